This design comes from an exercise in tuning for small area, a short achievable clock period and few clock cycles per item on the open sky130 flow, not from production work. In this exercise RTL edits were held to simulation tests only and were not proved equivalent to the original. Runs are listed by start time; runs that overlapped did not see each other's results, and the first one shown may already differ from the original design. Not every run is shown, and edits may drop behaviour that the tests do not exercise. Power and IR drop assume default switching activity.

===== config.mk =====
export PLATFORM = sky130hd
export DESIGN_NAME = geofence
export DESIGN_NICKNAME = geofence
export VERILOG_FILES = /design/flow/design.v
export SDC_FILE = /design/flow/constraint.sdc
export NUM_CORES = 4
export LEC_CHECK = 0
export CAP_MARGIN = 20
export CORE_MARGIN = 2
export CORE_UTILIZATION = 40
export SLEW_MARGIN = 20

===== constraint.sdc =====
create_clock -name core_clock -period 22.0 [get_ports {clk}]
set_input_delay 4.4000 -clock core_clock [delete_from_list [all_inputs] [get_ports {clk}]]
set_output_delay 4.4000 -clock core_clock [all_outputs]
set_load 0.01 [all_outputs]

===== design.v =====
module geofence_sqrt #(parameter WIDTH = 24) (a, root);
input  [WIDTH-1:0]       a;
output [(WIDTH+1)/2-1:0] root;
localparam RW = (WIDTH+1)/2;
reg [RW-1:0]  q;
reg [RW+3:0]  rem;
reg [RW+3:0]  trial;
reg [2*RW-1:0] x;
integer k;
always @(*) begin
    q = {RW{1'b0}};
    rem = {(RW+4){1'b0}};
    x = {{(2*RW-WIDTH){1'b0}}, a};
    for (k = RW-1; k >= 0; k = k - 1) begin
        rem = {rem[RW+1:0], x[2*RW-1:2*RW-2]};
        x = {x[2*RW-3:0], 2'b00};
        trial = {2'b00, q, 2'b01};
        if (rem >= trial) begin
            rem = rem - trial;
            q = {q[RW-2:0], 1'b1};
        end
        else begin
            q = {q[RW-2:0], 1'b0};
        end
    end
end
assign root = q;
endmodule
module geofence ( clk,reset,X,Y,R,valid,is_inside);
input clk;
input reset;
input [9:0] X;
input [9:0] Y;
input [10:0] R;
output valid;
output is_inside;
parameter read = 4'd0;
parameter get_vec = 4'd1;
parameter cal_out = 4'd2;
parameter reorder = 4'd3; 
parameter cal_diff = 4'd4;
parameter tri_sixarea = 4'd5;
parameter geofence_area = 4'd6;
parameter finish = 4'd7;
parameter cal_square = 4'd8;
parameter cal_radi = 4'd9;
parameter cal_s = 4'd10;
parameter compare = 4'd11;
parameter geo_mul = 4'd12;
parameter waiting = 4'd13;
parameter geo_point = 4'd14;
reg [3:0] state, next_state;
reg [9:0] xtmp[5:0];
reg [9:0] ytmp[5:0];
reg [10:0] rtmp[5:0];
reg [2:0] i,read_cnt5;
reg signed [10:0] vecx[4:0];
reg signed [10:0] vecy[4:0];
reg [2:0] outcnt [4:0];
reg s_done;
wire read_done, cal_done;
wire tri_done,geomul_done;
reg pass_wait, geo_done;
always @(posedge clk, posedge reset) begin
    if (reset) state <= read;
    else state <= next_state;
end
always @(*) begin
    case (state)
        read: begin
            if (read_done) next_state = get_vec;
            else next_state = read;
        end
        get_vec: next_state = cal_out;
        cal_out: begin
            if (cal_done) next_state = reorder;
            else next_state = cal_out;
        end
        reorder : next_state = cal_diff;
        cal_diff: next_state = cal_square;   
        cal_square: next_state = cal_radi;   
        cal_radi:begin                       
            if (s_done) next_state = tri_sixarea;
            else next_state = cal_s;
        end 
        cal_s: next_state = cal_square;      
        tri_sixarea:begin                    
            if (tri_done) next_state = waiting;
            else next_state = cal_diff;
        end
        waiting: next_state = geo_point;     
        geo_point: next_state = geo_mul;     
        geo_mul:begin                        
            next_state = geofence_area;
        end
        geofence_area :begin                 
            if (geo_done) next_state = compare;
            else next_state = geo_point;
        end
        compare: next_state = finish;        
        finish: next_state = read;           
        default: next_state = read;
    endcase
end
reg [11:0] p1,p2,p3,p4;
wire [23:0] x_squar, y_squar;
reg [23:0] sqrsum,sqrsum1;
wire [9:0] next_vecx,next_vecy,pos_x,pos_y;
wire [10:0] next_r,pos_r;
reg signed [23:0] tri_area, total;  
reg [2:0] tri_cnt;
wire [11:0] root1,root0;
wire [11:0] s;
reg [11:0] edge_reg;
always @(posedge clk, posedge reset) begin
    if (reset) tri_cnt <= 3'd0;
    else if (state == tri_sixarea | state == geofence_area) begin
        if (tri_cnt == 3'd5) tri_cnt <= 3'd0;
        else tri_cnt <= tri_cnt + 3'd1;
    end
    else if (state == waiting | state == finish) tri_cnt <= 3'd0;
end
assign next_vecx = (tri_cnt==3'd5)? xtmp[0] : xtmp[tri_cnt+1];
assign next_vecy = (tri_cnt==3'd5)? ytmp[0] : ytmp[tri_cnt+1];
assign next_r = (tri_cnt==3'd5)? rtmp[0] : rtmp[tri_cnt+1];
assign pos_x = xtmp[tri_cnt];
assign pos_y = ytmp[tri_cnt];
assign pos_r = rtmp[tri_cnt];
always @(posedge clk, posedge reset) begin
    if(reset) begin
        p1 <= 12'd0;
        p2 <= 12'd0;
        p3 <= 12'd0;
        p4 <= 12'd0;
    end
    else begin
        case (state)
        cal_diff:begin
            p1 <= (pos_x > next_vecx)? pos_x - next_vecx: next_vecx - pos_x;
            p2 <= (pos_x > next_vecx)? pos_x - next_vecx: next_vecx - pos_x;
            p3 <= (pos_y > next_vecy)? pos_y - next_vecy: next_vecy - pos_y;
            p4 <= (pos_y > next_vecy)? pos_y - next_vecy: next_vecy - pos_y;
        end
        cal_s:begin
            p1 <= s;
            p2 <= (s > pos_r)?s - pos_r : pos_r -s ;
            p3 <= (s > next_r)?s - next_r : next_r -s;
            p4 <= (s > edge_reg)?s - edge_reg : edge_reg - s;
        end
        geo_point:begin
            p1 <= pos_x;         
            p2 <= next_vecy;     
            p3 <= pos_y;         
            p4 <= next_vecx;     
        end
        endcase
    end
end
assign x_squar = p1 * p2;
assign y_squar = p3 * p4;
always @(posedge clk, posedge reset) begin
    if(reset) begin
        sqrsum <= 24'd0;
        sqrsum1 <= 24'd0;
    end
    else if (state== cal_square)begin
       if (s_done)begin
           sqrsum <= x_squar;
           sqrsum1 <= y_squar;
       end
       else begin
           sqrsum <= x_squar + y_squar; 
           sqrsum1 <= 24'd0;
       end
    end
    else if (state == geo_mul) begin
         sqrsum <= x_squar;
        sqrsum1 <= y_squar;
    end
end
wire signed [23:0]part_total;
assign part_total = sqrsum - sqrsum1;
geofence_sqrt #(24) U1(.a(sqrsum), .root(root0));
geofence_sqrt #(24) U2(.a(sqrsum1), .root(root1));
reg [11:0] edge_reg2;
always @(posedge clk, posedge reset) begin
    if (reset) begin
        edge_reg <= 12'd0;
        edge_reg2 <= 12'd0;
    end
    else if (state == cal_radi) begin
        edge_reg <= root0;
        edge_reg2 <= root1;
    end
end
always @(posedge clk, posedge reset) begin
    if (reset) s_done <= 0;
    else if (state == cal_s) s_done <= 1;
    else if (state == tri_sixarea) s_done <= 0; 
end
wire [12:0] s_mul2;
assign s_mul2 = (edge_reg + pos_r + next_r);
assign s = s_mul2 >> 1;
wire [23:0] product_tri;
assign product_tri = edge_reg * edge_reg2;
always @(posedge clk, posedge reset) begin
    if (reset) tri_area <= 24'd0;
    else if (state == tri_sixarea) tri_area <= tri_area + product_tri;
    else if (state == finish) tri_area <= 24'd0;
end
assign tri_done = (tri_cnt == 3'd5);
always @(posedge clk, posedge reset) begin
    if (reset) total <= 24'd0;
    else if (state == geofence_area) total <= total + part_total;
    else if (state == finish) total <= 24'd0;
end
always @(posedge clk, posedge reset) begin
    if (reset) geo_done <= 0;
    else if (state == geo_mul && tri_cnt == 3'd5)geo_done <= 1;
    else if (state == finish) geo_done <= 0;
end
wire compare_flag;
reg c_reg;
wire signed [23:0] total_geo;
assign total_geo = total >> 1;
assign compare_flag = (tri_area > total_geo);
always @(posedge clk, posedge reset) begin
    if (reset) c_reg <= 0;
    else if (state == compare) c_reg <= compare_flag;
    else if (state == read) c_reg <= 0;
end
assign is_inside = ~c_reg;
assign valid = (state == finish);
always @(posedge clk, posedge reset) begin
    if (reset)begin
        for (i=0;i<3'd6;i=i+1)begin
        xtmp[i] <= 10'd0;
        ytmp[i] <= 10'd0;
        rtmp[i] <= 11'd0;
        end
    end
    else if (state == read)begin
        xtmp[read_cnt5] <= X;
        ytmp[read_cnt5] <= Y;
        rtmp[read_cnt5] <= R;
    end
    else if (state == reorder) begin
        xtmp[outcnt[0]+3'd1] <= xtmp[1];
        xtmp[outcnt[1]+3'd1] <= xtmp[2];
        xtmp[outcnt[2]+3'd1] <= xtmp[3];
        xtmp[outcnt[3]+3'd1] <= xtmp[4];
        xtmp[outcnt[4]+3'd1] <= xtmp[5];
        ytmp[outcnt[0]+3'd1] <= ytmp[1];
        ytmp[outcnt[1]+3'd1] <= ytmp[2];
        ytmp[outcnt[2]+3'd1] <= ytmp[3];
        ytmp[outcnt[3]+3'd1] <= ytmp[4];
        ytmp[outcnt[4]+3'd1] <= ytmp[5];
        rtmp[outcnt[0]+3'd1] <= rtmp[1];
        rtmp[outcnt[1]+3'd1] <= rtmp[2];
        rtmp[outcnt[2]+3'd1] <= rtmp[3];
        rtmp[outcnt[3]+3'd1] <= rtmp[4];
        rtmp[outcnt[4]+3'd1] <= rtmp[5];
    end
end
assign read_done = (read_cnt5==3'd5);
always @(posedge clk, posedge reset) begin
    if (reset) read_cnt5 <= 3'd0;
    else if (state == read) read_cnt5 <= read_cnt5 + 3'd1;
    else read_cnt5 <= 3'd0; 
end
wire [9:0]ori_x,ori_y;
wire signed [21:0] outres1,outres2,fin_res;
assign ori_x = xtmp[0];
assign ori_y = ytmp[0];
reg [2:0] vid1,vid2;
always @(posedge clk, posedge reset) begin
    if (reset)begin
        for(i=0;i<5;i=i+1)begin
            vecx[i] <= 10'd0;
            vecy[i] <= 10'd0;
        end      
    end
    else if (state == get_vec)begin
        for(i=0;i<5;i=i+1)begin
           vecx[i] <= xtmp[i+1] - ori_x;
           vecy[i] <= ytmp[i+1] - ori_y;
        end
    end
end
always @(posedge clk, posedge reset) begin
    if (reset)begin
        vid1 <= 3'd0;
        vid2 <= 3'd0;
    end
    else if (state == cal_out) begin
        if (vid2==3'd4)begin
            vid2 <= 3'd0;
            if (vid1==3'd4)vid1 <= 3'd0;
            else vid1 <= vid1 + 3'd1;
        end
        else vid2 <= vid2 + 3'd1;
    end
    else if (state == reorder)begin
        vid1 <= 3'd0;
        vid2 <= 3'd0;
    end
end
assign cal_done = (vid1==3'd4 && vid2==3'd4);
wire signed [10:0] p1_x,p1_y,p2_x,p2_y;
assign p1_x = vecx[vid1];  
assign p1_y = vecy[vid1];  
assign p2_x = vecx[vid2];  
assign p2_y = vecy[vid2];  
assign outres1 = p1_x*p2_y; 
assign outres2 = p1_y*p2_x;
assign fin_res = outres1 - outres2;
always @(posedge clk, posedge reset)begin
    if(reset) begin
        for (i=0;i<5;i=i+1)
            outcnt[i] <= 3'd0; 
    end
    else if (state == cal_out)begin
        if (fin_res < 0) outcnt[vid1] <= outcnt[vid1] + 3'd1;
    end
    else if (state == finish) begin
        for (i=0;i<5;i=i+1)
            outcnt[i] <= 3'd0; 
    end
end
endmodule

===== run.sh =====
#!/bin/bash
# synth_recipe.tcl (not shown) runs the flow's synth.tcl, then flattens the netlist and writes it again
# the make line also repeats each setting of config.mk as NAME=value (left out here)
make -C /OpenROAD-flow-scripts/flow DESIGN_CONFIG=/design/flow/config.mk WORK_HOME=/design/flow/orfs CLKGATE_MAP_FILE= SYNTH_SCRIPT=/design/flow/synth_recipe.tcl finish

==> results by group, run 1 <==
Place
  • Port bufs: 34
  • DP Cell Count: 11728
  • Routability cong.: 0.941
  • Final HPWL DP: 195 mm

Job
  • Max-cap violations: 0

Global routing
  • First-pass GRT wire length: 410 mm
  • Residual overflow from global routing: 0
  • GR Util All Layers: 0.263
  • Largest net degree at the start of global routing: 218
  • Initial antenna violation count: 3
  • Vias in the first global route: 68686

Setup path
  • Most used cell, CP: nor2_1
  • Critical Path AT: 21.31 ns
  • Path type of the worst setup path: reg2reg
  • Highest-delay cell along the critical path: or4b_4
  • CP endpoint kind: register
  • Worst EP required: 22.55 ns
  • Slowest Stage Delay on Critical Path: 0.59 ns
  • Nature of the critical path startpoint: register
  • Crit-path max FO: 13

Logic synthesis
  • Top cells by area, synth: fa_1 17%, dfrtp_1 16%, ha_1 12%, nand2_1 5.1%, inv_1 5.0%
  • Syn Inst Count: 9577
  • Synth cell count leaders: 1049 x nand2_1, 1030 x inv_1, 819 x nor2_1, 749 x ha_1, 649 x a21oi_1
  • Sequential area share after synthesis: 0.161
  • Syn. warnings: 8
  • Most used flip-flop cell after synthesis: dfrtp_1
  • Post-Syn Area: 77600 um2
  • Syn avg cell area: 8.10 um2
  • EDFF count, synth: 0
  • #FFs+latches synth: 498
  • Async set-reset flop share out of synthesis: 1.00
  • Synth cell types: 120
  • Area leader, netlist: fa_1
  • Synth top area share: 0.166
  • Most frequent cell after synthesis: nand2_1

Finish
  • Biggest register: rtmp
  • Area delta synth->final: 7.70%
  • Max reg flops: 66
  • Fillers: 19095
  • # nets final: 10728
  • Largest regs: rtmp: 66 flops, xtmp: 60 flops, ytmp: 60 flops
  • Share of cells above drive strength 1: 0.0687
  • Final non-filler cell total: 11887

Routing
  • Number of routed nets with antenna violations: 0
  • DRC: 0
  • Vias after detailed routing: 69864
  • Initial DRC count: 6482
  • Metal1 wirelength: 121 mm
  • Met3 WL: 20.1 mm
  • Met2 wire len: 111 mm
  • Top Metal Used: met5
  • Vias per cell: 5.88
  • Drt pass-1 iters: 6
  • Routed WL: 264 mm
  • Post-DR wirelength/cell: 22.2 um

Floorplanning
  • Die height: 444 um
  • Die X: 444 um
  • Full die area: 197000 um2
  • # rows: 161
  • Ports: 35
  • Initial core utilization: 0.403
  • Core area: 193000 um2

Timing
  • Actual slew at the worst max-slew pin: 1.26 ns
  • Max Fclk: 0.0482 GHz
  • Relative slew slack: 0.158
  • Post-Route Skew: 0.0600 ns
  • Final hold viol count: 0
  • Final setup fails: 0
  • Final slew viol count: 0
  • Period Utilization, post-route: 0.943
  • Crit path time final: 20.76 ns

Outcome
  • Status: complete, no violations

Clock network
  • CTS HTree Levels: 3
  • Sink Count: 498
  • Num CTS Buffers: 70
  • Clock transition at the registers of the reported paths: 0.06 ns
  • Longest Clk Path Bufs: 3
  • CTS tree: built
  • Root buffer cell: clkbuf_16
  • Worst-Skew Late Latency: 0.72 ns

Min path
  • Worst min path class: reg2reg
## logic make-up after synthesis
kind of cell               share of synthesized area
buffers and inverters                         0.0829
xor gates and xnor gates                      0.0453
AOI/OAI and AO/OA                              0.220
other                                      0.0000483
adders and majority gates                      0.286
muxes                                         0.0447
and+or+nand+nor                                0.160
DFF                                            0.161
## area by class of cell
| cell class | count | area, um2 | area share |
|---|---|---|---|
| Antenna cell | 1 | 2.50 | 0.0000300 |
| Clock buffer | 91 | 1960 | 0.0235 |
| Clock inverter | 37 | 569 | 0.00681 |
| Inverter | 1042 | 3940 | 0.0471 |
| Multi-Input combinational cell | 7410 | 59200 | 0.709 |
| Sequential cell | 498 | 12500 | 0.149 |
| Tap cell | 2526 | 3160 | 0.0378 |
| Timing Repair Buffer | 282 | 2240 | 0.0268 |
## worst paths after layout
check | from | to | slack (ns) | cells after the start
worst max-delay path | sqrsum1[20]$_DFFE_PP0P_ | edge_reg2[0]$_DFFE_PP0N_ | 1.24 | 113
worst min-delay path | vecy[0][5]$_DFFE_PP0P_ | vecy[0][5]$_DFFE_PP0P_ | 0.50 | 2
worst max register to register | sqrsum1[20]$_DFFE_PP0P_ | edge_reg2[0]$_DFFE_PP0N_ | 1.24 | 113
worst min register to register | vecy[0][5]$_DFFE_PP0P_ | vecy[0][5]$_DFFE_PP0P_ | 0.50 | 2
max in group asynchronous | reset | vecy[4][10]$_DFFE_PP0P_ | 15.42 | 4
min in group asynchronous | reset | rtmp[4][9]$_DFFE_PP0P_ | 4.21 | 2
## metal layers
layer | up-vias | GRT usage
met3 | 524 | 0.0381
met2 | 2772 | 0.394
li1 | 32237 | -
met5 | - | 0
met4 | 2 | 0.106
met1 | 34329 | 0.379
## metrics by stage
step | setup WS, ns | setup TNS, ns | hold slack [ns] | util | area, um2
6_report | 1.24 | 0 | 0.496 | 0.434 | 83500
4_1_cts | 0.0909 | 0 | 0.496 | 0.431 | 83000
3_3_place_gp | 0.375 | 0 | 0.480 | 0.418 | 80500
3_5_place_dp | -0.117 | -0.117 | 0.488 | 0.418 | 80500
5_1_grt | -0.136 | -0.263 | 0.517 | 0.434 | 83500
2_1_floorplan | 0.0224 | 0 | 0.460 | - | 77600
## timing repair
| item | CTS | global route |
|---|---|---|
| setup buffers | 1 | 25 |
| endpoints found under the setup margin | 1 | 4 |
| pin swaps | 1 | 23 |
| cloned | 0 | 2 |
| hold buffers | 0 | 0 |
| resized for setup | 2 | 76 |
## worst max-delay path, delay by kind of cell, from the launching register on
| family | cells | cell delay [ns] |
|---|---|---|
| muxes | 2 | 0.64 |
| DFF | 1 | 0.47 |
| xor gates and xnor gates | 3 | 0.79 |
| adders and majority gates | 11 | 3.59 |
| and+or+nand+nor | 45 | 6.23 |
| buffers and inverters | 17 | 2.39 |
| AOI/OAI and AO/OA | 35 | 6.46 |
## placed cells by master, fill, tap and decap left out, types with 196 or more instances in the layout
master / n
fa_1: 642
a21o_1: 203
ha_1: 729
o21ai_0: 410
nand2_1: 1039
mux2i_1: 257
dfrtp_1: 493
a21oi_1: 639
o31ai_1: 196
inv_1: 1026
nor2_1: 812
a211oi_1: 295
buf_4: 243
xnor2_1: 309
Testbench counts, summed over its fixed seeds: cycles 230,392, objects 2,400.
Power of run 1 is not shown: default switching activity piles up to over one toggle a cycle in this logic, so the estimate is an artifact.
==> run 2, diff against run 1 <==
==> design.v (replaced) <==
module geofence_sqrt #(parameter [11:0] CUT = 12'b0000_0100_0100) (
    input         clk,
    input  [23:0] a,
    output [11:0] root
);
genvar k;
generate
for (k = 1; k <= 12; k = k + 1) begin : st
    wire [k-1:0]        r_in;
    wire [2*(13-k)-1:0] a_in;
    wire [k:0]          r_out;
    wire [k-1:0]        q_out;
    wire [k+1:0]        rem2;
    wire [k+2:0]        diff;
    wire                ge;
    if (k == 1) begin : f
        assign r_in = 1'b0;
        assign a_in = a;
        assign rem2 = {r_in, a_in[23:22]};
        assign diff = {1'b0, rem2} - 4'd1;
        assign ge = ~diff[k+2];
        assign q_out = ge;
    end else begin : n
        wire [k-2:0] q_in;
        if (CUT[k-2]) begin : c
            reg [k-2:0]         q_r;
            reg [k-1:0]         r_r;
            reg [2*(13-k)-1:0]  a_r;
            always @(posedge clk) begin
                q_r <= st[k-1].q_out;
                r_r <= st[k-1].r_out;
                a_r <= st[k-1].a_in[2*(13-k)-1:0];
            end
            assign q_in = q_r;
            assign r_in = r_r;
            assign a_in = a_r;
        end else begin : w
            assign q_in = st[k-1].q_out;
            assign r_in = st[k-1].r_out;
            assign a_in = st[k-1].a_in[2*(13-k)-1:0];
        end
        assign rem2 = {r_in, a_in[2*(13-k)-1:2*(12-k)]};
        assign diff = {1'b0, rem2} - {2'b00, q_in, 2'b01};
        assign ge = ~diff[k+2];
        assign q_out = {q_in, ge};
    end
    assign r_out = ge ? diff[k:0] : rem2[k:0];
end
endgenerate
reg [11:0] root_r;
always @(posedge clk) root_r <= st[12].q_out;
assign root = root_r;
endmodule
module geofence ( clk,reset,X,Y,R,valid,is_inside);
input clk;
input reset;
input [9:0] X;
input [9:0] Y;
input [10:0] R;
output valid;
output is_inside;
reg [5:0] cyc;
reg valid_r, isin_r;
reg [1:0] opm;    
reg       pm;     
reg [2:0] pa, pb;
reg [1:0] sq;     
reg       rh;     
reg       ce;     
reg [2:0] ci, cj;
reg       acc;    
always @(*) begin
    opm = 2'd0; pm = 1'b0; pa = 3'd0; pb = 3'd0; sq = 2'd0; rh = 1'b0; ce = 1'b0; ci = 3'd0; cj = 3'd0; acc = 1'b0;
    case (cyc)
    6'd0: begin opm = 2'd0; pm = 1'b0; pa = 3'd0; pb = 3'd0; sq = 2'd0; rh = 1'b0; ce = 1'b0; ci = 3'd0; cj = 3'd0; acc = 1'b0; end
    6'd1: begin opm = 2'd0; pm = 1'b0; pa = 3'd0; pb = 3'd0; sq = 2'd0; rh = 1'b0; ce = 1'b0; ci = 3'd0; cj = 3'd0; acc = 1'b0; end
    6'd2: begin opm = 2'd0; pm = 1'b0; pa = 3'd0; pb = 3'd0; sq = 2'd0; rh = 1'b0; ce = 1'b0; ci = 3'd0; cj = 3'd0; acc = 1'b0; end
    6'd3: begin opm = 2'd0; pm = 1'b0; pa = 3'd1; pb = 3'd2; sq = 2'd0; rh = 1'b0; ce = 1'b0; ci = 3'd0; cj = 3'd0; acc = 1'b0; end
    6'd4: begin opm = 2'd0; pm = 1'b0; pa = 3'd1; pb = 3'd3; sq = 2'd0; rh = 1'b0; ce = 1'b0; ci = 3'd0; cj = 3'd0; acc = 1'b0; end
    6'd5: begin opm = 2'd0; pm = 1'b0; pa = 3'd2; pb = 3'd3; sq = 2'd0; rh = 1'b0; ce = 1'b1; ci = 3'd1; cj = 3'd2; acc = 1'b0; end
    6'd6: begin opm = 2'd0; pm = 1'b0; pa = 3'd1; pb = 3'd4; sq = 2'd0; rh = 1'b0; ce = 1'b1; ci = 3'd1; cj = 3'd3; acc = 1'b0; end
    6'd7: begin opm = 2'd0; pm = 1'b0; pa = 3'd2; pb = 3'd4; sq = 2'd0; rh = 1'b0; ce = 1'b1; ci = 3'd2; cj = 3'd3; acc = 1'b0; end
    6'd8: begin opm = 2'd0; pm = 1'b0; pa = 3'd3; pb = 3'd4; sq = 2'd0; rh = 1'b0; ce = 1'b1; ci = 3'd1; cj = 3'd4; acc = 1'b0; end
    6'd9: begin opm = 2'd0; pm = 1'b0; pa = 3'd1; pb = 3'd5; sq = 2'd0; rh = 1'b0; ce = 1'b1; ci = 3'd2; cj = 3'd4; acc = 1'b0; end
    6'd10: begin opm = 2'd0; pm = 1'b0; pa = 3'd2; pb = 3'd5; sq = 2'd0; rh = 1'b0; ce = 1'b1; ci = 3'd3; cj = 3'd4; acc = 1'b0; end
    6'd11: begin opm = 2'd0; pm = 1'b0; pa = 3'd3; pb = 3'd5; sq = 2'd0; rh = 1'b0; ce = 1'b1; ci = 3'd1; cj = 3'd5; acc = 1'b0; end
    6'd12: begin opm = 2'd0; pm = 1'b0; pa = 3'd4; pb = 3'd5; sq = 2'd0; rh = 1'b0; ce = 1'b1; ci = 3'd2; cj = 3'd5; acc = 1'b0; end
    6'd13: begin opm = 2'd0; pm = 1'b0; pa = 3'd0; pb = 3'd0; sq = 2'd0; rh = 1'b0; ce = 1'b1; ci = 3'd3; cj = 3'd5; acc = 1'b0; end
    6'd14: begin opm = 2'd0; pm = 1'b0; pa = 3'd0; pb = 3'd0; sq = 2'd0; rh = 1'b0; ce = 1'b1; ci = 3'd4; cj = 3'd5; acc = 1'b0; end
    6'd15: begin opm = 2'd1; pm = 1'b1; pa = 3'd0; pb = 3'd0; sq = 2'd0; rh = 1'b0; ce = 1'b0; ci = 3'd0; cj = 3'd0; acc = 1'b0; end
    6'd16: begin opm = 2'd0; pm = 1'b0; pa = 3'd0; pb = 3'd0; sq = 2'd0; rh = 1'b0; ce = 1'b0; ci = 3'd0; cj = 3'd0; acc = 1'b0; end
    6'd17: begin opm = 2'd0; pm = 1'b0; pa = 3'd0; pb = 3'd0; sq = 2'd0; rh = 1'b0; ce = 1'b0; ci = 3'd0; cj = 3'd0; acc = 1'b0; end
    6'd18: begin opm = 2'd1; pm = 1'b1; pa = 3'd1; pb = 3'd0; sq = 2'd0; rh = 1'b0; ce = 1'b0; ci = 3'd0; cj = 3'd0; acc = 1'b0; end
    6'd19: begin opm = 2'd0; pm = 1'b1; pa = 3'd0; pb = 3'd0; sq = 2'd0; rh = 1'b1; ce = 1'b0; ci = 3'd0; cj = 3'd0; acc = 1'b0; end
    6'd20: begin opm = 2'd0; pm = 1'b0; pa = 3'd0; pb = 3'd0; sq = 2'd0; rh = 1'b0; ce = 1'b0; ci = 3'd0; cj = 3'd0; acc = 1'b0; end
    6'd21: begin opm = 2'd1; pm = 1'b1; pa = 3'd2; pb = 3'd0; sq = 2'd0; rh = 1'b0; ce = 1'b0; ci = 3'd0; cj = 3'd0; acc = 1'b0; end
    6'd22: begin opm = 2'd2; pm = 1'b1; pa = 3'd1; pb = 3'd0; sq = 2'd0; rh = 1'b1; ce = 1'b0; ci = 3'd0; cj = 3'd0; acc = 1'b0; end
    6'd23: begin opm = 2'd0; pm = 1'b0; pa = 3'd0; pb = 3'd0; sq = 2'd0; rh = 1'b0; ce = 1'b0; ci = 3'd0; cj = 3'd0; acc = 1'b0; end
    6'd24: begin opm = 2'd1; pm = 1'b1; pa = 3'd3; pb = 3'd0; sq = 2'd1; rh = 1'b0; ce = 1'b0; ci = 3'd0; cj = 3'd0; acc = 1'b0; end
    6'd25: begin opm = 2'd2; pm = 1'b1; pa = 3'd2; pb = 3'd0; sq = 2'd2; rh = 1'b1; ce = 1'b0; ci = 3'd0; cj = 3'd0; acc = 1'b0; end
    6'd26: begin opm = 2'd0; pm = 1'b0; pa = 3'd0; pb = 3'd0; sq = 2'd0; rh = 1'b0; ce = 1'b0; ci = 3'd0; cj = 3'd0; acc = 1'b0; end
    6'd27: begin opm = 2'd1; pm = 1'b1; pa = 3'd4; pb = 3'd0; sq = 2'd1; rh = 1'b0; ce = 1'b0; ci = 3'd0; cj = 3'd0; acc = 1'b0; end
    6'd28: begin opm = 2'd2; pm = 1'b1; pa = 3'd3; pb = 3'd0; sq = 2'd2; rh = 1'b1; ce = 1'b0; ci = 3'd0; cj = 3'd0; acc = 1'b0; end
    6'd29: begin opm = 2'd3; pm = 1'b1; pa = 3'd0; pb = 3'd0; sq = 2'd0; rh = 1'b0; ce = 1'b0; ci = 3'd0; cj = 3'd0; acc = 1'b0; end
    6'd30: begin opm = 2'd1; pm = 1'b1; pa = 3'd5; pb = 3'd0; sq = 2'd1; rh = 1'b0; ce = 1'b0; ci = 3'd0; cj = 3'd0; acc = 1'b0; end
    6'd31: begin opm = 2'd2; pm = 1'b1; pa = 3'd4; pb = 3'd0; sq = 2'd2; rh = 1'b1; ce = 1'b0; ci = 3'd0; cj = 3'd0; acc = 1'b1; end
    6'd32: begin opm = 2'd3; pm = 1'b1; pa = 3'd1; pb = 3'd0; sq = 2'd0; rh = 1'b0; ce = 1'b0; ci = 3'd0; cj = 3'd0; acc = 1'b0; end
    6'd33: begin opm = 2'd0; pm = 1'b0; pa = 3'd0; pb = 3'd0; sq = 2'd1; rh = 1'b0; ce = 1'b0; ci = 3'd0; cj = 3'd0; acc = 1'b0; end
    6'd34: begin opm = 2'd2; pm = 1'b1; pa = 3'd5; pb = 3'd0; sq = 2'd2; rh = 1'b1; ce = 1'b0; ci = 3'd0; cj = 3'd0; acc = 1'b1; end
    6'd35: begin opm = 2'd3; pm = 1'b1; pa = 3'd2; pb = 3'd0; sq = 2'd0; rh = 1'b0; ce = 1'b0; ci = 3'd0; cj = 3'd0; acc = 1'b0; end
    6'd36: begin opm = 2'd0; pm = 1'b0; pa = 3'd0; pb = 3'd0; sq = 2'd1; rh = 1'b0; ce = 1'b0; ci = 3'd0; cj = 3'd0; acc = 1'b0; end
    6'd37: begin opm = 2'd2; pm = 1'b0; pa = 3'd0; pb = 3'd0; sq = 2'd2; rh = 1'b0; ce = 1'b0; ci = 3'd0; cj = 3'd0; acc = 1'b1; end
    6'd38: begin opm = 2'd3; pm = 1'b1; pa = 3'd3; pb = 3'd0; sq = 2'd0; rh = 1'b0; ce = 1'b0; ci = 3'd0; cj = 3'd0; acc = 1'b0; end
    6'd39: begin opm = 2'd0; pm = 1'b0; pa = 3'd0; pb = 3'd0; sq = 2'd1; rh = 1'b0; ce = 1'b0; ci = 3'd0; cj = 3'd0; acc = 1'b0; end
    6'd40: begin opm = 2'd0; pm = 1'b0; pa = 3'd0; pb = 3'd0; sq = 2'd2; rh = 1'b0; ce = 1'b0; ci = 3'd0; cj = 3'd0; acc = 1'b1; end
    6'd41: begin opm = 2'd3; pm = 1'b1; pa = 3'd4; pb = 3'd0; sq = 2'd0; rh = 1'b0; ce = 1'b0; ci = 3'd0; cj = 3'd0; acc = 1'b0; end
    6'd42: begin opm = 2'd0; pm = 1'b0; pa = 3'd0; pb = 3'd0; sq = 2'd0; rh = 1'b0; ce = 1'b0; ci = 3'd0; cj = 3'd0; acc = 1'b0; end
    6'd43: begin opm = 2'd0; pm = 1'b0; pa = 3'd0; pb = 3'd0; sq = 2'd0; rh = 1'b0; ce = 1'b0; ci = 3'd0; cj = 3'd0; acc = 1'b1; end
    6'd44: begin opm = 2'd3; pm = 1'b1; pa = 3'd5; pb = 3'd0; sq = 2'd0; rh = 1'b0; ce = 1'b0; ci = 3'd0; cj = 3'd0; acc = 1'b0; end
    6'd45: begin opm = 2'd0; pm = 1'b0; pa = 3'd0; pb = 3'd0; sq = 2'd0; rh = 1'b0; ce = 1'b0; ci = 3'd0; cj = 3'd0; acc = 1'b0; end
    6'd46: begin opm = 2'd0; pm = 1'b0; pa = 3'd0; pb = 3'd0; sq = 2'd0; rh = 1'b0; ce = 1'b0; ci = 3'd0; cj = 3'd0; acc = 1'b1; end
    6'd47: begin opm = 2'd0; pm = 1'b0; pa = 3'd0; pb = 3'd0; sq = 2'd0; rh = 1'b0; ce = 1'b0; ci = 3'd0; cj = 3'd0; acc = 1'b0; end
    default: ;
    endcase
end
always @(posedge clk, posedge reset) begin
    if (reset) begin
        cyc <= 6'd0;
        valid_r <= 1'b0;
    end else begin
        cyc <= (cyc == 6'd47) ? 6'd0 : cyc + 6'd1;
        valid_r <= (cyc == 6'd46);
    end
end
assign valid = valid_r;
assign is_inside = isin_r;
reg [9:0]  px [0:5];
reg [9:0]  py [0:5];
reg [10:0] pr [0:5];
integer n;
always @(posedge clk) begin
    for (n = 0; n < 6; n = n + 1)
        if (cyc == n) begin
            px[n] <= X;
            py[n] <= Y;
            pr[n] <= R;
        end
end
reg [2:0] rank [1:5];
reg [5:0] sa, sb;    
integer m;
always @(*) begin
    sa = 6'd0; sb = 6'd0;
    if (!pm) begin
        sa[pa] = 1'b1;
        sb[pb] = 1'b1;
    end else begin
        sa[0] = (pa == 3'd0);
        sb[0] = (pa == 3'd5);
        for (m = 1; m < 6; m = m + 1) begin
            sa[m] = (rank[m] == pa - 3'd1);
            sb[m] = (rank[m] == pa);
        end
    end
end
reg [9:0]  xa, ya, xb, yb;
reg [10:0] ra, rb;
always @(*) begin
    xa = 10'd0; ya = 10'd0; ra = 11'd0; xb = 10'd0; yb = 10'd0; rb = 11'd0;
    for (m = 0; m < 6; m = m + 1) begin
        xa = xa | (px[m] & {10{sa[m]}});
        ya = ya | (py[m] & {10{sa[m]}});
        ra = ra | (pr[m] & {11{sa[m]}});
        xb = xb | (px[m] & {10{sb[m]}});
        yb = yb | (py[m] & {10{sb[m]}});
        rb = rb | (pr[m] & {11{sb[m]}});
    end
end
wire [11:0] sqo;             
reg  [10:0] rah, rbh;        
reg  [11:0] s_h, a_h;        
reg  [23:0] vh;              
reg  [11:0] t1h;             
reg  [23:0] p1, p2;          
reg         g1, g2;          
reg         gp1, gp2;        
wire [12:0] s2 = sqo + rah + rbh;
always @(posedge clk) begin
    if (rh) begin
        rah <= ra;
        rbh <= rb;
    end
    s_h <= s2[12:1];
    a_h <= sqo;
    vh  <= p2;
    t1h <= sqo;
end
reg [11:0] u1p, u1q, u2p, u2q, u3p, u3q, u4p, u4q;
reg        u3add;
always @(*) begin
    u3add = 1'b0;
    case (opm)
    2'd0: begin  
        u1p = xa;  u1q = px[0];
        u2p = yb;  u2q = py[0];
        u3p = ya;  u3q = py[0];
        u4p = xb;  u4q = px[0];
    end
    2'd1: begin  
        u1p = xa;  u1q = xb;
        u2p = xa;  u2q = xb;
        u3p = ya;  u3q = yb;
        u4p = ya;  u4q = yb;
    end
    2'd2: begin  
        u1p = s_h; u1q = 12'd0;
        u2p = s_h; u2q = rah;
        u3p = s_h; u3q = rbh;
        u4p = s_h; u4q = a_h;
    end
    default: begin  
        u1p = t1h; u1q = 12'd0;
        u2p = sqo; u2q = 12'd0;
        u3p = xa;  u3q = xb; u3add = 1'b1;
        u4p = yb;  u4q = ya;
    end
    endcase
end
wire [12:0] d1 = {1'b0, u1p} - {1'b0, u1q};
wire [12:0] d2 = {1'b0, u2p} - {1'b0, u2q};
wire [12:0] d3 = u3add ? ({1'b0, u3p} + {1'b0, u3q}) : ({1'b0, u3p} - {1'b0, u3q});
wire [12:0] d4 = {1'b0, u4p} - {1'b0, u4q};
wire [11:0] m1 = d1[12] ? -d1[11:0] : d1[11:0];
wire [11:0] m2 = d2[12] ? -d2[11:0] : d2[11:0];
wire [11:0] m3 = d3[12] ? -d3[11:0] : d3[11:0];
wire [11:0] m4 = d4[12] ? -d4[11:0] : d4[11:0];
reg [11:0] o1, o2, o3, o4;
always @(posedge clk) begin
    o1 <= m1; o2 <= m2; o3 <= m3; o4 <= m4;
    g1 <= d1[12] ^ d2[12];
    g2 <= d3[12] ^ d4[12];
    p1 <= o1 * o2;
    p2 <= o3 * o4;
    gp1 <= g1;
    gp2 <= g2;
end
wire p2gt = p2 > p1;
wire p2lt = p2 < p1;
wire ccw = gp2 ? (gp1 ? p2gt : 1'b1) : (gp1 ? 1'b0 : p2lt);
always @(posedge clk) begin
    for (m = 1; m < 6; m = m + 1) begin
        if (cyc == 6'd0)
            rank[m] <= 3'd0;
        else if (ce && ((ccw && cj == m) || (!ccw && ci == m)))
            rank[m] <= rank[m] + 3'd1;
    end
end
reg [23:0] sqi;
always @(*) begin
    case (sq)
    2'd0: sqi = p1 + p2;
    2'd1: sqi = p1;
    default: sqi = vh;
    endcase
end
geofence_sqrt #(.CUT(12'b0001_0010_0100)) U_SQ (.clk(clk), .a(sqi), .root(sqo));
reg [25:0] tacc;
reg [25:0] sacc;
wire [25:0] tnew = tacc + p1;
wire [25:0] snew = gp2 ? sacc - p2 : sacc + p2;
always @(posedge clk) begin
    if (cyc == 6'd0) begin
        tacc <= 26'd0;
        sacc <= 26'd0;
    end else if (acc) begin
        tacc <= tnew;
        sacc <= snew;
    end
    if (cyc == 6'd46)
        isin_r <= !snew[25] && ({tnew, 1'b0} <= {1'b0, snew});
end
endmodule
--- a/config.mk
+++ b/config.mk
@@ -7,2 +7,3 @@
 export LEC_CHECK = 0
+export ABC_CLOCK_PERIOD_IN_PS = 6000
 export CAP_MARGIN = 20
==> results by group, run 2 <==
Outcome
  • Status: complete, no violations

Logic synthesis
  • Syn Inst Count: 4526 (-53%)
  • Synth top area share: 0.154 (-0.0119)
  • Most frequent cell after synthesis: nand2_1
  • Top cells by area, synth: edfxtp_1 15%, dfxtp_1 15%, ha_1 12%, fa_1 11%, nand2_1 4.9%
  • #FFs+latches synth: 518 (+4.0%)
  • Area leader, netlist: edfxtp_1
  • Most used flip-flop cell after synthesis: dfxtp_1
  • Syn avg cell area: 9.01 um2 (+11%)
  • Post-Syn Area: 40800 um2 (-47%)
  • EDFF count, synth: 209 (+209)
  • Syn. warnings: 6 (-2)
  • Synth cell count leaders: 534 x nand2_1, 409 x inv_1, 403 x ha_1, 318 x nor2_1, 302 x dfxtp_1
  • Sequential area share after synthesis: 0.306 (+0.146)
  • Synth cell types: 101 (-16%)
  • Async set-reset flop share out of synthesis: 0.0135 (-0.986)

Clock network
  • Sink Count: 518 (+4.0%)
  • CTS tree: built
  • Longest Clk Path Bufs: 3 (unchanged)
  • Num CTS Buffers: 59 (-16%)
  • Clock transition at the registers of the reported paths: 0.07 ns (about the same)
  • Post-CTS Resized: 0 (-2)
  • Post-CTS setup buffer count: 0 (-1)
  • Worst-Skew Late Latency: 0.69 ns (-0.03 ns)
  • Hold_buf cts: 0 (unchanged)
  • Root buffer cell: clkbuf_16
  • CTS HTree Levels: 2 (-1)

Floorplanning
  • Ports: 35 (unchanged)
  • # rows: 117 (-27%)
  • Die height: 323 um (-27%)
  • Core area: 101000 um2 (-47%)
  • Initial core utilization: 0.402 (-0.000633)
  • Die X: 323 um (-27%)
  • Full die area: 105000 um2 (-47%)

Routing
  • Metal1 wirelength: 50.9 mm (-58%)
  • Met2 wire len: 52.9 mm (-53%)
  • Number of routed nets with antenna violations: 0 (unchanged)
  • Vias per cell: 5.59 (-4.9%)
  • Post-DR wirelength/cell: 19.6 um (-12%)
  • Initial DRC count: 3118 (-52%)
  • Drt pass-1 iters: 10 (+4)
  • Met3 WL: 7.09 mm (-65%)
  • Routed WL: 115 mm (-56%)
  • DRC: 0 (unchanged)
  • Top Metal Used: met4
  • Vias after detailed routing: 32924 (-53%)

Setup path
  • Worst r2r src: cyc[2]$_DFF_PP0_
  • Slowest Stage Delay on Critical Path: 0.99 ns (+0.40 ns)
  • WP buf/inv: 1 (-16)
  • CP endpoint kind: register
  • CP top delay family: compound AO/OA/AOI/OAI gates
  • Most used cell, CP: a21oi_1
  • CP startpoint: cyc[2]$_DFF_PP0_
  • Path type of the worst setup path: reg2reg
  • Highest-delay cell along the critical path: dfrtp_1
  • Critical Path AT: 9.39 ns (-11.92 ns)
  • Crit-path max FO: 35 (+22)
  • Worst EP required: 22.56 ns (about the same)
  • Nature of the critical path startpoint: register

Timing
  • Actual slew at the worst max-slew pin: 1.03 ns (-0.236 ns)
  • Relative slew slack: 0.315 (+0.157)
  • Post-Route Skew: 0.0416 ns (-0.0184 ns)
  • Final slew viol count: 0 (unchanged)
  • Final setup TNS: 0 ns (unchanged)
  • Setup ws final: 13.17 ns (+11.92 ns)
  • Crit path time final: 8.83 ns (-11.92 ns)
  • Final setup fails: 0 (unchanged)
  • RSZ-0062 raised after global routing: false
  • Period Utilization, post-route: 0.402 (-0.542)
  • Max Fclk: 0.113 GHz (+130%)
  • Final hold viol count: 0 (unchanged)

Place
  • Final HPWL DP: 88.0 mm (-55%)
  • Port bufs: 34 (unchanged)
  • Routability cong.: 0.944 (+0.32%)
  • Pre-CTS setup slack: 13.23 ns (+13.35 ns)
  • Placed instance area: 42600 um2 (-47%)

Finish
  • # nets final: 5124 (-52%)
  • Area delta synth->final: 9.47%
  • Design Area, Final: 44700 um2 (-47%)
  • Biggest register: pr
  • Commonest non-fill, non-tap cell in the layout: nand2_1
  • Share of cells above drive strength 1: 0.0500 (-0.0187)
  • ANT cells: 0 (-1)
  • Fillers: 9819 (-49%)
  • Largest regs: pr: 66 flops, px: 60 flops, py: 60 flops
  • Most frequent cells in the layout: 534 x nand2_1, 412 x inv_1, 403 x ha_1
  • Max reg flops: 66 (unchanged)

Job
  • Max-cap violations: 0 (unchanged)

Global routing
  • GR Util All Layers: 0.220 (-0.0435)
  • First-pass GRT wire length: 180 mm (-56%)
  • Largest net degree at the start of global routing: 70 (-68%)
  • Residual overflow from global routing: 0 (unchanged)
  • Vias in the first global route: 31951 (-53%)
  • Initial antenna violation count: 1 (-2)

Pwr
  • Pwr dens: 65.8 nW/um2
  • Peak VDD IR: 0.143 mV
  • Total power: 2940 uW
  • LEAKAGE: 0.0194 uW

Min path
  • Worst min path class: reg2reg
  • Hold Path Origin: U_SQ.st[4].n.c.a_r[2]$_DFF_P_
run 2: area by class of cell:
cell class	count	area [um2]	share of cell area
multi-input cells	3404	26200	0.586
clock buffers	73	1650	0.0370
repair buffers	74	641	0.0143
inverters	413	1550	0.0347
well taps	1368	1710	0.0383
clock inverters	39	439	0.00983
flip-flops and latches	518	12500	0.280
run 2: final timing paths:
path | end | slack (ns) | cells past startpoint
worst min-delay path | U_SQ.st[7].n.c.a_r[2]$_DFF_P_ | 0.32 | 0
max in group asynchronous | cyc[4]$_DFF_PP0_ | 17.79 | 2
min in group asynchronous | cyc[0]$_DFF_PP0_ | 3.97 | 2
worst min register to register | U_SQ.st[7].n.c.a_r[2]$_DFF_P_ | 0.32 | 0
worst max-delay path | o3[1]$_DFF_P_ | 13.17 | 30
worst max register to register | o3[1]$_DFF_P_ | 13.17 | 30
run 2: cells by family (layout without fill, tap and decap cells):
kind of cell    after synthesis  count (layout)  share of synthesized area
simple gates               1406            1406                      0.161
xor+xnor                    253             253                     0.0543
fa+ha+maj                   621             621                      0.231
buf+inv                     604             599                     0.0564
flops                       518             518                      0.306
compound gates             1078            1078                      0.178
mux                          46              46                     0.0132
run 2: power by group:
| part | switching [uW] | internal [uW] |
|---|---|---|
| clock network | 444 | 591 |
| registers | 28.2 | 1030 |
| logic | 468 | 383 |
| total | 940 | 2000 |
run 2: stage by stage:
| stage | cells | utilization | hold WS (ns) |
|---|---|---|---|
| 3_5_place_dp | 5777 | 0.420 | 0.312 |
| 5_1_grt | 5889 | 0.440 | 0.336 |
| 4_1_cts | 5889 | 0.440 | 0.324 |
| 2_1_floorplan | 4526 | - | 0.310 |
| 6_report | 5889 | 0.440 | 0.325 |
| 3_3_place_gp | 5777 | 0.419 | 0.312 |
run 2: per-layer routing:
layer	global-route usage	up-vias
met3	0.0281	226
met5	0	-
met1	0.296	15838
met2	0.358	1088
met4	0.0861	0
li1	-	15772
Testbench counts for the RTL of run 2, summed over its fixed seeds: cycles 115,192, objects 2,400.
==> run 3, diff against run 2 <==
==> design.v (replaced) <==
module geofence_sqrt #(parameter [11:0] CUT = 12'b0000_0100_0100) (
    input         clk,
    input  [23:0] a,
    output [11:0] root
);
genvar k;
generate
for (k = 1; k <= 12; k = k + 1) begin : st
    wire [k-1:0]        r_in;
    wire [2*(13-k)-1:0] a_in;
    wire [k:0]          r_out;
    wire [k-1:0]        q_out;
    wire [k+1:0]        rem2;
    wire [k+2:0]        diff;
    wire                ge;
    if (k == 1) begin : f
        assign r_in = 1'b0;
        assign a_in = a;
        assign rem2 = {r_in, a_in[23:22]};
        assign diff = {1'b0, rem2} - 4'd1;
        assign ge = ~diff[k+2];
        assign q_out = ge;
    end else begin : n
        wire [k-2:0] q_in;
        if (CUT[k-2]) begin : c
            reg [k-2:0]         q_r;
            reg [k-1:0]         r_r;
            reg [2*(13-k)-1:0]  a_r;
            always @(posedge clk) begin
                q_r <= st[k-1].q_out;
                r_r <= st[k-1].r_out;
                a_r <= st[k-1].a_in[2*(13-k)-1:0];
            end
            assign q_in = q_r;
            assign r_in = r_r;
            assign a_in = a_r;
        end else begin : w
            assign q_in = st[k-1].q_out;
            assign r_in = st[k-1].r_out;
            assign a_in = st[k-1].a_in[2*(13-k)-1:0];
        end
        assign rem2 = {r_in, a_in[2*(13-k)-1:2*(12-k)]};
        assign diff = {1'b0, rem2} - {2'b00, q_in, 2'b01};
        assign ge = ~diff[k+2];
        assign q_out = {q_in, ge};
    end
    assign r_out = ge ? diff[k:0] : rem2[k:0];
end
endgenerate
reg [11:0] root_r;
always @(posedge clk) root_r <= st[12].q_out;
assign root = root_r;
endmodule
module geofence ( clk,reset,X,Y,R,valid,is_inside);
input clk;
input reset;
input [9:0] X;
input [9:0] Y;
input [10:0] R;
output valid;
output is_inside;
reg [5:0] cyc;
reg valid_r, isin_r;
reg [1:0] opm;    
reg       npm;    
reg [2:0] npa, npb;
reg [2:0] nrot;   
reg [1:0] sq;     
reg       rh;     
reg       ce;     
reg [2:0] ci, cj;
reg       acc;    
localparam LAST = 6'd48;
always @(*) begin
    opm = 2'd0; sq = 2'd0; rh = 1'b0; ce = 1'b0; ci = 3'd0; cj = 3'd0; acc = 1'b0;
    npm = 1'b0; npa = 3'd0; npb = 3'd0; nrot = 3'd0;
    case (cyc)
    6'd0: begin opm = 2'd0; sq = 2'd0; rh = 1'b0; ce = 1'b0; ci = 3'd0; cj = 3'd0; acc = 1'b0; npm = 1'b0; npa = 3'd0; npb = 3'd0; nrot = 3'd1; end
    6'd1: begin opm = 2'd0; sq = 2'd0; rh = 1'b0; ce = 1'b0; ci = 3'd0; cj = 3'd0; acc = 1'b0; npm = 1'b0; npa = 3'd0; npb = 3'd0; nrot = 3'd2; end
    6'd2: begin opm = 2'd0; sq = 2'd0; rh = 1'b0; ce = 1'b0; ci = 3'd0; cj = 3'd0; acc = 1'b0; npm = 1'b0; npa = 3'd1; npb = 3'd2; nrot = 3'd3; end
    6'd3: begin opm = 2'd0; sq = 2'd0; rh = 1'b0; ce = 1'b0; ci = 3'd0; cj = 3'd0; acc = 1'b0; npm = 1'b0; npa = 3'd1; npb = 3'd3; nrot = 3'd4; end
    6'd4: begin opm = 2'd0; sq = 2'd0; rh = 1'b0; ce = 1'b0; ci = 3'd0; cj = 3'd0; acc = 1'b0; npm = 1'b0; npa = 3'd2; npb = 3'd3; nrot = 3'd5; end
    6'd5: begin opm = 2'd0; sq = 2'd0; rh = 1'b0; ce = 1'b1; ci = 3'd1; cj = 3'd2; acc = 1'b0; npm = 1'b0; npa = 3'd1; npb = 3'd4; nrot = 3'd0; end
    6'd6: begin opm = 2'd0; sq = 2'd0; rh = 1'b0; ce = 1'b1; ci = 3'd1; cj = 3'd3; acc = 1'b0; npm = 1'b0; npa = 3'd2; npb = 3'd4; nrot = 3'd1; end
    6'd7: begin opm = 2'd0; sq = 2'd0; rh = 1'b0; ce = 1'b1; ci = 3'd2; cj = 3'd3; acc = 1'b0; npm = 1'b0; npa = 3'd3; npb = 3'd4; nrot = 3'd2; end
    6'd8: begin opm = 2'd0; sq = 2'd0; rh = 1'b0; ce = 1'b1; ci = 3'd1; cj = 3'd4; acc = 1'b0; npm = 1'b0; npa = 3'd1; npb = 3'd5; nrot = 3'd3; end
    6'd9: begin opm = 2'd0; sq = 2'd0; rh = 1'b0; ce = 1'b1; ci = 3'd2; cj = 3'd4; acc = 1'b0; npm = 1'b0; npa = 3'd2; npb = 3'd5; nrot = 3'd4; end
    6'd10: begin opm = 2'd0; sq = 2'd0; rh = 1'b0; ce = 1'b1; ci = 3'd3; cj = 3'd4; acc = 1'b0; npm = 1'b0; npa = 3'd3; npb = 3'd5; nrot = 3'd5; end
    6'd11: begin opm = 2'd0; sq = 2'd0; rh = 1'b0; ce = 1'b1; ci = 3'd1; cj = 3'd5; acc = 1'b0; npm = 1'b0; npa = 3'd4; npb = 3'd5; nrot = 3'd0; end
    6'd12: begin opm = 2'd0; sq = 2'd0; rh = 1'b0; ce = 1'b1; ci = 3'd2; cj = 3'd5; acc = 1'b0; npm = 1'b0; npa = 3'd0; npb = 3'd0; nrot = 3'd1; end
    6'd13: begin opm = 2'd0; sq = 2'd0; rh = 1'b0; ce = 1'b1; ci = 3'd3; cj = 3'd5; acc = 1'b0; npm = 1'b0; npa = 3'd0; npb = 3'd0; nrot = 3'd2; end
    6'd14: begin opm = 2'd0; sq = 2'd0; rh = 1'b0; ce = 1'b1; ci = 3'd4; cj = 3'd5; acc = 1'b0; npm = 1'b0; npa = 3'd0; npb = 3'd0; nrot = 3'd3; end
    6'd15: begin opm = 2'd0; sq = 2'd0; rh = 1'b0; ce = 1'b0; ci = 3'd0; cj = 3'd0; acc = 1'b0; npm = 1'b1; npa = 3'd0; npb = 3'd0; nrot = 3'd4; end
    6'd16: begin opm = 2'd1; sq = 2'd0; rh = 1'b0; ce = 1'b0; ci = 3'd0; cj = 3'd0; acc = 1'b0; npm = 1'b0; npa = 3'd0; npb = 3'd0; nrot = 3'd5; end
    6'd17: begin opm = 2'd0; sq = 2'd0; rh = 1'b0; ce = 1'b0; ci = 3'd0; cj = 3'd0; acc = 1'b0; npm = 1'b0; npa = 3'd0; npb = 3'd0; nrot = 3'd0; end
    6'd18: begin opm = 2'd0; sq = 2'd0; rh = 1'b0; ce = 1'b0; ci = 3'd0; cj = 3'd0; acc = 1'b0; npm = 1'b1; npa = 3'd1; npb = 3'd0; nrot = 3'd1; end
    6'd19: begin opm = 2'd1; sq = 2'd0; rh = 1'b0; ce = 1'b0; ci = 3'd0; cj = 3'd0; acc = 1'b0; npm = 1'b1; npa = 3'd0; npb = 3'd0; nrot = 3'd2; end
    6'd20: begin opm = 2'd0; sq = 2'd0; rh = 1'b1; ce = 1'b0; ci = 3'd0; cj = 3'd0; acc = 1'b0; npm = 1'b0; npa = 3'd0; npb = 3'd0; nrot = 3'd3; end
    6'd21: begin opm = 2'd0; sq = 2'd0; rh = 1'b0; ce = 1'b0; ci = 3'd0; cj = 3'd0; acc = 1'b0; npm = 1'b1; npa = 3'd2; npb = 3'd0; nrot = 3'd4; end
    6'd22: begin opm = 2'd1; sq = 2'd0; rh = 1'b0; ce = 1'b0; ci = 3'd0; cj = 3'd0; acc = 1'b0; npm = 1'b1; npa = 3'd1; npb = 3'd0; nrot = 3'd5; end
    6'd23: begin opm = 2'd2; sq = 2'd0; rh = 1'b1; ce = 1'b0; ci = 3'd0; cj = 3'd0; acc = 1'b0; npm = 1'b0; npa = 3'd0; npb = 3'd0; nrot = 3'd0; end
    6'd24: begin opm = 2'd0; sq = 2'd0; rh = 1'b0; ce = 1'b0; ci = 3'd0; cj = 3'd0; acc = 1'b0; npm = 1'b1; npa = 3'd3; npb = 3'd0; nrot = 3'd1; end
    6'd25: begin opm = 2'd1; sq = 2'd1; rh = 1'b0; ce = 1'b0; ci = 3'd0; cj = 3'd0; acc = 1'b0; npm = 1'b1; npa = 3'd2; npb = 3'd0; nrot = 3'd2; end
    6'd26: begin opm = 2'd2; sq = 2'd2; rh = 1'b1; ce = 1'b0; ci = 3'd0; cj = 3'd0; acc = 1'b0; npm = 1'b0; npa = 3'd0; npb = 3'd0; nrot = 3'd3; end
    6'd27: begin opm = 2'd0; sq = 2'd0; rh = 1'b0; ce = 1'b0; ci = 3'd0; cj = 3'd0; acc = 1'b0; npm = 1'b1; npa = 3'd4; npb = 3'd0; nrot = 3'd4; end
    6'd28: begin opm = 2'd1; sq = 2'd1; rh = 1'b0; ce = 1'b0; ci = 3'd0; cj = 3'd0; acc = 1'b0; npm = 1'b1; npa = 3'd3; npb = 3'd0; nrot = 3'd5; end
    6'd29: begin opm = 2'd2; sq = 2'd2; rh = 1'b1; ce = 1'b0; ci = 3'd0; cj = 3'd0; acc = 1'b0; npm = 1'b1; npa = 3'd0; npb = 3'd0; nrot = 3'd0; end
    6'd30: begin opm = 2'd3; sq = 2'd0; rh = 1'b0; ce = 1'b0; ci = 3'd0; cj = 3'd0; acc = 1'b0; npm = 1'b1; npa = 3'd5; npb = 3'd0; nrot = 3'd1; end
    6'd31: begin opm = 2'd1; sq = 2'd1; rh = 1'b0; ce = 1'b0; ci = 3'd0; cj = 3'd0; acc = 1'b0; npm = 1'b1; npa = 3'd4; npb = 3'd0; nrot = 3'd2; end
    6'd32: begin opm = 2'd2; sq = 2'd2; rh = 1'b1; ce = 1'b0; ci = 3'd0; cj = 3'd0; acc = 1'b1; npm = 1'b1; npa = 3'd1; npb = 3'd0; nrot = 3'd3; end
    6'd33: begin opm = 2'd3; sq = 2'd0; rh = 1'b0; ce = 1'b0; ci = 3'd0; cj = 3'd0; acc = 1'b0; npm = 1'b0; npa = 3'd0; npb = 3'd0; nrot = 3'd4; end
    6'd34: begin opm = 2'd0; sq = 2'd1; rh = 1'b0; ce = 1'b0; ci = 3'd0; cj = 3'd0; acc = 1'b0; npm = 1'b1; npa = 3'd5; npb = 3'd0; nrot = 3'd5; end
    6'd35: begin opm = 2'd2; sq = 2'd2; rh = 1'b1; ce = 1'b0; ci = 3'd0; cj = 3'd0; acc = 1'b1; npm = 1'b1; npa = 3'd2; npb = 3'd0; nrot = 3'd0; end
    6'd36: begin opm = 2'd3; sq = 2'd0; rh = 1'b0; ce = 1'b0; ci = 3'd0; cj = 3'd0; acc = 1'b0; npm = 1'b0; npa = 3'd0; npb = 3'd0; nrot = 3'd1; end
    6'd37: begin opm = 2'd0; sq = 2'd1; rh = 1'b0; ce = 1'b0; ci = 3'd0; cj = 3'd0; acc = 1'b0; npm = 1'b0; npa = 3'd0; npb = 3'd0; nrot = 3'd2; end
    6'd38: begin opm = 2'd2; sq = 2'd2; rh = 1'b0; ce = 1'b0; ci = 3'd0; cj = 3'd0; acc = 1'b1; npm = 1'b1; npa = 3'd3; npb = 3'd0; nrot = 3'd3; end
    6'd39: begin opm = 2'd3; sq = 2'd0; rh = 1'b0; ce = 1'b0; ci = 3'd0; cj = 3'd0; acc = 1'b0; npm = 1'b0; npa = 3'd0; npb = 3'd0; nrot = 3'd4; end
    6'd40: begin opm = 2'd0; sq = 2'd1; rh = 1'b0; ce = 1'b0; ci = 3'd0; cj = 3'd0; acc = 1'b0; npm = 1'b0; npa = 3'd0; npb = 3'd0; nrot = 3'd5; end
    6'd41: begin opm = 2'd0; sq = 2'd2; rh = 1'b0; ce = 1'b0; ci = 3'd0; cj = 3'd0; acc = 1'b1; npm = 1'b1; npa = 3'd4; npb = 3'd0; nrot = 3'd0; end
    6'd42: begin opm = 2'd3; sq = 2'd0; rh = 1'b0; ce = 1'b0; ci = 3'd0; cj = 3'd0; acc = 1'b0; npm = 1'b0; npa = 3'd0; npb = 3'd0; nrot = 3'd1; end
    6'd43: begin opm = 2'd0; sq = 2'd0; rh = 1'b0; ce = 1'b0; ci = 3'd0; cj = 3'd0; acc = 1'b0; npm = 1'b0; npa = 3'd0; npb = 3'd0; nrot = 3'd2; end
    6'd44: begin opm = 2'd0; sq = 2'd0; rh = 1'b0; ce = 1'b0; ci = 3'd0; cj = 3'd0; acc = 1'b1; npm = 1'b1; npa = 3'd5; npb = 3'd0; nrot = 3'd3; end
    6'd45: begin opm = 2'd3; sq = 2'd0; rh = 1'b0; ce = 1'b0; ci = 3'd0; cj = 3'd0; acc = 1'b0; npm = 1'b0; npa = 3'd0; npb = 3'd0; nrot = 3'd4; end
    6'd46: begin opm = 2'd0; sq = 2'd0; rh = 1'b0; ce = 1'b0; ci = 3'd0; cj = 3'd0; acc = 1'b0; npm = 1'b0; npa = 3'd0; npb = 3'd0; nrot = 3'd5; end
    6'd47: begin opm = 2'd0; sq = 2'd0; rh = 1'b0; ce = 1'b0; ci = 3'd0; cj = 3'd0; acc = 1'b1; npm = 1'b0; npa = 3'd0; npb = 3'd0; nrot = 3'd0; end
    6'd48: begin opm = 2'd0; sq = 2'd0; rh = 1'b0; ce = 1'b0; ci = 3'd0; cj = 3'd0; acc = 1'b0; npm = 1'b0; npa = 3'd0; npb = 3'd0; nrot = 3'd0; end
    default: ;
    endcase
end
always @(posedge clk, posedge reset) begin
    if (reset) begin
        cyc <= 6'd0;
        valid_r <= 1'b0;
    end else begin
        cyc <= (cyc == LAST) ? 6'd0 : cyc + 6'd1;
        valid_r <= (cyc == LAST - 6'd1);
    end
end
assign valid = valid_r;
assign is_inside = isin_r;
reg [30:0] ring [0:5];
reg [9:0]  x0, y0;    
integer n;
always @(posedge clk) begin
    for (n = 0; n < 5; n = n + 1)
        ring[n] <= ring[n+1];
    ring[5] <= (cyc < 6'd6) ? {X, Y, R} : ring[0];
    if (cyc == 6'd0) begin
        x0 <= X;
        y0 <= Y;
    end
end
reg [2:0] rank [1:5];
reg [5:0] la, lb;    
reg [5:0] na, nb;    
reg [5:0] sa, sb;
integer m;
always @(*) begin
    la = 6'd0; lb = 6'd0;
    if (!npm) begin
        la[npa] = 1'b1;
        lb[npb] = 1'b1;
    end else begin
        la[0] = (npa == 3'd0);
        lb[0] = (npa == 3'd5);
        for (m = 1; m < 6; m = m + 1) begin
            la[m] = (rank[m] == npa - 3'd1);
            lb[m] = (rank[m] == npa);
        end
    end
    for (m = 0; m < 6; m = m + 1) begin
        na[m] = la[(m + nrot) % 6];
        nb[m] = lb[(m + nrot) % 6];
    end
end
always @(posedge clk) begin
    sa <= na;
    sb <= nb;
end
reg [9:0]  xa, ya, xb, yb;
reg [10:0] ra, rb;
always @(*) begin
    xa = 10'd0; ya = 10'd0; ra = 11'd0; xb = 10'd0; yb = 10'd0; rb = 11'd0;
    for (m = 0; m < 6; m = m + 1) begin
        xa = xa | (ring[m][30:21] & {10{sa[m]}});
        ya = ya | (ring[m][20:11] & {10{sa[m]}});
        ra = ra | (ring[m][10:0]  & {11{sa[m]}});
        xb = xb | (ring[m][30:21] & {10{sb[m]}});
        yb = yb | (ring[m][20:11] & {10{sb[m]}});
        rb = rb | (ring[m][10:0]  & {11{sb[m]}});
    end
end
wire [11:0] sqo;             
reg  [10:0] rah, rbh;        
reg  [11:0] s_h, a_h;        
reg  [23:0] vh;              
reg  [11:0] t1h;             
reg  [23:0] p1, p2;          
reg         g1, g2;          
reg         gp1, gp2;        
wire [12:0] s2 = sqo + rah + rbh;
always @(posedge clk) begin
    if (rh) begin
        rah <= ra;
        rbh <= rb;
    end
    s_h <= s2[12:1];
    a_h <= sqo;
    vh  <= p2;
    t1h <= sqo;
end
reg [11:0] u1p, u1q, u2p, u2q, u3p, u3q, u4p, u4q;
reg        u3add;
always @(*) begin
    u3add = 1'b0;
    case (opm)
    2'd0: begin  
        u1p = xa;  u1q = x0;
        u2p = yb;  u2q = y0;
        u3p = ya;  u3q = y0;
        u4p = xb;  u4q = x0;
    end
    2'd1: begin  
        u1p = xa;  u1q = xb;
        u2p = xa;  u2q = xb;
        u3p = ya;  u3q = yb;
        u4p = ya;  u4q = yb;
    end
    2'd2: begin  
        u1p = s_h; u1q = 12'd0;
        u2p = s_h; u2q = rah;
        u3p = s_h; u3q = rbh;
        u4p = s_h; u4q = a_h;
    end
    default: begin  
        u1p = t1h; u1q = 12'd0;
        u2p = sqo; u2q = 12'd0;
        u3p = xa;  u3q = xb; u3add = 1'b1;
        u4p = yb;  u4q = ya;
    end
    endcase
end
wire [12:0] d1 = {1'b0, u1p} - {1'b0, u1q};
wire [12:0] d2 = {1'b0, u2p} - {1'b0, u2q};
wire [12:0] d3 = u3add ? ({1'b0, u3p} + {1'b0, u3q}) : ({1'b0, u3p} - {1'b0, u3q});
wire [12:0] d4 = {1'b0, u4p} - {1'b0, u4q};
wire [11:0] m1 = d1[12] ? -d1[11:0] : d1[11:0];
wire [11:0] m2 = d2[12] ? -d2[11:0] : d2[11:0];
wire [11:0] m3 = d3[12] ? -d3[11:0] : d3[11:0];
wire [11:0] m4 = d4[12] ? -d4[11:0] : d4[11:0];
reg [11:0] o1, o2, o3, o4;
always @(posedge clk) begin
    o1 <= m1; o2 <= m2; o3 <= m3; o4 <= m4;
    g1 <= d1[12] ^ d2[12];
    g2 <= d3[12] ^ d4[12];
    p1 <= o1 * o2;
    p2 <= o3 * o4;
    gp1 <= g1;
    gp2 <= g2;
end
wire p2gt = p2 > p1;
wire p2lt = p2 < p1;
wire ccw = gp2 ? (gp1 ? p2gt : 1'b1) : (gp1 ? 1'b0 : p2lt);
always @(posedge clk) begin
    for (m = 1; m < 6; m = m + 1) begin
        if (cyc == 6'd0)
            rank[m] <= 3'd0;
        else if (ce && ((ccw && cj == m) || (!ccw && ci == m)))
            rank[m] <= rank[m] + 3'd1;
    end
end
reg [23:0] sqi;
always @(*) begin
    case (sq)
    2'd0: sqi = p1 + p2;
    2'd1: sqi = p1;
    default: sqi = vh;
    endcase
end
geofence_sqrt #(.CUT(12'b0001_0010_0100)) U_SQ (.clk(clk), .a(sqi), .root(sqo));
reg [25:0] tacc;
reg [25:0] sacc;
wire [25:0] tnew = tacc + p1;
wire [25:0] snew = gp2 ? sacc - p2 : sacc + p2;
always @(posedge clk) begin
    if (cyc == 6'd0) begin
        tacc <= 26'd0;
        sacc <= 26'd0;
    end else if (acc) begin
        tacc <= tnew;
        sacc <= snew;
    end
    if (cyc == LAST - 6'd1)
        isin_r <= !snew[25] && ({tnew, 1'b0} <= {1'b0, snew});
end
endmodule
==> results by group, run 3 <==
Global routing
  • First-pass GRT wire length: 174 mm (-3.3%)
  • Vias in the first global route: 31698 (-0.79%)
  • GR Util All Layers: 0.208 (-0.0120)
  • Residual overflow from global routing: 0 (unchanged)
  • Initial antenna violation count: 3 (+2)
  • Largest net degree at the start of global routing: 83 (+19%)

Finish
  • # nets final: 5294 (+3.3%)
  • Area delta synth->final: 9.31%
  • ANT cells: 0 (unchanged)
  • Largest regs: ring: 186 flops, U_SQ.st.n.c.a_r: 36 flops
  • Commonest non-fill, non-tap cell in the layout: nand2_1
  • Share of cells above drive strength 1: 0.0556 (+0.00561)
  • Max reg flops: 186 (+180%)
  • Biggest register: ring
  • Most frequent cells in the layout: 531 x nand2_1, 500 x dfxtp_1, 420 x ha_1
  • Post-layout util: 0.440 (about the same)
  • Final non-filler cell total: 6044 (+2.6%)

Routing
  • Vias after detailed routing: 32834 (-0.27%)
  • Post-DR wirelength/cell: 18.1 um (-7.6%)
  • Vias per cell: 5.43 (-2.8%)
  • Routed WL: 109 mm (-5.2%)
  • Drt pass-1 iters: 6 (-4)
  • DRC: 0 (unchanged)
  • Number of routed nets with antenna violations: 0 (unchanged)
  • Initial DRC count: 2598 (-17%)

Clock network
  • CTS HTree Levels: 2 (unchanged)
  • Worst-Skew Late Latency: 0.68 ns (about the same)
  • Post-CTS setup buffer count: 0 (unchanged)
  • Clock transition at the registers of the reported paths: 0.06 ns (about the same)
  • Longest Clk Path Bufs: 3 (unchanged)
  • Post-CTS Resized: 0 (unchanged)
  • Root buffer cell: clkbuf_16
  • Hold_buf cts: 0 (unchanged)
  • Sink Count: 550 (+6.2%)
  • Num CTS Buffers: 61 (+3.4%)
  • CTS tree: built

Timing
  • Final setup TNS: 0 ns (unchanged)
  • Post-Route Skew: 0.0610 ns (+0.0194 ns)
  • Relative slew slack: 0.318 (+0.00249)
  • Actual slew at the worst max-slew pin: 1.01 ns (-0.0131 ns)
  • Max Fclk: 0.141 GHz (+25%)
  • Final hold slack: 0.324 ns (-0.000191 ns)
  • Period Utilization, post-route: 0.322 (-0.0792)
  • Final slew viol count: 0 (unchanged)
  • RSZ-0062 raised after global routing: false
  • Crit path time final: 7.09 ns (-1.74 ns)
  • Final hold viol count: 0 (unchanged)
  • Final setup fails: 0 (unchanged)

Floorplanning
  • Die X: 324 um (+0.15%)
  • Ports: 35 (unchanged)
  • Initial core utilization: 0.403 (+0.000652)
  • Die height: 324 um (+0.15%)
  • # rows: 117 (unchanged)
  • Full die area: 105000 um2 (+0.30%)
  • Core area: 102000 um2 (+0.14%)

Logic synthesis
  • #FFs+latches synth: 550 (+6.2%)
  • EDFF count, synth: 43 (-79%)
  • Synth cell types: 90 (-11%)
  • Most used flip-flop cell after synthesis: dfxtp_1
  • Synth cell count leaders: 531 x nand2_1, 500 x dfxtp_1, 420 x ha_1, 420 x inv_1, 333 x a21oi_1
  • Area leader, netlist: dfxtp_1
  • Top cells by area, synth: dfxtp_1 24%, ha_1 13%, fa_1 11%, nand2_1 4.9%, xnor2_1 4.4%
  • Syn avg cell area: 8.72 um2 (-3.3%)
  • Syn Inst Count: 4695 (+3.7%)
  • Most frequent cell after synthesis: nand2_1
  • Syn. warnings: 4 (-2)
  • Sequential area share after synthesis: 0.280 (-0.0259)
  • Post-Syn Area: 40900 um2 (+0.31%)
  • Async set-reset flop share out of synthesis: 0.0127 (-0.000786)
  • Synth top area share: 0.245 (+0.0908)

Setup path
  • Highest-delay cell along the critical path: o21ai_1
  • CP endpoint kind: register
  • Path type of the worst setup path: reg2reg
  • RR Endpoint: U_SQ.root_r[0]$_DFF_P_
  • Worst r2r src: U_SQ.st[10].n.c.q_r[0]$_DFF_P_
  • Slowest Stage Delay on Critical Path: 0.70 ns (-0.29 ns)
  • R2R Setup Slk: 14.91 ns (+1.74 ns)
  • Crit-path max FO: 17 (-51%)
  • Nature of the critical path startpoint: register
  • Critical Path AT: 7.58 ns (-1.81 ns)
  • Register-to-Register Path Depth: 29 (-3.3%)
  • Worst EP required: 22.49 ns (-0.07 ns)
  • Most used cell, CP: a21o_1

Place
  • Port bufs: 34 (unchanged)
  • DP Cell Count: 5928 (+2.6%)
  • Routability cong.: 0.901 (-4.5%)
  • Final HPWL DP: 82.8 mm (-5.9%)

Min path
  • WHS Path Cells: 0 (unchanged)
  • Worst Hold Path EP: U_SQ.st[7].n.c.a_r[10]$_DFF_P_
  • Hold Path Origin: U_SQ.st[4].n.c.a_r[10]$_DFF_P_
  • Worst min path class: reg2reg

Job
  • Max-cap violations: 0 (unchanged)

Outcome
  • Status: complete, no violations
run 3: kinds of logic (layout without fill, tap and decap cells):
kind of cell | after synthesis | after routing | share of synthesized area
AO/OA/AOI/OAI | 1136 | 1136 | 0.180
XOR/XNOR | 300 | 300 | 0.0642
adder cells (fa/ha/maj) | 638 | 638 | 0.235
buffers and inverters | 621 | 602 | 0.0584
flip-flops | 550 | 550 | 0.280
multiplexers | 96 | 96 | 0.0260
AND/OR/NAND/NOR | 1354 | 1354 | 0.156
run 3: metal layers:
layer | track usage | routed length [um] | up-vias
met3 | 0.0226 | 5240 | 172
met4 | 0.0600 | 2890 | 0
li1 | - | - | 16077
met5 | 0 | 0 | -
met1 | 0.290 | 51300 | 15778
met2 | 0.339 | 49900 | 807
run 3: worst max-delay path by stage:
stage / to / slack [ns] / cells past startpoint / start
finish: U_SQ.root_r[0]$_DFF_P_ / 14.91 / 29 / U_SQ.st[10].n.c.q_r[0]$_DFF_P_
global route: U_SQ.root_r[0]$_DFF_P_ / 14.24 / 29 / U_SQ.st[10].n.c.q_r[0]$_DFF_P_
CTS: U_SQ.root_r[0]$_DFF_P_ / 14.96 / 29 / U_SQ.st[10].n.c.q_r[0]$_DFF_P_
detailed placement: U_SQ.root_r[0]$_DFF_P_ / 15.03 / 29 / U_SQ.st[10].n.c.q_r[0]$_DFF_P_
global placement: U_SQ.root_r[0]$_DFF_P_ / 15.07 / 29 / U_SQ.st[10].n.c.q_r[0]$_DFF_P_
floorplan: o4[10]$_DFF_P_ / 16.27 / 28 / cyc[1]$_DFF_PP0_
run 3: layout make-up:
cell class / instances / area (um2)
repair buffers: 64 / 566
inverters: 422 / 1590
multi-input cells: 3524 / 27100
clock buffers: 76 / 1690
well taps: 1368 / 1710
flip-flops and latches: 550 / 11500
clock inverters: 40 / 569
fillers: 10022 / 56900
run 3: worst max-delay path: cells and delay by family (launching register included):
kind                     cells  cell delay, ns
AO/OA/AOI/OAI               17            3.94
adder cells (fa/ha/maj)      3            0.95
buffers and inverters        3            0.90
AND/OR/NAND/NOR              6            0.84
flip-flops                   1            0.33
run 3: per-stage QoR:
| step | instance area [um2] | worst slack (ns) |
|---|---|---|
| finish | 44700 | 14.91 |
| global route | 44700 | 14.24 |
| CTS | 44700 | 14.96 |
| detailed placement | 42500 | 15.03 |
| global placement | 42500 | 15.07 |
| floorplan | 40900 | 16.27 |
Testbench counts for the RTL of run 3, summed over its fixed seeds: cycles 117,592, objects 2,400.
Power of run 3 is not shown: default switching activity piles up to over one toggle a cycle in this logic, so the estimate is an artifact.
==> run 4, diff against run 3 <==
==> flow/run.sh (new file) <==
#!/bin/bash
# The standard layout (standard.sh, unchanged synthesis and steps),
# with repair_timing asked for 15 ns of extra setup slack so that it works
# on the paths that set the achieved period. Same clock and constraints.
set -euo pipefail
bash standard.sh SETUP_SLACK_MARGIN=15 finish > flow_make.log 2>&1
==> standard.sh (new file) <==
#!/bin/bash
# synth_recipe.tcl (not shown) runs the flow's synth.tcl, then flattens the netlist and writes it again
# the make line also repeats each setting of config.mk as NAME=value (left out here)
make -C /OpenROAD-flow-scripts/flow DESIGN_CONFIG=/design/flow/config.mk WORK_HOME=/design/flow/orfs CLKGATE_MAP_FILE= SYNTH_SCRIPT=/design/flow/synth_recipe.tcl "${@:-finish}"
removed: run.sh
==> results by group, run 4 <==
Clock network
  • CTS HTree Levels: 2 (unchanged)
  • Worst-Skew Late Latency: 0.68 ns (about the same)
  • Root buffer cell: clkbuf_16
  • Clock transition at the registers of the reported paths: 0.06 ns (about the same)
  • Sink Count: 550 (unchanged)
  • CTS tree: built
  • Num CTS Buffers: 61 (unchanged)
  • Longest Clk Path Bufs: 3 (unchanged)

Routing
  • DRC: 0 (unchanged)
  • Routed WL: 109 mm (+0.11%)
  • Drt pass-1 iters: 7 (+1)
  • Post-DR wirelength/cell: 18.1 um (about the same)
  • Vias per cell: 5.43 (about the same)
  • Vias after detailed routing: 32862 (+0.085%)
  • Number of routed nets with antenna violations: 0 (unchanged)
  • Initial DRC count: 2317 (-11%)

Timing
  • RSZ-0062 raised after global routing: false
  • Final setup fails: 0 (unchanged)
  • Actual slew at the worst max-slew pin: 1.04 ns (+0.0243 ns)
  • Final slew viol count: 0 (unchanged)
  • Final setup TNS: 0 ns (unchanged)
  • Crit path time final: 6.48 ns (-0.606 ns)
  • Final hold viol count: 0 (unchanged)
  • Relative slew slack: 0.301 (-0.0164)
  • Post-Route Skew: 0.0625 ns (+0.00154 ns)
  • Max Fclk: 0.154 GHz (+9.3%)
  • Period Utilization, post-route: 0.295 (-0.0276)

Setup path
  • Slowest Stage Delay on Critical Path: 0.62 ns (-0.08 ns)
  • CP endpoint kind: register
  • Critical-path cell list: inv_1 -> ha_1 -> nand2_1 -> a31oi_2 -> a32o_2 -> nor2_4 -> buf_6 -> mux4_2 -> o311ai_1 -> mux2_2 -> ha_1 -> a21boi_0 -> o21a_1 -> nor3_1 -> a211oi_1 -> nand2_1 -> a21oi_1 -> o21bai_1 -> nand2_2 -> o31ai_1 -> xnor2_1
  • Nature of the critical path startpoint: register
  • CP startpoint: cyc[1]$_DFF_PP0_
  • Path type of the worst setup path: reg2reg
  • Worst r2r src: cyc[1]$_DFF_PP0_
  • Crit-path max FO: 78 (+61)
  • Worst EP required: 22.56 ns (+0.07 ns)
  • Highest-delay cell along the critical path: mux4_2
  • Critical Path AT: 7.04 ns (-0.54 ns)

Finish
  • # nets final: 5297 (+0.057%)
  • ANT cells: 0 (unchanged)
  • Max reg flops: 186 (unchanged)
  • Most frequent cells in the layout: 531 x nand2_1, 500 x dfxtp_1, 420 x ha_1
  • Share of cells above drive strength 1: 0.0568 (+0.00125)
  • Largest regs: ring: 186 flops, U_SQ.st.n.c.a_r: 36 flops
  • Storage cell area: 11500 um2 (unchanged)
  • Biggest register: ring
  • Multi-input gate area: 27100 um2 (about the same)
  • Area delta synth->final: 9.44%
  • Fillers: 10017 (-0.050%)
  • Commonest non-fill, non-tap cell in the layout: nand2_1

Logic synthesis
  • #FFs+latches synth: 550 (unchanged)
  • Synth cell count leaders: 531 x nand2_1, 500 x dfxtp_1, 420 x ha_1, 420 x inv_1, 333 x a21oi_1
  • Syn Inst Count: 4695 (unchanged)
  • Syn avg cell area: 8.72 um2 (unchanged)
  • Synth cell types: 90 (unchanged)
  • Most frequent cell after synthesis: nand2_1
  • Syn. warnings: 4 (unchanged)
  • Post-Syn Area: 40900 um2 (unchanged)
  • Top cells by area, synth: dfxtp_1 24%, ha_1 13%, fa_1 11%, nand2_1 4.9%, xnor2_1 4.4%
  • Area leader, netlist: dfxtp_1
  • Most used flip-flop cell after synthesis: dfxtp_1
  • Synth top area share: 0.245 (unchanged)
  • Async set-reset flop share out of synthesis: 0.0127 (unchanged)
  • EDFF count, synth: 43 (unchanged)
  • Sequential area share after synthesis: 0.280 (unchanged)

Place
  • Port bufs: 34 (unchanged)
  • Final HPWL DP: 82.8 mm (unchanged)
  • Routability cong.: 0.901 (unchanged)

Global routing
  • First-pass GRT wire length: 174 mm (about the same)
  • Residual overflow from global routing: 0 (unchanged)
  • GR Util All Layers: 0.208 (about the same)
  • Largest net degree at the start of global routing: 83 (unchanged)
  • Vias in the first global route: 31695 (-0.0095%)
  • Initial antenna violation count: 3 (unchanged)

Floorplanning
  • Initial core utilization: 0.403 (unchanged)
  • Core area: 102000 um2 (unchanged)
  • # rows: 117 (unchanged)
  • Full die area: 105000 um2 (unchanged)
  • Die height: 324 um (unchanged)
  • Die X: 324 um (unchanged)
  • Ports: 35 (unchanged)

Min path
  • Hold Path Origin: U_SQ.st[4].n.c.a_r[10]$_DFF_P_
  • Worst min path class: reg2reg

Job
  • Max-cap violations: 0 (unchanged)

Outcome
  • Status: complete, no violations
==> run 4: cell type report <==
cell class	count	share of cell area
inverters	422	0.0355
clock inverters	40	0.0127
repair buffers	67	0.0135
clock buffers	76	0.0378
well taps	1368	0.0382
multi-input cells	3524	0.606
flip-flops and latches	550	0.256
==> run 4: routing by layer <==
layer  wire (um)  GRT usage
met5           0          0
met4        2860     0.0600
met3        5250     0.0226
met2       49800      0.339
met1       51600      0.290
==> run 4: cells by family (layout without fill, tap and decap cells) <==
kind of cell / Yosys count / count (layout) / synth area share
AND/OR/NAND/NOR: 1354 / 1354 / 0.156
AO/OA/AOI/OAI: 1136 / 1136 / 0.180
adder cells (fa/ha/maj): 638 / 638 / 0.235
buffers and inverters: 621 / 605 / 0.0584
flip-flops: 550 / 550 / 0.280
XOR/XNOR: 300 / 300 / 0.0642
multiplexers: 96 / 96 / 0.0260
==> run 4: repair_timing <==
item	CTS	global route
gates resized for setup	1	8
buffers inserted	0	3
hold buffers	0	0
setup endpoints to repair	1	26
cloned	0	0
==> run 4: worst paths after layout <==
check	endpoint	slack [ns]	depth (start not counted)
worst min register to register	U_SQ.st[7].n.c.a_r[10]$_DFF_P_	0.32	0
worst max-delay path	o3[11]$_DFF_P_	15.52	21
min in group asynchronous	valid_r$_DFF_PP0_	3.96	2
worst min-delay path	U_SQ.st[7].n.c.a_r[10]$_DFF_P_	0.32	0
max in group asynchronous	cyc[1]$_DFF_PP0_	17.82	2
worst max register to register	o3[11]$_DFF_P_	15.52	21
==> run 4: critical path: cells and delay by family (launching register included) <==
family	cells	cell delay (ns)
compound gates	9	2.05
simple gates	5	1.08
mux	2	1.02
fa+ha+maj	2	0.85
buf+inv	2	0.64
flops	1	0.56
xor+xnor	1	0.12
==> run 4: through the flow <==
stage	instance area [um2]	util	cells	worst slack (ns)	hold slack, ns
floorplan	40900	-	4695	16.27	0.310
global placement	42500	0.418	5928	15.07	0.313
detailed placement	42500	0.418	5928	15.03	0.315
CTS	44700	0.440	6044	15.32	0.333
global route	44800	0.441	6047	15.01	0.333
finish	44800	0.441	6047	15.52	0.324
Power of run 4 is left out for the same reason.
==> run 5, diff against run 4 <==
--- a/design.v
+++ b/design.v
@@ -72,3 +72,3 @@
 reg       acc;    
-localparam LAST = 6'd48;
+localparam LAST = 6'd47;
 always @(*) begin
@@ -91,37 +91,36 @@
     6'd13: begin opm = 2'd0; sq = 2'd0; rh = 1'b0; ce = 1'b1; ci = 3'd3; cj = 3'd5; acc = 1'b0; npm = 1'b0; npa = 3'd0; npb = 3'd0; nrot = 3'd2; end
-    6'd14: begin opm = 2'd0; sq = 2'd0; rh = 1'b0; ce = 1'b1; ci = 3'd4; cj = 3'd5; acc = 1'b0; npm = 1'b0; npa = 3'd0; npb = 3'd0; nrot = 3'd3; end
-    6'd15: begin opm = 2'd0; sq = 2'd0; rh = 1'b0; ce = 1'b0; ci = 3'd0; cj = 3'd0; acc = 1'b0; npm = 1'b1; npa = 3'd0; npb = 3'd0; nrot = 3'd4; end
-    6'd16: begin opm = 2'd1; sq = 2'd0; rh = 1'b0; ce = 1'b0; ci = 3'd0; cj = 3'd0; acc = 1'b0; npm = 1'b0; npa = 3'd0; npb = 3'd0; nrot = 3'd5; end
-    6'd17: begin opm = 2'd0; sq = 2'd0; rh = 1'b0; ce = 1'b0; ci = 3'd0; cj = 3'd0; acc = 1'b0; npm = 1'b0; npa = 3'd0; npb = 3'd0; nrot = 3'd0; end
-    6'd18: begin opm = 2'd0; sq = 2'd0; rh = 1'b0; ce = 1'b0; ci = 3'd0; cj = 3'd0; acc = 1'b0; npm = 1'b1; npa = 3'd1; npb = 3'd0; nrot = 3'd1; end
-    6'd19: begin opm = 2'd1; sq = 2'd0; rh = 1'b0; ce = 1'b0; ci = 3'd0; cj = 3'd0; acc = 1'b0; npm = 1'b1; npa = 3'd0; npb = 3'd0; nrot = 3'd2; end
-    6'd20: begin opm = 2'd0; sq = 2'd0; rh = 1'b1; ce = 1'b0; ci = 3'd0; cj = 3'd0; acc = 1'b0; npm = 1'b0; npa = 3'd0; npb = 3'd0; nrot = 3'd3; end
-    6'd21: begin opm = 2'd0; sq = 2'd0; rh = 1'b0; ce = 1'b0; ci = 3'd0; cj = 3'd0; acc = 1'b0; npm = 1'b1; npa = 3'd2; npb = 3'd0; nrot = 3'd4; end
-    6'd22: begin opm = 2'd1; sq = 2'd0; rh = 1'b0; ce = 1'b0; ci = 3'd0; cj = 3'd0; acc = 1'b0; npm = 1'b1; npa = 3'd1; npb = 3'd0; nrot = 3'd5; end
-    6'd23: begin opm = 2'd2; sq = 2'd0; rh = 1'b1; ce = 1'b0; ci = 3'd0; cj = 3'd0; acc = 1'b0; npm = 1'b0; npa = 3'd0; npb = 3'd0; nrot = 3'd0; end
-    6'd24: begin opm = 2'd0; sq = 2'd0; rh = 1'b0; ce = 1'b0; ci = 3'd0; cj = 3'd0; acc = 1'b0; npm = 1'b1; npa = 3'd3; npb = 3'd0; nrot = 3'd1; end
-    6'd25: begin opm = 2'd1; sq = 2'd1; rh = 1'b0; ce = 1'b0; ci = 3'd0; cj = 3'd0; acc = 1'b0; npm = 1'b1; npa = 3'd2; npb = 3'd0; nrot = 3'd2; end
-    6'd26: begin opm = 2'd2; sq = 2'd2; rh = 1'b1; ce = 1'b0; ci = 3'd0; cj = 3'd0; acc = 1'b0; npm = 1'b0; npa = 3'd0; npb = 3'd0; nrot = 3'd3; end
-    6'd27: begin opm = 2'd0; sq = 2'd0; rh = 1'b0; ce = 1'b0; ci = 3'd0; cj = 3'd0; acc = 1'b0; npm = 1'b1; npa = 3'd4; npb = 3'd0; nrot = 3'd4; end
-    6'd28: begin opm = 2'd1; sq = 2'd1; rh = 1'b0; ce = 1'b0; ci = 3'd0; cj = 3'd0; acc = 1'b0; npm = 1'b1; npa = 3'd3; npb = 3'd0; nrot = 3'd5; end
-    6'd29: begin opm = 2'd2; sq = 2'd2; rh = 1'b1; ce = 1'b0; ci = 3'd0; cj = 3'd0; acc = 1'b0; npm = 1'b1; npa = 3'd0; npb = 3'd0; nrot = 3'd0; end
-    6'd30: begin opm = 2'd3; sq = 2'd0; rh = 1'b0; ce = 1'b0; ci = 3'd0; cj = 3'd0; acc = 1'b0; npm = 1'b1; npa = 3'd5; npb = 3'd0; nrot = 3'd1; end
-    6'd31: begin opm = 2'd1; sq = 2'd1; rh = 1'b0; ce = 1'b0; ci = 3'd0; cj = 3'd0; acc = 1'b0; npm = 1'b1; npa = 3'd4; npb = 3'd0; nrot = 3'd2; end
-    6'd32: begin opm = 2'd2; sq = 2'd2; rh = 1'b1; ce = 1'b0; ci = 3'd0; cj = 3'd0; acc = 1'b1; npm = 1'b1; npa = 3'd1; npb = 3'd0; nrot = 3'd3; end
-    6'd33: begin opm = 2'd3; sq = 2'd0; rh = 1'b0; ce = 1'b0; ci = 3'd0; cj = 3'd0; acc = 1'b0; npm = 1'b0; npa = 3'd0; npb = 3'd0; nrot = 3'd4; end
-    6'd34: begin opm = 2'd0; sq = 2'd1; rh = 1'b0; ce = 1'b0; ci = 3'd0; cj = 3'd0; acc = 1'b0; npm = 1'b1; npa = 3'd5; npb = 3'd0; nrot = 3'd5; end
-    6'd35: begin opm = 2'd2; sq = 2'd2; rh = 1'b1; ce = 1'b0; ci = 3'd0; cj = 3'd0; acc = 1'b1; npm = 1'b1; npa = 3'd2; npb = 3'd0; nrot = 3'd0; end
-    6'd36: begin opm = 2'd3; sq = 2'd0; rh = 1'b0; ce = 1'b0; ci = 3'd0; cj = 3'd0; acc = 1'b0; npm = 1'b0; npa = 3'd0; npb = 3'd0; nrot = 3'd1; end
-    6'd37: begin opm = 2'd0; sq = 2'd1; rh = 1'b0; ce = 1'b0; ci = 3'd0; cj = 3'd0; acc = 1'b0; npm = 1'b0; npa = 3'd0; npb = 3'd0; nrot = 3'd2; end
-    6'd38: begin opm = 2'd2; sq = 2'd2; rh = 1'b0; ce = 1'b0; ci = 3'd0; cj = 3'd0; acc = 1'b1; npm = 1'b1; npa = 3'd3; npb = 3'd0; nrot = 3'd3; end
-    6'd39: begin opm = 2'd3; sq = 2'd0; rh = 1'b0; ce = 1'b0; ci = 3'd0; cj = 3'd0; acc = 1'b0; npm = 1'b0; npa = 3'd0; npb = 3'd0; nrot = 3'd4; end
-    6'd40: begin opm = 2'd0; sq = 2'd1; rh = 1'b0; ce = 1'b0; ci = 3'd0; cj = 3'd0; acc = 1'b0; npm = 1'b0; npa = 3'd0; npb = 3'd0; nrot = 3'd5; end
-    6'd41: begin opm = 2'd0; sq = 2'd2; rh = 1'b0; ce = 1'b0; ci = 3'd0; cj = 3'd0; acc = 1'b1; npm = 1'b1; npa = 3'd4; npb = 3'd0; nrot = 3'd0; end
-    6'd42: begin opm = 2'd3; sq = 2'd0; rh = 1'b0; ce = 1'b0; ci = 3'd0; cj = 3'd0; acc = 1'b0; npm = 1'b0; npa = 3'd0; npb = 3'd0; nrot = 3'd1; end
-    6'd43: begin opm = 2'd0; sq = 2'd0; rh = 1'b0; ce = 1'b0; ci = 3'd0; cj = 3'd0; acc = 1'b0; npm = 1'b0; npa = 3'd0; npb = 3'd0; nrot = 3'd2; end
-    6'd44: begin opm = 2'd0; sq = 2'd0; rh = 1'b0; ce = 1'b0; ci = 3'd0; cj = 3'd0; acc = 1'b1; npm = 1'b1; npa = 3'd5; npb = 3'd0; nrot = 3'd3; end
-    6'd45: begin opm = 2'd3; sq = 2'd0; rh = 1'b0; ce = 1'b0; ci = 3'd0; cj = 3'd0; acc = 1'b0; npm = 1'b0; npa = 3'd0; npb = 3'd0; nrot = 3'd4; end
-    6'd46: begin opm = 2'd0; sq = 2'd0; rh = 1'b0; ce = 1'b0; ci = 3'd0; cj = 3'd0; acc = 1'b0; npm = 1'b0; npa = 3'd0; npb = 3'd0; nrot = 3'd5; end
-    6'd47: begin opm = 2'd0; sq = 2'd0; rh = 1'b0; ce = 1'b0; ci = 3'd0; cj = 3'd0; acc = 1'b1; npm = 1'b0; npa = 3'd0; npb = 3'd0; nrot = 3'd0; end
-    6'd48: begin opm = 2'd0; sq = 2'd0; rh = 1'b0; ce = 1'b0; ci = 3'd0; cj = 3'd0; acc = 1'b0; npm = 1'b0; npa = 3'd0; npb = 3'd0; nrot = 3'd0; end
+    6'd14: begin opm = 2'd0; sq = 2'd0; rh = 1'b0; ce = 1'b1; ci = 3'd4; cj = 3'd5; acc = 1'b0; npm = 1'b1; npa = 3'd0; npb = 3'd0; nrot = 3'd3; end
+    6'd15: begin opm = 2'd1; sq = 2'd0; rh = 1'b0; ce = 1'b0; ci = 3'd0; cj = 3'd0; acc = 1'b0; npm = 1'b0; npa = 3'd0; npb = 3'd0; nrot = 3'd4; end
+    6'd16: begin opm = 2'd0; sq = 2'd0; rh = 1'b0; ce = 1'b0; ci = 3'd0; cj = 3'd0; acc = 1'b0; npm = 1'b0; npa = 3'd0; npb = 3'd0; nrot = 3'd5; end
+    6'd17: begin opm = 2'd0; sq = 2'd0; rh = 1'b0; ce = 1'b0; ci = 3'd0; cj = 3'd0; acc = 1'b0; npm = 1'b1; npa = 3'd1; npb = 3'd0; nrot = 3'd0; end
+    6'd18: begin opm = 2'd1; sq = 2'd0; rh = 1'b0; ce = 1'b0; ci = 3'd0; cj = 3'd0; acc = 1'b0; npm = 1'b1; npa = 3'd0; npb = 3'd0; nrot = 3'd1; end
+    6'd19: begin opm = 2'd0; sq = 2'd0; rh = 1'b1; ce = 1'b0; ci = 3'd0; cj = 3'd0; acc = 1'b0; npm = 1'b0; npa = 3'd0; npb = 3'd0; nrot = 3'd2; end
+    6'd20: begin opm = 2'd0; sq = 2'd0; rh = 1'b0; ce = 1'b0; ci = 3'd0; cj = 3'd0; acc = 1'b0; npm = 1'b1; npa = 3'd2; npb = 3'd0; nrot = 3'd3; end
+    6'd21: begin opm = 2'd1; sq = 2'd0; rh = 1'b0; ce = 1'b0; ci = 3'd0; cj = 3'd0; acc = 1'b0; npm = 1'b1; npa = 3'd1; npb = 3'd0; nrot = 3'd4; end
+    6'd22: begin opm = 2'd2; sq = 2'd0; rh = 1'b1; ce = 1'b0; ci = 3'd0; cj = 3'd0; acc = 1'b0; npm = 1'b0; npa = 3'd0; npb = 3'd0; nrot = 3'd5; end
+    6'd23: begin opm = 2'd0; sq = 2'd0; rh = 1'b0; ce = 1'b0; ci = 3'd0; cj = 3'd0; acc = 1'b0; npm = 1'b1; npa = 3'd3; npb = 3'd0; nrot = 3'd0; end
+    6'd24: begin opm = 2'd1; sq = 2'd1; rh = 1'b0; ce = 1'b0; ci = 3'd0; cj = 3'd0; acc = 1'b0; npm = 1'b1; npa = 3'd2; npb = 3'd0; nrot = 3'd1; end
+    6'd25: begin opm = 2'd2; sq = 2'd2; rh = 1'b1; ce = 1'b0; ci = 3'd0; cj = 3'd0; acc = 1'b0; npm = 1'b0; npa = 3'd0; npb = 3'd0; nrot = 3'd2; end
+    6'd26: begin opm = 2'd0; sq = 2'd0; rh = 1'b0; ce = 1'b0; ci = 3'd0; cj = 3'd0; acc = 1'b0; npm = 1'b1; npa = 3'd4; npb = 3'd0; nrot = 3'd3; end
+    6'd27: begin opm = 2'd1; sq = 2'd1; rh = 1'b0; ce = 1'b0; ci = 3'd0; cj = 3'd0; acc = 1'b0; npm = 1'b1; npa = 3'd3; npb = 3'd0; nrot = 3'd4; end
+    6'd28: begin opm = 2'd2; sq = 2'd2; rh = 1'b1; ce = 1'b0; ci = 3'd0; cj = 3'd0; acc = 1'b0; npm = 1'b1; npa = 3'd0; npb = 3'd0; nrot = 3'd5; end
+    6'd29: begin opm = 2'd3; sq = 2'd0; rh = 1'b0; ce = 1'b0; ci = 3'd0; cj = 3'd0; acc = 1'b0; npm = 1'b1; npa = 3'd5; npb = 3'd0; nrot = 3'd0; end
+    6'd30: begin opm = 2'd1; sq = 2'd1; rh = 1'b0; ce = 1'b0; ci = 3'd0; cj = 3'd0; acc = 1'b0; npm = 1'b1; npa = 3'd4; npb = 3'd0; nrot = 3'd1; end
+    6'd31: begin opm = 2'd2; sq = 2'd2; rh = 1'b1; ce = 1'b0; ci = 3'd0; cj = 3'd0; acc = 1'b1; npm = 1'b1; npa = 3'd1; npb = 3'd0; nrot = 3'd2; end
+    6'd32: begin opm = 2'd3; sq = 2'd0; rh = 1'b0; ce = 1'b0; ci = 3'd0; cj = 3'd0; acc = 1'b0; npm = 1'b0; npa = 3'd0; npb = 3'd0; nrot = 3'd3; end
+    6'd33: begin opm = 2'd0; sq = 2'd1; rh = 1'b0; ce = 1'b0; ci = 3'd0; cj = 3'd0; acc = 1'b0; npm = 1'b1; npa = 3'd5; npb = 3'd0; nrot = 3'd4; end
+    6'd34: begin opm = 2'd2; sq = 2'd2; rh = 1'b1; ce = 1'b0; ci = 3'd0; cj = 3'd0; acc = 1'b1; npm = 1'b1; npa = 3'd2; npb = 3'd0; nrot = 3'd5; end
+    6'd35: begin opm = 2'd3; sq = 2'd0; rh = 1'b0; ce = 1'b0; ci = 3'd0; cj = 3'd0; acc = 1'b0; npm = 1'b0; npa = 3'd0; npb = 3'd0; nrot = 3'd0; end
+    6'd36: begin opm = 2'd0; sq = 2'd1; rh = 1'b0; ce = 1'b0; ci = 3'd0; cj = 3'd0; acc = 1'b0; npm = 1'b0; npa = 3'd0; npb = 3'd0; nrot = 3'd1; end
+    6'd37: begin opm = 2'd2; sq = 2'd2; rh = 1'b0; ce = 1'b0; ci = 3'd0; cj = 3'd0; acc = 1'b1; npm = 1'b1; npa = 3'd3; npb = 3'd0; nrot = 3'd2; end
+    6'd38: begin opm = 2'd3; sq = 2'd0; rh = 1'b0; ce = 1'b0; ci = 3'd0; cj = 3'd0; acc = 1'b0; npm = 1'b0; npa = 3'd0; npb = 3'd0; nrot = 3'd3; end
+    6'd39: begin opm = 2'd0; sq = 2'd1; rh = 1'b0; ce = 1'b0; ci = 3'd0; cj = 3'd0; acc = 1'b0; npm = 1'b0; npa = 3'd0; npb = 3'd0; nrot = 3'd4; end
+    6'd40: begin opm = 2'd0; sq = 2'd2; rh = 1'b0; ce = 1'b0; ci = 3'd0; cj = 3'd0; acc = 1'b1; npm = 1'b1; npa = 3'd4; npb = 3'd0; nrot = 3'd5; end
+    6'd41: begin opm = 2'd3; sq = 2'd0; rh = 1'b0; ce = 1'b0; ci = 3'd0; cj = 3'd0; acc = 1'b0; npm = 1'b0; npa = 3'd0; npb = 3'd0; nrot = 3'd0; end
+    6'd42: begin opm = 2'd0; sq = 2'd0; rh = 1'b0; ce = 1'b0; ci = 3'd0; cj = 3'd0; acc = 1'b0; npm = 1'b0; npa = 3'd0; npb = 3'd0; nrot = 3'd1; end
+    6'd43: begin opm = 2'd0; sq = 2'd0; rh = 1'b0; ce = 1'b0; ci = 3'd0; cj = 3'd0; acc = 1'b1; npm = 1'b1; npa = 3'd5; npb = 3'd0; nrot = 3'd2; end
+    6'd44: begin opm = 2'd3; sq = 2'd0; rh = 1'b0; ce = 1'b0; ci = 3'd0; cj = 3'd0; acc = 1'b0; npm = 1'b0; npa = 3'd0; npb = 3'd0; nrot = 3'd3; end
+    6'd45: begin opm = 2'd0; sq = 2'd0; rh = 1'b0; ce = 1'b0; ci = 3'd0; cj = 3'd0; acc = 1'b0; npm = 1'b0; npa = 3'd0; npb = 3'd0; nrot = 3'd4; end
+    6'd46: begin opm = 2'd0; sq = 2'd0; rh = 1'b0; ce = 1'b0; ci = 3'd0; cj = 3'd0; acc = 1'b1; npm = 1'b0; npa = 3'd0; npb = 3'd0; nrot = 3'd5; end
+    6'd47: begin opm = 2'd0; sq = 2'd0; rh = 1'b0; ce = 1'b0; ci = 3'd0; cj = 3'd0; acc = 1'b0; npm = 1'b0; npa = 3'd0; npb = 3'd0; nrot = 3'd0; end
     default: ;
@@ -153,2 +152,3 @@
 reg [2:0] rank [1:5];
+reg [2:0] rankn [1:5];    
 reg [5:0] la, lb;    
@@ -166,4 +166,4 @@
         for (m = 1; m < 6; m = m + 1) begin
-            la[m] = (rank[m] == npa - 3'd1);
-            lb[m] = (rank[m] == npa);
+            la[m] = (rankn[m] == npa - 3'd1);
+            lb[m] = (rankn[m] == npa);
         end
@@ -263,9 +263,15 @@
 wire ccw = gp2 ? (gp1 ? p2gt : 1'b1) : (gp1 ? 1'b0 : p2lt);
-always @(posedge clk) begin
+always @(*) begin
     for (m = 1; m < 6; m = m + 1) begin
         if (cyc == 6'd0)
-            rank[m] <= 3'd0;
+            rankn[m] = 3'd0;
         else if (ce && ((ccw && cj == m) || (!ccw && ci == m)))
-            rank[m] <= rank[m] + 3'd1;
-    end
+            rankn[m] = rank[m] + 3'd1;
+        else
+            rankn[m] = rank[m];
+    end
+end
+always @(posedge clk) begin
+    for (m = 1; m < 6; m = m + 1)
+        rank[m] <= rankn[m];
 end
==> flow/run.sh (replaced) <==
#!/bin/bash
# The standard layout (standard.sh, unchanged synthesis and steps),
# with repair_timing asked for 16.5 ns of extra setup slack so that it works
# on the paths that set the achieved period. Same clock and constraints.
set -euo pipefail
bash standard.sh SETUP_SLACK_MARGIN=16.5 finish > flow_make.log 2>&1
==> results by group, run 5 <==
Outcome
  • Status: complete, no violations

Global routing
  • Largest net degree at the start of global routing: 68 (-18%)
  • Vias in the first global route: 32687 (+3.1%)
  • Residual overflow from global routing: 0 (unchanged)
  • First-pass GRT wire length: 179 mm (+3.1%)
  • GR Util All Layers: 0.211 (+0.00281)
  • Initial antenna violation count: 3 (unchanged)

Setup path
  • Slowest Stage Delay on Critical Path: 0.37 ns (-0.25 ns)
  • CP top delay family: flip-flops
  • Critical-path cell list: buf_2
  • Critical Path AT: 1.20 ns (-5.84 ns)
  • WP buf/inv: 1 (-1)
  • CP endpoint kind: primary output
  • Path type of the worst setup path: reg2out
  • Nature of the critical path startpoint: register
  • Crit-path max FO: 1 (-99%)
  • Worst EP required: 17.60 ns (-4.96 ns)
  • Highest-delay cell along the critical path: edfxtp_1

Logic synthesis
  • Synth top area share: 0.244 (-0.000708)
  • Synth cell types: 99 (+10%)
  • Area leader, netlist: dfxtp_1
  • Most used flip-flop cell after synthesis: dfxtp_1
  • Syn. warnings: 5 (+1)
  • Synth cell count leaders: 517 x nand2_1, 500 x dfxtp_1, 456 x inv_1, 420 x ha_1, 359 x nor2_1
  • Syn avg cell area: 8.61 um2 (-1.2%)
  • Syn Inst Count: 4765 (+1.5%)
  • EDFF count, synth: 43 (unchanged)
  • Sequential area share after synthesis: 0.280 (-0.000812)
  • Most frequent cell after synthesis: nand2_1
  • Async set-reset flop share out of synthesis: 0.0127 (unchanged)
  • #FFs+latches synth: 550 (unchanged)
  • Top cells by area, synth: dfxtp_1 24%, ha_1 13%, fa_1 11%, nand2_1 4.7%, xnor2_1 4.5%
  • Post-Syn Area: 41000 um2 (+0.29%)

Timing
  • Crit path time final: 5.60 ns (-0.888 ns)
  • Max Fclk: 0.179 GHz (+16%)
  • Relative slew slack: 0.165 (-0.136)
  • Final slew viol count: 0 (unchanged)
  • Final hold viol count: 0 (unchanged)
  • RSZ-0062 raised after global routing: true
  • Final setup fails: 0 (unchanged)
  • Final setup TNS: 0 ns (unchanged)
  • Period Utilization, post-route: 0.254 (-0.0403)
  • Post-Route Skew: 0.0493 ns (-0.0133 ns)
  • Actual slew at the worst max-slew pin: 1.25 ns (+0.213 ns)

Routing
  • Vias after detailed routing: 33973 (+3.4%)
  • Number of routed nets with antenna violations: 0 (unchanged)
  • Routed WL: 116 mm (+5.7%)
  • Initial DRC count: 2131 (-8.0%)
  • DRC: 0 (unchanged)
  • Drt pass-1 iters: 6 (-1)
  • Post-DR wirelength/cell: 18.6 um (+2.5%)
  • Vias per cell: 5.45 (+0.30%)

Floorplanning
  • Initial core utilization: 0.403 (+0.000589)
  • Die height: 324 um (+0.14%)
  • # rows: 117 (unchanged)
  • Die X: 324 um (+0.14%)
  • Ports: 35 (unchanged)
  • Full die area: 105000 um2 (+0.29%)
  • Core area: 102000 um2 (+0.14%)

Place
  • Final HPWL DP: 85.2 mm (+2.9%)
  • Port bufs: 34 (unchanged)
  • Routability cong.: 0.931 (+3.4%)

Finish
  • Most frequent cells in the layout: 511 x nand2_1, 450 x inv_1, 445 x dfxtp_1
  • Max reg flops: 186 (unchanged)
  • Largest regs: ring: 186 flops, U_SQ.st.n.c.a_r: 36 flops
  • Area delta synth->final: 14.6%
  • Share of cells above drive strength 1: 0.117 (+0.0599)
  • Biggest register: ring
  • Commonest non-fill, non-tap cell in the layout: nand2_1
  • # nets final: 5482 (+3.5%)

Clock network
  • CTS HTree Levels: 2 (unchanged)
  • Worst-Skew Late Latency: 0.69 ns (about the same)
  • Hold_buf cts: 0 (unchanged)
  • Sink Count: 550 (unchanged)
  • Num CTS Buffers: 61 (unchanged)
  • Root buffer cell: clkbuf_16
  • Longest Clk Path Bufs: 3 (unchanged)
  • Clock transition at the registers of the reported paths: 0.06 ns (about the same)
  • CTS tree: built

Min path
  • Worst min path class: reg2reg

Job
  • Max-cap violations: 0 (unchanged)
## run 5: cell families (layout without fill, tap and decap cells)
family	Yosys count	in the layout	share of synthesized area
muxes	87	87	0.0232
buffers and inverters	653	748	0.0604
xor gates and xnor gates	273	273	0.0583
DFF	550	550	0.280
adders and majority gates	638	638	0.234
other	0	1	0
AOI/OAI and AO/OA	1122	1125	0.180
and+or+nand+nor	1442	1443	0.165
## run 5: metal layers
| layer | vias to the layer above | wire, um | track usage |
|---|---|---|---|
| met3 | 212 | 5330 | 0.0214 |
| met2 | 870 | 54500 | 0.355 |
| met1 | 16385 | 52000 | 0.280 |
| met4 | 0 | 3850 | 0.0738 |
| met5 | - | 0 | 0 |
| li1 | 16506 | - | - |
## run 5: final cells by class
class	count	area, um2
diodes	1	2.50
clock buffers	78	1660
clock inverters	38	563
fillers	9705	54700
inverters	460	1740
multi-input cells	3566	28200
flip-flops and latches	550	11600
well taps	1368	1710
repair buffers	172	1570
## run 5: final timing paths
| check | from | endpoint | slack (ns) | cells past startpoint |
|---|---|---|---|---|
| max | isin_r$_DFFE_PP_ | is_inside | 16.40 | 1 |
| min | U_SQ.st[4].n.c.a_r[6]$_DFF_P_ | U_SQ.st[7].n.c.a_r[6]$_DFF_P_ | 0.32 | 0 |
| max reg2reg | o3[5]$_DFF_P_ | p2[22]$_DFF_P_ | 16.49 | 19 |
| min reg2reg | U_SQ.st[4].n.c.a_r[6]$_DFF_P_ | U_SQ.st[7].n.c.a_r[6]$_DFF_P_ | 0.32 | 0 |
| max in group asynchronous | reset | cyc[4]$_DFF_PP0_ | 17.64 | 2 |
| min in group asynchronous | reset | cyc[5]$_DFF_PP0_ | 4.03 | 2 |
## run 5: metrics by stage
stage	hold slack, ns	std cells	setup slack, ns	utilization	area [um2]
after floorplan	0.310	4765	16.50	-	41100
after global placement	0.310	6006	14.71	0.419	42700
after CTS	0.323	6180	16.33	0.452	46000
final	0.324	6233	16.40	0.462	47100
after detailed placement	0.312	6006	14.64	0.419	42700
after global routing	0.322	6232	16.36	0.462	47000
## run 5: timing repair
item | 4_1_cts | 5_1_grt
gates cloned | 6 | 2
setup buffers | 52 | 50
pin swaps | 34 | 83
resized for setup | 184 | 151
endpoints found under the setup margin | 70 | 74
hold endpoints to repair | 0 | 0
Testbench counts for the RTL of run 5, summed over its fixed seeds: cycles 115,192, objects 2,400.
Power of run 5 is not shown: the default activity estimate is doubtful for this run.
==> run 6, diff against run 5 <==
--- a/design.v
+++ b/design.v
@@ -226,3 +226,3 @@
         u3p = ya;  u3q = yb;
-        u4p = ya;  u4q = yb;
+        u4p = yb;  u4q = ya;
     end
@@ -261,4 +261,3 @@
 wire p2gt = p2 > p1;
-wire p2lt = p2 < p1;
-wire ccw = gp2 ? (gp1 ? p2gt : 1'b1) : (gp1 ? 1'b0 : p2lt);
+wire ccw = gp2 ? (gp1 ? p2gt : 1'b1) : (gp1 ? 1'b0 : !p2gt);
 always @(*) begin
@@ -286,16 +285,12 @@
 geofence_sqrt #(.CUT(12'b0001_0010_0100)) U_SQ (.clk(clk), .a(sqi), .root(sqo));
-reg [25:0] tacc;
-reg [25:0] sacc;
-wire [25:0] tnew = tacc + p1;
-wire [25:0] snew = gp2 ? sacc - p2 : sacc + p2;
-always @(posedge clk) begin
-    if (cyc == 6'd0) begin
-        tacc <= 26'd0;
-        sacc <= 26'd0;
-    end else if (acc) begin
-        tacc <= tnew;
-        sacc <= snew;
-    end
+reg  [26:0] dacc;
+wire [26:0] dadd = {2'b00, p1, 1'b0} + (gp2 ? {3'b000, p2} : ~{3'b000, p2}) + {26'd0, ~gp2};
+wire [26:0] dnew = dacc + dadd;
+always @(posedge clk) begin
+    if (cyc == 6'd0)
+        dacc <= 27'd0;
+    else if (acc)
+        dacc <= dnew;
     if (cyc == LAST - 6'd1)
-        isin_r <= !snew[25] && ({tnew, 1'b0} <= {1'b0, snew});
+        isin_r <= dnew[26] || (dnew == 27'd0);
 end
==> flow/run.sh (replaced) <==
#!/bin/bash
# The standard layout (standard.sh, unchanged synthesis and steps),
# with repair_timing asked for 17 ns of extra setup slack so that it works
# on the paths that set the achieved period. Same clock and constraints.
set -euo pipefail
bash standard.sh SETUP_SLACK_MARGIN=17 finish > flow_make.log 2>&1
==> results by group, run 6 <==
Floorplanning
  • # rows: 114 (-2.6%)
  • Ports: 35 (unchanged)
  • Full die area: 99700 um2 (-5.2%)
  • Die height: 316 um (-2.6%)
  • Die X: 316 um (-2.6%)
  • Initial core utilization: 0.403 (-0.000700)
  • Core area: 96600 um2 (-5.1%)

Routing
  • Routed WL: 113 mm (-2.5%)
  • Vias after detailed routing: 32384 (-4.7%)
  • Drt pass-1 iters: 6 (unchanged)
  • DRC: 0 (unchanged)
  • Post-DR wirelength/cell: 18.8 um (+1.3%)
  • Number of routed nets with antenna violations: 0 (unchanged)
  • Initial DRC count: 2235 (+4.9%)
  • Vias per cell: 5.40 (-1.0%)

Global routing
  • First-pass GRT wire length: 172 mm (-4.3%)
  • Residual overflow from global routing: 0 (unchanged)
  • Met1 usage: 0.291 (+0.0108)
  • Gr busiest metal: met2
  • Vias in the first global route: 31226 (-4.5%)
  • GR Util All Layers: 0.217 (+0.00616)
  • M2 GR Usage: 0.354 (-0.000421)
  • Largest net degree at the start of global routing: 54 (-21%)
  • Met3 GRT Util: 0.0310 (+0.00959)
  • Initial antenna violation count: 2 (-1)

Logic synthesis
  • Syn. warnings: 5 (unchanged)
  • Async set-reset flop share out of synthesis: 0.0133 (+0.000606)
  • Synth cell types: 84 (-15%)
  • Synth top area share: 0.245 (+0.000649)
  • Most frequent cell after synthesis: nand2_1
  • #FFs+latches synth: 525 (-4.5%)
  • Synth cell count leaders: 521 x nand2_1, 485 x inv_1, 475 x dfxtp_1, 371 x ha_1, 270 x a21oi_1
  • Syn Inst Count: 4475 (-6.1%)
  • Syn avg cell area: 8.69 um2 (+0.89%)
  • Sequential area share after synthesis: 0.282 (+0.00263)
  • Most used flip-flop cell after synthesis: dfxtp_1
  • EDFF count, synth: 43 (unchanged)
  • Post-Syn Area: 38900 um2 (-5.3%)
  • Area leader, netlist: dfxtp_1
  • Top cells by area, synth: dfxtp_1 24%, fa_1 12%, ha_1 12%, nand2_1 5.0%, inv_1 4.7%

Timing
  • Actual slew at the worst max-slew pin: 0.920 ns (-0.332 ns)
  • Final setup TNS: 0 ns (unchanged)
  • Post-Route Skew: 0.0600 ns (+0.0107 ns)
  • Max Fclk: 0.180 GHz (+0.75%)
  • Final setup fails: 0 (unchanged)
  • Final hold viol count: 0 (unchanged)
  • Final slew viol count: 0 (unchanged)
  • Crit path time final: 5.56 ns (-0.0418 ns)
  • Period Utilization, post-route: 0.253 (-0.00190)
  • Relative slew slack: 0.381 (+0.216)
  • RSZ-0062 raised after global routing: true

Place
  • Routability cong.: 0.891 (-4.3%)
  • Port bufs: 34 (unchanged)
  • Final HPWL DP: 79.0 mm (-7.3%)

Clock network
  • Sink Count: 525 (-4.5%)
  • Clock transition at the registers of the reported paths: 0.06 ns (about the same)
  • Root buffer cell: clkbuf_16
  • Hold_buf cts: 0 (unchanged)
  • Num CTS Buffers: 59 (-3.3%)
  • CTS HTree Levels: 2 (unchanged)
  • Longest Clk Path Bufs: 3 (unchanged)
  • Worst-Skew Late Latency: 0.69 ns (about the same)
  • CTS tree: built

Min path
  • Hold Path Origin: U_SQ.st[4].n.c.a_r[7]$_DFF_P_
  • Worst Hold Path EP: U_SQ.st[7].n.c.a_r[7]$_DFF_P_
  • WHS Path Cells: 0 (unchanged)
  • Worst min path class: reg2reg

Finish
  • Share of cells above drive strength 1: 0.183 (+0.0663)
  • ANT cells: 0 (-1)
  • # nets final: 5324 (-2.9%)
  • Biggest register: ring
  • Commonest non-fill, non-tap cell in the layout: nand2_1
  • Max reg flops: 186 (unchanged)
  • Most frequent cells in the layout: 498 x nand2_1, 460 x inv_1, 420 x dfxtp_1
  • Largest regs: ring: 186 flops, U_SQ.st.n.c.a_r: 36 flops, dacc: 27 flops
  • Post-layout util: 0.490 (+0.0277)
  • Area delta synth->final: 21.7%

Setup path
  • CP top delay family: flip-flops
  • Critical Path AT: 1.16 ns (-0.04 ns)
  • CP endpoint kind: primary output
  • Worst r2r src: o2[4]$_DFF_P_
  • Critical-path cell list: buf_6
  • Nature of the critical path startpoint: register
  • Path type of the worst setup path: reg2out
  • Crit path depth: 1 (unchanged)
  • WP buf/inv: 1 (unchanged)
  • Slowest Stage Delay on Critical Path: 0.37 ns (about the same)
  • R2R Setup Slk: 16.53 ns (+0.04 ns)
  • RR Endpoint: p1[22]$_DFF_P_
  • Worst EP required: 17.60 ns (about the same)
  • Crit-path max FO: 1 (unchanged)
  • Highest-delay cell along the critical path: dfrtp_1
  • Register-to-Register Path Depth: 22 (+3)

Job
  • Max-cap violations: 0 (unchanged)

Outcome
  • Status: complete, no violations
[run 6: cell count changes after synthesis, sizes merged, moves of 27 or more]
cell / change
and3: -27
a21oi: -44
xnor2: -32
xor2: +27
nor2: -99
ha: -49
inv: +31
[run 6: final cells by class]
class | instances | area [um2]
Inverter | 489 | 1860
Clock inverter | 28 | 325
Sequential cell | 525 | 11200
Fill cell | 8987 | 49200
Multi-Input combinational cell | 3275 | 27600
Timing Repair Buffer | 329 | 3170
Tap cell | 1276 | 1600
Clock buffer | 80 | 1640
[run 6: logic make-up (layout without fill, tap and decap cells)]
logic type,count (synthesis),count (layout),synth area share
and+or+nand+nor,1291,1291,0.153
AOI/OAI and AO/OA,1002,1003,0.167
buffers and inverters,676,926,0.0655
adders and majority gates,612,612,0.243
DFF,525,525,0.282
xor gates and xnor gates,268,268,0.0604
muxes,101,101,0.0283
[run 6: layer usage]
layer | wire length, um | part of all wire
met1 | 50300 | 0.45
met2 | 52200 | 0.46
met3 | 5730 | 0.051
met4 | 4590 | 0.041
met5 | 0 | 0
[run 6: how the worst max path moves through the flow]
stage	slack, ns	to	start
floorplan	16.81	p1[22]$_DFF_P_	o1[2]$_DFF_P_
global placement	15.49	o2[4]$_DFF_P_	cyc[5]$_DFF_PP0_
detailed placement	15.33	o2[4]$_DFF_P_	cyc[5]$_DFF_PP0_
CTS	16.40	valid	valid_r$_DFF_PP0_
global route	16.37	p1[22]$_DFF_P_	o2[4]$_DFF_P_
finish	16.44	valid	valid_r$_DFF_PP0_
[run 6: timing repair]
item | CTS | global route
pin swaps | 157 | 184
endpoints found under the hold margin | 0 | 0
cloned | 12 | 4
gates resized for setup | 338 | 281
setup buffers | 154 | 86
setup endpoints to repair | 89 | 96
[run 6: stage by stage]
| step | std cells | area (um2) | setup WS [ns] | hold WS (ns) |
|---|---|---|---|---|
| after global placement | 5638 | 40700 | 15.49 | 0.310 |
| after detailed placement | 5638 | 40700 | 15.33 | 0.313 |
| after CTS | 5912 | 45400 | 16.40 | 0.320 |
| after global routing | 6002 | 47300 | 16.37 | 0.319 |
| final | 6002 | 47300 | 16.44 | 0.319 |
| after floorplan | 4475 | 39500 | 16.81 | 0.310 |
Testbench counts for the RTL of run 6, summed over its fixed seeds: cycles 115,192, objects 2,400.
Power of run 6 is left out: the tool's default activity adds up to more than one toggle a clock period on the data nets, which glitch-free logic cannot reach.
==> run 7, diff against run 6 <==
==> design.v (replaced) <==
module geofence_sqrt #(parameter [11:0] CUT = 12'b0000_0100_0100) (
    input         clk,
    input  [23:0] a,
    output [11:0] root
);
genvar k;
generate
for (k = 1; k <= 12; k = k + 1) begin : st
    wire [k-1:0]        r_in;
    wire [2*(13-k)-1:0] a_in;
    wire [k:0]          r_out;
    wire [k-1:0]        q_out;
    wire [k+1:0]        rem2;
    wire [k+2:0]        diff;
    wire                ge;
    if (k == 1) begin : f
        assign r_in = 1'b0;
        assign a_in = a;
        assign rem2 = {r_in, a_in[23:22]};
        assign diff = {1'b0, rem2} - 4'd1;
        assign ge = ~diff[k+2];
        assign q_out = ge;
    end else begin : n
        wire [k-2:0] q_in;
        if (CUT[k-2]) begin : c
            reg [k-2:0]         q_r;
            reg [k-1:0]         r_r;
            reg [2*(13-k)-1:0]  a_r;
            always @(posedge clk) begin
                q_r <= st[k-1].q_out;
                r_r <= st[k-1].r_out;
                a_r <= st[k-1].a_in[2*(13-k)-1:0];
            end
            assign q_in = q_r;
            assign r_in = r_r;
            assign a_in = a_r;
        end else begin : w
            assign q_in = st[k-1].q_out;
            assign r_in = st[k-1].r_out;
            assign a_in = st[k-1].a_in[2*(13-k)-1:0];
        end
        assign rem2 = {r_in, a_in[2*(13-k)-1:2*(12-k)]};
        assign diff = {1'b0, rem2} - {2'b00, q_in, 2'b01};
        assign ge = ~diff[k+2];
        assign q_out = {q_in, ge};
    end
    assign r_out = ge ? diff[k:0] : rem2[k:0];
end
endgenerate
reg [11:0] root_r;
always @(posedge clk) root_r <= st[12].q_out;
assign root = root_r;
endmodule
module geofence ( clk,reset,X,Y,R,valid,is_inside);
input clk;
input reset;
input [9:0] X;
input [9:0] Y;
input [10:0] R;
output valid;
output is_inside;
reg [5:0] cyc;
reg valid_r, isin_r;
reg [1:0] opm;    
reg       npm;    
reg [2:0] npa, npb;
reg [2:0] nrot;   
reg [1:0] sq;     
reg [2:0] we;     
reg [1:0] asel;   
reg [2:0] nre;    
reg       ce;     
reg [2:0] ci, cj;
reg       acc;    
localparam LAST = 6'd41;
always @(*) begin
    opm = 2'd0; sq = 2'd0; we = 3'd0; asel = 2'd0; acc = 1'b0; ce = 1'b0; ci = 3'd0; cj = 3'd0;
    npm = 1'b0; npa = 3'd0; npb = 3'd0; nre = 3'd0; nrot = 3'd0;
    case (cyc)
    6'd0: begin opm = 2'd0; sq = 2'd0; we = 3'd0; asel = 2'd0; acc = 1'b0; ce = 1'b0; ci = 3'd0; cj = 3'd0; npm = 1'b0; npa = 3'd0; npb = 3'd0; nre = 3'd0; nrot = 3'd1; end
    6'd1: begin opm = 2'd0; sq = 2'd0; we = 3'd0; asel = 2'd0; acc = 1'b0; ce = 1'b0; ci = 3'd0; cj = 3'd0; npm = 1'b0; npa = 3'd0; npb = 3'd0; nre = 3'd0; nrot = 3'd2; end
    6'd2: begin opm = 2'd0; sq = 2'd0; we = 3'd0; asel = 2'd0; acc = 1'b0; ce = 1'b0; ci = 3'd0; cj = 3'd0; npm = 1'b0; npa = 3'd1; npb = 3'd2; nre = 3'd0; nrot = 3'd3; end
    6'd3: begin opm = 2'd0; sq = 2'd0; we = 3'd0; asel = 2'd0; acc = 1'b0; ce = 1'b0; ci = 3'd0; cj = 3'd0; npm = 1'b0; npa = 3'd1; npb = 3'd3; nre = 3'd0; nrot = 3'd4; end
    6'd4: begin opm = 2'd0; sq = 2'd0; we = 3'd0; asel = 2'd0; acc = 1'b0; ce = 1'b0; ci = 3'd0; cj = 3'd0; npm = 1'b0; npa = 3'd2; npb = 3'd3; nre = 3'd0; nrot = 3'd5; end
    6'd5: begin opm = 2'd0; sq = 2'd0; we = 3'd0; asel = 2'd0; acc = 1'b0; ce = 1'b1; ci = 3'd1; cj = 3'd2; npm = 1'b0; npa = 3'd1; npb = 3'd4; nre = 3'd0; nrot = 3'd0; end
    6'd6: begin opm = 2'd0; sq = 2'd0; we = 3'd0; asel = 2'd0; acc = 1'b0; ce = 1'b1; ci = 3'd1; cj = 3'd3; npm = 1'b0; npa = 3'd2; npb = 3'd4; nre = 3'd0; nrot = 3'd1; end
    6'd7: begin opm = 2'd0; sq = 2'd0; we = 3'd0; asel = 2'd0; acc = 1'b0; ce = 1'b1; ci = 3'd2; cj = 3'd3; npm = 1'b0; npa = 3'd3; npb = 3'd4; nre = 3'd0; nrot = 3'd2; end
    6'd8: begin opm = 2'd0; sq = 2'd0; we = 3'd0; asel = 2'd0; acc = 1'b0; ce = 1'b1; ci = 3'd1; cj = 3'd4; npm = 1'b0; npa = 3'd1; npb = 3'd5; nre = 3'd0; nrot = 3'd3; end
    6'd9: begin opm = 2'd0; sq = 2'd0; we = 3'd0; asel = 2'd0; acc = 1'b0; ce = 1'b1; ci = 3'd2; cj = 3'd4; npm = 1'b0; npa = 3'd2; npb = 3'd5; nre = 3'd0; nrot = 3'd4; end
    6'd10: begin opm = 2'd0; sq = 2'd0; we = 3'd0; asel = 2'd0; acc = 1'b0; ce = 1'b1; ci = 3'd3; cj = 3'd4; npm = 1'b0; npa = 3'd3; npb = 3'd5; nre = 3'd0; nrot = 3'd5; end
    6'd11: begin opm = 2'd0; sq = 2'd0; we = 3'd0; asel = 2'd0; acc = 1'b0; ce = 1'b1; ci = 3'd1; cj = 3'd5; npm = 1'b0; npa = 3'd4; npb = 3'd5; nre = 3'd0; nrot = 3'd0; end
    6'd12: begin opm = 2'd0; sq = 2'd0; we = 3'd0; asel = 2'd0; acc = 1'b0; ce = 1'b1; ci = 3'd2; cj = 3'd5; npm = 1'b0; npa = 3'd0; npb = 3'd0; nre = 3'd0; nrot = 3'd1; end
    6'd13: begin opm = 2'd0; sq = 2'd0; we = 3'd0; asel = 2'd0; acc = 1'b0; ce = 1'b1; ci = 3'd3; cj = 3'd5; npm = 1'b0; npa = 3'd0; npb = 3'd0; nre = 3'd0; nrot = 3'd2; end
    6'd14: begin opm = 2'd0; sq = 2'd0; we = 3'd0; asel = 2'd0; acc = 1'b0; ce = 1'b1; ci = 3'd4; cj = 3'd5; npm = 1'b1; npa = 3'd0; npb = 3'd0; nre = 3'd0; nrot = 3'd3; end
    6'd15: begin opm = 2'd1; sq = 2'd0; we = 3'd0; asel = 2'd0; acc = 1'b0; ce = 1'b0; ci = 3'd0; cj = 3'd0; npm = 1'b1; npa = 3'd1; npb = 3'd0; nre = 3'd0; nrot = 3'd4; end
    6'd16: begin opm = 2'd1; sq = 2'd0; we = 3'd0; asel = 2'd0; acc = 1'b0; ce = 1'b0; ci = 3'd0; cj = 3'd0; npm = 1'b1; npa = 3'd2; npb = 3'd0; nre = 3'd0; nrot = 3'd5; end
    6'd17: begin opm = 2'd1; sq = 2'd0; we = 3'd0; asel = 2'd0; acc = 1'b0; ce = 1'b0; ci = 3'd0; cj = 3'd0; npm = 1'b1; npa = 3'd3; npb = 3'd0; nre = 3'd0; nrot = 3'd0; end
    6'd18: begin opm = 2'd1; sq = 2'd0; we = 3'd0; asel = 2'd0; acc = 1'b0; ce = 1'b0; ci = 3'd0; cj = 3'd0; npm = 1'b1; npa = 3'd4; npb = 3'd0; nre = 3'd0; nrot = 3'd1; end
    6'd19: begin opm = 2'd1; sq = 2'd0; we = 3'd0; asel = 2'd0; acc = 1'b0; ce = 1'b0; ci = 3'd0; cj = 3'd0; npm = 1'b1; npa = 3'd5; npb = 3'd0; nre = 3'd0; nrot = 3'd2; end
    6'd20: begin opm = 2'd1; sq = 2'd0; we = 3'd0; asel = 2'd0; acc = 1'b0; ce = 1'b0; ci = 3'd0; cj = 3'd0; npm = 1'b0; npa = 3'd0; npb = 3'd0; nre = 3'd0; nrot = 3'd3; end
    6'd21: begin opm = 2'd2; sq = 2'd0; we = 3'd0; asel = 2'd0; acc = 1'b0; ce = 1'b0; ci = 3'd0; cj = 3'd0; npm = 1'b0; npa = 3'd0; npb = 3'd0; nre = 3'd1; nrot = 3'd4; end
    6'd22: begin opm = 2'd0; sq = 2'd0; we = 3'd1; asel = 2'd0; acc = 1'b0; ce = 1'b0; ci = 3'd0; cj = 3'd0; npm = 1'b0; npa = 3'd0; npb = 3'd0; nre = 3'd0; nrot = 3'd5; end
    6'd23: begin opm = 2'd2; sq = 2'd1; we = 3'd2; asel = 2'd1; acc = 1'b0; ce = 1'b0; ci = 3'd0; cj = 3'd0; npm = 1'b0; npa = 3'd0; npb = 3'd0; nre = 3'd2; nrot = 3'd0; end
    6'd24: begin opm = 2'd0; sq = 2'd2; we = 3'd4; asel = 2'd0; acc = 1'b0; ce = 1'b0; ci = 3'd0; cj = 3'd0; npm = 1'b0; npa = 3'd0; npb = 3'd0; nre = 3'd0; nrot = 3'd1; end
    6'd25: begin opm = 2'd2; sq = 2'd1; we = 3'd1; asel = 2'd2; acc = 1'b0; ce = 1'b0; ci = 3'd0; cj = 3'd0; npm = 1'b0; npa = 3'd0; npb = 3'd0; nre = 3'd3; nrot = 3'd2; end
    6'd26: begin opm = 2'd0; sq = 2'd2; we = 3'd2; asel = 2'd0; acc = 1'b0; ce = 1'b0; ci = 3'd0; cj = 3'd0; npm = 1'b0; npa = 3'd0; npb = 3'd0; nre = 3'd0; nrot = 3'd3; end
    6'd27: begin opm = 2'd2; sq = 2'd1; we = 3'd0; asel = 2'd3; acc = 1'b0; ce = 1'b0; ci = 3'd0; cj = 3'd0; npm = 1'b1; npa = 3'd0; npb = 3'd0; nre = 3'd4; nrot = 3'd4; end
    6'd28: begin opm = 2'd3; sq = 2'd2; we = 3'd0; asel = 2'd0; acc = 1'b0; ce = 1'b0; ci = 3'd0; cj = 3'd0; npm = 1'b0; npa = 3'd0; npb = 3'd0; nre = 3'd0; nrot = 3'd5; end
    6'd29: begin opm = 2'd2; sq = 2'd1; we = 3'd0; asel = 2'd1; acc = 1'b0; ce = 1'b0; ci = 3'd0; cj = 3'd0; npm = 1'b1; npa = 3'd1; npb = 3'd0; nre = 3'd5; nrot = 3'd0; end
    6'd30: begin opm = 2'd3; sq = 2'd2; we = 3'd0; asel = 2'd0; acc = 1'b1; ce = 1'b0; ci = 3'd0; cj = 3'd0; npm = 1'b0; npa = 3'd0; npb = 3'd0; nre = 3'd0; nrot = 3'd1; end
    6'd31: begin opm = 2'd2; sq = 2'd1; we = 3'd0; asel = 2'd2; acc = 1'b0; ce = 1'b0; ci = 3'd0; cj = 3'd0; npm = 1'b1; npa = 3'd2; npb = 3'd0; nre = 3'd0; nrot = 3'd2; end
    6'd32: begin opm = 2'd3; sq = 2'd2; we = 3'd0; asel = 2'd0; acc = 1'b1; ce = 1'b0; ci = 3'd0; cj = 3'd0; npm = 1'b0; npa = 3'd0; npb = 3'd0; nre = 3'd0; nrot = 3'd3; end
    6'd33: begin opm = 2'd0; sq = 2'd1; we = 3'd0; asel = 2'd0; acc = 1'b0; ce = 1'b0; ci = 3'd0; cj = 3'd0; npm = 1'b1; npa = 3'd3; npb = 3'd0; nre = 3'd0; nrot = 3'd4; end
    6'd34: begin opm = 2'd3; sq = 2'd2; we = 3'd0; asel = 2'd0; acc = 1'b1; ce = 1'b0; ci = 3'd0; cj = 3'd0; npm = 1'b0; npa = 3'd0; npb = 3'd0; nre = 3'd0; nrot = 3'd5; end
    6'd35: begin opm = 2'd0; sq = 2'd0; we = 3'd0; asel = 2'd0; acc = 1'b0; ce = 1'b0; ci = 3'd0; cj = 3'd0; npm = 1'b1; npa = 3'd4; npb = 3'd0; nre = 3'd0; nrot = 3'd0; end
    6'd36: begin opm = 2'd3; sq = 2'd0; we = 3'd0; asel = 2'd0; acc = 1'b1; ce = 1'b0; ci = 3'd0; cj = 3'd0; npm = 1'b0; npa = 3'd0; npb = 3'd0; nre = 3'd0; nrot = 3'd1; end
    6'd37: begin opm = 2'd0; sq = 2'd0; we = 3'd0; asel = 2'd0; acc = 1'b0; ce = 1'b0; ci = 3'd0; cj = 3'd0; npm = 1'b1; npa = 3'd5; npb = 3'd0; nre = 3'd0; nrot = 3'd2; end
    6'd38: begin opm = 2'd3; sq = 2'd0; we = 3'd0; asel = 2'd0; acc = 1'b1; ce = 1'b0; ci = 3'd0; cj = 3'd0; npm = 1'b0; npa = 3'd0; npb = 3'd0; nre = 3'd0; nrot = 3'd3; end
    6'd39: begin opm = 2'd0; sq = 2'd0; we = 3'd0; asel = 2'd0; acc = 1'b0; ce = 1'b0; ci = 3'd0; cj = 3'd0; npm = 1'b0; npa = 3'd0; npb = 3'd0; nre = 3'd0; nrot = 3'd4; end
    6'd40: begin opm = 2'd0; sq = 2'd0; we = 3'd0; asel = 2'd0; acc = 1'b1; ce = 1'b0; ci = 3'd0; cj = 3'd0; npm = 1'b0; npa = 3'd0; npb = 3'd0; nre = 3'd0; nrot = 3'd5; end
    6'd41: begin opm = 2'd0; sq = 2'd0; we = 3'd0; asel = 2'd0; acc = 1'b0; ce = 1'b0; ci = 3'd0; cj = 3'd0; npm = 1'b0; npa = 3'd0; npb = 3'd0; nre = 3'd0; nrot = 3'd0; end
    default: ;
    endcase
end
always @(posedge clk, posedge reset) begin
    if (reset) begin
        cyc <= 6'd0;
        valid_r <= 1'b0;
    end else begin
        cyc <= (cyc == LAST) ? 6'd0 : cyc + 6'd1;
        valid_r <= (cyc == LAST - 6'd1);
    end
end
assign valid = valid_r;
assign is_inside = isin_r;
reg [30:0] ring [0:5];
reg [9:0]  x0, y0;    
integer n;
always @(posedge clk) begin
    for (n = 0; n < 5; n = n + 1)
        ring[n] <= ring[n+1];
    ring[5] <= (cyc < 6'd6) ? {X, Y, R} : ring[0];
    if (cyc == 6'd0) begin
        x0 <= X;
        y0 <= Y;
    end
end
reg [2:0] rank [1:5];
reg [2:0] rankn [1:5];    
reg [5:0] la, lb, lra, lrb;    
reg [5:0] na, nb, nra, nrb;    
reg [5:0] sa, sb, sra, srb;
integer m;
always @(*) begin
    la = 6'd0; lb = 6'd0;
    if (!npm) begin
        la[npa] = 1'b1;
        lb[npb] = 1'b1;
    end else begin
        la[0] = (npa == 3'd0);
        lb[0] = (npa == 3'd5);
        for (m = 1; m < 6; m = m + 1) begin
            la[m] = (rankn[m] == npa - 3'd1);
            lb[m] = (rankn[m] == npa);
        end
    end
    lra[0] = (nre == 3'd0);
    lrb[0] = (nre == 3'd5);
    for (m = 1; m < 6; m = m + 1) begin
        lra[m] = (rankn[m] == nre - 3'd1);
        lrb[m] = (rankn[m] == nre);
    end
    for (m = 0; m < 6; m = m + 1) begin
        na[m] = la[(m + nrot) % 6];
        nb[m] = lb[(m + nrot) % 6];
        nra[m] = lra[(m + nrot) % 6];
        nrb[m] = lrb[(m + nrot) % 6];
    end
end
always @(posedge clk) begin
    sa <= na;
    sb <= nb;
    sra <= nra;
    srb <= nrb;
end
reg [9:0]  xa, ya, xb, yb;
reg [10:0] ra, rb;
always @(*) begin
    xa = 10'd0; ya = 10'd0; ra = 11'd0; xb = 10'd0; yb = 10'd0; rb = 11'd0;
    for (m = 0; m < 6; m = m + 1) begin
        xa = xa | (ring[m][30:21] & {10{sa[m]}});
        ya = ya | (ring[m][20:11] & {10{sa[m]}});
        ra = ra | (ring[m][10:0]  & {11{sra[m]}});
        xb = xb | (ring[m][30:21] & {10{sb[m]}});
        yb = yb | (ring[m][20:11] & {10{sb[m]}});
        rb = rb | (ring[m][10:0]  & {11{srb[m]}});
    end
end
wire [11:0] sqo;             
reg  [11:0] rsum;            
reg  [11:0] rdif;            
reg  [11:0] af [0:2];        
reg  [11:0] as;              
reg  [23:0] vh;              
reg  [11:0] t1h;             
reg  [23:0] p1, p2;          
reg         g1, g2;          
reg         gp1, gp2;        
always @(*) begin
    case (asel)
    2'd0: as = sqo;
    2'd1: as = af[0];
    2'd2: as = af[1];
    default: as = af[2];
    endcase
end
always @(posedge clk) begin
    rsum <= ra + rb;
    rdif <= ra - rb;
    for (m = 0; m < 3; m = m + 1)
        if (we[m]) af[m] <= sqo;
    vh  <= p2;
    t1h <= sqo;
end
reg [13:0] u1p, u1q, u2p, u2q, u3p, u3q, u4p, u4q;
reg        sb1, sb2, sb3, sb4, hv;
always @(*) begin
    sb1 = 1'b1; sb2 = 1'b1; sb3 = 1'b1; sb4 = 1'b1; hv = 1'b0;
    case (opm)
    2'd0: begin  
        u1p = xa;  u1q = x0;
        u2p = yb;  u2q = y0;
        u3p = ya;  u3q = y0;
        u4p = xb;  u4q = x0;
    end
    2'd1: begin  
        u1p = xa;  u1q = xb;
        u2p = xa;  u2q = xb;
        u3p = ya;  u3q = yb;
        u4p = yb;  u4q = ya;
    end
    2'd2: begin  
        hv = 1'b1;
        u1p = as;   u1q = rsum; sb1 = 1'b0;
        u2p = as;   u2q = {{2{rdif[11]}}, rdif};
        u3p = as;   u3q = {{2{rdif[11]}}, rdif}; sb3 = 1'b0;
        u4p = rsum; u4q = as;
    end
    default: begin  
        u1p = t1h; u1q = 14'd0;
        u2p = sqo; u2q = 14'd0;
        u3p = xa;  u3q = xb; sb3 = 1'b0;
        u4p = yb;  u4q = ya;
    end
    endcase
end
function [12:0] opu;    
    input [13:0] p, q;
    input        sub, h;
    reg [13:0] x, y;
    begin
        x = sub ? p - q : p + q;
        y = h ? {x[13], x[13:1]} : x;
        opu = {y[13], (y[13] ? -y[11:0] : y[11:0])};
    end
endfunction
wire [12:0] d1 = opu(u1p, u1q, sb1, hv);
wire [12:0] d2 = opu(u2p, u2q, sb2, hv);
wire [12:0] d3 = opu(u3p, u3q, sb3, hv);
wire [12:0] d4 = opu(u4p, u4q, sb4, hv);
reg [11:0] o1, o2, o3, o4;
always @(posedge clk) begin
    o1 <= d1[11:0]; o2 <= d2[11:0]; o3 <= d3[11:0]; o4 <= d4[11:0];
    g1 <= d1[12] ^ d2[12];
    g2 <= d3[12] ^ d4[12];
    p1 <= o1 * o2;
    p2 <= o3 * o4;
    gp1 <= g1;
    gp2 <= g2;
end
wire p2gt = p2 > p1;
wire ccw = gp2 ? (gp1 ? p2gt : 1'b1) : (gp1 ? 1'b0 : !p2gt);
always @(*) begin
    for (m = 1; m < 6; m = m + 1) begin
        if (cyc == 6'd0)
            rankn[m] = 3'd0;
        else if (ce && ((ccw && cj == m) || (!ccw && ci == m)))
            rankn[m] = rank[m] + 3'd1;
        else
            rankn[m] = rank[m];
    end
end
always @(posedge clk) begin
    for (m = 1; m < 6; m = m + 1)
        rank[m] <= rankn[m];
end
reg [23:0] sqi;
always @(*) begin
    case (sq)
    2'd0: sqi = p1 + p2;
    2'd1: sqi = p1;
    default: sqi = vh;
    endcase
end
geofence_sqrt #(.CUT(12'b0001_0010_0100)) U_SQ (.clk(clk), .a(sqi), .root(sqo));
reg  [26:0] dacc;
wire [26:0] dadd = {2'b00, p1, 1'b0} + (gp2 ? {3'b000, p2} : ~{3'b000, p2}) + {26'd0, ~gp2};
wire [26:0] dnew = dacc + dadd;
always @(posedge clk) begin
    if (cyc == 6'd0)
        dacc <= 27'd0;
    else if (acc)
        dacc <= dnew;
    if (cyc == LAST - 6'd1)
        isin_r <= dnew[26] || (dnew == 27'd0);
end
endmodule
==> flow/run.sh (replaced) <==
#!/bin/bash
# The standard layout (standard.sh, unchanged synthesis and steps),
# with repair_timing asked for 16.5 ns of extra setup slack so that it works
# on the paths that set the achieved period. Same clock and constraints.
set -euo pipefail
bash standard.sh SETUP_SLACK_MARGIN=16.5 finish > flow_make.log 2>&1
==> results by group, run 7 <==
Setup path
  • CP top delay family: flip-flops
  • CP endpoint kind: primary output
  • Nature of the critical path startpoint: register
  • RR Endpoint: p1[19]$_DFF_P_
  • Critical Path AT: 1.20 ns (+0.04 ns)
  • Slowest Stage Delay on Critical Path: 0.42 ns (+0.05 ns)
  • Crit-path max FO: 1 (unchanged)
  • Worst r2r src: o2[4]$_DFF_P_
  • Critical-path cell list: buf_6
  • R2R Setup Slk: 16.65 ns (+0.12 ns)
  • Path type of the worst setup path: reg2out
  • Highest-delay cell along the critical path: edfxtp_1
  • WP buf/inv: 1 (unchanged)
  • Worst EP required: 17.60 ns (about the same)
  • Register-to-Register Path Depth: 18 (-18%)
  • CP startpoint: isin_r$_DFFE_PP_
  • End point of the critical path: is_inside
  • Crit path depth: 1 (unchanged)

Clock network
  • Longest Clk Path Bufs: 3 (unchanged)
  • Hold_buf cts: 0 (unchanged)
  • CTS HTree Levels: 2 (unchanged)
  • Sink Count: 562 (+7.0%)
  • CTS tree: built
  • Root buffer cell: clkbuf_16
  • Clock transition at the registers of the reported paths: 0.07 ns (about the same)
  • Num CTS Buffers: 61 (+3.4%)
  • Worst-Skew Late Latency: 0.69 ns (about the same)

Timing
  • Post-Route Skew: 0.0799 ns (+0.0200 ns)
  • Final hold viol count: 0 (unchanged)
  • RSZ-0062 raised after global routing: true
  • Crit path time final: 5.60 ns (+0.0413 ns)
  • Period Utilization, post-route: 0.254 (+0.00188)
  • Relative slew slack: 0.341 (-0.0397)
  • Final hold slack: 0.322 ns (+0.00231 ns)
  • Final setup fails: 0 (unchanged)
  • Actual slew at the worst max-slew pin: 0.988 ns (+0.0681 ns)
  • Final slew viol count: 0 (unchanged)
  • Max Fclk: 0.179 GHz (-0.74%)
  • Setup ws final: 16.40 ns (-0.0413 ns)
  • Final setup TNS: 0 ns (unchanged)

Global routing
  • First-pass GRT wire length: 184 mm (+7.2%)
  • Met3 GRT Util: 0.0241 (-0.00681)
  • GR Util All Layers: 0.211 (-0.00545)
  • Largest net degree at the start of global routing: 90 (+67%)
  • Residual overflow from global routing: 0 (unchanged)
  • Met1 usage: 0.284 (-0.00728)
  • Gr busiest metal: met2
  • Initial antenna violation count: 2 (unchanged)
  • M2 GR Usage: 0.350 (-0.00404)
  • Vias in the first global route: 33377 (+6.9%)

Place
  • Pre-CTS setup slack: 15.43 ns (+0.101 ns)
  • Port bufs: 34 (unchanged)
  • Routability cong.: 0.910 (+2.1%)
  • Final HPWL DP: 88.2 mm (+12%)

Floorplanning
  • Initial core utilization: 0.403 (about the same)
  • Ports: 35 (unchanged)
  • Die X: 329 um (+4.3%)
  • # rows: 119 (+4.4%)
  • Core area: 105000 um2 (+8.9%)
  • Full die area: 108000 um2 (+8.8%)
  • Die height: 329 um (+4.3%)

Finish
  • Multi-input gate area: 28300 um2 (+2.6%)
  • Fillers: 10375 (+15%)
  • Biggest register: ring
  • ANT cells: 0 (unchanged)
  • Share of cells above drive strength 1: 0.104 (-0.0788)
  • Storage cell area: 12000 um2 (+7.8%)
  • Commonest non-fill, non-tap cell in the layout: nand2_1
  • Area delta synth->final: 12.8%
  • # nets final: 5620 (+5.6%)
  • Post-layout util: 0.454 (-0.0357)
  • Max reg flops: 186 (unchanged)
  • Most frequent cells in the layout: 536 x nand2_1, 527 x inv_1, 453 x dfxtp_1
  • Largest regs: ring: 186 flops, U_SQ.st.n.c.a_r: 36 flops, af: 36 flops

Logic synthesis
  • Syn avg cell area: 8.59 um2 (-1.1%)
  • Most frequent cell after synthesis: nand2_1
  • EDFF count, synth: 57 (+33%)
  • Syn. warnings: 6 (+1)
  • Synth cell count leaders: 543 x nand2_1, 533 x inv_1, 498 x dfxtp_1, 400 x ha_1, 355 x a21oi_1
  • Area leader, netlist: dfxtp_1
  • Synth top area share: 0.235 (-0.00910)
  • Post-Syn Area: 42300 um2 (+8.9%)
  • Top cells by area, synth: dfxtp_1 24%, ha_1 12%, fa_1 11%, nand2_1 4.8%, inv_1 4.7%
  • Syn Inst Count: 4928 (+10%)
  • Async set-reset flop share out of synthesis: 0.0125 (-0.000878)
  • Most used flip-flop cell after synthesis: dfxtp_1
  • #FFs+latches synth: 562 (+7.0%)
  • Synth cell types: 108 (+29%)
  • Sequential area share after synthesis: 0.280 (-0.00226)

Routing
  • Initial DRC count: 2446 (+9.4%)
  • Vias per cell: 5.42 (+0.48%)
  • DRC: 0 (unchanged)
  • Number of routed nets with antenna violations: 0 (unchanged)
  • Vias after detailed routing: 34682 (+7.1%)
  • Post-DR wirelength/cell: 18.4 um (-1.9%)
  • Routed WL: 118 mm (+4.6%)
  • Drt pass-1 iters: 8 (+2)

Min path
  • Worst min path class: reg2reg

Job
  • Max-cap violations: 0 (unchanged)

Outcome
  • Status: complete, no violations
-- run 7: cell count changes after synthesis, moves of 14 or more --
| cell | delta |
|---|---|
| a211oi_1 | +30 |
| nor2_1 | +43 |
| xnor2_1 | +25 |
| o211ai_1 | +18 |
| a21oi_1 | +85 |
| clkbuf_1 | +14 |
| and3_1 | +19 |
| o22ai_1 | +27 |
| inv_1 | +48 |
| ha_1 | +29 |
| edfxtp_1 | +14 |
| nand2_1 | +22 |
| dfxtp_1 | +23 |
| buf_2 | +15 |
-- run 7: how the worst min path moves through the flow --
stage,startpoint,endpoint,slack [ns],cells after the start
final,U_SQ.st[4].n.c.a_r[2]$_DFF_P_,U_SQ.st[7].n.c.a_r[2]$_DFF_P_,0.32,0
after global routing,U_SQ.st[4].n.c.a_r[9]$_DFF_P_,U_SQ.st[7].n.c.a_r[9]$_DFF_P_,0.33,0
after CTS,U_SQ.st[7].n.c.a_r[4]$_DFF_P_,U_SQ.st[10].n.c.a_r[4]$_DFF_P_,0.33,0
after detailed placement,U_SQ.st[7].n.c.a_r[2]$_DFF_P_,U_SQ.st[10].n.c.a_r[2]$_DFF_P_,0.31,0
after global placement,U_SQ.st[4].n.c.a_r[10]$_DFF_P_,U_SQ.st[7].n.c.a_r[10]$_DFF_P_,0.31,0
after floorplan,U_SQ.st[7].n.c.a_r[0]$_DFF_P_,U_SQ.st[10].n.c.a_r[0]$_DFF_P_,0.31,0
-- run 7: area by class of cell --
cell class	count	share of cell area
inverters	538	0.0424
repair buffers	173	0.0323
clock inverters	34	0.00859
flip-flops and latches	562	0.252
multi-input cells	3618	0.593
well taps	1391	0.0364
clock buffers	81	0.0357
-- run 7: timing repair --
| item | in CTS | in global routing |
|---|---|---|
| gates cloned | 0 | 4 |
| resized for setup | 144 | 156 |
| pin swaps | 12 | 83 |
| setup endpoints to repair | 72 | 86 |
| buffers inserted | 20 | 70 |
-- run 7: per-layer routing --
metal	vias to the layer above	share of wire
li1	16931	-
met1	16567	0.45
met2	972	0.47
met3	212	0.050
met4	0	0.035
met5	-	0
-- run 7: stage by stage --
step,cells,instance area [um2]
after floorplan,4928,42400
after detailed placement,6188,44000
after global routing,6397,47800
after CTS,6323,46600
after global placement,6188,44000
final,6397,47800
-- run 7: logic make-up after synthesis --
| kind of cell | share of synthesized area |
|---|---|
| mux | 0.0269 |
| flops | 0.280 |
| fa+ha+maj | 0.229 |
| xor+xnor | 0.0629 |
| buf+inv | 0.0673 |
| compound gates | 0.181 |
| simple gates | 0.153 |
Testbench counts for the RTL of run 7, summed over its fixed seeds: cycles 100,792, objects 2,400.
Power of run 7 is not shown: the default activity estimate is doubtful for this run.
==> run 8, diff against run 7 <==
==> design.v (replaced) <==
module geofence_sqrt #(parameter [11:0] CUT = 12'b0000_0100_0100) (
    input         clk,
    input  [23:0] a,
    output [11:0] root
);
genvar k;
generate
for (k = 1; k <= 12; k = k + 1) begin : st
    wire [k-1:0]        r_in;
    wire [2*(13-k)-1:0] a_in;
    wire [k:0]          r_out;
    wire [k-1:0]        q_out;
    wire [k+1:0]        rem2;
    wire [k+2:0]        diff;
    wire                ge;
    if (k == 1) begin : f
        assign r_in = 1'b0;
        assign a_in = a;
        assign rem2 = {r_in, a_in[23:22]};
        assign diff = {1'b0, rem2} - 4'd1;
        assign ge = ~diff[k+2];
        assign q_out = ge;
    end else begin : n
        wire [k-2:0] q_in;
        if (CUT[k-2]) begin : c
            reg [k-2:0]         q_r;
            reg [k-1:0]         r_r;
            reg [2*(13-k)-1:0]  a_r;
            always @(posedge clk) begin
                q_r <= st[k-1].q_out;
                r_r <= st[k-1].r_out;
                a_r <= st[k-1].a_in[2*(13-k)-1:0];
            end
            assign q_in = q_r;
            assign r_in = r_r;
            assign a_in = a_r;
        end else begin : w
            assign q_in = st[k-1].q_out;
            assign r_in = st[k-1].r_out;
            assign a_in = st[k-1].a_in[2*(13-k)-1:0];
        end
        assign rem2 = {r_in, a_in[2*(13-k)-1:2*(12-k)]};
        assign diff = {1'b0, rem2} - {2'b00, q_in, 2'b01};
        assign ge = ~diff[k+2];
        assign q_out = {q_in, ge};
    end
    assign r_out = ge ? diff[k:0] : rem2[k:0];
end
endgenerate
reg [11:0] root_r;
always @(posedge clk) root_r <= st[12].q_out;
assign root = root_r;
endmodule
module geofence ( clk,reset,X,Y,R,valid,is_inside);
input clk;
input reset;
input [9:0] X;
input [9:0] Y;
input [10:0] R;
output valid;
output is_inside;
reg [5:0] cyc;
reg valid_r, isin_r;
reg [1:0] opm;    
reg       npm;    
reg [2:0] npa, npb;
reg [2:0] nrot;   
reg       sq;     
reg [2:0] nre;    
reg       ce;     
reg [2:0] ci, cj;
reg       acc;    
localparam LAST = 6'd35;
always @(*) begin
    opm = 2'd0; sq = 1'b0; acc = 1'b0; ce = 1'b0; ci = 3'd0; cj = 3'd0;
    npm = 1'b0; npa = 3'd0; npb = 3'd0; nre = 3'd0; nrot = 3'd0;
    case (cyc)
    6'd0: begin opm = 2'd0; sq = 1'b0; acc = 1'b0; ce = 1'b0; ci = 3'd0; cj = 3'd0; npm = 1'b0; npa = 3'd0; npb = 3'd0; nre = 3'd0; nrot = 3'd1; end
    6'd1: begin opm = 2'd0; sq = 1'b0; acc = 1'b0; ce = 1'b0; ci = 3'd0; cj = 3'd0; npm = 1'b0; npa = 3'd0; npb = 3'd0; nre = 3'd0; nrot = 3'd2; end
    6'd2: begin opm = 2'd0; sq = 1'b0; acc = 1'b0; ce = 1'b0; ci = 3'd0; cj = 3'd0; npm = 1'b0; npa = 3'd1; npb = 3'd2; nre = 3'd0; nrot = 3'd3; end
    6'd3: begin opm = 2'd0; sq = 1'b0; acc = 1'b0; ce = 1'b0; ci = 3'd0; cj = 3'd0; npm = 1'b0; npa = 3'd1; npb = 3'd3; nre = 3'd0; nrot = 3'd4; end
    6'd4: begin opm = 2'd0; sq = 1'b0; acc = 1'b0; ce = 1'b0; ci = 3'd0; cj = 3'd0; npm = 1'b0; npa = 3'd2; npb = 3'd3; nre = 3'd0; nrot = 3'd5; end
    6'd5: begin opm = 2'd0; sq = 1'b0; acc = 1'b0; ce = 1'b1; ci = 3'd1; cj = 3'd2; npm = 1'b0; npa = 3'd1; npb = 3'd4; nre = 3'd0; nrot = 3'd0; end
    6'd6: begin opm = 2'd0; sq = 1'b0; acc = 1'b0; ce = 1'b1; ci = 3'd1; cj = 3'd3; npm = 1'b0; npa = 3'd2; npb = 3'd4; nre = 3'd0; nrot = 3'd1; end
    6'd7: begin opm = 2'd0; sq = 1'b0; acc = 1'b0; ce = 1'b1; ci = 3'd2; cj = 3'd3; npm = 1'b0; npa = 3'd3; npb = 3'd4; nre = 3'd0; nrot = 3'd2; end
    6'd8: begin opm = 2'd0; sq = 1'b0; acc = 1'b0; ce = 1'b1; ci = 3'd1; cj = 3'd4; npm = 1'b0; npa = 3'd1; npb = 3'd5; nre = 3'd0; nrot = 3'd3; end
    6'd9: begin opm = 2'd0; sq = 1'b0; acc = 1'b0; ce = 1'b1; ci = 3'd2; cj = 3'd4; npm = 1'b0; npa = 3'd2; npb = 3'd5; nre = 3'd0; nrot = 3'd4; end
    6'd10: begin opm = 2'd0; sq = 1'b0; acc = 1'b0; ce = 1'b1; ci = 3'd3; cj = 3'd4; npm = 1'b0; npa = 3'd3; npb = 3'd5; nre = 3'd0; nrot = 3'd5; end
    6'd11: begin opm = 2'd0; sq = 1'b0; acc = 1'b0; ce = 1'b1; ci = 3'd1; cj = 3'd5; npm = 1'b0; npa = 3'd4; npb = 3'd5; nre = 3'd0; nrot = 3'd0; end
    6'd12: begin opm = 2'd0; sq = 1'b0; acc = 1'b0; ce = 1'b1; ci = 3'd2; cj = 3'd5; npm = 1'b0; npa = 3'd0; npb = 3'd0; nre = 3'd0; nrot = 3'd1; end
    6'd13: begin opm = 2'd0; sq = 1'b0; acc = 1'b0; ce = 1'b1; ci = 3'd3; cj = 3'd5; npm = 1'b0; npa = 3'd0; npb = 3'd0; nre = 3'd0; nrot = 3'd2; end
    6'd14: begin opm = 2'd0; sq = 1'b0; acc = 1'b0; ce = 1'b1; ci = 3'd4; cj = 3'd5; npm = 1'b1; npa = 3'd0; npb = 3'd0; nre = 3'd0; nrot = 3'd3; end
    6'd15: begin opm = 2'd1; sq = 1'b0; acc = 1'b0; ce = 1'b0; ci = 3'd0; cj = 3'd0; npm = 1'b1; npa = 3'd1; npb = 3'd0; nre = 3'd0; nrot = 3'd4; end
    6'd16: begin opm = 2'd1; sq = 1'b0; acc = 1'b0; ce = 1'b0; ci = 3'd0; cj = 3'd0; npm = 1'b1; npa = 3'd2; npb = 3'd0; nre = 3'd0; nrot = 3'd5; end
    6'd17: begin opm = 2'd1; sq = 1'b0; acc = 1'b0; ce = 1'b0; ci = 3'd0; cj = 3'd0; npm = 1'b1; npa = 3'd3; npb = 3'd0; nre = 3'd0; nrot = 3'd0; end
    6'd18: begin opm = 2'd1; sq = 1'b0; acc = 1'b0; ce = 1'b0; ci = 3'd0; cj = 3'd0; npm = 1'b1; npa = 3'd4; npb = 3'd0; nre = 3'd0; nrot = 3'd1; end
    6'd19: begin opm = 2'd1; sq = 1'b0; acc = 1'b0; ce = 1'b0; ci = 3'd0; cj = 3'd0; npm = 1'b1; npa = 3'd5; npb = 3'd0; nre = 3'd0; nrot = 3'd2; end
    6'd20: begin opm = 2'd1; sq = 1'b0; acc = 1'b0; ce = 1'b0; ci = 3'd0; cj = 3'd0; npm = 1'b0; npa = 3'd0; npb = 3'd0; nre = 3'd1; nrot = 3'd3; end
    6'd21: begin opm = 2'd2; sq = 1'b0; acc = 1'b0; ce = 1'b0; ci = 3'd0; cj = 3'd0; npm = 1'b0; npa = 3'd0; npb = 3'd0; nre = 3'd2; nrot = 3'd4; end
    6'd22: begin opm = 2'd2; sq = 1'b0; acc = 1'b0; ce = 1'b0; ci = 3'd0; cj = 3'd0; npm = 1'b0; npa = 3'd0; npb = 3'd0; nre = 3'd3; nrot = 3'd5; end
    6'd23: begin opm = 2'd2; sq = 1'b1; acc = 1'b0; ce = 1'b0; ci = 3'd0; cj = 3'd0; npm = 1'b0; npa = 3'd0; npb = 3'd0; nre = 3'd4; nrot = 3'd0; end
    6'd24: begin opm = 2'd2; sq = 1'b1; acc = 1'b0; ce = 1'b0; ci = 3'd0; cj = 3'd0; npm = 1'b0; npa = 3'd0; npb = 3'd0; nre = 3'd5; nrot = 3'd1; end
    6'd25: begin opm = 2'd2; sq = 1'b1; acc = 1'b0; ce = 1'b0; ci = 3'd0; cj = 3'd0; npm = 1'b0; npa = 3'd0; npb = 3'd0; nre = 3'd0; nrot = 3'd2; end
    6'd26: begin opm = 2'd2; sq = 1'b1; acc = 1'b0; ce = 1'b0; ci = 3'd0; cj = 3'd0; npm = 1'b1; npa = 3'd0; npb = 3'd0; nre = 3'd0; nrot = 3'd3; end
    6'd27: begin opm = 2'd3; sq = 1'b1; acc = 1'b0; ce = 1'b0; ci = 3'd0; cj = 3'd0; npm = 1'b1; npa = 3'd1; npb = 3'd0; nre = 3'd0; nrot = 3'd4; end
    6'd28: begin opm = 2'd3; sq = 1'b1; acc = 1'b0; ce = 1'b0; ci = 3'd0; cj = 3'd0; npm = 1'b1; npa = 3'd2; npb = 3'd0; nre = 3'd0; nrot = 3'd5; end
    6'd29: begin opm = 2'd3; sq = 1'b0; acc = 1'b1; ce = 1'b0; ci = 3'd0; cj = 3'd0; npm = 1'b1; npa = 3'd3; npb = 3'd0; nre = 3'd0; nrot = 3'd0; end
    6'd30: begin opm = 2'd3; sq = 1'b0; acc = 1'b1; ce = 1'b0; ci = 3'd0; cj = 3'd0; npm = 1'b1; npa = 3'd4; npb = 3'd0; nre = 3'd0; nrot = 3'd1; end
    6'd31: begin opm = 2'd3; sq = 1'b0; acc = 1'b1; ce = 1'b0; ci = 3'd0; cj = 3'd0; npm = 1'b1; npa = 3'd5; npb = 3'd0; nre = 3'd0; nrot = 3'd2; end
    6'd32: begin opm = 2'd3; sq = 1'b0; acc = 1'b1; ce = 1'b0; ci = 3'd0; cj = 3'd0; npm = 1'b0; npa = 3'd0; npb = 3'd0; nre = 3'd0; nrot = 3'd3; end
    6'd33: begin opm = 2'd0; sq = 1'b0; acc = 1'b1; ce = 1'b0; ci = 3'd0; cj = 3'd0; npm = 1'b0; npa = 3'd0; npb = 3'd0; nre = 3'd0; nrot = 3'd4; end
    6'd34: begin opm = 2'd0; sq = 1'b0; acc = 1'b1; ce = 1'b0; ci = 3'd0; cj = 3'd0; npm = 1'b0; npa = 3'd0; npb = 3'd0; nre = 3'd0; nrot = 3'd5; end
    6'd35: begin opm = 2'd0; sq = 1'b0; acc = 1'b0; ce = 1'b0; ci = 3'd0; cj = 3'd0; npm = 1'b0; npa = 3'd0; npb = 3'd0; nre = 3'd0; nrot = 3'd0; end
    default: ;
    endcase
end
always @(posedge clk, posedge reset) begin
    if (reset) begin
        cyc <= 6'd0;
        valid_r <= 1'b0;
    end else begin
        cyc <= (cyc == LAST) ? 6'd0 : cyc + 6'd1;
        valid_r <= (cyc == LAST - 6'd1);
    end
end
assign valid = valid_r;
assign is_inside = isin_r;
reg [30:0] ring [0:5];
reg [9:0]  x0, y0;    
integer n;
always @(posedge clk) begin
    for (n = 0; n < 5; n = n + 1)
        ring[n] <= ring[n+1];
    ring[5] <= (cyc < 6'd6) ? {X, Y, R} : ring[0];
    if (cyc == 6'd0) begin
        x0 <= X;
        y0 <= Y;
    end
end
reg [2:0] rank [1:5];
reg [2:0] rankn [1:5];    
reg [5:0] la, lb, lra, lrb;    
reg [5:0] na, nb, nra, nrb;    
reg [5:0] sa, sb, sra, srb;
integer m;
always @(*) begin
    la = 6'd0; lb = 6'd0;
    if (!npm) begin
        la[npa] = 1'b1;
        lb[npb] = 1'b1;
    end else begin
        la[0] = (npa == 3'd0);
        lb[0] = (npa == 3'd5);
        for (m = 1; m < 6; m = m + 1) begin
            la[m] = (rankn[m] == npa - 3'd1);
            lb[m] = (rankn[m] == npa);
        end
    end
    lra[0] = (nre == 3'd0);
    lrb[0] = (nre == 3'd5);
    for (m = 1; m < 6; m = m + 1) begin
        lra[m] = (rankn[m] == nre - 3'd1);
        lrb[m] = (rankn[m] == nre);
    end
    for (m = 0; m < 6; m = m + 1) begin
        na[m] = la[(m + nrot) % 6];
        nb[m] = lb[(m + nrot) % 6];
        nra[m] = lra[(m + nrot) % 6];
        nrb[m] = lrb[(m + nrot) % 6];
    end
end
always @(posedge clk) begin
    sa <= na;
    sb <= nb;
    sra <= nra;
    srb <= nrb;
end
reg [9:0]  xa, ya, xb, yb;
reg [10:0] ra, rb;
always @(*) begin
    xa = 10'd0; ya = 10'd0; ra = 11'd0; xb = 10'd0; yb = 10'd0; rb = 11'd0;
    for (m = 0; m < 6; m = m + 1) begin
        xa = xa | (ring[m][30:21] & {10{sa[m]}});
        ya = ya | (ring[m][20:11] & {10{sa[m]}});
        ra = ra | (ring[m][10:0]  & {11{sra[m]}});
        xb = xb | (ring[m][30:21] & {10{sb[m]}});
        yb = yb | (ring[m][20:11] & {10{sb[m]}});
        rb = rb | (ring[m][10:0]  & {11{srb[m]}});
    end
end
wire [11:0] sqo;             
wire [11:0] sqo1;            
reg  [11:0] rsum;            
reg  [11:0] rdif;            
wire [11:0] as = sqo;        
reg  [23:0] p1, p2;          
reg         g1, g2;          
reg         gp1, gp2;        
always @(posedge clk) begin
    rsum <= ra + rb;
    rdif <= ra - rb;
end
reg [13:0] u1p, u1q, u2p, u2q, u3p, u3q, u4p, u4q;
reg        sb1, sb2, sb3, sb4, hv;
always @(*) begin
    sb1 = 1'b1; sb2 = 1'b1; sb3 = 1'b1; sb4 = 1'b1; hv = 1'b0;
    case (opm)
    2'd0: begin  
        u1p = xa;  u1q = x0;
        u2p = yb;  u2q = y0;
        u3p = ya;  u3q = y0;
        u4p = xb;  u4q = x0;
    end
    2'd1: begin  
        u1p = xa;  u1q = xb;
        u2p = xa;  u2q = xb;
        u3p = ya;  u3q = yb;
        u4p = yb;  u4q = ya;
    end
    2'd2: begin  
        hv = 1'b1;
        u1p = as;   u1q = rsum; sb1 = 1'b0;
        u2p = as;   u2q = {{2{rdif[11]}}, rdif};
        u3p = as;   u3q = {{2{rdif[11]}}, rdif}; sb3 = 1'b0;
        u4p = rsum; u4q = as;
    end
    default: begin  
        u1p = sqo; u1q = 14'd0;
        u2p = sqo1; u2q = 14'd0;
        u3p = xa;  u3q = xb; sb3 = 1'b0;
        u4p = yb;  u4q = ya;
    end
    endcase
end
function [12:0] opu;    
    input [13:0] p, q;
    input        sub, h;
    reg [13:0] x, y;
    begin
        x = sub ? p - q : p + q;
        y = h ? {x[13], x[13:1]} : x;
        opu = {y[13], (y[13] ? -y[11:0] : y[11:0])};
    end
endfunction
wire [12:0] d1 = opu(u1p, u1q, sb1, hv);
wire [12:0] d2 = opu(u2p, u2q, sb2, hv);
wire [12:0] d3 = opu(u3p, u3q, sb3, hv);
wire [12:0] d4 = opu(u4p, u4q, sb4, hv);
reg [11:0] o1, o2, o3, o4;
always @(posedge clk) begin
    o1 <= d1[11:0]; o2 <= d2[11:0]; o3 <= d3[11:0]; o4 <= d4[11:0];
    g1 <= d1[12] ^ d2[12];
    g2 <= d3[12] ^ d4[12];
    p1 <= o1 * o2;
    p2 <= o3 * o4;
    gp1 <= g1;
    gp2 <= g2;
end
wire p2gt = p2 > p1;
wire ccw = gp2 ? (gp1 ? p2gt : 1'b1) : (gp1 ? 1'b0 : !p2gt);
always @(*) begin
    for (m = 1; m < 6; m = m + 1) begin
        if (cyc == 6'd0)
            rankn[m] = 3'd0;
        else if (ce && ((ccw && cj == m) || (!ccw && ci == m)))
            rankn[m] = rank[m] + 3'd1;
        else
            rankn[m] = rank[m];
    end
end
always @(posedge clk) begin
    for (m = 1; m < 6; m = m + 1)
        rank[m] <= rankn[m];
end
wire [23:0] sqi = sq ? p1 : p1 + p2;
geofence_sqrt #(.CUT(12'b0001_0010_0100)) U_SQ (.clk(clk), .a(sqi), .root(sqo));
geofence_sqrt #(.CUT(12'b0001_0010_0100)) U_SQ1 (.clk(clk), .a(p2), .root(sqo1));
reg  [26:0] dacc;
wire [26:0] dadd = {2'b00, p1, 1'b0} + (gp2 ? {3'b000, p2} : ~{3'b000, p2}) + {26'd0, ~gp2};
wire [26:0] dnew = dacc + dadd;
always @(posedge clk) begin
    if (cyc == 6'd0)
        dacc <= 27'd0;
    else if (acc)
        dacc <= dnew;
    if (cyc == LAST - 6'd1)
        isin_r <= dnew[26] || (dnew == 27'd0);
end
endmodule
==> results by group, run 8 <==
Timing
  • Final setup TNS: 0 ns (unchanged)
  • Final hold viol count: 0 (unchanged)
  • Actual slew at the worst max-slew pin: 0.988 ns (-0.000621 ns)
  • Final hold slack: 0.320 ns (-0.00123 ns)
  • Period Utilization, post-route: 0.253 (-0.00189)
  • Max Fclk: 0.180 GHz (+0.75%)
  • Crit path time final: 5.56 ns (-0.0416 ns)
  • Post-Route Skew: 0.0245 ns (-0.0554 ns)
  • Relative slew slack: 0.333 (-0.00820)
  • Final setup fails: 0 (unchanged)
  • Final slew viol count: 0 (unchanged)
  • RSZ-0062 raised after global routing: true

Global routing
  • Largest net degree at the start of global routing: 64 (-29%)
  • Initial antenna violation count: 1 (-1)
  • Residual overflow from global routing: 0 (unchanged)
  • First-pass GRT wire length: 204 mm (+11%)
  • GR Util All Layers: 0.219 (+0.00772)
  • Vias in the first global route: 36754 (+10%)

Routing
  • DRC: 0 (unchanged)
  • Drt pass-1 iters: 7 (-1)
  • Post-DR wirelength/cell: 18.8 um (+2.0%)
  • Number of routed nets with antenna violations: 0 (unchanged)
  • Initial DRC count: 2725 (+11%)
  • Vias per cell: 5.43 (+0.24%)
  • Routed WL: 131 mm (+11%)
  • Vias after detailed routing: 37938 (+9.4%)

Floorplanning
  • Core area: 113000 um2 (+7.2%)
  • Die X: 341 um (+3.6%)
  • Die height: 341 um (+3.6%)
  • Ports: 35 (unchanged)
  • Initial core utilization: 0.404 (+0.00127)
  • # rows: 123 (+3.4%)
  • Full die area: 117000 um2 (+7.4%)

Logic synthesis
  • Async set-reset flop share out of synthesis: 0.0121 (-0.000324)
  • Most frequent cell after synthesis: inv_1
  • Post-Syn Area: 45500 um2 (+7.5%)
  • Synth cell count leaders: 622 x inv_1, 554 x nand2_1, 549 x dfxtp_1, 476 x ha_1, 358 x nor2_1
  • Most used flip-flop cell after synthesis: dfxtp_1
  • Sequential area share after synthesis: 0.259 (-0.0209)
  • Top cells by area, synth: dfxtp_1 24%, ha_1 13%, fa_1 10%, inv_1 5.1%, xnor2_1 4.9%
  • Syn Inst Count: 5343 (+8.4%)
  • #FFs+latches synth: 577 (+2.7%)
  • Area leader, netlist: dfxtp_1
  • Synth cell types: 116 (+7.4%)
  • EDFF count, synth: 21 (-63%)
  • Synth top area share: 0.241 (+0.00599)
  • Syn. warnings: 5 (-1)
  • Syn avg cell area: 8.52 um2 (-0.85%)

Place
  • Final HPWL DP: 98.8 mm (+12%)
  • Port bufs: 34 (unchanged)
  • Routability cong.: 0.943 (+3.6%)

Job
  • Max-cap violations: 0 (unchanged)

Setup path
  • Worst EP required: 22.50 ns (+4.90 ns)
  • Highest-delay cell along the critical path: dfxtp_1
  • Crit-path max FO: 8 (+7)
  • Slowest Stage Delay on Critical Path: 0.44 ns (+0.02 ns)
  • Path type of the worst setup path: reg2reg
  • Critical Path AT: 6.06 ns (+4.86 ns)
  • CP endpoint kind: register
  • Nature of the critical path startpoint: register
  • Register-to-Register Path Depth: 28 (+10)

Clock network
  • Num CTS Buffers: 67 (+9.8%)
  • CTS HTree Levels: 3 (+1)
  • Root buffer cell: clkbuf_16
  • Longest Clk Path Bufs: 3 (unchanged)
  • CTS tree: built
  • Sink Count: 577 (+2.7%)
  • Worst-Skew Late Latency: 0.63 ns (-0.06 ns)
  • Clock transition at the registers of the reported paths: 0.06 ns (about the same)
  • Hold_buf cts: 0 (unchanged)

Finish
  • # nets final: 6175 (+9.9%)
  • Largest regs: ring: 186 flops, U_SQ.st.n.c.a_r: 36 flops, U_SQ1.st.n.c.a_r: 36 flops
  • Area delta synth->final: 15.3%
  • Most frequent cells in the layout: 611 x inv_1, 542 x nand2_1, 502 x dfxtp_1
  • Commonest non-fill, non-tap cell in the layout: inv_1
  • Max reg flops: 186 (unchanged)
  • Share of cells above drive strength 1: 0.131 (+0.0265)
  • Biggest register: ring
  • Fillers: 10851 (+4.6%)
  • ANT cells: 0 (unchanged)

Outcome
  • Status: complete, no violations

Min path
  • WHS Path Cells: 0 (unchanged)
  • Worst min path class: reg2reg
-- run 8: changes by cell type in the layout (fill, tap and decap cells not counted), sizes merged, moves of 45 or more --
cell,before,now
buf,137,182
dfxtp,498,549
ha,400,476
inv,536,630
nor2,304,360
xnor2,202,256
-- run 8: critical path, delay by kind of cell, from the launching register on --
kind / cells / cell delay [ns]
AO/OA/AOI/OAI: 15 / 2.73
multiplexers: 1 / 0.18
AND/OR/NAND/NOR: 5 / 0.51
buffers and inverters: 4 / 0.66
adder cells (fa/ha/maj): 3 / 0.88
flip-flops: 1 / 0.44
-- run 8: cell families after synthesis --
group,synth area share
adders and majority gates,0.233
muxes,0.0282
buffers and inverters,0.0700
DFF,0.259
xor gates and xnor gates,0.0679
and+or+nand+nor,0.158
AOI/OAI and AO/OA,0.183
-- run 8: stage by stage --
step                      worst slack, ns  area (um2)  cells  utilization
final                               16.45       52500   6981        0.466
after global routing                16.29       52500   6981        0.466
after CTS                           16.42       50800   6899        0.451
after detailed placement            14.76       47300   6710        0.420
after global placement              14.91       47300   6710        0.420
after floorplan                     16.46       45700   5343            -
-- run 8: worst paths after layout --
| check | start | end | slack, ns |
|---|---|---|---|
| worst max-delay path | U_SQ1.st[10].n.c.q_r[2]$_DFF_P_ | U_SQ1.root_r[0]$_DFF_P_ | 16.45 |
| worst min-delay path | U_SQ.st[7].n.c.a_r[3]$_DFF_P_ | U_SQ.st[10].n.c.a_r[3]$_DFF_P_ | 0.32 |
| worst max register to register | U_SQ1.st[10].n.c.q_r[2]$_DFF_P_ | U_SQ1.root_r[0]$_DFF_P_ | 16.45 |
| worst min register to register | U_SQ.st[7].n.c.a_r[3]$_DFF_P_ | U_SQ.st[10].n.c.a_r[3]$_DFF_P_ | 0.32 |
| max in group asynchronous | reset | cyc[2]$_DFF_PP0_ | 17.68 |
| min in group asynchronous | reset | cyc[3]$_DFF_PP0_ | 4.04 |
-- run 8: what timing repair did --
action	4_1_cts	5_1_grt
endpoints found under the setup margin	89	94
pin swaps	44	94
gates cloned	6	2
resized for setup	190	231
setup buffers	66	80
-- run 8: final cells by class --
type | instances | area, um2 | area share
Multi-Input combinational cell | 3943 | 32200 | 0.613
Sequential cell | 577 | 11900 | 0.227
Inverter | 627 | 2380 | 0.0453
Clock buffer | 91 | 1930 | 0.0368
Timing Repair Buffer | 217 | 1900 | 0.0362
Tap cell | 1500 | 1880 | 0.0357
Clock inverter | 26 | 319 | 0.00608
-- run 8: layer usage --
metal,routed length (um),track usage,part of all wire
met1,58600,0.288,0.45
met2,60900,0.364,0.46
met3,6360,0.0286,0.048
met5,13,0,0.000099
met4,5350,0.0867,0.041
Testbench counts for the RTL of run 8, summed over its fixed seeds: cycles 86,392, objects 2,400.
Power of run 8 is left out: the tool's default activity adds up to more than one toggle a clock period on the data nets, which glitch-free logic cannot reach.
==> run 9, diff against run 8 <==
--- a/design.v
+++ b/design.v
@@ -53,2 +53,227 @@
 endmodule
+module geofence_mul (input [11:0] a, input [11:0] b, output [23:0] y);
+wire w0 = (a[0] & b[9]) ^ (a[1] & b[8]);
+wire w1 = (a[0] & b[9]) & (a[1] & b[8]);
+wire w2 = (a[0] & b[10]) ^ (a[1] & b[9]) ^ (a[2] & b[8]);
+wire w3 = ((a[0] & b[10]) & (a[1] & b[9])) | ((a[0] & b[10]) & (a[2] & b[8])) | ((a[1] & b[9]) & (a[2] & b[8]));
+wire w4 = (a[3] & b[7]) ^ (a[4] & b[6]);
+wire w5 = (a[3] & b[7]) & (a[4] & b[6]);
+wire w6 = (a[0] & b[11]) ^ (a[1] & b[10]) ^ (a[2] & b[9]);
+wire w7 = ((a[0] & b[11]) & (a[1] & b[10])) | ((a[0] & b[11]) & (a[2] & b[9])) | ((a[1] & b[10]) & (a[2] & b[9]));
+wire w8 = (a[3] & b[8]) ^ (a[4] & b[7]) ^ (a[5] & b[6]);
+wire w9 = ((a[3] & b[8]) & (a[4] & b[7])) | ((a[3] & b[8]) & (a[5] & b[6])) | ((a[4] & b[7]) & (a[5] & b[6]));
+wire w10 = (a[6] & b[5]) ^ (a[7] & b[4]);
+wire w11 = (a[6] & b[5]) & (a[7] & b[4]);
+wire w12 = (a[1] & b[11]) ^ (a[2] & b[10]) ^ (a[3] & b[9]);
+wire w13 = ((a[1] & b[11]) & (a[2] & b[10])) | ((a[1] & b[11]) & (a[3] & b[9])) | ((a[2] & b[10]) & (a[3] & b[9]));
+wire w14 = (a[4] & b[8]) ^ (a[5] & b[7]) ^ (a[6] & b[6]);
+wire w15 = ((a[4] & b[8]) & (a[5] & b[7])) | ((a[4] & b[8]) & (a[6] & b[6])) | ((a[5] & b[7]) & (a[6] & b[6]));
+wire w16 = (a[7] & b[5]) ^ (a[8] & b[4]);
+wire w17 = (a[7] & b[5]) & (a[8] & b[4]);
+wire w18 = (a[2] & b[11]) ^ (a[3] & b[10]) ^ (a[4] & b[9]);
+wire w19 = ((a[2] & b[11]) & (a[3] & b[10])) | ((a[2] & b[11]) & (a[4] & b[9])) | ((a[3] & b[10]) & (a[4] & b[9]));
+wire w20 = (a[5] & b[8]) ^ (a[6] & b[7]) ^ (a[7] & b[6]);
+wire w21 = ((a[5] & b[8]) & (a[6] & b[7])) | ((a[5] & b[8]) & (a[7] & b[6])) | ((a[6] & b[7]) & (a[7] & b[6]));
+wire w22 = (a[3] & b[11]) ^ (a[4] & b[10]) ^ (a[5] & b[9]);
+wire w23 = ((a[3] & b[11]) & (a[4] & b[10])) | ((a[3] & b[11]) & (a[5] & b[9])) | ((a[4] & b[10]) & (a[5] & b[9]));
+wire w24 = (a[0] & b[6]) ^ (a[1] & b[5]);
+wire w25 = (a[0] & b[6]) & (a[1] & b[5]);
+wire w26 = (a[0] & b[7]) ^ (a[1] & b[6]) ^ (a[2] & b[5]);
+wire w27 = ((a[0] & b[7]) & (a[1] & b[6])) | ((a[0] & b[7]) & (a[2] & b[5])) | ((a[1] & b[6]) & (a[2] & b[5]));
+wire w28 = (a[3] & b[4]) ^ (a[4] & b[3]);
+wire w29 = (a[3] & b[4]) & (a[4] & b[3]);
+wire w30 = (a[0] & b[8]) ^ (a[1] & b[7]) ^ (a[2] & b[6]);
+wire w31 = ((a[0] & b[8]) & (a[1] & b[7])) | ((a[0] & b[8]) & (a[2] & b[6])) | ((a[1] & b[7]) & (a[2] & b[6]));
+wire w32 = (a[3] & b[5]) ^ (a[4] & b[4]) ^ (a[5] & b[3]);
+wire w33 = ((a[3] & b[5]) & (a[4] & b[4])) | ((a[3] & b[5]) & (a[5] & b[3])) | ((a[4] & b[4]) & (a[5] & b[3]));
+wire w34 = (a[6] & b[2]) ^ (a[7] & b[1]);
+wire w35 = (a[6] & b[2]) & (a[7] & b[1]);
+wire w36 = (w0) ^ (a[2] & b[7]) ^ (a[3] & b[6]);
+wire w37 = ((w0) & (a[2] & b[7])) | ((w0) & (a[3] & b[6])) | ((a[2] & b[7]) & (a[3] & b[6]));
+wire w38 = (a[4] & b[5]) ^ (a[5] & b[4]) ^ (a[6] & b[3]);
+wire w39 = ((a[4] & b[5]) & (a[5] & b[4])) | ((a[4] & b[5]) & (a[6] & b[3])) | ((a[5] & b[4]) & (a[6] & b[3]));
+wire w40 = (a[7] & b[2]) ^ (a[8] & b[1]) ^ (a[9] & b[0]);
+wire w41 = ((a[7] & b[2]) & (a[8] & b[1])) | ((a[7] & b[2]) & (a[9] & b[0])) | ((a[8] & b[1]) & (a[9] & b[0]));
+wire w42 = (w2) ^ (w4) ^ (a[5] & b[5]);
+wire w43 = ((w2) & (w4)) | ((w2) & (a[5] & b[5])) | ((w4) & (a[5] & b[5]));
+wire w44 = (a[6] & b[4]) ^ (a[7] & b[3]) ^ (a[8] & b[2]);
+wire w45 = ((a[6] & b[4]) & (a[7] & b[3])) | ((a[6] & b[4]) & (a[8] & b[2])) | ((a[7] & b[3]) & (a[8] & b[2]));
+wire w46 = (a[9] & b[1]) ^ (a[10] & b[0]) ^ (w1);
+wire w47 = ((a[9] & b[1]) & (a[10] & b[0])) | ((a[9] & b[1]) & (w1)) | ((a[10] & b[0]) & (w1));
+wire w48 = (w6) ^ (w8) ^ (w10);
+wire w49 = ((w6) & (w8)) | ((w6) & (w10)) | ((w8) & (w10));
+wire w50 = (a[8] & b[3]) ^ (a[9] & b[2]) ^ (a[10] & b[1]);
+wire w51 = ((a[8] & b[3]) & (a[9] & b[2])) | ((a[8] & b[3]) & (a[10] & b[1])) | ((a[9] & b[2]) & (a[10] & b[1]));
+wire w52 = (a[11] & b[0]) ^ (w3) ^ (w5);
+wire w53 = ((a[11] & b[0]) & (w3)) | ((a[11] & b[0]) & (w5)) | ((w3) & (w5));
+wire w54 = (w12) ^ (w14) ^ (w16);
+wire w55 = ((w12) & (w14)) | ((w12) & (w16)) | ((w14) & (w16));
+wire w56 = (a[9] & b[3]) ^ (a[10] & b[2]) ^ (a[11] & b[1]);
+wire w57 = ((a[9] & b[3]) & (a[10] & b[2])) | ((a[9] & b[3]) & (a[11] & b[1])) | ((a[10] & b[2]) & (a[11] & b[1]));
+wire w58 = (w7) ^ (w9) ^ (w11);
+wire w59 = ((w7) & (w9)) | ((w7) & (w11)) | ((w9) & (w11));
+wire w60 = (w18) ^ (w20) ^ (a[8] & b[5]);
+wire w61 = ((w18) & (w20)) | ((w18) & (a[8] & b[5])) | ((w20) & (a[8] & b[5]));
+wire w62 = (a[9] & b[4]) ^ (a[10] & b[3]) ^ (a[11] & b[2]);
+wire w63 = ((a[9] & b[4]) & (a[10] & b[3])) | ((a[9] & b[4]) & (a[11] & b[2])) | ((a[10] & b[3]) & (a[11] & b[2]));
+wire w64 = (w13) ^ (w15) ^ (w17);
+wire w65 = ((w13) & (w15)) | ((w13) & (w17)) | ((w15) & (w17));
+wire w66 = (w22) ^ (a[6] & b[8]) ^ (a[7] & b[7]);
+wire w67 = ((w22) & (a[6] & b[8])) | ((w22) & (a[7] & b[7])) | ((a[6] & b[8]) & (a[7] & b[7]));
+wire w68 = (a[8] & b[6]) ^ (a[9] & b[5]) ^ (a[10] & b[4]);
+wire w69 = ((a[8] & b[6]) & (a[9] & b[5])) | ((a[8] & b[6]) & (a[10] & b[4])) | ((a[9] & b[5]) & (a[10] & b[4]));
+wire w70 = (a[11] & b[3]) ^ (w19) ^ (w21);
+wire w71 = ((a[11] & b[3]) & (w19)) | ((a[11] & b[3]) & (w21)) | ((w19) & (w21));
+wire w72 = (a[4] & b[11]) ^ (a[5] & b[10]) ^ (a[6] & b[9]);
+wire w73 = ((a[4] & b[11]) & (a[5] & b[10])) | ((a[4] & b[11]) & (a[6] & b[9])) | ((a[5] & b[10]) & (a[6] & b[9]));
+wire w74 = (a[7] & b[8]) ^ (a[8] & b[7]) ^ (a[9] & b[6]);
+wire w75 = ((a[7] & b[8]) & (a[8] & b[7])) | ((a[7] & b[8]) & (a[9] & b[6])) | ((a[8] & b[7]) & (a[9] & b[6]));
+wire w76 = (a[10] & b[5]) ^ (a[11] & b[4]) ^ (w23);
+wire w77 = ((a[10] & b[5]) & (a[11] & b[4])) | ((a[10] & b[5]) & (w23)) | ((a[11] & b[4]) & (w23));
+wire w78 = (a[5] & b[11]) ^ (a[6] & b[10]) ^ (a[7] & b[9]);
+wire w79 = ((a[5] & b[11]) & (a[6] & b[10])) | ((a[5] & b[11]) & (a[7] & b[9])) | ((a[6] & b[10]) & (a[7] & b[9]));
+wire w80 = (a[8] & b[8]) ^ (a[9] & b[7]) ^ (a[10] & b[6]);
+wire w81 = ((a[8] & b[8]) & (a[9] & b[7])) | ((a[8] & b[8]) & (a[10] & b[6])) | ((a[9] & b[7]) & (a[10] & b[6]));
+wire w82 = (a[6] & b[11]) ^ (a[7] & b[10]) ^ (a[8] & b[9]);
+wire w83 = ((a[6] & b[11]) & (a[7] & b[10])) | ((a[6] & b[11]) & (a[8] & b[9])) | ((a[7] & b[10]) & (a[8] & b[9]));
+wire w84 = (a[0] & b[4]) ^ (a[1] & b[3]);
+wire w85 = (a[0] & b[4]) & (a[1] & b[3]);
+wire w86 = (a[0] & b[5]) ^ (a[1] & b[4]) ^ (a[2] & b[3]);
+wire w87 = ((a[0] & b[5]) & (a[1] & b[4])) | ((a[0] & b[5]) & (a[2] & b[3])) | ((a[1] & b[4]) & (a[2] & b[3]));
+wire w88 = (a[3] & b[2]) ^ (a[4] & b[1]);
+wire w89 = (a[3] & b[2]) & (a[4] & b[1]);
+wire w90 = (w24) ^ (a[2] & b[4]) ^ (a[3] & b[3]);
+wire w91 = ((w24) & (a[2] & b[4])) | ((w24) & (a[3] & b[3])) | ((a[2] & b[4]) & (a[3] & b[3]));
+wire w92 = (a[4] & b[2]) ^ (a[5] & b[1]) ^ (a[6] & b[0]);
+wire w93 = ((a[4] & b[2]) & (a[5] & b[1])) | ((a[4] & b[2]) & (a[6] & b[0])) | ((a[5] & b[1]) & (a[6] & b[0]));
+wire w94 = (w26) ^ (w28) ^ (a[5] & b[2]);
+wire w95 = ((w26) & (w28)) | ((w26) & (a[5] & b[2])) | ((w28) & (a[5] & b[2]));
+wire w96 = (a[6] & b[1]) ^ (a[7] & b[0]) ^ (w25);
+wire w97 = ((a[6] & b[1]) & (a[7] & b[0])) | ((a[6] & b[1]) & (w25)) | ((a[7] & b[0]) & (w25));
+wire w98 = (w30) ^ (w32) ^ (w34);
+wire w99 = ((w30) & (w32)) | ((w30) & (w34)) | ((w32) & (w34));
+wire w100 = (a[8] & b[0]) ^ (w27) ^ (w29);
+wire w101 = ((a[8] & b[0]) & (w27)) | ((a[8] & b[0]) & (w29)) | ((w27) & (w29));
+wire w102 = (w36) ^ (w38) ^ (w40);
+wire w103 = ((w36) & (w38)) | ((w36) & (w40)) | ((w38) & (w40));
+wire w104 = (w31) ^ (w33) ^ (w35);
+wire w105 = ((w31) & (w33)) | ((w31) & (w35)) | ((w33) & (w35));
+wire w106 = (w42) ^ (w44) ^ (w46);
+wire w107 = ((w42) & (w44)) | ((w42) & (w46)) | ((w44) & (w46));
+wire w108 = (w37) ^ (w39) ^ (w41);
+wire w109 = ((w37) & (w39)) | ((w37) & (w41)) | ((w39) & (w41));
+wire w110 = (w48) ^ (w50) ^ (w52);
+wire w111 = ((w48) & (w50)) | ((w48) & (w52)) | ((w50) & (w52));
+wire w112 = (w43) ^ (w45) ^ (w47);
+wire w113 = ((w43) & (w45)) | ((w43) & (w47)) | ((w45) & (w47));
+wire w114 = (w54) ^ (w56) ^ (w58);
+wire w115 = ((w54) & (w56)) | ((w54) & (w58)) | ((w56) & (w58));
+wire w116 = (w49) ^ (w51) ^ (w53);
+wire w117 = ((w49) & (w51)) | ((w49) & (w53)) | ((w51) & (w53));
+wire w118 = (w60) ^ (w62) ^ (w64);
+wire w119 = ((w60) & (w62)) | ((w60) & (w64)) | ((w62) & (w64));
+wire w120 = (w55) ^ (w57) ^ (w59);
+wire w121 = ((w55) & (w57)) | ((w55) & (w59)) | ((w57) & (w59));
+wire w122 = (w66) ^ (w68) ^ (w70);
+wire w123 = ((w66) & (w68)) | ((w66) & (w70)) | ((w68) & (w70));
+wire w124 = (w61) ^ (w63) ^ (w65);
+wire w125 = ((w61) & (w63)) | ((w61) & (w65)) | ((w63) & (w65));
+wire w126 = (w72) ^ (w74) ^ (w76);
+wire w127 = ((w72) & (w74)) | ((w72) & (w76)) | ((w74) & (w76));
+wire w128 = (w67) ^ (w69) ^ (w71);
+wire w129 = ((w67) & (w69)) | ((w67) & (w71)) | ((w69) & (w71));
+wire w130 = (w78) ^ (w80) ^ (a[11] & b[5]);
+wire w131 = ((w78) & (w80)) | ((w78) & (a[11] & b[5])) | ((w80) & (a[11] & b[5]));
+wire w132 = (w73) ^ (w75) ^ (w77);
+wire w133 = ((w73) & (w75)) | ((w73) & (w77)) | ((w75) & (w77));
+wire w134 = (w82) ^ (a[9] & b[8]) ^ (a[10] & b[7]);
+wire w135 = ((w82) & (a[9] & b[8])) | ((w82) & (a[10] & b[7])) | ((a[9] & b[8]) & (a[10] & b[7]));
+wire w136 = (a[11] & b[6]) ^ (w79) ^ (w81);
+wire w137 = ((a[11] & b[6]) & (w79)) | ((a[11] & b[6]) & (w81)) | ((w79) & (w81));
+wire w138 = (a[7] & b[11]) ^ (a[8] & b[10]) ^ (a[9] & b[9]);
+wire w139 = ((a[7] & b[11]) & (a[8] & b[10])) | ((a[7] & b[11]) & (a[9] & b[9])) | ((a[8] & b[10]) & (a[9] & b[9]));
+wire w140 = (a[10] & b[8]) ^ (a[11] & b[7]) ^ (w83);
+wire w141 = ((a[10] & b[8]) & (a[11] & b[7])) | ((a[10] & b[8]) & (w83)) | ((a[11] & b[7]) & (w83));
+wire w142 = (a[8] & b[11]) ^ (a[9] & b[10]) ^ (a[10] & b[9]);
+wire w143 = ((a[8] & b[11]) & (a[9] & b[10])) | ((a[8] & b[11]) & (a[10] & b[9])) | ((a[9] & b[10]) & (a[10] & b[9]));
+wire w144 = (a[0] & b[3]) ^ (a[1] & b[2]);
+wire w145 = (a[0] & b[3]) & (a[1] & b[2]);
+wire w146 = (w84) ^ (a[2] & b[2]) ^ (a[3] & b[1]);
+wire w147 = ((w84) & (a[2] & b[2])) | ((w84) & (a[3] & b[1])) | ((a[2] & b[2]) & (a[3] & b[1]));
+wire w148 = (w86) ^ (w88) ^ (a[5] & b[0]);
+wire w149 = ((w86) & (w88)) | ((w86) & (a[5] & b[0])) | ((w88) & (a[5] & b[0]));
+wire w150 = (w90) ^ (w92) ^ (w87);
+wire w151 = ((w90) & (w92)) | ((w90) & (w87)) | ((w92) & (w87));
+wire w152 = (w94) ^ (w96) ^ (w91);
+wire w153 = ((w94) & (w96)) | ((w94) & (w91)) | ((w96) & (w91));
+wire w154 = (w98) ^ (w100) ^ (w95);
+wire w155 = ((w98) & (w100)) | ((w98) & (w95)) | ((w100) & (w95));
+wire w156 = (w102) ^ (w104) ^ (w99);
+wire w157 = ((w102) & (w104)) | ((w102) & (w99)) | ((w104) & (w99));
+wire w158 = (w106) ^ (w108) ^ (w103);
+wire w159 = ((w106) & (w108)) | ((w106) & (w103)) | ((w108) & (w103));
+wire w160 = (w110) ^ (w112) ^ (w107);
+wire w161 = ((w110) & (w112)) | ((w110) & (w107)) | ((w112) & (w107));
+wire w162 = (w114) ^ (w116) ^ (w111);
+wire w163 = ((w114) & (w116)) | ((w114) & (w111)) | ((w116) & (w111));
+wire w164 = (w118) ^ (w120) ^ (w115);
+wire w165 = ((w118) & (w120)) | ((w118) & (w115)) | ((w120) & (w115));
+wire w166 = (w122) ^ (w124) ^ (w119);
+wire w167 = ((w122) & (w124)) | ((w122) & (w119)) | ((w124) & (w119));
+wire w168 = (w126) ^ (w128) ^ (w123);
+wire w169 = ((w126) & (w128)) | ((w126) & (w123)) | ((w128) & (w123));
+wire w170 = (w130) ^ (w132) ^ (w127);
+wire w171 = ((w130) & (w132)) | ((w130) & (w127)) | ((w132) & (w127));
+wire w172 = (w134) ^ (w136) ^ (w131);
+wire w173 = ((w134) & (w136)) | ((w134) & (w131)) | ((w136) & (w131));
+wire w174 = (w138) ^ (w140) ^ (w135);
+wire w175 = ((w138) & (w140)) | ((w138) & (w135)) | ((w140) & (w135));
+wire w176 = (w142) ^ (a[11] & b[8]) ^ (w139);
+wire w177 = ((w142) & (a[11] & b[8])) | ((w142) & (w139)) | ((a[11] & b[8]) & (w139));
+wire w178 = (a[9] & b[11]) ^ (a[10] & b[10]) ^ (a[11] & b[9]);
+wire w179 = ((a[9] & b[11]) & (a[10] & b[10])) | ((a[9] & b[11]) & (a[11] & b[9])) | ((a[10] & b[10]) & (a[11] & b[9]));
+wire w180 = (a[0] & b[2]) ^ (a[1] & b[1]);
+wire w181 = (a[0] & b[2]) & (a[1] & b[1]);
+wire w182 = (w144) ^ (a[2] & b[1]) ^ (a[3] & b[0]);
+wire w183 = ((w144) & (a[2] & b[1])) | ((w144) & (a[3] & b[0])) | ((a[2] & b[1]) & (a[3] & b[0]));
+wire w184 = (w146) ^ (a[4] & b[0]) ^ (w145);
+wire w185 = ((w146) & (a[4] & b[0])) | ((w146) & (w145)) | ((a[4] & b[0]) & (w145));
+wire w186 = (w148) ^ (w85) ^ (w147);
+wire w187 = ((w148) & (w85)) | ((w148) & (w147)) | ((w85) & (w147));
+wire w188 = (w150) ^ (w89) ^ (w149);
+wire w189 = ((w150) & (w89)) | ((w150) & (w149)) | ((w89) & (w149));
+wire w190 = (w152) ^ (w93) ^ (w151);
+wire w191 = ((w152) & (w93)) | ((w152) & (w151)) | ((w93) & (w151));
+wire w192 = (w154) ^ (w97) ^ (w153);
+wire w193 = ((w154) & (w97)) | ((w154) & (w153)) | ((w97) & (w153));
+wire w194 = (w156) ^ (w101) ^ (w155);
+wire w195 = ((w156) & (w101)) | ((w156) & (w155)) | ((w101) & (w155));
+wire w196 = (w158) ^ (w105) ^ (w157);
+wire w197 = ((w158) & (w105)) | ((w158) & (w157)) | ((w105) & (w157));
+wire w198 = (w160) ^ (w109) ^ (w159);
+wire w199 = ((w160) & (w109)) | ((w160) & (w159)) | ((w109) & (w159));
+wire w200 = (w162) ^ (w113) ^ (w161);
+wire w201 = ((w162) & (w113)) | ((w162) & (w161)) | ((w113) & (w161));
+wire w202 = (w164) ^ (w117) ^ (w163);
+wire w203 = ((w164) & (w117)) | ((w164) & (w163)) | ((w117) & (w163));
+wire w204 = (w166) ^ (w121) ^ (w165);
+wire w205 = ((w166) & (w121)) | ((w166) & (w165)) | ((w121) & (w165));
+wire w206 = (w168) ^ (w125) ^ (w167);
+wire w207 = ((w168) & (w125)) | ((w168) & (w167)) | ((w125) & (w167));
+wire w208 = (w170) ^ (w129) ^ (w169);
+wire w209 = ((w170) & (w129)) | ((w170) & (w169)) | ((w129) & (w169));
+wire w210 = (w172) ^ (w133) ^ (w171);
+wire w211 = ((w172) & (w133)) | ((w172) & (w171)) | ((w133) & (w171));
+wire w212 = (w174) ^ (w137) ^ (w173);
+wire w213 = ((w174) & (w137)) | ((w174) & (w173)) | ((w137) & (w173));
+wire w214 = (w176) ^ (w141) ^ (w175);
+wire w215 = ((w176) & (w141)) | ((w176) & (w175)) | ((w141) & (w175));
+wire w216 = (w178) ^ (w143) ^ (w177);
+wire w217 = ((w178) & (w143)) | ((w178) & (w177)) | ((w143) & (w177));
+wire w218 = (a[10] & b[11]) ^ (a[11] & b[10]) ^ (w179);
+wire w219 = ((a[10] & b[11]) & (a[11] & b[10])) | ((a[10] & b[11]) & (w179)) | ((a[11] & b[10]) & (w179));
+wire [23:0] r0 = {1'b0, a[11] & b[11], w218, w216, w214, w212, w210, w208, w206, w204, w202, w200, w198, w196, w194, w192, w190, w188, w186, w184, w182, w180, a[0] & b[1], a[0] & b[0]};
+wire [23:0] r1 = {1'b0, w219, w217, w215, w213, w211, w209, w207, w205, w203, w201, w199, w197, w195, w193, w191, w189, w187, w185, w183, w181, a[2] & b[0], a[1] & b[0], 1'b0};
+assign y = r0 + r1;
+endmodule
 module geofence ( clk,reset,X,Y,R,valid,is_inside);
@@ -249,2 +474,5 @@
 reg [11:0] o1, o2, o3, o4;
+wire [23:0] m12, m34;
+geofence_mul U_M1 (.a(o1), .b(o2), .y(m12));
+geofence_mul U_M2 (.a(o3), .b(o4), .y(m34));
 always @(posedge clk) begin
@@ -253,4 +481,4 @@
     g2 <= d3[12] ^ d4[12];
-    p1 <= o1 * o2;
-    p2 <= o3 * o4;
+    p1 <= m12;
+    p2 <= m34;
     gp1 <= g1;
==> results by group, run 9 <==
Outcome
  • Status: complete, no violations

Routing
  • Vias per cell: 5.56 (+2.3%)
  • Post-DR wirelength/cell: 19.4 um (+3.1%)
  • Routed WL: 133 mm (+1.5%)
  • Number of routed nets with antenna violations: 0 (unchanged)
  • Drt pass-1 iters: 11 (+4)
  • Initial DRC count: 3177 (+17%)
  • DRC: 0 (unchanged)
  • Vias after detailed routing: 38188 (+0.66%)

Logic synthesis
  • Synth top area share: 0.244 (+0.00244)
  • Synth cell count leaders: 549 x dfxtp_1, 546 x inv_1, 417 x ha_1, 397 x nand2_1, 346 x nor2_1
  • #FFs+latches synth: 577 (unchanged)
  • Sequential area share after synthesis: 0.262 (+0.00262)
  • Synth Area in Compound Gates: 0.192 (+0.00885)
  • Post-synthesis simple-gate area fraction: 0.173 (+0.0146)
  • Most frequent cell after synthesis: dfxtp_1
  • Post-Synth Adder-Cell Area: 0.219 (-0.0140)
  • Post-Syn Area: 45100 um2 (-1.0%)
  • Syn. warnings: 5 (unchanged)
  • Async set-reset flop share out of synthesis: 0.0121 (unchanged)
  • Largest family of logic cells by synthesized area: adder cells
  • EDFF count, synth: 21 (unchanged)
  • Area leader, netlist: dfxtp_1
  • Syn avg cell area: 8.57 um2 (+0.54%)
  • Most used flip-flop cell after synthesis: dfxtp_1
  • Xor/xnor share of the synthesized area: 0.0684 (+0.000492)
  • Syn Inst Count: 5261 (-1.5%)
  • Synth cell types: 114 (-1.7%)
  • Mux share of post-synthesis cell area: 0.0205 (-0.00771)
  • Top cells by area, synth: dfxtp_1 24%, ha_1 12%, fa_1 10%, inv_1 4.5%, xnor2_1 4.5%

Setup path
  • CP endpoint kind: primary output
  • Worst EP required: 17.60 ns (-4.90 ns)
  • Slowest Stage Delay on Critical Path: 0.37 ns (-0.07 ns)
  • Critical-path cell list: buf_2
  • Crit path depth: 1 (-96%)
  • RR Endpoint: p1[22]$_DFF_P_
  • CP top delay family: flip-flops
  • Register-to-Register Path Depth: 17 (-39%)
  • WP buf/inv: 1 (-3)
  • Nature of the critical path startpoint: register
  • Critical Path AT: 1.15 ns (-4.91 ns)
  • R2R Setup Slk: 16.62 ns (+0.18 ns)
  • Worst r2r src: o2[8]$_DFF_P_
  • Path type of the worst setup path: reg2out
  • Crit-path max FO: 1 (-7)
  • Highest-delay cell along the critical path: dfrtp_1

Timing
  • Final setup fails: 0 (unchanged)
  • Final hold viol count: 0 (unchanged)
  • Relative slew slack: 0.216 (-0.117)
  • Max Fclk: 0.180 GHz (+0.13%)
  • Actual slew at the worst max-slew pin: 1.18 ns (+0.189 ns)
  • RSZ-0062 raised after global routing: true
  • Crit path time final: 5.55 ns (-0.00740 ns)
  • Final setup TNS: 0 ns (unchanged)
  • Post-Route Skew: 0.0538 ns (+0.0293 ns)
  • Final slew viol count: 0 (unchanged)
  • Period Utilization, post-route: 0.252 (-0.000336)

Floorplanning
  • Initial core utilization: 0.402 (-0.00240)
  • Ports: 35 (unchanged)
  • Die height: 340 um (-0.50%)
  • # rows: 123 (unchanged)
  • Full die area: 115000 um2 (-0.99%)
  • Core area: 112000 um2 (-0.41%)
  • Die X: 340 um (-0.50%)

Finish
  • Commonest non-fill, non-tap cell in the layout: inv_1
  • Biggest register: ring
  • ANT cells: 0 (unchanged)
  • # nets final: 5998 (-2.9%)
  • Largest regs: ring: 186 flops, U_SQ.st.n.c.a_r: 36 flops, U_SQ1.st.n.c.a_r: 36 flops
  • Final non-filler cell total: 6869 (-1.6%)
  • Multi-input gate area: 31500 um2 (-2.1%)
  • Fillers: 10825 (-0.24%)
  • Area delta synth->final: 14.2%
  • Max reg flops: 186 (unchanged)
  • Storage cell area: 11900 um2 (-0.45%)
  • Share of cells above drive strength 1: 0.110 (-0.0213)
  • Most frequent cells in the layout: 535 x inv_1, 516 x dfxtp_1, 395 x ha_1
  • Design Area, Final: 51500 um2 (-2.0%)

Global routing
  • Residual overflow from global routing: 0 (unchanged)
  • Initial antenna violation count: 0 (-1)
  • GR Util All Layers: 0.220 (+0.00131)
  • Largest net degree at the start of global routing: 65 (+1.6%)
  • First-pass GRT wire length: 204 mm (about the same)
  • Vias in the first global route: 36717 (-0.10%)

Job
  • Max-cap violations: 0 (unchanged)

Clock network
  • Sink Count: 577 (unchanged)
  • Worst-Skew Late Latency: 0.66 ns (+0.03 ns)
  • Num CTS Buffers: 67 (unchanged)
  • Clock transition at the registers of the reported paths: 0.06 ns (about the same)
  • Longest Clk Path Bufs: 3 (unchanged)
  • CTS HTree Levels: 3 (unchanged)
  • CTS tree: built
  • Root buffer cell: clkbuf_16

Place
  • Placed instance area: 46900 um2 (-0.86%)
  • Port bufs: 34 (unchanged)
  • DP Cell Count: 6626 (-1.3%)
  • Routability cong.: 0.965 (+2.3%)
  • Final HPWL DP: 98.8 mm (about the same)

Min path
  • Worst Hold Path EP: U_SQ1.st[7].n.c.a_r[10]$_DFF_P_
  • Hold Path Origin: U_SQ1.st[4].n.c.a_r[10]$_DFF_P_
  • WHS Path Cells: 0 (unchanged)
  • Worst min path class: reg2reg
-- run 9: cell types whose count changed after synthesis, sizes merged, moves of 17 or more --
cell    delta
nand2    -156
and2     +137
inv       -73
ha        -59
nand3     +34
a221oi    -26
xnor2     -25
a222oi    +24
xor2      +24
mux2      -23
o21ai     +21
o41ai     -21
a21oi     -17
o221ai    +17
-- run 9: how the worst max path moves through the flow --
stage,start,to,slack [ns]
finish,valid_r$_DFF_PP0_,valid,16.45
detailed placement,U_SQ1.st[7].n.c.q_r[1]$_DFF_P_,U_SQ1.st[10].n.c.r_r[8]$_DFF_P_,15.42
global placement,U_SQ.st[10].n.c.q_r[0]$_DFF_P_,U_SQ.root_r[0]$_DFF_P_,15.44
global route,cyc[1]$_DFF_PP0_,o3[9]$_DFF_P_,16.39
floorplan,cyc[0]$_DFF_PP0_,o4[11]$_DFF_P_,16.42
CTS,valid_r$_DFF_PP0_,valid,16.39
-- run 9: logic make-up (layout without fill, tap and decap cells) --
group           after synthesis  in the layout
compound gates             1267           1271
xor+xnor                    352            352
fa+ha+maj                   650            650
buf+inv                     765            868
flops                       577            577
mux                          84             84
simple gates               1566           1567
-- run 9: area by class of cell --
cell class,count,area share
multi-input combinational,3924,0.612
sequential,577,0.231
inverter,554,0.0408
clock buffer,91,0.0383
tap,1500,0.0365
timing repair buffer,190,0.0317
clock inverter,32,0.0101
timing repair inverter,1,0.000146
-- run 9: what timing repair did --
action                                 in CTS  in global routing
gates resized for setup                   120                171
endpoints found under the hold margin       0                  0
setup endpoints to repair                  91                 87
hold buffers                                0                  0
setup buffers                              55                 54
pin swaps                                  22                 82
gates cloned                                1                 10
-- run 9: routing by layer --
layer	up-vias	track usage	routed length, um
met5	-	0	0
met2	1195	0.367	61700
li1	18346	-	-
met1	18365	0.289	58800
met3	282	0.0326	7490
met4	0	0.0807	5310
-- run 9: per-stage QoR --
step / worst slack, ns / utilization / hold WS, ns
after CTS: 16.39 / 0.447 / 0.324
after detailed placement: 15.42 / 0.418 / 0.312
after floorplan: 16.42 / - / 0.310
final: 16.45 / 0.459 / 0.322
after global placement: 15.44 / 0.418 / 0.310
after global routing: 16.39 / 0.459 / 0.328
Testbench counts for the RTL of run 9, summed over its fixed seeds: cycles 86,392, objects 2,400.
Power of run 9 is left out for the same reason.
==> run 10, diff against run 9 <==
==> design.v: back to that of run 8 <==
--- a/config.mk
+++ b/config.mk
@@ -10,3 +10,3 @@
 export CORE_MARGIN = 2
-export CORE_UTILIZATION = 40
+export CORE_UTILIZATION = 60
 export SLEW_MARGIN = 20
==> results by group, run 10 <==
Setup path
  • Worst r2r src: cyc[0]$_DFF_PP0_
  • Critical Path AT: 6.19 ns (+5.04 ns)
  • CP top delay family: compound AO/OA/AOI/OAI gates
  • CP endpoint kind: register
  • WP buf/inv: 3 (+2)
  • Highest-delay cell along the critical path: fa_1
  • R2R Setup Slk: 16.40 ns (-0.22 ns)
  • Worst EP required: 22.60 ns (+5.00 ns)
  • Register-to-Register Path Depth: 26 (+9)
  • Slowest Stage Delay on Critical Path: 0.45 ns (+0.08 ns)
  • Nature of the critical path startpoint: register
  • Path type of the worst setup path: reg2reg
  • RR Endpoint: o3[11]$_DFF_P_
  • Most used cell, CP: a21oi_2
  • Crit-path max FO: 5 (+4)
  • Crit path depth: 26 (+25)

Clock network
  • Longest Clk Path Bufs: 3 (unchanged)
  • CTS tree: built
  • Root buffer cell: clkbuf_16
  • Clock transition at the registers of the reported paths: 0.08 ns (+0.02 ns)
  • Num CTS Buffers: 66 (-1.5%)
  • Worst-Skew Late Latency: 0.65 ns (about the same)
  • CTS HTree Levels: 3 (unchanged)
  • Sink Count: 577 (unchanged)

Logic synthesis
  • Area leader, netlist: dfxtp_1
  • Mux share of post-synthesis cell area: 0.0282 (+0.00771)
  • Post-Syn Area: 45500 um2 (+1.0%)
  • Most frequent cell after synthesis: inv_1
  • Largest family of logic cells by synthesized area: adder cells
  • Post-Synth Adder-Cell Area: 0.233 (+0.0140)
  • Top cells by area, synth: dfxtp_1 24%, ha_1 13%, fa_1 10%, inv_1 5.1%, xnor2_1 4.9%
  • Most used flip-flop cell after synthesis: dfxtp_1
  • Syn. warnings: 5 (unchanged)
  • Synth Area in Compound Gates: 0.183 (-0.00885)
  • Synth cell count leaders: 622 x inv_1, 554 x nand2_1, 549 x dfxtp_1, 476 x ha_1, 358 x nor2_1
  • #FFs+latches synth: 577 (unchanged)
  • Async set-reset flop share out of synthesis: 0.0121 (unchanged)
  • Syn avg cell area: 8.52 um2 (-0.54%)
  • Synth cell types: 116 (+1.8%)
  • Xor/xnor share of the synthesized area: 0.0679 (-0.000492)
  • EDFF count, synth: 21 (unchanged)
  • Synth top area share: 0.241 (-0.00244)
  • Syn Inst Count: 5343 (+1.6%)
  • Sequential area share after synthesis: 0.259 (-0.00262)
  • Post-synthesis simple-gate area fraction: 0.158 (-0.0146)

Timing
  • Actual slew at the worst max-slew pin: 1.07 ns (-0.108 ns)
  • Final setup TNS: 0 ns (unchanged)
  • Relative slew slack: 0.287 (+0.0717)
  • Crit path time final: 5.60 ns (+0.0507 ns)
  • RSZ-0062 raised after global routing: true
  • Final slew viol count: 0 (unchanged)
  • Post-Route Skew: 0.0491 ns (-0.00465 ns)
  • Max Fclk: 0.179 GHz (-0.91%)
  • Final hold viol count: 0 (unchanged)
  • Period Utilization, post-route: 0.254 (+0.00230)
  • Final setup fails: 0 (unchanged)
  • Final hold slack: 0.299 ns (-0.0227 ns)
  • Setup ws final: 16.40 ns (-0.0507 ns)

Place
  • Routability cong.: 0.995 (+3.1%)
  • Final HPWL DP: 96.8 mm (-2.0%)
  • Port bufs: 34 (unchanged)
  • Pre-CTS setup slack: 14.90 ns (-0.518 ns)
  • Placed instance area: 46700 um2 (-0.47%)

Min path
  • WHS Path Cells: 0 (unchanged)
  • Worst min path class: reg2reg
  • Worst Hold Path EP: U_SQ1.st[7].n.c.a_r[6]$_DFF_P_
  • Hold Path Origin: U_SQ1.st[4].n.c.a_r[6]$_DFF_P_

Floorplanning
  • Core area: 75600 um2 (-33%)
  • Full die area: 78100 um2 (-32%)
  • Ports: 35 (unchanged)
  • Die X: 279 um (-18%)
  • Die height: 279 um (-18%)
  • # rows: 101 (-18%)
  • Initial core utilization: 0.602 (+0.201)

Finish
  • Biggest register: ring
  • Share of cells above drive strength 1: 0.132 (+0.0230)
  • # nets final: 6167 (+2.8%)
  • Max reg flops: 186 (unchanged)
  • Fillers: 6247 (-42%)
  • Most frequent cells in the layout: 598 x inv_1, 531 x nand2_1, 499 x dfxtp_1
  • Commonest non-fill, non-tap cell in the layout: inv_1
  • Largest regs: ring: 186 flops, U_SQ.st.n.c.a_r: 36 flops, U_SQ1.st.n.c.a_r: 36 flops
  • Design Area, Final: 51900 um2 (+0.92%)
  • Area delta synth->final: 14.1% (about the same)

Routing
  • Met3 WL: 8.40 mm (+12%)
  • Initial DRC count: 3119 (-1.8%)
  • Number of routed nets with antenna violations: 0 (unchanged)
  • Met2 wire len: 59.3 mm (-3.8%)
  • Top Metal Used: met5
  • Routed WL: 130 mm (-2.8%)
  • DRC: 0 (unchanged)
  • Metal1 wirelength: 56.4 mm (-4.0%)
  • Vias per cell: 5.99 (+7.7%)
  • Post-DR wirelength/cell: 20.1 um (+3.5%)
  • Vias after detailed routing: 38632 (+1.2%)
  • Drt pass-1 iters: 8 (-3)

Outcome
  • Status: complete, no violations

Global routing
  • Vias in the first global route: 36635 (-0.22%)
  • Residual overflow from global routing: 0 (unchanged)
  • Largest net degree at the start of global routing: 60 (-7.7%)
  • GR Util All Layers: 0.322 (+0.102)
  • First-pass GRT wire length: 199 mm (-2.4%)
  • Initial antenna violation count: 2 (+2)

Job
  • Max-cap violations: 0 (unchanged)
## run 10: cell count changes in the layout (fill, tap and decap cells not counted), sizes merged, moves of 19 or more
cell    before  now
o41ai        6   27
o21ai      228  205
xnor2      231  256
nand2      398  555
and2       267  130
buf        155  174
a222oi      30    6
ha         417  476
a221oi      18   44
xor2       121   97
inv        551  630
mux2        43   66
nand3      154  120
## run 10: logic make-up (layout without fill, tap and decap cells)
kind of cell,count (synthesis),in the layout
simple gates,1532,1533
compound gates,1229,1229
buf+inv,828,957
fa+ha+maj,709,709
flops,577,577
xor+xnor,353,353
mux,115,115
other cells,0,1
## run 10: metrics by stage
step	std cells	utilization
CTS	6386	0.666
finish	6452	0.687
global route	6451	0.687
floorplan	5343	-
detailed placement	6192	0.618
global placement	6192	0.618
## run 10: timing repair
action	in CTS	in global routing
setup endpoints to repair	89	93
pin swaps	34	142
resized for setup	185	258
buffers inserted	73	62
cloned	5	3
hold buffers	0	0
## run 10: how the worst max path moves through the flow
stage / startpoint / to / slack, ns
detailed placement: cyc[1]$_DFF_PP0_ / o2[11]$_DFF_P_ / 14.90
finish: cyc[0]$_DFF_PP0_ / o3[11]$_DFF_P_ / 16.40
global placement: cyc[1]$_DFF_PP0_ / o2[11]$_DFF_P_ / 15.01
CTS: cyc[0]$_DFF_PP0_ / o2[11]$_DFF_P_ / 16.42
global route: cyc[0]$_DFF_PP0_ / o3[11]$_DFF_P_ / 16.13
floorplan: cyc[1]$_DFF_PP0_ / o3[11]$_DFF_P_ / 16.46
## run 10: layer usage
metal / vias up / track usage
met3: 271 / 0.0519
met2: 1264 / 0.526
li1: 18519 / -
met4: 2 / 0.123
met1: 18576 / 0.430
met5: - / 0
## run 10: cell type report
cell class                 count  area, um2  share of cell area
clock inverter                35        589              0.0113
multi-input combinational   3939      32000               0.616
inverter                     627       2380              0.0458
clock buffer                  81       1790              0.0344
antenna                        1       2.50           0.0000482
sequential                   577      11900               0.230
tap                          978       1220              0.0236
timing repair buffer         214       2030              0.0390
Testbench counts for the RTL of run 10, summed over its fixed seeds: cycles 86,392, objects 2,400.
Power of run 10 is left out for the same reason.
==> run 11, diff against run 10 <==
==> design.v: back to that of run 9 <==
==> flow/run.sh (replaced) <==
#!/bin/bash
# The standard layout (standard.sh, unchanged synthesis and steps),
# with repair_timing asked for 16.7 ns of extra setup slack so that it works
# on the paths that set the achieved period. Same clock and constraints.
set -euo pipefail
bash standard.sh SETUP_SLACK_MARGIN=16.7 finish > flow_make.log 2>&1
--- a/config.mk
+++ b/config.mk
@@ -10,3 +10,3 @@
 export CORE_MARGIN = 2
-export CORE_UTILIZATION = 60
+export CORE_UTILIZATION = 40
 export SLEW_MARGIN = 20
==> results by group, run 11 <==
Min path
  • Worst min path class: reg2reg

Finish
  • Biggest register: ring
  • # nets final: 6069 (-1.6%)
  • Max reg flops: 186 (unchanged)
  • Area delta synth->final: 16.3%
  • Most frequent cells in the layout: 527 x inv_1, 509 x dfxtp_1, 384 x nand2_1
  • Final non-filler cell total: 6937 (+7.5%)
  • Largest regs: ring: 186 flops, U_SQ.st.n.c.a_r: 36 flops, U_SQ1.st.n.c.a_r: 36 flops
  • Share of cells above drive strength 1: 0.139 (+0.00642)
  • Commonest non-fill, non-tap cell in the layout: inv_1

Logic synthesis
  • Most used flip-flop cell after synthesis: dfxtp_1
  • Sequential area share after synthesis: 0.262 (+0.00262)
  • #FFs+latches synth: 577 (unchanged)
  • Synth cell count leaders: 549 x dfxtp_1, 546 x inv_1, 417 x ha_1, 397 x nand2_1, 346 x nor2_1
  • Syn Inst Count: 5261 (-1.5%)
  • Syn. warnings: 5 (unchanged)
  • Synth top area share: 0.244 (+0.00244)
  • Area leader, netlist: dfxtp_1
  • EDFF count, synth: 21 (unchanged)
  • Most frequent cell after synthesis: dfxtp_1
  • Synth cell types: 114 (-1.7%)
  • Post-Syn Area: 45100 um2 (-1.0%)
  • Syn avg cell area: 8.57 um2 (+0.54%)
  • Async set-reset flop share out of synthesis: 0.0121 (unchanged)
  • Top cells by area, synth: dfxtp_1 24%, ha_1 12%, fa_1 10%, inv_1 4.5%, xnor2_1 4.5%

Floorplanning
  • # rows: 123 (+22%)
  • Initial core utilization: 0.402 (-0.201)
  • Die height: 340 um (+22%)
  • Die X: 340 um (+22%)
  • Ports: 35 (unchanged)
  • Core area: 112000 um2 (+48%)
  • Full die area: 115000 um2 (+48%)

Clock network
  • Worst-Skew Late Latency: 0.67 ns (+0.02 ns)
  • Num CTS Buffers: 60 (-9.1%)
  • Sink Count: 577 (unchanged)
  • CTS tree: built
  • Root buffer cell: clkbuf_16
  • Clock transition at the registers of the reported paths: 0.06 ns (-0.02 ns)
  • CTS HTree Levels: 2 (-1)
  • Hold_buf cts: 0 (unchanged)
  • Longest Clk Path Bufs: 3 (unchanged)

Setup path
  • Worst EP required: 17.60 ns (-5.00 ns)
  • Critical Path AT: 1.17 ns (-5.02 ns)
  • CP endpoint kind: primary output
  • Nature of the critical path startpoint: register
  • Slowest Stage Delay on Critical Path: 0.36 ns (-0.09 ns)
  • WP buf/inv: 1 (-2)
  • Path type of the worst setup path: reg2out
  • Critical-path cell list: buf_2
  • CP top delay family: flip-flops
  • Crit-path max FO: 1 (-4)
  • Highest-delay cell along the critical path: edfxtp_1
  • R2R Setup Slk: 16.76 ns (+0.36 ns)

Global routing
  • Largest net degree at the start of global routing: 65 (+8.3%)
  • Met1 usage: 0.296 (-0.133)
  • Gr busiest metal: met2
  • Vias in the first global route: 37268 (+1.7%)
  • Residual overflow from global routing: 0 (unchanged)
  • M2 GR Usage: 0.374 (-0.153)
  • First-pass GRT wire length: 209 mm (+4.6%)
  • Met3 GRT Util: 0.0308 (-0.0211)
  • Initial antenna violation count: 1 (-1)
  • GR Util All Layers: 0.224 (-0.0987)

Timing
  • Actual slew at the worst max-slew pin: 1.21 ns (+0.137 ns)
  • Max Fclk: 0.180 GHz (+0.55%)
  • Relative slew slack: 0.196 (-0.0910)
  • Crit path time final: 5.57 ns (-0.0305 ns)
  • Final setup fails: 0 (unchanged)
  • RSZ-0062 raised after global routing: true
  • Post-Route Skew: 0.0357 ns (-0.0134 ns)
  • Period Utilization, post-route: 0.253 (-0.00139)
  • Final setup TNS: 0 ns (unchanged)
  • Final hold viol count: 0 (unchanged)
  • Final slew viol count: 0 (unchanged)

Place
  • Port bufs: 34 (unchanged)
  • Final HPWL DP: 98.8 mm (+2.0%)
  • DP Cell Count: 6626 (+7.0%)
  • Routability cong.: 0.982 (-1.2%)

Routing
  • Vias per cell: 5.56 (-7.1%)
  • Routed WL: 134 mm (+3.8%)
  • Post-DR wirelength/cell: 19.4 um (-3.5%)
  • Number of routed nets with antenna violations: 0 (unchanged)
  • Vias after detailed routing: 38586 (-0.12%)
  • DRC: 0 (unchanged)
  • Initial DRC count: 3317 (+6.3%)
  • Drt pass-1 iters: 9 (+1)

Outcome
  • Status: complete, no violations

Job
  • Max-cap violations: 0 (unchanged)
-- run 11: cell count changes after synthesis, sizes merged, moves of 23 or more --
cell,delta
mux2,-23
a222oi,+24
xnor2,-25
xor2,+24
nand3,+34
and2,+137
inv,-73
ha,-59
nand2,-156
a221oi,-26
-- run 11: area by class of cell --
cell class                 count  area, um2
antenna                        1       2.50
multi-input combinational   3924      32100
tap                         1500       1880
inverter                     554       2110
timing repair buffer         268       2360
fill                       10668      59800
timing repair inverter         1       7.51
sequential                   577      11900
clock inverter                27        317
clock buffer                  85       1760
-- run 11: cells by family after synthesis --
family,Yosys count,share of synthesized area
and+or+nand+nor,1566,0.173
AOI/OAI and AO/OA,1267,0.192
buffers and inverters,765,0.0652
adders and majority gates,650,0.219
DFF,577,0.262
xor gates and xnor gates,352,0.0684
muxes,84,0.0205
-- run 11: routing by layer --
| metal | vias up | share of wire | wire length (um) |
|---|---|---|---|
| li1 | 18492 | - | - |
| met1 | 18472 | 0.44 | 59000 |
| met2 | 1333 | 0.46 | 62300 |
| met3 | 287 | 0.059 | 7890 |
| met4 | 2 | 0.039 | 5230 |
| met5 | - | 0.000097 | 13 |
-- run 11: through the flow --
stage | hold slack, ns | setup slack, ns | utilization | instance area, um2
2_1_floorplan | 0.310 | 16.62 | - | 45300
5_1_grt | 0.332 | 16.37 | 0.467 | 52400
3_3_place_gp | 0.310 | 15.58 | 0.419 | 47000
6_report | 0.325 | 16.43 | 0.467 | 52400
3_5_place_dp | 0.312 | 15.57 | 0.419 | 47000
4_1_cts | 0.323 | 16.37 | 0.450 | 50500
-- run 11: path summary, 6_finish.rpt --
| path | from | endpoint | depth (start not counted) |
|---|---|---|---|
| max in group asynchronous | reset | cyc[5]$_DFF_PP0_ | 2 |
| worst min register to register | U_SQ1.st[4].n.c.a_r[6]$_DFF_P_ | U_SQ1.st[7].n.c.a_r[6]$_DFF_P_ | 0 |
| worst min-delay path | U_SQ1.st[4].n.c.a_r[6]$_DFF_P_ | U_SQ1.st[7].n.c.a_r[6]$_DFF_P_ | 0 |
| worst max-delay path | isin_r$_DFFE_PP_ | is_inside | 1 |
| worst max register to register | U_SQ.st[10].n.c.q_r[4]$_DFF_P_ | U_SQ.root_r[0]$_DFF_P_ | 29 |
| min in group asynchronous | reset | cyc[1]$_DFF_PP0_ | 2 |
-- run 11: repair_timing --
item | CTS | global route
buffers inserted | 90 | 94
cloned | 7 | 7
resized for setup | 178 | 267
pin swaps | 62 | 149
endpoints found under the setup margin | 104 | 98
Testbench counts for the RTL of run 11, summed over its fixed seeds: cycles 86,392, objects 2,400.
Power of run 11 is left out for the same reason.
==> run 12, diff against run 11 <==
==> flow/run.sh (replaced) <==
#!/bin/bash
# The standard layout (standard.sh, unchanged synthesis and steps),
# with repair_timing asked for 16.3 ns of extra setup slack so that it works
# on the paths that set the achieved period. Same clock and constraints.
set -euo pipefail
bash standard.sh SETUP_SLACK_MARGIN=16.3 finish > flow_make.log 2>&1
==> results by group, run 12 <==
Setup path
  • R2R Setup Slk: 16.46 ns (-0.30 ns)
  • Critical-path cell list: clkdlybuf4s15_1
  • CP top delay family: flip-flops
  • Path type of the worst setup path: reg2out
  • Critical Path AT: 1.24 ns (+0.07 ns)
  • Crit-path max FO: 1 (unchanged)
  • Worst EP required: 17.60 ns (about the same)
  • Slowest Stage Delay on Critical Path: 0.36 ns (about the same)
  • Nature of the critical path startpoint: register
  • CP endpoint kind: primary output
  • Highest-delay cell along the critical path: dfrtp_1
  • WP buf/inv: 1 (unchanged)

Finish
  • Design Area, Final: 50300 um2 (-4.0%)
  • Fillers: 10892 (+2.1%)
  • Storage cell area: 11800 um2 (-0.67%)
  • Max reg flops: 186 (unchanged)
  • Share of cells above drive strength 1: 0.0868 (-0.0521)
  • Multi-input gate area: 31000 um2 (-3.2%)
  • Largest regs: ring: 186 flops, U_SQ.st.n.c.a_r: 36 flops, U_SQ1.st.n.c.a_r: 36 flops
  • Area delta synth->final: 11.6%
  • Commonest non-fill, non-tap cell in the layout: inv_1
  • Biggest register: ring
  • Post-layout util: 0.448 (-0.0188)
  • Final non-filler cell total: 6815 (-1.8%)
  • Most frequent cells in the layout: 541 x inv_1, 527 x dfxtp_1, 409 x ha_1
  • # nets final: 5945 (-2.0%)

Clock network
  • Worst-Skew Late Latency: 0.64 ns (-0.03 ns)
  • Hold_buf cts: 0 (unchanged)
  • Sink Count: 577 (unchanged)
  • CTS HTree Levels: 3 (+1)
  • Num CTS Buffers: 66 (+10%)
  • CTS tree: built
  • Clock transition at the registers of the reported paths: 0.06 ns (about the same)
  • Longest Clk Path Bufs: 3 (unchanged)
  • Root buffer cell: clkbuf_16

Timing
  • RSZ-0062 raised after global routing: true
  • Period Utilization, post-route: 0.256 (+0.00310)
  • Max Fclk: 0.177 GHz (-1.2%)
  • Actual slew at the worst max-slew pin: 1.20 ns (-0.00596 ns)
  • Post-Route Skew: 0.0168 ns (-0.0189 ns)
  • Final setup TNS: 0 ns (unchanged)
  • Final hold viol count: 0 (unchanged)
  • Final setup fails: 0 (unchanged)
  • Relative slew slack: 0.198 (+0.00196)
  • Final slew viol count: 0 (unchanged)
  • Crit path time final: 5.64 ns (+0.0683 ns)

Outcome
  • Status: complete, no violations

Logic synthesis
  • Synth cell count leaders: 549 x dfxtp_1, 546 x inv_1, 417 x ha_1, 397 x nand2_1, 346 x nor2_1
  • Synth cell types: 114 (unchanged)
  • Most used flip-flop cell after synthesis: dfxtp_1
  • Syn avg cell area: 8.57 um2 (unchanged)
  • Syn Inst Count: 5261 (unchanged)
  • Most frequent cell after synthesis: dfxtp_1
  • #FFs+latches synth: 577 (unchanged)
  • EDFF count, synth: 21 (unchanged)
  • Area leader, netlist: dfxtp_1
  • Top cells by area, synth: dfxtp_1 24%, ha_1 12%, fa_1 10%, inv_1 4.5%, xnor2_1 4.5%
  • Syn. warnings: 5 (unchanged)
  • Post-Syn Area: 45100 um2 (unchanged)
  • Synth top area share: 0.244 (unchanged)
  • Sequential area share after synthesis: 0.262 (unchanged)
  • Async set-reset flop share out of synthesis: 0.0121 (unchanged)

Place
  • DP Cell Count: 6626 (unchanged)
  • Routability cong.: 0.946 (-3.7%)
  • Placed instance area: 46900 um2 (-0.26%)
  • Port bufs: 34 (unchanged)
  • Final HPWL DP: 98.9 mm (about the same)

Routing
  • Routed WL: 130 mm (-3.5%)
  • Post-DR wirelength/cell: 19.0 um (-1.7%)
  • Initial DRC count: 3075 (-7.3%)
  • Number of routed nets with antenna violations: 0 (unchanged)
  • Vias per cell: 5.49 (-1.2%)
  • DRC: 0 (unchanged)
  • Drt pass-1 iters: 9 (unchanged)
  • Vias after detailed routing: 37446 (-3.0%)

Floorplanning
  • Die X: 340 um (unchanged)
  • Initial core utilization: 0.402 (unchanged)
  • Core area: 112000 um2 (unchanged)
  • Die height: 340 um (unchanged)
  • Full die area: 115000 um2 (unchanged)
  • # rows: 123 (unchanged)
  • Ports: 35 (unchanged)

Global routing
  • Initial antenna violation count: 2 (+1)
  • Vias in the first global route: 35896 (-3.7%)
  • GR Util All Layers: 0.218 (-0.00605)
  • First-pass GRT wire length: 201 mm (-3.4%)
  • Residual overflow from global routing: 0 (unchanged)
  • Largest net degree at the start of global routing: 63 (-3.1%)

Min path
  • Worst min path class: reg2reg

Job
  • Max-cap violations: 0 (unchanged)
-- run 12: cell counts after synthesis --
No cell type changed its count.
-- run 12: final timing paths --
kind	from	to	cells after the start
max	valid_r$_DFF_PP0_	valid	1
min	U_SQ.st[7].n.c.a_r[1]$_DFF_P_	U_SQ.st[10].n.c.a_r[1]$_DFF_P_	0
max reg2reg	p1[20]$_DFF_P_	sa[1]$_DFF_P_	13
min reg2reg	U_SQ.st[7].n.c.a_r[1]$_DFF_P_	U_SQ.st[10].n.c.a_r[1]$_DFF_P_	0
max in group asynchronous	reset	cyc[5]$_DFF_PP0_	2
min in group asynchronous	reset	valid_r$_DFF_PP0_	2
-- run 12: per-stage QoR --
| stage | hold slack (ns) | worst slack, ns |
|---|---|---|
| floorplan | 0.310 | 16.31 |
| global placement | 0.311 | 15.15 |
| detailed placement | 0.313 | 15.07 |
| CTS | 0.321 | 16.31 |
| global route | 0.318 | 16.21 |
| finish | 0.320 | 16.36 |
-- run 12: cell families after synthesis --
group	share of synthesized area
AOI/OAI and AO/OA	0.192
xor gates and xnor gates	0.0684
muxes	0.0205
buffers and inverters	0.0652
and+or+nand+nor	0.173
adders and majority gates	0.219
DFF	0.262
-- run 12: final cells by class --
class	instances	share of cell area
antenna	2	0.0000995
clock buffer	91	0.0377
clock inverter	28	0.00771
inverter	554	0.0416
multi-input combinational	3924	0.617
sequential	577	0.235
tap	1500	0.0373
timing repair buffer	138	0.0234
timing repair inverter	1	0.000149
-- run 12: metal layers --
layer | GRT usage | vias to the layer above | part of all wire
met5 | 0 | - | 0
met4 | 0.0752 | 0 | 0.036
met3 | 0.0292 | 247 | 0.051
met2 | 0.364 | 1074 | 0.47
met1 | 0.287 | 17879 | 0.45
li1 | - | 18246 | -
-- run 12: timing repair --
item,in CTS,in global routing
buffers inserted,26,35
setup endpoints to repair,79,76
pin swaps,10,35
resized for setup,65,106
gates cloned,2,5
Power of run 12 is left out for the same reason.
==> run 13, diff against run 12 <==
==> design.v (replaced) <==
module geofence_sqrt #(parameter NS = 11, parameter [NS-1:0] CUT = 'b10_0100_1000) (
    input             clk,
    input  [2*NS-1:0] a,
    output [NS-1:0]   root
);
genvar k;
generate
for (k = 1; k <= NS; k = k + 1) begin : st
    wire [k-1:0]          r_in;
    wire [2*(NS+1-k)-1:0] a_in;
    wire [k:0]            r_out;
    wire [k-1:0]          q_out;
    wire [k+1:0]          rem2;
    wire [k+2:0]          diff;
    wire                  ge;
    if (k == 1) begin : f
        assign r_in = 1'b0;
        assign a_in = a;
        assign rem2 = {r_in, a_in[2*NS-1:2*NS-2]};
        assign diff = {1'b0, rem2} - 4'd1;
        assign ge = ~diff[k+2];
        assign q_out = ge;
    end else begin : n
        wire [k-2:0] q_in;
        if (CUT[k-2]) begin : c
            reg [k-2:0]           q_r;
            reg [k-1:0]           r_r;
            reg [2*(NS+1-k)-1:0]  a_r;
            always @(posedge clk) begin
                q_r <= st[k-1].q_out;
                r_r <= st[k-1].r_out;
                a_r <= st[k-1].a_in[2*(NS+1-k)-1:0];
            end
            assign q_in = q_r;
            assign r_in = r_r;
            assign a_in = a_r;
        end else begin : w
            assign q_in = st[k-1].q_out;
            assign r_in = st[k-1].r_out;
            assign a_in = st[k-1].a_in[2*(NS+1-k)-1:0];
        end
        assign rem2 = {r_in, a_in[2*(NS+1-k)-1:2*(NS-k)]};
        assign diff = {1'b0, rem2} - {2'b00, q_in, 2'b01};
        assign ge = ~diff[k+2];
        assign q_out = {q_in, ge};
    end
    assign r_out = ge ? diff[k:0] : rem2[k:0];
end
endgenerate
reg [NS-1:0] root_r;
always @(posedge clk) root_r <= st[NS].q_out;
assign root = root_r;
endmodule
module geofence_mul_a (input [11:0] a, input [10:0] b, output [22:0] y);
wire w0 = (a[0] & b[9]) ^ (a[1] & b[8]);
wire w1 = (a[0] & b[9]) & (a[1] & b[8]);
wire w2 = (a[0] & b[10]) ^ (a[1] & b[9]) ^ (a[2] & b[8]);
wire w3 = ((a[0] & b[10]) & (a[1] & b[9])) | ((a[0] & b[10]) & (a[2] & b[8])) | ((a[1] & b[9]) & (a[2] & b[8]));
wire w4 = (a[3] & b[7]) ^ (a[4] & b[6]);
wire w5 = (a[3] & b[7]) & (a[4] & b[6]);
wire w6 = (a[1] & b[10]) ^ (a[2] & b[9]) ^ (a[3] & b[8]);
wire w7 = ((a[1] & b[10]) & (a[2] & b[9])) | ((a[1] & b[10]) & (a[3] & b[8])) | ((a[2] & b[9]) & (a[3] & b[8]));
wire w8 = (a[4] & b[7]) ^ (a[5] & b[6]) ^ (a[6] & b[5]);
wire w9 = ((a[4] & b[7]) & (a[5] & b[6])) | ((a[4] & b[7]) & (a[6] & b[5])) | ((a[5] & b[6]) & (a[6] & b[5]));
wire w10 = (a[2] & b[10]) ^ (a[3] & b[9]) ^ (a[4] & b[8]);
wire w11 = ((a[2] & b[10]) & (a[3] & b[9])) | ((a[2] & b[10]) & (a[4] & b[8])) | ((a[3] & b[9]) & (a[4] & b[8]));
wire w12 = (a[5] & b[7]) ^ (a[6] & b[6]);
wire w13 = (a[5] & b[7]) & (a[6] & b[6]);
wire w14 = (a[3] & b[10]) ^ (a[4] & b[9]) ^ (a[5] & b[8]);
wire w15 = ((a[3] & b[10]) & (a[4] & b[9])) | ((a[3] & b[10]) & (a[5] & b[8])) | ((a[4] & b[9]) & (a[5] & b[8]));
wire w16 = (a[0] & b[6]) ^ (a[1] & b[5]);
wire w17 = (a[0] & b[6]) & (a[1] & b[5]);
wire w18 = (a[0] & b[7]) ^ (a[1] & b[6]) ^ (a[2] & b[5]);
wire w19 = ((a[0] & b[7]) & (a[1] & b[6])) | ((a[0] & b[7]) & (a[2] & b[5])) | ((a[1] & b[6]) & (a[2] & b[5]));
wire w20 = (a[3] & b[4]) ^ (a[4] & b[3]);
wire w21 = (a[3] & b[4]) & (a[4] & b[3]);
wire w22 = (a[0] & b[8]) ^ (a[1] & b[7]) ^ (a[2] & b[6]);
wire w23 = ((a[0] & b[8]) & (a[1] & b[7])) | ((a[0] & b[8]) & (a[2] & b[6])) | ((a[1] & b[7]) & (a[2] & b[6]));
wire w24 = (a[3] & b[5]) ^ (a[4] & b[4]) ^ (a[5] & b[3]);
wire w25 = ((a[3] & b[5]) & (a[4] & b[4])) | ((a[3] & b[5]) & (a[5] & b[3])) | ((a[4] & b[4]) & (a[5] & b[3]));
wire w26 = (a[6] & b[2]) ^ (a[7] & b[1]);
wire w27 = (a[6] & b[2]) & (a[7] & b[1]);
wire w28 = (w0) ^ (a[2] & b[7]) ^ (a[3] & b[6]);
wire w29 = ((w0) & (a[2] & b[7])) | ((w0) & (a[3] & b[6])) | ((a[2] & b[7]) & (a[3] & b[6]));
wire w30 = (a[4] & b[5]) ^ (a[5] & b[4]) ^ (a[6] & b[3]);
wire w31 = ((a[4] & b[5]) & (a[5] & b[4])) | ((a[4] & b[5]) & (a[6] & b[3])) | ((a[5] & b[4]) & (a[6] & b[3]));
wire w32 = (a[7] & b[2]) ^ (a[8] & b[1]) ^ (a[9] & b[0]);
wire w33 = ((a[7] & b[2]) & (a[8] & b[1])) | ((a[7] & b[2]) & (a[9] & b[0])) | ((a[8] & b[1]) & (a[9] & b[0]));
wire w34 = (w2) ^ (w4) ^ (a[5] & b[5]);
wire w35 = ((w2) & (w4)) | ((w2) & (a[5] & b[5])) | ((w4) & (a[5] & b[5]));
wire w36 = (a[6] & b[4]) ^ (a[7] & b[3]) ^ (a[8] & b[2]);
wire w37 = ((a[6] & b[4]) & (a[7] & b[3])) | ((a[6] & b[4]) & (a[8] & b[2])) | ((a[7] & b[3]) & (a[8] & b[2]));
wire w38 = (a[9] & b[1]) ^ (a[10] & b[0]) ^ (w1);
wire w39 = ((a[9] & b[1]) & (a[10] & b[0])) | ((a[9] & b[1]) & (w1)) | ((a[10] & b[0]) & (w1));
wire w40 = (w6) ^ (w8) ^ (a[7] & b[4]);
wire w41 = ((w6) & (w8)) | ((w6) & (a[7] & b[4])) | ((w8) & (a[7] & b[4]));
wire w42 = (a[8] & b[3]) ^ (a[9] & b[2]) ^ (a[10] & b[1]);
wire w43 = ((a[8] & b[3]) & (a[9] & b[2])) | ((a[8] & b[3]) & (a[10] & b[1])) | ((a[9] & b[2]) & (a[10] & b[1]));
wire w44 = (a[11] & b[0]) ^ (w3) ^ (w5);
wire w45 = ((a[11] & b[0]) & (w3)) | ((a[11] & b[0]) & (w5)) | ((w3) & (w5));
wire w46 = (w10) ^ (w12) ^ (a[7] & b[5]);
wire w47 = ((w10) & (w12)) | ((w10) & (a[7] & b[5])) | ((w12) & (a[7] & b[5]));
wire w48 = (a[8] & b[4]) ^ (a[9] & b[3]) ^ (a[10] & b[2]);
wire w49 = ((a[8] & b[4]) & (a[9] & b[3])) | ((a[8] & b[4]) & (a[10] & b[2])) | ((a[9] & b[3]) & (a[10] & b[2]));
wire w50 = (a[11] & b[1]) ^ (w7) ^ (w9);
wire w51 = ((a[11] & b[1]) & (w7)) | ((a[11] & b[1]) & (w9)) | ((w7) & (w9));
wire w52 = (w14) ^ (a[6] & b[7]) ^ (a[7] & b[6]);
wire w53 = ((w14) & (a[6] & b[7])) | ((w14) & (a[7] & b[6])) | ((a[6] & b[7]) & (a[7] & b[6]));
wire w54 = (a[8] & b[5]) ^ (a[9] & b[4]) ^ (a[10] & b[3]);
wire w55 = ((a[8] & b[5]) & (a[9] & b[4])) | ((a[8] & b[5]) & (a[10] & b[3])) | ((a[9] & b[4]) & (a[10] & b[3]));
wire w56 = (a[11] & b[2]) ^ (w11) ^ (w13);
wire w57 = ((a[11] & b[2]) & (w11)) | ((a[11] & b[2]) & (w13)) | ((w11) & (w13));
wire w58 = (a[4] & b[10]) ^ (a[5] & b[9]) ^ (a[6] & b[8]);
wire w59 = ((a[4] & b[10]) & (a[5] & b[9])) | ((a[4] & b[10]) & (a[6] & b[8])) | ((a[5] & b[9]) & (a[6] & b[8]));
wire w60 = (a[7] & b[7]) ^ (a[8] & b[6]) ^ (a[9] & b[5]);
wire w61 = ((a[7] & b[7]) & (a[8] & b[6])) | ((a[7] & b[7]) & (a[9] & b[5])) | ((a[8] & b[6]) & (a[9] & b[5]));
wire w62 = (a[10] & b[4]) ^ (a[11] & b[3]) ^ (w15);
wire w63 = ((a[10] & b[4]) & (a[11] & b[3])) | ((a[10] & b[4]) & (w15)) | ((a[11] & b[3]) & (w15));
wire w64 = (a[5] & b[10]) ^ (a[6] & b[9]) ^ (a[7] & b[8]);
wire w65 = ((a[5] & b[10]) & (a[6] & b[9])) | ((a[5] & b[10]) & (a[7] & b[8])) | ((a[6] & b[9]) & (a[7] & b[8]));
wire w66 = (a[8] & b[7]) ^ (a[9] & b[6]) ^ (a[10] & b[5]);
wire w67 = ((a[8] & b[7]) & (a[9] & b[6])) | ((a[8] & b[7]) & (a[10] & b[5])) | ((a[9] & b[6]) & (a[10] & b[5]));
wire w68 = (a[6] & b[10]) ^ (a[7] & b[9]) ^ (a[8] & b[8]);
wire w69 = ((a[6] & b[10]) & (a[7] & b[9])) | ((a[6] & b[10]) & (a[8] & b[8])) | ((a[7] & b[9]) & (a[8] & b[8]));
wire w70 = (a[0] & b[4]) ^ (a[1] & b[3]);
wire w71 = (a[0] & b[4]) & (a[1] & b[3]);
wire w72 = (a[0] & b[5]) ^ (a[1] & b[4]) ^ (a[2] & b[3]);
wire w73 = ((a[0] & b[5]) & (a[1] & b[4])) | ((a[0] & b[5]) & (a[2] & b[3])) | ((a[1] & b[4]) & (a[2] & b[3]));
wire w74 = (a[3] & b[2]) ^ (a[4] & b[1]);
wire w75 = (a[3] & b[2]) & (a[4] & b[1]);
wire w76 = (w16) ^ (a[2] & b[4]) ^ (a[3] & b[3]);
wire w77 = ((w16) & (a[2] & b[4])) | ((w16) & (a[3] & b[3])) | ((a[2] & b[4]) & (a[3] & b[3]));
wire w78 = (a[4] & b[2]) ^ (a[5] & b[1]) ^ (a[6] & b[0]);
wire w79 = ((a[4] & b[2]) & (a[5] & b[1])) | ((a[4] & b[2]) & (a[6] & b[0])) | ((a[5] & b[1]) & (a[6] & b[0]));
wire w80 = (w18) ^ (w20) ^ (a[5] & b[2]);
wire w81 = ((w18) & (w20)) | ((w18) & (a[5] & b[2])) | ((w20) & (a[5] & b[2]));
wire w82 = (a[6] & b[1]) ^ (a[7] & b[0]) ^ (w17);
wire w83 = ((a[6] & b[1]) & (a[7] & b[0])) | ((a[6] & b[1]) & (w17)) | ((a[7] & b[0]) & (w17));
wire w84 = (w22) ^ (w24) ^ (w26);
wire w85 = ((w22) & (w24)) | ((w22) & (w26)) | ((w24) & (w26));
wire w86 = (a[8] & b[0]) ^ (w19) ^ (w21);
wire w87 = ((a[8] & b[0]) & (w19)) | ((a[8] & b[0]) & (w21)) | ((w19) & (w21));
wire w88 = (w28) ^ (w30) ^ (w32);
wire w89 = ((w28) & (w30)) | ((w28) & (w32)) | ((w30) & (w32));
wire w90 = (w23) ^ (w25) ^ (w27);
wire w91 = ((w23) & (w25)) | ((w23) & (w27)) | ((w25) & (w27));
wire w92 = (w34) ^ (w36) ^ (w38);
wire w93 = ((w34) & (w36)) | ((w34) & (w38)) | ((w36) & (w38));
wire w94 = (w29) ^ (w31) ^ (w33);
wire w95 = ((w29) & (w31)) | ((w29) & (w33)) | ((w31) & (w33));
wire w96 = (w40) ^ (w42) ^ (w44);
wire w97 = ((w40) & (w42)) | ((w40) & (w44)) | ((w42) & (w44));
wire w98 = (w35) ^ (w37) ^ (w39);
wire w99 = ((w35) & (w37)) | ((w35) & (w39)) | ((w37) & (w39));
wire w100 = (w46) ^ (w48) ^ (w50);
wire w101 = ((w46) & (w48)) | ((w46) & (w50)) | ((w48) & (w50));
wire w102 = (w41) ^ (w43) ^ (w45);
wire w103 = ((w41) & (w43)) | ((w41) & (w45)) | ((w43) & (w45));
wire w104 = (w52) ^ (w54) ^ (w56);
wire w105 = ((w52) & (w54)) | ((w52) & (w56)) | ((w54) & (w56));
wire w106 = (w47) ^ (w49) ^ (w51);
wire w107 = ((w47) & (w49)) | ((w47) & (w51)) | ((w49) & (w51));
wire w108 = (w58) ^ (w60) ^ (w62);
wire w109 = ((w58) & (w60)) | ((w58) & (w62)) | ((w60) & (w62));
wire w110 = (w53) ^ (w55) ^ (w57);
wire w111 = ((w53) & (w55)) | ((w53) & (w57)) | ((w55) & (w57));
wire w112 = (w64) ^ (w66) ^ (a[11] & b[4]);
wire w113 = ((w64) & (w66)) | ((w64) & (a[11] & b[4])) | ((w66) & (a[11] & b[4]));
wire w114 = (w59) ^ (w61) ^ (w63);
wire w115 = ((w59) & (w61)) | ((w59) & (w63)) | ((w61) & (w63));
wire w116 = (w68) ^ (a[9] & b[7]) ^ (a[10] & b[6]);
wire w117 = ((w68) & (a[9] & b[7])) | ((w68) & (a[10] & b[6])) | ((a[9] & b[7]) & (a[10] & b[6]));
wire w118 = (a[11] & b[5]) ^ (w65) ^ (w67);
wire w119 = ((a[11] & b[5]) & (w65)) | ((a[11] & b[5]) & (w67)) | ((w65) & (w67));
wire w120 = (a[7] & b[10]) ^ (a[8] & b[9]) ^ (a[9] & b[8]);
wire w121 = ((a[7] & b[10]) & (a[8] & b[9])) | ((a[7] & b[10]) & (a[9] & b[8])) | ((a[8] & b[9]) & (a[9] & b[8]));
wire w122 = (a[10] & b[7]) ^ (a[11] & b[6]) ^ (w69);
wire w123 = ((a[10] & b[7]) & (a[11] & b[6])) | ((a[10] & b[7]) & (w69)) | ((a[11] & b[6]) & (w69));
wire w124 = (a[8] & b[10]) ^ (a[9] & b[9]) ^ (a[10] & b[8]);
wire w125 = ((a[8] & b[10]) & (a[9] & b[9])) | ((a[8] & b[10]) & (a[10] & b[8])) | ((a[9] & b[9]) & (a[10] & b[8]));
wire w126 = (a[0] & b[3]) ^ (a[1] & b[2]);
wire w127 = (a[0] & b[3]) & (a[1] & b[2]);
wire w128 = (w70) ^ (a[2] & b[2]) ^ (a[3] & b[1]);
wire w129 = ((w70) & (a[2] & b[2])) | ((w70) & (a[3] & b[1])) | ((a[2] & b[2]) & (a[3] & b[1]));
wire w130 = (w72) ^ (w74) ^ (a[5] & b[0]);
wire w131 = ((w72) & (w74)) | ((w72) & (a[5] & b[0])) | ((w74) & (a[5] & b[0]));
wire w132 = (w76) ^ (w78) ^ (w73);
wire w133 = ((w76) & (w78)) | ((w76) & (w73)) | ((w78) & (w73));
wire w134 = (w80) ^ (w82) ^ (w77);
wire w135 = ((w80) & (w82)) | ((w80) & (w77)) | ((w82) & (w77));
wire w136 = (w84) ^ (w86) ^ (w81);
wire w137 = ((w84) & (w86)) | ((w84) & (w81)) | ((w86) & (w81));
wire w138 = (w88) ^ (w90) ^ (w85);
wire w139 = ((w88) & (w90)) | ((w88) & (w85)) | ((w90) & (w85));
wire w140 = (w92) ^ (w94) ^ (w89);
wire w141 = ((w92) & (w94)) | ((w92) & (w89)) | ((w94) & (w89));
wire w142 = (w96) ^ (w98) ^ (w93);
wire w143 = ((w96) & (w98)) | ((w96) & (w93)) | ((w98) & (w93));
wire w144 = (w100) ^ (w102) ^ (w97);
wire w145 = ((w100) & (w102)) | ((w100) & (w97)) | ((w102) & (w97));
wire w146 = (w104) ^ (w106) ^ (w101);
wire w147 = ((w104) & (w106)) | ((w104) & (w101)) | ((w106) & (w101));
wire w148 = (w108) ^ (w110) ^ (w105);
wire w149 = ((w108) & (w110)) | ((w108) & (w105)) | ((w110) & (w105));
wire w150 = (w112) ^ (w114) ^ (w109);
wire w151 = ((w112) & (w114)) | ((w112) & (w109)) | ((w114) & (w109));
wire w152 = (w116) ^ (w118) ^ (w113);
wire w153 = ((w116) & (w118)) | ((w116) & (w113)) | ((w118) & (w113));
wire w154 = (w120) ^ (w122) ^ (w117);
wire w155 = ((w120) & (w122)) | ((w120) & (w117)) | ((w122) & (w117));
wire w156 = (w124) ^ (a[11] & b[7]) ^ (w121);
wire w157 = ((w124) & (a[11] & b[7])) | ((w124) & (w121)) | ((a[11] & b[7]) & (w121));
wire w158 = (a[9] & b[10]) ^ (a[10] & b[9]) ^ (a[11] & b[8]);
wire w159 = ((a[9] & b[10]) & (a[10] & b[9])) | ((a[9] & b[10]) & (a[11] & b[8])) | ((a[10] & b[9]) & (a[11] & b[8]));
wire w160 = (a[0] & b[2]) ^ (a[1] & b[1]);
wire w161 = (a[0] & b[2]) & (a[1] & b[1]);
wire w162 = (w126) ^ (a[2] & b[1]) ^ (a[3] & b[0]);
wire w163 = ((w126) & (a[2] & b[1])) | ((w126) & (a[3] & b[0])) | ((a[2] & b[1]) & (a[3] & b[0]));
wire w164 = (w128) ^ (a[4] & b[0]) ^ (w127);
wire w165 = ((w128) & (a[4] & b[0])) | ((w128) & (w127)) | ((a[4] & b[0]) & (w127));
wire w166 = (w130) ^ (w71) ^ (w129);
wire w167 = ((w130) & (w71)) | ((w130) & (w129)) | ((w71) & (w129));
wire w168 = (w132) ^ (w75) ^ (w131);
wire w169 = ((w132) & (w75)) | ((w132) & (w131)) | ((w75) & (w131));
wire w170 = (w134) ^ (w79) ^ (w133);
wire w171 = ((w134) & (w79)) | ((w134) & (w133)) | ((w79) & (w133));
wire w172 = (w136) ^ (w83) ^ (w135);
wire w173 = ((w136) & (w83)) | ((w136) & (w135)) | ((w83) & (w135));
wire w174 = (w138) ^ (w87) ^ (w137);
wire w175 = ((w138) & (w87)) | ((w138) & (w137)) | ((w87) & (w137));
wire w176 = (w140) ^ (w91) ^ (w139);
wire w177 = ((w140) & (w91)) | ((w140) & (w139)) | ((w91) & (w139));
wire w178 = (w142) ^ (w95) ^ (w141);
wire w179 = ((w142) & (w95)) | ((w142) & (w141)) | ((w95) & (w141));
wire w180 = (w144) ^ (w99) ^ (w143);
wire w181 = ((w144) & (w99)) | ((w144) & (w143)) | ((w99) & (w143));
wire w182 = (w146) ^ (w103) ^ (w145);
wire w183 = ((w146) & (w103)) | ((w146) & (w145)) | ((w103) & (w145));
wire w184 = (w148) ^ (w107) ^ (w147);
wire w185 = ((w148) & (w107)) | ((w148) & (w147)) | ((w107) & (w147));
wire w186 = (w150) ^ (w111) ^ (w149);
wire w187 = ((w150) & (w111)) | ((w150) & (w149)) | ((w111) & (w149));
wire w188 = (w152) ^ (w115) ^ (w151);
wire w189 = ((w152) & (w115)) | ((w152) & (w151)) | ((w115) & (w151));
wire w190 = (w154) ^ (w119) ^ (w153);
wire w191 = ((w154) & (w119)) | ((w154) & (w153)) | ((w119) & (w153));
wire w192 = (w156) ^ (w123) ^ (w155);
wire w193 = ((w156) & (w123)) | ((w156) & (w155)) | ((w123) & (w155));
wire w194 = (w158) ^ (w125) ^ (w157);
wire w195 = ((w158) & (w125)) | ((w158) & (w157)) | ((w125) & (w157));
wire w196 = (a[10] & b[10]) ^ (a[11] & b[9]) ^ (w159);
wire w197 = ((a[10] & b[10]) & (a[11] & b[9])) | ((a[10] & b[10]) & (w159)) | ((a[11] & b[9]) & (w159));
wire [22:0] r0 = {1'b0, a[11] & b[10], w196, w194, w192, w190, w188, w186, w184, w182, w180, w178, w176, w174, w172, w170, w168, w166, w164, w162, w160, a[0] & b[1], a[0] & b[0]};
wire [22:0] r1 = {1'b0, w197, w195, w193, w191, w189, w187, w185, w183, w181, w179, w177, w175, w173, w171, w169, w167, w165, w163, w161, a[2] & b[0], a[1] & b[0], 1'b0};
assign y = r0 + r1;
endmodule
module geofence_mul_b (input [10:0] a, input [10:0] b, output [21:0] y);
wire w0 = (a[0] & b[9]) ^ (a[1] & b[8]);
wire w1 = (a[0] & b[9]) & (a[1] & b[8]);
wire w2 = (a[0] & b[10]) ^ (a[1] & b[9]) ^ (a[2] & b[8]);
wire w3 = ((a[0] & b[10]) & (a[1] & b[9])) | ((a[0] & b[10]) & (a[2] & b[8])) | ((a[1] & b[9]) & (a[2] & b[8]));
wire w4 = (a[3] & b[7]) ^ (a[4] & b[6]);
wire w5 = (a[3] & b[7]) & (a[4] & b[6]);
wire w6 = (a[1] & b[10]) ^ (a[2] & b[9]) ^ (a[3] & b[8]);
wire w7 = ((a[1] & b[10]) & (a[2] & b[9])) | ((a[1] & b[10]) & (a[3] & b[8])) | ((a[2] & b[9]) & (a[3] & b[8]));
wire w8 = (a[4] & b[7]) ^ (a[5] & b[6]);
wire w9 = (a[4] & b[7]) & (a[5] & b[6]);
wire w10 = (a[2] & b[10]) ^ (a[3] & b[9]) ^ (a[4] & b[8]);
wire w11 = ((a[2] & b[10]) & (a[3] & b[9])) | ((a[2] & b[10]) & (a[4] & b[8])) | ((a[3] & b[9]) & (a[4] & b[8]));
wire w12 = (a[0] & b[6]) ^ (a[1] & b[5]);
wire w13 = (a[0] & b[6]) & (a[1] & b[5]);
wire w14 = (a[0] & b[7]) ^ (a[1] & b[6]) ^ (a[2] & b[5]);
wire w15 = ((a[0] & b[7]) & (a[1] & b[6])) | ((a[0] & b[7]) & (a[2] & b[5])) | ((a[1] & b[6]) & (a[2] & b[5]));
wire w16 = (a[3] & b[4]) ^ (a[4] & b[3]);
wire w17 = (a[3] & b[4]) & (a[4] & b[3]);
wire w18 = (a[0] & b[8]) ^ (a[1] & b[7]) ^ (a[2] & b[6]);
wire w19 = ((a[0] & b[8]) & (a[1] & b[7])) | ((a[0] & b[8]) & (a[2] & b[6])) | ((a[1] & b[7]) & (a[2] & b[6]));
wire w20 = (a[3] & b[5]) ^ (a[4] & b[4]) ^ (a[5] & b[3]);
wire w21 = ((a[3] & b[5]) & (a[4] & b[4])) | ((a[3] & b[5]) & (a[5] & b[3])) | ((a[4] & b[4]) & (a[5] & b[3]));
wire w22 = (a[6] & b[2]) ^ (a[7] & b[1]);
wire w23 = (a[6] & b[2]) & (a[7] & b[1]);
wire w24 = (w0) ^ (a[2] & b[7]) ^ (a[3] & b[6]);
wire w25 = ((w0) & (a[2] & b[7])) | ((w0) & (a[3] & b[6])) | ((a[2] & b[7]) & (a[3] & b[6]));
wire w26 = (a[4] & b[5]) ^ (a[5] & b[4]) ^ (a[6] & b[3]);
wire w27 = ((a[4] & b[5]) & (a[5] & b[4])) | ((a[4] & b[5]) & (a[6] & b[3])) | ((a[5] & b[4]) & (a[6] & b[3]));
wire w28 = (a[7] & b[2]) ^ (a[8] & b[1]) ^ (a[9] & b[0]);
wire w29 = ((a[7] & b[2]) & (a[8] & b[1])) | ((a[7] & b[2]) & (a[9] & b[0])) | ((a[8] & b[1]) & (a[9] & b[0]));
wire w30 = (w2) ^ (w4) ^ (a[5] & b[5]);
wire w31 = ((w2) & (w4)) | ((w2) & (a[5] & b[5])) | ((w4) & (a[5] & b[5]));
wire w32 = (a[6] & b[4]) ^ (a[7] & b[3]) ^ (a[8] & b[2]);
wire w33 = ((a[6] & b[4]) & (a[7] & b[3])) | ((a[6] & b[4]) & (a[8] & b[2])) | ((a[7] & b[3]) & (a[8] & b[2]));
wire w34 = (a[9] & b[1]) ^ (a[10] & b[0]) ^ (w1);
wire w35 = ((a[9] & b[1]) & (a[10] & b[0])) | ((a[9] & b[1]) & (w1)) | ((a[10] & b[0]) & (w1));
wire w36 = (w6) ^ (w8) ^ (a[6] & b[5]);
wire w37 = ((w6) & (w8)) | ((w6) & (a[6] & b[5])) | ((w8) & (a[6] & b[5]));
wire w38 = (a[7] & b[4]) ^ (a[8] & b[3]) ^ (a[9] & b[2]);
wire w39 = ((a[7] & b[4]) & (a[8] & b[3])) | ((a[7] & b[4]) & (a[9] & b[2])) | ((a[8] & b[3]) & (a[9] & b[2]));
wire w40 = (a[10] & b[1]) ^ (w3) ^ (w5);
wire w41 = ((a[10] & b[1]) & (w3)) | ((a[10] & b[1]) & (w5)) | ((w3) & (w5));
wire w42 = (w10) ^ (a[5] & b[7]) ^ (a[6] & b[6]);
wire w43 = ((w10) & (a[5] & b[7])) | ((w10) & (a[6] & b[6])) | ((a[5] & b[7]) & (a[6] & b[6]));
wire w44 = (a[7] & b[5]) ^ (a[8] & b[4]) ^ (a[9] & b[3]);
wire w45 = ((a[7] & b[5]) & (a[8] & b[4])) | ((a[7] & b[5]) & (a[9] & b[3])) | ((a[8] & b[4]) & (a[9] & b[3]));
wire w46 = (a[10] & b[2]) ^ (w7) ^ (w9);
wire w47 = ((a[10] & b[2]) & (w7)) | ((a[10] & b[2]) & (w9)) | ((w7) & (w9));
wire w48 = (a[3] & b[10]) ^ (a[4] & b[9]) ^ (a[5] & b[8]);
wire w49 = ((a[3] & b[10]) & (a[4] & b[9])) | ((a[3] & b[10]) & (a[5] & b[8])) | ((a[4] & b[9]) & (a[5] & b[8]));
wire w50 = (a[6] & b[7]) ^ (a[7] & b[6]) ^ (a[8] & b[5]);
wire w51 = ((a[6] & b[7]) & (a[7] & b[6])) | ((a[6] & b[7]) & (a[8] & b[5])) | ((a[7] & b[6]) & (a[8] & b[5]));
wire w52 = (a[9] & b[4]) ^ (a[10] & b[3]) ^ (w11);
wire w53 = ((a[9] & b[4]) & (a[10] & b[3])) | ((a[9] & b[4]) & (w11)) | ((a[10] & b[3]) & (w11));
wire w54 = (a[4] & b[10]) ^ (a[5] & b[9]) ^ (a[6] & b[8]);
wire w55 = ((a[4] & b[10]) & (a[5] & b[9])) | ((a[4] & b[10]) & (a[6] & b[8])) | ((a[5] & b[9]) & (a[6] & b[8]));
wire w56 = (a[7] & b[7]) ^ (a[8] & b[6]) ^ (a[9] & b[5]);
wire w57 = ((a[7] & b[7]) & (a[8] & b[6])) | ((a[7] & b[7]) & (a[9] & b[5])) | ((a[8] & b[6]) & (a[9] & b[5]));
wire w58 = (a[5] & b[10]) ^ (a[6] & b[9]) ^ (a[7] & b[8]);
wire w59 = ((a[5] & b[10]) & (a[6] & b[9])) | ((a[5] & b[10]) & (a[7] & b[8])) | ((a[6] & b[9]) & (a[7] & b[8]));
wire w60 = (a[0] & b[4]) ^ (a[1] & b[3]);
wire w61 = (a[0] & b[4]) & (a[1] & b[3]);
wire w62 = (a[0] & b[5]) ^ (a[1] & b[4]) ^ (a[2] & b[3]);
wire w63 = ((a[0] & b[5]) & (a[1] & b[4])) | ((a[0] & b[5]) & (a[2] & b[3])) | ((a[1] & b[4]) & (a[2] & b[3]));
wire w64 = (a[3] & b[2]) ^ (a[4] & b[1]);
wire w65 = (a[3] & b[2]) & (a[4] & b[1]);
wire w66 = (w12) ^ (a[2] & b[4]) ^ (a[3] & b[3]);
wire w67 = ((w12) & (a[2] & b[4])) | ((w12) & (a[3] & b[3])) | ((a[2] & b[4]) & (a[3] & b[3]));
wire w68 = (a[4] & b[2]) ^ (a[5] & b[1]) ^ (a[6] & b[0]);
wire w69 = ((a[4] & b[2]) & (a[5] & b[1])) | ((a[4] & b[2]) & (a[6] & b[0])) | ((a[5] & b[1]) & (a[6] & b[0]));
wire w70 = (w14) ^ (w16) ^ (a[5] & b[2]);
wire w71 = ((w14) & (w16)) | ((w14) & (a[5] & b[2])) | ((w16) & (a[5] & b[2]));
wire w72 = (a[6] & b[1]) ^ (a[7] & b[0]) ^ (w13);
wire w73 = ((a[6] & b[1]) & (a[7] & b[0])) | ((a[6] & b[1]) & (w13)) | ((a[7] & b[0]) & (w13));
wire w74 = (w18) ^ (w20) ^ (w22);
wire w75 = ((w18) & (w20)) | ((w18) & (w22)) | ((w20) & (w22));
wire w76 = (a[8] & b[0]) ^ (w15) ^ (w17);
wire w77 = ((a[8] & b[0]) & (w15)) | ((a[8] & b[0]) & (w17)) | ((w15) & (w17));
wire w78 = (w24) ^ (w26) ^ (w28);
wire w79 = ((w24) & (w26)) | ((w24) & (w28)) | ((w26) & (w28));
wire w80 = (w19) ^ (w21) ^ (w23);
wire w81 = ((w19) & (w21)) | ((w19) & (w23)) | ((w21) & (w23));
wire w82 = (w30) ^ (w32) ^ (w34);
wire w83 = ((w30) & (w32)) | ((w30) & (w34)) | ((w32) & (w34));
wire w84 = (w25) ^ (w27) ^ (w29);
wire w85 = ((w25) & (w27)) | ((w25) & (w29)) | ((w27) & (w29));
wire w86 = (w36) ^ (w38) ^ (w40);
wire w87 = ((w36) & (w38)) | ((w36) & (w40)) | ((w38) & (w40));
wire w88 = (w31) ^ (w33) ^ (w35);
wire w89 = ((w31) & (w33)) | ((w31) & (w35)) | ((w33) & (w35));
wire w90 = (w42) ^ (w44) ^ (w46);
wire w91 = ((w42) & (w44)) | ((w42) & (w46)) | ((w44) & (w46));
wire w92 = (w37) ^ (w39) ^ (w41);
wire w93 = ((w37) & (w39)) | ((w37) & (w41)) | ((w39) & (w41));
wire w94 = (w48) ^ (w50) ^ (w52);
wire w95 = ((w48) & (w50)) | ((w48) & (w52)) | ((w50) & (w52));
wire w96 = (w43) ^ (w45) ^ (w47);
wire w97 = ((w43) & (w45)) | ((w43) & (w47)) | ((w45) & (w47));
wire w98 = (w54) ^ (w56) ^ (a[10] & b[4]);
wire w99 = ((w54) & (w56)) | ((w54) & (a[10] & b[4])) | ((w56) & (a[10] & b[4]));
wire w100 = (w49) ^ (w51) ^ (w53);
wire w101 = ((w49) & (w51)) | ((w49) & (w53)) | ((w51) & (w53));
wire w102 = (w58) ^ (a[8] & b[7]) ^ (a[9] & b[6]);
wire w103 = ((w58) & (a[8] & b[7])) | ((w58) & (a[9] & b[6])) | ((a[8] & b[7]) & (a[9] & b[6]));
wire w104 = (a[10] & b[5]) ^ (w55) ^ (w57);
wire w105 = ((a[10] & b[5]) & (w55)) | ((a[10] & b[5]) & (w57)) | ((w55) & (w57));
wire w106 = (a[6] & b[10]) ^ (a[7] & b[9]) ^ (a[8] & b[8]);
wire w107 = ((a[6] & b[10]) & (a[7] & b[9])) | ((a[6] & b[10]) & (a[8] & b[8])) | ((a[7] & b[9]) & (a[8] & b[8]));
wire w108 = (a[9] & b[7]) ^ (a[10] & b[6]) ^ (w59);
wire w109 = ((a[9] & b[7]) & (a[10] & b[6])) | ((a[9] & b[7]) & (w59)) | ((a[10] & b[6]) & (w59));
wire w110 = (a[7] & b[10]) ^ (a[8] & b[9]) ^ (a[9] & b[8]);
wire w111 = ((a[7] & b[10]) & (a[8] & b[9])) | ((a[7] & b[10]) & (a[9] & b[8])) | ((a[8] & b[9]) & (a[9] & b[8]));
wire w112 = (a[0] & b[3]) ^ (a[1] & b[2]);
wire w113 = (a[0] & b[3]) & (a[1] & b[2]);
wire w114 = (w60) ^ (a[2] & b[2]) ^ (a[3] & b[1]);
wire w115 = ((w60) & (a[2] & b[2])) | ((w60) & (a[3] & b[1])) | ((a[2] & b[2]) & (a[3] & b[1]));
wire w116 = (w62) ^ (w64) ^ (a[5] & b[0]);
wire w117 = ((w62) & (w64)) | ((w62) & (a[5] & b[0])) | ((w64) & (a[5] & b[0]));
wire w118 = (w66) ^ (w68) ^ (w63);
wire w119 = ((w66) & (w68)) | ((w66) & (w63)) | ((w68) & (w63));
wire w120 = (w70) ^ (w72) ^ (w67);
wire w121 = ((w70) & (w72)) | ((w70) & (w67)) | ((w72) & (w67));
wire w122 = (w74) ^ (w76) ^ (w71);
wire w123 = ((w74) & (w76)) | ((w74) & (w71)) | ((w76) & (w71));
wire w124 = (w78) ^ (w80) ^ (w75);
wire w125 = ((w78) & (w80)) | ((w78) & (w75)) | ((w80) & (w75));
wire w126 = (w82) ^ (w84) ^ (w79);
wire w127 = ((w82) & (w84)) | ((w82) & (w79)) | ((w84) & (w79));
wire w128 = (w86) ^ (w88) ^ (w83);
wire w129 = ((w86) & (w88)) | ((w86) & (w83)) | ((w88) & (w83));
wire w130 = (w90) ^ (w92) ^ (w87);
wire w131 = ((w90) & (w92)) | ((w90) & (w87)) | ((w92) & (w87));
wire w132 = (w94) ^ (w96) ^ (w91);
wire w133 = ((w94) & (w96)) | ((w94) & (w91)) | ((w96) & (w91));
wire w134 = (w98) ^ (w100) ^ (w95);
wire w135 = ((w98) & (w100)) | ((w98) & (w95)) | ((w100) & (w95));
wire w136 = (w102) ^ (w104) ^ (w99);
wire w137 = ((w102) & (w104)) | ((w102) & (w99)) | ((w104) & (w99));
wire w138 = (w106) ^ (w108) ^ (w103);
wire w139 = ((w106) & (w108)) | ((w106) & (w103)) | ((w108) & (w103));
wire w140 = (w110) ^ (a[10] & b[7]) ^ (w107);
wire w141 = ((w110) & (a[10] & b[7])) | ((w110) & (w107)) | ((a[10] & b[7]) & (w107));
wire w142 = (a[8] & b[10]) ^ (a[9] & b[9]) ^ (a[10] & b[8]);
wire w143 = ((a[8] & b[10]) & (a[9] & b[9])) | ((a[8] & b[10]) & (a[10] & b[8])) | ((a[9] & b[9]) & (a[10] & b[8]));
wire w144 = (a[0] & b[2]) ^ (a[1] & b[1]);
wire w145 = (a[0] & b[2]) & (a[1] & b[1]);
wire w146 = (w112) ^ (a[2] & b[1]) ^ (a[3] & b[0]);
wire w147 = ((w112) & (a[2] & b[1])) | ((w112) & (a[3] & b[0])) | ((a[2] & b[1]) & (a[3] & b[0]));
wire w148 = (w114) ^ (a[4] & b[0]) ^ (w113);
wire w149 = ((w114) & (a[4] & b[0])) | ((w114) & (w113)) | ((a[4] & b[0]) & (w113));
wire w150 = (w116) ^ (w61) ^ (w115);
wire w151 = ((w116) & (w61)) | ((w116) & (w115)) | ((w61) & (w115));
wire w152 = (w118) ^ (w65) ^ (w117);
wire w153 = ((w118) & (w65)) | ((w118) & (w117)) | ((w65) & (w117));
wire w154 = (w120) ^ (w69) ^ (w119);
wire w155 = ((w120) & (w69)) | ((w120) & (w119)) | ((w69) & (w119));
wire w156 = (w122) ^ (w73) ^ (w121);
wire w157 = ((w122) & (w73)) | ((w122) & (w121)) | ((w73) & (w121));
wire w158 = (w124) ^ (w77) ^ (w123);
wire w159 = ((w124) & (w77)) | ((w124) & (w123)) | ((w77) & (w123));
wire w160 = (w126) ^ (w81) ^ (w125);
wire w161 = ((w126) & (w81)) | ((w126) & (w125)) | ((w81) & (w125));
wire w162 = (w128) ^ (w85) ^ (w127);
wire w163 = ((w128) & (w85)) | ((w128) & (w127)) | ((w85) & (w127));
wire w164 = (w130) ^ (w89) ^ (w129);
wire w165 = ((w130) & (w89)) | ((w130) & (w129)) | ((w89) & (w129));
wire w166 = (w132) ^ (w93) ^ (w131);
wire w167 = ((w132) & (w93)) | ((w132) & (w131)) | ((w93) & (w131));
wire w168 = (w134) ^ (w97) ^ (w133);
wire w169 = ((w134) & (w97)) | ((w134) & (w133)) | ((w97) & (w133));
wire w170 = (w136) ^ (w101) ^ (w135);
wire w171 = ((w136) & (w101)) | ((w136) & (w135)) | ((w101) & (w135));
wire w172 = (w138) ^ (w105) ^ (w137);
wire w173 = ((w138) & (w105)) | ((w138) & (w137)) | ((w105) & (w137));
wire w174 = (w140) ^ (w109) ^ (w139);
wire w175 = ((w140) & (w109)) | ((w140) & (w139)) | ((w109) & (w139));
wire w176 = (w142) ^ (w111) ^ (w141);
wire w177 = ((w142) & (w111)) | ((w142) & (w141)) | ((w111) & (w141));
wire w178 = (a[9] & b[10]) ^ (a[10] & b[9]) ^ (w143);
wire w179 = ((a[9] & b[10]) & (a[10] & b[9])) | ((a[9] & b[10]) & (w143)) | ((a[10] & b[9]) & (w143));
wire [21:0] r0 = {1'b0, a[10] & b[10], w178, w176, w174, w172, w170, w168, w166, w164, w162, w160, w158, w156, w154, w152, w150, w148, w146, w144, a[0] & b[1], a[0] & b[0]};
wire [21:0] r1 = {1'b0, w179, w177, w175, w173, w171, w169, w167, w165, w163, w161, w159, w157, w155, w153, w151, w149, w147, w145, a[2] & b[0], a[1] & b[0], 1'b0};
assign y = r0 + r1;
endmodule
module geofence ( clk,reset,X,Y,R,valid,is_inside);
input clk;
input reset;
input [9:0] X;
input [9:0] Y;
input [10:0] R;
output valid;
output is_inside;
reg [5:0] cyc;
reg valid_r, isin_r;
reg [1:0] opm;    
reg       npm;    
reg [2:0] npa, npb;
reg [2:0] nrot;   
reg       sq;     
reg [2:0] nre;    
reg       ce;     
reg [2:0] ci, cj;
reg       acc;    
localparam LAST = 6'd35;
always @(*) begin
    opm = 2'd0; sq = 1'b0; acc = 1'b0; ce = 1'b0; ci = 3'd0; cj = 3'd0;
    npm = 1'b0; npa = 3'd0; npb = 3'd0; nre = 3'd0; nrot = 3'd0;
    case (cyc)
    6'd0: begin opm = 2'd0; sq = 1'b0; acc = 1'b0; ce = 1'b0; ci = 3'd0; cj = 3'd0; npm = 1'b0; npa = 3'd0; npb = 3'd0; nre = 3'd0; nrot = 3'd1; end
    6'd1: begin opm = 2'd0; sq = 1'b0; acc = 1'b0; ce = 1'b0; ci = 3'd0; cj = 3'd0; npm = 1'b0; npa = 3'd0; npb = 3'd0; nre = 3'd0; nrot = 3'd2; end
    6'd2: begin opm = 2'd0; sq = 1'b0; acc = 1'b0; ce = 1'b0; ci = 3'd0; cj = 3'd0; npm = 1'b0; npa = 3'd1; npb = 3'd2; nre = 3'd0; nrot = 3'd3; end
    6'd3: begin opm = 2'd0; sq = 1'b0; acc = 1'b0; ce = 1'b0; ci = 3'd0; cj = 3'd0; npm = 1'b0; npa = 3'd1; npb = 3'd3; nre = 3'd0; nrot = 3'd4; end
    6'd4: begin opm = 2'd0; sq = 1'b0; acc = 1'b0; ce = 1'b0; ci = 3'd0; cj = 3'd0; npm = 1'b0; npa = 3'd2; npb = 3'd3; nre = 3'd0; nrot = 3'd5; end
    6'd5: begin opm = 2'd0; sq = 1'b0; acc = 1'b0; ce = 1'b1; ci = 3'd1; cj = 3'd2; npm = 1'b0; npa = 3'd1; npb = 3'd4; nre = 3'd0; nrot = 3'd0; end
    6'd6: begin opm = 2'd0; sq = 1'b0; acc = 1'b0; ce = 1'b1; ci = 3'd1; cj = 3'd3; npm = 1'b0; npa = 3'd2; npb = 3'd4; nre = 3'd0; nrot = 3'd1; end
    6'd7: begin opm = 2'd0; sq = 1'b0; acc = 1'b0; ce = 1'b1; ci = 3'd2; cj = 3'd3; npm = 1'b0; npa = 3'd3; npb = 3'd4; nre = 3'd0; nrot = 3'd2; end
    6'd8: begin opm = 2'd0; sq = 1'b0; acc = 1'b0; ce = 1'b1; ci = 3'd1; cj = 3'd4; npm = 1'b0; npa = 3'd1; npb = 3'd5; nre = 3'd0; nrot = 3'd3; end
    6'd9: begin opm = 2'd0; sq = 1'b0; acc = 1'b0; ce = 1'b1; ci = 3'd2; cj = 3'd4; npm = 1'b0; npa = 3'd2; npb = 3'd5; nre = 3'd0; nrot = 3'd4; end
    6'd10: begin opm = 2'd0; sq = 1'b0; acc = 1'b0; ce = 1'b1; ci = 3'd3; cj = 3'd4; npm = 1'b0; npa = 3'd3; npb = 3'd5; nre = 3'd0; nrot = 3'd5; end
    6'd11: begin opm = 2'd0; sq = 1'b0; acc = 1'b0; ce = 1'b1; ci = 3'd1; cj = 3'd5; npm = 1'b0; npa = 3'd4; npb = 3'd5; nre = 3'd0; nrot = 3'd0; end
    6'd12: begin opm = 2'd0; sq = 1'b0; acc = 1'b0; ce = 1'b1; ci = 3'd2; cj = 3'd5; npm = 1'b0; npa = 3'd0; npb = 3'd0; nre = 3'd0; nrot = 3'd1; end
    6'd13: begin opm = 2'd0; sq = 1'b0; acc = 1'b0; ce = 1'b1; ci = 3'd3; cj = 3'd5; npm = 1'b0; npa = 3'd0; npb = 3'd0; nre = 3'd0; nrot = 3'd2; end
    6'd14: begin opm = 2'd0; sq = 1'b0; acc = 1'b0; ce = 1'b1; ci = 3'd4; cj = 3'd5; npm = 1'b1; npa = 3'd0; npb = 3'd0; nre = 3'd0; nrot = 3'd3; end
    6'd15: begin opm = 2'd1; sq = 1'b0; acc = 1'b0; ce = 1'b0; ci = 3'd0; cj = 3'd0; npm = 1'b1; npa = 3'd1; npb = 3'd0; nre = 3'd0; nrot = 3'd4; end
    6'd16: begin opm = 2'd1; sq = 1'b0; acc = 1'b0; ce = 1'b0; ci = 3'd0; cj = 3'd0; npm = 1'b1; npa = 3'd2; npb = 3'd0; nre = 3'd0; nrot = 3'd5; end
    6'd17: begin opm = 2'd1; sq = 1'b0; acc = 1'b0; ce = 1'b0; ci = 3'd0; cj = 3'd0; npm = 1'b1; npa = 3'd3; npb = 3'd0; nre = 3'd0; nrot = 3'd0; end
    6'd18: begin opm = 2'd1; sq = 1'b0; acc = 1'b0; ce = 1'b0; ci = 3'd0; cj = 3'd0; npm = 1'b1; npa = 3'd4; npb = 3'd0; nre = 3'd0; nrot = 3'd1; end
    6'd19: begin opm = 2'd1; sq = 1'b0; acc = 1'b0; ce = 1'b0; ci = 3'd0; cj = 3'd0; npm = 1'b1; npa = 3'd5; npb = 3'd0; nre = 3'd0; nrot = 3'd2; end
    6'd20: begin opm = 2'd1; sq = 1'b0; acc = 1'b0; ce = 1'b0; ci = 3'd0; cj = 3'd0; npm = 1'b0; npa = 3'd0; npb = 3'd0; nre = 3'd1; nrot = 3'd3; end
    6'd21: begin opm = 2'd2; sq = 1'b0; acc = 1'b0; ce = 1'b0; ci = 3'd0; cj = 3'd0; npm = 1'b0; npa = 3'd0; npb = 3'd0; nre = 3'd2; nrot = 3'd4; end
    6'd22: begin opm = 2'd2; sq = 1'b0; acc = 1'b0; ce = 1'b0; ci = 3'd0; cj = 3'd0; npm = 1'b0; npa = 3'd0; npb = 3'd0; nre = 3'd3; nrot = 3'd5; end
    6'd23: begin opm = 2'd2; sq = 1'b1; acc = 1'b0; ce = 1'b0; ci = 3'd0; cj = 3'd0; npm = 1'b0; npa = 3'd0; npb = 3'd0; nre = 3'd4; nrot = 3'd0; end
    6'd24: begin opm = 2'd2; sq = 1'b1; acc = 1'b0; ce = 1'b0; ci = 3'd0; cj = 3'd0; npm = 1'b0; npa = 3'd0; npb = 3'd0; nre = 3'd5; nrot = 3'd1; end
    6'd25: begin opm = 2'd2; sq = 1'b1; acc = 1'b0; ce = 1'b0; ci = 3'd0; cj = 3'd0; npm = 1'b0; npa = 3'd0; npb = 3'd0; nre = 3'd0; nrot = 3'd2; end
    6'd26: begin opm = 2'd2; sq = 1'b1; acc = 1'b0; ce = 1'b0; ci = 3'd0; cj = 3'd0; npm = 1'b1; npa = 3'd0; npb = 3'd0; nre = 3'd0; nrot = 3'd3; end
    6'd27: begin opm = 2'd3; sq = 1'b1; acc = 1'b0; ce = 1'b0; ci = 3'd0; cj = 3'd0; npm = 1'b1; npa = 3'd1; npb = 3'd0; nre = 3'd0; nrot = 3'd4; end
    6'd28: begin opm = 2'd3; sq = 1'b1; acc = 1'b0; ce = 1'b0; ci = 3'd0; cj = 3'd0; npm = 1'b1; npa = 3'd2; npb = 3'd0; nre = 3'd0; nrot = 3'd5; end
    6'd29: begin opm = 2'd3; sq = 1'b0; acc = 1'b1; ce = 1'b0; ci = 3'd0; cj = 3'd0; npm = 1'b1; npa = 3'd3; npb = 3'd0; nre = 3'd0; nrot = 3'd0; end
    6'd30: begin opm = 2'd3; sq = 1'b0; acc = 1'b1; ce = 1'b0; ci = 3'd0; cj = 3'd0; npm = 1'b1; npa = 3'd4; npb = 3'd0; nre = 3'd0; nrot = 3'd1; end
    6'd31: begin opm = 2'd3; sq = 1'b0; acc = 1'b1; ce = 1'b0; ci = 3'd0; cj = 3'd0; npm = 1'b1; npa = 3'd5; npb = 3'd0; nre = 3'd0; nrot = 3'd2; end
    6'd32: begin opm = 2'd3; sq = 1'b0; acc = 1'b1; ce = 1'b0; ci = 3'd0; cj = 3'd0; npm = 1'b0; npa = 3'd0; npb = 3'd0; nre = 3'd0; nrot = 3'd3; end
    6'd33: begin opm = 2'd0; sq = 1'b0; acc = 1'b1; ce = 1'b0; ci = 3'd0; cj = 3'd0; npm = 1'b0; npa = 3'd0; npb = 3'd0; nre = 3'd0; nrot = 3'd4; end
    6'd34: begin opm = 2'd0; sq = 1'b0; acc = 1'b1; ce = 1'b0; ci = 3'd0; cj = 3'd0; npm = 1'b0; npa = 3'd0; npb = 3'd0; nre = 3'd0; nrot = 3'd5; end
    6'd35: begin opm = 2'd0; sq = 1'b0; acc = 1'b0; ce = 1'b0; ci = 3'd0; cj = 3'd0; npm = 1'b0; npa = 3'd0; npb = 3'd0; nre = 3'd0; nrot = 3'd0; end
    default: ;
    endcase
end
always @(posedge clk, posedge reset) begin
    if (reset) begin
        cyc <= 6'd0;
        valid_r <= 1'b0;
    end else begin
        cyc <= (cyc == LAST) ? 6'd0 : cyc + 6'd1;
        valid_r <= (cyc == LAST - 6'd1);
    end
end
assign valid = valid_r;
assign is_inside = isin_r;
reg [30:0] ring [0:5];
reg [9:0]  x0, y0;    
integer n;
always @(posedge clk) begin
    for (n = 0; n < 5; n = n + 1)
        ring[n] <= ring[n+1];
    ring[5] <= (cyc < 6'd6) ? {X, Y, R} : ring[0];
    if (cyc == 6'd0) begin
        x0 <= X;
        y0 <= Y;
    end
end
reg [2:0] rank [1:5];
reg [2:0] rankn [1:5];    
reg [5:0] la, lb, lra, lrb;    
reg [5:0] na, nb, nra, nrb;    
reg [5:0] sa, sb, sra, srb;
integer m;
always @(*) begin
    la = 6'd0; lb = 6'd0;
    if (!npm) begin
        la[npa] = 1'b1;
        lb[npb] = 1'b1;
    end else begin
        la[0] = (npa == 3'd0);
        lb[0] = (npa == 3'd5);
        for (m = 1; m < 6; m = m + 1) begin
            la[m] = (rankn[m] == npa - 3'd1);
            lb[m] = (rankn[m] == npa);
        end
    end
    lra[0] = (nre == 3'd0);
    lrb[0] = (nre == 3'd5);
    for (m = 1; m < 6; m = m + 1) begin
        lra[m] = (rankn[m] == nre - 3'd1);
        lrb[m] = (rankn[m] == nre);
    end
    for (m = 0; m < 6; m = m + 1) begin
        na[m] = la[(m + nrot) % 6];
        nb[m] = lb[(m + nrot) % 6];
        nra[m] = lra[(m + nrot) % 6];
        nrb[m] = lrb[(m + nrot) % 6];
    end
end
always @(posedge clk) begin
    sa <= na;
    sb <= nb;
    sra <= nra;
    srb <= nrb;
end
reg [9:0]  xa, ya, xb, yb;
reg [10:0] ra, rb;
always @(*) begin
    xa = 10'd0; ya = 10'd0; ra = 11'd0; xb = 10'd0; yb = 10'd0; rb = 11'd0;
    for (m = 0; m < 6; m = m + 1) begin
        xa = xa | (ring[m][30:21] & {10{sa[m]}});
        ya = ya | (ring[m][20:11] & {10{sa[m]}});
        ra = ra | (ring[m][10:0]  & {11{sra[m]}});
        xb = xb | (ring[m][30:21] & {10{sb[m]}});
        yb = yb | (ring[m][20:11] & {10{sb[m]}});
        rb = rb | (ring[m][10:0]  & {11{srb[m]}});
    end
end
wire [10:0] sqo;             
wire [10:0] sqo1;            
reg  [11:0] rsum;            
reg  [11:0] rdif;            
wire [10:0] as = sqo;        
reg  [21:0] p1, p2;          
reg         g1, g2;          
reg         gp1, gp2;        
always @(posedge clk) begin
    rsum <= ra + rb;
    rdif <= ra - rb;
end
reg [13:0] u1p, u1q, u2p, u2q, u3p, u3q, u4p, u4q;
reg        sb1, sb2, sb3, sb4, hv;
always @(*) begin
    sb1 = 1'b1; sb2 = 1'b1; sb3 = 1'b1; sb4 = 1'b1; hv = 1'b0;
    case (opm)
    2'd0: begin  
        u1p = xa;  u1q = x0;
        u2p = yb;  u2q = y0;
        u3p = ya;  u3q = y0;
        u4p = xb;  u4q = x0;
    end
    2'd1: begin  
        u1p = xa;  u1q = xb;
        u2p = xa;  u2q = xb;
        u3p = ya;  u3q = yb;
        u4p = yb;  u4q = ya;
    end
    2'd2: begin  
        hv = 1'b1;
        u1p = as;   u1q = rsum; sb1 = 1'b0;
        u2p = as;   u2q = {{2{rdif[11]}}, rdif};
        u3p = as;   u3q = {{2{rdif[11]}}, rdif}; sb3 = 1'b0;
        u4p = rsum; u4q = as;
    end
    default: begin  
        u1p = sqo; u1q = 14'd0;
        u2p = sqo1; u2q = 14'd0;
        u3p = xa;  u3q = xb; sb3 = 1'b0;
        u4p = yb;  u4q = ya;
    end
    endcase
end
function [12:0] opu;    
    input [13:0] p, q;
    input        sub, h;
    reg [13:0] x, y;
    begin
        x = sub ? p - q : p + q;
        y = h ? {x[13], x[13:1]} : x;
        opu = {y[13], (y[13] ? -y[11:0] : y[11:0])};
    end
endfunction
wire [12:0] d1 = opu(u1p, u1q, sb1, hv);
wire [12:0] d2 = opu(u2p, u2q, sb2, hv);
wire [12:0] d3 = opu(u3p, u3q, sb3, hv);
wire [12:0] d4 = opu(u4p, u4q, sb4, hv);
reg [11:0] o1;
reg [10:0] o2, o3, o4;
wire [22:0] m12;
wire [21:0] m34;
geofence_mul_a U_M1 (.a(o1), .b(o2), .y(m12));
geofence_mul_b U_M2 (.a(o3), .b(o4), .y(m34));
always @(posedge clk) begin
    o1 <= d1[11:0]; o2 <= d2[10:0]; o3 <= d3[10:0]; o4 <= d4[10:0];
    g1 <= d1[12] ^ d2[12];
    g2 <= d3[12] ^ d4[12];
    p1 <= m12[21:0];
    p2 <= m34;
    gp1 <= g1;
    gp2 <= g2;
end
wire p2gt = p2 > p1;
wire ccw = gp2 ? (gp1 ? p2gt : 1'b1) : (gp1 ? 1'b0 : !p2gt);
always @(*) begin
    for (m = 1; m < 6; m = m + 1) begin
        if (cyc == 6'd0)
            rankn[m] = 3'd0;
        else if (ce && ((ccw && cj == m) || (!ccw && ci == m)))
            rankn[m] = rank[m] + 3'd1;
        else
            rankn[m] = rank[m];
    end
end
always @(posedge clk) begin
    for (m = 1; m < 6; m = m + 1)
        rank[m] <= rankn[m];
end
wire [21:0] sqi = sq ? p1 : p1 + p2;
geofence_sqrt #(.NS(11), .CUT(11'b100_1001_000)) U_SQ (.clk(clk), .a(sqi), .root(sqo));
geofence_sqrt #(.NS(11), .CUT(11'b100_1001_000)) U_SQ1 (.clk(clk), .a(p2), .root(sqo1));
reg  [26:0] dacc;
wire [26:0] dadd = {4'b0000, p1, 1'b0} + (gp2 ? {5'b00000, p2} : ~{5'b00000, p2}) + {26'd0, ~gp2};
wire [26:0] dnew = dacc + dadd;
always @(posedge clk) begin
    if (cyc == 6'd0)
        dacc <= 27'd0;
    else if (acc)
        dacc <= dnew;
    if (cyc == LAST - 6'd1)
        isin_r <= dnew[26] || (dnew == 27'd0);
end
endmodule
==> flow/run.sh (replaced) <==
#!/bin/bash
# The standard layout (standard.sh, unchanged synthesis and steps),
# with repair_timing asked for 16.5 ns of extra setup slack so that it works
# on the paths that set the achieved period. Same clock and constraints.
set -euo pipefail
bash standard.sh SETUP_SLACK_MARGIN=16.5 finish > flow_make.log 2>&1
==> results by group, run 13 <==
Clock network
  • Sink Count: 556 (-3.6%)
  • Worst-Skew Late Latency: 0.67 ns (+0.03 ns)
  • Num CTS Buffers: 60 (-9.1%)
  • CTS tree: built
  • Clock transition at the registers of the reported paths: 0.06 ns (about the same)
  • Root buffer cell: clkbuf_16
  • Longest Clk Path Bufs: 3 (unchanged)
  • CTS HTree Levels: 2 (-1)
  • Hold_buf cts: 0 (unchanged)

Timing
  • Max Fclk: 0.180 GHz (+1.3%)
  • Final hold viol count: 0 (unchanged)
  • Final setup fails: 0 (unchanged)
  • Post-Route Skew: 0.0443 ns (+0.0275 ns)
  • RSZ-0062 raised after global routing: true
  • Relative slew slack: 0.342 (+0.143)
  • Period Utilization, post-route: 0.253 (-0.00333)
  • Actual slew at the worst max-slew pin: 0.988 ns (-0.212 ns)
  • Final slew viol count: 0 (unchanged)
  • Crit path time final: 5.56 ns (-0.0732 ns)
  • Final setup TNS: 0 ns (unchanged)

Routing
  • Vias per cell: 5.50 (about the same)
  • Drt pass-1 iters: 6 (-3)
  • Vias after detailed routing: 34763 (-7.2%)
  • Post-DR wirelength/cell: 19.0 um (-0.45%)
  • Number of routed nets with antenna violations: 0 (unchanged)
  • Initial DRC count: 2537 (-17%)
  • Routed WL: 120 mm (-7.6%)
  • DRC: 0 (unchanged)

Logic synthesis
  • Area leader, netlist: dfxtp_1
  • Top cells by area, synth: dfxtp_1 25%, ha_1 11%, fa_1 9.7%, xnor2_1 4.5%, inv_1 4.3%
  • EDFF count, synth: 21 (unchanged)
  • Synth top area share: 0.255 (+0.0108)
  • #FFs+latches synth: 556 (-3.6%)
  • Synth cell count leaders: 528 x dfxtp_1, 477 x inv_1, 379 x nand2_1, 378 x ha_1, 332 x nor2_1
  • Sequential area share after synthesis: 0.274 (+0.0123)
  • Syn Inst Count: 4833 (-8.1%)
  • Most frequent cell after synthesis: dfxtp_1
  • Async set-reset flop share out of synthesis: 0.0126 (+0.000458)
  • Post-Syn Area: 41500 um2 (-7.9%)
  • Syn. warnings: 5 (unchanged)
  • Syn avg cell area: 8.59 um2 (+0.27%)
  • Most used flip-flop cell after synthesis: dfxtp_1
  • Synth cell types: 105 (-7.9%)

Job
  • Max-cap violations: 0 (unchanged)

Floorplanning
  • Die X: 326 um (-4.0%)
  • Die height: 326 um (-4.0%)
  • Initial core utilization: 0.402 (+0.000552)
  • Ports: 35 (unchanged)
  • Full die area: 106000 um2 (-7.8%)
  • # rows: 118 (-4.1%)
  • Core area: 103000 um2 (-8.0%)

Setup path
  • CP top delay family: flip-flops
  • Critical-path cell list: buf_2
  • CP endpoint kind: primary output
  • Path type of the worst setup path: reg2out
  • Nature of the critical path startpoint: register
  • Worst EP required: 17.60 ns (about the same)
  • Slowest Stage Delay on Critical Path: 0.37 ns (about the same)
  • Crit-path max FO: 1 (unchanged)
  • Critical Path AT: 1.16 ns (-0.08 ns)
  • Highest-delay cell along the critical path: edfxtp_1
  • WP buf/inv: 1 (unchanged)

Place
  • Routability cong.: 0.925 (-2.2%)
  • Final HPWL DP: 88.3 mm (-11%)
  • DP Cell Count: 6084 (-8.2%)
  • Port bufs: 34 (unchanged)

Global routing
  • Largest net degree at the start of global routing: 73 (+16%)
  • GR Util All Layers: 0.215 (-0.00241)
  • Vias in the first global route: 33493 (-6.7%)
  • Initial antenna violation count: 7 (+5)
  • Residual overflow from global routing: 0 (unchanged)
  • First-pass GRT wire length: 185 mm (-8.2%)

Finish
  • Final non-filler cell total: 6324 (-7.2%)
  • Share of cells above drive strength 1: 0.132 (+0.0457)
  • Largest regs: ring: 186 flops, dacc: 27 flops
  • ANT cells: 0 (-2)
  • Most frequent cells in the layout: 481 x dfxtp_1, 461 x inv_1, 359 x nand2_1
  • Area delta synth->final: 15.5%
  • Fillers: 9814 (-9.9%)
  • Commonest non-fill, non-tap cell in the layout: dfxtp_1
  • # nets final: 5506 (-7.4%)
  • Max reg flops: 186 (unchanged)
  • Biggest register: ring

Min path
  • Worst min path class: reg2reg

Outcome
  • Status: complete, no violations
-- run 13: cell types whose count changed in the layout (fill, tap and decap cells not counted), moves of 26 or more --
cell,previous run,this run
and2_1,263,231
o211ai_1,38,12
dfxtp_1,527,481
buf_4,94,129
fa_1,232,201
inv_1,541,461
ha_1,409,336
nor2_1,342,316
nand3_1,154,124
nand2_1,395,359
-- run 13: final cells by class --
cell class                      instances  area, um2  area share
Clock buffer                           78       1680      0.0351
Clock inverter                         35        420     0.00877
Inverter                              483       1840      0.0384
Multi-Input combinational cell       3596      29000       0.604
Sequential cell                       556      11500       0.240
Tap cell                             1380       1730      0.0360
Timing Repair Buffer                  196       1800      0.0376
-- run 13: cells by family after synthesis --
group | count (synthesis) | share of synthesized area
AO/OA/AOI/OAI | 1113 | 0.177
XOR/XNOR | 328 | 0.0692
adder cells (fa/ha/maj) | 580 | 0.211
buffers and inverters | 682 | 0.0625
flip-flops | 556 | 0.274
multiplexers | 129 | 0.0333
AND/OR/NAND/NOR | 1445 | 0.172
-- run 13: layer usage --
metal  vias up  global-route usage  share of wire
li1      16768                   -              -
met3       226              0.0289          0.053
met4        10              0.0742          0.035
met2      1033               0.363           0.47
met5         -                   0        0.00061
met1     16726               0.281           0.44
-- run 13: final timing paths --
kind / start / to / slack [ns] / cells past startpoint
worst max register to register: p1[1]$_DFF_P_ / U_SQ.st[5].n.c.r_r[4]$_DFF_P_ / 16.48 / 24
min in group asynchronous: reset / valid_r$_DFF_PP0_ / 4.00 / 2
max in group asynchronous: reset / cyc[5]$_DFF_PP0_ / 17.73 / 2
worst min register to register: U_SQ1.st[5].n.c.a_r[0]$_DFF_P_ / U_SQ1.st[8].n.c.a_r[0]$_DFF_P_ / 0.32 / 0
worst max-delay path: isin_r$_DFFE_PP_ / is_inside / 16.44 / 1
worst min-delay path: U_SQ1.st[5].n.c.a_r[0]$_DFF_P_ / U_SQ1.st[8].n.c.a_r[0]$_DFF_P_ / 0.32 / 0
-- run 13: through the flow --
step	utilization	setup WS, ns	area, um2	hold slack [ns]
final	0.464	16.44	47900	0.324
after global routing	0.464	16.21	47900	0.328
after CTS	0.448	16.38	46300	0.326
after detailed placement	0.419	15.36	43200	0.312
after global placement	0.419	15.49	43200	0.311
after floorplan	-	16.49	41700	0.310
-- run 13: timing repair --
action / in CTS / in global routing
pin swaps: 44 / 89
setup endpoints to repair: 104 / 117
buffers inserted: 57 / 66
gates cloned: 1 / 3
gates resized for setup: 129 / 270
Testbench counts for the RTL of run 13, summed over its fixed seeds: cycles 86,392, objects 2,400.
Power of run 13 is left out for the same reason.
==> run 14, diff against run 13 <==
--- a/design.v
+++ b/design.v
@@ -579,3 +579,3 @@
 wire [10:0] sqo;             
-wire [10:0] sqo1;            
+wire [9:0]  sqo1;            
 reg  [11:0] rsum;            
@@ -669,3 +669,3 @@
 geofence_sqrt #(.NS(11), .CUT(11'b100_1001_000)) U_SQ (.clk(clk), .a(sqi), .root(sqo));
-geofence_sqrt #(.NS(11), .CUT(11'b100_1001_000)) U_SQ1 (.clk(clk), .a(p2), .root(sqo1));
+geofence_sqrt #(.NS(10), .CUT(10'b10_0100_100)) U_SQ1 (.clk(clk), .a(p2[19:0]), .root(sqo1));
 reg  [26:0] dacc;
==> results by group, run 14 <==
Logic synthesis
  • Syn Inst Count: 4807 (-0.54%)
  • Area leader, netlist: dfxtp_1
  • Sequential area share after synthesis: 0.273 (-0.00145)
  • Syn. warnings: 6 (+1)
  • Synth cell count leaders: 521 x dfxtp_1, 490 x inv_1, 368 x ha_1, 358 x nor2_1, 346 x nand2_1
  • Most frequent cell after synthesis: dfxtp_1
  • #FFs+latches synth: 549 (-1.3%)
  • Async set-reset flop share out of synthesis: 0.0128 (+0.000161)
  • Synth top area share: 0.253 (-0.00158)
  • Top cells by area, synth: dfxtp_1 25%, ha_1 11%, fa_1 9.8%, xnor2_1 4.5%, inv_1 4.5%
  • EDFF count, synth: 21 (unchanged)
  • Post-Syn Area: 41200 um2 (-0.71%)
  • Most used flip-flop cell after synthesis: dfxtp_1
  • Syn avg cell area: 8.58 um2 (-0.17%)
  • Synth cell types: 107 (+1.9%)

Routing
  • Number of routed nets with antenna violations: 0 (unchanged)
  • Post-DR wirelength/cell: 19.1 um (+0.58%)
  • Routed WL: 120 mm (-0.33%)
  • Vias after detailed routing: 34343 (-1.2%)
  • DRC: 0 (unchanged)
  • Drt pass-1 iters: 7 (+1)
  • Vias per cell: 5.48 (-0.31%)
  • Initial DRC count: 2432 (-4.1%)

Setup path
  • CP top delay family: flip-flops
  • End point of the critical path: is_inside
  • Critical Path AT: 1.18 ns (+0.02 ns)
  • Register-to-Register Path Depth: 25 (+4.2%)
  • CP endpoint kind: primary output
  • Critical-path cell list: buf_2
  • Slowest Stage Delay on Critical Path: 0.37 ns (about the same)
  • CP startpoint: isin_r$_DFFE_PP_
  • Worst r2r src: U_SQ.st[8].n.c.q_r[0]$_DFF_P_
  • WP buf/inv: 1 (unchanged)
  • Highest-delay cell along the critical path: edfxtp_1
  • Path type of the worst setup path: reg2out
  • Crit path depth: 1 (unchanged)
  • Crit-path max FO: 1 (unchanged)
  • R2R Setup Slk: 16.48 ns (about the same)
  • Nature of the critical path startpoint: register
  • RR Endpoint: U_SQ.st[11].n.c.r_r[4]$_DFF_P_
  • Worst EP required: 17.60 ns (about the same)

Finish
  • Max reg flops: 186 (unchanged)
  • Fillers: 9944 (+1.3%)
  • Design Area, Final: 46900 um2 (-2.2%)
  • Most frequent cells in the layout: 490 x dfxtp_1, 473 x inv_1, 352 x nor2_1
  • Largest regs: ring: 186 flops, dacc: 27 flops
  • Share of cells above drive strength 1: 0.113 (-0.0191)
  • # nets final: 5450 (-1.0%)
  • Commonest non-fill, non-tap cell in the layout: dfxtp_1
  • Area delta synth->final: 13.7%
  • Biggest register: ring
  • Final non-filler cell total: 6267 (-0.90%)

Global routing
  • Residual overflow from global routing: 0 (unchanged)
  • GR Util All Layers: 0.218 (+0.00260)
  • Largest net degree at the start of global routing: 53 (-27%)
  • Initial antenna violation count: 3 (-4)
  • Vias in the first global route: 33501 (+0.024%)
  • First-pass GRT wire length: 186 mm (+0.52%)

Timing
  • Relative slew slack: 0.256 (-0.0859)
  • Actual slew at the worst max-slew pin: 1.12 ns (+0.129 ns)
  • Crit path time final: 5.58 ns (+0.0194 ns)
  • Final hold viol count: 0 (unchanged)
  • Post-Route Skew: 0.0409 ns (-0.00347 ns)
  • Max Fclk: 0.179 GHz (-0.35%)
  • Final hold slack: 0.305 ns (-0.0195 ns)
  • Final slew viol count: 0 (unchanged)
  • Final setup fails: 0 (unchanged)
  • RSZ-0062 raised after global routing: true
  • Period Utilization, post-route: 0.254 (+0.000882)
  • Final setup TNS: 0 ns (unchanged)

Outcome
  • Status: complete, no violations

Floorplanning
  • # rows: 117 (-0.85%)
  • Full die area: 106000 um2 (-0.70%)
  • Ports: 35 (unchanged)
  • Die X: 325 um (-0.35%)
  • Initial core utilization: 0.404 (+0.00172)
  • Die height: 325 um (-0.35%)
  • Core area: 102000 um2 (-1.1%)

Clock network
  • Longest Clk Path Bufs: 3 (unchanged)
  • CTS HTree Levels: 2 (unchanged)
  • Hold_buf cts: 0 (unchanged)
  • Worst-Skew Late Latency: 0.67 ns (about the same)
  • Sink Count: 549 (-1.3%)
  • Root buffer cell: clkbuf_16
  • CTS tree: built
  • Clock transition at the registers of the reported paths: 0.07 ns (about the same)
  • Num CTS Buffers: 61 (+1.7%)

Place
  • Port bufs: 34 (unchanged)
  • Placed instance area: 42900 um2 (-0.83%)
  • DP Cell Count: 6051 (-0.54%)
  • Routability cong.: 0.945 (+2.1%)
  • Final HPWL DP: 90.0 mm (+1.9%)

Job
  • Max-cap violations: 0 (unchanged)

Min path
  • Worst min path class: reg2reg
-- run 14: logic make-up after synthesis --
| group | share of synthesized area |
|---|---|
| adder cells (fa/ha/maj) | 0.210 |
| buffers and inverters | 0.0642 |
| AO/OA/AOI/OAI | 0.189 |
| multiplexers | 0.0267 |
| XOR/XNOR | 0.0663 |
| AND/OR/NAND/NOR | 0.171 |
| flip-flops | 0.273 |
-- run 14: worst min-delay path by stage --
stage / startpoint / end / cells after the start
global route: U_SQ1.st[4].n.c.a_r[4]$_DFF_P_ / U_SQ1.st[7].n.c.a_r[4]$_DFF_P_ / 0
floorplan: U_SQ.st[8].n.c.a_r[0]$_DFF_P_ / U_SQ.st[11].n.c.a_r[0]$_DFF_P_ / 0
global placement: U_SQ1.st[4].n.c.a_r[3]$_DFF_P_ / U_SQ1.st[7].n.c.a_r[3]$_DFF_P_ / 0
finish: U_SQ1.st[4].n.c.a_r[4]$_DFF_P_ / U_SQ1.st[7].n.c.a_r[4]$_DFF_P_ / 0
detailed placement: U_SQ.st[8].n.c.a_r[0]$_DFF_P_ / U_SQ.st[11].n.c.a_r[0]$_DFF_P_ / 0
CTS: U_SQ1.st[4].n.c.a_r[4]$_DFF_P_ / U_SQ1.st[7].n.c.a_r[4]$_DFF_P_ / 0
-- run 14: layout make-up --
cell class,instances,area [um2],share of cell area
multi-input combinational,3571,28400,0.607
sequential,549,11300,0.241
inverter,493,1880,0.0401
tap,1368,1710,0.0365
clock buffer,77,1690,0.0360
timing repair buffer,171,1460,0.0311
clock inverter,36,398,0.00849
antenna,2,5.00,0.000107
-- run 14: metrics by stage --
step            util  setup slack [ns]
6_report       0.459             16.42
5_1_grt        0.459             16.31
4_1_cts        0.449             16.32
3_5_place_dp   0.420             15.15
3_3_place_gp   0.420             15.16
2_1_floorplan      -             16.50
-- run 14: routing by layer --
| layer | global-route usage | part of all wire |
|---|---|---|
| met5 | 0 | 0 |
| met4 | 0.0723 | 0.033 |
| met3 | 0.0273 | 0.052 |
| met2 | 0.374 | 0.48 |
| met1 | 0.282 | 0.44 |
-- run 14: what timing repair did --
action / CTS / global route
setup buffers: 52 / 45
gates resized for setup: 119 / 162
hold endpoints to repair: 0 / 0
pin swaps: 27 / 61
setup endpoints to repair: 85 / 91
cloned: 2 / 2
Testbench counts for the RTL of run 14, summed over its fixed seeds: cycles 86,392, objects 2,400.
Power of run 14 is left out for the same reason.
==> run 15, diff against run 14 <==
--- a/design.v
+++ b/design.v
@@ -454,3 +454,2 @@
 reg [2:0] npa, npb;
-reg [2:0] nrot;   
 reg       sq;     
@@ -463,40 +462,40 @@
     opm = 2'd0; sq = 1'b0; acc = 1'b0; ce = 1'b0; ci = 3'd0; cj = 3'd0;
-    npm = 1'b0; npa = 3'd0; npb = 3'd0; nre = 3'd0; nrot = 3'd0;
+    npm = 1'b0; npa = 3'd0; npb = 3'd0; nre = 3'd0;
     case (cyc)
-    6'd0: begin opm = 2'd0; sq = 1'b0; acc = 1'b0; ce = 1'b0; ci = 3'd0; cj = 3'd0; npm = 1'b0; npa = 3'd0; npb = 3'd0; nre = 3'd0; nrot = 3'd1; end
-    6'd1: begin opm = 2'd0; sq = 1'b0; acc = 1'b0; ce = 1'b0; ci = 3'd0; cj = 3'd0; npm = 1'b0; npa = 3'd0; npb = 3'd0; nre = 3'd0; nrot = 3'd2; end
-    6'd2: begin opm = 2'd0; sq = 1'b0; acc = 1'b0; ce = 1'b0; ci = 3'd0; cj = 3'd0; npm = 1'b0; npa = 3'd1; npb = 3'd2; nre = 3'd0; nrot = 3'd3; end
-    6'd3: begin opm = 2'd0; sq = 1'b0; acc = 1'b0; ce = 1'b0; ci = 3'd0; cj = 3'd0; npm = 1'b0; npa = 3'd1; npb = 3'd3; nre = 3'd0; nrot = 3'd4; end
-    6'd4: begin opm = 2'd0; sq = 1'b0; acc = 1'b0; ce = 1'b0; ci = 3'd0; cj = 3'd0; npm = 1'b0; npa = 3'd2; npb = 3'd3; nre = 3'd0; nrot = 3'd5; end
-    6'd5: begin opm = 2'd0; sq = 1'b0; acc = 1'b0; ce = 1'b1; ci = 3'd1; cj = 3'd2; npm = 1'b0; npa = 3'd1; npb = 3'd4; nre = 3'd0; nrot = 3'd0; end
-    6'd6: begin opm = 2'd0; sq = 1'b0; acc = 1'b0; ce = 1'b1; ci = 3'd1; cj = 3'd3; npm = 1'b0; npa = 3'd2; npb = 3'd4; nre = 3'd0; nrot = 3'd1; end
-    6'd7: begin opm = 2'd0; sq = 1'b0; acc = 1'b0; ce = 1'b1; ci = 3'd2; cj = 3'd3; npm = 1'b0; npa = 3'd3; npb = 3'd4; nre = 3'd0; nrot = 3'd2; end
-    6'd8: begin opm = 2'd0; sq = 1'b0; acc = 1'b0; ce = 1'b1; ci = 3'd1; cj = 3'd4; npm = 1'b0; npa = 3'd1; npb = 3'd5; nre = 3'd0; nrot = 3'd3; end
-    6'd9: begin opm = 2'd0; sq = 1'b0; acc = 1'b0; ce = 1'b1; ci = 3'd2; cj = 3'd4; npm = 1'b0; npa = 3'd2; npb = 3'd5; nre = 3'd0; nrot = 3'd4; end
-    6'd10: begin opm = 2'd0; sq = 1'b0; acc = 1'b0; ce = 1'b1; ci = 3'd3; cj = 3'd4; npm = 1'b0; npa = 3'd3; npb = 3'd5; nre = 3'd0; nrot = 3'd5; end
-    6'd11: begin opm = 2'd0; sq = 1'b0; acc = 1'b0; ce = 1'b1; ci = 3'd1; cj = 3'd5; npm = 1'b0; npa = 3'd4; npb = 3'd5; nre = 3'd0; nrot = 3'd0; end
-    6'd12: begin opm = 2'd0; sq = 1'b0; acc = 1'b0; ce = 1'b1; ci = 3'd2; cj = 3'd5; npm = 1'b0; npa = 3'd0; npb = 3'd0; nre = 3'd0; nrot = 3'd1; end
-    6'd13: begin opm = 2'd0; sq = 1'b0; acc = 1'b0; ce = 1'b1; ci = 3'd3; cj = 3'd5; npm = 1'b0; npa = 3'd0; npb = 3'd0; nre = 3'd0; nrot = 3'd2; end
-    6'd14: begin opm = 2'd0; sq = 1'b0; acc = 1'b0; ce = 1'b1; ci = 3'd4; cj = 3'd5; npm = 1'b1; npa = 3'd0; npb = 3'd0; nre = 3'd0; nrot = 3'd3; end
-    6'd15: begin opm = 2'd1; sq = 1'b0; acc = 1'b0; ce = 1'b0; ci = 3'd0; cj = 3'd0; npm = 1'b1; npa = 3'd1; npb = 3'd0; nre = 3'd0; nrot = 3'd4; end
-    6'd16: begin opm = 2'd1; sq = 1'b0; acc = 1'b0; ce = 1'b0; ci = 3'd0; cj = 3'd0; npm = 1'b1; npa = 3'd2; npb = 3'd0; nre = 3'd0; nrot = 3'd5; end
-    6'd17: begin opm = 2'd1; sq = 1'b0; acc = 1'b0; ce = 1'b0; ci = 3'd0; cj = 3'd0; npm = 1'b1; npa = 3'd3; npb = 3'd0; nre = 3'd0; nrot = 3'd0; end
-    6'd18: begin opm = 2'd1; sq = 1'b0; acc = 1'b0; ce = 1'b0; ci = 3'd0; cj = 3'd0; npm = 1'b1; npa = 3'd4; npb = 3'd0; nre = 3'd0; nrot = 3'd1; end
-    6'd19: begin opm = 2'd1; sq = 1'b0; acc = 1'b0; ce = 1'b0; ci = 3'd0; cj = 3'd0; npm = 1'b1; npa = 3'd5; npb = 3'd0; nre = 3'd0; nrot = 3'd2; end
-    6'd20: begin opm = 2'd1; sq = 1'b0; acc = 1'b0; ce = 1'b0; ci = 3'd0; cj = 3'd0; npm = 1'b0; npa = 3'd0; npb = 3'd0; nre = 3'd1; nrot = 3'd3; end
-    6'd21: begin opm = 2'd2; sq = 1'b0; acc = 1'b0; ce = 1'b0; ci = 3'd0; cj = 3'd0; npm = 1'b0; npa = 3'd0; npb = 3'd0; nre = 3'd2; nrot = 3'd4; end
-    6'd22: begin opm = 2'd2; sq = 1'b0; acc = 1'b0; ce = 1'b0; ci = 3'd0; cj = 3'd0; npm = 1'b0; npa = 3'd0; npb = 3'd0; nre = 3'd3; nrot = 3'd5; end
-    6'd23: begin opm = 2'd2; sq = 1'b1; acc = 1'b0; ce = 1'b0; ci = 3'd0; cj = 3'd0; npm = 1'b0; npa = 3'd0; npb = 3'd0; nre = 3'd4; nrot = 3'd0; end
-    6'd24: begin opm = 2'd2; sq = 1'b1; acc = 1'b0; ce = 1'b0; ci = 3'd0; cj = 3'd0; npm = 1'b0; npa = 3'd0; npb = 3'd0; nre = 3'd5; nrot = 3'd1; end
-    6'd25: begin opm = 2'd2; sq = 1'b1; acc = 1'b0; ce = 1'b0; ci = 3'd0; cj = 3'd0; npm = 1'b0; npa = 3'd0; npb = 3'd0; nre = 3'd0; nrot = 3'd2; end
-    6'd26: begin opm = 2'd2; sq = 1'b1; acc = 1'b0; ce = 1'b0; ci = 3'd0; cj = 3'd0; npm = 1'b1; npa = 3'd0; npb = 3'd0; nre = 3'd0; nrot = 3'd3; end
-    6'd27: begin opm = 2'd3; sq = 1'b1; acc = 1'b0; ce = 1'b0; ci = 3'd0; cj = 3'd0; npm = 1'b1; npa = 3'd1; npb = 3'd0; nre = 3'd0; nrot = 3'd4; end
-    6'd28: begin opm = 2'd3; sq = 1'b1; acc = 1'b0; ce = 1'b0; ci = 3'd0; cj = 3'd0; npm = 1'b1; npa = 3'd2; npb = 3'd0; nre = 3'd0; nrot = 3'd5; end
-    6'd29: begin opm = 2'd3; sq = 1'b0; acc = 1'b1; ce = 1'b0; ci = 3'd0; cj = 3'd0; npm = 1'b1; npa = 3'd3; npb = 3'd0; nre = 3'd0; nrot = 3'd0; end
-    6'd30: begin opm = 2'd3; sq = 1'b0; acc = 1'b1; ce = 1'b0; ci = 3'd0; cj = 3'd0; npm = 1'b1; npa = 3'd4; npb = 3'd0; nre = 3'd0; nrot = 3'd1; end
-    6'd31: begin opm = 2'd3; sq = 1'b0; acc = 1'b1; ce = 1'b0; ci = 3'd0; cj = 3'd0; npm = 1'b1; npa = 3'd5; npb = 3'd0; nre = 3'd0; nrot = 3'd2; end
-    6'd32: begin opm = 2'd3; sq = 1'b0; acc = 1'b1; ce = 1'b0; ci = 3'd0; cj = 3'd0; npm = 1'b0; npa = 3'd0; npb = 3'd0; nre = 3'd0; nrot = 3'd3; end
-    6'd33: begin opm = 2'd0; sq = 1'b0; acc = 1'b1; ce = 1'b0; ci = 3'd0; cj = 3'd0; npm = 1'b0; npa = 3'd0; npb = 3'd0; nre = 3'd0; nrot = 3'd4; end
-    6'd34: begin opm = 2'd0; sq = 1'b0; acc = 1'b1; ce = 1'b0; ci = 3'd0; cj = 3'd0; npm = 1'b0; npa = 3'd0; npb = 3'd0; nre = 3'd0; nrot = 3'd5; end
-    6'd35: begin opm = 2'd0; sq = 1'b0; acc = 1'b0; ce = 1'b0; ci = 3'd0; cj = 3'd0; npm = 1'b0; npa = 3'd0; npb = 3'd0; nre = 3'd0; nrot = 3'd0; end
+    6'd0: begin opm = 2'd0; sq = 1'b0; acc = 1'b0; ce = 1'b0; ci = 3'd0; cj = 3'd0; npm = 1'b0; npa = 3'd0; npb = 3'd0; nre = 3'd0; end
+    6'd1: begin opm = 2'd0; sq = 1'b0; acc = 1'b0; ce = 1'b0; ci = 3'd0; cj = 3'd0; npm = 1'b0; npa = 3'd0; npb = 3'd0; nre = 3'd0; end
+    6'd2: begin opm = 2'd0; sq = 1'b0; acc = 1'b0; ce = 1'b0; ci = 3'd0; cj = 3'd0; npm = 1'b0; npa = 3'd4; npb = 3'd5; nre = 3'd0; end
+    6'd3: begin opm = 2'd0; sq = 1'b0; acc = 1'b0; ce = 1'b0; ci = 3'd0; cj = 3'd0; npm = 1'b0; npa = 3'd3; npb = 3'd5; nre = 3'd0; end
+    6'd4: begin opm = 2'd0; sq = 1'b0; acc = 1'b0; ce = 1'b0; ci = 3'd0; cj = 3'd0; npm = 1'b0; npa = 3'd3; npb = 3'd4; nre = 3'd0; end
+    6'd5: begin opm = 2'd0; sq = 1'b0; acc = 1'b0; ce = 1'b1; ci = 3'd2; cj = 3'd3; npm = 1'b0; npa = 3'd1; npb = 3'd4; nre = 3'd0; end
+    6'd6: begin opm = 2'd0; sq = 1'b0; acc = 1'b0; ce = 1'b1; ci = 3'd1; cj = 3'd3; npm = 1'b0; npa = 3'd1; npb = 3'd3; nre = 3'd0; end
+    6'd7: begin opm = 2'd0; sq = 1'b0; acc = 1'b0; ce = 1'b1; ci = 3'd1; cj = 3'd2; npm = 1'b0; npa = 3'd1; npb = 3'd2; nre = 3'd0; end
+    6'd8: begin opm = 2'd0; sq = 1'b0; acc = 1'b0; ce = 1'b1; ci = 3'd5; cj = 3'd2; npm = 1'b0; npa = 3'd4; npb = 3'd2; nre = 3'd0; end
+    6'd9: begin opm = 2'd0; sq = 1'b0; acc = 1'b0; ce = 1'b1; ci = 3'd5; cj = 3'd1; npm = 1'b0; npa = 3'd4; npb = 3'd1; nre = 3'd0; end
+    6'd10: begin opm = 2'd0; sq = 1'b0; acc = 1'b0; ce = 1'b1; ci = 3'd5; cj = 3'd0; npm = 1'b0; npa = 3'd4; npb = 3'd0; nre = 3'd0; end
+    6'd11: begin opm = 2'd0; sq = 1'b0; acc = 1'b0; ce = 1'b1; ci = 3'd2; cj = 3'd0; npm = 1'b0; npa = 3'd4; npb = 3'd5; nre = 3'd0; end
+    6'd12: begin opm = 2'd0; sq = 1'b0; acc = 1'b0; ce = 1'b1; ci = 3'd2; cj = 3'd5; npm = 1'b0; npa = 3'd0; npb = 3'd0; nre = 3'd0; end
+    6'd13: begin opm = 2'd0; sq = 1'b0; acc = 1'b0; ce = 1'b1; ci = 3'd2; cj = 3'd4; npm = 1'b0; npa = 3'd0; npb = 3'd0; nre = 3'd0; end
+    6'd14: begin opm = 2'd0; sq = 1'b0; acc = 1'b0; ce = 1'b1; ci = 3'd2; cj = 3'd3; npm = 1'b1; npa = 3'd0; npb = 3'd0; nre = 3'd0; end
+    6'd15: begin opm = 2'd1; sq = 1'b0; acc = 1'b0; ce = 1'b0; ci = 3'd0; cj = 3'd0; npm = 1'b1; npa = 3'd1; npb = 3'd0; nre = 3'd0; end
+    6'd16: begin opm = 2'd1; sq = 1'b0; acc = 1'b0; ce = 1'b0; ci = 3'd0; cj = 3'd0; npm = 1'b1; npa = 3'd2; npb = 3'd0; nre = 3'd0; end
+    6'd17: begin opm = 2'd1; sq = 1'b0; acc = 1'b0; ce = 1'b0; ci = 3'd0; cj = 3'd0; npm = 1'b1; npa = 3'd3; npb = 3'd0; nre = 3'd0; end
+    6'd18: begin opm = 2'd1; sq = 1'b0; acc = 1'b0; ce = 1'b0; ci = 3'd0; cj = 3'd0; npm = 1'b1; npa = 3'd4; npb = 3'd0; nre = 3'd0; end
+    6'd19: begin opm = 2'd1; sq = 1'b0; acc = 1'b0; ce = 1'b0; ci = 3'd0; cj = 3'd0; npm = 1'b1; npa = 3'd5; npb = 3'd0; nre = 3'd0; end
+    6'd20: begin opm = 2'd1; sq = 1'b0; acc = 1'b0; ce = 1'b0; ci = 3'd0; cj = 3'd0; npm = 1'b0; npa = 3'd0; npb = 3'd0; nre = 3'd1; end
+    6'd21: begin opm = 2'd2; sq = 1'b0; acc = 1'b0; ce = 1'b0; ci = 3'd0; cj = 3'd0; npm = 1'b0; npa = 3'd0; npb = 3'd0; nre = 3'd2; end
+    6'd22: begin opm = 2'd2; sq = 1'b0; acc = 1'b0; ce = 1'b0; ci = 3'd0; cj = 3'd0; npm = 1'b0; npa = 3'd0; npb = 3'd0; nre = 3'd3; end
+    6'd23: begin opm = 2'd2; sq = 1'b1; acc = 1'b0; ce = 1'b0; ci = 3'd0; cj = 3'd0; npm = 1'b0; npa = 3'd0; npb = 3'd0; nre = 3'd4; end
+    6'd24: begin opm = 2'd2; sq = 1'b1; acc = 1'b0; ce = 1'b0; ci = 3'd0; cj = 3'd0; npm = 1'b0; npa = 3'd0; npb = 3'd0; nre = 3'd5; end
+    6'd25: begin opm = 2'd2; sq = 1'b1; acc = 1'b0; ce = 1'b0; ci = 3'd0; cj = 3'd0; npm = 1'b0; npa = 3'd0; npb = 3'd0; nre = 3'd0; end
+    6'd26: begin opm = 2'd2; sq = 1'b1; acc = 1'b0; ce = 1'b0; ci = 3'd0; cj = 3'd0; npm = 1'b1; npa = 3'd0; npb = 3'd0; nre = 3'd0; end
+    6'd27: begin opm = 2'd3; sq = 1'b1; acc = 1'b0; ce = 1'b0; ci = 3'd0; cj = 3'd0; npm = 1'b1; npa = 3'd1; npb = 3'd0; nre = 3'd0; end
+    6'd28: begin opm = 2'd3; sq = 1'b1; acc = 1'b0; ce = 1'b0; ci = 3'd0; cj = 3'd0; npm = 1'b1; npa = 3'd2; npb = 3'd0; nre = 3'd0; end
+    6'd29: begin opm = 2'd3; sq = 1'b0; acc = 1'b1; ce = 1'b0; ci = 3'd0; cj = 3'd0; npm = 1'b1; npa = 3'd3; npb = 3'd0; nre = 3'd0; end
+    6'd30: begin opm = 2'd3; sq = 1'b0; acc = 1'b1; ce = 1'b0; ci = 3'd0; cj = 3'd0; npm = 1'b1; npa = 3'd4; npb = 3'd0; nre = 3'd0; end
+    6'd31: begin opm = 2'd3; sq = 1'b0; acc = 1'b1; ce = 1'b0; ci = 3'd0; cj = 3'd0; npm = 1'b1; npa = 3'd5; npb = 3'd0; nre = 3'd0; end
+    6'd32: begin opm = 2'd3; sq = 1'b0; acc = 1'b1; ce = 1'b0; ci = 3'd0; cj = 3'd0; npm = 1'b0; npa = 3'd0; npb = 3'd0; nre = 3'd0; end
+    6'd33: begin opm = 2'd0; sq = 1'b0; acc = 1'b1; ce = 1'b0; ci = 3'd0; cj = 3'd0; npm = 1'b0; npa = 3'd0; npb = 3'd0; nre = 3'd0; end
+    6'd34: begin opm = 2'd0; sq = 1'b0; acc = 1'b1; ce = 1'b0; ci = 3'd0; cj = 3'd0; npm = 1'b0; npa = 3'd0; npb = 3'd0; nre = 3'd0; end
+    6'd35: begin opm = 2'd0; sq = 1'b0; acc = 1'b0; ce = 1'b0; ci = 3'd0; cj = 3'd0; npm = 1'b0; npa = 3'd0; npb = 3'd0; nre = 3'd0; end
     default: ;
@@ -516,8 +515,13 @@
 reg [30:0] ring [0:5];
-reg [9:0]  x0, y0;    
+reg [2:0]  pos [0:5];
+reg [2:0]  posn [0:5];    
+reg [9:0]  x0, y0;        
 integer n;
 always @(posedge clk) begin
-    for (n = 0; n < 5; n = n + 1)
+    for (n = 0; n < 5; n = n + 1) begin
         ring[n] <= ring[n+1];
+        pos[n] <= posn[n+1];
+    end
     ring[5] <= (cyc < 6'd6) ? {X, Y, R} : ring[0];
+    pos[5] <= (cyc < 6'd6) ? {2'b00, cyc != 6'd0} : posn[0];
     if (cyc == 6'd0) begin
@@ -527,32 +531,19 @@
 end
-reg [2:0] rank [1:5];
-reg [2:0] rankn [1:5];    
-reg [5:0] la, lb, lra, lrb;    
 reg [5:0] na, nb, nra, nrb;    
 reg [5:0] sa, sb, sra, srb;
+reg [2:0] npb1, nre1;
 integer m;
 always @(*) begin
-    la = 6'd0; lb = 6'd0;
-    if (!npm) begin
-        la[npa] = 1'b1;
-        lb[npb] = 1'b1;
-    end else begin
-        la[0] = (npa == 3'd0);
-        lb[0] = (npa == 3'd5);
-        for (m = 1; m < 6; m = m + 1) begin
-            la[m] = (rankn[m] == npa - 3'd1);
-            lb[m] = (rankn[m] == npa);
-        end
-    end
-    lra[0] = (nre == 3'd0);
-    lrb[0] = (nre == 3'd5);
-    for (m = 1; m < 6; m = m + 1) begin
-        lra[m] = (rankn[m] == nre - 3'd1);
-        lrb[m] = (rankn[m] == nre);
-    end
+    npb1 = (npa == 3'd5) ? 3'd0 : npa + 3'd1;
+    nre1 = (nre == 3'd5) ? 3'd0 : nre + 3'd1;
     for (m = 0; m < 6; m = m + 1) begin
-        na[m] = la[(m + nrot) % 6];
-        nb[m] = lb[(m + nrot) % 6];
-        nra[m] = lra[(m + nrot) % 6];
-        nrb[m] = lrb[(m + nrot) % 6];
+        if (!npm) begin
+            na[m] = (npa == m);
+            nb[m] = (npb == m);
+        end else begin
+            na[m] = (posn[(m + 1) % 6] == npa);
+            nb[m] = (posn[(m + 1) % 6] == npb1);
+        end
+        nra[m] = (posn[(m + 1) % 6] == nre);
+        nrb[m] = (posn[(m + 1) % 6] == nre1);
     end
@@ -654,14 +645,4 @@
 always @(*) begin
-    for (m = 1; m < 6; m = m + 1) begin
-        if (cyc == 6'd0)
-            rankn[m] = 3'd0;
-        else if (ce && ((ccw && cj == m) || (!ccw && ci == m)))
-            rankn[m] = rank[m] + 3'd1;
-        else
-            rankn[m] = rank[m];
-    end
-end
-always @(posedge clk) begin
-    for (m = 1; m < 6; m = m + 1)
-        rank[m] <= rankn[m];
+    for (m = 0; m < 6; m = m + 1)
+        posn[m] = pos[m] + {2'b00, ce && (ccw ? (cj == m) : (ci == m))};
 end
==> results by group, run 15 <==
Floorplanning
  • Die X: 318 um (-2.2%)
  • Core area: 98000 um2 (-4.0%)
  • Ports: 35 (unchanged)
  • Die height: 318 um (-2.2%)
  • Initial core utilization: 0.402 (-0.00221)
  • # rows: 115 (-1.7%)
  • Full die area: 101000 um2 (-4.4%)

Logic synthesis
  • Area leader, netlist: dfxtp_1
  • Async set-reset flop share out of synthesis: 0.0127 (-0.0000693)
  • Synth cell types: 98 (-8.4%)
  • Top cells by area, synth: dfxtp_1 27%, ha_1 11%, fa_1 10%, inv_1 4.5%, xnor2_1 4.4%
  • Sequential area share after synthesis: 0.287 (+0.0143)
  • Syn Inst Count: 4502 (-6.3%)
  • Most frequent cell after synthesis: dfxtp_1
  • Syn. warnings: 6 (unchanged)
  • Post-Syn Area: 39400 um2 (-4.5%)
  • Synth top area share: 0.266 (+0.0134)
  • #FFs+latches synth: 552 (+0.55%)
  • Most used flip-flop cell after synthesis: dfxtp_1
  • Synth cell count leaders: 524 x dfxtp_1, 473 x inv_1, 352 x ha_1, 340 x nor2_1, 277 x a21oi_1
  • EDFF count, synth: 21 (unchanged)
  • Syn avg cell area: 8.75 um2 (+2.0%)

Clock network
  • Root buffer cell: clkbuf_16
  • Hold_buf cts: 0 (unchanged)
  • Clock transition at the registers of the reported paths: 0.06 ns (about the same)
  • Sink Count: 552 (+0.55%)
  • Longest Clk Path Bufs: 3 (unchanged)
  • CTS HTree Levels: 2 (unchanged)
  • Num CTS Buffers: 58 (-4.9%)
  • Worst-Skew Late Latency: 0.66 ns (about the same)
  • CTS tree: built

Setup path
  • Worst r2r src: p2[5]$_DFF_P_
  • Worst EP required: 17.60 ns (about the same)
  • Crit-path max FO: 1 (unchanged)
  • Critical Path AT: 1.17 ns (about the same)
  • Crit path depth: 1 (unchanged)
  • CP startpoint: isin_r$_DFFE_PP_
  • RR Endpoint: U_SQ.st[5].n.c.r_r[4]$_DFF_P_
  • Path type of the worst setup path: reg2out
  • CP endpoint kind: primary output
  • R2R Setup Slk: 16.48 ns (about the same)
  • Register-to-Register Path Depth: 24 (-4.0%)
  • Critical-path cell list: buf_2
  • Nature of the critical path startpoint: register
  • Slowest Stage Delay on Critical Path: 0.37 ns (about the same)
  • WP buf/inv: 1 (unchanged)
  • End point of the critical path: is_inside
  • CP top delay family: flip-flops
  • Highest-delay cell along the critical path: edfxtp_1

Global routing
  • First-pass GRT wire length: 170 mm (-8.4%)
  • Largest net degree at the start of global routing: 68 (+28%)
  • Vias in the first global route: 30821 (-8.0%)
  • Residual overflow from global routing: 0 (unchanged)
  • GR Util All Layers: 0.210 (-0.00750)
  • Initial antenna violation count: 4 (+1)

Timing
  • Max Fclk: 0.180 GHz (+0.29%)
  • Final setup fails: 0 (unchanged)
  • RSZ-0062 raised after global routing: true
  • Actual slew at the worst max-slew pin: 1.10 ns (-0.0210 ns)
  • Final hold viol count: 0 (unchanged)
  • Crit path time final: 5.57 ns (-0.0164 ns)
  • Period Utilization, post-route: 0.253 (-0.000745)
  • Final setup TNS: 0 ns (unchanged)
  • Final slew viol count: 0 (unchanged)
  • Relative slew slack: 0.269 (+0.0130)
  • Post-Route Skew: 0.0403 ns (-0.000607 ns)

Outcome
  • Status: complete, no violations

Finish
  • Biggest register: ring
  • Area delta synth->final: 14.0%
  • Post-layout util: 0.458 (-0.00153)
  • Share of cells above drive strength 1: 0.110 (-0.00300)
  • Max reg flops: 186 (unchanged)
  • Commonest non-fill, non-tap cell in the layout: dfxtp_1
  • Fillers: 9413 (-5.3%)
  • Largest regs: ring: 186 flops, dacc: 27 flops
  • # nets final: 5124 (-6.0%)
  • Most frequent cells in the layout: 483 x dfxtp_1, 463 x inv_1, 337 x nor2_1

Routing
  • Initial DRC count: 2175 (-11%)
  • DRC: 0 (unchanged)
  • Routed WL: 110 mm (-7.7%)
  • Vias after detailed routing: 31671 (-7.8%)
  • Drt pass-1 iters: 6 (-1)
  • Number of routed nets with antenna violations: 0 (unchanged)
  • Post-DR wirelength/cell: 18.8 um (-1.5%)
  • Vias per cell: 5.39 (-1.7%)

Place
  • Final HPWL DP: 83.4 mm (-7.3%)
  • Routability cong.: 0.960 (+1.6%)
  • Port bufs: 34 (unchanged)

Job
  • Max-cap violations: 0 (unchanged)

Min path
  • Hold Path Origin: U_SQ.st[5].n.c.a_r[7]$_DFF_P_
  • Worst min path class: reg2reg
## run 15: per-stage QoR
stage | setup slack, ns | instances | hold WS [ns] | area, um2
floorplan | 16.48 | 4502 | 0.310 | 39400
global placement | 15.50 | 5680 | 0.310 | 40900
detailed placement | 15.33 | 5680 | 0.312 | 40900
CTS | 16.40 | 5818 | 0.325 | 43800
global route | 16.29 | 5873 | 0.329 | 44900
finish | 16.43 | 5877 | 0.324 | 44900
## run 15: kinds of logic after synthesis
kind of cell,synth area share
fa+ha+maj,0.215
mux,0.0269
compound gates,0.179
buf+inv,0.0631
flops,0.287
xor+xnor,0.0694
simple gates,0.160
## run 15: layout make-up
cell class,count,area (um2),area share
Sequential cell,552,11400,0.253
Antenna cell,4,10.0,0.000223
Timing Repair Buffer,148,1450,0.0322
Clock buffer,66,1530,0.0342
Inverter,481,1820,0.0406
Clock inverter,43,551,0.0123
Tap cell,1287,1610,0.0359
Multi-Input combinational cell,3296,26500,0.591
## run 15: layer usage
layer	part of all wire	GRT usage	routed length, um
met3	0.043	0.0209	4790
met2	0.47	0.353	51900
met1	0.44	0.274	48600
met4	0.045	0.0929	5000
met5	0	0	0
## run 15: worst min path at each step
stage | endpoint | slack (ns) | depth (start not counted)
final | U_SQ.st[8].n.c.a_r[7]$_DFF_P_ | 0.32 | 0
after global routing | U_SQ.st[8].n.c.a_r[5]$_DFF_P_ | 0.33 | 0
after CTS | U_SQ.st[8].n.c.a_r[5]$_DFF_P_ | 0.33 | 0
after detailed placement | U_SQ.st[11].n.c.a_r[1]$_DFF_P_ | 0.31 | 0
after global placement | U_SQ.st[8].n.c.a_r[2]$_DFF_P_ | 0.31 | 0
after floorplan | U_SQ.st[11].n.c.a_r[0]$_DFF_P_ | 0.31 | 0
## run 15: timing repair
action	CTS	global route
gates cloned	1	7
setup buffers	28	48
gates resized for setup	144	150
pin swaps	23	48
setup endpoints to repair	94	90
Testbench counts for the RTL of run 15, summed over its fixed seeds: cycles 86,392, objects 2,400.
Power of run 15 is left out for the same reason.
==> run 16, diff against run 15 <==
--- a/design.v
+++ b/design.v
@@ -484,8 +484,8 @@
     6'd19: begin opm = 2'd1; sq = 1'b0; acc = 1'b0; ce = 1'b0; ci = 3'd0; cj = 3'd0; npm = 1'b1; npa = 3'd5; npb = 3'd0; nre = 3'd0; end
-    6'd20: begin opm = 2'd1; sq = 1'b0; acc = 1'b0; ce = 1'b0; ci = 3'd0; cj = 3'd0; npm = 1'b0; npa = 3'd0; npb = 3'd0; nre = 3'd1; end
-    6'd21: begin opm = 2'd2; sq = 1'b0; acc = 1'b0; ce = 1'b0; ci = 3'd0; cj = 3'd0; npm = 1'b0; npa = 3'd0; npb = 3'd0; nre = 3'd2; end
-    6'd22: begin opm = 2'd2; sq = 1'b0; acc = 1'b0; ce = 1'b0; ci = 3'd0; cj = 3'd0; npm = 1'b0; npa = 3'd0; npb = 3'd0; nre = 3'd3; end
-    6'd23: begin opm = 2'd2; sq = 1'b1; acc = 1'b0; ce = 1'b0; ci = 3'd0; cj = 3'd0; npm = 1'b0; npa = 3'd0; npb = 3'd0; nre = 3'd4; end
-    6'd24: begin opm = 2'd2; sq = 1'b1; acc = 1'b0; ce = 1'b0; ci = 3'd0; cj = 3'd0; npm = 1'b0; npa = 3'd0; npb = 3'd0; nre = 3'd5; end
-    6'd25: begin opm = 2'd2; sq = 1'b1; acc = 1'b0; ce = 1'b0; ci = 3'd0; cj = 3'd0; npm = 1'b0; npa = 3'd0; npb = 3'd0; nre = 3'd0; end
+    6'd20: begin opm = 2'd1; sq = 1'b0; acc = 1'b0; ce = 1'b0; ci = 3'd0; cj = 3'd0; npm = 1'b0; npa = 3'd0; npb = 3'd0; nre = 3'd0; end
+    6'd21: begin opm = 2'd2; sq = 1'b0; acc = 1'b0; ce = 1'b0; ci = 3'd0; cj = 3'd0; npm = 1'b0; npa = 3'd0; npb = 3'd0; nre = 3'd1; end
+    6'd22: begin opm = 2'd2; sq = 1'b0; acc = 1'b0; ce = 1'b0; ci = 3'd0; cj = 3'd0; npm = 1'b0; npa = 3'd0; npb = 3'd0; nre = 3'd2; end
+    6'd23: begin opm = 2'd2; sq = 1'b1; acc = 1'b0; ce = 1'b0; ci = 3'd0; cj = 3'd0; npm = 1'b0; npa = 3'd0; npb = 3'd0; nre = 3'd3; end
+    6'd24: begin opm = 2'd2; sq = 1'b1; acc = 1'b0; ce = 1'b0; ci = 3'd0; cj = 3'd0; npm = 1'b0; npa = 3'd0; npb = 3'd0; nre = 3'd4; end
+    6'd25: begin opm = 2'd2; sq = 1'b1; acc = 1'b0; ce = 1'b0; ci = 3'd0; cj = 3'd0; npm = 1'b0; npa = 3'd0; npb = 3'd0; nre = 3'd5; end
     6'd26: begin opm = 2'd2; sq = 1'b1; acc = 1'b0; ce = 1'b0; ci = 3'd0; cj = 3'd0; npm = 1'b1; npa = 3'd0; npb = 3'd0; nre = 3'd0; end
@@ -571,4 +571,4 @@
 wire [9:0]  sqo1;            
-reg  [11:0] rsum;            
-reg  [11:0] rdif;            
+wire [11:0] rsum;            
+wire [11:0] rdif;            
 wire [10:0] as = sqo;        
@@ -577,6 +577,4 @@
 reg         gp1, gp2;        
-always @(posedge clk) begin
-    rsum <= ra + rb;
-    rdif <= ra - rb;
-end
+assign rsum = ra + rb;
+assign rdif = ra - rb;
 reg [13:0] u1p, u1q, u2p, u2q, u3p, u3q, u4p, u4q;
@@ -651,8 +649,8 @@
 geofence_sqrt #(.NS(10), .CUT(10'b10_0100_100)) U_SQ1 (.clk(clk), .a(p2[19:0]), .root(sqo1));
-reg  [26:0] dacc;
-wire [26:0] dadd = {4'b0000, p1, 1'b0} + (gp2 ? {5'b00000, p2} : ~{5'b00000, p2}) + {26'd0, ~gp2};
-wire [26:0] dnew = dacc + dadd;
+reg  [24:0] dacc;
+wire [24:0] dadd = {2'b00, p1, 1'b0} + (gp2 ? {3'b000, p2} : ~{3'b000, p2}) + {24'd0, ~gp2};
+wire [24:0] dnew = dacc + dadd;
 always @(posedge clk) begin
     if (cyc == 6'd0)
-        dacc <= 27'd0;
+        dacc <= 25'd0;
     else if (acc)
@@ -660,3 +658,3 @@
     if (cyc == LAST - 6'd1)
-        isin_r <= dnew[26] || (dnew == 27'd0);
+        isin_r <= dnew[24] || (dnew == 25'd0);
 end
==> results by group, run 16 <==
Outcome
  • Status: complete, no violations

Setup path
  • Worst EP required: 17.60 ns (about the same)
  • Path type of the worst setup path: reg2out
  • Critical Path AT: 1.29 ns (+0.12 ns)
  • CP startpoint: isin_r$_DFFE_PP_
  • R2R Setup Slk: 16.54 ns (+0.06 ns)
  • Crit-path max FO: 1 (unchanged)
  • Highest-delay cell along the critical path: edfxtp_1
  • Nature of the critical path startpoint: register
  • Register-to-Register Path Depth: 25 (+4.2%)
  • RR Endpoint: U_SQ.st[5].n.c.r_r[3]$_DFF_P_
  • Slowest Stage Delay on Critical Path: 0.47 ns (+0.10 ns)
  • Critical-path cell list: buf_2
  • CP top delay family: flip-flops
  • CP endpoint kind: primary output
  • Worst r2r src: p1[11]$_DFF_P_
  • WP buf/inv: 1 (unchanged)

Finish
  • # nets final: 5087 (-0.72%)
  • Final non-filler cell total: 5819 (-0.99%)
  • Largest regs: ring: 186 flops, dacc: 25 flops
  • Biggest register: ring
  • Fillers: 9079 (-3.5%)
  • Commonest non-fill, non-tap cell in the layout: dfxtp_1
  • Max reg flops: 186 (unchanged)
  • Share of cells above drive strength 1: 0.138 (+0.0280)
  • Most frequent cells in the layout: 451 x dfxtp_1, 437 x inv_1, 329 x nand2_1
  • Area delta synth->final: 17.2%

Routing
  • Initial DRC count: 2663 (+22%)
  • Top Metal Used: met4
  • DRC: 0 (unchanged)
  • Vias per cell: 5.51 (+2.2%)
  • Routed WL: 114 mm (+3.3%)
  • Number of routed nets with antenna violations: 0 (unchanged)
  • Metal1 wirelength: 51.3 mm (+5.6%)
  • Drt pass-1 iters: 6 (unchanged)
  • Met3 WL: 8.57 mm (+79%)
  • Vias after detailed routing: 32043 (+1.2%)
  • Post-DR wirelength/cell: 19.6 um (+4.3%)
  • Met2 wire len: 50.8 mm (-2.3%)

Min path
  • Hold Path Origin: U_SQ.st[5].n.c.a_r[4]$_DFF_P_
  • Worst Hold Path EP: U_SQ.st[8].n.c.a_r[4]$_DFF_P_
  • Worst min path class: reg2reg
  • WHS Path Cells: 0 (unchanged)

Global routing
  • Vias in the first global route: 30804 (-0.055%)
  • Initial antenna violation count: 3 (-1)
  • Largest net degree at the start of global routing: 62 (-8.8%)
  • First-pass GRT wire length: 174 mm (+2.1%)
  • Residual overflow from global routing: 0 (unchanged)
  • GR Util All Layers: 0.223 (+0.0125)

Clock network
  • Root buffer cell: clkbuf_16
  • CTS HTree Levels: 2 (unchanged)
  • Longest Clk Path Bufs: 3 (unchanged)
  • Num CTS Buffers: 59 (+1.7%)
  • Sink Count: 527 (-4.5%)
  • CTS tree: built
  • Worst-Skew Late Latency: 0.66 ns (about the same)
  • Hold_buf cts: 0 (unchanged)
  • Clock transition at the registers of the reported paths: 0.06 ns (about the same)

Floorplanning
  • Full die area: 98400 um2 (-2.6%)
  • Die X: 314 um (-1.3%)
  • Core area: 95000 um2 (-3.0%)
  • Initial core utilization: 0.404 (+0.00179)
  • Ports: 35 (unchanged)
  • Die height: 314 um (-1.3%)
  • # rows: 113 (-1.7%)

Logic synthesis
  • Synth top area share: 0.261 (-0.00592)
  • Sequential area share after synthesis: 0.282 (-0.00538)
  • EDFF count, synth: 21 (unchanged)
  • Post-Syn Area: 38300 um2 (-2.6%)
  • Syn Inst Count: 4436 (-1.5%)
  • Synth cell count leaders: 499 x dfxtp_1, 451 x inv_1, 350 x ha_1, 338 x nand2_1, 322 x nor2_1
  • Area leader, netlist: dfxtp_1
  • Async set-reset flop share out of synthesis: 0.0133 (+0.000602)
  • Synth cell types: 90 (-8.2%)
  • Syn avg cell area: 8.64 um2 (-1.2%)
  • Most used flip-flop cell after synthesis: dfxtp_1
  • Top cells by area, synth: dfxtp_1 26%, ha_1 11%, fa_1 10%, xnor2_1 5.0%, inv_1 4.4%
  • Most frequent cell after synthesis: dfxtp_1
  • Syn. warnings: 6 (unchanged)
  • #FFs+latches synth: 527 (-4.5%)

Timing
  • Final hold viol count: 0 (unchanged)
  • Final slew viol count: 0 (unchanged)
  • Final hold slack: 0.323 ns (-0.00105 ns)
  • Relative slew slack: 0.266 (-0.00229)
  • Final setup fails: 0 (unchanged)
  • Final setup TNS: 0 ns (unchanged)
  • Period Utilization, post-route: 0.259 (+0.00555)
  • Crit path time final: 5.69 ns (+0.122 ns)
  • RSZ-0062 raised after global routing: true
  • Post-Route Skew: 0.0511 ns (+0.0109 ns)
  • Max Fclk: 0.176 GHz (-2.1%)
  • Actual slew at the worst max-slew pin: 1.10 ns (+0.000884 ns)

Place
  • Final HPWL DP: 83.2 mm (-0.31%)
  • DP Cell Count: 5585 (-1.7%)
  • Routability cong.: 0.950 (-1.1%)
  • Port bufs: 34 (unchanged)

Job
  • Max-cap violations: 0 (unchanged)
-- run 16: worst reg2reg max path: cells and delay by family, from the launching register on --
family / cells / cell delay, ns
and+or+nand+nor: 7 / 1.58
adders and majority gates: 4 / 1.07
AOI/OAI and AO/OA: 6 / 0.91
muxes: 4 / 0.87
DFF: 1 / 0.47
buffers and inverters: 4 / 0.46
-- run 16: kinds of logic after synthesis --
kind of cell	after synthesis	synth area share
compound gates	1032	0.176
xor+xnor	323	0.0738
fa+ha+maj	550	0.219
buf+inv	638	0.0632
flops	527	0.282
mux	84	0.0236
simple gates	1282	0.163
-- run 16: layout make-up --
type | count | area [um2] | area share
diodes | 1 | 2.50 | 0.0000557
clock buffers | 76 | 1640 | 0.0365
clock inverters | 34 | 598 | 0.0133
inverters | 453 | 1720 | 0.0383
multi-input cells | 3271 | 26600 | 0.592
flip-flops and latches | 527 | 10900 | 0.243
well taps | 1265 | 1580 | 0.0352
repair buffers | 192 | 1870 | 0.0417
-- run 16: worst max-delay path by stage --
| stage | to | cells past startpoint |
|---|---|---|
| floorplan | U_SQ.st[5].n.c.r_r[3]$_DFF_P_ | 27 |
| global placement | U_SQ.st[11].n.c.r_r[8]$_DFF_P_ | 26 |
| detailed placement | U_SQ.st[11].n.c.r_r[9]$_DFF_P_ | 26 |
| CTS | is_inside | 1 |
| global route | is_inside | 1 |
| finish | is_inside | 1 |
-- run 16: what timing repair did --
| item | 4_1_cts | 5_1_grt |
|---|---|---|
| pin swaps | 29 | 96 |
| setup buffers | 53 | 60 |
| endpoints found under the setup margin | 94 | 93 |
| gates cloned | 4 | 5 |
| gates resized for setup | 151 | 256 |
| hold endpoints to repair | 0 | 0 |
-- run 16: routing by layer --
metal,vias to the layer above,GRT usage
met1,15497,0.308
met5,-,0
li1,15291,-
met2,1058,0.352
met4,0,0.0633
met3,197,0.0438
-- run 16: metrics by stage --
stage                     area, um2  setup slack, ns  utilization
after global routing          45000            16.25        0.473
after global placement        40000            15.50        0.421
final                         45000            16.31        0.473
after detailed placement      40000            15.41        0.421
after CTS                     43200            16.24        0.455
after floorplan               38400            16.50            -
Testbench counts for the RTL of run 16, summed over its fixed seeds: cycles 86,392, objects 2,400.
Power of run 16 is left out for the same reason.
==> run 17, diff against run 16 <==
==> flow/run.sh (replaced) <==
#!/bin/bash
# The standard layout (standard.sh, unchanged synthesis and steps),
# with repair_timing asked for 16.3 ns of extra setup slack so that it works
# on the paths that set the achieved period. Same clock and constraints.
set -euo pipefail
bash standard.sh SETUP_SLACK_MARGIN=16.3 finish > flow_make.log 2>&1
==> results by group, run 17 <==
Timing
  • Final slew viol count: 0 (unchanged)
  • Final setup TNS: 0 ns (unchanged)
  • Actual slew at the worst max-slew pin: 1.09 ns (-0.00649 ns)
  • Post-Route Skew: 0.0707 ns (+0.0196 ns)
  • Period Utilization, post-route: 0.254 (-0.00466)
  • Final hold viol count: 0 (unchanged)
  • Crit path time final: 5.59 ns (-0.103 ns)
  • Max Fclk: 0.179 GHz (+1.8%)
  • Relative slew slack: 0.273 (+0.00703)
  • RSZ-0062 raised after global routing: true
  • Final setup fails: 0 (unchanged)

Floorplanning
  • Die height: 314 um (unchanged)
  • Ports: 35 (unchanged)
  • Die X: 314 um (unchanged)
  • Core area: 95000 um2 (unchanged)
  • Full die area: 98400 um2 (unchanged)
  • # rows: 113 (unchanged)
  • Initial core utilization: 0.404 (unchanged)

Finish
  • Max reg flops: 186 (unchanged)
  • Most frequent cells in the layout: 454 x dfxtp_1, 441 x inv_1, 333 x nand2_1, 333 x ha_1, 309 x nor2_1
  • Biggest register: ring
  • Share of cells above drive strength 1: 0.114 (-0.0243)
  • Fillers: 9179 (+1.1%)
  • Design Area, Final: 43800 um2 (-2.6%)
  • # nets final: 5048 (-0.77%)
  • Commonest non-fill, non-tap cell in the layout: dfxtp_1
  • Area delta synth->final: 14.2%
  • Largest regs: ring: 186 flops, dacc: 25 flops
  • Post-layout util: 0.461 (-0.0124)
  • Storage cell area: 10900 um2 (-0.13%)
  • Multi-input gate area: 26000 um2 (-2.1%)
  • Final non-filler cell total: 5782 (-0.64%)

Clock network
  • Sink Count: 527 (unchanged)
  • Clock transition at the registers of the reported paths: 0.07 ns (about the same)
  • Worst-Skew Late Latency: 0.65 ns (about the same)
  • Num CTS Buffers: 59 (unchanged)
  • Longest Clk Path Bufs: 3 (unchanged)
  • CTS HTree Levels: 2 (unchanged)
  • Root buffer cell: clkbuf_16
  • CTS tree: built

Routing
  • Number of routed nets with antenna violations: 0 (unchanged)
  • Initial DRC count: 2477 (-7.0%)
  • Routed WL: 111 mm (-2.9%)
  • Drt pass-1 iters: 6 (unchanged)
  • Post-DR wirelength/cell: 19.1 um (-2.2%)
  • Vias per cell: 5.45 (-1.0%)
  • Vias after detailed routing: 31520 (-1.6%)
  • DRC: 0 (unchanged)

Logic synthesis
  • Synth cell count leaders: 499 x dfxtp_1, 451 x inv_1, 350 x ha_1, 338 x nand2_1, 322 x nor2_1
  • Syn Inst Count: 4436 (unchanged)
  • #FFs+latches synth: 527 (unchanged)
  • Post-Syn Area: 38300 um2 (unchanged)
  • Area leader, netlist: dfxtp_1
  • Top cells by area, synth: dfxtp_1 26%, ha_1 11%, fa_1 10%, xnor2_1 5.0%, inv_1 4.4%
  • Syn avg cell area: 8.64 um2 (unchanged)
  • Synth cell types: 90 (unchanged)
  • Sequential area share after synthesis: 0.282 (unchanged)
  • Synth top area share: 0.261 (unchanged)
  • Syn. warnings: 6 (unchanged)
  • Most used flip-flop cell after synthesis: dfxtp_1
  • Most frequent cell after synthesis: dfxtp_1
  • EDFF count, synth: 21 (unchanged)
  • Async set-reset flop share out of synthesis: 0.0133 (unchanged)

Place
  • Final HPWL DP: 82.2 mm (-1.1%)
  • DP Cell Count: 5585 (unchanged)
  • Routability cong.: 0.966 (+1.7%)
  • Port bufs: 34 (unchanged)
  • Placed instance area: 39900 um2 (-0.16%)

Outcome
  • Status: complete, no violations

Setup path
  • Critical Path AT: 1.19 ns (-0.10 ns)
  • WP buf/inv: 1 (unchanged)
  • Crit-path max FO: 1 (unchanged)
  • CP top delay family: flip-flops
  • Path type of the worst setup path: reg2out
  • RR Endpoint: p1[20]$_DFF_P_
  • Highest-delay cell along the critical path: edfxtp_1
  • Worst EP required: 17.60 ns (about the same)
  • Critical-path cell list: buf_2
  • Slowest Stage Delay on Critical Path: 0.43 ns (-0.04 ns)
  • CP endpoint kind: primary output
  • Register-to-Register Path Depth: 18 (-28%)
  • Nature of the critical path startpoint: register
  • R2R Setup Slk: 16.50 ns (-0.04 ns)
  • Worst r2r src: o2[9]$_DFF_P_

Min path
  • Hold Path Origin: U_SQ1.st[4].n.c.a_r[0]$_DFF_P_
  • WHS Path Cells: 0 (unchanged)
  • Worst Hold Path EP: U_SQ1.st[7].n.c.a_r[0]$_DFF_P_
  • Worst min path class: reg2reg

Global routing
  • First-pass GRT wire length: 171 mm (-1.4%)
  • Initial antenna violation count: 6 (+3)
  • Residual overflow from global routing: 0 (unchanged)
  • Largest net degree at the start of global routing: 65 (+4.8%)
  • GR Util All Layers: 0.219 (-0.00368)
  • Vias in the first global route: 30196 (-2.0%)

Job
  • Max-cap violations: 0 (unchanged)
## run 17: cell counts after synthesis
No cell type changed its count.
## run 17: what timing repair did
| item | CTS | global route |
|---|---|---|
| setup buffers | 24 | 56 |
| hold endpoints to repair | 0 | 0 |
| cloned | 2 | 2 |
| resized for setup | 120 | 171 |
| hold buffers | 0 | 0 |
| pin swaps | 23 | 62 |
| setup endpoints to repair | 88 | 88 |
## run 17: logic make-up (layout without fill, tap and decap cells)
group,count (synthesis),in the layout,share of synthesized area
buf+inv,638,718,0.0632
flops,527,527,0.282
fa+ha+maj,550,550,0.219
simple gates,1282,1282,0.163
compound gates,1032,1032,0.176
xor+xnor,323,323,0.0738
other cells,0,1,0
mux,84,84,0.0236
## run 17: worst max-delay path by stage
stage | slack [ns] | cells past startpoint | from | to
after floorplan | 16.34 | 28 | U_SQ.st[8].n.c.q_r[0]$_DFF_P_ | U_SQ.st[11].n.c.r_r[4]$_DFF_P_
after global placement | 15.01 | 26 | U_SQ.st[8].n.c.q_r[0]$_DFF_P_ | U_SQ.st[11].n.c.r_r[8]$_DFF_P_
after detailed placement | 14.93 | 28 | U_SQ.st[8].n.c.q_r[0]$_DFF_P_ | U_SQ.st[11].n.c.r_r[8]$_DFF_P_
after CTS | 16.30 | 18 | o2[10]$_DFF_P_ | p1[20]$_DFF_P_
after global routing | 16.20 | 28 | U_SQ.st[8].n.c.a_r[6]$_DFF_P_ | U_SQ.st[11].n.c.r_r[4]$_DFF_P_
final | 16.41 | 1 | isin_r$_DFFE_PP_ | is_inside
## run 17: per-layer routing
| layer | global-route usage | part of all wire | up-vias | routed length, um |
|---|---|---|---|---|
| li1 | - | - | 15211 | - |
| met1 | 0.313 | 0.46 | 15162 | 50900 |
| met2 | 0.354 | 0.46 | 994 | 50400 |
| met3 | 0.0261 | 0.065 | 153 | 7140 |
| met4 | 0.0495 | 0.020 | 0 | 2260 |
| met5 | 0 | 0 | - | 0 |
## run 17: stage by stage
stage,worst slack [ns],hold WS (ns)
after floorplan,16.34,0.310
after global placement,15.01,0.310
after detailed placement,14.93,0.312
after CTS,16.30,0.326
after global routing,16.20,0.331
final,16.41,0.324
## run 17: cell type report
class / instances / area share
Multi-Input combinational cell: 3271 / 0.595
Clock inverter: 37 / 0.0103
Antenna cell: 1 / 0.0000572
Tap cell: 1265 / 0.0362
Inverter: 453 / 0.0393
Sequential cell: 527 / 0.249
Clock buffer: 75 / 0.0374
Timing Repair Buffer: 153 / 0.0326
Power of run 17 is left out for the same reason.
==> run 18, diff against run 17 <==
==> design.v: back to that of run 15 <==
--- a/config.mk
+++ b/config.mk
@@ -11,2 +11,4 @@
 export CORE_UTILIZATION = 40
+export CTS_CLUSTER_DIAMETER = 150
+export CTS_CLUSTER_SIZE = 20
 export SLEW_MARGIN = 20
==> results by group, run 18 <==
Timing
  • Crit path time final: 5.66 ns (+0.0747 ns)
  • RSZ-0062 raised after global routing: true
  • Final setup fails: 0 (unchanged)
  • Final setup TNS: 0 ns (unchanged)
  • Final hold viol count: 0 (unchanged)
  • Post-Route Skew: 0.0588 ns (-0.0119 ns)
  • Max Fclk: 0.177 GHz (-1.3%)
  • Period Utilization, post-route: 0.257 (+0.00340)
  • Actual slew at the worst max-slew pin: 1.07 ns (-0.0247 ns)
  • Final slew viol count: 0 (unchanged)
  • Relative slew slack: 0.290 (+0.0164)

Setup path
  • Highest-delay cell along the critical path: dfrtp_1
  • Worst EP required: 17.60 ns (about the same)
  • Crit-path max FO: 1 (unchanged)
  • WP buf/inv: 1 (unchanged)
  • Critical-path cell list: clkdlybuf4s15_1
  • CP endpoint kind: primary output
  • Path type of the worst setup path: reg2out
  • Nature of the critical path startpoint: register
  • CP top delay family: flip-flops
  • Critical Path AT: 1.26 ns (+0.07 ns)
  • R2R Setup Slk: 16.48 ns (-0.02 ns)
  • Slowest Stage Delay on Critical Path: 0.37 ns (-0.06 ns)

Logic synthesis
  • Xor/xnor share of the synthesized area: 0.0694 (-0.00434)
  • Syn avg cell area: 8.75 um2 (+1.2%)
  • Area leader, netlist: dfxtp_1
  • Post-synthesis simple-gate area fraction: 0.160 (-0.00324)
  • Post-Syn Area: 39400 um2 (+2.7%)
  • Top cells by area, synth: dfxtp_1 27%, ha_1 11%, fa_1 10%, inv_1 4.5%, xnor2_1 4.4%
  • #FFs+latches synth: 552 (+4.7%)
  • Mux share of post-synthesis cell area: 0.0269 (+0.00326)
  • Synth Area in Compound Gates: 0.179 (+0.00311)
  • Most used flip-flop cell after synthesis: dfxtp_1
  • Synth top area share: 0.266 (+0.00592)
  • Syn Inst Count: 4502 (+1.5%)
  • Syn. warnings: 6 (unchanged)
  • Most frequent cell after synthesis: dfxtp_1
  • Synth cell count leaders: 524 x dfxtp_1, 473 x inv_1, 352 x ha_1, 340 x nor2_1, 277 x a21oi_1
  • Synth cell types: 98 (+8.9%)
  • EDFF count, synth: 21 (unchanged)
  • Largest family of logic cells by synthesized area: adder cells
  • Async set-reset flop share out of synthesis: 0.0127 (-0.000602)
  • Post-Synth Adder-Cell Area: 0.215 (-0.00404)
  • Sequential area share after synthesis: 0.287 (+0.00538)

Global routing
  • First-pass GRT wire length: 169 mm (-1.3%)
  • Initial antenna violation count: 8 (+2)
  • Largest net degree at the start of global routing: 69 (+6.2%)
  • GR Util All Layers: 0.208 (-0.0111)
  • Residual overflow from global routing: 0 (unchanged)
  • Vias in the first global route: 30377 (+0.60%)

Floorplanning
  • Full die area: 101000 um2 (+2.6%)
  • # rows: 115 (+1.8%)
  • Die height: 318 um (+1.3%)
  • Ports: 35 (unchanged)
  • Core area: 98000 um2 (+3.1%)
  • Initial core utilization: 0.402 (-0.00179)
  • Die X: 318 um (+1.3%)

Clock network
  • Longest Clk Path Bufs: 3 (unchanged)
  • Sink Count: 552 (+4.7%)
  • Root buffer cell: clkbuf_16
  • CTS HTree Levels: 1 (-1)
  • CTS tree: built
  • Clock transition at the registers of the reported paths: 0.10 ns (+0.03 ns)
  • Worst-Skew Late Latency: 0.67 ns (+0.02 ns)
  • Num CTS Buffers: 31 (-47%)

Finish
  • # nets final: 5067 (+0.38%)
  • Fillers: 9613 (+4.7%)
  • Largest regs: ring: 186 flops, dacc: 27 flops
  • Area delta synth->final: 9.21%
  • Max reg flops: 186 (unchanged)
  • Share of cells above drive strength 1: 0.0793 (-0.0348)
  • Commonest non-fill, non-tap cell in the layout: dfxtp_1
  • Multi-input gate area: 26300 um2 (+0.92%)
  • Storage cell area: 11300 um2 (+3.9%)
  • Biggest register: ring
  • Most frequent cells in the layout: 502 x dfxtp_1, 464 x inv_1, 337 x nor2_1

Routing
  • Number of routed nets with antenna violations: 0 (unchanged)
  • Post-DR wirelength/cell: 18.9 um (-1.2%)
  • Initial DRC count: 2031 (-18%)
  • Vias per cell: 5.43 (-0.47%)
  • Drt pass-1 iters: 7 (+1)
  • Routed WL: 109 mm (-1.2%)
  • DRC: 0 (unchanged)
  • Vias after detailed routing: 31362 (-0.50%)

Place
  • Final HPWL DP: 83.7 mm (+1.8%)
  • Routability cong.: 0.993 (+2.8%)
  • Port bufs: 34 (unchanged)

Outcome
  • Status: complete, no violations

Job
  • Max-cap violations: 0 (unchanged)

Min path
  • Worst min path class: reg2reg
## run 18: final timing paths
| path | to | from | cells after the start |
|---|---|---|---|
| setup / recovery | valid | valid_r$_DFF_PP0_ | 1 |
| hold / removal | U_SQ.st[11].n.c.a_r[1]$_DFF_P_ | U_SQ.st[8].n.c.a_r[1]$_DFF_P_ | 0 |
| setup reg to reg | U_SQ.st[5].n.c.r_r[3]$_DFF_P_ | p1[5]$_DFF_P_ | 26 |
| hold reg to reg | U_SQ.st[11].n.c.a_r[1]$_DFF_P_ | U_SQ.st[8].n.c.a_r[1]$_DFF_P_ | 0 |
| max in group asynchronous | cyc[2]$_DFF_PP0_ | reset | 2 |
| min in group asynchronous | cyc[3]$_DFF_PP0_ | reset | 2 |
## run 18: routing by layer
layer	up-vias	track usage	routed length [um]
met5	-	0	0
met4	0	0.0880	5170
met3	202	0.0162	4540
met2	793	0.349	50700
met1	15011	0.275	48900
li1	15356	-	-
## run 18: per-stage QoR
stage	util	instances	setup slack (ns)	hold WS [ns]	cell area, um2
2_1_floorplan	-	4502	16.31	0.310	39400
3_3_place_gp	0.418	5680	15.50	0.311	40900
3_5_place_dp	0.418	5680	15.30	0.312	40900
4_1_cts	0.430	5733	16.29	0.328	42100
5_1_grt	0.439	5778	16.24	0.338	43000
6_report	0.439	5780	16.34	0.331	43000
## run 18: layout make-up
class	count	area share
diodes	2	0.000116
clock buffers	41	0.0189
clock inverters	3	0.000757
inverters	481	0.0423
multi-input cells	3296	0.611
flip-flops and latches	552	0.264
well taps	1287	0.0375
repair buffers	118	0.0255
## run 18: cell families after synthesis
logic type | Yosys count
xor gates and xnor gates | 309
AOI/OAI and AO/OA | 1069
adders and majority gates | 554
DFF | 552
muxes | 99
buffers and inverters | 655
and+or+nand+nor | 1264
## run 18: what timing repair did
action / in CTS / in global routing
resized for setup: 76 / 124
cloned: 0 / 4
endpoints found under the setup margin: 77 / 88
buffers inserted: 9 / 41
pin swaps: 8 / 31
hold buffers: 0 / 0
hold endpoints to repair: 0 / 0
Testbench counts for the RTL of run 18, summed over its fixed seeds: cycles 86,392, objects 2,400.
Power of run 18 is left out for the same reason.
==> run 19, diff against run 18 <==
==> design.v: back to that of run 16 <==
==> results by group, run 19 <==
Routing
  • Vias after detailed routing: 31150 (-0.68%)
  • Vias per cell: 5.46 (+0.58%)
  • Number of routed nets with antenna violations: 0 (unchanged)
  • Post-DR wirelength/cell: 19.3 um (+2.0%)
  • Drt pass-1 iters: 5 (-2)
  • Initial DRC count: 2589 (+27%)
  • DRC: 0 (unchanged)
  • Routed WL: 110 mm (+0.78%)

Global routing
  • First-pass GRT wire length: 170 mm (+0.56%)
  • Largest net degree at the start of global routing: 65 (-5.8%)
  • Vias in the first global route: 29798 (-1.9%)
  • GR Util All Layers: 0.217 (+0.00905)
  • Initial antenna violation count: 5 (-3)
  • Residual overflow from global routing: 0 (unchanged)

Finish
  • # nets final: 5017 (-0.99%)
  • Design Area, Final: 42600 um2 (-1.0%)
  • Max reg flops: 186 (unchanged)
  • Commonest non-fill, non-tap cell in the layout: dfxtp_1
  • Biggest register: ring
  • Most frequent cells in the layout: 457 x dfxtp_1, 440 x inv_1, 332 x nand2_1
  • Largest regs: ring: 186 flops, dacc: 25 flops
  • Area delta synth->final: 11.0%
  • ANT cells: 0 (-2)
  • Share of cells above drive strength 1: 0.100 (+0.0211)
  • Final non-filler cell total: 5708 (-1.2%)

Clock network
  • CTS HTree Levels: 1 (unchanged)
  • Root buffer cell: clkbuf_16
  • Sink Count: 527 (-4.5%)
  • Clock transition at the registers of the reported paths: 0.09 ns (about the same)
  • Hold_buf cts: 0 (unchanged)
  • CTS tree: built
  • Longest Clk Path Bufs: 3 (unchanged)
  • Worst-Skew Late Latency: 0.64 ns (-0.03 ns)
  • Num CTS Buffers: 30 (-3.2%)

Logic synthesis
  • Syn Inst Count: 4436 (-1.5%)
  • Synth top area share: 0.261 (-0.00592)
  • Most frequent cell after synthesis: dfxtp_1
  • Area leader, netlist: dfxtp_1
  • Async set-reset flop share out of synthesis: 0.0133 (+0.000602)
  • Synth cell count leaders: 499 x dfxtp_1, 451 x inv_1, 350 x ha_1, 338 x nand2_1, 322 x nor2_1
  • Most used flip-flop cell after synthesis: dfxtp_1
  • Top cells by area, synth: dfxtp_1 26%, ha_1 11%, fa_1 10%, xnor2_1 5.0%, inv_1 4.4%
  • Syn. warnings: 6 (unchanged)
  • Synth cell types: 90 (-8.2%)
  • #FFs+latches synth: 527 (-4.5%)
  • EDFF count, synth: 21 (unchanged)
  • Syn avg cell area: 8.64 um2 (-1.2%)
  • Post-Syn Area: 38300 um2 (-2.6%)
  • Sequential area share after synthesis: 0.282 (-0.00538)

Place
  • Placed instance area: 39900 um2 (-2.5%)
  • Routability cong.: 0.966 (-2.7%)
  • Port bufs: 34 (unchanged)
  • DP Cell Count: 5585 (-1.7%)
  • Final HPWL DP: 82.2 mm (-1.8%)

Floorplanning
  • Die X: 314 um (-1.3%)
  • # rows: 113 (-1.7%)
  • Ports: 35 (unchanged)
  • Die height: 314 um (-1.3%)
  • Core area: 95000 um2 (-3.0%)
  • Initial core utilization: 0.404 (+0.00179)
  • Full die area: 98400 um2 (-2.6%)

Setup path
  • Critical-path cell list: buf_2
  • Worst EP required: 17.60 ns (about the same)
  • Crit-path max FO: 1 (unchanged)
  • Path type of the worst setup path: reg2out
  • CP top delay family: flip-flops
  • Highest-delay cell along the critical path: edfxtp_1
  • WP buf/inv: 1 (unchanged)
  • Critical Path AT: 1.24 ns (-0.02 ns)
  • Nature of the critical path startpoint: register
  • Slowest Stage Delay on Critical Path: 0.45 ns (+0.08 ns)
  • CP endpoint kind: primary output

Timing
  • Final setup TNS: 0 ns (unchanged)
  • Final hold viol count: 0 (unchanged)
  • Crit path time final: 5.64 ns (-0.0180 ns)
  • Relative slew slack: 0.263 (-0.0273)
  • Final setup fails: 0 (unchanged)
  • Period Utilization, post-route: 0.256 (-0.000818)
  • Final slew viol count: 0 (unchanged)
  • Max Fclk: 0.177 GHz (+0.32%)
  • Post-Route Skew: 0.0300 ns (-0.0288 ns)
  • RSZ-0062 raised after global routing: true
  • Actual slew at the worst max-slew pin: 1.11 ns (+0.0409 ns)

Min path
  • Worst min path class: reg2reg

Job
  • Max-cap violations: 0 (unchanged)

Outcome
  • Status: complete, no violations
==> run 19: cell types whose count changed in the layout (fill, tap and decap cells not counted), moves of 21 or more <==
cell	delta
inv_1	-24
nor2_1	-28
mux2i_1	-21
dfxtp_1	-45
buf_4	+32
nand2_1	+70
==> run 19: cell families after synthesis <==
| logic type | after synthesis | synth area share |
|---|---|---|
| XOR/XNOR | 323 | 0.0738 |
| multiplexers | 84 | 0.0236 |
| adder cells (fa/ha/maj) | 550 | 0.219 |
| flip-flops | 527 | 0.282 |
| AND/OR/NAND/NOR | 1282 | 0.163 |
| buffers and inverters | 638 | 0.0632 |
| AO/OA/AOI/OAI | 1032 | 0.176 |
==> run 19: repair_timing <==
action,in CTS,in global routing
pin swaps,23,57
endpoints found under the setup margin,86,88
resized for setup,127,169
buffers inserted,26,52
gates cloned,2,2
==> run 19: final timing paths <==
path / startpoint / to / slack, ns / cells past startpoint
setup reg to reg: p2[1]$_DFF_P_ / U_SQ.st[5].n.c.r_r[3]$_DFF_P_ / 16.48 / 26
hold reg to reg: U_SQ.st[5].n.c.a_r[7]$_DFF_P_ / U_SQ.st[8].n.c.a_r[7]$_DFF_P_ / 0.32 / 0
max in group asynchronous: reset / cyc[2]$_DFF_PP0_ / 17.67 / 2
hold / removal: U_SQ.st[5].n.c.a_r[7]$_DFF_P_ / U_SQ.st[8].n.c.a_r[7]$_DFF_P_ / 0.32 / 0
min in group asynchronous: reset / cyc[3]$_DFF_PP0_ / 4.04 / 2
setup / recovery: isin_r$_DFFE_PP_ / is_inside / 16.36 / 1
==> run 19: per-stage QoR <==
step	worst slack, ns	hold slack [ns]	utilization
floorplan	16.34	0.310	-
global placement	15.01	0.310	0.420
detailed placement	14.93	0.312	0.420
CTS	16.30	0.331	0.436
global route	16.23	0.331	0.448
finish	16.36	0.321	0.448
==> run 19: area by class of cell <==
class                           instances  area (um2)
Multi-Input combinational cell       3271       26100
Sequential cell                       527       10900
Clock inverter                          2        32.5
Inverter                              453        1720
Fill cell                            9313       52500
Tap cell                             1265        1580
Clock buffer                           39         785
Timing Repair Buffer                  151        1410
==> run 19: metal layers <==
| layer | GRT usage | routed length [um] |
|---|---|---|
| met5 | 0 | 0 |
| met4 | 0.0424 | 2150 |
| met3 | 0.0226 | 6780 |
| met2 | 0.352 | 50200 |
| met1 | 0.313 | 51100 |
Testbench counts for the RTL of run 19, summed over its fixed seeds: cycles 86,392, objects 2,400.
Power of run 19 is left out for the same reason.
==> run 20, diff against run 19 <==
--- a/design.v
+++ b/design.v
@@ -647,4 +647,4 @@
 wire [21:0] sqi = sq ? p1 : p1 + p2;
-geofence_sqrt #(.NS(11), .CUT(11'b100_1001_000)) U_SQ (.clk(clk), .a(sqi), .root(sqo));
-geofence_sqrt #(.NS(10), .CUT(10'b10_0100_100)) U_SQ1 (.clk(clk), .a(p2[19:0]), .root(sqo1));
+geofence_sqrt #(.NS(11), .CUT(11'b001_0100_1000)) U_SQ (.clk(clk), .a(sqi), .root(sqo));
+geofence_sqrt #(.NS(10), .CUT(10'b00_1010_1000)) U_SQ1 (.clk(clk), .a(p2[19:0]), .root(sqo1));
 reg  [24:0] dacc;
==> results by group, run 20 <==
Timing
  • Post-Route Skew: 0.0675 ns (+0.0375 ns)
  • Max Fclk: 0.179 GHz (+1.0%)
  • Final hold viol count: 0 (unchanged)
  • Crit path time final: 5.58 ns (-0.0586 ns)
  • Period Utilization, post-route: 0.254 (-0.00266)
  • Final slew viol count: 0 (unchanged)
  • Actual slew at the worst max-slew pin: 1.11 ns (+0.000214 ns)
  • Relative slew slack: 0.260 (-0.00251)
  • Final setup TNS: 0 ns (unchanged)
  • Final setup fails: 0 (unchanged)
  • RSZ-0062 raised after global routing: true

Global routing
  • First-pass GRT wire length: 168 mm (-0.95%)
  • GR Util All Layers: 0.214 (-0.00276)
  • Largest net degree at the start of global routing: 66 (+1.5%)
  • Initial antenna violation count: 1 (-4)
  • Vias in the first global route: 30031 (+0.78%)
  • Residual overflow from global routing: 0 (unchanged)

Clock network
  • Root buffer cell: clkbuf_16
  • Clock transition at the registers of the reported paths: 0.08 ns (about the same)
  • CTS HTree Levels: 1 (unchanged)
  • Worst-Skew Late Latency: 0.67 ns (+0.03 ns)
  • Longest Clk Path Bufs: 3 (unchanged)
  • Hold_buf cts: 0 (unchanged)
  • Num CTS Buffers: 30 (unchanged)
  • Sink Count: 527 (unchanged)
  • CTS tree: built

Logic synthesis
  • Area leader, netlist: dfxtp_1
  • Most frequent cell after synthesis: dfxtp_1
  • Post-Syn Area: 38200 um2 (-0.42%)
  • Syn avg cell area: 8.78 um2 (+1.5%)
  • EDFF count, synth: 21 (unchanged)
  • Sequential area share after synthesis: 0.283 (+0.00119)
  • #FFs+latches synth: 527 (unchanged)
  • Syn. warnings: 6 (unchanged)
  • Synth cell count leaders: 499 x dfxtp_1, 450 x inv_1, 349 x ha_1, 347 x nand2_1, 262 x a21oi_1
  • Async set-reset flop share out of synthesis: 0.0133 (unchanged)
  • Synth top area share: 0.262 (+0.00110)
  • Syn Inst Count: 4351 (-1.9%)
  • Synth cell types: 113 (+26%)
  • Top cells by area, synth: dfxtp_1 26%, ha_1 11%, fa_1 10%, inv_1 4.4%, xnor2_1 4.3%
  • Most used flip-flop cell after synthesis: dfxtp_1

Place
  • Routability cong.: 0.950 (-1.7%)
  • Port bufs: 34 (unchanged)
  • Final HPWL DP: 80.5 mm (-2.0%)

Setup path
  • CP startpoint: isin_r$_DFFE_PP_
  • Register-to-Register Path Depth: 27 (+3.8%)
  • Path type of the worst setup path: reg2out
  • Slowest Stage Delay on Critical Path: 0.38 ns (-0.07 ns)
  • R2R Setup Slk: 16.49 ns (about the same)
  • Crit-path max FO: 1 (unchanged)
  • RR Endpoint: o3[3]$_DFF_P_
  • Highest-delay cell along the critical path: edfxtp_1
  • CP endpoint kind: primary output
  • WP buf/inv: 1 (unchanged)
  • Critical-path cell list: buf_2
  • CP top delay family: flip-flops
  • Critical Path AT: 1.18 ns (-0.06 ns)
  • Worst r2r src: cyc[1]$_DFF_PP0_
  • Worst EP required: 17.60 ns (about the same)
  • Nature of the critical path startpoint: register

Min path
  • Hold Path Origin: U_SQ.st[5].n.c.a_r[7]$_DFF_P_
  • Worst min path class: reg2reg
  • WHS Path Cells: 0 (unchanged)
  • Worst Hold Path EP: U_SQ.st[8].n.c.a_r[7]$_DFF_P_

Floorplanning
  • # rows: 113 (unchanged)
  • Die height: 313 um (-0.21%)
  • Ports: 35 (unchanged)
  • Initial core utilization: 0.402 (-0.00110)
  • Full die area: 97900 um2 (-0.42%)
  • Die X: 313 um (-0.21%)
  • Core area: 94900 um2 (-0.15%)

Routing
  • Vias after detailed routing: 30476 (-2.2%)
  • Drt pass-1 iters: 8 (+3)
  • DRC: 0 (unchanged)
  • Vias per cell: 5.45 (about the same)
  • Number of routed nets with antenna violations: 0 (unchanged)
  • Routed WL: 107 mm (-3.3%)
  • Initial DRC count: 2444 (-5.6%)
  • Post-DR wirelength/cell: 19.1 um (-1.2%)

Finish
  • Commonest non-fill, non-tap cell in the layout: dfxtp_1
  • Max reg flops: 186 (unchanged)
  • Most frequent cells in the layout: 467 x dfxtp_1, 447 x inv_1, 343 x nand2_1
  • Area delta synth->final: 9.01%
  • ANT cells: 0 (unchanged)
  • # nets final: 4896 (-2.4%)
  • Share of cells above drive strength 1: 0.0773 (-0.0231)
  • Largest regs: ring: 186 flops, U_SQ.st.n.c.a_r: 26 flops, dacc: 25 flops
  • Biggest register: ring

Job
  • Max-cap violations: 0 (unchanged)

Outcome
  • Status: complete, no violations
-- run 20: repair_timing --
action	4_1_cts	5_1_grt
setup endpoints to repair	52	72
setup buffers	15	24
pin swaps	9	28
resized for setup	62	129
gates cloned	2	3
-- run 20: routing by layer --
metal | vias up | routed length (um) | track usage
met3 | 197 | 5840 | 0.0224
met2 | 898 | 48400 | 0.356
met1 | 14595 | 48600 | 0.294
li1 | 14786 | - | -
met4 | 0 | 3740 | 0.0613
met5 | - | 0 | 0
-- run 20: worst max-delay path by stage --
| stage | to | slack (ns) | depth (start not counted) |
|---|---|---|---|
| 3_3_place_gp | o3[6]$_DFF_P_ | 14.88 | 26 |
| 2_1_floorplan | o1[10]$_DFF_P_ | 16.34 | 28 |
| 6_report | is_inside | 16.42 | 1 |
| 4_1_cts | o3[3]$_DFF_P_ | 16.31 | 21 |
| 5_1_grt | o3[3]$_DFF_P_ | 16.26 | 28 |
| 3_5_place_dp | o3[6]$_DFF_P_ | 14.79 | 26 |
-- run 20: final cells by class --
class	count	area (um2)
Multi-Input combinational cell	3189	25600
Fill cell	9244	53200
Sequential cell	527	10900
Clock inverter	2	32.5
Inverter	455	1720
Tap cell	1265	1580
Clock buffer	39	785
Timing Repair Buffer	111	1050
-- run 20: kinds of logic after synthesis --
logic type	Yosys count	synth area share
mux	73	0.0211
buf+inv	637	0.0635
simple gates	1204	0.155
flops	527	0.283
xor+xnor	322	0.0744
compound gates	1039	0.184
fa+ha+maj	549	0.219
-- run 20: per-stage QoR --
| step | cell area, um2 | instances | hold slack (ns) | setup slack [ns] | util |
|---|---|---|---|---|---|
| detailed placement | 39700 | 5503 | 0.312 | 14.79 | 0.419 |
| floorplan | 38200 | 4351 | 0.310 | 16.34 | - |
| finish | 41600 | 5588 | 0.331 | 16.42 | 0.439 |
| global route | 41600 | 5588 | 0.340 | 16.26 | 0.439 |
| global placement | 39700 | 5503 | 0.310 | 14.88 | 0.419 |
| CTS | 40900 | 5561 | 0.316 | 16.31 | 0.431 |
Testbench counts for the RTL of run 20, summed over its fixed seeds: cycles 86,392, objects 2,400.
Power of run 20 is left out for the same reason.
==> run 21, diff against run 20 <==
--- a/design.v
+++ b/design.v
@@ -460,42 +460,42 @@
 localparam LAST = 6'd35;
-always @(*) begin
-    opm = 2'd0; sq = 1'b0; acc = 1'b0; ce = 1'b0; ci = 3'd0; cj = 3'd0;
-    npm = 1'b0; npa = 3'd0; npb = 3'd0; nre = 3'd0;
+always @(posedge clk) begin
+    opm <= 2'd0; sq <= 1'b0; acc <= 1'b0; ce <= 1'b0; ci <= 3'd0; cj <= 3'd0;
+    npm <= 1'b0; npa <= 3'd0; npb <= 3'd0; nre <= 3'd0;
     case (cyc)
-    6'd0: begin opm = 2'd0; sq = 1'b0; acc = 1'b0; ce = 1'b0; ci = 3'd0; cj = 3'd0; npm = 1'b0; npa = 3'd0; npb = 3'd0; nre = 3'd0; end
-    6'd1: begin opm = 2'd0; sq = 1'b0; acc = 1'b0; ce = 1'b0; ci = 3'd0; cj = 3'd0; npm = 1'b0; npa = 3'd0; npb = 3'd0; nre = 3'd0; end
-    6'd2: begin opm = 2'd0; sq = 1'b0; acc = 1'b0; ce = 1'b0; ci = 3'd0; cj = 3'd0; npm = 1'b0; npa = 3'd4; npb = 3'd5; nre = 3'd0; end
-    6'd3: begin opm = 2'd0; sq = 1'b0; acc = 1'b0; ce = 1'b0; ci = 3'd0; cj = 3'd0; npm = 1'b0; npa = 3'd3; npb = 3'd5; nre = 3'd0; end
-    6'd4: begin opm = 2'd0; sq = 1'b0; acc = 1'b0; ce = 1'b0; ci = 3'd0; cj = 3'd0; npm = 1'b0; npa = 3'd3; npb = 3'd4; nre = 3'd0; end
-    6'd5: begin opm = 2'd0; sq = 1'b0; acc = 1'b0; ce = 1'b1; ci = 3'd2; cj = 3'd3; npm = 1'b0; npa = 3'd1; npb = 3'd4; nre = 3'd0; end
-    6'd6: begin opm = 2'd0; sq = 1'b0; acc = 1'b0; ce = 1'b1; ci = 3'd1; cj = 3'd3; npm = 1'b0; npa = 3'd1; npb = 3'd3; nre = 3'd0; end
-    6'd7: begin opm = 2'd0; sq = 1'b0; acc = 1'b0; ce = 1'b1; ci = 3'd1; cj = 3'd2; npm = 1'b0; npa = 3'd1; npb = 3'd2; nre = 3'd0; end
-    6'd8: begin opm = 2'd0; sq = 1'b0; acc = 1'b0; ce = 1'b1; ci = 3'd5; cj = 3'd2; npm = 1'b0; npa = 3'd4; npb = 3'd2; nre = 3'd0; end
-    6'd9: begin opm = 2'd0; sq = 1'b0; acc = 1'b0; ce = 1'b1; ci = 3'd5; cj = 3'd1; npm = 1'b0; npa = 3'd4; npb = 3'd1; nre = 3'd0; end
-    6'd10: begin opm = 2'd0; sq = 1'b0; acc = 1'b0; ce = 1'b1; ci = 3'd5; cj = 3'd0; npm = 1'b0; npa = 3'd4; npb = 3'd0; nre = 3'd0; end
-    6'd11: begin opm = 2'd0; sq = 1'b0; acc = 1'b0; ce = 1'b1; ci = 3'd2; cj = 3'd0; npm = 1'b0; npa = 3'd4; npb = 3'd5; nre = 3'd0; end
-    6'd12: begin opm = 2'd0; sq = 1'b0; acc = 1'b0; ce = 1'b1; ci = 3'd2; cj = 3'd5; npm = 1'b0; npa = 3'd0; npb = 3'd0; nre = 3'd0; end
-    6'd13: begin opm = 2'd0; sq = 1'b0; acc = 1'b0; ce = 1'b1; ci = 3'd2; cj = 3'd4; npm = 1'b0; npa = 3'd0; npb = 3'd0; nre = 3'd0; end
-    6'd14: begin opm = 2'd0; sq = 1'b0; acc = 1'b0; ce = 1'b1; ci = 3'd2; cj = 3'd3; npm = 1'b1; npa = 3'd0; npb = 3'd0; nre = 3'd0; end
-    6'd15: begin opm = 2'd1; sq = 1'b0; acc = 1'b0; ce = 1'b0; ci = 3'd0; cj = 3'd0; npm = 1'b1; npa = 3'd1; npb = 3'd0; nre = 3'd0; end
-    6'd16: begin opm = 2'd1; sq = 1'b0; acc = 1'b0; ce = 1'b0; ci = 3'd0; cj = 3'd0; npm = 1'b1; npa = 3'd2; npb = 3'd0; nre = 3'd0; end
-    6'd17: begin opm = 2'd1; sq = 1'b0; acc = 1'b0; ce = 1'b0; ci = 3'd0; cj = 3'd0; npm = 1'b1; npa = 3'd3; npb = 3'd0; nre = 3'd0; end
-    6'd18: begin opm = 2'd1; sq = 1'b0; acc = 1'b0; ce = 1'b0; ci = 3'd0; cj = 3'd0; npm = 1'b1; npa = 3'd4; npb = 3'd0; nre = 3'd0; end
-    6'd19: begin opm = 2'd1; sq = 1'b0; acc = 1'b0; ce = 1'b0; ci = 3'd0; cj = 3'd0; npm = 1'b1; npa = 3'd5; npb = 3'd0; nre = 3'd0; end
-    6'd20: begin opm = 2'd1; sq = 1'b0; acc = 1'b0; ce = 1'b0; ci = 3'd0; cj = 3'd0; npm = 1'b0; npa = 3'd0; npb = 3'd0; nre = 3'd0; end
-    6'd21: begin opm = 2'd2; sq = 1'b0; acc = 1'b0; ce = 1'b0; ci = 3'd0; cj = 3'd0; npm = 1'b0; npa = 3'd0; npb = 3'd0; nre = 3'd1; end
-    6'd22: begin opm = 2'd2; sq = 1'b0; acc = 1'b0; ce = 1'b0; ci = 3'd0; cj = 3'd0; npm = 1'b0; npa = 3'd0; npb = 3'd0; nre = 3'd2; end
-    6'd23: begin opm = 2'd2; sq = 1'b1; acc = 1'b0; ce = 1'b0; ci = 3'd0; cj = 3'd0; npm = 1'b0; npa = 3'd0; npb = 3'd0; nre = 3'd3; end
-    6'd24: begin opm = 2'd2; sq = 1'b1; acc = 1'b0; ce = 1'b0; ci = 3'd0; cj = 3'd0; npm = 1'b0; npa = 3'd0; npb = 3'd0; nre = 3'd4; end
-    6'd25: begin opm = 2'd2; sq = 1'b1; acc = 1'b0; ce = 1'b0; ci = 3'd0; cj = 3'd0; npm = 1'b0; npa = 3'd0; npb = 3'd0; nre = 3'd5; end
-    6'd26: begin opm = 2'd2; sq = 1'b1; acc = 1'b0; ce = 1'b0; ci = 3'd0; cj = 3'd0; npm = 1'b1; npa = 3'd0; npb = 3'd0; nre = 3'd0; end
-    6'd27: begin opm = 2'd3; sq = 1'b1; acc = 1'b0; ce = 1'b0; ci = 3'd0; cj = 3'd0; npm = 1'b1; npa = 3'd1; npb = 3'd0; nre = 3'd0; end
-    6'd28: begin opm = 2'd3; sq = 1'b1; acc = 1'b0; ce = 1'b0; ci = 3'd0; cj = 3'd0; npm = 1'b1; npa = 3'd2; npb = 3'd0; nre = 3'd0; end
-    6'd29: begin opm = 2'd3; sq = 1'b0; acc = 1'b1; ce = 1'b0; ci = 3'd0; cj = 3'd0; npm = 1'b1; npa = 3'd3; npb = 3'd0; nre = 3'd0; end
-    6'd30: begin opm = 2'd3; sq = 1'b0; acc = 1'b1; ce = 1'b0; ci = 3'd0; cj = 3'd0; npm = 1'b1; npa = 3'd4; npb = 3'd0; nre = 3'd0; end
-    6'd31: begin opm = 2'd3; sq = 1'b0; acc = 1'b1; ce = 1'b0; ci = 3'd0; cj = 3'd0; npm = 1'b1; npa = 3'd5; npb = 3'd0; nre = 3'd0; end
-    6'd32: begin opm = 2'd3; sq = 1'b0; acc = 1'b1; ce = 1'b0; ci = 3'd0; cj = 3'd0; npm = 1'b0; npa = 3'd0; npb = 3'd0; nre = 3'd0; end
-    6'd33: begin opm = 2'd0; sq = 1'b0; acc = 1'b1; ce = 1'b0; ci = 3'd0; cj = 3'd0; npm = 1'b0; npa = 3'd0; npb = 3'd0; nre = 3'd0; end
-    6'd34: begin opm = 2'd0; sq = 1'b0; acc = 1'b1; ce = 1'b0; ci = 3'd0; cj = 3'd0; npm = 1'b0; npa = 3'd0; npb = 3'd0; nre = 3'd0; end
-    6'd35: begin opm = 2'd0; sq = 1'b0; acc = 1'b0; ce = 1'b0; ci = 3'd0; cj = 3'd0; npm = 1'b0; npa = 3'd0; npb = 3'd0; nre = 3'd0; end
+    6'd0: begin opm <= 2'd0; sq <= 1'b0; acc <= 1'b0; ce <= 1'b0; ci <= 3'd0; cj <= 3'd0; npm <= 1'b0; npa <= 3'd0; npb <= 3'd0; nre <= 3'd0; end
+    6'd1: begin opm <= 2'd0; sq <= 1'b0; acc <= 1'b0; ce <= 1'b0; ci <= 3'd0; cj <= 3'd0; npm <= 1'b0; npa <= 3'd4; npb <= 3'd5; nre <= 3'd0; end
+    6'd2: begin opm <= 2'd0; sq <= 1'b0; acc <= 1'b0; ce <= 1'b0; ci <= 3'd0; cj <= 3'd0; npm <= 1'b0; npa <= 3'd3; npb <= 3'd5; nre <= 3'd0; end
+    6'd3: begin opm <= 2'd0; sq <= 1'b0; acc <= 1'b0; ce <= 1'b0; ci <= 3'd0; cj <= 3'd0; npm <= 1'b0; npa <= 3'd3; npb <= 3'd4; nre <= 3'd0; end
+    6'd4: begin opm <= 2'd0; sq <= 1'b0; acc <= 1'b0; ce <= 1'b1; ci <= 3'd2; cj <= 3'd3; npm <= 1'b0; npa <= 3'd1; npb <= 3'd4; nre <= 3'd0; end
+    6'd5: begin opm <= 2'd0; sq <= 1'b0; acc <= 1'b0; ce <= 1'b1; ci <= 3'd1; cj <= 3'd3; npm <= 1'b0; npa <= 3'd1; npb <= 3'd3; nre <= 3'd0; end
+    6'd6: begin opm <= 2'd0; sq <= 1'b0; acc <= 1'b0; ce <= 1'b1; ci <= 3'd1; cj <= 3'd2; npm <= 1'b0; npa <= 3'd1; npb <= 3'd2; nre <= 3'd0; end
+    6'd7: begin opm <= 2'd0; sq <= 1'b0; acc <= 1'b0; ce <= 1'b1; ci <= 3'd5; cj <= 3'd2; npm <= 1'b0; npa <= 3'd4; npb <= 3'd2; nre <= 3'd0; end
+    6'd8: begin opm <= 2'd0; sq <= 1'b0; acc <= 1'b0; ce <= 1'b1; ci <= 3'd5; cj <= 3'd1; npm <= 1'b0; npa <= 3'd4; npb <= 3'd1; nre <= 3'd0; end
+    6'd9: begin opm <= 2'd0; sq <= 1'b0; acc <= 1'b0; ce <= 1'b1; ci <= 3'd5; cj <= 3'd0; npm <= 1'b0; npa <= 3'd4; npb <= 3'd0; nre <= 3'd0; end
+    6'd10: begin opm <= 2'd0; sq <= 1'b0; acc <= 1'b0; ce <= 1'b1; ci <= 3'd2; cj <= 3'd0; npm <= 1'b0; npa <= 3'd4; npb <= 3'd5; nre <= 3'd0; end
+    6'd11: begin opm <= 2'd0; sq <= 1'b0; acc <= 1'b0; ce <= 1'b1; ci <= 3'd2; cj <= 3'd5; npm <= 1'b0; npa <= 3'd0; npb <= 3'd0; nre <= 3'd0; end
+    6'd12: begin opm <= 2'd0; sq <= 1'b0; acc <= 1'b0; ce <= 1'b1; ci <= 3'd2; cj <= 3'd4; npm <= 1'b0; npa <= 3'd0; npb <= 3'd0; nre <= 3'd0; end
+    6'd13: begin opm <= 2'd0; sq <= 1'b0; acc <= 1'b0; ce <= 1'b1; ci <= 3'd2; cj <= 3'd3; npm <= 1'b1; npa <= 3'd0; npb <= 3'd0; nre <= 3'd0; end
+    6'd14: begin opm <= 2'd1; sq <= 1'b0; acc <= 1'b0; ce <= 1'b0; ci <= 3'd0; cj <= 3'd0; npm <= 1'b1; npa <= 3'd1; npb <= 3'd0; nre <= 3'd0; end
+    6'd15: begin opm <= 2'd1; sq <= 1'b0; acc <= 1'b0; ce <= 1'b0; ci <= 3'd0; cj <= 3'd0; npm <= 1'b1; npa <= 3'd2; npb <= 3'd0; nre <= 3'd0; end
+    6'd16: begin opm <= 2'd1; sq <= 1'b0; acc <= 1'b0; ce <= 1'b0; ci <= 3'd0; cj <= 3'd0; npm <= 1'b1; npa <= 3'd3; npb <= 3'd0; nre <= 3'd0; end
+    6'd17: begin opm <= 2'd1; sq <= 1'b0; acc <= 1'b0; ce <= 1'b0; ci <= 3'd0; cj <= 3'd0; npm <= 1'b1; npa <= 3'd4; npb <= 3'd0; nre <= 3'd0; end
+    6'd18: begin opm <= 2'd1; sq <= 1'b0; acc <= 1'b0; ce <= 1'b0; ci <= 3'd0; cj <= 3'd0; npm <= 1'b1; npa <= 3'd5; npb <= 3'd0; nre <= 3'd0; end
+    6'd19: begin opm <= 2'd1; sq <= 1'b0; acc <= 1'b0; ce <= 1'b0; ci <= 3'd0; cj <= 3'd0; npm <= 1'b0; npa <= 3'd0; npb <= 3'd0; nre <= 3'd0; end
+    6'd20: begin opm <= 2'd2; sq <= 1'b0; acc <= 1'b0; ce <= 1'b0; ci <= 3'd0; cj <= 3'd0; npm <= 1'b0; npa <= 3'd0; npb <= 3'd0; nre <= 3'd1; end
+    6'd21: begin opm <= 2'd2; sq <= 1'b0; acc <= 1'b0; ce <= 1'b0; ci <= 3'd0; cj <= 3'd0; npm <= 1'b0; npa <= 3'd0; npb <= 3'd0; nre <= 3'd2; end
+    6'd22: begin opm <= 2'd2; sq <= 1'b1; acc <= 1'b0; ce <= 1'b0; ci <= 3'd0; cj <= 3'd0; npm <= 1'b0; npa <= 3'd0; npb <= 3'd0; nre <= 3'd3; end
+    6'd23: begin opm <= 2'd2; sq <= 1'b1; acc <= 1'b0; ce <= 1'b0; ci <= 3'd0; cj <= 3'd0; npm <= 1'b0; npa <= 3'd0; npb <= 3'd0; nre <= 3'd4; end
+    6'd24: begin opm <= 2'd2; sq <= 1'b1; acc <= 1'b0; ce <= 1'b0; ci <= 3'd0; cj <= 3'd0; npm <= 1'b0; npa <= 3'd0; npb <= 3'd0; nre <= 3'd5; end
+    6'd25: begin opm <= 2'd2; sq <= 1'b1; acc <= 1'b0; ce <= 1'b0; ci <= 3'd0; cj <= 3'd0; npm <= 1'b1; npa <= 3'd0; npb <= 3'd0; nre <= 3'd0; end
+    6'd26: begin opm <= 2'd3; sq <= 1'b1; acc <= 1'b0; ce <= 1'b0; ci <= 3'd0; cj <= 3'd0; npm <= 1'b1; npa <= 3'd1; npb <= 3'd0; nre <= 3'd0; end
+    6'd27: begin opm <= 2'd3; sq <= 1'b1; acc <= 1'b0; ce <= 1'b0; ci <= 3'd0; cj <= 3'd0; npm <= 1'b1; npa <= 3'd2; npb <= 3'd0; nre <= 3'd0; end
+    6'd28: begin opm <= 2'd3; sq <= 1'b0; acc <= 1'b1; ce <= 1'b0; ci <= 3'd0; cj <= 3'd0; npm <= 1'b1; npa <= 3'd3; npb <= 3'd0; nre <= 3'd0; end
+    6'd29: begin opm <= 2'd3; sq <= 1'b0; acc <= 1'b1; ce <= 1'b0; ci <= 3'd0; cj <= 3'd0; npm <= 1'b1; npa <= 3'd4; npb <= 3'd0; nre <= 3'd0; end
+    6'd30: begin opm <= 2'd3; sq <= 1'b0; acc <= 1'b1; ce <= 1'b0; ci <= 3'd0; cj <= 3'd0; npm <= 1'b1; npa <= 3'd5; npb <= 3'd0; nre <= 3'd0; end
+    6'd31: begin opm <= 2'd3; sq <= 1'b0; acc <= 1'b1; ce <= 1'b0; ci <= 3'd0; cj <= 3'd0; npm <= 1'b0; npa <= 3'd0; npb <= 3'd0; nre <= 3'd0; end
+    6'd32: begin opm <= 2'd0; sq <= 1'b0; acc <= 1'b1; ce <= 1'b0; ci <= 3'd0; cj <= 3'd0; npm <= 1'b0; npa <= 3'd0; npb <= 3'd0; nre <= 3'd0; end
+    6'd33: begin opm <= 2'd0; sq <= 1'b0; acc <= 1'b1; ce <= 1'b0; ci <= 3'd0; cj <= 3'd0; npm <= 1'b0; npa <= 3'd0; npb <= 3'd0; nre <= 3'd0; end
+    6'd34: begin opm <= 2'd0; sq <= 1'b0; acc <= 1'b0; ce <= 1'b0; ci <= 3'd0; cj <= 3'd0; npm <= 1'b0; npa <= 3'd0; npb <= 3'd0; nre <= 3'd0; end
+    6'd35: begin opm <= 2'd0; sq <= 1'b0; acc <= 1'b0; ce <= 1'b0; ci <= 3'd0; cj <= 3'd0; npm <= 1'b0; npa <= 3'd0; npb <= 3'd0; nre <= 3'd0; end
     default: ;
==> results by group, run 21 <==
Outcome
  • Status: complete, no violations

Timing
  • Final setup fails: 0 (unchanged)
  • Final setup TNS: 0 ns (unchanged)
  • Crit path time final: 5.85 ns (+0.265 ns)
  • Period Utilization, post-route: 0.266 (+0.0120)
  • Relative slew slack: 0.296 (+0.0357)
  • Actual slew at the worst max-slew pin: 1.05 ns (-0.0597 ns)
  • RSZ-0062 raised after global routing: true
  • Final hold viol count: 0 (unchanged)
  • Post-Route Skew: 0.0513 ns (-0.0162 ns)
  • Max Fclk: 0.171 GHz (-4.5%)
  • Final slew viol count: 0 (unchanged)

Place
  • Final HPWL DP: 80.6 mm (about the same)
  • Port bufs: 34 (unchanged)
  • Placed instance area: 40400 um2 (+1.8%)
  • Routability cong.: 0.928 (-2.3%)

Logic synthesis
  • Syn avg cell area: 8.81 um2 (+0.37%)
  • Top cells by area, synth: dfxtp_1 27%, ha_1 11%, fa_1 10%, inv_1 4.5%, xnor2_1 4.0%
  • Syn Inst Count: 4415 (+1.5%)
  • Synth top area share: 0.268 (+0.00608)
  • Synth cell types: 82 (-27%)
  • Sequential area share after synthesis: 0.288 (+0.00570)
  • Most frequent cell after synthesis: dfxtp_1
  • Syn. warnings: 6 (unchanged)
  • Most used flip-flop cell after synthesis: dfxtp_1
  • Async set-reset flop share out of synthesis: 0.0128 (-0.000509)
  • Synth cell count leaders: 520 x dfxtp_1, 465 x inv_1, 339 x ha_1, 312 x nor2_1, 271 x nand2_1
  • Post-Syn Area: 38900 um2 (+1.8%)
  • Area leader, netlist: dfxtp_1
  • #FFs+latches synth: 548 (+4.0%)
  • EDFF count, synth: 21 (unchanged)

Setup path
  • CP startpoint: p2[0]$_DFF_P_
  • R2R Setup Slk: 16.15 ns (-0.34 ns)
  • RR Endpoint: U_SQ.st[5].n.c.r_r[3]$_DFF_P_
  • Worst r2r src: p2[0]$_DFF_P_
  • Critical Path AT: 6.34 ns (+5.16 ns)
  • Nature of the critical path startpoint: register
  • Register-to-Register Path Depth: 27 (unchanged)
  • CP endpoint kind: register
  • Path type of the worst setup path: reg2reg
  • Worst EP required: 22.49 ns (+4.89 ns)
  • Crit-path max FO: 4 (+3)
  • End point of the critical path: U_SQ.st[5].n.c.r_r[3]$_DFF_P_

Routing
  • Number of routed nets with antenna violations: 0 (unchanged)
  • Drt pass-1 iters: 6 (-2)
  • Vias after detailed routing: 30896 (+1.4%)
  • Vias per cell: 5.46 (+0.11%)
  • Initial DRC count: 2293 (-6.2%)
  • Post-DR wirelength/cell: 18.8 um (-1.4%)
  • Routed WL: 106 mm (-0.17%)
  • DRC: 0 (unchanged)

Finish
  • # nets final: 4942 (+0.94%)
  • Area delta synth->final: 9.32%
  • Post-layout util: 0.440 (+0.00147)
  • Commonest non-fill, non-tap cell in the layout: dfxtp_1
  • ANT cells: 0 (unchanged)
  • Share of cells above drive strength 1: 0.0824 (+0.00510)
  • Max reg flops: 186 (unchanged)
  • Design Area, Final: 42500 um2 (+2.1%)
  • Most frequent cells in the layout: 489 x dfxtp_1, 458 x inv_1, 320 x ha_1
  • Largest regs: ring: 186 flops, U_SQ.st.n.c.a_r: 26 flops, dacc: 25 flops
  • Biggest register: ring

Min path
  • WHS Path Cells: 0 (unchanged)
  • Worst min path class: reg2reg

Floorplanning
  • Die height: 316 um (+0.91%)
  • # rows: 114 (+0.88%)
  • Initial core utilization: 0.403 (about the same)
  • Full die area: 99700 um2 (+1.8%)
  • Ports: 35 (unchanged)
  • Core area: 96600 um2 (+1.8%)
  • Die X: 316 um (+0.91%)

Clock network
  • Longest Clk Path Bufs: 3 (unchanged)
  • Sink Count: 548 (+4.0%)
  • CTS tree: built
  • Hold_buf cts: 0 (unchanged)
  • Clock transition at the registers of the reported paths: 0.09 ns (about the same)
  • Root buffer cell: clkbuf_16
  • CTS HTree Levels: 2 (+1)
  • Num CTS Buffers: 34 (+13%)
  • Worst-Skew Late Latency: 0.62 ns (-0.05 ns)

Global routing
  • GR Util All Layers: 0.209 (-0.00487)
  • Initial antenna violation count: 9 (+8)
  • First-pass GRT wire length: 165 mm (-1.9%)
  • Largest net degree at the start of global routing: 82 (+24%)
  • Residual overflow from global routing: 0 (unchanged)
  • Vias in the first global route: 30117 (+0.29%)

Job
  • Max-cap violations: 0 (unchanged)
[run 21: cell count changes after synthesis, sizes merged, moves of 20 or more]
cell	before	now
a21oi	263	229
a221oi	32	9
clkbuf	146	166
dfxtp	499	520
mux2i	26	72
nand2	351	271
nor2	260	313
o21ai	166	187
xor2	134	110
[run 21: area by class of cell]
type                            instances  area [um2]
Clock inverter                          6        96.3
Clock buffer                           43         895
Inverter                              472        1770
Multi-Input combinational cell       3205       25900
Timing Repair Buffer                  109         948
Fill cell                            9429       54100
Sequential cell                       548       11300
Tap cell                             1276        1600
[run 21: per-stage QoR]
step,worst slack (ns),cells,hold WS (ns)
after floorplan,16.24,4415,0.310
after global placement,15.53,5562,0.311
after detailed placement,15.49,5562,0.312
after CTS,16.27,5630,0.331
after global routing,15.99,5659,0.334
final,16.15,5659,0.331
[run 21: critical path, stage by stage, from the launching register on]
cell and delay [ns]:
dfxtp_4 0.37, ha_4 0.13, inv_2 0.03, fa_2 0.36, o21bai_4 0.20, a2111oi_4 0.11
a2111o_1 0.47, a21oi_2 0.20, o2111ai_1 0.14, and3_4 0.24, ha_4 0.16, o31a_1 0.12
a21oi_2 0.16, inv_2 0.07, mux2i_1 0.12, ha_2 0.20, or3_4 0.41, nor4_4 0.19
nor4_4 0.08, a31o_2 0.25, inv_4 0.06, mux2i_1 0.20, xor2_1 0.25, ha_2 0.24
and4b_1 0.20, a221oi_2 0.23, nand4b_1 0.23, mux2_4 0.31
[run 21: logic make-up (layout without fill, tap and decap cells)]
kind of cell               count (synthesis)  count (layout)  share of synthesized area
buffers and inverters                    662             630                     0.0639
and+or+nand+nor                         1241            1241                      0.160
adders and majority gates                539             539                      0.212
DFF                                      548             548                      0.288
AOI/OAI and AO/OA                        992             992                      0.167
muxes                                    145             145                     0.0437
xor gates and xnor gates                 288             288                     0.0649
[run 21: metal layers]
metal | GRT usage | share of wire | vias up
li1 | - | - | 15005
met1 | 0.273 | 0.44 | 14823
met2 | 0.355 | 0.47 | 862
met3 | 0.0334 | 0.057 | 198
met4 | 0.0659 | 0.030 | 8
met5 | 0 | 0.00043 | -
[run 21: timing repair]
item,in CTS,in global routing
pin swaps,13,24
setup buffers,19,28
setup endpoints to repair,32,49
gates cloned,0,1
gates resized for setup,78,102
[run 21: worst min-delay path by stage]
stage	to	startpoint
floorplan	U_SQ.st[10].n.c.a_r[0]$_DFF_P_	U_SQ.st[8].n.c.a_r[0]$_DFF_P_
global placement	U_SQ.st[8].n.c.a_r[3]$_DFF_P_	U_SQ.st[5].n.c.a_r[3]$_DFF_P_
detailed placement	U_SQ.st[10].n.c.a_r[1]$_DFF_P_	U_SQ.st[8].n.c.a_r[1]$_DFF_P_
CTS	U_SQ.st[10].n.c.a_r[1]$_DFF_P_	U_SQ.st[8].n.c.a_r[1]$_DFF_P_
global route	U_SQ1.st[9].n.c.a_r[2]$_DFF_P_	U_SQ1.st[7].n.c.a_r[2]$_DFF_P_
finish	U_SQ1.st[9].n.c.a_r[2]$_DFF_P_	U_SQ1.st[7].n.c.a_r[2]$_DFF_P_
Testbench counts for the RTL of run 21, summed over its fixed seeds: cycles 86,392, objects 2,400.
Power of run 21 is left out for the same reason.
==> run 22, diff against run 21 <==
--- a/design.v
+++ b/design.v
@@ -452,2 +452,3 @@
 reg [1:0] opm;    
+reg [1:0] nopm;   
 reg       npm;    
@@ -460,42 +461,42 @@
 localparam LAST = 6'd35;
-always @(posedge clk) begin
-    opm <= 2'd0; sq <= 1'b0; acc <= 1'b0; ce <= 1'b0; ci <= 3'd0; cj <= 3'd0;
-    npm <= 1'b0; npa <= 3'd0; npb <= 3'd0; nre <= 3'd0;
+always @(*) begin
+    sq = 1'b0; acc = 1'b0; ce = 1'b0; ci = 3'd0; cj = 3'd0;
+    npm = 1'b0; npa = 3'd0; npb = 3'd0; nre = 3'd0; nopm = 2'd0;
     case (cyc)
-    6'd0: begin opm <= 2'd0; sq <= 1'b0; acc <= 1'b0; ce <= 1'b0; ci <= 3'd0; cj <= 3'd0; npm <= 1'b0; npa <= 3'd0; npb <= 3'd0; nre <= 3'd0; end
-    6'd1: begin opm <= 2'd0; sq <= 1'b0; acc <= 1'b0; ce <= 1'b0; ci <= 3'd0; cj <= 3'd0; npm <= 1'b0; npa <= 3'd4; npb <= 3'd5; nre <= 3'd0; end
-    6'd2: begin opm <= 2'd0; sq <= 1'b0; acc <= 1'b0; ce <= 1'b0; ci <= 3'd0; cj <= 3'd0; npm <= 1'b0; npa <= 3'd3; npb <= 3'd5; nre <= 3'd0; end
-    6'd3: begin opm <= 2'd0; sq <= 1'b0; acc <= 1'b0; ce <= 1'b0; ci <= 3'd0; cj <= 3'd0; npm <= 1'b0; npa <= 3'd3; npb <= 3'd4; nre <= 3'd0; end
-    6'd4: begin opm <= 2'd0; sq <= 1'b0; acc <= 1'b0; ce <= 1'b1; ci <= 3'd2; cj <= 3'd3; npm <= 1'b0; npa <= 3'd1; npb <= 3'd4; nre <= 3'd0; end
-    6'd5: begin opm <= 2'd0; sq <= 1'b0; acc <= 1'b0; ce <= 1'b1; ci <= 3'd1; cj <= 3'd3; npm <= 1'b0; npa <= 3'd1; npb <= 3'd3; nre <= 3'd0; end
-    6'd6: begin opm <= 2'd0; sq <= 1'b0; acc <= 1'b0; ce <= 1'b1; ci <= 3'd1; cj <= 3'd2; npm <= 1'b0; npa <= 3'd1; npb <= 3'd2; nre <= 3'd0; end
-    6'd7: begin opm <= 2'd0; sq <= 1'b0; acc <= 1'b0; ce <= 1'b1; ci <= 3'd5; cj <= 3'd2; npm <= 1'b0; npa <= 3'd4; npb <= 3'd2; nre <= 3'd0; end
-    6'd8: begin opm <= 2'd0; sq <= 1'b0; acc <= 1'b0; ce <= 1'b1; ci <= 3'd5; cj <= 3'd1; npm <= 1'b0; npa <= 3'd4; npb <= 3'd1; nre <= 3'd0; end
-    6'd9: begin opm <= 2'd0; sq <= 1'b0; acc <= 1'b0; ce <= 1'b1; ci <= 3'd5; cj <= 3'd0; npm <= 1'b0; npa <= 3'd4; npb <= 3'd0; nre <= 3'd0; end
-    6'd10: begin opm <= 2'd0; sq <= 1'b0; acc <= 1'b0; ce <= 1'b1; ci <= 3'd2; cj <= 3'd0; npm <= 1'b0; npa <= 3'd4; npb <= 3'd5; nre <= 3'd0; end
-    6'd11: begin opm <= 2'd0; sq <= 1'b0; acc <= 1'b0; ce <= 1'b1; ci <= 3'd2; cj <= 3'd5; npm <= 1'b0; npa <= 3'd0; npb <= 3'd0; nre <= 3'd0; end
-    6'd12: begin opm <= 2'd0; sq <= 1'b0; acc <= 1'b0; ce <= 1'b1; ci <= 3'd2; cj <= 3'd4; npm <= 1'b0; npa <= 3'd0; npb <= 3'd0; nre <= 3'd0; end
-    6'd13: begin opm <= 2'd0; sq <= 1'b0; acc <= 1'b0; ce <= 1'b1; ci <= 3'd2; cj <= 3'd3; npm <= 1'b1; npa <= 3'd0; npb <= 3'd0; nre <= 3'd0; end
-    6'd14: begin opm <= 2'd1; sq <= 1'b0; acc <= 1'b0; ce <= 1'b0; ci <= 3'd0; cj <= 3'd0; npm <= 1'b1; npa <= 3'd1; npb <= 3'd0; nre <= 3'd0; end
-    6'd15: begin opm <= 2'd1; sq <= 1'b0; acc <= 1'b0; ce <= 1'b0; ci <= 3'd0; cj <= 3'd0; npm <= 1'b1; npa <= 3'd2; npb <= 3'd0; nre <= 3'd0; end
-    6'd16: begin opm <= 2'd1; sq <= 1'b0; acc <= 1'b0; ce <= 1'b0; ci <= 3'd0; cj <= 3'd0; npm <= 1'b1; npa <= 3'd3; npb <= 3'd0; nre <= 3'd0; end
-    6'd17: begin opm <= 2'd1; sq <= 1'b0; acc <= 1'b0; ce <= 1'b0; ci <= 3'd0; cj <= 3'd0; npm <= 1'b1; npa <= 3'd4; npb <= 3'd0; nre <= 3'd0; end
-    6'd18: begin opm <= 2'd1; sq <= 1'b0; acc <= 1'b0; ce <= 1'b0; ci <= 3'd0; cj <= 3'd0; npm <= 1'b1; npa <= 3'd5; npb <= 3'd0; nre <= 3'd0; end
-    6'd19: begin opm <= 2'd1; sq <= 1'b0; acc <= 1'b0; ce <= 1'b0; ci <= 3'd0; cj <= 3'd0; npm <= 1'b0; npa <= 3'd0; npb <= 3'd0; nre <= 3'd0; end
-    6'd20: begin opm <= 2'd2; sq <= 1'b0; acc <= 1'b0; ce <= 1'b0; ci <= 3'd0; cj <= 3'd0; npm <= 1'b0; npa <= 3'd0; npb <= 3'd0; nre <= 3'd1; end
-    6'd21: begin opm <= 2'd2; sq <= 1'b0; acc <= 1'b0; ce <= 1'b0; ci <= 3'd0; cj <= 3'd0; npm <= 1'b0; npa <= 3'd0; npb <= 3'd0; nre <= 3'd2; end
-    6'd22: begin opm <= 2'd2; sq <= 1'b1; acc <= 1'b0; ce <= 1'b0; ci <= 3'd0; cj <= 3'd0; npm <= 1'b0; npa <= 3'd0; npb <= 3'd0; nre <= 3'd3; end
-    6'd23: begin opm <= 2'd2; sq <= 1'b1; acc <= 1'b0; ce <= 1'b0; ci <= 3'd0; cj <= 3'd0; npm <= 1'b0; npa <= 3'd0; npb <= 3'd0; nre <= 3'd4; end
-    6'd24: begin opm <= 2'd2; sq <= 1'b1; acc <= 1'b0; ce <= 1'b0; ci <= 3'd0; cj <= 3'd0; npm <= 1'b0; npa <= 3'd0; npb <= 3'd0; nre <= 3'd5; end
-    6'd25: begin opm <= 2'd2; sq <= 1'b1; acc <= 1'b0; ce <= 1'b0; ci <= 3'd0; cj <= 3'd0; npm <= 1'b1; npa <= 3'd0; npb <= 3'd0; nre <= 3'd0; end
-    6'd26: begin opm <= 2'd3; sq <= 1'b1; acc <= 1'b0; ce <= 1'b0; ci <= 3'd0; cj <= 3'd0; npm <= 1'b1; npa <= 3'd1; npb <= 3'd0; nre <= 3'd0; end
-    6'd27: begin opm <= 2'd3; sq <= 1'b1; acc <= 1'b0; ce <= 1'b0; ci <= 3'd0; cj <= 3'd0; npm <= 1'b1; npa <= 3'd2; npb <= 3'd0; nre <= 3'd0; end
-    6'd28: begin opm <= 2'd3; sq <= 1'b0; acc <= 1'b1; ce <= 1'b0; ci <= 3'd0; cj <= 3'd0; npm <= 1'b1; npa <= 3'd3; npb <= 3'd0; nre <= 3'd0; end
-    6'd29: begin opm <= 2'd3; sq <= 1'b0; acc <= 1'b1; ce <= 1'b0; ci <= 3'd0; cj <= 3'd0; npm <= 1'b1; npa <= 3'd4; npb <= 3'd0; nre <= 3'd0; end
-    6'd30: begin opm <= 2'd3; sq <= 1'b0; acc <= 1'b1; ce <= 1'b0; ci <= 3'd0; cj <= 3'd0; npm <= 1'b1; npa <= 3'd5; npb <= 3'd0; nre <= 3'd0; end
-    6'd31: begin opm <= 2'd3; sq <= 1'b0; acc <= 1'b1; ce <= 1'b0; ci <= 3'd0; cj <= 3'd0; npm <= 1'b0; npa <= 3'd0; npb <= 3'd0; nre <= 3'd0; end
-    6'd32: begin opm <= 2'd0; sq <= 1'b0; acc <= 1'b1; ce <= 1'b0; ci <= 3'd0; cj <= 3'd0; npm <= 1'b0; npa <= 3'd0; npb <= 3'd0; nre <= 3'd0; end
-    6'd33: begin opm <= 2'd0; sq <= 1'b0; acc <= 1'b1; ce <= 1'b0; ci <= 3'd0; cj <= 3'd0; npm <= 1'b0; npa <= 3'd0; npb <= 3'd0; nre <= 3'd0; end
-    6'd34: begin opm <= 2'd0; sq <= 1'b0; acc <= 1'b0; ce <= 1'b0; ci <= 3'd0; cj <= 3'd0; npm <= 1'b0; npa <= 3'd0; npb <= 3'd0; nre <= 3'd0; end
-    6'd35: begin opm <= 2'd0; sq <= 1'b0; acc <= 1'b0; ce <= 1'b0; ci <= 3'd0; cj <= 3'd0; npm <= 1'b0; npa <= 3'd0; npb <= 3'd0; nre <= 3'd0; end
+    6'd0: begin sq = 1'b0; acc = 1'b0; ce = 1'b0; ci = 3'd0; cj = 3'd0; npm = 1'b0; npa = 3'd0; npb = 3'd0; nre = 3'd0; nopm = 2'd0; end
+    6'd1: begin sq = 1'b0; acc = 1'b0; ce = 1'b0; ci = 3'd0; cj = 3'd0; npm = 1'b0; npa = 3'd0; npb = 3'd0; nre = 3'd0; nopm = 2'd0; end
+    6'd2: begin sq = 1'b0; acc = 1'b0; ce = 1'b0; ci = 3'd0; cj = 3'd0; npm = 1'b0; npa = 3'd4; npb = 3'd5; nre = 3'd0; nopm = 2'd0; end
+    6'd3: begin sq = 1'b0; acc = 1'b0; ce = 1'b0; ci = 3'd0; cj = 3'd0; npm = 1'b0; npa = 3'd3; npb = 3'd5; nre = 3'd0; nopm = 2'd0; end
+    6'd4: begin sq = 1'b0; acc = 1'b0; ce = 1'b0; ci = 3'd0; cj = 3'd0; npm = 1'b0; npa = 3'd3; npb = 3'd4; nre = 3'd0; nopm = 2'd0; end
+    6'd5: begin sq = 1'b0; acc = 1'b0; ce = 1'b1; ci = 3'd2; cj = 3'd3; npm = 1'b0; npa = 3'd1; npb = 3'd4; nre = 3'd0; nopm = 2'd0; end
+    6'd6: begin sq = 1'b0; acc = 1'b0; ce = 1'b1; ci = 3'd1; cj = 3'd3; npm = 1'b0; npa = 3'd1; npb = 3'd3; nre = 3'd0; nopm = 2'd0; end
+    6'd7: begin sq = 1'b0; acc = 1'b0; ce = 1'b1; ci = 3'd1; cj = 3'd2; npm = 1'b0; npa = 3'd1; npb = 3'd2; nre = 3'd0; nopm = 2'd0; end
+    6'd8: begin sq = 1'b0; acc = 1'b0; ce = 1'b1; ci = 3'd5; cj = 3'd2; npm = 1'b0; npa = 3'd4; npb = 3'd2; nre = 3'd0; nopm = 2'd0; end
+    6'd9: begin sq = 1'b0; acc = 1'b0; ce = 1'b1; ci = 3'd5; cj = 3'd1; npm = 1'b0; npa = 3'd4; npb = 3'd1; nre = 3'd0; nopm = 2'd0; end
+    6'd10: begin sq = 1'b0; acc = 1'b0; ce = 1'b1; ci = 3'd5; cj = 3'd0; npm = 1'b0; npa = 3'd4; npb = 3'd0; nre = 3'd0; nopm = 2'd0; end
+    6'd11: begin sq = 1'b0; acc = 1'b0; ce = 1'b1; ci = 3'd2; cj = 3'd0; npm = 1'b0; npa = 3'd4; npb = 3'd5; nre = 3'd0; nopm = 2'd0; end
+    6'd12: begin sq = 1'b0; acc = 1'b0; ce = 1'b1; ci = 3'd2; cj = 3'd5; npm = 1'b0; npa = 3'd0; npb = 3'd0; nre = 3'd0; nopm = 2'd0; end
+    6'd13: begin sq = 1'b0; acc = 1'b0; ce = 1'b1; ci = 3'd2; cj = 3'd4; npm = 1'b0; npa = 3'd0; npb = 3'd0; nre = 3'd0; nopm = 2'd0; end
+    6'd14: begin sq = 1'b0; acc = 1'b0; ce = 1'b1; ci = 3'd2; cj = 3'd3; npm = 1'b1; npa = 3'd0; npb = 3'd0; nre = 3'd0; nopm = 2'd1; end
+    6'd15: begin sq = 1'b0; acc = 1'b0; ce = 1'b0; ci = 3'd0; cj = 3'd0; npm = 1'b1; npa = 3'd1; npb = 3'd0; nre = 3'd0; nopm = 2'd1; end
+    6'd16: begin sq = 1'b0; acc = 1'b0; ce = 1'b0; ci = 3'd0; cj = 3'd0; npm = 1'b1; npa = 3'd2; npb = 3'd0; nre = 3'd0; nopm = 2'd1; end
+    6'd17: begin sq = 1'b0; acc = 1'b0; ce = 1'b0; ci = 3'd0; cj = 3'd0; npm = 1'b1; npa = 3'd3; npb = 3'd0; nre = 3'd0; nopm = 2'd1; end
+    6'd18: begin sq = 1'b0; acc = 1'b0; ce = 1'b0; ci = 3'd0; cj = 3'd0; npm = 1'b1; npa = 3'd4; npb = 3'd0; nre = 3'd0; nopm = 2'd1; end
+    6'd19: begin sq = 1'b0; acc = 1'b0; ce = 1'b0; ci = 3'd0; cj = 3'd0; npm = 1'b1; npa = 3'd5; npb = 3'd0; nre = 3'd0; nopm = 2'd1; end
+    6'd20: begin sq = 1'b0; acc = 1'b0; ce = 1'b0; ci = 3'd0; cj = 3'd0; npm = 1'b0; npa = 3'd0; npb = 3'd0; nre = 3'd0; nopm = 2'd2; end
+    6'd21: begin sq = 1'b0; acc = 1'b0; ce = 1'b0; ci = 3'd0; cj = 3'd0; npm = 1'b0; npa = 3'd0; npb = 3'd0; nre = 3'd1; nopm = 2'd2; end
+    6'd22: begin sq = 1'b0; acc = 1'b0; ce = 1'b0; ci = 3'd0; cj = 3'd0; npm = 1'b0; npa = 3'd0; npb = 3'd0; nre = 3'd2; nopm = 2'd2; end
+    6'd23: begin sq = 1'b1; acc = 1'b0; ce = 1'b0; ci = 3'd0; cj = 3'd0; npm = 1'b0; npa = 3'd0; npb = 3'd0; nre = 3'd3; nopm = 2'd2; end
+    6'd24: begin sq = 1'b1; acc = 1'b0; ce = 1'b0; ci = 3'd0; cj = 3'd0; npm = 1'b0; npa = 3'd0; npb = 3'd0; nre = 3'd4; nopm = 2'd2; end
+    6'd25: begin sq = 1'b1; acc = 1'b0; ce = 1'b0; ci = 3'd0; cj = 3'd0; npm = 1'b0; npa = 3'd0; npb = 3'd0; nre = 3'd5; nopm = 2'd2; end
+    6'd26: begin sq = 1'b1; acc = 1'b0; ce = 1'b0; ci = 3'd0; cj = 3'd0; npm = 1'b1; npa = 3'd0; npb = 3'd0; nre = 3'd0; nopm = 2'd3; end
+    6'd27: begin sq = 1'b1; acc = 1'b0; ce = 1'b0; ci = 3'd0; cj = 3'd0; npm = 1'b1; npa = 3'd1; npb = 3'd0; nre = 3'd0; nopm = 2'd3; end
+    6'd28: begin sq = 1'b1; acc = 1'b0; ce = 1'b0; ci = 3'd0; cj = 3'd0; npm = 1'b1; npa = 3'd2; npb = 3'd0; nre = 3'd0; nopm = 2'd3; end
+    6'd29: begin sq = 1'b0; acc = 1'b1; ce = 1'b0; ci = 3'd0; cj = 3'd0; npm = 1'b1; npa = 3'd3; npb = 3'd0; nre = 3'd0; nopm = 2'd3; end
+    6'd30: begin sq = 1'b0; acc = 1'b1; ce = 1'b0; ci = 3'd0; cj = 3'd0; npm = 1'b1; npa = 3'd4; npb = 3'd0; nre = 3'd0; nopm = 2'd3; end
+    6'd31: begin sq = 1'b0; acc = 1'b1; ce = 1'b0; ci = 3'd0; cj = 3'd0; npm = 1'b1; npa = 3'd5; npb = 3'd0; nre = 3'd0; nopm = 2'd3; end
+    6'd32: begin sq = 1'b0; acc = 1'b1; ce = 1'b0; ci = 3'd0; cj = 3'd0; npm = 1'b0; npa = 3'd0; npb = 3'd0; nre = 3'd0; nopm = 2'd0; end
+    6'd33: begin sq = 1'b0; acc = 1'b1; ce = 1'b0; ci = 3'd0; cj = 3'd0; npm = 1'b0; npa = 3'd0; npb = 3'd0; nre = 3'd0; nopm = 2'd0; end
+    6'd34: begin sq = 1'b0; acc = 1'b1; ce = 1'b0; ci = 3'd0; cj = 3'd0; npm = 1'b0; npa = 3'd0; npb = 3'd0; nre = 3'd0; nopm = 2'd0; end
+    6'd35: begin sq = 1'b0; acc = 1'b0; ce = 1'b0; ci = 3'd0; cj = 3'd0; npm = 1'b0; npa = 3'd0; npb = 3'd0; nre = 3'd0; nopm = 2'd0; end
     default: ;
@@ -551,2 +552,3 @@
 always @(posedge clk) begin
+    opm <= nopm;
     sa <= na;
==> results by group, run 22 <==
Outcome
  • Status: complete, no violations

Logic synthesis
  • Area leader, netlist: dfxtp_1
  • Syn Inst Count: 4331 (-1.9%)
  • Synth cell count leaders: 501 x dfxtp_1, 456 x inv_1, 348 x ha_1, 299 x nor2_1, 285 x a21oi_1
  • Most used flip-flop cell after synthesis: dfxtp_1
  • Syn avg cell area: 8.81 um2 (about the same)
  • #FFs+latches synth: 529 (-3.5%)
  • Synth top area share: 0.263 (-0.00477)
  • Async set-reset flop share out of synthesis: 0.0132 (+0.000459)
  • Syn. warnings: 6 (unchanged)
  • Sequential area share after synthesis: 0.284 (-0.00437)
  • Post-Syn Area: 38100 um2 (-1.9%)
  • EDFF count, synth: 21 (unchanged)
  • Top cells by area, synth: dfxtp_1 26%, ha_1 11%, fa_1 10%, xnor2_1 4.6%, inv_1 4.5%
  • Synth cell types: 98 (+20%)
  • Most frequent cell after synthesis: dfxtp_1

Routing
  • Initial DRC count: 2713 (+18%)
  • Vias per cell: 5.41 (-0.95%)
  • Vias after detailed routing: 30122 (-2.5%)
  • Drt pass-1 iters: 6 (unchanged)
  • Number of routed nets with antenna violations: 0 (unchanged)
  • Post-DR wirelength/cell: 18.9 um (+0.39%)
  • Routed WL: 105 mm (-1.2%)
  • DRC: 0 (unchanged)

Floorplanning
  • Ports: 35 (unchanged)
  • Die X: 313 um (-0.95%)
  • Core area: 94700 um2 (-1.9%)
  • Full die area: 97900 um2 (-1.9%)
  • Initial core utilization: 0.403 (about the same)
  • Die height: 313 um (-0.95%)
  • # rows: 113 (-0.88%)

Finish
  • ANT cells: 0 (unchanged)
  • Multi-input gate area: 25400 um2 (-1.8%)
  • Commonest non-fill, non-tap cell in the layout: dfxtp_1
  • Storage cell area: 10900 um2 (-3.5%)
  • Most frequent cells in the layout: 464 x dfxtp_1, 451 x inv_1, 329 x ha_1
  • Fillers: 9393 (-0.38%)
  • Biggest register: ring
  • Largest regs: ring: 186 flops, U_SQ.st.n.c.a_r: 26 flops, dacc: 25 flops
  • Area delta synth->final: 8.58%
  • Share of cells above drive strength 1: 0.0792 (-0.00315)
  • # nets final: 4877 (-1.3%)
  • Max reg flops: 186 (unchanged)

Setup path
  • Path type of the worst setup path: reg2out
  • Critical Path AT: 1.23 ns (-5.11 ns)
  • Nature of the critical path startpoint: register
  • Crit-path max FO: 1 (-3)
  • CP top delay family: flip-flops
  • Worst EP required: 17.60 ns (-4.89 ns)
  • Critical-path cell list: buf_2
  • Highest-delay cell along the critical path: edfxtp_1
  • CP endpoint kind: primary output
  • WP buf/inv: 1 (-2)
  • Slowest Stage Delay on Critical Path: 0.43 ns (-0.04 ns)

Timing
  • Final hold viol count: 0 (unchanged)
  • Actual slew at the worst max-slew pin: 1.07 ns (+0.0255 ns)
  • Final slew viol count: 0 (unchanged)
  • Final setup TNS: 0 ns (unchanged)
  • Final setup fails: 0 (unchanged)
  • Crit path time final: 5.63 ns (-0.221 ns)
  • RSZ-0062 raised after global routing: true
  • Max Fclk: 0.178 GHz (+3.9%)
  • Relative slew slack: 0.281 (-0.0145)
  • Post-Route Skew: 0.0474 ns (-0.00392 ns)
  • Period Utilization, post-route: 0.256 (-0.0101)

Global routing
  • Initial antenna violation count: 1 (-8)
  • First-pass GRT wire length: 166 mm (+0.23%)
  • Vias in the first global route: 29253 (-2.9%)
  • Residual overflow from global routing: 0 (unchanged)
  • GR Util All Layers: 0.211 (+0.00130)
  • Largest net degree at the start of global routing: 59 (-28%)

Place
  • Final HPWL DP: 79.9 mm (-0.86%)
  • Port bufs: 34 (unchanged)
  • Routability cong.: 0.915 (-1.4%)

Clock network
  • Num CTS Buffers: 30 (-12%)
  • Longest Clk Path Bufs: 3 (unchanged)
  • CTS HTree Levels: 1 (-1)
  • Worst-Skew Late Latency: 0.67 ns (+0.05 ns)
  • Root buffer cell: clkbuf_16
  • CTS tree: built
  • Clock transition at the registers of the reported paths: 0.09 ns (about the same)
  • Sink Count: 529 (-3.5%)

Job
  • Max-cap violations: 0 (unchanged)

Min path
  • Worst min path class: reg2reg
## run 22: cell families after synthesis
group / share of synthesized area
AO/OA/AOI/OAI: 0.170
XOR/XNOR: 0.0707
adder cells (fa/ha/maj): 0.219
buffers and inverters: 0.0629
flip-flops: 0.284
multiplexers: 0.0383
AND/OR/NAND/NOR: 0.154
## run 22: worst paths after layout
check,startpoint,end,slack (ns),cells past startpoint
max in group asynchronous,reset,cyc[0]$_DFF_PP0_,17.79,2
min in group asynchronous,reset,valid_r$_DFF_PP0_,3.96,2
hold / removal,U_SQ1.st[7].n.c.a_r[3]$_DFF_P_,U_SQ1.st[9].n.c.a_r[3]$_DFF_P_,0.33,0
hold reg to reg,U_SQ1.st[7].n.c.a_r[3]$_DFF_P_,U_SQ1.st[9].n.c.a_r[3]$_DFF_P_,0.33,0
setup / recovery,isin_r$_DFFE_PP_,is_inside,16.37,1
setup reg to reg,p2[1]$_DFF_P_,U_SQ.st[5].n.c.r_r[3]$_DFF_P_,16.39,27
## run 22: layout make-up
class                           instances  area share
Multi-Input combinational cell       3166       0.614
Sequential cell                       529       0.263
Inverter                              462      0.0420
Clock buffer                           39      0.0189
Tap cell                             1265      0.0382
Timing Repair Buffer                  107      0.0222
Clock inverter                          2     0.00112
## run 22: through the flow
stage	cell area (um2)	hold slack (ns)	setup slack, ns	utilization	cells
2_1_floorplan	38100	0.310	16.31	-	4331
3_3_place_gp	39700	0.312	15.67	0.419	5485
3_5_place_dp	39700	0.314	15.57	0.419	5485
4_1_cts	40800	0.332	16.22	0.431	5542
5_1_grt	41400	0.338	16.15	0.437	5570
6_report	41400	0.331	16.37	0.437	5570
## run 22: what timing repair did
| action | in CTS | in global routing |
|---|---|---|
| buffers inserted | 16 | 28 |
| hold endpoints to repair | 0 | 0 |
| pin swaps | 11 | 32 |
| endpoints found under the setup margin | 15 | 48 |
| hold buffers | 0 | 0 |
| resized for setup | 53 | 116 |
## run 22: layer usage
layer	track usage	part of all wire
met1	0.305	0.47
met2	0.340	0.45
met3	0.0195	0.053
met4	0.0458	0.022
met5	0	0
Testbench counts for the RTL of run 22, summed over its fixed seeds: cycles 86,392, objects 2,400.
Power of run 22 is left out for the same reason.

re-timing with driven ports:
The flow's constraints put no driver on any port. The routed layouts listed below were extracted and timed again, unchanged, in two steps.
Step 1 (the two cells are an assumption about what drives the block):
set clk [get_ports {clk}]
set_driving_cell -lib_cell sky130_fd_sc_hd__clkbuf_16 $clk
set_driving_cell -lib_cell sky130_fd_sc_hd__buf_2 [delete_from_list [all_inputs] $clk]
Step 2 also shifts input and output timing later by t, the mid clock arrival at the registers, as if the neighbouring blocks saw the same clock.
a / b / c = ideal ports / drivers / drivers and shift; a / b = the first two.
| run | shift t [ns] | setup WS [ns] | worst setup path at the end | slew at the worst register clock pin (ns) | worst data-port slew with drivers (ns) |
|---|---|---|---|---|---|
| run 1 | 0.768 | 1.243 / 1.243 / 1.243 | register to register | 0.08 / 0.08 | 0.06 |
| run 2 | 0.740 | 13.166 / 13.166 / 13.166 | register to register | 0.07 / 0.07 | 0.06 |
| run 3 | 0.712 | 14.909 / 14.909 / 14.909 | register to register | 0.07 / 0.07 | 0.04 |
| run 4 | 0.712 | 15.515 / 15.515 / 15.515 | register to register | 0.07 / 0.07 | 0.04 |
| run 5 | 0.734 | 16.403 / 16.338 / 16.494 | register to register | 0.07 / 0.07 | 0.04 |
| run 6 | 0.724 | 16.445 / 16.381 / 16.527 | register to register | 0.07 / 0.07 | 0.06 |
| run 7 | 0.722 | 16.403 / 16.335 / 16.653 | register to register | 0.07 / 0.07 | 0.03 |
| run 8 | 0.685 | 16.445 / 16.408 / 16.445 | register to register | 0.06 / 0.06 | 0.07 |
| run 9 | 0.695 | 16.452 / 16.388 / 16.624 | register to register | 0.08 / 0.08 | 0.04 |
| run 10 | 0.695 | 16.402 / 16.402 / 16.402 | register to register | 0.08 / 0.08 | 0.06 |
| run 11 | 0.722 | 16.432 / 16.361 / 16.620 | input to register | 0.08 / 0.08 | 0.04 |
| run 12 | 0.696 | 16.364 / 16.297 / 16.458 | register to register | 0.07 / 0.07 | 0.04 |
| run 13 | 0.720 | 16.437 / 16.367 / 16.477 | register to register | 0.07 / 0.07 | 0.09 |
| run 14 | 0.717 | 16.418 / 16.353 / 16.483 | register to register | 0.07 / 0.07 | 0.04 |
| run 15 | 0.705 | 16.434 / 16.369 / 16.476 | register to register | 0.08 / 0.08 | 0.07 |
| run 16 | 0.696 | 16.312 / 16.250 / 16.541 | register to register | 0.08 / 0.08 | 0.04 |
| run 17 | 0.680 | 16.415 / 16.348 / 16.500 | register to register | 0.07 / 0.07 | 0.04 |
| run 18 | 0.703 | 16.340 / 16.278 / 16.484 | register to register | 0.11 / 0.11 | 0.04 |
| run 19 | 0.688 | 16.358 / 16.295 / 16.483 | register to register | 0.10 / 0.10 | 0.04 |
| run 20 | 0.693 | 16.417 / 16.355 / 16.491 | register to register | 0.10 / 0.10 | 0.04 |
| run 21 | 0.655 | 16.152 / 16.152 / 16.152 | register to register | 0.09 / 0.09 | 0.04 |
| run 22 | 0.709 | 16.373 / 16.308 / 16.387 | register to register | 0.10 / 0.10 | 0.04 |
After both steps every run listed still meets setup and hold.
